Context: an optimization exercise on an open-source flow, tuned for small area and a short achievable clock period. The choices shown serve that exercise and are no tape-out recipe. RTL that was checked went through simulation tests only; none was proved equivalent to the original. Runs are listed by start time; runs that overlapped did not see each other's results, and the first one shown may already differ from the original design. The series may have gaps, and a smaller design here may also do less where the tests do not look. Function not checked in runs 1, 5, 7, 8, 12, 17, 19 and 21 to 27: the RTL went through the layout flow alone. No driver is modelled on the clock port, so clocking that relies on it looks cheaper here than on a real chip. No activity file was given, so power comes from the tool's default toggle rates.

### design/flow/design.v
module dff16(reset_n,clk,d_in,q_out); 
input reset_n,clk; 
input [15:0]d_in; 
output reg [15:0]q_out;  
always @(posedge clk or negedge reset_n) 
begin 
if(!reset_n) 
	q_out<=16'h0; 
else  
	q_out<=d_in; 
end 
endmodule
module add32(a,b,out); 
input [31:0]a,b; 
output [34:0]out; 
assign out=a+b; 
endmodule
module mult16(outcome,a,b); 
input [15:0]a,b;  
output wire [31:0]outcome; 
wire [30:0] temp0; 
wire [29:0] temp1; 
wire [28:0] temp2; 
wire [27:0] temp3; 
wire [26:0] temp4;  
wire [25:0] temp5; 
wire [24:0] temp6; 
wire [23:0] temp7; 
wire [22:0] temp8; 
wire [21:0] temp9; 
wire [20:0] temp10; 
wire [19:0] temp11; 
wire [18:0] temp12; 
wire [17:0] temp13; 
wire [16:0] temp14; 
wire [15:0] temp15; 
function [15:0] mult16x1; 
input [15:0] operand; 
input sel; 
begin  
   mult16x1=(sel)?(operand):15'b0;  
end
endfunction 
assign temp15=mult16x1(a,b[0]); 
assign temp14=((mult16x1(a,b[1]))<<1); 
assign temp13=((mult16x1(a,b[2]))<<2); 
assign temp12=((mult16x1(a,b[3]))<<3); 
assign temp11=((mult16x1(a,b[4]))<<4); 
assign temp10=((mult16x1(a,b[5]))<<5); 
assign temp9=((mult16x1(a,b[6]))<<6); 
assign temp8=((mult16x1(a,b[7]))<<7); 
assign temp7=((mult16x1(a,b[8]))<<8); 
assign temp6=((mult16x1(a,b[9]))<<9); 
assign temp5=((mult16x1(a,b[10]))<<10); 
assign temp4=((mult16x1(a,b[11]))<<11); 
assign temp3=((mult16x1(a,b[12]))<<12); 
assign temp2=((mult16x1(a,b[13]))<<13); 
assign temp1=((mult16x1(a,b[14]))<<14); 
assign temp0=((mult16x1(a,b[15]))<<15); 
assign outcome=(temp0+temp1+temp2+temp3+temp4+temp5+temp6+temp7+temp8+temp9+temp10+temp11+temp12+temp13+temp14+temp15)/256; 
endmodule
module Fir(reset_n,clk,x_in,y_out);
input reset_n,clk;
input [15:0]x_in;
output [23:0]y_out;
wire [15:0]q1,q2,q3,q4;  
wire [31:0]mout0,mout1,mout2,mout3,mout4; 
wire [34:0]aout1,aout2,aout3,aout4; 
dff16 	D1(.reset_n(reset_n),.clk(clk),.d_in(x_in),.q_out(q1)), 
	D2(.reset_n(reset_n),.clk(clk),.d_in(q1),.q_out(q2)), 
	D3(.reset_n(reset_n),.clk(clk),.d_in(q2),.q_out(q3)),
	D4(.reset_n(reset_n),.clk(clk),.d_in(q3),.q_out(q4));	
mult16 	m0(.outcome(mout0),.a(x_in),.b(16'h0040)), 
	m1(.outcome(mout1),.a(q1),.b(16'h00e0)), 
	m2(.outcome(mout2),.a(q2),.b(16'h0100)), 
	m3(.outcome(mout3),.a(q3),.b(16'h00e0)),
	m4(.outcome(mout4),.a(q4),.b(16'h0040)); 
add32 	a1(.a(mout0),.b(mout1),.out(aout1)),  
      	a2(.a(aout1),.b(mout2),.out(aout2)), 
      	a3(.a(aout2),.b(mout3),.out(aout3)),
	a4(.a(aout3),.b(mout4),.out(aout4));
assign y_out=aout4[23:0];
endmodule
### design/flow/run.sh
#!/bin/bash
# synth_recipe.tcl (not shown) runs the flow's synth.tcl, then flattens the netlist and writes it again
# the make line also repeats each setting of config.mk as NAME=value (left out here)
make -C /OpenROAD-flow-scripts/flow DESIGN_CONFIG=/design/flow/config.mk WORK_HOME=/design/flow/orfs CLKGATE_MAP_FILE= SYNTH_SCRIPT=/design/flow/synth_recipe.tcl finish
### design/flow/config.mk
export PLATFORM = sky130hd
export DESIGN_NAME = Fir
export DESIGN_NICKNAME = Fir
export VERILOG_FILES = /design/flow/design.v
export SDC_FILE = /design/flow/constraint.sdc
export NUM_CORES = 4
export LEC_CHECK = 0
export CAP_MARGIN = 20
export CORE_MARGIN = 2
export CORE_UTILIZATION = 40
export SLEW_MARGIN = 20
### design/flow/constraint.sdc
create_clock -name core_clock -period 10.0 [get_ports {clk}]
set_input_delay 2.0000 -clock core_clock [delete_from_list [all_inputs] [get_ports {clk}]]
set_output_delay 2.0000 -clock core_clock [all_outputs]
set_load 0.01 [all_outputs]
==> out/results.ini, run 1 <==
[final_layout]
drive_gt1_frac = 0.04661
nets = 855
layoutNonFillerInstCount = 919
area_growth_pct = 15.15
fillers = 1468
antenna_cells = 0
utilization = 0.4725

[timing]
rsz0062_at_grt = no
fin_setup_tns_ns = 0
setup_viol = 0
max_freq_ghz = 0.1066
maxSlewHeadroom = 0.5938
tightest_slew_ns = 0.6014
period_needed_ns = 9.384
fin_crit_sh = 0.9384
hold_violations = 0
skew_ns = 0.005146
drv_slew = 0

[power_and_ir_drop]
totalPowerFinal_uw = 3052
cellPowerDensity_nw_per_um2 = 423.3
ir_drop_mv = 0.4223
p_leak_uw = 0.003390

[clock_network]
clockRootBuffer = clkbuf_16
htreeDepth = 3
cts_tree = built
clk_latency_ns = 0.32
post-cts-setup-buffers = 0
cts_max_path_buffers = 2
cts_resized = 0
holdBufCountCts = 0
cts_buffers = 9
clock_sinks = 62
path_clk_slew_ns = 0.06

[synth]
synth_xor_area_frac = 0.08393
synth_top_family_by_area = adder cells
synth_top_cell_area_share = 0.2478
syn_area_um2 = 6261
ys.flop_type = dfrtp_1
muxShareOfSynthArea = 0.005196
yosys.area_share.simple = 0.09932
avgSynthCellArea_um2 = 9.559
syn_inst = 655
yosys.area.top_type = dfrtp_1
synth_fa_ha_area_frac = 0.3229
synth_seq_cells = 62
synth-compound-area-share = 0.1839
synthArstFlopShare = 1.000
synthTopCellsByArea = dfrtp_1 (25%), ha_1 (18%), fa_1 (15%), xnor2_1 (6.2%), inv_1 (5.2%)
yosysUniqueCellTypes = 58
ys_seq_area_frac = 0.2478
yosysWarningCount = 5
synth_edf_count = 0

[placement]
routabilityCongestion = 0.8164
dpl.cell_count = 903
post-dp-hpwl_um = 10850
io_buffers = 37

[route]
detail-route-antenna-nets = 0
drt-initial-drc-count = 208
via_per_inst = 5.129
first_pass_iters = 4
wire_per_inst_um = 14.53
drc = 0
routed_wl_um = 13360
vias = 4714

[worst_setup_path]
reg2reg_depth = 0
required_ns = 8.00
path_class = flop to output pin
worst_setup_path_end_kind = output pin
startpoint_type = flop
cp.arrival_ns = 7.38
path_max_fanout = 5
reg2reg_slack_ns = 9.33

[global_routing]
grt-ovfl-total = 0
antenna_found_initial = 0
track_usage = 0.1717
grt_pass1_wl_um = 22870
grt_pass1_vias = 4845
grt_start_max_net_pins = 51

[die]
fp.dieArea_um2 = 16670
start_util = 0.4103
boundaryPins = 42
die_h_um = 129.1
num_rows = 45
core_um2 = 15260
die_width_um = 129.1

[min_path]
min_path_type = flop to flop
min_path_cells = 0

[outcome]
run_status = finished clean

[run]
cap_viol_max_count = 0

synth_stat cells, drive strengths merged (9+ instances only):
cell    number
dfrtp       62
nand2       29
ha          88
nor3         9
o21ai       42
xor2        16
a21o        16
a211oi       9
inv         86
fa          46
a21oi       56
nor2        45
xnor2       44
o21a        15
o21bai      10
power by group:
part	leakage (uW)	internal [uW]	total, uW	switching, uW
Sequential	0.000722	264	278	14.3
Clock	0.000163	226	340	114
Combinational	0.00250	1260	2430	1170
worst max-delay path, stage by stage, from the launching register on:
cell and delay, ns:
dfrtp_1 0.43, ha_1 0.29, fa_1 0.42, a21oi_1 0.17, nor2b_1 0.09, a41o_1 0.28, a21oi_1 0.24, o21bai_1 0.09
a21oi_1 0.18, xnor2_1 0.14, ha_1 0.28, and3_1 0.17, o31ai_1 0.10, a21oi_1 0.17, o41ai_1 0.53, o21bai_2 0.26
o211ai_1 0.10, and3_1 0.22, fa_1 0.51, inv_1 0.04, ha_1 0.29, ha_1 0.31, ha_1 0.26, or3_1 0.38
o22ai_1 0.28, nand3_1 0.11, o311ai_0 0.12, clkdlybuf4s50_1 0.60
path summary, 6_finish.rpt:
check                              from           end
min reg2reg                D2.q_out[15]  D3.q_out[15]
min in group asynchronous       reset_n   D1.q_out[3]
max in group asynchronous       reset_n  D1.q_out[10]
min                        D2.q_out[15]  D3.q_out[15]
max reg2reg                D1.q_out[15]  D2.q_out[15]
max                         D1.q_out[1]     y_out[18]
final cells by class:
type	instances	area, um^2	area share
multi-input combinational	506	4368	0.6059
inverter	86	322.8	0.04478
sequential	62	1551	0.2152
clock inverter	6	91.34	0.01267
tap	211	264.0	0.03662
clock buffer	10	239.0	0.03315
timing repair buffer	38	372.9	0.05172
registers in the layout (all words and copies together), names as in the netlist:
register  cells
D4.q_out     14
D3.q_out     16
D1.q_out     16
D2.q_out     16
placed cells by master, fill, tap and decap left out, types with 4 or more instances in the layout:
cell type,instances
a211oi_1,7
a21o_1,16
a21oi_1,55
and3_1,7
clkbuf_16,9
clkdlybuf4s50_1,36
conb_1,4
dfrtp_1,62
fa_1,46
ha_1,88
inv_1,86
nand2_1,29
nand2b_1,6
nand3_1,7
nor2_1,45
nor2b_1,7
nor3_1,8
o211ai_1,5
o21a_1,15
o21ai_0,36
o21ai_1,6
o21bai_1,9
xnor2_1,44
xor2_1,16
cells by family (layout without fill, tap and decap cells):
family          Yosys count  in the layout
compound gates          178            178
fa+ha+maj               134            134
simple gates            127            127
buf+inv                  90            140
flops                    62             62
xor+xnor                 60             60
mux                       3              3
other cells               1              4
through the flow:
stage,area (um^2),worst slack (ns),hold slack (ns)
after floorplan,6272,2.086,0.3537
after global placement,6879,1.120,0.3744
after detailed placement,6879,0.9792,0.3735
after CTS,7209,0.5749,0.3858
after global routing,7209,0.04158,0.4046
final,7209,0.6162,0.3798
layer usage:
layer / vias to the layer above / wire length [um] / track usage
met2: 94 / 6629 / 0.3062
met4: 0 / 227 / 0.03708
met1: 2242 / 6074 / 0.2162
li1: 2360 / - / -
met5: - / 0 / 0
met3: 18 / 424 / 0.03344
==> run 2: changes to the inputs <==
==> design/flow/design.v (replaced) <==
module dff16(reset_n,clk,d_in,q_out);
input reset_n,clk;
input [15:0]d_in;
output reg [15:0]q_out;
always @(posedge clk or negedge reset_n)
begin
if(!reset_n)
	q_out<=16'h0;
else
	q_out<=d_in;
end
endmodule
module add32(a,b,out);
input [31:0]a,b;
output [34:0]out;
assign out=a+b;
endmodule
module mult7_8(a,y);
input [15:0]a;
output [15:0]y;
wire [18:0]t;
assign t={a,3'b0}-{3'b0,a};
assign y=t[18:3];
endmodule
module Fir(reset_n,clk,x_in,y_out);
input reset_n,clk;
input [15:0]x_in;
output [23:0]y_out;
wire [15:0]f;    
wire [13:0]q;    
wire [16:0]s3;
wire [17:0]s2,s1;
wire [17:0]y;
reg [13:0]r4;
reg [16:0]r3;
reg [17:0]r2,r1;
mult7_8 m(.a(x_in),.y(f));
assign q=x_in[15:2];
assign s3=f+r4;
assign s2=x_in+r3;
assign s1=f+r2;
assign y=q+r1;
always @(posedge clk or negedge reset_n)
begin
if(!reset_n)
	begin
	r4<=14'h0;
	r3<=17'h0;
	r2<=18'h0;
	r1<=18'h0;
	end
else
	begin
	r4<=q;
	r3<=s3;
	r2<=s2;
	r1<=s1;
	end
end
assign y_out={6'b0,y};
endmodule
==> run 2 against run 1 <==
Compared with the run above:
- setup slack better by 2.1 ns
- worst hold slack better by 0.072 ns
- clock power down about 10%
- via count down 17%
- sequential power up 53%
- fmax up 28%
- wire length down 16%
- sequential cell count up 5
- sequential share of layout area up 7.0 points
- combinational power down 54%
- non-clock buffer count down 2
==> out/results.ini, run 2 <==
[global_routing]
grt_pass1_vias = 3919
track_usage = 0.1780
grt-ovfl-total = 0
grt_pass1_wl_um = 18510
antenna_found_initial = 0
grt_start_max_net_pins = 68

[die]
core_um2 = 12470
start_util = 0.4054
num_rows = 41
die_h_um = 116.4
die_width_um = 116.4
boundaryPins = 42
fp.dieArea_um2 = 13550

[final_layout]
final_cell_mix = ha_1 (73), dfrtp_1 (67), nor2_1 (47)
layoutNonFillerInstCount = 752
reg.largest.list = r1: 18 flops, r2: 18 flops, r3: 17 flops
antenna_cells = 0
area_growth_pct = 16.51
stdcell_area_um2 = 5888
nets = 670
mostFrequentLayoutCell = ha_1
drive_gt1_frac = 0.05000

[clock_network]
clock_sinks = 67
cts_tree = built
clk_latency_ns = 0.33
clockRootBuffer = clkbuf_16
holdBufCountCts = 0
cts_resized = 0
htreeDepth = 3
path_clk_slew_ns = 0.05
cts_buffers = 9
post-cts-setup-buffers = 0
cts_max_path_buffers = 2

[route]
drc = 0
first_pass_iters = 4
via_per_inst = 5.201
wire_per_inst_um = 14.91
routed_wl_um = 11210
drt-initial-drc-count = 178
detail-route-antenna-nets = 0
vias = 3911

[timing]
skew_ns = 0.005518
setup_viol = 0
max_freq_ghz = 0.1366
period_needed_ns = 7.321
worst_slack_ns = 2.679
maxSlewHeadroom = 0.4302
rsz0062_at_grt = no
drv_slew = 0
hold_violations = 0
fin_crit_sh = 0.7321
fin_setup_tns_ns = 0
tightest_slew_ns = 0.8547

[synth]
ys.flop_type = dfrtp_1
avgSynthCellArea_um2 = 9.553
syn_inst = 529
synth_edf_count = 0
synthArstFlopShare = 1.000
synthTopCellsByArea = dfrtp_1 (33%), ha_1 (18%), xnor2_1 (8.0%), a21oi_1 (4.0%), nor2_1 (3.5%)
synth_seq_cells = 67
yosysMostFrequentCell = ha_1
yosysWarningCount = 1
synth_top_cell_area_share = 0.3318
yosysUniqueCellTypes = 55
ys_seq_area_frac = 0.3318
syn_area_um2 = 5054
netlist_top_cells_count = ha_1 (73), dfrtp_1 (67), nor2_1 (47)
yosys.area.top_type = dfrtp_1

[worst_setup_path]
worst_setup_path_end_kind = output pin
path_class = input pin to output pin
required_ns = 8.00
crit-reg2reg-launch = r4[0]
cp.arrival_ns = 5.32
crit_path_start = x_in[2]
path_max_fanout = 6
startpoint_type = input pin

[placement]
placed_area_um2 = 5595
post-dp-hpwl_um = 8771
dpl.cell_count = 736
routabilityCongestion = 0.8265
place_ws_ns = 2.689
io_buffers = 35

[power_and_ir_drop]
cellPowerDensity_nw_per_um2 = 313.1
totalPowerFinal_uw = 1844
ir_drop_mv = 0.08925
p_leak_uw = 0.002643

[min_path]
hold_start = r2[17]
min_path_type = flop to flop

[run]
cap_viol_max_count = 0

[outcome]
run_status = finished clean

run 2: path summary, 6_finish.rpt:
path	to	cells after the start	slack [ns]
max	y_out[16]	12	2.68
min in group asynchronous	r2[3]	2	1.86
min reg2reg	r1[17]	1	0.45
max in group asynchronous	r1[2]	2	7.57
max reg2reg	r3[12]	9	7.36
min	r1[17]	1	0.45
run 2: where the power goes:
| part | internal (uW) | switching [uW] |
|---|---|---|
| Sequential | 384 | 42.4 |
| Clock | 195 | 112 |
| Combinational | 538 | 573 |
| Total | 1120 | 727 |
run 2: cell families (layout without fill, tap and decap cells):
logic type / after synthesis / in the layout / synth area share
xor gates and xnor gates: 64 / 64 / 0.1124
AOI/OAI and AO/OA: 148 / 148 / 0.1956
muxes: 1 / 1 / 0.001981
DFF: 67 / 67 / 0.3318
adders and majority gates: 77 / 77 / 0.1966
buffers and inverters: 44 / 90 / 0.03714
and+or+nand+nor: 127 / 127 / 0.1238
other: 1 / 6 / 0.0007420
run 2: stage by stage:
stage / util / hold slack (ns)
finish: 0.4723 / 0.4513
global route: 0.4723 / 0.4693
CTS: 0.4723 / 0.4520
detailed placement: 0.4489 / 0.4449
global placement: 0.4489 / 0.4449
floorplan: - / 0.4254
run 2: critical path, cell delays in order:
cell and delay, ns:
clkdlybuf4s50_1 0.62, ha_1 0.23, inv_1 0.06, fa_1 0.40, nor2b_1 0.17, o31a_1 0.21
o2111ai_1 0.20, a311oi_1 0.41, o21a_1 0.19, o211ai_1 0.10, xnor2_1 0.16, clkdlybuf4s50_1 0.56
run 2: per-layer routing:
metal	track usage	vias to the layer above	share of wire
met2	0.2957	54	0.47
met5	0	-	0
met3	0.02387	9	0.027
li1	-	1980	-
met1	0.2405	1868	0.49
met4	0.05952	0	0.012
run 2: final cells by class:
class                   count  area (um^2)
fillers                  1161         6578
multi-input cells         423         3208
flip-flops and latches     67         1677
repair buffers             36        352.8
clock buffers              15        287.8
well taps                 172        215.2
inverters                  38        142.6
clock inverters             1        5.005
==> run 3: changes to the inputs <==
--- a/design/flow/config.mk
+++ b/design/flow/config.mk
@@ -5,7 +5,9 @@
 export SDC_FILE = /design/flow/constraint.sdc
 export NUM_CORES = 4
 export LEC_CHECK = 0
+export ABC_CLOCK_PERIOD_IN_PS = 1500
 export CAP_MARGIN = 20
 export CORE_MARGIN = 2
 export CORE_UTILIZATION = 40
+export SETUP_SLACK_MARGIN = 4.5
 export SLEW_MARGIN = 20
==> run 3 against run 2 <==
Compared with the run above:
- non-clock buffer count is 15 higher
- still clean
- clock power is 1% lower
- largest power group unchanged
- via count is 4.0% higher
- sequential power is 4% higher
- synthesized area stayed put
- final cell count is 1.9% higher
- first-iteration DRC count is 58% higher
- die area stayed put
- utilization is 3.2 points higher
- global-route usage is 0.90 points higher
- sequential cell count stayed put
==> out/results.ini, run 3 <==
[outcome]
run_status = finished clean

[synth]
synth_seq_cells = 67
synthArstFlopShare = 1.000
synth_edf_count = 0
netlist_top_cells_count = ha_1 (73), dfrtp_1 (67), nor2_1 (47)
synthTopCellsByArea = dfrtp_1 (33%), ha_1 (18%), xnor2_1 (8.0%), a21oi_1 (4.0%), nor2_1 (3.5%)
yosysMostFrequentCell = ha_1
synth_top_cell_area_share = 0.3318
ys.flop_type = dfrtp_1
avgSynthCellArea_um2 = 9.553
yosysWarningCount = 1
yosysUniqueCellTypes = 55
syn_inst = 529
yosys.area.top_type = dfrtp_1
ys_seq_area_frac = 0.3318
syn_area_um2 = 5054

[route]
first_pass_iters = 6
wire_per_inst_um = 15.76
vias = 4066
detail-route-antenna-nets = 0
drt-initial-drc-count = 281
routed_wl_um = 12070
drc = 0
via_per_inst = 5.308

[clock_network]
htreeDepth = 3
clk_latency_ns = 0.33
path_clk_slew_ns = 0.05
clock_sinks = 67
clockRootBuffer = clkbuf_16
holdBufCountCts = 0
cts_max_path_buffers = 2
cts_buffers = 9
cts_tree = built

[timing]
tightest_slew_ns = 0.8364
fin_setup_tns_ns = 0
maxSlewHeadroom = 0.4424
period_needed_ns = 5.937
max_freq_ghz = 0.1684
drv_slew = 0
setup_viol = 0
rsz0062_at_grt = yes
hold_violations = 0
hold_ws_ns = 0.4506
fin_crit_sh = 0.5937
skew_ns = 0.003159

[global_routing]
grt_start_max_net_pins = 68
grt_pass1_wl_um = 19490
grt-ovfl-total = 0
grt_pass1_vias = 4084
antenna_found_initial = 0
track_usage = 0.1870

[die]
core_um2 = 12470
die_h_um = 116.4
num_rows = 41
fp.dieArea_um2 = 13550
die_width_um = 116.4
boundaryPins = 42
start_util = 0.4054

[worst_setup_path]
crit_chain = buf_12 > ha_4 > inv_2 > fa_2 > nor2b_2 > o31a_1 > o2111ai_2 > a311oi_2 > o21a_1 > nor2_2 > xnor2_1 > buf_2
path_class = input pin to output pin
startpoint_type = input pin
reg2reg_slack_ns = 7.42
slowest_stage = fa_2
max_stage_delay_ns = 0.34
cp.arrival_ns = 3.94
path_max_fanout = 2
worst_setup_path_end_kind = output pin
required_ns = 8.00

[placement]
post-dp-hpwl_um = 8784
io_buffers = 35
routabilityCongestion = 0.7954

[final_layout]
mostFrequentLayoutCell = dfrtp_1
fillers = 1122
nets = 685
antenna_cells = 0
drive_gt1_frac = 0.2003
utilization = 0.5047
area_growth_pct = 24.49
reg.largest.list = r1: 18 flops, r2: 18 flops, r3: 17 flops
final_cell_mix = dfrtp_1 (67), ha_1 (57), nor2_1 (43)

[run]
cap_viol_max_count = 0

[min_path]
min_path_type = flop to flop

[power_and_ir_drop]
p_leak_uw = 0.002790
ir_drop_mv = 0.09125
totalPowerFinal_uw = 1963
cellPowerDensity_nw_per_um2 = 312.0

[run 3: cell counts after synthesis]
Identical to the previous run, type by type.
[run 3: logic make-up (layout without fill, tap and decap cells)]
group / count (synthesis) / count (layout) / share of synthesized area
simple gates: 127 / 127 / 0.1238
mux: 1 / 1 / 0.001981
other cells: 1 / 6 / 0.0007420
buf+inv: 44 / 104 / 0.03714
compound gates: 148 / 148 / 0.1956
flops: 67 / 67 / 0.3318
xor+xnor: 64 / 64 / 0.1124
fa+ha+maj: 77 / 77 / 0.1966
[run 3: cell type report]
cell class	count	area, um^2	area share
clock buffers	12	236.5	0.03759
clock inverters	3	40.04	0.006364
inverters	38	142.6	0.02267
multi-input cells	423	3580	0.5690
flip-flops and latches	67	1677	0.2665
well taps	172	215.2	0.03421
repair buffers	51	400.4	0.06364
[run 3: timing repair]
item	in CTS	in global routing
pin swaps	32	25
gates resized for setup	165	31
buffers inserted	9	6
endpoints found under the setup margin	36	30
[run 3: critical path: cells and delay by family]
family / cells / cell delay, ns
XOR/XNOR: 1 / 0.17
AND/OR/NAND/NOR: 2 / 0.19
adder cells (fa/ha/maj): 2 / 0.47
AO/OA/AOI/OAI: 4 / 0.81
buffers and inverters: 3 / 0.28
[run 3: stage by stage]
step / area, um^2 / cells / setup slack, ns
after floorplan: 5100 / 534 / 4.227
after global placement: 5623 / 736 / 2.842
after detailed placement: 5623 / 736 / 2.784
after CTS: 6161 / 760 / 4.001
after global routing: 6291 / 766 / 3.936
final: 6291 / 766 / 4.063
[run 3: report_power, final]
part | internal, uW | switching (uW)
sequential | 384 | 57.7
clock | 191 | 111
combinational | 577 | 642
total | 1150 | 810
[run 3: worst paths after layout]
check | startpoint | cells after the start | to
max in group asynchronous | reset_n | 2 | r2[5]
min | r2[17] | 1 | r1[17]
max reg2reg | r2[0] | 9 | r1[16]
min reg2reg | r2[17] | 1 | r1[17]
min in group asynchronous | reset_n | 2 | r4[2]
max | x_in[2] | 12 | y_out[14]
[run 3: routing by layer]
metal	routed length, um	GRT usage
met1	5759	0.2523
met2	5712	0.3081
met3	353	0.01972
met4	244	0.07619
met5	0	0
==> run 4: changes to the inputs <==
--- a/design/flow/config.mk
+++ b/design/flow/config.mk
@@ -5,7 +5,6 @@
 export SDC_FILE = /design/flow/constraint.sdc
 export NUM_CORES = 4
 export LEC_CHECK = 0
-export ABC_CLOCK_PERIOD_IN_PS = 1500
 export CAP_MARGIN = 20
 export CORE_MARGIN = 2
 export CORE_UTILIZATION = 40
==> run 4 against run 3 <==
Compared with the run above:
- via count is the same
- clock power is essentially flat
- register-to-register slack is essentially flat
- clock skew did not move
- die area stayed put
- combinational power barely moved
- highest routed layer unchanged
==> out/results.ini, run 4 <==
[worst_setup_path]
cp.arrival_ns = 3.94
path_max_fanout = 2
required_ns = 8.00
path_class = input pin to output pin
reg2reg_depth = 9
path_depth = 12
reg2reg_slack_ns = 7.42
crit-reg2reg-launch = r2[0]
cpLargestDelayFamily = compound AO/OA/AOI/OAI gates
path_buf_inv = 3
slowest_stage = fa_2
worst_setup_path_end_kind = output pin
crit_chain = buf_12 > ha_4 > inv_2 > fa_2 > nor2b_2 > o31a_1 > o2111ai_2 > a311oi_2 > o21a_1 > nor2_2 > xnor2_1 > buf_2
crit_path_end = y_out[14]
crit_path_start = x_in[2]
max_stage_delay_ns = 0.34
startpoint_type = input pin
r2r_end = r1[16]

[placement]
io_buffers = 35
routabilityCongestion = 0.7954
post-dp-hpwl_um = 8784
place_ws_ns = 2.784

[power_and_ir_drop]
comb_power_share = 0.621
pwr-share-seq = 0.225
clockPowerShare = 0.154
totalPowerFinal_uw = 1963
p_switching_uw = 810.3
power.internal_uw = 1153
ir_drop_mv = 0.09125
cellPowerDensity_nw_per_um2 = 312.0
p_leak_uw = 0.002790
switching_share = 0.4128

[global_routing]
track_usage = 0.1870
grt_pass1_vias = 4084
antenna_found_initial = 0
grt_pass1_wl_um = 19490
grt-ovfl-total = 0
grt_start_max_net_pins = 68

[timing]
tightest_slew_ns = 0.8364
drv_slew = 0
skew_ns = 0.003159
maxSlewHeadroom = 0.4424
hold_ws_ns = 0.4506
max_freq_ghz = 0.1684
rsz0062_at_grt = yes
period_needed_ns = 5.937
fin_setup_tns_ns = 0
fin_crit_sh = 0.5937
hold_violations = 0
worst_slack_ns = 4.063
setup_viol = 0

[die]
boundaryPins = 42
fp.dieArea_um2 = 13550
die_h_um = 116.4
die_width_um = 116.4
num_rows = 41
core_um2 = 12470
start_util = 0.4054

[synth]
synth_top_family_by_area = adder cells
ys.flop_type = dfrtp_1
netlist_top_cells_count = ha_1 (73), dfrtp_1 (67), nor2_1 (47)
yosysMostFrequentCell = ha_1
synth-compound-area-share = 0.1956
synthArstFlopShare = 1.000
synth_top_cell_area_share = 0.3318
yosysUniqueCellTypes = 55
synthTopCellsByArea = dfrtp_1 (33%), ha_1 (18%), xnor2_1 (8.0%), a21oi_1 (4.0%), nor2_1 (3.5%)
syn_inst = 529
avgSynthCellArea_um2 = 9.553
yosys.area.top_type = dfrtp_1
synth_fa_ha_area_frac = 0.1966
yosys.area_share.simple = 0.1238
synth_edf_count = 0
yosysWarningCount = 1
muxShareOfSynthArea = 0.001981
synth_xor_area_frac = 0.1124
ys_seq_area_frac = 0.3318
syn_area_um2 = 5054
synth_seq_cells = 67

[final_layout]
antenna_cells = 0
drive_gt1_frac = 0.2003
final_cell_mix = dfrtp_1 (67), ha_1 (57), nor2_1 (43)
area_growth_pct = 24.49
reg.largest.list = r1: 18 flops, r2: 18 flops, r3: 17 flops
mostFrequentLayoutCell = dfrtp_1
nets = 685

[route]
wire_per_inst_um = 15.76
drt-initial-drc-count = 281
detail-route-antenna-nets = 0
routed_wl_um = 12070
drc = 0
via_per_inst = 5.308
first_pass_iters = 6
vias = 4066

[clock_network]
cts_max_path_buffers = 2
cts_tree = built
htreeDepth = 3
cts_buffers = 9
clock_sinks = 67
holdBufCountCts = 0
path_clk_slew_ns = 0.05
clk_latency_ns = 0.33
clockRootBuffer = clkbuf_16

[min_path]
min_path_cells = 1
min_path_type = flop to flop

[outcome]
run_status = finished clean

[run]
cap_viol_max_count = 0

-- run 4: how the worst min path moves through the flow --
| stage | start | to | slack (ns) |
|---|---|---|---|
| after floorplan | r2[17] | r1[17] | 0.43 |
| after global placement | r2[17] | r1[17] | 0.44 |
| after detailed placement | r2[17] | r1[17] | 0.45 |
| after CTS | r2[17] | r1[17] | 0.45 |
| after global routing | r2[17] | r1[17] | 0.48 |
| final | r2[17] | r1[17] | 0.45 |
-- run 4: power groups by stage --
stage               logic (uW)  clock network [uW]  registers, uW
floorplan                  802                   0            419
global placement          1090                   0            430
detailed placement        1120                   0            430
CTS                       1160                 309            436
global route              1350                 319            452
finish                    1220                 302            442
-- run 4: worst reg2reg max path, cell delays in order, from the launching register on --
cell and delay, ns:
dfrtp_1 0.36, ha_1 0.23, fa_1 0.42, a21o_1 0.19, a21oi_2 0.20, o21ai_1 0.13
a31oi_4 0.25, o21ai_2 0.13, nor4b_1 0.17, or3_1 0.38
-- run 4: through the flow --
stage                     instance area, um^2  instances    util
final                                    6291        766  0.5047
after global routing                     6291        766  0.5047
after CTS                                6161        760  0.4942
after detailed placement                 5623        736  0.4511
after global placement                   5623        736  0.4511
after floorplan                          5100        534       -
-- run 4: per-layer routing --
layer | vias to the layer above | share of wire | global-route usage
li1 | 2008 | - | -
met1 | 1960 | 0.48 | 0.2523
met2 | 79 | 0.47 | 0.3081
met3 | 19 | 0.029 | 0.01972
met4 | 0 | 0.020 | 0.07619
met5 | - | 0 | 0
-- run 4: layout make-up --
type | instances | area (um^2)
clock buffers | 12 | 236.5
repair buffers | 51 | 400.4
inverters | 38 | 142.6
flip-flops and latches | 67 | 1677
fillers | 1122 | 6175
clock inverters | 3 | 40.04
well taps | 172 | 215.2
multi-input cells | 423 | 3580
-- run 4: logic make-up (layout without fill, tap and decap cells) --
group	Yosys count	count (layout)
AO/OA/AOI/OAI	148	148
flip-flops	67	67
XOR/XNOR	64	64
multiplexers	1	1
AND/OR/NAND/NOR	127	127
other	1	6
adder cells (fa/ha/maj)	77	77
buffers and inverters	44	104
-- run 4: repair_timing --
action                                  in CTS  in global routing
pin swaps                                   32                 25
gates resized for setup                    165                 31
endpoints found under the setup margin      36                 30
buffers inserted                             9                  6
==> run 5: changes to the inputs <==
==> design/flow/design.v (replaced) <==
module dffr(reset_n,clk,d_in,q_out);
parameter W=16;
input reset_n,clk;
input [W-1:0]d_in;
output reg [W-1:0]q_out;
always @(posedge clk or negedge reset_n)
begin
if(!reset_n)
	q_out<={W{1'b0}};
else
	q_out<=d_in;
end
endmodule
module add_f(a,b,cin,s);
input [15:0]a,b;
input cin;
output [16:0]s;
wire [15:0]p=a^b;
wire [15:0]g0=a&b;
wire G0_1,G0_3,P0_3,G0_5,P0_5,G0_7,P0_7,G0_9,P0_9,G0_11,P0_11,G0_13,P0_13,G0_15,P0_15,G1_2,G1_3,G1_6,P1_6,G1_7,P1_7,G1_10,P1_10,G1_11,P1_11,G1_14,P1_14,G1_15,P1_15,G2_4,G2_5,G2_6,G2_7,G2_12,P2_12,G2_13,P2_13,G2_14,P2_14,G2_15,P2_15,G3_8,G3_9,G3_10,G3_11,G3_12,G3_13,G3_14,G3_15,G4_16;
assign G0_1=g0[0]|(p[0]&cin);
assign G0_3=g0[2]|(p[2]&g0[1]);
assign P0_3=p[2]&p[1];
assign G0_5=g0[4]|(p[4]&g0[3]);
assign P0_5=p[4]&p[3];
assign G0_7=g0[6]|(p[6]&g0[5]);
assign P0_7=p[6]&p[5];
assign G0_9=g0[8]|(p[8]&g0[7]);
assign P0_9=p[8]&p[7];
assign G0_11=g0[10]|(p[10]&g0[9]);
assign P0_11=p[10]&p[9];
assign G0_13=g0[12]|(p[12]&g0[11]);
assign P0_13=p[12]&p[11];
assign G0_15=g0[14]|(p[14]&g0[13]);
assign P0_15=p[14]&p[13];
assign G1_2=g0[1]|(p[1]&G0_1);
assign G1_3=G0_3|(P0_3&G0_1);
assign G1_6=g0[5]|(p[5]&G0_5);
assign P1_6=p[5]&P0_5;
assign G1_7=G0_7|(P0_7&G0_5);
assign P1_7=P0_7&P0_5;
assign G1_10=g0[9]|(p[9]&G0_9);
assign P1_10=p[9]&P0_9;
assign G1_11=G0_11|(P0_11&G0_9);
assign P1_11=P0_11&P0_9;
assign G1_14=g0[13]|(p[13]&G0_13);
assign P1_14=p[13]&P0_13;
assign G1_15=G0_15|(P0_15&G0_13);
assign P1_15=P0_15&P0_13;
assign G2_4=g0[3]|(p[3]&G1_3);
assign G2_5=G0_5|(P0_5&G1_3);
assign G2_6=G1_6|(P1_6&G1_3);
assign G2_7=G1_7|(P1_7&G1_3);
assign G2_12=g0[11]|(p[11]&G1_11);
assign P2_12=p[11]&P1_11;
assign G2_13=G0_13|(P0_13&G1_11);
assign P2_13=P0_13&P1_11;
assign G2_14=G1_14|(P1_14&G1_11);
assign P2_14=P1_14&P1_11;
assign G2_15=G1_15|(P1_15&G1_11);
assign P2_15=P1_15&P1_11;
assign G3_8=g0[7]|(p[7]&G2_7);
assign G3_9=G0_9|(P0_9&G2_7);
assign G3_10=G1_10|(P1_10&G2_7);
assign G3_11=G1_11|(P1_11&G2_7);
assign G3_12=G2_12|(P2_12&G2_7);
assign G3_13=G2_13|(P2_13&G2_7);
assign G3_14=G2_14|(P2_14&G2_7);
assign G3_15=G2_15|(P2_15&G2_7);
assign G4_16=g0[15]|(p[15]&G3_15);
assign s[0]=p[0]^cin;
assign s[1]=p[1]^G0_1;
assign s[2]=p[2]^G1_2;
assign s[3]=p[3]^G1_3;
assign s[4]=p[4]^G2_4;
assign s[5]=p[5]^G2_5;
assign s[6]=p[6]^G2_6;
assign s[7]=p[7]^G2_7;
assign s[8]=p[8]^G3_8;
assign s[9]=p[9]^G3_9;
assign s[10]=p[10]^G3_10;
assign s[11]=p[11]^G3_11;
assign s[12]=p[12]^G3_12;
assign s[13]=p[13]^G3_13;
assign s[14]=p[14]^G3_14;
assign s[15]=p[15]^G3_15;
assign s[16]=G4_16;
endmodule
module add_3(a,b,cin,s);
input [15:0]a,b;
input cin;
output [16:0]s;
wire [15:0]p=a^b;
wire [15:0]g0=a&b;
wire G0_1,G0_3,P0_3,G0_5,P0_5,G0_7,P0_7,G0_9,P0_9,G0_11,P0_11,G0_13,P0_13,G0_15,P0_15,G1_2,G1_3,G1_6,P1_6,G1_7,P1_7,G1_10,P1_10,G1_11,P1_11,G1_14,P1_14,G1_15,P1_15,G2_4,G2_5,G2_6,G2_7,G2_12,P2_12,G2_13,P2_13,G2_14,P2_14,G2_15,P2_15,G3_8,G3_9,G3_10,G3_11,G3_12,G3_13,G3_14,G3_15,G4_16;
assign G0_1=g0[0]|(p[0]&cin);
assign G0_3=g0[2]|(p[2]&g0[1]);
assign P0_3=p[2]&p[1];
assign G0_5=g0[4]|(p[4]&g0[3]);
assign P0_5=p[4]&p[3];
assign G0_7=g0[6]|(p[6]&g0[5]);
assign P0_7=p[6]&p[5];
assign G0_9=g0[8]|(p[8]&g0[7]);
assign P0_9=p[8]&p[7];
assign G0_11=g0[10]|(p[10]&g0[9]);
assign P0_11=p[10]&p[9];
assign G0_13=g0[12]|(p[12]&g0[11]);
assign P0_13=p[12]&p[11];
assign G0_15=g0[14]|(p[14]&g0[13]);
assign P0_15=p[14]&p[13];
assign G1_2=g0[1]|(p[1]&G0_1);
assign G1_3=G0_3|(P0_3&G0_1);
assign G1_6=g0[5]|(p[5]&G0_5);
assign P1_6=p[5]&P0_5;
assign G1_7=G0_7|(P0_7&G0_5);
assign P1_7=P0_7&P0_5;
assign G1_10=g0[9]|(p[9]&G0_9);
assign P1_10=p[9]&P0_9;
assign G1_11=G0_11|(P0_11&G0_9);
assign P1_11=P0_11&P0_9;
assign G1_14=g0[13]|(p[13]&G0_13);
assign P1_14=p[13]&P0_13;
assign G1_15=G0_15|(P0_15&G0_13);
assign P1_15=P0_15&P0_13;
assign G2_4=g0[3]|(p[3]&G1_3);
assign G2_5=G0_5|(P0_5&G1_3);
assign G2_6=G1_6|(P1_6&G1_3);
assign G2_7=G1_7|(P1_7&G1_3);
assign G2_12=g0[11]|(p[11]&G1_11);
assign P2_12=p[11]&P1_11;
assign G2_13=G0_13|(P0_13&G1_11);
assign P2_13=P0_13&P1_11;
assign G2_14=G1_14|(P1_14&G1_11);
assign P2_14=P1_14&P1_11;
assign G2_15=G1_15|(P1_15&G1_11);
assign P2_15=P1_15&P1_11;
assign G3_8=g0[7]|(p[7]&G2_7);
assign G3_9=G0_9|(P0_9&G2_7);
assign G3_10=G1_10|(P1_10&G2_7);
assign G3_11=G1_11|(P1_11&G2_7);
assign G3_12=G2_12|(P2_12&G2_7);
assign G3_13=G2_13|(P2_13&G2_7);
assign G3_14=G2_14|(P2_14&G2_7);
assign G3_15=G2_15|(P2_15&G2_7);
assign G4_16=g0[15]|(p[15]&G3_15);
assign s[0]=p[0]^cin;
assign s[1]=p[1]^G0_1;
assign s[2]=p[2]^G1_2;
assign s[3]=p[3]^G1_3;
assign s[4]=p[4]^G2_4;
assign s[5]=p[5]^G2_5;
assign s[6]=p[6]^G2_6;
assign s[7]=p[7]^G2_7;
assign s[8]=p[8]^G3_8;
assign s[9]=p[9]^G3_9;
assign s[10]=p[10]^G3_10;
assign s[11]=p[11]^G3_11;
assign s[12]=p[12]^G3_12;
assign s[13]=p[13]^G3_13;
assign s[14]=p[14]^G3_14;
assign s[15]=p[15]^G3_15;
assign s[16]=G4_16;
endmodule
module add_2(a,b,cin,s);
input [16:0]a,b;
input cin;
output [17:0]s;
wire [16:0]p=a^b;
wire [16:0]g0=a&b;
wire G0_1,G0_3,P0_3,G0_5,P0_5,G0_7,P0_7,G0_9,P0_9,G0_11,P0_11,G0_13,P0_13,G0_15,P0_15,G0_17,P0_17,G1_2,G1_3,G1_6,P1_6,G1_7,P1_7,G1_10,P1_10,G1_11,P1_11,G1_14,P1_14,G1_15,P1_15,G2_4,G2_5,G2_6,G2_7,G2_12,P2_12,G2_13,P2_13,G2_14,P2_14,G2_15,P2_15,G3_8,G3_9,G3_10,G3_11,G3_12,G3_13,G3_14,G3_15,G4_16,G4_17;
assign G0_1=g0[0]|(p[0]&cin);
assign G0_3=g0[2]|(p[2]&g0[1]);
assign P0_3=p[2]&p[1];
assign G0_5=g0[4]|(p[4]&g0[3]);
assign P0_5=p[4]&p[3];
assign G0_7=g0[6]|(p[6]&g0[5]);
assign P0_7=p[6]&p[5];
assign G0_9=g0[8]|(p[8]&g0[7]);
assign P0_9=p[8]&p[7];
assign G0_11=g0[10]|(p[10]&g0[9]);
assign P0_11=p[10]&p[9];
assign G0_13=g0[12]|(p[12]&g0[11]);
assign P0_13=p[12]&p[11];
assign G0_15=g0[14]|(p[14]&g0[13]);
assign P0_15=p[14]&p[13];
assign G0_17=g0[16]|(p[16]&g0[15]);
assign P0_17=p[16]&p[15];
assign G1_2=g0[1]|(p[1]&G0_1);
assign G1_3=G0_3|(P0_3&G0_1);
assign G1_6=g0[5]|(p[5]&G0_5);
assign P1_6=p[5]&P0_5;
assign G1_7=G0_7|(P0_7&G0_5);
assign P1_7=P0_7&P0_5;
assign G1_10=g0[9]|(p[9]&G0_9);
assign P1_10=p[9]&P0_9;
assign G1_11=G0_11|(P0_11&G0_9);
assign P1_11=P0_11&P0_9;
assign G1_14=g0[13]|(p[13]&G0_13);
assign P1_14=p[13]&P0_13;
assign G1_15=G0_15|(P0_15&G0_13);
assign P1_15=P0_15&P0_13;
assign G2_4=g0[3]|(p[3]&G1_3);
assign G2_5=G0_5|(P0_5&G1_3);
assign G2_6=G1_6|(P1_6&G1_3);
assign G2_7=G1_7|(P1_7&G1_3);
assign G2_12=g0[11]|(p[11]&G1_11);
assign P2_12=p[11]&P1_11;
assign G2_13=G0_13|(P0_13&G1_11);
assign P2_13=P0_13&P1_11;
assign G2_14=G1_14|(P1_14&G1_11);
assign P2_14=P1_14&P1_11;
assign G2_15=G1_15|(P1_15&G1_11);
assign P2_15=P1_15&P1_11;
assign G3_8=g0[7]|(p[7]&G2_7);
assign G3_9=G0_9|(P0_9&G2_7);
assign G3_10=G1_10|(P1_10&G2_7);
assign G3_11=G1_11|(P1_11&G2_7);
assign G3_12=G2_12|(P2_12&G2_7);
assign G3_13=G2_13|(P2_13&G2_7);
assign G3_14=G2_14|(P2_14&G2_7);
assign G3_15=G2_15|(P2_15&G2_7);
assign G4_16=g0[15]|(p[15]&G3_15);
assign G4_17=G0_17|(P0_17&G3_15);
assign s[0]=p[0]^cin;
assign s[1]=p[1]^G0_1;
assign s[2]=p[2]^G1_2;
assign s[3]=p[3]^G1_3;
assign s[4]=p[4]^G2_4;
assign s[5]=p[5]^G2_5;
assign s[6]=p[6]^G2_6;
assign s[7]=p[7]^G2_7;
assign s[8]=p[8]^G3_8;
assign s[9]=p[9]^G3_9;
assign s[10]=p[10]^G3_10;
assign s[11]=p[11]^G3_11;
assign s[12]=p[12]^G3_12;
assign s[13]=p[13]^G3_13;
assign s[14]=p[14]^G3_14;
assign s[15]=p[15]^G3_15;
assign s[16]=p[16]^G4_16;
assign s[17]=G4_17;
endmodule
module add_1(a,b,cin,s);
input [17:0]a,b;
input cin;
output [18:0]s;
wire [17:0]p=a^b;
wire [17:0]g0=a&b;
wire G0_1,G0_3,P0_3,G0_5,P0_5,G0_7,P0_7,G0_9,P0_9,G0_11,P0_11,G0_13,P0_13,G0_15,P0_15,G0_17,P0_17,G1_2,G1_3,G1_6,P1_6,G1_7,P1_7,G1_10,P1_10,G1_11,P1_11,G1_14,P1_14,G1_15,P1_15,G1_18,P1_18,G2_4,G2_5,G2_6,G2_7,G2_12,P2_12,G2_13,P2_13,G2_14,P2_14,G2_15,P2_15,G3_8,G3_9,G3_10,G3_11,G3_12,G3_13,G3_14,G3_15,G4_16,G4_17,G4_18;
assign G0_1=g0[0]|(p[0]&cin);
assign G0_3=g0[2]|(p[2]&g0[1]);
assign P0_3=p[2]&p[1];
assign G0_5=g0[4]|(p[4]&g0[3]);
assign P0_5=p[4]&p[3];
assign G0_7=g0[6]|(p[6]&g0[5]);
assign P0_7=p[6]&p[5];
assign G0_9=g0[8]|(p[8]&g0[7]);
assign P0_9=p[8]&p[7];
assign G0_11=g0[10]|(p[10]&g0[9]);
assign P0_11=p[10]&p[9];
assign G0_13=g0[12]|(p[12]&g0[11]);
assign P0_13=p[12]&p[11];
assign G0_15=g0[14]|(p[14]&g0[13]);
assign P0_15=p[14]&p[13];
assign G0_17=g0[16]|(p[16]&g0[15]);
assign P0_17=p[16]&p[15];
assign G1_2=g0[1]|(p[1]&G0_1);
assign G1_3=G0_3|(P0_3&G0_1);
assign G1_6=g0[5]|(p[5]&G0_5);
assign P1_6=p[5]&P0_5;
assign G1_7=G0_7|(P0_7&G0_5);
assign P1_7=P0_7&P0_5;
assign G1_10=g0[9]|(p[9]&G0_9);
assign P1_10=p[9]&P0_9;
assign G1_11=G0_11|(P0_11&G0_9);
assign P1_11=P0_11&P0_9;
assign G1_14=g0[13]|(p[13]&G0_13);
assign P1_14=p[13]&P0_13;
assign G1_15=G0_15|(P0_15&G0_13);
assign P1_15=P0_15&P0_13;
assign G1_18=g0[17]|(p[17]&G0_17);
assign P1_18=p[17]&P0_17;
assign G2_4=g0[3]|(p[3]&G1_3);
assign G2_5=G0_5|(P0_5&G1_3);
assign G2_6=G1_6|(P1_6&G1_3);
assign G2_7=G1_7|(P1_7&G1_3);
assign G2_12=g0[11]|(p[11]&G1_11);
assign P2_12=p[11]&P1_11;
assign G2_13=G0_13|(P0_13&G1_11);
assign P2_13=P0_13&P1_11;
assign G2_14=G1_14|(P1_14&G1_11);
assign P2_14=P1_14&P1_11;
assign G2_15=G1_15|(P1_15&G1_11);
assign P2_15=P1_15&P1_11;
assign G3_8=g0[7]|(p[7]&G2_7);
assign G3_9=G0_9|(P0_9&G2_7);
assign G3_10=G1_10|(P1_10&G2_7);
assign G3_11=G1_11|(P1_11&G2_7);
assign G3_12=G2_12|(P2_12&G2_7);
assign G3_13=G2_13|(P2_13&G2_7);
assign G3_14=G2_14|(P2_14&G2_7);
assign G3_15=G2_15|(P2_15&G2_7);
assign G4_16=g0[15]|(p[15]&G3_15);
assign G4_17=G0_17|(P0_17&G3_15);
assign G4_18=G1_18|(P1_18&G3_15);
assign s[0]=p[0]^cin;
assign s[1]=p[1]^G0_1;
assign s[2]=p[2]^G1_2;
assign s[3]=p[3]^G1_3;
assign s[4]=p[4]^G2_4;
assign s[5]=p[5]^G2_5;
assign s[6]=p[6]^G2_6;
assign s[7]=p[7]^G2_7;
assign s[8]=p[8]^G3_8;
assign s[9]=p[9]^G3_9;
assign s[10]=p[10]^G3_10;
assign s[11]=p[11]^G3_11;
assign s[12]=p[12]^G3_12;
assign s[13]=p[13]^G3_13;
assign s[14]=p[14]^G3_14;
assign s[15]=p[15]^G3_15;
assign s[16]=p[16]^G4_16;
assign s[17]=p[17]^G4_17;
assign s[18]=G4_18;
endmodule
module add_y(a,b,cin,s);
input [17:0]a,b;
input cin;
output [18:0]s;
wire [17:0]p=a^b;
wire [17:0]g0=a&b;
wire G0_1,G0_3,P0_3,G0_5,P0_5,G0_7,P0_7,G0_9,P0_9,G0_11,P0_11,G0_13,P0_13,G0_15,P0_15,G0_17,P0_17,G1_2,G1_3,G1_6,P1_6,G1_7,P1_7,G1_10,P1_10,G1_11,P1_11,G1_14,P1_14,G1_15,P1_15,G1_18,P1_18,G2_4,G2_5,G2_6,G2_7,G2_12,P2_12,G2_13,P2_13,G2_14,P2_14,G2_15,P2_15,G3_8,G3_9,G3_10,G3_11,G3_12,G3_13,G3_14,G3_15,G4_16,G4_17,G4_18;
assign G0_1=g0[0]|(p[0]&cin);
assign G0_3=g0[2]|(p[2]&g0[1]);
assign P0_3=p[2]&p[1];
assign G0_5=g0[4]|(p[4]&g0[3]);
assign P0_5=p[4]&p[3];
assign G0_7=g0[6]|(p[6]&g0[5]);
assign P0_7=p[6]&p[5];
assign G0_9=g0[8]|(p[8]&g0[7]);
assign P0_9=p[8]&p[7];
assign G0_11=g0[10]|(p[10]&g0[9]);
assign P0_11=p[10]&p[9];
assign G0_13=g0[12]|(p[12]&g0[11]);
assign P0_13=p[12]&p[11];
assign G0_15=g0[14]|(p[14]&g0[13]);
assign P0_15=p[14]&p[13];
assign G0_17=g0[16]|(p[16]&g0[15]);
assign P0_17=p[16]&p[15];
assign G1_2=g0[1]|(p[1]&G0_1);
assign G1_3=G0_3|(P0_3&G0_1);
assign G1_6=g0[5]|(p[5]&G0_5);
assign P1_6=p[5]&P0_5;
assign G1_7=G0_7|(P0_7&G0_5);
assign P1_7=P0_7&P0_5;
assign G1_10=g0[9]|(p[9]&G0_9);
assign P1_10=p[9]&P0_9;
assign G1_11=G0_11|(P0_11&G0_9);
assign P1_11=P0_11&P0_9;
assign G1_14=g0[13]|(p[13]&G0_13);
assign P1_14=p[13]&P0_13;
assign G1_15=G0_15|(P0_15&G0_13);
assign P1_15=P0_15&P0_13;
assign G1_18=g0[17]|(p[17]&G0_17);
assign P1_18=p[17]&P0_17;
assign G2_4=g0[3]|(p[3]&G1_3);
assign G2_5=G0_5|(P0_5&G1_3);
assign G2_6=G1_6|(P1_6&G1_3);
assign G2_7=G1_7|(P1_7&G1_3);
assign G2_12=g0[11]|(p[11]&G1_11);
assign P2_12=p[11]&P1_11;
assign G2_13=G0_13|(P0_13&G1_11);
assign P2_13=P0_13&P1_11;
assign G2_14=G1_14|(P1_14&G1_11);
assign P2_14=P1_14&P1_11;
assign G2_15=G1_15|(P1_15&G1_11);
assign P2_15=P1_15&P1_11;
assign G3_8=g0[7]|(p[7]&G2_7);
assign G3_9=G0_9|(P0_9&G2_7);
assign G3_10=G1_10|(P1_10&G2_7);
assign G3_11=G1_11|(P1_11&G2_7);
assign G3_12=G2_12|(P2_12&G2_7);
assign G3_13=G2_13|(P2_13&G2_7);
assign G3_14=G2_14|(P2_14&G2_7);
assign G3_15=G2_15|(P2_15&G2_7);
assign G4_16=g0[15]|(p[15]&G3_15);
assign G4_17=G0_17|(P0_17&G3_15);
assign G4_18=G1_18|(P1_18&G3_15);
assign s[0]=p[0]^cin;
assign s[1]=p[1]^G0_1;
assign s[2]=p[2]^G1_2;
assign s[3]=p[3]^G1_3;
assign s[4]=p[4]^G2_4;
assign s[5]=p[5]^G2_5;
assign s[6]=p[6]^G2_6;
assign s[7]=p[7]^G2_7;
assign s[8]=p[8]^G3_8;
assign s[9]=p[9]^G3_9;
assign s[10]=p[10]^G3_10;
assign s[11]=p[11]^G3_11;
assign s[12]=p[12]^G3_12;
assign s[13]=p[13]^G3_13;
assign s[14]=p[14]^G3_14;
assign s[15]=p[15]^G3_15;
assign s[16]=p[16]^G4_16;
assign s[17]=p[17]^G4_17;
assign s[18]=G4_18;
endmodule
module mult7_8(a,y);
input [15:0]a;
output [15:0]y;
wire [16:0]t;
add_f s(.a(a),.b({3'b111,~a[15:3]}),.cin(a[2:0]==3'b0),.s(t));
assign y=t[15:0];
endmodule
module Fir(reset_n,clk,x_in,y_out);
input reset_n,clk;
input [15:0]x_in;
output [23:0]y_out;
wire [15:0]f;    
wire [13:0]q;    
wire [16:0]s3,s2;
wire [18:0]s1,y;
wire [13:0]r4;
wire [16:0]r3;
wire [17:0]r2,r1;
wire s2_hi;
mult7_8 m(.a(x_in),.y(f));
assign q=x_in[15:2];
add_3 a3(.a(f),.b({2'b0,r4}),.cin(1'b0),.s(s3));
add_2 a2(.a({1'b0,x_in}),.b(r3),.cin(1'b0),.s({s2_hi,s2}));
add_1 a1(.a({2'b0,f}),.b(r2),.cin(1'b0),.s(s1));
add_y a0(.a({4'b0,q}),.b(r1),.cin(1'b0),.s(y));
dffr #(14) d4(.reset_n(reset_n),.clk(clk),.d_in(q),.q_out(r4));
dffr #(17) d3(.reset_n(reset_n),.clk(clk),.d_in(s3),.q_out(r3));
dffr #(18) d2(.reset_n(reset_n),.clk(clk),.d_in({s2_hi,s2}),.q_out(r2));
dffr #(18) d1(.reset_n(reset_n),.clk(clk),.d_in(s1[17:0]),.q_out(r1));
assign y_out={6'b0,y[17:0]};
endmodule
--- a/design/flow/config.mk
+++ b/design/flow/config.mk
@@ -8,5 +8,7 @@
 export CAP_MARGIN = 20
 export CORE_MARGIN = 2
 export CORE_UTILIZATION = 40
+export CTS_BUF_LIST = sky130_fd_sc_hd__clkbuf_4
+export CTS_CLUSTER_SIZE = 30
 export SETUP_SLACK_MARGIN = 4.5
 export SLEW_MARGIN = 20
==> run 5 against run 4 <==
Compared with the run above:
- wire length down 16%
- die area fell by 4.5%
- global-route usage decreased by 1.6 points
- synthesized cell count down 14%
- sequential power about the same
- critical path type unchanged
- critical endpoint is now y_out[16]
- largest cell class unchanged
- largest power group unchanged
==> out/results.ini, run 5 <==
[synth]
synth_top_cell_area_share = 0.3480
ys_seq_area_frac = 0.3480
synth_edf_count = 0
netlist_top_cells_count = ha_1 (74), dfrtp_1 (67), inv_1 (38), xnor2_1 (38), a21oi_1 (34)
yosysMostFrequentCell = ha_1
yosysWarningCount = 3
synthArstFlopShare = 1.000
synth_seq_cells = 67
synthTopCellsByArea = dfrtp_1 (35%), ha_1 (19%), fa_1 (7.5%), xnor2_1 (6.9%), a21oi_1 (3.5%)
ys.flop_type = dfrtp_1
yosys.area.top_type = dfrtp_1
yosysUniqueCellTypes = 51
syn_inst = 455
avgSynthCellArea_um2 = 10.59
syn_area_um2 = 4818

[clock_network]
cts_buffers = 9
htreeDepth = 3
cts_max_path_buffers = 2
clock_sinks = 67
clockRootBuffer = clkbuf_4
path_clk_slew_ns = 0.11
clk_latency_ns = 0.43
cts_tree = built

[die]
num_rows = 40
die_h_um = 113.8
core_um2 = 11860
start_util = 0.4062
fp.dieArea_um2 = 12940
die_width_um = 113.8
boundaryPins = 42

[timing]
maxSlewHeadroom = 0.4503
period_needed_ns = 6.035
drv_slew = 0
hold_ws_ns = 0.4716
skew_ns = 0.01844
setup_viol = 0
rsz0062_at_grt = yes
max_freq_ghz = 0.1657
fin_setup_tns_ns = 0
hold_violations = 0
fin_crit_sh = 0.6035
tightest_slew_ns = 0.8246

[route]
routed_wl_um = 10160
first_pass_iters = 4
detail-route-antenna-nets = 0
drt-initial-drc-count = 132
drc = 0
via_per_inst = 5.260
vias = 3524
wire_per_inst_um = 15.16

[global_routing]
track_usage = 0.1710
grt_start_max_net_pins = 68
grt_pass1_vias = 3679
grt_pass1_wl_um = 17270
grt-ovfl-total = 0
antenna_found_initial = 0

[worst_setup_path]
path_max_fanout = 3
worst_setup_path_end_kind = output pin
required_ns = 8.00
reg2reg_depth = 9
cp.arrival_ns = 4.03
path_class = input pin to output pin
startpoint_type = input pin

[final_layout]
final_cell_mix = dfrtp_1 (67), ha_1 (60), inv_1 (36)
mostFrequentLayoutCell = dfrtp_1
area_growth_pct = 22.15
seq_area_um2 = 1677
multi_input_area_um2 = 3306
nets = 628
fillers = 1076
reg.largest.list = d1.q_out: 18 flops, d2.q_out: 18 flops, d3.q_out: 17 flops
drive_gt1_frac = 0.2161
antenna_cells = 0

[power_and_ir_drop]
cellPowerDensity_nw_per_um2 = 299.1
p_leak_uw = 0.002719
ir_drop_mv = 0.08364

[run]
cap_viol_max_count = 0

[min_path]
min_path_cells = 1
min_path_type = flop to flop

[outcome]
run_status = finished clean

[placement]
io_buffers = 35
post-dp-hpwl_um = 7770
routabilityCongestion = 0.8226

## run 5: cell families (layout without fill, tap and decap cells)
family                     count (synthesis)  after routing  share of synthesized area
other                                      1              6                  0.0007783
xor gates and xnor gates                  55             55                    0.09997
DFF                                       67             67                     0.3480
and+or+nand+nor                           77             77                    0.07739
AOI/OAI and AO/OA                        119            119                     0.1680
buffers and inverters                     44            107                    0.03895
adders and majority gates                 92             92                     0.2669
## run 5: worst max-delay path, cell delays in order
cell and delay [ns]:
buf_12 0.11, ha_4 0.15, or3_4 0.37, a311o_1 0.36, buf_6 0.14, a221oi_4 0.22
buf_4 0.17, o31ai_4 0.06, ha_2 0.19, xor2_2 0.13, buf_2 0.13
## run 5: cell type report
type                    count  area share
inverters                  38     0.02466
clock buffers              10     0.01276
well taps                 147     0.03125
flip-flops and latches     67      0.2849
multi-input cells         349      0.5617
clock inverters             6     0.01361
repair buffers             53     0.07122
## run 5: metrics by stage
step             util  area [um^2]  setup slack, ns  total power, uW  std cells
2_1_floorplan       -         4887            4.358             1159        460
3_3_place_gp   0.4535         5379            2.977             1446        637
3_5_place_dp   0.4535         5379            2.940             1473        637
4_1_cts        0.4883         5792            3.951             1730        666
5_1_grt        0.4962         5886            3.874             1926        670
6_report       0.4962         5886            3.965             1760        670
## run 5: power breakdown
| group | total, uW | internal [uW] | switching [uW] |
|---|---|---|---|
| sequential | 441 | 384 | 56.9 |
| combinational | 1120 | 560 | 557 |
| clock | 203 | 102 | 101 |
## run 5: routing by layer
| metal | vias to the layer above | track usage | part of all wire |
|---|---|---|---|
| li1 | 1733 | - | - |
| met1 | 1714 | 0.2296 | 0.48 |
| met2 | 56 | 0.2719 | 0.46 |
| met3 | 21 | 0.02976 | 0.037 |
| met4 | 0 | 0.07724 | 0.024 |
| met5 | - | 0 | 0 |
## run 5: path summary, 6_finish.rpt
kind / from / endpoint / slack, ns
max: x_in[5] / y_out[16] / 3.97
min: d3.q_out[16] / d2.q_out[16] / 0.47
max reg2reg: d3.q_out[1] / d2.q_out[15] / 7.19
min reg2reg: d3.q_out[16] / d2.q_out[16] / 0.47
max in group asynchronous: reset_n / d1.q_out[16] / 7.72
min in group asynchronous: reset_n / d4.q_out[8] / 1.75
## run 5: what timing repair did
item	CTS	global route
hold buffers	0	0
setup buffers	13	4
endpoints found under the setup margin	33	23
resized for setup	145	32
pin swaps	22	17
==> run 6: changes to the inputs <==
==> design/flow/design.v (replaced) <==
module dff16(reset_n,clk,d_in,q_out);
input reset_n,clk;
input [15:0]d_in;
output reg [15:0]q_out;
always @(posedge clk or negedge reset_n)
begin
if(!reset_n)
	q_out<=16'h0;
else
	q_out<=d_in;
end
endmodule
module add32(a,b,out);
input [31:0]a,b;
output [34:0]out;
assign out=a+b;
endmodule
module mult7_8(a,y);
input [15:0]a;
output [15:0]y;
wire [18:0]t;
assign t={a,3'b0}-{3'b0,a};
assign y=t[18:3];
endmodule
module Fir(reset_n,clk,x_in,y_out);
input reset_n,clk;
input [15:0]x_in;
output [23:0]y_out;
wire [15:0]f;    
wire [13:0]q;    
wire [16:0]s3;
wire [17:0]s2,s1;
wire [17:0]y;
reg [13:0]r4;
reg [16:0]r3;
reg [17:0]r2,r1;
mult7_8 m(.a(x_in),.y(f));
assign q=x_in[15:2];
assign s3=f+r4;
assign s2=x_in+r3;
assign s1=f+r2;
assign y=q+r1;
always @(posedge clk or negedge reset_n)
begin
if(!reset_n)
	begin
	r4<=14'h0;
	r3<=17'h0;
	r2<=18'h0;
	r1<=18'h0;
	end
else
	begin
	r4<=q;
	r3<=s3;
	r2<=s2;
	r1<=s1;
	end
end
assign y_out={6'b0,y};
endmodule
==> run 6 against run 5 <==
Compared with the run above:
- final cell count rose by 14%
- total power rose by 4.1%
- utilization fell by 0.40 points
- global-route usage rose by 1.3 points
- first-iteration DRC count rose by 83%
- wire length rose by 18%
- sequential share of layout area fell by 1.2 points
- largest power group unchanged
==> out/results.ini, run 6 <==
[worst_setup_path]
path_max_fanout = 2
crit_path_end = y_out[14]
r2r_end = r1[16]
worst_setup_path_end_kind = output pin
required_ns = 8.00
crit_path_start = x_in[2]
startpoint_type = input pin
path_class = input pin to output pin
reg2reg_depth = 9
cp.arrival_ns = 3.94
crit-reg2reg-launch = r2[0]
reg2reg_slack_ns = 7.40

[power_and_ir_drop]
cellPowerDensity_nw_per_um2 = 298.6
power.internal_uw = 1042
p_leak_uw = 0.002718
clockPowerShare = 0.097
ir_drop_mv = 0.08268
comb_power_share = 0.663
switching_share = 0.4311
totalPowerFinal_uw = 1832
pwr-share-seq = 0.240
p_switching_uw = 789.9

[die]
core_um2 = 12470
die_h_um = 116.4
boundaryPins = 42
num_rows = 41
die_width_um = 116.4
start_util = 0.4054
fp.dieArea_um2 = 13550

[route]
vias = 4047
routed_wl_um = 11960
detail-route-antenna-nets = 0
wire_per_inst_um = 15.64
drc = 0
first_pass_iters = 4
drt-initial-drc-count = 242
via_per_inst = 5.290

[clock_network]
cts_tree = built
clk_latency_ns = 0.42
holdBufCountCts = 0
clock_sinks = 67
cts_max_path_buffers = 2
clockRootBuffer = clkbuf_4
path_clk_slew_ns = 0.10
htreeDepth = 3
cts_buffers = 9

[synth]
yosysWarningCount = 1
syn_area_um2 = 5054
yosys.area.top_type = dfrtp_1
synth_top_cell_area_share = 0.3318
ys_seq_area_frac = 0.3318
netlist_top_cells_count = ha_1 (73), dfrtp_1 (67), nor2_1 (47)
syn_inst = 529
ys.flop_type = dfrtp_1
yosysMostFrequentCell = ha_1
synth_edf_count = 0
synth_seq_cells = 67
avgSynthCellArea_um2 = 9.553
yosysUniqueCellTypes = 55
synthTopCellsByArea = dfrtp_1 (33%), ha_1 (18%), xnor2_1 (8.0%), a21oi_1 (4.0%), nor2_1 (3.5%)
synthArstFlopShare = 1.000

[timing]
max_freq_ghz = 0.1684
maxSlewHeadroom = 0.4463
skew_ns = 0.008237
hold_violations = 0
fin_setup_tns_ns = 0
period_needed_ns = 5.937
drv_slew = 0
rsz0062_at_grt = yes
worst_slack_ns = 4.063
setup_viol = 0
tightest_slew_ns = 0.8306
fin_crit_sh = 0.5937

[global_routing]
grt.busiest_layer = met2
track_usage = 0.1840
antenna_found_initial = 0
grt_util_met1 = 0.2500
grt_pass1_wl_um = 19180
gr-usage-met3 = 0.02491
grt-ovfl-total = 0
grt_pass1_vias = 4024
met2_usage = 0.3016
grt_start_max_net_pins = 68

[final_layout]
final_cell_mix = dfrtp_1 (67), ha_1 (56), xnor2_1 (43), nor2_1 (43)
seq_area_um2 = 1677
area_growth_pct = 21.42
antenna_cells = 0
fillers = 1142
reg.largest.list = r1: 18 flops, r2: 18 flops, r3: 17 flops
nets = 684
multi_input_area_um2 = 3578
mostFrequentLayoutCell = dfrtp_1
drive_gt1_frac = 0.2024
stdcell_area_um2 = 6136
utilization = 0.4922

[placement]
post-dp-hpwl_um = 8784
place_ws_ns = 2.784
placed_area_um2 = 5623
io_buffers = 35
routabilityCongestion = 0.7954

[outcome]
run_status = finished clean

[run]
cap_viol_max_count = 0

[min_path]
min_path_type = flop to flop

## run 6: area by class of cell
type                    instances  share of cell area
inverters                      38             0.02325
flip-flops and latches         67              0.2732
repair buffers                 50             0.06403
clock inverters                 3            0.006525
well taps                     172             0.03507
clock buffers                  12             0.01468
multi-input cells             423              0.5832
## run 6: worst max-delay path, cell delays in order
cell       delay [ns]
buf_12           0.08
ha_4             0.13
inv_2            0.03
fa_2             0.34
nor2b_2          0.14
o31a_1           0.19
o2111ai_2        0.16
a311oi_2         0.27
o21a_1           0.19
nor2_2           0.05
xnor2_1          0.17
buf_2            0.16
## run 6: timing repair
item	CTS	global route
resized for setup	158	35
setup endpoints to repair	32	28
cloned	0	0
buffers inserted	7	7
pin swaps	31	29
hold endpoints to repair	0	0
## run 6: logic make-up (layout without fill, tap and decap cells)
kind of cell | Yosys count | after routing | share of synthesized area
AOI/OAI and AO/OA | 148 | 148 | 0.1956
xor gates and xnor gates | 64 | 64 | 0.1124
adders and majority gates | 77 | 77 | 0.1966
buffers and inverters | 44 | 103 | 0.03714
DFF | 67 | 67 | 0.3318
muxes | 1 | 1 | 0.001981
other | 1 | 6 | 0.0007420
and+or+nand+nor | 127 | 127 | 0.1238
## run 6: worst min path at each step
stage | startpoint | to | cells after the start
floorplan | r2[17] | r1[17] | 1
global placement | r2[17] | r1[17] | 1
detailed placement | r2[17] | r1[17] | 1
CTS | r2[17] | r1[17] | 1
global route | r2[17] | r1[17] | 1
finish | r2[17] | r1[17] | 1
## run 6: power groups by stage
stage | Combinational [uW] | Sequential [uW] | Clock (uW)
2_1_floorplan | 802 | 419 | 0
3_3_place_gp | 1090 | 430 | 0
3_5_place_dp | 1120 | 430 | 0
4_1_cts | 1150 | 434 | 186
5_1_grt | 1340 | 450 | 195
6_report | 1210 | 440 | 178
## run 6: per-layer routing
| metal | up-vias | part of all wire |
|---|---|---|
| li1 | 2009 | - |
| met1 | 1947 | 0.48 |
| met2 | 80 | 0.48 |
| met3 | 11 | 0.028 |
| met4 | 0 | 0.0090 |
| met5 | - | 0 |
## run 6: through the flow
step	instances	hold WS [ns]
after global routing	765	0.4915
final	765	0.4577
after detailed placement	736	0.4470
after CTS	758	0.4622
after global placement	736	0.4443
after floorplan	534	0.4254
==> run 7: changes to the inputs <==
==> design/flow/design.v (replaced) <==
module fadd(a,b,c,s,co);
input a,b,c;
output s,co;
assign s=a^b^c;
assign co=(a&b)|(a&c)|(b&c);
endmodule
module hadd(a,b,s,co);
input a,b;
output s,co;
assign s=a^b;
assign co=a&b;
endmodule
module Fir(reset_n,clk,x_in,y_out);
input reset_n,clk;
input [15:0]x_in;
output [23:0]y_out;
reg [13:0]r4;
reg [17:0]r3;
reg [17:0]r2;
reg [17:0]r1;
reg c3_9;
reg c2_9;
reg c1_9;
wire zx;
wire [17:0]a3_s;
wire [18:0]a3_c;
wire [17:0]a3_r;
wire [18:0]a3_k;
wire [17:0]a2_s;
wire [18:0]a2_c;
wire [17:0]a2_r;
wire [18:0]a2_k;
wire [17:0]a1_s;
wire [18:0]a1_c;
wire [17:0]a1_r;
wire [18:0]a1_k;
wire [17:0]r1i9;
wire [17:0]yg;
wire [17:0]yp;
wire [17:0]yt;
wire yG0_1;
wire yP0_1;
wire yG0_3;
wire yP0_3;
wire yG0_5;
wire yP0_5;
wire yG0_7;
wire yP0_7;
wire yG0_9;
wire yP0_9;
wire yG0_11;
wire yP0_11;
wire yG0_13;
wire yP0_13;
wire yG0_15;
wire yP0_15;
wire yG0_17;
wire yP0_17;
wire yG1_2;
wire yP1_2;
wire yG1_3;
wire yP1_3;
wire yG1_6;
wire yP1_6;
wire yG1_7;
wire yP1_7;
wire yG1_10;
wire yP1_10;
wire yG1_11;
wire yP1_11;
wire yG1_14;
wire yP1_14;
wire yG1_15;
wire yP1_15;
wire yG2_4;
wire yP2_4;
wire yG2_5;
wire yP2_5;
wire yG2_6;
wire yP2_6;
wire yG2_7;
wire yP2_7;
wire yG2_12;
wire yP2_12;
wire yG2_13;
wire yP2_13;
wire yG2_14;
wire yP2_14;
wire yG2_15;
wire yP2_15;
wire yG3_8;
wire yP3_8;
wire yG3_9;
wire yP3_9;
wire yG3_10;
wire yP3_10;
wire yG3_11;
wire yP3_11;
wire yG3_12;
wire yP3_12;
wire yG3_13;
wire yP3_13;
wire yG3_14;
wire yP3_14;
wire yG3_15;
wire yP3_15;
wire yG4_16;
wire yP4_16;
wire yG4_17;
wire yP4_17;
wire [17:0]y;
assign zx=~(x_in[2]|x_in[1]|x_in[0]);    
fadd u1(.a(x_in[0]),.b(~x_in[3]),.c(r4[0]),.s(a3_s[0]),.co(a3_c[1]));
fadd u2(.a(x_in[1]),.b(~x_in[4]),.c(r4[1]),.s(a3_s[1]),.co(a3_c[2]));
fadd u3(.a(x_in[2]),.b(~x_in[5]),.c(r4[2]),.s(a3_s[2]),.co(a3_c[3]));
fadd u4(.a(x_in[3]),.b(~x_in[6]),.c(r4[3]),.s(a3_s[3]),.co(a3_c[4]));
fadd u5(.a(x_in[4]),.b(~x_in[7]),.c(r4[4]),.s(a3_s[4]),.co(a3_c[5]));
fadd u6(.a(x_in[5]),.b(~x_in[8]),.c(r4[5]),.s(a3_s[5]),.co(a3_c[6]));
fadd u7(.a(x_in[6]),.b(~x_in[9]),.c(r4[6]),.s(a3_s[6]),.co(a3_c[7]));
fadd u8(.a(x_in[7]),.b(~x_in[10]),.c(r4[7]),.s(a3_s[7]),.co(a3_c[8]));
fadd u9(.a(x_in[8]),.b(~x_in[11]),.c(r4[8]),.s(a3_s[8]),.co(a3_c[9]));
fadd u10(.a(x_in[9]),.b(~x_in[12]),.c(r4[9]),.s(a3_s[9]),.co(a3_c[10]));
fadd u11(.a(x_in[10]),.b(~x_in[13]),.c(r4[10]),.s(a3_s[10]),.co(a3_c[11]));
fadd u12(.a(x_in[11]),.b(~x_in[14]),.c(r4[11]),.s(a3_s[11]),.co(a3_c[12]));
fadd u13(.a(x_in[12]),.b(~x_in[15]),.c(r4[12]),.s(a3_s[12]),.co(a3_c[13]));
assign a3_s[13]=~(x_in[13]^r4[13]);
assign a3_c[14]=x_in[13]|r4[13];
assign a3_s[14]=~(x_in[14]^a3_c[14]);
assign a3_c[15]=x_in[14]|a3_c[14];
assign a3_s[15]=~(x_in[15]^a3_c[15]);
assign a3_c[16]=x_in[15]|a3_c[15];
hadd u14(.a(a3_s[0]),.b(zx),.s(a3_r[0]),.co(a3_k[1]));
fadd u15(.a(a3_s[1]),.b(a3_c[1]),.c(a3_k[1]),.s(a3_r[1]),.co(a3_k[2]));
fadd u16(.a(a3_s[2]),.b(a3_c[2]),.c(a3_k[2]),.s(a3_r[2]),.co(a3_k[3]));
fadd u17(.a(a3_s[3]),.b(a3_c[3]),.c(a3_k[3]),.s(a3_r[3]),.co(a3_k[4]));
fadd u18(.a(a3_s[4]),.b(a3_c[4]),.c(a3_k[4]),.s(a3_r[4]),.co(a3_k[5]));
fadd u19(.a(a3_s[5]),.b(a3_c[5]),.c(a3_k[5]),.s(a3_r[5]),.co(a3_k[6]));
fadd u20(.a(a3_s[6]),.b(a3_c[6]),.c(a3_k[6]),.s(a3_r[6]),.co(a3_k[7]));
fadd u21(.a(a3_s[7]),.b(a3_c[7]),.c(a3_k[7]),.s(a3_r[7]),.co(a3_k[8]));
fadd u22(.a(a3_s[8]),.b(a3_c[8]),.c(a3_k[8]),.s(a3_r[8]),.co(a3_k[9]));
hadd u23(.a(a3_s[9]),.b(a3_c[9]),.s(a3_r[9]),.co(a3_k[10]));
fadd u24(.a(a3_s[10]),.b(a3_c[10]),.c(a3_k[10]),.s(a3_r[10]),.co(a3_k[11]));
fadd u25(.a(a3_s[11]),.b(a3_c[11]),.c(a3_k[11]),.s(a3_r[11]),.co(a3_k[12]));
fadd u26(.a(a3_s[12]),.b(a3_c[12]),.c(a3_k[12]),.s(a3_r[12]),.co(a3_k[13]));
fadd u27(.a(a3_s[13]),.b(a3_c[13]),.c(a3_k[13]),.s(a3_r[13]),.co(a3_k[14]));
hadd u28(.a(a3_s[14]),.b(a3_k[14]),.s(a3_r[14]),.co(a3_k[15]));
hadd u29(.a(a3_s[15]),.b(a3_k[15]),.s(a3_r[15]),.co(a3_k[16]));
assign a3_r[16]=~(a3_c[16]^a3_k[16]);
assign a3_k[17]=a3_c[16]|a3_k[16];
hadd u30(.a(1'b1),.b(a3_k[17]),.s(a3_r[17]),.co(a3_k[18]));
hadd u31(.a(x_in[0]),.b(r3[0]),.s(a2_r[0]),.co(a2_k[1]));
fadd u32(.a(x_in[1]),.b(r3[1]),.c(a2_k[1]),.s(a2_r[1]),.co(a2_k[2]));
fadd u33(.a(x_in[2]),.b(r3[2]),.c(a2_k[2]),.s(a2_r[2]),.co(a2_k[3]));
fadd u34(.a(x_in[3]),.b(r3[3]),.c(a2_k[3]),.s(a2_r[3]),.co(a2_k[4]));
fadd u35(.a(x_in[4]),.b(r3[4]),.c(a2_k[4]),.s(a2_r[4]),.co(a2_k[5]));
fadd u36(.a(x_in[5]),.b(r3[5]),.c(a2_k[5]),.s(a2_r[5]),.co(a2_k[6]));
fadd u37(.a(x_in[6]),.b(r3[6]),.c(a2_k[6]),.s(a2_r[6]),.co(a2_k[7]));
fadd u38(.a(x_in[7]),.b(r3[7]),.c(a2_k[7]),.s(a2_r[7]),.co(a2_k[8]));
fadd u39(.a(x_in[8]),.b(r3[8]),.c(a2_k[8]),.s(a2_r[8]),.co(a2_k[9]));
fadd u40(.a(x_in[9]),.b(r3[9]),.c(c3_9),.s(a2_r[9]),.co(a2_k[10]));
fadd u41(.a(x_in[10]),.b(r3[10]),.c(a2_k[10]),.s(a2_r[10]),.co(a2_k[11]));
fadd u42(.a(x_in[11]),.b(r3[11]),.c(a2_k[11]),.s(a2_r[11]),.co(a2_k[12]));
fadd u43(.a(x_in[12]),.b(r3[12]),.c(a2_k[12]),.s(a2_r[12]),.co(a2_k[13]));
fadd u44(.a(x_in[13]),.b(r3[13]),.c(a2_k[13]),.s(a2_r[13]),.co(a2_k[14]));
fadd u45(.a(x_in[14]),.b(r3[14]),.c(a2_k[14]),.s(a2_r[14]),.co(a2_k[15]));
fadd u46(.a(x_in[15]),.b(r3[15]),.c(a2_k[15]),.s(a2_r[15]),.co(a2_k[16]));
hadd u47(.a(r3[16]),.b(a2_k[16]),.s(a2_r[16]),.co(a2_k[17]));
hadd u48(.a(r3[17]),.b(a2_k[17]),.s(a2_r[17]),.co(a2_k[18]));
fadd u49(.a(x_in[0]),.b(~x_in[3]),.c(r2[0]),.s(a1_s[0]),.co(a1_c[1]));
fadd u50(.a(x_in[1]),.b(~x_in[4]),.c(r2[1]),.s(a1_s[1]),.co(a1_c[2]));
fadd u51(.a(x_in[2]),.b(~x_in[5]),.c(r2[2]),.s(a1_s[2]),.co(a1_c[3]));
fadd u52(.a(x_in[3]),.b(~x_in[6]),.c(r2[3]),.s(a1_s[3]),.co(a1_c[4]));
fadd u53(.a(x_in[4]),.b(~x_in[7]),.c(r2[4]),.s(a1_s[4]),.co(a1_c[5]));
fadd u54(.a(x_in[5]),.b(~x_in[8]),.c(r2[5]),.s(a1_s[5]),.co(a1_c[6]));
fadd u55(.a(x_in[6]),.b(~x_in[9]),.c(r2[6]),.s(a1_s[6]),.co(a1_c[7]));
fadd u56(.a(x_in[7]),.b(~x_in[10]),.c(r2[7]),.s(a1_s[7]),.co(a1_c[8]));
fadd u57(.a(x_in[8]),.b(~x_in[11]),.c(r2[8]),.s(a1_s[8]),.co(a1_c[9]));
fadd u58(.a(x_in[9]),.b(~x_in[12]),.c(r2[9]),.s(a1_s[9]),.co(a1_c[10]));
fadd u59(.a(x_in[10]),.b(~x_in[13]),.c(r2[10]),.s(a1_s[10]),.co(a1_c[11]));
fadd u60(.a(x_in[11]),.b(~x_in[14]),.c(r2[11]),.s(a1_s[11]),.co(a1_c[12]));
fadd u61(.a(x_in[12]),.b(~x_in[15]),.c(r2[12]),.s(a1_s[12]),.co(a1_c[13]));
assign a1_s[13]=~(x_in[13]^r2[13]);
assign a1_c[14]=x_in[13]|r2[13];
assign a1_s[14]=~(x_in[14]^r2[14]);
assign a1_c[15]=x_in[14]|r2[14];
assign a1_s[15]=~(x_in[15]^r2[15]);
assign a1_c[16]=x_in[15]|r2[15];
assign a1_s[16]=~(r2[16]^a1_c[16]);
assign a1_c[17]=r2[16]|a1_c[16];
assign a1_s[17]=~(r2[17]^a1_c[17]);
assign a1_c[18]=r2[17]|a1_c[17];
hadd u62(.a(a1_s[0]),.b(zx),.s(a1_r[0]),.co(a1_k[1]));
fadd u63(.a(a1_s[1]),.b(a1_c[1]),.c(a1_k[1]),.s(a1_r[1]),.co(a1_k[2]));
fadd u64(.a(a1_s[2]),.b(a1_c[2]),.c(a1_k[2]),.s(a1_r[2]),.co(a1_k[3]));
fadd u65(.a(a1_s[3]),.b(a1_c[3]),.c(a1_k[3]),.s(a1_r[3]),.co(a1_k[4]));
fadd u66(.a(a1_s[4]),.b(a1_c[4]),.c(a1_k[4]),.s(a1_r[4]),.co(a1_k[5]));
fadd u67(.a(a1_s[5]),.b(a1_c[5]),.c(a1_k[5]),.s(a1_r[5]),.co(a1_k[6]));
fadd u68(.a(a1_s[6]),.b(a1_c[6]),.c(a1_k[6]),.s(a1_r[6]),.co(a1_k[7]));
fadd u69(.a(a1_s[7]),.b(a1_c[7]),.c(a1_k[7]),.s(a1_r[7]),.co(a1_k[8]));
fadd u70(.a(a1_s[8]),.b(a1_c[8]),.c(a1_k[8]),.s(a1_r[8]),.co(a1_k[9]));
fadd u71(.a(a1_s[9]),.b(a1_c[9]),.c(c2_9),.s(a1_r[9]),.co(a1_k[10]));
fadd u72(.a(a1_s[10]),.b(a1_c[10]),.c(a1_k[10]),.s(a1_r[10]),.co(a1_k[11]));
fadd u73(.a(a1_s[11]),.b(a1_c[11]),.c(a1_k[11]),.s(a1_r[11]),.co(a1_k[12]));
fadd u74(.a(a1_s[12]),.b(a1_c[12]),.c(a1_k[12]),.s(a1_r[12]),.co(a1_k[13]));
fadd u75(.a(a1_s[13]),.b(a1_c[13]),.c(a1_k[13]),.s(a1_r[13]),.co(a1_k[14]));
fadd u76(.a(a1_s[14]),.b(a1_c[14]),.c(a1_k[14]),.s(a1_r[14]),.co(a1_k[15]));
fadd u77(.a(a1_s[15]),.b(a1_c[15]),.c(a1_k[15]),.s(a1_r[15]),.co(a1_k[16]));
hadd u78(.a(a1_s[16]),.b(a1_k[16]),.s(a1_r[16]),.co(a1_k[17]));
hadd u79(.a(a1_s[17]),.b(a1_k[17]),.s(a1_r[17]),.co(a1_k[18]));
assign r1i9[8:0]=r1[8:0];
assign r1i9[9]=r1[9]^c1_9;
assign r1i9[10]=r1[10]^(c1_9&(&r1[9:9]));
assign r1i9[11]=r1[11]^(c1_9&(&r1[10:9]));
assign r1i9[12]=r1[12]^(c1_9&(&r1[11:9]));
assign r1i9[13]=r1[13]^(c1_9&(&r1[12:9]));
assign r1i9[14]=r1[14]^(c1_9&(&r1[13:9]));
assign r1i9[15]=r1[15]^(c1_9&(&r1[14:9]));
assign r1i9[16]=r1[16]^(c1_9&(&r1[15:9]));
assign r1i9[17]=r1[17]^(c1_9&(&r1[16:9]));
assign yg[0]=x_in[2]&r1i9[0];
assign yp[0]=x_in[2]|r1i9[0];
assign yt[0]=x_in[2]^r1i9[0];
assign yg[1]=x_in[3]&r1i9[1];
assign yp[1]=x_in[3]|r1i9[1];
assign yt[1]=x_in[3]^r1i9[1];
assign yg[2]=x_in[4]&r1i9[2];
assign yp[2]=x_in[4]|r1i9[2];
assign yt[2]=x_in[4]^r1i9[2];
assign yg[3]=x_in[5]&r1i9[3];
assign yp[3]=x_in[5]|r1i9[3];
assign yt[3]=x_in[5]^r1i9[3];
assign yg[4]=x_in[6]&r1i9[4];
assign yp[4]=x_in[6]|r1i9[4];
assign yt[4]=x_in[6]^r1i9[4];
assign yg[5]=x_in[7]&r1i9[5];
assign yp[5]=x_in[7]|r1i9[5];
assign yt[5]=x_in[7]^r1i9[5];
assign yg[6]=x_in[8]&r1i9[6];
assign yp[6]=x_in[8]|r1i9[6];
assign yt[6]=x_in[8]^r1i9[6];
assign yg[7]=x_in[9]&r1i9[7];
assign yp[7]=x_in[9]|r1i9[7];
assign yt[7]=x_in[9]^r1i9[7];
assign yg[8]=x_in[10]&r1i9[8];
assign yp[8]=x_in[10]|r1i9[8];
assign yt[8]=x_in[10]^r1i9[8];
assign yg[9]=x_in[11]&r1i9[9];
assign yp[9]=x_in[11]|r1i9[9];
assign yt[9]=x_in[11]^r1i9[9];
assign yg[10]=x_in[12]&r1i9[10];
assign yp[10]=x_in[12]|r1i9[10];
assign yt[10]=x_in[12]^r1i9[10];
assign yg[11]=x_in[13]&r1i9[11];
assign yp[11]=x_in[13]|r1i9[11];
assign yt[11]=x_in[13]^r1i9[11];
assign yg[12]=x_in[14]&r1i9[12];
assign yp[12]=x_in[14]|r1i9[12];
assign yt[12]=x_in[14]^r1i9[12];
assign yg[13]=x_in[15]&r1i9[13];
assign yp[13]=x_in[15]|r1i9[13];
assign yt[13]=x_in[15]^r1i9[13];
assign yg[14]=1'b0;
assign yp[14]=r1i9[14];
assign yt[14]=r1i9[14];
assign yg[15]=1'b0;
assign yp[15]=r1i9[15];
assign yt[15]=r1i9[15];
assign yg[16]=1'b0;
assign yp[16]=r1i9[16];
assign yt[16]=r1i9[16];
assign yg[17]=1'b0;
assign yp[17]=r1i9[17];
assign yt[17]=r1i9[17];
assign yG0_1=yg[1]|(yp[1]&yg[0]);
assign yP0_1=yp[1]&yp[0];
assign yG0_3=yg[3]|(yp[3]&yg[2]);
assign yP0_3=yp[3]&yp[2];
assign yG0_5=yg[5]|(yp[5]&yg[4]);
assign yP0_5=yp[5]&yp[4];
assign yG0_7=yg[7]|(yp[7]&yg[6]);
assign yP0_7=yp[7]&yp[6];
assign yG0_9=yg[9]|(yp[9]&yg[8]);
assign yP0_9=yp[9]&yp[8];
assign yG0_11=yg[11]|(yp[11]&yg[10]);
assign yP0_11=yp[11]&yp[10];
assign yG0_13=yg[13]|(yp[13]&yg[12]);
assign yP0_13=yp[13]&yp[12];
assign yG0_15=yg[15]|(yp[15]&yg[14]);
assign yP0_15=yp[15]&yp[14];
assign yG0_17=yg[17]|(yp[17]&yg[16]);
assign yP0_17=yp[17]&yp[16];
assign yG1_2=yg[2]|(yp[2]&yG0_1);
assign yP1_2=yp[2]&yP0_1;
assign yG1_3=yG0_3|(yP0_3&yG0_1);
assign yP1_3=yP0_3&yP0_1;
assign yG1_6=yg[6]|(yp[6]&yG0_5);
assign yP1_6=yp[6]&yP0_5;
assign yG1_7=yG0_7|(yP0_7&yG0_5);
assign yP1_7=yP0_7&yP0_5;
assign yG1_10=yg[10]|(yp[10]&yG0_9);
assign yP1_10=yp[10]&yP0_9;
assign yG1_11=yG0_11|(yP0_11&yG0_9);
assign yP1_11=yP0_11&yP0_9;
assign yG1_14=yg[14]|(yp[14]&yG0_13);
assign yP1_14=yp[14]&yP0_13;
assign yG1_15=yG0_15|(yP0_15&yG0_13);
assign yP1_15=yP0_15&yP0_13;
assign yG2_4=yg[4]|(yp[4]&yG1_3);
assign yP2_4=yp[4]&yP1_3;
assign yG2_5=yG0_5|(yP0_5&yG1_3);
assign yP2_5=yP0_5&yP1_3;
assign yG2_6=yG1_6|(yP1_6&yG1_3);
assign yP2_6=yP1_6&yP1_3;
assign yG2_7=yG1_7|(yP1_7&yG1_3);
assign yP2_7=yP1_7&yP1_3;
assign yG2_12=yg[12]|(yp[12]&yG1_11);
assign yP2_12=yp[12]&yP1_11;
assign yG2_13=yG0_13|(yP0_13&yG1_11);
assign yP2_13=yP0_13&yP1_11;
assign yG2_14=yG1_14|(yP1_14&yG1_11);
assign yP2_14=yP1_14&yP1_11;
assign yG2_15=yG1_15|(yP1_15&yG1_11);
assign yP2_15=yP1_15&yP1_11;
assign yG3_8=yg[8]|(yp[8]&yG2_7);
assign yP3_8=yp[8]&yP2_7;
assign yG3_9=yG0_9|(yP0_9&yG2_7);
assign yP3_9=yP0_9&yP2_7;
assign yG3_10=yG1_10|(yP1_10&yG2_7);
assign yP3_10=yP1_10&yP2_7;
assign yG3_11=yG1_11|(yP1_11&yG2_7);
assign yP3_11=yP1_11&yP2_7;
assign yG3_12=yG2_12|(yP2_12&yG2_7);
assign yP3_12=yP2_12&yP2_7;
assign yG3_13=yG2_13|(yP2_13&yG2_7);
assign yP3_13=yP2_13&yP2_7;
assign yG3_14=yG2_14|(yP2_14&yG2_7);
assign yP3_14=yP2_14&yP2_7;
assign yG3_15=yG2_15|(yP2_15&yG2_7);
assign yP3_15=yP2_15&yP2_7;
assign yG4_16=yg[16]|(yp[16]&yG3_15);
assign yP4_16=yp[16]&yP3_15;
assign yG4_17=yG0_17|(yP0_17&yG3_15);
assign yP4_17=yP0_17&yP3_15;
assign y[0]=yt[0];
assign y[1]=yt[1]^yg[0];
assign y[2]=yt[2]^yG0_1;
assign y[3]=yt[3]^yG1_2;
assign y[4]=yt[4]^yG1_3;
assign y[5]=yt[5]^yG2_4;
assign y[6]=yt[6]^yG2_5;
assign y[7]=yt[7]^yG2_6;
assign y[8]=yt[8]^yG2_7;
assign y[9]=yt[9]^yG3_8;
assign y[10]=yt[10]^yG3_9;
assign y[11]=yt[11]^yG3_10;
assign y[12]=yt[12]^yG3_11;
assign y[13]=yt[13]^yG3_12;
assign y[14]=yt[14]^yG3_13;
assign y[15]=yt[15]^yG3_14;
assign y[16]=yt[16]^yG3_15;
assign y[17]=yt[17]^yG4_16;
always @(posedge clk or negedge reset_n)
begin
if(!reset_n)
	begin
	r4<=14'h0;
	r3<=18'h0;
	r2<=18'h0;
	r1<=18'h0;
	c3_9<=1'h0;
	c2_9<=1'h0;
	c1_9<=1'h0;
	end
else
	begin
	r4<=x_in[15:2];
	r3<={a3_r[17],a3_r[16],a3_r[15],a3_r[14],a3_r[13],a3_r[12],a3_r[11],a3_r[10],a3_r[9],a3_r[8],a3_r[7],a3_r[6],a3_r[5],a3_r[4],a3_r[3],a3_r[2],a3_r[1],a3_r[0]};
	r2<={a2_r[17],a2_r[16],a2_r[15],a2_r[14],a2_r[13],a2_r[12],a2_r[11],a2_r[10],a2_r[9],a2_r[8],a2_r[7],a2_r[6],a2_r[5],a2_r[4],a2_r[3],a2_r[2],a2_r[1],a2_r[0]};
	r1<={a1_r[17],a1_r[16],a1_r[15],a1_r[14],a1_r[13],a1_r[12],a1_r[11],a1_r[10],a1_r[9],a1_r[8],a1_r[7],a1_r[6],a1_r[5],a1_r[4],a1_r[3],a1_r[2],a1_r[1],a1_r[0]};
	c3_9<=a3_k[9];
	c2_9<=a2_k[9];
	c1_9<=a1_k[9];
	end
end
assign y_out={6'b0,y};
endmodule
--- a/design/flow/config.mk
+++ b/design/flow/config.mk
@@ -12,3 +12,5 @@
 export CTS_CLUSTER_SIZE = 30
 export SETUP_SLACK_MARGIN = 4.5
 export SLEW_MARGIN = 20
+export SYNTH_HIERARCHICAL = 1
+export SYNTH_MINIMUM_KEEP_SIZE = 0
==> run 7 against run 6 <==
Compared with the run above:
- still clean on timing, DRC and antenna
- non-clock buffer count is 2 lower
- clock power up 19%
- die area shrank 11%
- sequential cell count grew 4
- total power down 13%
- final cell count decreased by 33%
- combinational power down 23%
- setup slack got worse by 0.22 ns
- fmax fell by 3.6%
- critical path type unchanged
- critical endpoint is now y_out[15]
- highest routed layer unchanged
==> out/results.ini, run 7 <==
[outcome]
run_status = finished clean

[placement]
place_ws_ns = 2.726
routabilityCongestion = 0.7774
io_buffers = 35
post-dp-hpwl_um = 6023

[power_and_ir_drop]
totalPowerFinal_uw = 1602
cellPowerDensity_nw_per_um2 = 299.0
ir_drop_mv = 0.1326
p_leak_uw = 0.002454

[route]
first_pass_iters = 4
wire_per_inst_um = 14.73
via_per_inst = 4.561
drt-initial-drc-count = 44
vias = 2349
drc = 0
detail-route-antenna-nets = 0
routed_wl_um = 7586

[worst_setup_path]
crit-reg2reg-launch = r4[0]
r2r_end = r3[8]
worst_setup_path_end_kind = output pin
reg2reg_depth = 10
required_ns = 8.00
path_class = input pin to output pin
reg2reg_slack_ns = 5.86
startpoint_type = input pin
path_max_fanout = 3
crit_path_start = x_in[2]
cp.arrival_ns = 4.16
crit_path_end = y_out[15]

[die]
die_h_um = 110.0
die_width_um = 110.0
start_util = 0.4124
core_um2 = 10890
num_rows = 38
fp.dieArea_um2 = 12090
boundaryPins = 42

[synth]
ys.flop_type = dfrtp_1
yosysUniqueCellTypes = 33
netlist_top_cells_count = fa_1 (72), dfrtp_1 (71), inv_1 (52)
synthTopCellsByArea = dfrtp_1 (40%), fa_1 (32%), ha_1 (13%), inv_1 (4.3%), xnor2_1 (2.5%)
ys_seq_area_frac = 0.3957
syn_area_um2 = 4491
synthArstFlopShare = 1.000
yosysMostFrequentCell = fa_1
synth_top_cell_area_share = 0.3957
syn_inst = 312
yosysWarningCount = 7
synth_seq_cells = 71
avgSynthCellArea_um2 = 14.39
synth_edf_count = 0
yosys.area.top_type = dfrtp_1

[timing]
tightest_slew_ns = 0.9154
maxSlewHeadroom = 0.3898
drv_slew = 0
skew_ns = 0.008190
rsz0062_at_grt = yes
max_freq_ghz = 0.1624
worst_slack_ns = 3.844
hold_violations = 0
period_needed_ns = 6.156
fin_setup_tns_ns = 0
fin_crit_sh = 0.6156
setup_viol = 0

[global_routing]
grt_pass1_vias = 2637
antenna_found_initial = 0
grt_pass1_wl_um = 13010
grt_start_max_net_pins = 72
track_usage = 0.1503
grt-ovfl-total = 0

[clock_network]
cts_buffers = 9
clk_latency_ns = 0.44
holdBufCountCts = 0
clock_sinks = 71
clockRootBuffer = clkbuf_4
path_clk_slew_ns = 0.12
cts_tree = built
cts_max_path_buffers = 2
htreeDepth = 3

[final_layout]
area_growth_pct = 19.28
reg.largest.list = r1: 18 flops, r2: 18 flops, r3: 18 flops
antenna_cells = 0
nets = 506
final_cell_mix = dfrtp_1 (71), fa_1 (47), inv_1 (41)
mostFrequentLayoutCell = dfrtp_1
drive_gt1_frac = 0.3200

[min_path]
min_path_type = flop to flop
hold_start = r3[17]

[run]
cap_viol_max_count = 0

run 7: how the worst min path moves through the flow:
stage,end,slack [ns],cells after the start
after detailed placement,r2[16],0.47,1
after global routing,r2[16],0.52,1
final,r2[17],0.49,1
after CTS,r2[17],0.50,1
after global placement,r2[16],0.47,1
after floorplan,r2[0],0.44,1
run 7: critical path: stages:
cell	delay (ns)
buf_12	0.10
ha_4	0.15
fa_2	0.36
and2b_2	0.23
o2111ai_2	0.18
nand3_2	0.11
a21o_1	0.21
buf_4	0.14
buf_6	0.10
maj3_2	0.29
xor2_1	0.13
buf_2	0.15
run 7: through the flow:
stage	cell area, um^2	util	hold WS (ns)	cells
finish	5356	0.4920	0.4870	515
global route	5356	0.4920	0.5190	515
CTS	5340	0.4905	0.4967	513
detailed placement	5087	0.4672	0.4688	487
global placement	5087	0.4672	0.4700	487
floorplan	4604	-	0.4430	317
run 7: area by class of cell:
type,instances,area [um^2]
clock buffers,9,67.56
clock inverters,7,96.34
fillers,959,5532
inverters,52,201.4
multi-input cells,188,2669
flip-flops and latches,71,1777
well taps,140,175.2
repair buffers,48,370.4
run 7: modules after synthesis, one instance, submodules excluded:
module / times used / cells / cell area [um^2] / flip-flops and latches
Fir: 1 / 233 / 2992 / 71
fadd: 68 / 1 / 20.02 / 0
hadd: 11 / 1 / 12.51 / 0
run 7: cells by family (layout without fill, tap and decap cells):
| kind of cell | Yosys count | in the layout | synth area share |
|---|---|---|---|
| buf+inv | 58 | 116 | 0.05350 |
| compound gates | 15 | 15 | 0.02424 |
| simple gates | 27 | 27 | 0.03427 |
| flops | 71 | 71 | 0.3957 |
| other cells | 2 | 7 | 0.001672 |
| xor+xnor | 20 | 20 | 0.03901 |
| fa+ha+maj | 119 | 119 | 0.4517 |
run 7: timing repair:
action	4_1_cts	5_1_grt
resized for setup	148	22
pin swaps	17	14
setup endpoints to repair	34	18
setup buffers	10	2
run 7: metal layers:
| metal | vias to the layer above | global-route usage | share of wire |
|---|---|---|---|
| met2 | 40 | 0.2498 | 0.52 |
| met5 | - | 0 | 0 |
| met3 | 11 | 0.03616 | 0.039 |
| met1 | 1232 | 0.1892 | 0.42 |
| met4 | 0 | 0.05967 | 0.016 |
| li1 | 1066 | - | - |
run 7: report_power, final:
part           switching, uW  total (uW)  internal, uW
sequential              60.4         461           400
clock                    109         211           102
combinational            454         930           476
==> run 8: changes to the inputs <==
==> design/flow/design.v (replaced) <==
module fadd(a,b,c,s,co);
input a,b,c;
output s,co;
assign s=a^b^c;
assign co=(a&b)|(a&c)|(b&c);
endmodule
module hadd(a,b,s,co);
input a,b;
output s,co;
assign s=a^b;
assign co=a&b;
endmodule
module ygp(a,b,gn,pn);
input a,b;
output gn,pn;
assign gn=~(a&b);
assign pn=~(a|b);
endmodule
module yxor(a,b,t);
input a,b;
output t;
assign t=a^b;
endmodule
module yadd(gn,pn,t,h,h1,h2,h3,y);
input [13:0]gn,pn,t;
input [3:0]h;
input h1,h2,h3;    
output [17:0]y;
wire G0_1,G0_3,P0_3,G0_5,P0_5,G0_7,P0_7,G0_9,P0_9,G0_11,P0_11,G0_13,P0_13,G1_2,G1_3,G1_6,P1_6,G1_7,P1_7,G1_10,P1_10,G1_11,P1_11,G2_4,G2_5,G2_6,G2_7,G2_12,P2_12,G2_13,P2_13,G3_8,G3_9,G3_10,G3_11,G3_12,G3_13;
assign G0_1=~gn[1]|(~pn[1]&~gn[0]);
assign G0_3=~gn[3]|(~pn[3]&~gn[2]);
assign P0_3=~pn[3]&~pn[2];
assign G0_5=~gn[5]|(~pn[5]&~gn[4]);
assign P0_5=~pn[5]&~pn[4];
assign G0_7=~gn[7]|(~pn[7]&~gn[6]);
assign P0_7=~pn[7]&~pn[6];
assign G0_9=~gn[9]|(~pn[9]&~gn[8]);
assign P0_9=~pn[9]&~pn[8];
assign G0_11=~gn[11]|(~pn[11]&~gn[10]);
assign P0_11=~pn[11]&~pn[10];
assign G0_13=~gn[13]|(~pn[13]&~gn[12]);
assign P0_13=~pn[13]&~pn[12];
assign G1_2=~gn[2]|(~pn[2]&G0_1);
assign G1_3=G0_3|(P0_3&G0_1);
assign G1_6=~gn[6]|(~pn[6]&G0_5);
assign P1_6=~pn[6]&P0_5;
assign G1_7=G0_7|(P0_7&G0_5);
assign P1_7=P0_7&P0_5;
assign G1_10=~gn[10]|(~pn[10]&G0_9);
assign P1_10=~pn[10]&P0_9;
assign G1_11=G0_11|(P0_11&G0_9);
assign P1_11=P0_11&P0_9;
assign G2_4=~gn[4]|(~pn[4]&G1_3);
assign G2_5=G0_5|(P0_5&G1_3);
assign G2_6=G1_6|(P1_6&G1_3);
assign G2_7=G1_7|(P1_7&G1_3);
assign G2_12=~gn[12]|(~pn[12]&G1_11);
assign P2_12=~pn[12]&P1_11;
assign G2_13=G0_13|(P0_13&G1_11);
assign P2_13=P0_13&P1_11;
assign G3_8=~gn[8]|(~pn[8]&G2_7);
assign G3_9=G0_9|(P0_9&G2_7);
assign G3_10=G1_10|(P1_10&G2_7);
assign G3_11=G1_11|(P1_11&G2_7);
assign G3_12=G2_12|(P2_12&G2_7);
assign G3_13=G2_13|(P2_13&G2_7);
assign y[0]=t[0];
assign y[1]=t[1]^~gn[0];
assign y[2]=t[2]^G0_1;
assign y[3]=t[3]^G1_2;
assign y[4]=t[4]^G1_3;
assign y[5]=t[5]^G2_4;
assign y[6]=t[6]^G2_5;
assign y[7]=t[7]^G2_6;
assign y[8]=t[8]^G2_7;
assign y[9]=t[9]^G3_8;
assign y[10]=t[10]^G3_9;
assign y[11]=t[11]^G3_10;
assign y[12]=t[12]^G3_11;
assign y[13]=t[13]^G3_12;
assign y[14]=h[0]^G3_13;
assign y[15]=h[1]^(G3_13&h1);
assign y[16]=h[2]^(G3_13&h2);
assign y[17]=h[3]^(G3_13&h3);
endmodule
module Fir(reset_n,clk,x_in,y_out);
input reset_n,clk;
input [15:0]x_in;
output [23:0]y_out;
reg [13:0]r4;
reg [17:0]r3;
reg [17:0]r2;
reg [17:0]r1;
reg c3_6;
reg c2_6;
reg c1_6;
reg c3_12;
reg c2_12;
reg c1_12;
wire zx;
wire [17:0]a3_s;
wire [18:0]a3_c;
wire [17:0]a3_r;
wire [18:0]a3_k;
wire [17:0]a2_s;
wire [18:0]a2_c;
wire [17:0]a2_r;
wire [18:0]a2_k;
wire [17:0]a1_s;
wire [18:0]a1_c;
wire [17:0]a1_r;
wire [18:0]a1_k;
wire [17:0]r1i6;
wire [17:0]r1i12;
wire [13:0]yg;
wire [13:0]yp;
wire [13:0]yt;
wire [17:0]y;
wire yh1;
wire yh2;
assign zx=~(x_in[2]|x_in[1]|x_in[0]);    
fadd u1(.a(x_in[0]),.b(~x_in[3]),.c(r4[0]),.s(a3_s[0]),.co(a3_c[1]));
fadd u2(.a(x_in[1]),.b(~x_in[4]),.c(r4[1]),.s(a3_s[1]),.co(a3_c[2]));
fadd u3(.a(x_in[2]),.b(~x_in[5]),.c(r4[2]),.s(a3_s[2]),.co(a3_c[3]));
fadd u4(.a(x_in[3]),.b(~x_in[6]),.c(r4[3]),.s(a3_s[3]),.co(a3_c[4]));
fadd u5(.a(x_in[4]),.b(~x_in[7]),.c(r4[4]),.s(a3_s[4]),.co(a3_c[5]));
fadd u6(.a(x_in[5]),.b(~x_in[8]),.c(r4[5]),.s(a3_s[5]),.co(a3_c[6]));
fadd u7(.a(x_in[6]),.b(~x_in[9]),.c(r4[6]),.s(a3_s[6]),.co(a3_c[7]));
fadd u8(.a(x_in[7]),.b(~x_in[10]),.c(r4[7]),.s(a3_s[7]),.co(a3_c[8]));
fadd u9(.a(x_in[8]),.b(~x_in[11]),.c(r4[8]),.s(a3_s[8]),.co(a3_c[9]));
fadd u10(.a(x_in[9]),.b(~x_in[12]),.c(r4[9]),.s(a3_s[9]),.co(a3_c[10]));
fadd u11(.a(x_in[10]),.b(~x_in[13]),.c(r4[10]),.s(a3_s[10]),.co(a3_c[11]));
fadd u12(.a(x_in[11]),.b(~x_in[14]),.c(r4[11]),.s(a3_s[11]),.co(a3_c[12]));
fadd u13(.a(x_in[12]),.b(~x_in[15]),.c(r4[12]),.s(a3_s[12]),.co(a3_c[13]));
assign a3_s[13]=~(x_in[13]^r4[13]);
assign a3_c[14]=x_in[13]|r4[13];
assign a3_s[14]=~(x_in[14]^a3_c[14]);
assign a3_c[15]=x_in[14]|a3_c[14];
assign a3_s[15]=~(x_in[15]^a3_c[15]);
assign a3_c[16]=x_in[15]|a3_c[15];
hadd u14(.a(a3_s[0]),.b(zx),.s(a3_r[0]),.co(a3_k[1]));
fadd u15(.a(a3_s[1]),.b(a3_c[1]),.c(a3_k[1]),.s(a3_r[1]),.co(a3_k[2]));
fadd u16(.a(a3_s[2]),.b(a3_c[2]),.c(a3_k[2]),.s(a3_r[2]),.co(a3_k[3]));
fadd u17(.a(a3_s[3]),.b(a3_c[3]),.c(a3_k[3]),.s(a3_r[3]),.co(a3_k[4]));
fadd u18(.a(a3_s[4]),.b(a3_c[4]),.c(a3_k[4]),.s(a3_r[4]),.co(a3_k[5]));
fadd u19(.a(a3_s[5]),.b(a3_c[5]),.c(a3_k[5]),.s(a3_r[5]),.co(a3_k[6]));
hadd u20(.a(a3_s[6]),.b(a3_c[6]),.s(a3_r[6]),.co(a3_k[7]));
fadd u21(.a(a3_s[7]),.b(a3_c[7]),.c(a3_k[7]),.s(a3_r[7]),.co(a3_k[8]));
fadd u22(.a(a3_s[8]),.b(a3_c[8]),.c(a3_k[8]),.s(a3_r[8]),.co(a3_k[9]));
fadd u23(.a(a3_s[9]),.b(a3_c[9]),.c(a3_k[9]),.s(a3_r[9]),.co(a3_k[10]));
fadd u24(.a(a3_s[10]),.b(a3_c[10]),.c(a3_k[10]),.s(a3_r[10]),.co(a3_k[11]));
fadd u25(.a(a3_s[11]),.b(a3_c[11]),.c(a3_k[11]),.s(a3_r[11]),.co(a3_k[12]));
hadd u26(.a(a3_s[12]),.b(a3_c[12]),.s(a3_r[12]),.co(a3_k[13]));
fadd u27(.a(a3_s[13]),.b(a3_c[13]),.c(a3_k[13]),.s(a3_r[13]),.co(a3_k[14]));
hadd u28(.a(a3_s[14]),.b(a3_k[14]),.s(a3_r[14]),.co(a3_k[15]));
hadd u29(.a(a3_s[15]),.b(a3_k[15]),.s(a3_r[15]),.co(a3_k[16]));
assign a3_r[16]=~(a3_c[16]^a3_k[16]);
assign a3_k[17]=a3_c[16]|a3_k[16];
hadd u30(.a(1'b1),.b(a3_k[17]),.s(a3_r[17]),.co(a3_k[18]));
hadd u31(.a(x_in[0]),.b(r3[0]),.s(a2_r[0]),.co(a2_k[1]));
fadd u32(.a(x_in[1]),.b(r3[1]),.c(a2_k[1]),.s(a2_r[1]),.co(a2_k[2]));
fadd u33(.a(x_in[2]),.b(r3[2]),.c(a2_k[2]),.s(a2_r[2]),.co(a2_k[3]));
fadd u34(.a(x_in[3]),.b(r3[3]),.c(a2_k[3]),.s(a2_r[3]),.co(a2_k[4]));
fadd u35(.a(x_in[4]),.b(r3[4]),.c(a2_k[4]),.s(a2_r[4]),.co(a2_k[5]));
fadd u36(.a(x_in[5]),.b(r3[5]),.c(a2_k[5]),.s(a2_r[5]),.co(a2_k[6]));
fadd u37(.a(x_in[6]),.b(r3[6]),.c(c3_6),.s(a2_r[6]),.co(a2_k[7]));
fadd u38(.a(x_in[7]),.b(r3[7]),.c(a2_k[7]),.s(a2_r[7]),.co(a2_k[8]));
fadd u39(.a(x_in[8]),.b(r3[8]),.c(a2_k[8]),.s(a2_r[8]),.co(a2_k[9]));
fadd u40(.a(x_in[9]),.b(r3[9]),.c(a2_k[9]),.s(a2_r[9]),.co(a2_k[10]));
fadd u41(.a(x_in[10]),.b(r3[10]),.c(a2_k[10]),.s(a2_r[10]),.co(a2_k[11]));
fadd u42(.a(x_in[11]),.b(r3[11]),.c(a2_k[11]),.s(a2_r[11]),.co(a2_k[12]));
fadd u43(.a(x_in[12]),.b(r3[12]),.c(c3_12),.s(a2_r[12]),.co(a2_k[13]));
fadd u44(.a(x_in[13]),.b(r3[13]),.c(a2_k[13]),.s(a2_r[13]),.co(a2_k[14]));
fadd u45(.a(x_in[14]),.b(r3[14]),.c(a2_k[14]),.s(a2_r[14]),.co(a2_k[15]));
fadd u46(.a(x_in[15]),.b(r3[15]),.c(a2_k[15]),.s(a2_r[15]),.co(a2_k[16]));
hadd u47(.a(r3[16]),.b(a2_k[16]),.s(a2_r[16]),.co(a2_k[17]));
hadd u48(.a(r3[17]),.b(a2_k[17]),.s(a2_r[17]),.co(a2_k[18]));
fadd u49(.a(x_in[0]),.b(~x_in[3]),.c(r2[0]),.s(a1_s[0]),.co(a1_c[1]));
fadd u50(.a(x_in[1]),.b(~x_in[4]),.c(r2[1]),.s(a1_s[1]),.co(a1_c[2]));
fadd u51(.a(x_in[2]),.b(~x_in[5]),.c(r2[2]),.s(a1_s[2]),.co(a1_c[3]));
fadd u52(.a(x_in[3]),.b(~x_in[6]),.c(r2[3]),.s(a1_s[3]),.co(a1_c[4]));
fadd u53(.a(x_in[4]),.b(~x_in[7]),.c(r2[4]),.s(a1_s[4]),.co(a1_c[5]));
fadd u54(.a(x_in[5]),.b(~x_in[8]),.c(r2[5]),.s(a1_s[5]),.co(a1_c[6]));
fadd u55(.a(x_in[6]),.b(~x_in[9]),.c(r2[6]),.s(a1_s[6]),.co(a1_c[7]));
fadd u56(.a(x_in[7]),.b(~x_in[10]),.c(r2[7]),.s(a1_s[7]),.co(a1_c[8]));
fadd u57(.a(x_in[8]),.b(~x_in[11]),.c(r2[8]),.s(a1_s[8]),.co(a1_c[9]));
fadd u58(.a(x_in[9]),.b(~x_in[12]),.c(r2[9]),.s(a1_s[9]),.co(a1_c[10]));
fadd u59(.a(x_in[10]),.b(~x_in[13]),.c(r2[10]),.s(a1_s[10]),.co(a1_c[11]));
fadd u60(.a(x_in[11]),.b(~x_in[14]),.c(r2[11]),.s(a1_s[11]),.co(a1_c[12]));
fadd u61(.a(x_in[12]),.b(~x_in[15]),.c(r2[12]),.s(a1_s[12]),.co(a1_c[13]));
assign a1_s[13]=~(x_in[13]^r2[13]);
assign a1_c[14]=x_in[13]|r2[13];
assign a1_s[14]=~(x_in[14]^r2[14]);
assign a1_c[15]=x_in[14]|r2[14];
assign a1_s[15]=~(x_in[15]^r2[15]);
assign a1_c[16]=x_in[15]|r2[15];
assign a1_s[16]=~(r2[16]^a1_c[16]);
assign a1_c[17]=r2[16]|a1_c[16];
assign a1_s[17]=~(r2[17]^a1_c[17]);
assign a1_c[18]=r2[17]|a1_c[17];
hadd u62(.a(a1_s[0]),.b(zx),.s(a1_r[0]),.co(a1_k[1]));
fadd u63(.a(a1_s[1]),.b(a1_c[1]),.c(a1_k[1]),.s(a1_r[1]),.co(a1_k[2]));
fadd u64(.a(a1_s[2]),.b(a1_c[2]),.c(a1_k[2]),.s(a1_r[2]),.co(a1_k[3]));
fadd u65(.a(a1_s[3]),.b(a1_c[3]),.c(a1_k[3]),.s(a1_r[3]),.co(a1_k[4]));
fadd u66(.a(a1_s[4]),.b(a1_c[4]),.c(a1_k[4]),.s(a1_r[4]),.co(a1_k[5]));
fadd u67(.a(a1_s[5]),.b(a1_c[5]),.c(a1_k[5]),.s(a1_r[5]),.co(a1_k[6]));
fadd u68(.a(a1_s[6]),.b(a1_c[6]),.c(c2_6),.s(a1_r[6]),.co(a1_k[7]));
fadd u69(.a(a1_s[7]),.b(a1_c[7]),.c(a1_k[7]),.s(a1_r[7]),.co(a1_k[8]));
fadd u70(.a(a1_s[8]),.b(a1_c[8]),.c(a1_k[8]),.s(a1_r[8]),.co(a1_k[9]));
fadd u71(.a(a1_s[9]),.b(a1_c[9]),.c(a1_k[9]),.s(a1_r[9]),.co(a1_k[10]));
fadd u72(.a(a1_s[10]),.b(a1_c[10]),.c(a1_k[10]),.s(a1_r[10]),.co(a1_k[11]));
fadd u73(.a(a1_s[11]),.b(a1_c[11]),.c(a1_k[11]),.s(a1_r[11]),.co(a1_k[12]));
fadd u74(.a(a1_s[12]),.b(a1_c[12]),.c(c2_12),.s(a1_r[12]),.co(a1_k[13]));
fadd u75(.a(a1_s[13]),.b(a1_c[13]),.c(a1_k[13]),.s(a1_r[13]),.co(a1_k[14]));
fadd u76(.a(a1_s[14]),.b(a1_c[14]),.c(a1_k[14]),.s(a1_r[14]),.co(a1_k[15]));
fadd u77(.a(a1_s[15]),.b(a1_c[15]),.c(a1_k[15]),.s(a1_r[15]),.co(a1_k[16]));
hadd u78(.a(a1_s[16]),.b(a1_k[16]),.s(a1_r[16]),.co(a1_k[17]));
hadd u79(.a(a1_s[17]),.b(a1_k[17]),.s(a1_r[17]),.co(a1_k[18]));
assign r1i6[5:0]=r1[5:0];
assign r1i6[6]=r1[6]^c1_6;
assign r1i6[7]=r1[7]^(c1_6&(&r1[6:6]));
assign r1i6[8]=r1[8]^(c1_6&(&r1[7:6]));
assign r1i6[9]=r1[9]^(c1_6&(&r1[8:6]));
assign r1i6[10]=r1[10]^(c1_6&(&r1[9:6]));
assign r1i6[11]=r1[11]^(c1_6&(&r1[10:6]));
assign r1i6[12]=r1[12]^(c1_6&(&r1[11:6]));
assign r1i6[13]=r1[13]^(c1_6&(&r1[12:6]));
assign r1i6[14]=r1[14]^(c1_6&(&r1[13:6]));
assign r1i6[15]=r1[15]^(c1_6&(&r1[14:6]));
assign r1i6[16]=r1[16]^(c1_6&(&r1[15:6]));
assign r1i6[17]=r1[17]^(c1_6&(&r1[16:6]));
assign r1i12[11:0]=r1i6[11:0];
assign r1i12[12]=r1i6[12]^c1_12;
assign r1i12[13]=r1i6[13]^(c1_12&(&r1i6[12:12]));
assign r1i12[14]=r1i6[14]^(c1_12&(&r1i6[13:12]));
assign r1i12[15]=r1i6[15]^(c1_12&(&r1i6[14:12]));
assign r1i12[16]=r1i6[16]^(c1_12&(&r1i6[15:12]));
assign r1i12[17]=r1i6[17]^(c1_12&(&r1i6[16:12]));
ygp u80(.a(x_in[2]),.b(r1i12[0]),.gn(yg[0]),.pn(yp[0]));
yxor u81(.a(x_in[2]),.b(r1i12[0]),.t(yt[0]));
ygp u82(.a(x_in[3]),.b(r1i12[1]),.gn(yg[1]),.pn(yp[1]));
yxor u83(.a(x_in[3]),.b(r1i12[1]),.t(yt[1]));
ygp u84(.a(x_in[4]),.b(r1i12[2]),.gn(yg[2]),.pn(yp[2]));
yxor u85(.a(x_in[4]),.b(r1i12[2]),.t(yt[2]));
ygp u86(.a(x_in[5]),.b(r1i12[3]),.gn(yg[3]),.pn(yp[3]));
yxor u87(.a(x_in[5]),.b(r1i12[3]),.t(yt[3]));
ygp u88(.a(x_in[6]),.b(r1i12[4]),.gn(yg[4]),.pn(yp[4]));
yxor u89(.a(x_in[6]),.b(r1i12[4]),.t(yt[4]));
ygp u90(.a(x_in[7]),.b(r1i12[5]),.gn(yg[5]),.pn(yp[5]));
yxor u91(.a(x_in[7]),.b(r1i12[5]),.t(yt[5]));
ygp u92(.a(x_in[8]),.b(r1i12[6]),.gn(yg[6]),.pn(yp[6]));
yxor u93(.a(x_in[8]),.b(r1i12[6]),.t(yt[6]));
ygp u94(.a(x_in[9]),.b(r1i12[7]),.gn(yg[7]),.pn(yp[7]));
yxor u95(.a(x_in[9]),.b(r1i12[7]),.t(yt[7]));
ygp u96(.a(x_in[10]),.b(r1i12[8]),.gn(yg[8]),.pn(yp[8]));
yxor u97(.a(x_in[10]),.b(r1i12[8]),.t(yt[8]));
ygp u98(.a(x_in[11]),.b(r1i12[9]),.gn(yg[9]),.pn(yp[9]));
yxor u99(.a(x_in[11]),.b(r1i12[9]),.t(yt[9]));
ygp u100(.a(x_in[12]),.b(r1i12[10]),.gn(yg[10]),.pn(yp[10]));
yxor u101(.a(x_in[12]),.b(r1i12[10]),.t(yt[10]));
ygp u102(.a(x_in[13]),.b(r1i12[11]),.gn(yg[11]),.pn(yp[11]));
yxor u103(.a(x_in[13]),.b(r1i12[11]),.t(yt[11]));
ygp u104(.a(x_in[14]),.b(r1i12[12]),.gn(yg[12]),.pn(yp[12]));
yxor u105(.a(x_in[14]),.b(r1i12[12]),.t(yt[12]));
ygp u106(.a(x_in[15]),.b(r1i12[13]),.gn(yg[13]),.pn(yp[13]));
yxor u107(.a(x_in[15]),.b(r1i12[13]),.t(yt[13]));
assign yh2=r1i12[14]&r1i12[15]&r1i12[16];
assign yh1=r1i12[14]&r1i12[15];
yadd ya(.gn(yg),.pn(yp),.t(yt),.h(r1i12[17:14]),.h1(r1i12[14]),.h2(yh1),.h3(yh2),.y(y));
always @(posedge clk or negedge reset_n)
begin
if(!reset_n)
	begin
	r4<=14'h0;
	r3<=18'h0;
	r2<=18'h0;
	r1<=18'h0;
	c3_6<=1'h0;
	c2_6<=1'h0;
	c1_6<=1'h0;
	c3_12<=1'h0;
	c2_12<=1'h0;
	c1_12<=1'h0;
	end
else
	begin
	r4<=x_in[15:2];
	r3<={a3_r[17],a3_r[16],a3_r[15],a3_r[14],a3_r[13],a3_r[12],a3_r[11],a3_r[10],a3_r[9],a3_r[8],a3_r[7],a3_r[6],a3_r[5],a3_r[4],a3_r[3],a3_r[2],a3_r[1],a3_r[0]};
	r2<={a2_r[17],a2_r[16],a2_r[15],a2_r[14],a2_r[13],a2_r[12],a2_r[11],a2_r[10],a2_r[9],a2_r[8],a2_r[7],a2_r[6],a2_r[5],a2_r[4],a2_r[3],a2_r[2],a2_r[1],a2_r[0]};
	r1<={a1_r[17],a1_r[16],a1_r[15],a1_r[14],a1_r[13],a1_r[12],a1_r[11],a1_r[10],a1_r[9],a1_r[8],a1_r[7],a1_r[6],a1_r[5],a1_r[4],a1_r[3],a1_r[2],a1_r[1],a1_r[0]};
	c3_6<=a3_k[6];
	c2_6<=a2_k[6];
	c1_6<=a1_k[6];
	c3_12<=a3_k[12];
	c2_12<=a2_k[12];
	c1_12<=a1_k[12];
	end
end
assign y_out={6'b0,y};
endmodule
--- a/design/flow/config.mk
+++ b/design/flow/config.mk
@@ -8,9 +8,9 @@
 export CAP_MARGIN = 20
 export CORE_MARGIN = 2
 export CORE_UTILIZATION = 40
-export CTS_BUF_LIST = sky130_fd_sc_hd__clkbuf_4
+export CTS_BUF_LIST = sky130_fd_sc_hd__clkbuf_4 sky130_fd_sc_hd__clkbuf_8
 export CTS_CLUSTER_SIZE = 30
-export SETUP_SLACK_MARGIN = 4.5
+export SETUP_SLACK_MARGIN = 4.3
 export SLEW_MARGIN = 20
 export SYNTH_HIERARCHICAL = 1
 export SYNTH_MINIMUM_KEEP_SIZE = 0
==> run 8 against run 7 <==
Compared with the run above:
- still clean on timing, DRC and antenna
- setup slack gained 0.57 ns
- combinational power increased by 17%
- clock skew rose by 0.0013 ns
- synthesized cell count is 27% higher
- final area up 6.0%
- critical path type unchanged
- clock power grew 12%
- global-route usage decreased by 0.49 points
- utilization shrank 1.5 points
- critical path depth is 4 lower
- die area rose by 7.9%
- total power is 14% higher
- first-iteration DRC count grew to 3.3 times the previous value
==> out/results.ini, run 8 <==
[placement]
routabilityCongestion = 0.8520
io_buffers = 35
post-dp-hpwl_um = 6427
dpl.cell_count = 573

[final_layout]
layoutNonFillerInstCount = 601
final_cell_mix = dfrtp_1 (74), fa_1 (67), inv_1 (40)
utilization = 0.4766
drive_gt1_frac = 0.1740
antenna_cells = 0
reg.largest.list = r1: 18 flops, r2: 18 flops, r3: 18 flops
area_growth_pct = 16.84
nets = 556
mostFrequentLayoutCell = dfrtp_1

[die]
core_um2 = 11910
fp.dieArea_um2 = 13040
num_rows = 40
boundaryPins = 42
start_util = 0.4079
die_width_um = 114.2
die_h_um = 114.2

[clock_network]
clock_sinks = 74
htreeDepth = 3
cts_tree = built
cts_max_path_buffers = 2
holdBufCountCts = 0
path_clk_slew_ns = 0.08
clk_latency_ns = 0.35
cts_buffers = 9
clockRootBuffer = clkbuf_8

[synth]
syn_area_um2 = 4858
syn_inst = 395
yosysWarningCount = 7
avgSynthCellArea_um2 = 12.30

[timing]
maxSlewHeadroom = 0.3732
rsz0062_at_grt = yes
hold_ws_ns = 0.4789
period_needed_ns = 5.591
max_freq_ghz = 0.1789
skew_ns = 0.009484
tightest_slew_ns = 0.9402
fin_crit_sh = 0.5591
drv_slew = 0
hold_violations = 0
fin_setup_tns_ns = 0
setup_viol = 0

[worst_setup_path]
crit_chain = clkbuf_4 > nand2_1 > o21a_1 > o21ai_4 > nor2_2 > o2111a_1 > a311oi_1 > clkdlybuf4s15_1
path_max_fanout = 8
cpLargestDelayFamily = compound AO/OA/AOI/OAI gates
path_class = input pin to output pin
required_ns = 8.00
max_stage_delay_ns = 0.28
worst_setup_path_end_kind = output pin
slowest_stage = clkdlybuf4s15_1
cp.arrival_ns = 3.59
path_buf_inv = 2
startpoint_type = input pin

[min_path]
min_path_type = flop to flop

[global_routing]
grt_start_max_net_pins = 75
antenna_found_initial = 0
track_usage = 0.1454
grt_pass1_vias = 3172
grt-ovfl-total = 0
grt_pass1_wl_um = 14730

[route]
wire_per_inst_um = 13.74
drt-initial-drc-count = 146
detail-route-antenna-nets = 0
drc = 0
routed_wl_um = 8255
first_pass_iters = 4
via_per_inst = 4.855
vias = 2918

[power_and_ir_drop]
p_leak_uw = 0.002510
cellPowerDensity_nw_per_um2 = 320.3
ir_drop_mv = 0.09218

[run]
cap_viol_max_count = 0

[outcome]
run_status = finished clean

[run 8: layer usage]
| metal | global-route usage | part of all wire |
|---|---|---|
| met5 | 0 | 0 |
| met2 | 0.2282 | 0.48 |
| met4 | 0.05366 | 0.017 |
| met1 | 0.2006 | 0.47 |
| met3 | 0.03176 | 0.033 |
[run 8: worst paths after layout]
path	from	end	slack, ns	depth (start not counted)
worst min register to register	r3[0]	r2[0]	0.48	1
worst max register to register	r2[6]	r1[11]	6.58	7
worst min-delay path	r3[0]	r2[0]	0.48	1
worst max-delay path	x_in[4]	y_out[7]	4.41	8
min in group asynchronous	reset_n	r1[17]	1.79	1
max in group asynchronous	reset_n	r4[1]	7.60	1
[run 8: layout make-up]
cell class / instances / area (um^2)
fillers: 1082 / 6235
clock inverters: 5 / 63.81
inverters: 40 / 150.1
repair buffers: 47 / 362.8
well taps: 147 / 183.9
clock buffers: 11 / 145.1
flip-flops and latches: 74 / 1852
multi-input cells: 277 / 2919
[run 8: per-stage QoR]
| stage | cell area, um^2 | power, uW | worst slack, ns |
|---|---|---|---|
| after floorplan | 4877 | 1208 | 4.719 |
| after global placement | 5348 | 1561 | 3.310 |
| after detailed placement | 5348 | 1600 | 3.211 |
| after CTS | 5629 | 1828 | 4.298 |
| after global routing | 5677 | 2005 | 4.277 |
| final | 5677 | 1818 | 4.409 |
[run 8: repair_timing]
action | in CTS | in global routing
resized for setup | 109 | 31
buffers inserted | 8 | 4
endpoints found under the hold margin | 0 | 0
pin swaps | 7 | 9
setup endpoints to repair | 17 | 12
[run 8: worst register-to-register path, stage by stage (launching register included)]
cell	delay [ns]
dfrtp_1	0.38
fa_1	0.46
fa_1	0.44
fa_1	0.38
fa_1	0.40
fa_1	0.39
fa_1	0.39
fa_1	0.45
[run 8: power by group]
part	switching [uW]	internal, uW	total [uW]
sequential	79.8	415	495
combinational	575	512	1090
clock	110	126	237
==> run 9: changes to the inputs <==
--- a/design/flow/design.v
+++ b/design/flow/design.v
@@ -91,12 +91,9 @@
 reg [17:0]r3;
 reg [17:0]r2;
 reg [17:0]r1;
-reg c3_6;
-reg c2_6;
-reg c1_6;
-reg c3_12;
-reg c2_12;
-reg c1_12;
+reg c3_9;
+reg c2_9;
+reg c1_9;
 wire zx;
 wire [17:0]a3_s;
 wire [18:0]a3_c;
@@ -110,8 +107,7 @@
 wire [18:0]a1_c;
 wire [17:0]a1_r;
 wire [18:0]a1_k;
-wire [17:0]r1i6;
-wire [17:0]r1i12;
+wire [17:0]r1i9;
 wire [13:0]yg;
 wire [13:0]yp;
 wire [13:0]yt;
@@ -144,13 +140,13 @@
 fadd u17(.a(a3_s[3]),.b(a3_c[3]),.c(a3_k[3]),.s(a3_r[3]),.co(a3_k[4]));
 fadd u18(.a(a3_s[4]),.b(a3_c[4]),.c(a3_k[4]),.s(a3_r[4]),.co(a3_k[5]));
 fadd u19(.a(a3_s[5]),.b(a3_c[5]),.c(a3_k[5]),.s(a3_r[5]),.co(a3_k[6]));
-hadd u20(.a(a3_s[6]),.b(a3_c[6]),.s(a3_r[6]),.co(a3_k[7]));
+fadd u20(.a(a3_s[6]),.b(a3_c[6]),.c(a3_k[6]),.s(a3_r[6]),.co(a3_k[7]));
 fadd u21(.a(a3_s[7]),.b(a3_c[7]),.c(a3_k[7]),.s(a3_r[7]),.co(a3_k[8]));
 fadd u22(.a(a3_s[8]),.b(a3_c[8]),.c(a3_k[8]),.s(a3_r[8]),.co(a3_k[9]));
-fadd u23(.a(a3_s[9]),.b(a3_c[9]),.c(a3_k[9]),.s(a3_r[9]),.co(a3_k[10]));
+hadd u23(.a(a3_s[9]),.b(a3_c[9]),.s(a3_r[9]),.co(a3_k[10]));
 fadd u24(.a(a3_s[10]),.b(a3_c[10]),.c(a3_k[10]),.s(a3_r[10]),.co(a3_k[11]));
 fadd u25(.a(a3_s[11]),.b(a3_c[11]),.c(a3_k[11]),.s(a3_r[11]),.co(a3_k[12]));
-hadd u26(.a(a3_s[12]),.b(a3_c[12]),.s(a3_r[12]),.co(a3_k[13]));
+fadd u26(.a(a3_s[12]),.b(a3_c[12]),.c(a3_k[12]),.s(a3_r[12]),.co(a3_k[13]));
 fadd u27(.a(a3_s[13]),.b(a3_c[13]),.c(a3_k[13]),.s(a3_r[13]),.co(a3_k[14]));
 hadd u28(.a(a3_s[14]),.b(a3_k[14]),.s(a3_r[14]),.co(a3_k[15]));
 hadd u29(.a(a3_s[15]),.b(a3_k[15]),.s(a3_r[15]),.co(a3_k[16]));
@@ -163,13 +159,13 @@
 fadd u34(.a(x_in[3]),.b(r3[3]),.c(a2_k[3]),.s(a2_r[3]),.co(a2_k[4]));
 fadd u35(.a(x_in[4]),.b(r3[4]),.c(a2_k[4]),.s(a2_r[4]),.co(a2_k[5]));
 fadd u36(.a(x_in[5]),.b(r3[5]),.c(a2_k[5]),.s(a2_r[5]),.co(a2_k[6]));
-fadd u37(.a(x_in[6]),.b(r3[6]),.c(c3_6),.s(a2_r[6]),.co(a2_k[7]));
+fadd u37(.a(x_in[6]),.b(r3[6]),.c(a2_k[6]),.s(a2_r[6]),.co(a2_k[7]));
 fadd u38(.a(x_in[7]),.b(r3[7]),.c(a2_k[7]),.s(a2_r[7]),.co(a2_k[8]));
 fadd u39(.a(x_in[8]),.b(r3[8]),.c(a2_k[8]),.s(a2_r[8]),.co(a2_k[9]));
-fadd u40(.a(x_in[9]),.b(r3[9]),.c(a2_k[9]),.s(a2_r[9]),.co(a2_k[10]));
+fadd u40(.a(x_in[9]),.b(r3[9]),.c(c3_9),.s(a2_r[9]),.co(a2_k[10]));
 fadd u41(.a(x_in[10]),.b(r3[10]),.c(a2_k[10]),.s(a2_r[10]),.co(a2_k[11]));
 fadd u42(.a(x_in[11]),.b(r3[11]),.c(a2_k[11]),.s(a2_r[11]),.co(a2_k[12]));
-fadd u43(.a(x_in[12]),.b(r3[12]),.c(c3_12),.s(a2_r[12]),.co(a2_k[13]));
+fadd u43(.a(x_in[12]),.b(r3[12]),.c(a2_k[12]),.s(a2_r[12]),.co(a2_k[13]));
 fadd u44(.a(x_in[13]),.b(r3[13]),.c(a2_k[13]),.s(a2_r[13]),.co(a2_k[14]));
 fadd u45(.a(x_in[14]),.b(r3[14]),.c(a2_k[14]),.s(a2_r[14]),.co(a2_k[15]));
 fadd u46(.a(x_in[15]),.b(r3[15]),.c(a2_k[15]),.s(a2_r[15]),.co(a2_k[16]));
@@ -204,69 +200,59 @@
 fadd u65(.a(a1_s[3]),.b(a1_c[3]),.c(a1_k[3]),.s(a1_r[3]),.co(a1_k[4]));
 fadd u66(.a(a1_s[4]),.b(a1_c[4]),.c(a1_k[4]),.s(a1_r[4]),.co(a1_k[5]));
 fadd u67(.a(a1_s[5]),.b(a1_c[5]),.c(a1_k[5]),.s(a1_r[5]),.co(a1_k[6]));
-fadd u68(.a(a1_s[6]),.b(a1_c[6]),.c(c2_6),.s(a1_r[6]),.co(a1_k[7]));
+fadd u68(.a(a1_s[6]),.b(a1_c[6]),.c(a1_k[6]),.s(a1_r[6]),.co(a1_k[7]));
 fadd u69(.a(a1_s[7]),.b(a1_c[7]),.c(a1_k[7]),.s(a1_r[7]),.co(a1_k[8]));
 fadd u70(.a(a1_s[8]),.b(a1_c[8]),.c(a1_k[8]),.s(a1_r[8]),.co(a1_k[9]));
-fadd u71(.a(a1_s[9]),.b(a1_c[9]),.c(a1_k[9]),.s(a1_r[9]),.co(a1_k[10]));
+fadd u71(.a(a1_s[9]),.b(a1_c[9]),.c(c2_9),.s(a1_r[9]),.co(a1_k[10]));
 fadd u72(.a(a1_s[10]),.b(a1_c[10]),.c(a1_k[10]),.s(a1_r[10]),.co(a1_k[11]));
 fadd u73(.a(a1_s[11]),.b(a1_c[11]),.c(a1_k[11]),.s(a1_r[11]),.co(a1_k[12]));
-fadd u74(.a(a1_s[12]),.b(a1_c[12]),.c(c2_12),.s(a1_r[12]),.co(a1_k[13]));
+fadd u74(.a(a1_s[12]),.b(a1_c[12]),.c(a1_k[12]),.s(a1_r[12]),.co(a1_k[13]));
 fadd u75(.a(a1_s[13]),.b(a1_c[13]),.c(a1_k[13]),.s(a1_r[13]),.co(a1_k[14]));
 fadd u76(.a(a1_s[14]),.b(a1_c[14]),.c(a1_k[14]),.s(a1_r[14]),.co(a1_k[15]));
 fadd u77(.a(a1_s[15]),.b(a1_c[15]),.c(a1_k[15]),.s(a1_r[15]),.co(a1_k[16]));
 hadd u78(.a(a1_s[16]),.b(a1_k[16]),.s(a1_r[16]),.co(a1_k[17]));
 hadd u79(.a(a1_s[17]),.b(a1_k[17]),.s(a1_r[17]),.co(a1_k[18]));
-assign r1i6[5:0]=r1[5:0];
-assign r1i6[6]=r1[6]^c1_6;
-assign r1i6[7]=r1[7]^(c1_6&(&r1[6:6]));
-assign r1i6[8]=r1[8]^(c1_6&(&r1[7:6]));
-assign r1i6[9]=r1[9]^(c1_6&(&r1[8:6]));
-assign r1i6[10]=r1[10]^(c1_6&(&r1[9:6]));
-assign r1i6[11]=r1[11]^(c1_6&(&r1[10:6]));
-assign r1i6[12]=r1[12]^(c1_6&(&r1[11:6]));
-assign r1i6[13]=r1[13]^(c1_6&(&r1[12:6]));
-assign r1i6[14]=r1[14]^(c1_6&(&r1[13:6]));
-assign r1i6[15]=r1[15]^(c1_6&(&r1[14:6]));
-assign r1i6[16]=r1[16]^(c1_6&(&r1[15:6]));
-assign r1i6[17]=r1[17]^(c1_6&(&r1[16:6]));
-assign r1i12[11:0]=r1i6[11:0];
-assign r1i12[12]=r1i6[12]^c1_12;
-assign r1i12[13]=r1i6[13]^(c1_12&(&r1i6[12:12]));
-assign r1i12[14]=r1i6[14]^(c1_12&(&r1i6[13:12]));
-assign r1i12[15]=r1i6[15]^(c1_12&(&r1i6[14:12]));
-assign r1i12[16]=r1i6[16]^(c1_12&(&r1i6[15:12]));
-assign r1i12[17]=r1i6[17]^(c1_12&(&r1i6[16:12]));
-ygp u80(.a(x_in[2]),.b(r1i12[0]),.gn(yg[0]),.pn(yp[0]));
-yxor u81(.a(x_in[2]),.b(r1i12[0]),.t(yt[0]));
-ygp u82(.a(x_in[3]),.b(r1i12[1]),.gn(yg[1]),.pn(yp[1]));
-yxor u83(.a(x_in[3]),.b(r1i12[1]),.t(yt[1]));
-ygp u84(.a(x_in[4]),.b(r1i12[2]),.gn(yg[2]),.pn(yp[2]));
-yxor u85(.a(x_in[4]),.b(r1i12[2]),.t(yt[2]));
-ygp u86(.a(x_in[5]),.b(r1i12[3]),.gn(yg[3]),.pn(yp[3]));
-yxor u87(.a(x_in[5]),.b(r1i12[3]),.t(yt[3]));
-ygp u88(.a(x_in[6]),.b(r1i12[4]),.gn(yg[4]),.pn(yp[4]));
-yxor u89(.a(x_in[6]),.b(r1i12[4]),.t(yt[4]));
-ygp u90(.a(x_in[7]),.b(r1i12[5]),.gn(yg[5]),.pn(yp[5]));
-yxor u91(.a(x_in[7]),.b(r1i12[5]),.t(yt[5]));
-ygp u92(.a(x_in[8]),.b(r1i12[6]),.gn(yg[6]),.pn(yp[6]));
-yxor u93(.a(x_in[8]),.b(r1i12[6]),.t(yt[6]));
-ygp u94(.a(x_in[9]),.b(r1i12[7]),.gn(yg[7]),.pn(yp[7]));
-yxor u95(.a(x_in[9]),.b(r1i12[7]),.t(yt[7]));
-ygp u96(.a(x_in[10]),.b(r1i12[8]),.gn(yg[8]),.pn(yp[8]));
-yxor u97(.a(x_in[10]),.b(r1i12[8]),.t(yt[8]));
-ygp u98(.a(x_in[11]),.b(r1i12[9]),.gn(yg[9]),.pn(yp[9]));
-yxor u99(.a(x_in[11]),.b(r1i12[9]),.t(yt[9]));
-ygp u100(.a(x_in[12]),.b(r1i12[10]),.gn(yg[10]),.pn(yp[10]));
-yxor u101(.a(x_in[12]),.b(r1i12[10]),.t(yt[10]));
-ygp u102(.a(x_in[13]),.b(r1i12[11]),.gn(yg[11]),.pn(yp[11]));
-yxor u103(.a(x_in[13]),.b(r1i12[11]),.t(yt[11]));
-ygp u104(.a(x_in[14]),.b(r1i12[12]),.gn(yg[12]),.pn(yp[12]));
-yxor u105(.a(x_in[14]),.b(r1i12[12]),.t(yt[12]));
-ygp u106(.a(x_in[15]),.b(r1i12[13]),.gn(yg[13]),.pn(yp[13]));
-yxor u107(.a(x_in[15]),.b(r1i12[13]),.t(yt[13]));
-assign yh2=r1i12[14]&r1i12[15]&r1i12[16];
-assign yh1=r1i12[14]&r1i12[15];
-yadd ya(.gn(yg),.pn(yp),.t(yt),.h(r1i12[17:14]),.h1(r1i12[14]),.h2(yh1),.h3(yh2),.y(y));
+assign r1i9[8:0]=r1[8:0];
+assign r1i9[9]=r1[9]^c1_9;
+assign r1i9[10]=r1[10]^(c1_9&(&r1[9:9]));
+assign r1i9[11]=r1[11]^(c1_9&(&r1[10:9]));
+assign r1i9[12]=r1[12]^(c1_9&(&r1[11:9]));
+assign r1i9[13]=r1[13]^(c1_9&(&r1[12:9]));
+assign r1i9[14]=r1[14]^(c1_9&(&r1[13:9]));
+assign r1i9[15]=r1[15]^(c1_9&(&r1[14:9]));
+assign r1i9[16]=r1[16]^(c1_9&(&r1[15:9]));
+assign r1i9[17]=r1[17]^(c1_9&(&r1[16:9]));
+ygp u80(.a(x_in[2]),.b(r1i9[0]),.gn(yg[0]),.pn(yp[0]));
+yxor u81(.a(x_in[2]),.b(r1i9[0]),.t(yt[0]));
+ygp u82(.a(x_in[3]),.b(r1i9[1]),.gn(yg[1]),.pn(yp[1]));
+yxor u83(.a(x_in[3]),.b(r1i9[1]),.t(yt[1]));
+ygp u84(.a(x_in[4]),.b(r1i9[2]),.gn(yg[2]),.pn(yp[2]));
+yxor u85(.a(x_in[4]),.b(r1i9[2]),.t(yt[2]));
+ygp u86(.a(x_in[5]),.b(r1i9[3]),.gn(yg[3]),.pn(yp[3]));
+yxor u87(.a(x_in[5]),.b(r1i9[3]),.t(yt[3]));
+ygp u88(.a(x_in[6]),.b(r1i9[4]),.gn(yg[4]),.pn(yp[4]));
+yxor u89(.a(x_in[6]),.b(r1i9[4]),.t(yt[4]));
+ygp u90(.a(x_in[7]),.b(r1i9[5]),.gn(yg[5]),.pn(yp[5]));
+yxor u91(.a(x_in[7]),.b(r1i9[5]),.t(yt[5]));
+ygp u92(.a(x_in[8]),.b(r1i9[6]),.gn(yg[6]),.pn(yp[6]));
+yxor u93(.a(x_in[8]),.b(r1i9[6]),.t(yt[6]));
+ygp u94(.a(x_in[9]),.b(r1i9[7]),.gn(yg[7]),.pn(yp[7]));
+yxor u95(.a(x_in[9]),.b(r1i9[7]),.t(yt[7]));
+ygp u96(.a(x_in[10]),.b(r1i9[8]),.gn(yg[8]),.pn(yp[8]));
+yxor u97(.a(x_in[10]),.b(r1i9[8]),.t(yt[8]));
+ygp u98(.a(x_in[11]),.b(r1i9[9]),.gn(yg[9]),.pn(yp[9]));
+yxor u99(.a(x_in[11]),.b(r1i9[9]),.t(yt[9]));
+ygp u100(.a(x_in[12]),.b(r1i9[10]),.gn(yg[10]),.pn(yp[10]));
+yxor u101(.a(x_in[12]),.b(r1i9[10]),.t(yt[10]));
+ygp u102(.a(x_in[13]),.b(r1i9[11]),.gn(yg[11]),.pn(yp[11]));
+yxor u103(.a(x_in[13]),.b(r1i9[11]),.t(yt[11]));
+ygp u104(.a(x_in[14]),.b(r1i9[12]),.gn(yg[12]),.pn(yp[12]));
+yxor u105(.a(x_in[14]),.b(r1i9[12]),.t(yt[12]));
+ygp u106(.a(x_in[15]),.b(r1i9[13]),.gn(yg[13]),.pn(yp[13]));
+yxor u107(.a(x_in[15]),.b(r1i9[13]),.t(yt[13]));
+assign yh2=r1i9[14]&r1i9[15]&r1i9[16];
+assign yh1=r1i9[14]&r1i9[15];
+yadd ya(.gn(yg),.pn(yp),.t(yt),.h(r1i9[17:14]),.h1(r1i9[14]),.h2(yh1),.h3(yh2),.y(y));
 always @(posedge clk or negedge reset_n)
 begin
 if(!reset_n)
@@ -275,12 +261,9 @@
 	r3<=18'h0;
 	r2<=18'h0;
 	r1<=18'h0;
-	c3_6<=1'h0;
-	c2_6<=1'h0;
-	c1_6<=1'h0;
-	c3_12<=1'h0;
-	c2_12<=1'h0;
-	c1_12<=1'h0;
+	c3_9<=1'h0;
+	c2_9<=1'h0;
+	c1_9<=1'h0;
 	end
 else
 	begin
@@ -288,12 +271,9 @@
 	r3<={a3_r[17],a3_r[16],a3_r[15],a3_r[14],a3_r[13],a3_r[12],a3_r[11],a3_r[10],a3_r[9],a3_r[8],a3_r[7],a3_r[6],a3_r[5],a3_r[4],a3_r[3],a3_r[2],a3_r[1],a3_r[0]};
 	r2<={a2_r[17],a2_r[16],a2_r[15],a2_r[14],a2_r[13],a2_r[12],a2_r[11],a2_r[10],a2_r[9],a2_r[8],a2_r[7],a2_r[6],a2_r[5],a2_r[4],a2_r[3],a2_r[2],a2_r[1],a2_r[0]};
 	r1<={a1_r[17],a1_r[16],a1_r[15],a1_r[14],a1_r[13],a1_r[12],a1_r[11],a1_r[10],a1_r[9],a1_r[8],a1_r[7],a1_r[6],a1_r[5],a1_r[4],a1_r[3],a1_r[2],a1_r[1],a1_r[0]};
-	c3_6<=a3_k[6];
-	c2_6<=a2_k[6];
-	c1_6<=a1_k[6];
-	c3_12<=a3_k[12];
-	c2_12<=a2_k[12];
-	c1_12<=a1_k[12];
+	c3_9<=a3_k[9];
+	c2_9<=a2_k[9];
+	c1_9<=a1_k[9];
 	end
 end
 assign y_out={6'b0,y};
==> run 9 against run 8 <==
Compared with the run above:
- count of clock-buffer cells in the layout is the same
- utilization is 1.1 points higher
- global-route usage increased by 0.36 points
- highest routed layer unchanged
==> out/results.ini, run 9 <==
[outcome]
run_status = finished clean

[run]
cap_viol_max_count = 0

[min_path]
hold_end = r2[0]
hold_start = r3[0]
min_path_cells = 1
min_path_type = flop to flop

[route]
via_per_inst = 4.754
detail-route-antenna-nets = 0
vias = 2710
routed_wl_um = 8026
wire_per_inst_um = 14.08
drc = 0
first_pass_iters = 4
drt-initial-drc-count = 92

[clock_network]
clk_latency_ns = 0.34
htreeDepth = 3
cts_buffers = 9
clockRootBuffer = clkbuf_8
path_clk_slew_ns = 0.08
holdBufCountCts = 0
cts_max_path_buffers = 2
cts_tree = built
clock_sinks = 71

[die]
start_util = 0.4080
die_width_um = 111.5
boundaryPins = 42
num_rows = 39
fp.dieArea_um2 = 12420
die_h_um = 111.5
core_um2 = 11320

[timing]
fin_setup_tns_ns = 0
period_needed_ns = 5.629
fin_crit_sh = 0.5629
tightest_slew_ns = 0.9100
rsz0062_at_grt = no
drv_slew = 0
hold_violations = 0
max_freq_ghz = 0.1777
maxSlewHeadroom = 0.3933
setup_viol = 0
skew_ns = 0.008707
hold_ws_ns = 0.4720

[power_and_ir_drop]
totalPowerFinal_uw = 1709
p_leak_uw = 0.002441
ir_drop_mv = 0.1526
cellPowerDensity_nw_per_um2 = 309.6

[synth]
yosysWarningCount = 7
syn_area_um2 = 4619
syn_inst = 363
avgSynthCellArea_um2 = 12.73

[global_routing]
grt_pass1_vias = 3083
grt_pass1_wl_um = 14660
grt-ovfl-total = 0
grt_start_max_net_pins = 72
track_usage = 0.1490
antenna_found_initial = 0

[placement]
io_buffers = 35
post-dp-hpwl_um = 6279
routabilityCongestion = 0.8046

[final_layout]
reg.largest.list = r1: 18 flops, r2: 18 flops, r3: 18 flops
final_cell_mix = dfrtp_1 (71), fa_1 (50), inv_1 (37)
area_growth_pct = 19.50
antenna_cells = 0
drive_gt1_frac = 0.2459
mostFrequentLayoutCell = dfrtp_1
nets = 528

[worst_setup_path]
startpoint_type = input pin
path_class = input pin to flop
crit-reg2reg-launch = r4[0]
reg2reg_slack_ns = 5.94
required_ns = 10.22
path_max_fanout = 4
r2r_end = r3[8]
cp.arrival_ns = 5.85
worst_setup_path_end_kind = flop
reg2reg_depth = 10

run 9: how the worst max path moves through the flow:
stage                       start   endpoint  slack, ns  depth (start not counted)
after floorplan           x_in[3]      r1[8]       4.31                         11
after global placement    x_in[5]  y_out[14]       3.30                          8
after detailed placement  x_in[5]  y_out[13]       3.22                          8
after CTS                 x_in[2]  y_out[13]       4.24                         10
after global routing      x_in[3]  y_out[11]       4.30                         10
final                     x_in[0]      r3[8]       4.37                         11
run 9: area by class of cell:
class	instances	area (um^2)
Timing Repair Buffer	51	402.9
Clock buffer	11	145.1
Multi-Input combinational cell	252	2796
Sequential cell	71	1777
Clock inverter	5	81.33
Inverter	37	138.9
Fill cell	974	5801
Tap cell	143	178.9
run 9: layer usage:
| layer | global-route usage | wire (um) |
|---|---|---|
| met2 | 0.2378 | 3876 |
| met4 | 0.04198 | 94 |
| met5 | 0 | 0 |
| met1 | 0.2078 | 3817 |
| met3 | 0.03375 | 237 |
run 9: worst max-delay path, stage by stage:
cell             delay, ns
clkdlybuf4s15_2       0.23
fa_1                  0.49
ha_1                  0.22
fa_1                  0.39
fa_2                  0.36
fa_2                  0.35
fa_2                  0.34
fa_2                  0.34
fa_2                  0.34
fa_2                  0.34
fa_1                  0.43
run 9: where the power goes:
part           internal (uW)  switching, uW
Sequential               401           68.9
Clock                    150            106
Combinational            478            505
run 9: timing repair:
action,in CTS,in global routing
pin swaps,7,7
gates cloned,0,0
buffers inserted,14,1
gates resized for setup,118,35
endpoints found under the setup margin,29,16
run 9: per-stage QoR:
step                cell area [um^2]  cells    util  worst slack [ns]
global placement                5154    539  0.4552             3.303
global route                    5520    570  0.4876             4.298
detailed placement              5154    539  0.4552             3.220
finish                          5520    570  0.4876             4.371
CTS                             5494    569  0.4853             4.238
floorplan                       4678    368       -             4.311
==> run 10: changes to the inputs <==
==> design/flow/flow/run.sh (new file) <==
#!/bin/bash
# Own layout flow: the standard flow (standard.sh), with two changes:
#  - clock tree synthesis without dummy load cells (-dont_use_dummy_load),
#  - port buffers start from buf_2 instead of the flow's default choice.
# Each tool's output goes to the ORFS logs under orfs/logs/; make's own output
# goes to flow_make.log here.
set -euo pipefail
bash standard.sh \
  "CTS_ARGS=-sink_clustering_enable -repair_clock_nets -dont_use_dummy_load -sink_clustering_size 30 -buf_list {sky130_fd_sc_hd__clkbuf_4 sky130_fd_sc_hd__clkbuf_8}" \
  "BUFFER_PORTS_ARGS=-buffer_cell sky130_fd_sc_hd__buf_2" \
  finish > flow_make.log 2>&1
==> design/flow/standard.sh (new file) <==
#!/bin/bash
# synth_recipe.tcl (not shown) runs the flow's synth.tcl, then flattens the netlist and writes it again
# the make line also repeats each setting of config.mk as NAME=value (left out here)
make -C /OpenROAD-flow-scripts/flow DESIGN_CONFIG=/design/flow/config.mk WORK_HOME=/design/flow/orfs CLKGATE_MAP_FILE= SYNTH_SCRIPT=/design/flow/synth_recipe.tcl "${@:-finish}"
removed: design/flow/run.sh
==> run 10 against run 9 <==
Compared with the run above:
- still clean on timing, DRC and antenna
- sequential share of layout area rose by 1.8 points
- register-to-register slack got worse by 0.03 ns
- first-iteration DRC count rose by 27%
- utilization fell by 2.6 points
- global-route usage fell by 0.89 points
- largest cell class unchanged
==> out/results.ini, run 10 <==
[global_routing]
track_usage = 0.1401
grt_pass1_vias = 2880
grt_start_max_net_pins = 72
grt-ovfl-total = 0
antenna_found_initial = 0
grt_pass1_wl_um = 13710

[final_layout]
nets = 522
final_cell_mix = dfrtp_1 (71), fa_1 (52), inv_1 (36)
fillers = 1021
antenna_cells = 0
multi_input_area_um2 = 2729
reg.largest.list = r1: 18 flops, r2: 18 flops, r3: 18 flops
mostFrequentLayoutCell = dfrtp_1
seq_area_um2 = 1777
area_growth_pct = 13.24
drive_gt1_frac = 0.2174

[die]
start_util = 0.4080
die_h_um = 111.5
boundaryPins = 42
fp.dieArea_um2 = 12420
core_um2 = 11320
die_width_um = 111.5
num_rows = 39

[placement]
post-dp-hpwl_um = 6071
routabilityCongestion = 0.7860
io_buffers = 35

[worst_setup_path]
startpoint_type = input pin
cp.arrival_ns = 5.80
reg2reg_slack_ns = 5.91
reg2reg_depth = 10
required_ns = 10.21
path_max_fanout = 8
critPathMostFrequentCell = fa_2
r2r_end = r1[8]
cpLargestDelayFamily = adder cells
path_buf_inv = 2
max_stage_delay_ns = 0.46
slowest_stage = fa_1
crit-reg2reg-launch = r2[0]
worst_setup_path_end_kind = flop
crit_chain = buf_6 > inv_1 > fa_1 > ha_1 > fa_1 > fa_2 > fa_2 > fa_2 > fa_2 > fa_2 > fa_2 > fa_1
path_class = input pin to flop

[timing]
drv_slew = 0
setup_viol = 0
period_needed_ns = 5.594
skew_ns = 0.02960
rsz0062_at_grt = yes
tightest_slew_ns = 0.8952
max_freq_ghz = 0.1788
fin_crit_sh = 0.5594
maxSlewHeadroom = 0.4032
hold_violations = 0
fin_setup_tns_ns = 0

[power_and_ir_drop]
ir_drop_mv = 0.1446
totalPowerFinal_uw = 1537
cellPowerDensity_nw_per_um2 = 293.8
p_leak_uw = 0.002339

[clock_network]
clock_sinks = 71
holdBufCountCts = 0
cts_buffers = 9
clk_latency_ns = 0.35
cts_tree = built
path_clk_slew_ns = 0.07
clockRootBuffer = clkbuf_8
htreeDepth = 3
cts_max_path_buffers = 2

[route]
first_pass_iters = 4
drt-initial-drc-count = 117
drc = 0
via_per_inst = 4.801
drt-met1-wl_um = 3810
wl_met2_um = 3562
dr_wl_met3_um = 280
vias = 2674
dr.max_layer_used = met4
routed_wl_um = 7781
detail-route-antenna-nets = 0
wire_per_inst_um = 13.97

[min_path]
min_path_type = flop to flop
hold_start = r3[16]
min_path_cells = 1
hold_end = r2[16]

[synth]
avgSynthCellArea_um2 = 12.73
syn_inst = 363
yosysWarningCount = 7
syn_area_um2 = 4619

[run]
cap_viol_max_count = 0

[outcome]
run_status = finished clean

[run 10: power by group]
| part | internal (uW) | switching (uW) |
|---|---|---|
| Clock | 80.1 | 90.1 |
| Sequential | 402 | 65.5 |
| Combinational | 416 | 484 |
| Total | 898 | 639 |
[run 10: through the flow]
stage                     hold WS, ns  setup slack [ns]    util  area (um^2)  std cells
after global routing           0.4955             4.257  0.4621         5231        557
after detailed placement       0.4651             3.876  0.4402         4984        539
after floorplan                0.4430             4.311       -         4678        368
after global placement         0.4472             3.932  0.4402         4984        539
final                          0.4875             4.406  0.4621         5231        557
after CTS                      0.4897             4.304  0.4548         5149        551
[run 10: how the worst max path moves through the flow]
stage / startpoint / endpoint / slack [ns] / depth (start not counted)
finish: x_in[3] / r1[8] / 4.41 / 12
CTS: x_in[2] / y_out[16] / 4.30 / 10
detailed placement: x_in[12] / r1[17] / 3.88 / 12
global placement: x_in[3] / r1[8] / 3.93 / 12
global route: x_in[2] / y_out[14] / 4.26 / 9
floorplan: x_in[3] / r1[8] / 4.31 / 11
[run 10: metal layers]
layer | track usage | up-vias
li1 | - | 1258
met1 | 0.1988 | 1356
met2 | 0.2122 | 50
met5 | 0 | -
met4 | 0.04691 | 0
met3 | 0.03702 | 10
[run 10: worst reg2reg max path, cell delays in order (launching register included)]
cell and delay, ns:
dfrtp_1 0.39, fa_1 0.44, ha_1 0.22, fa_1 0.41
fa_2 0.36, fa_2 0.34, fa_2 0.34, fa_2 0.34
fa_2 0.34, fa_2 0.34, fa_1 0.42
[run 10: area by class of cell]
cell class / count / area share
clock buffer: 9 / 0.02368
inverter: 37 / 0.02655
multi-input combinational: 252 / 0.5216
sequential: 71 / 0.3396
tap: 143 / 0.03420
timing repair buffer: 45 / 0.05429
[run 10: timing repair]
item	CTS	global route
endpoints found under the setup margin	9	12
buffers inserted	3	6
resized for setup	8	14
endpoints found under the hold margin	0	0
pin swaps	3	3
==> run 11: changes to the inputs <==
==> design/flow/flow/run.sh (replaced) <==
#!/bin/bash
# Own layout flow: the standard flow (standard.sh), with two changes:
#  - clock tree synthesis without dummy load cells (-dont_use_dummy_load),
#  - port buffers start from buf_1 instead of the flow's default choice.
# Each tool's output goes to the ORFS logs under orfs/logs/; make's own output
# goes to flow_make.log here.
set -euo pipefail
bash standard.sh \
  "CTS_ARGS=-sink_clustering_enable -repair_clock_nets -dont_use_dummy_load -sink_clustering_size 30 -buf_list {sky130_fd_sc_hd__clkbuf_4 sky130_fd_sc_hd__clkbuf_8}" \
  "BUFFER_PORTS_ARGS=-buffer_cell sky130_fd_sc_hd__buf_1" \
  finish > flow_make.log 2>&1
--- a/design/flow/config.mk
+++ b/design/flow/config.mk
@@ -10,7 +10,7 @@
 export CORE_UTILIZATION = 40
 export CTS_BUF_LIST = sky130_fd_sc_hd__clkbuf_4 sky130_fd_sc_hd__clkbuf_8
 export CTS_CLUSTER_SIZE = 30
-export SETUP_SLACK_MARGIN = 4.3
+export SETUP_SLACK_MARGIN = 4.6
 export SLEW_MARGIN = 20
 export SYNTH_HIERARCHICAL = 1
 export SYNTH_MINIMUM_KEEP_SIZE = 0
==> run 11 against run 10 <==
Compared with the run above:
- final cell count grew 2.7%
- die area did not move
- highest routed layer unchanged
- synthesized area is the same
- still clean on timing, DRC and antenna
- utilization grew 2.6 points
==> out/results.ini, run 11 <==
[outcome]
run_status = finished clean

[timing]
period_needed_ns = 5.556
fin_setup_tns_ns = 0
rsz0062_at_grt = yes
skew_ns = 0.02720
fin_crit_sh = 0.5556
max_freq_ghz = 0.1800
worst_slack_ns = 4.444
drv_slew = 0
hold_violations = 0
setup_viol = 0
tightest_slew_ns = 0.9070
maxSlewHeadroom = 0.3953

[power_and_ir_drop]
switching_share = 0.4196
p_leak_uw = 0.002423
comb_power_share = 0.606
totalPowerFinal_uw = 1632
ir_drop_mv = 0.1824
p_switching_uw = 685.0
power.internal_uw = 947.4
clockPowerShare = 0.105
pwr-share-seq = 0.289
cellPowerDensity_nw_per_um2 = 295.7

[clock_network]
path_clk_slew_ns = 0.08
clockRootBuffer = clkbuf_8
clk_latency_ns = 0.35
cts_tree = built
htreeDepth = 3
cts_buffers = 9
clock_sinks = 71
cts_max_path_buffers = 2

[global_routing]
grt_pass1_vias = 3074
antenna_found_initial = 0
grt_start_max_net_pins = 72
grt_pass1_wl_um = 14970
grt-ovfl-total = 0
track_usage = 0.1531

[min_path]
min_path_type = flop to flop

[die]
die_h_um = 111.5
num_rows = 39
boundaryPins = 42
die_width_um = 111.5
core_um2 = 11320
start_util = 0.4080
fp.dieArea_um2 = 12420

[worst_setup_path]
cpLargestDelayFamily = buffers and inverters
crit_chain = buf_12 > nand2_4 > o21a_4 > nor4_4 > buf_4 > o211ai_1 > buf_4 > nand4_1 > xor2_1 > buf_2
path_buf_inv = 4
reg2reg_slack_ns = 5.93
max_stage_delay_ns = 0.28
slowest_stage = nor4_4
critPathMostFrequentCell = buf_4
required_ns = 8.00
path_max_fanout = 4
path_class = input pin to output pin
startpoint_type = input pin
worst_setup_path_end_kind = output pin
cp.arrival_ns = 3.56

[route]
wire_per_inst_um = 14.46
drt-initial-drc-count = 129
detail-route-antenna-nets = 0
first_pass_iters = 4
via_per_inst = 4.818
routed_wl_um = 8273
drc = 0
vias = 2756

[placement]
post-dp-hpwl_um = 6207
routabilityCongestion = 0.7623
place_ws_ns = 3.728
io_buffers = 35

[final_layout]
mostFrequentLayoutCell = dfrtp_1
drive_gt1_frac = 0.2984
antenna_cells = 0
area_growth_pct = 19.50
reg.largest.list = r1: 18 flops, r2: 18 flops, r3: 18 flops
fillers = 1016
final_cell_mix = dfrtp_1 (71), fa_1 (43), inv_1 (35)
nets = 537

[synth]
avgSynthCellArea_um2 = 12.73
syn_inst = 363
syn_area_um2 = 4619
yosysWarningCount = 7

[run]
cap_viol_max_count = 0

==> run 11: routing by layer <==
metal	routed length, um	global-route usage
met1	3857	0.2163
met2	3936	0.2354
met3	284	0.03430
met4	194	0.05597
met5	0	0
==> run 11: worst register-to-register path, stage by stage (launching register included) <==
cell     delay, ns
dfrtp_1       0.40
fa_1          0.47
ha_2          0.20
fa_2          0.33
fa_2          0.34
fa_2          0.35
fa_2          0.35
fa_2          0.34
fa_2          0.34
fa_2          0.35
fa_2          0.52
==> run 11: area by class of cell <==
| class | instances | area (um^2) | share of cell area |
|---|---|---|---|
| multi-input combinational | 252 | 2872 | 0.5202 |
| sequential | 71 | 1777 | 0.3218 |
| timing repair buffer | 60 | 427.9 | 0.07752 |
| tap | 143 | 178.9 | 0.03241 |
| inverter | 37 | 141.4 | 0.02561 |
| clock buffer | 9 | 123.9 | 0.02244 |
==> run 11: final timing paths <==
| check | endpoint | startpoint | cells past startpoint |
|---|---|---|---|
| worst min-delay path | r2[0] | r3[0] | 1 |
| max in group asynchronous | r2[10] | reset_n | 2 |
| worst min register to register | r2[0] | r3[0] | 1 |
| min in group asynchronous | r2[17] | reset_n | 2 |
| worst max-delay path | y_out[11] | x_in[2] | 10 |
| worst max register to register | r3[8] | r4[0] | 10 |
==> run 11: repair_timing <==
| item | CTS | global route |
|---|---|---|
| setup endpoints to repair | 25 | 20 |
| hold buffers | 0 | 0 |
| resized for setup | 67 | 29 |
| gates cloned | 0 | 0 |
| buffers inserted | 11 | 13 |
| pin swaps | 14 | 17 |
==> run 11: stage by stage <==
stage	cell area [um^2]	hold WS (ns)	util	instances
after global routing	5520	0.4942	0.4876	572
after floorplan	4693	0.4430	-	368
after CTS	5330	0.4751	0.4708	559
final	5520	0.4733	0.4876	572
after detailed placement	4956	0.4566	0.4378	539
after global placement	4956	0.4482	0.4378	539
==> run 11: power by group through the flow <==
stage               Sequential, uW  Clock [uW]  Combinational, uW
finish                         472         171                989
global route                   487         189               1140
CTS                            472         179                932
detailed placement             475           0                847
global placement               471           0                818
floorplan                      461           0                637
==> run 12: changes to the inputs <==
==> design/flow/design.v: back to that of run 8 <==
==> run 12 against run 11 <==
Compared with the run above:
- still clean on timing, DRC and antenna
- utilization rose by 0.30 points
- combinational power rose by 18%
- clock skew barely moved
- setup slack improved by 0.13 ns
- global-route usage fell by 0.30 points
- count of clock-buffer cells in the layout did not move
- sequential cell count rose by 3
- non-clock buffer count rose by 6
- sequential share of layout area fell by 0.50 points
- via count rose by 10%
- total power rose by 13%
- final area rose by 5.9%
- largest cell class unchanged
- largest power group unchanged
==> out/results.ini, run 12 <==
[global_routing]
antenna_found_initial = 0
grt_pass1_vias = 3130
grt_start_max_net_pins = 75
grt_pass1_wl_um = 15030
track_usage = 0.1502
grt-ovfl-total = 0

[clock_network]
clk_latency_ns = 0.35
path_clk_slew_ns = 0.08
clockRootBuffer = clkbuf_8
cts_buffers = 9
cts_tree = built
holdBufCountCts = 0
cts_max_path_buffers = 2
htreeDepth = 3
clock_sinks = 74

[die]
fp.dieArea_um2 = 13040
start_util = 0.4079
die_width_um = 114.2
num_rows = 40
die_h_um = 114.2
boundaryPins = 42
core_um2 = 11910

[route]
first_pass_iters = 4
vias = 3040
drc = 0
drt-initial-drc-count = 153
detail-route-antenna-nets = 0
via_per_inst = 4.959
wire_per_inst_um = 14.51
routed_wl_um = 8893

[worst_setup_path]
path_class = input pin to output pin
reg2reg_slack_ns = 6.60
reg2reg_depth = 7
crit-reg2reg-launch = r2[6]
crit_path_start = x_in[5]
worst_setup_path_end_kind = output pin
crit_chain = buf_12 > nor2_4 > buf_6 > nor4_4 > buf_4 > o211ai_1 > buf_4 > buf_6 > nand4_1 > o2111ai_2 > buf_2
required_ns = 8.00
startpoint_type = input pin
path_max_fanout = 8
r2r_end = r1[11]
cp.arrival_ns = 3.43
max_stage_delay_ns = 0.23
crit_path_end = y_out[16]
slowest_stage = nor4_4

[timing]
hold_ws_ns = 0.4725
period_needed_ns = 5.426
setup_viol = 0
maxSlewHeadroom = 0.3811
fin_setup_tns_ns = 0
fin_crit_sh = 0.5426
skew_ns = 0.02726
rsz0062_at_grt = yes
hold_violations = 0
max_freq_ghz = 0.1843
drv_slew = 0
tightest_slew_ns = 0.9284

[min_path]
min_path_type = flop to flop
hold_start = r3[0]

[placement]
routabilityCongestion = 0.8509
io_buffers = 35
placed_area_um2 = 5135
post-dp-hpwl_um = 6588

[outcome]
run_status = finished clean

[power_and_ir_drop]
ir_drop_mv = 0.08822
p_leak_uw = 0.002598
cellPowerDensity_nw_per_um2 = 315.4

[final_layout]
reg.largest.list = r1: 18 flops, r2: 18 flops, r3: 18 flops
nets = 575
mostFrequentLayoutCell = dfrtp_1
area_growth_pct = 20.29
antenna_cells = 0
stdcell_area_um2 = 5844
seq_area_um2 = 1852
multi_input_area_um2 = 3000
final_cell_mix = dfrtp_1 (74), fa_1 (67), inv_1 (40)
fillers = 1071
drive_gt1_frac = 0.2275
utilization = 0.4907

[run]
cap_viol_max_count = 0

[synth]
syn_area_um2 = 4858
syn_inst = 395
yosysWarningCount = 7
avgSynthCellArea_um2 = 12.30

run 12: layer usage:
metal,up-vias,track usage,routed length [um]
li1,1418,-,-
met1,1549,0.2088,4048
met2,64,0.2357,4382
met3,9,0.03229,349
met4,0,0.05203,113
met5,-,0,0
run 12: area by class of cell:
cell class	count	share of cell area
repair buffers	66	0.09141
clock buffers	9	0.02119
flip-flops and latches	74	0.3168
well taps	147	0.03147
multi-input cells	277	0.5134
inverters	40	0.02569
run 12: stage by stage:
| step | cells | worst slack [ns] | total power (uW) |
|---|---|---|---|
| after floorplan | 400 | 4.719 | 1208 |
| after global routing | 613 | 4.483 | 2029 |
| after detailed placement | 573 | 4.011 | 1458 |
| final | 613 | 4.574 | 1843 |
| after CTS | 595 | 4.489 | 1726 |
| after global placement | 573 | 4.070 | 1416 |
run 12: worst min path at each step:
stage	end	slack (ns)	depth (start not counted)
floorplan	r2[0]	0.44	1
global route	r2[0]	0.51	1
global placement	r2[0]	0.45	1
finish	r2[0]	0.47	1
CTS	r2[0]	0.48	1
detailed placement	r2[0]	0.46	1
run 12: worst max-delay path: cells and delay by family:
family          cells  cell delay, ns
compound gates      2            0.20
buf+inv             6            0.84
simple gates        3            0.37
run 12: power breakdown:
| part | internal (uW) | switching (uW) | leakage, uW |
|---|---|---|---|
| combinational | 547 | 626 | 0.00167 |
| clock | 80.2 | 92.5 | 0.0000647 |
| sequential | 415 | 81.9 | 0.000864 |
| total | 1040 | 800 | 0.00260 |
run 12: what timing repair did:
| action | in CTS | in global routing |
|---|---|---|
| buffers inserted | 13 | 18 |
| gates resized for setup | 67 | 43 |
| setup endpoints to repair | 16 | 13 |
| pin swaps | 17 | 20 |
==> run 13: changes to the inputs <==
==> design/flow/design.v (replaced) <==
module fadd(a,b,c,s,co);
input a,b,c;
output s,co;
assign s=a^b^c;
assign co=(a&b)|(a&c)|(b&c);
endmodule
module hadd(a,b,s,co);
input a,b;
output s,co;
assign s=a^b;
assign co=a&b;
endmodule
module ygp(a,b,gn,pn);
input a,b;
output gn,pn;
assign gn=~(a&b);
assign pn=~(a|b);
endmodule
module yxor(a,b,t);
input a,b;
output t;
assign t=a^b;
endmodule
module yadd(gn,pn,t,h,h1,h2,h3,y);
input [13:0]gn,pn,t;
input [3:0]h;
input h1,h2,h3;    
output [17:0]y;
wire G0_1,G0_2,P0_2,G0_3,P0_3,G0_4,P0_4,G0_5,P0_5,G0_6,P0_6,G0_7,P0_7,G0_8,P0_8,G0_9,P0_9,G0_10,P0_10,G0_11,P0_11,G0_12,P0_12,G0_13,P0_13,G1_2,G1_3,G1_4,P1_4,G1_5,P1_5,G1_6,P1_6,G1_7,P1_7,G1_8,P1_8,G1_9,P1_9,G1_10,P1_10,G1_11,P1_11,G1_12,P1_12,G1_13,P1_13,G2_4,G2_5,G2_6,G2_7,G2_8,P2_8,G2_9,P2_9,G2_10,P2_10,G2_11,P2_11,G2_12,P2_12,G2_13,P2_13,G3_8,G3_9,G3_10,G3_11,G3_12,G3_13;
assign G0_1=~gn[1]|(~pn[1]&~gn[0]);
assign G0_2=~gn[2]|(~pn[2]&~gn[1]);
assign P0_2=~pn[2]&~pn[1];
assign G0_3=~gn[3]|(~pn[3]&~gn[2]);
assign P0_3=~pn[3]&~pn[2];
assign G0_4=~gn[4]|(~pn[4]&~gn[3]);
assign P0_4=~pn[4]&~pn[3];
assign G0_5=~gn[5]|(~pn[5]&~gn[4]);
assign P0_5=~pn[5]&~pn[4];
assign G0_6=~gn[6]|(~pn[6]&~gn[5]);
assign P0_6=~pn[6]&~pn[5];
assign G0_7=~gn[7]|(~pn[7]&~gn[6]);
assign P0_7=~pn[7]&~pn[6];
assign G0_8=~gn[8]|(~pn[8]&~gn[7]);
assign P0_8=~pn[8]&~pn[7];
assign G0_9=~gn[9]|(~pn[9]&~gn[8]);
assign P0_9=~pn[9]&~pn[8];
assign G0_10=~gn[10]|(~pn[10]&~gn[9]);
assign P0_10=~pn[10]&~pn[9];
assign G0_11=~gn[11]|(~pn[11]&~gn[10]);
assign P0_11=~pn[11]&~pn[10];
assign G0_12=~gn[12]|(~pn[12]&~gn[11]);
assign P0_12=~pn[12]&~pn[11];
assign G0_13=~gn[13]|(~pn[13]&~gn[12]);
assign P0_13=~pn[13]&~pn[12];
assign G1_2=G0_2|(P0_2&~gn[0]);
assign G1_3=G0_3|(P0_3&G0_1);
assign G1_4=G0_4|(P0_4&G0_2);
assign P1_4=P0_4&P0_2;
assign G1_5=G0_5|(P0_5&G0_3);
assign P1_5=P0_5&P0_3;
assign G1_6=G0_6|(P0_6&G0_4);
assign P1_6=P0_6&P0_4;
assign G1_7=G0_7|(P0_7&G0_5);
assign P1_7=P0_7&P0_5;
assign G1_8=G0_8|(P0_8&G0_6);
assign P1_8=P0_8&P0_6;
assign G1_9=G0_9|(P0_9&G0_7);
assign P1_9=P0_9&P0_7;
assign G1_10=G0_10|(P0_10&G0_8);
assign P1_10=P0_10&P0_8;
assign G1_11=G0_11|(P0_11&G0_9);
assign P1_11=P0_11&P0_9;
assign G1_12=G0_12|(P0_12&G0_10);
assign P1_12=P0_12&P0_10;
assign G1_13=G0_13|(P0_13&G0_11);
assign P1_13=P0_13&P0_11;
assign G2_4=G1_4|(P1_4&~gn[0]);
assign G2_5=G1_5|(P1_5&G0_1);
assign G2_6=G1_6|(P1_6&G1_2);
assign G2_7=G1_7|(P1_7&G1_3);
assign G2_8=G1_8|(P1_8&G1_4);
assign P2_8=P1_8&P1_4;
assign G2_9=G1_9|(P1_9&G1_5);
assign P2_9=P1_9&P1_5;
assign G2_10=G1_10|(P1_10&G1_6);
assign P2_10=P1_10&P1_6;
assign G2_11=G1_11|(P1_11&G1_7);
assign P2_11=P1_11&P1_7;
assign G2_12=G1_12|(P1_12&G1_8);
assign P2_12=P1_12&P1_8;
assign G2_13=G1_13|(P1_13&G1_9);
assign P2_13=P1_13&P1_9;
assign G3_8=G2_8|(P2_8&~gn[0]);
assign G3_9=G2_9|(P2_9&G0_1);
assign G3_10=G2_10|(P2_10&G1_2);
assign G3_11=G2_11|(P2_11&G1_3);
assign G3_12=G2_12|(P2_12&G2_4);
assign G3_13=G2_13|(P2_13&G2_5);
assign y[0]=t[0];
assign y[1]=t[1]^~gn[0];
assign y[2]=t[2]^G0_1;
assign y[3]=t[3]^G1_2;
assign y[4]=t[4]^G1_3;
assign y[5]=t[5]^G2_4;
assign y[6]=t[6]^G2_5;
assign y[7]=t[7]^G2_6;
assign y[8]=t[8]^G2_7;
assign y[9]=t[9]^G3_8;
assign y[10]=t[10]^G3_9;
assign y[11]=t[11]^G3_10;
assign y[12]=t[12]^G3_11;
assign y[13]=t[13]^G3_12;
assign y[14]=h[0]^G3_13;
assign y[15]=h[1]^(G3_13&h1);
assign y[16]=h[2]^(G3_13&h2);
assign y[17]=h[3]^(G3_13&h3);
endmodule
module Fir(reset_n,clk,x_in,y_out);
input reset_n,clk;
input [15:0]x_in;
output [23:0]y_out;
reg [13:0]r4;
reg [17:0]r3;
reg [17:0]r2;
reg [17:0]r1;
reg c3_9;
reg c2_9;
reg c1_9;
wire zx;
wire [17:0]a3_s;
wire [18:0]a3_c;
wire [17:0]a3_r;
wire [18:0]a3_k;
wire [17:0]a2_s;
wire [18:0]a2_c;
wire [17:0]a2_r;
wire [18:0]a2_k;
wire [17:0]a1_s;
wire [18:0]a1_c;
wire [17:0]a1_r;
wire [18:0]a1_k;
wire [17:0]r1i9;
wire [13:0]yg;
wire [13:0]yp;
wire [13:0]yt;
wire [17:0]y;
wire yh1;
wire yh2;
assign zx=~(x_in[2]|x_in[1]|x_in[0]);    
fadd u1(.a(x_in[0]),.b(~x_in[3]),.c(r4[0]),.s(a3_s[0]),.co(a3_c[1]));
fadd u2(.a(x_in[1]),.b(~x_in[4]),.c(r4[1]),.s(a3_s[1]),.co(a3_c[2]));
fadd u3(.a(x_in[2]),.b(~x_in[5]),.c(r4[2]),.s(a3_s[2]),.co(a3_c[3]));
fadd u4(.a(x_in[3]),.b(~x_in[6]),.c(r4[3]),.s(a3_s[3]),.co(a3_c[4]));
fadd u5(.a(x_in[4]),.b(~x_in[7]),.c(r4[4]),.s(a3_s[4]),.co(a3_c[5]));
fadd u6(.a(x_in[5]),.b(~x_in[8]),.c(r4[5]),.s(a3_s[5]),.co(a3_c[6]));
fadd u7(.a(x_in[6]),.b(~x_in[9]),.c(r4[6]),.s(a3_s[6]),.co(a3_c[7]));
fadd u8(.a(x_in[7]),.b(~x_in[10]),.c(r4[7]),.s(a3_s[7]),.co(a3_c[8]));
fadd u9(.a(x_in[8]),.b(~x_in[11]),.c(r4[8]),.s(a3_s[8]),.co(a3_c[9]));
fadd u10(.a(x_in[9]),.b(~x_in[12]),.c(r4[9]),.s(a3_s[9]),.co(a3_c[10]));
fadd u11(.a(x_in[10]),.b(~x_in[13]),.c(r4[10]),.s(a3_s[10]),.co(a3_c[11]));
fadd u12(.a(x_in[11]),.b(~x_in[14]),.c(r4[11]),.s(a3_s[11]),.co(a3_c[12]));
fadd u13(.a(x_in[12]),.b(~x_in[15]),.c(r4[12]),.s(a3_s[12]),.co(a3_c[13]));
assign a3_s[13]=~(x_in[13]^r4[13]);
assign a3_c[14]=x_in[13]|r4[13];
assign a3_s[14]=~(x_in[14]^a3_c[14]);
assign a3_c[15]=x_in[14]|a3_c[14];
assign a3_s[15]=~(x_in[15]^a3_c[15]);
assign a3_c[16]=x_in[15]|a3_c[15];
hadd u14(.a(a3_s[0]),.b(zx),.s(a3_r[0]),.co(a3_k[1]));
fadd u15(.a(a3_s[1]),.b(a3_c[1]),.c(a3_k[1]),.s(a3_r[1]),.co(a3_k[2]));
fadd u16(.a(a3_s[2]),.b(a3_c[2]),.c(a3_k[2]),.s(a3_r[2]),.co(a3_k[3]));
fadd u17(.a(a3_s[3]),.b(a3_c[3]),.c(a3_k[3]),.s(a3_r[3]),.co(a3_k[4]));
fadd u18(.a(a3_s[4]),.b(a3_c[4]),.c(a3_k[4]),.s(a3_r[4]),.co(a3_k[5]));
fadd u19(.a(a3_s[5]),.b(a3_c[5]),.c(a3_k[5]),.s(a3_r[5]),.co(a3_k[6]));
fadd u20(.a(a3_s[6]),.b(a3_c[6]),.c(a3_k[6]),.s(a3_r[6]),.co(a3_k[7]));
fadd u21(.a(a3_s[7]),.b(a3_c[7]),.c(a3_k[7]),.s(a3_r[7]),.co(a3_k[8]));
fadd u22(.a(a3_s[8]),.b(a3_c[8]),.c(a3_k[8]),.s(a3_r[8]),.co(a3_k[9]));
hadd u23(.a(a3_s[9]),.b(a3_c[9]),.s(a3_r[9]),.co(a3_k[10]));
fadd u24(.a(a3_s[10]),.b(a3_c[10]),.c(a3_k[10]),.s(a3_r[10]),.co(a3_k[11]));
fadd u25(.a(a3_s[11]),.b(a3_c[11]),.c(a3_k[11]),.s(a3_r[11]),.co(a3_k[12]));
fadd u26(.a(a3_s[12]),.b(a3_c[12]),.c(a3_k[12]),.s(a3_r[12]),.co(a3_k[13]));
fadd u27(.a(a3_s[13]),.b(a3_c[13]),.c(a3_k[13]),.s(a3_r[13]),.co(a3_k[14]));
hadd u28(.a(a3_s[14]),.b(a3_k[14]),.s(a3_r[14]),.co(a3_k[15]));
hadd u29(.a(a3_s[15]),.b(a3_k[15]),.s(a3_r[15]),.co(a3_k[16]));
assign a3_r[16]=~(a3_c[16]^a3_k[16]);
assign a3_k[17]=a3_c[16]|a3_k[16];
hadd u30(.a(1'b1),.b(a3_k[17]),.s(a3_r[17]),.co(a3_k[18]));
hadd u31(.a(x_in[0]),.b(r3[0]),.s(a2_r[0]),.co(a2_k[1]));
fadd u32(.a(x_in[1]),.b(r3[1]),.c(a2_k[1]),.s(a2_r[1]),.co(a2_k[2]));
fadd u33(.a(x_in[2]),.b(r3[2]),.c(a2_k[2]),.s(a2_r[2]),.co(a2_k[3]));
fadd u34(.a(x_in[3]),.b(r3[3]),.c(a2_k[3]),.s(a2_r[3]),.co(a2_k[4]));
fadd u35(.a(x_in[4]),.b(r3[4]),.c(a2_k[4]),.s(a2_r[4]),.co(a2_k[5]));
fadd u36(.a(x_in[5]),.b(r3[5]),.c(a2_k[5]),.s(a2_r[5]),.co(a2_k[6]));
fadd u37(.a(x_in[6]),.b(r3[6]),.c(a2_k[6]),.s(a2_r[6]),.co(a2_k[7]));
fadd u38(.a(x_in[7]),.b(r3[7]),.c(a2_k[7]),.s(a2_r[7]),.co(a2_k[8]));
fadd u39(.a(x_in[8]),.b(r3[8]),.c(a2_k[8]),.s(a2_r[8]),.co(a2_k[9]));
fadd u40(.a(x_in[9]),.b(r3[9]),.c(c3_9),.s(a2_r[9]),.co(a2_k[10]));
fadd u41(.a(x_in[10]),.b(r3[10]),.c(a2_k[10]),.s(a2_r[10]),.co(a2_k[11]));
fadd u42(.a(x_in[11]),.b(r3[11]),.c(a2_k[11]),.s(a2_r[11]),.co(a2_k[12]));
fadd u43(.a(x_in[12]),.b(r3[12]),.c(a2_k[12]),.s(a2_r[12]),.co(a2_k[13]));
fadd u44(.a(x_in[13]),.b(r3[13]),.c(a2_k[13]),.s(a2_r[13]),.co(a2_k[14]));
fadd u45(.a(x_in[14]),.b(r3[14]),.c(a2_k[14]),.s(a2_r[14]),.co(a2_k[15]));
fadd u46(.a(x_in[15]),.b(r3[15]),.c(a2_k[15]),.s(a2_r[15]),.co(a2_k[16]));
hadd u47(.a(r3[16]),.b(a2_k[16]),.s(a2_r[16]),.co(a2_k[17]));
hadd u48(.a(r3[17]),.b(a2_k[17]),.s(a2_r[17]),.co(a2_k[18]));
fadd u49(.a(x_in[0]),.b(~x_in[3]),.c(r2[0]),.s(a1_s[0]),.co(a1_c[1]));
fadd u50(.a(x_in[1]),.b(~x_in[4]),.c(r2[1]),.s(a1_s[1]),.co(a1_c[2]));
fadd u51(.a(x_in[2]),.b(~x_in[5]),.c(r2[2]),.s(a1_s[2]),.co(a1_c[3]));
fadd u52(.a(x_in[3]),.b(~x_in[6]),.c(r2[3]),.s(a1_s[3]),.co(a1_c[4]));
fadd u53(.a(x_in[4]),.b(~x_in[7]),.c(r2[4]),.s(a1_s[4]),.co(a1_c[5]));
fadd u54(.a(x_in[5]),.b(~x_in[8]),.c(r2[5]),.s(a1_s[5]),.co(a1_c[6]));
fadd u55(.a(x_in[6]),.b(~x_in[9]),.c(r2[6]),.s(a1_s[6]),.co(a1_c[7]));
fadd u56(.a(x_in[7]),.b(~x_in[10]),.c(r2[7]),.s(a1_s[7]),.co(a1_c[8]));
fadd u57(.a(x_in[8]),.b(~x_in[11]),.c(r2[8]),.s(a1_s[8]),.co(a1_c[9]));
fadd u58(.a(x_in[9]),.b(~x_in[12]),.c(r2[9]),.s(a1_s[9]),.co(a1_c[10]));
fadd u59(.a(x_in[10]),.b(~x_in[13]),.c(r2[10]),.s(a1_s[10]),.co(a1_c[11]));
fadd u60(.a(x_in[11]),.b(~x_in[14]),.c(r2[11]),.s(a1_s[11]),.co(a1_c[12]));
fadd u61(.a(x_in[12]),.b(~x_in[15]),.c(r2[12]),.s(a1_s[12]),.co(a1_c[13]));
assign a1_s[13]=~(x_in[13]^r2[13]);
assign a1_c[14]=x_in[13]|r2[13];
assign a1_s[14]=~(x_in[14]^r2[14]);
assign a1_c[15]=x_in[14]|r2[14];
assign a1_s[15]=~(x_in[15]^r2[15]);
assign a1_c[16]=x_in[15]|r2[15];
assign a1_s[16]=~(r2[16]^a1_c[16]);
assign a1_c[17]=r2[16]|a1_c[16];
assign a1_s[17]=~(r2[17]^a1_c[17]);
assign a1_c[18]=r2[17]|a1_c[17];
hadd u62(.a(a1_s[0]),.b(zx),.s(a1_r[0]),.co(a1_k[1]));
fadd u63(.a(a1_s[1]),.b(a1_c[1]),.c(a1_k[1]),.s(a1_r[1]),.co(a1_k[2]));
fadd u64(.a(a1_s[2]),.b(a1_c[2]),.c(a1_k[2]),.s(a1_r[2]),.co(a1_k[3]));
fadd u65(.a(a1_s[3]),.b(a1_c[3]),.c(a1_k[3]),.s(a1_r[3]),.co(a1_k[4]));
fadd u66(.a(a1_s[4]),.b(a1_c[4]),.c(a1_k[4]),.s(a1_r[4]),.co(a1_k[5]));
fadd u67(.a(a1_s[5]),.b(a1_c[5]),.c(a1_k[5]),.s(a1_r[5]),.co(a1_k[6]));
fadd u68(.a(a1_s[6]),.b(a1_c[6]),.c(a1_k[6]),.s(a1_r[6]),.co(a1_k[7]));
fadd u69(.a(a1_s[7]),.b(a1_c[7]),.c(a1_k[7]),.s(a1_r[7]),.co(a1_k[8]));
fadd u70(.a(a1_s[8]),.b(a1_c[8]),.c(a1_k[8]),.s(a1_r[8]),.co(a1_k[9]));
fadd u71(.a(a1_s[9]),.b(a1_c[9]),.c(c2_9),.s(a1_r[9]),.co(a1_k[10]));
fadd u72(.a(a1_s[10]),.b(a1_c[10]),.c(a1_k[10]),.s(a1_r[10]),.co(a1_k[11]));
fadd u73(.a(a1_s[11]),.b(a1_c[11]),.c(a1_k[11]),.s(a1_r[11]),.co(a1_k[12]));
fadd u74(.a(a1_s[12]),.b(a1_c[12]),.c(a1_k[12]),.s(a1_r[12]),.co(a1_k[13]));
fadd u75(.a(a1_s[13]),.b(a1_c[13]),.c(a1_k[13]),.s(a1_r[13]),.co(a1_k[14]));
fadd u76(.a(a1_s[14]),.b(a1_c[14]),.c(a1_k[14]),.s(a1_r[14]),.co(a1_k[15]));
fadd u77(.a(a1_s[15]),.b(a1_c[15]),.c(a1_k[15]),.s(a1_r[15]),.co(a1_k[16]));
hadd u78(.a(a1_s[16]),.b(a1_k[16]),.s(a1_r[16]),.co(a1_k[17]));
hadd u79(.a(a1_s[17]),.b(a1_k[17]),.s(a1_r[17]),.co(a1_k[18]));
assign r1i9[8:0]=r1[8:0];
assign r1i9[9]=r1[9]^c1_9;
assign r1i9[10]=r1[10]^(c1_9&(&r1[9:9]));
assign r1i9[11]=r1[11]^(c1_9&(&r1[10:9]));
assign r1i9[12]=r1[12]^(c1_9&(&r1[11:9]));
assign r1i9[13]=r1[13]^(c1_9&(&r1[12:9]));
assign r1i9[14]=r1[14]^(c1_9&(&r1[13:9]));
assign r1i9[15]=r1[15]^(c1_9&(&r1[14:9]));
assign r1i9[16]=r1[16]^(c1_9&(&r1[15:9]));
assign r1i9[17]=r1[17]^(c1_9&(&r1[16:9]));
ygp u80(.a(x_in[2]),.b(r1i9[0]),.gn(yg[0]),.pn(yp[0]));
yxor u81(.a(x_in[2]),.b(r1i9[0]),.t(yt[0]));
ygp u82(.a(x_in[3]),.b(r1i9[1]),.gn(yg[1]),.pn(yp[1]));
yxor u83(.a(x_in[3]),.b(r1i9[1]),.t(yt[1]));
ygp u84(.a(x_in[4]),.b(r1i9[2]),.gn(yg[2]),.pn(yp[2]));
yxor u85(.a(x_in[4]),.b(r1i9[2]),.t(yt[2]));
ygp u86(.a(x_in[5]),.b(r1i9[3]),.gn(yg[3]),.pn(yp[3]));
yxor u87(.a(x_in[5]),.b(r1i9[3]),.t(yt[3]));
ygp u88(.a(x_in[6]),.b(r1i9[4]),.gn(yg[4]),.pn(yp[4]));
yxor u89(.a(x_in[6]),.b(r1i9[4]),.t(yt[4]));
ygp u90(.a(x_in[7]),.b(r1i9[5]),.gn(yg[5]),.pn(yp[5]));
yxor u91(.a(x_in[7]),.b(r1i9[5]),.t(yt[5]));
ygp u92(.a(x_in[8]),.b(r1i9[6]),.gn(yg[6]),.pn(yp[6]));
yxor u93(.a(x_in[8]),.b(r1i9[6]),.t(yt[6]));
ygp u94(.a(x_in[9]),.b(r1i9[7]),.gn(yg[7]),.pn(yp[7]));
yxor u95(.a(x_in[9]),.b(r1i9[7]),.t(yt[7]));
ygp u96(.a(x_in[10]),.b(r1i9[8]),.gn(yg[8]),.pn(yp[8]));
yxor u97(.a(x_in[10]),.b(r1i9[8]),.t(yt[8]));
ygp u98(.a(x_in[11]),.b(r1i9[9]),.gn(yg[9]),.pn(yp[9]));
yxor u99(.a(x_in[11]),.b(r1i9[9]),.t(yt[9]));
ygp u100(.a(x_in[12]),.b(r1i9[10]),.gn(yg[10]),.pn(yp[10]));
yxor u101(.a(x_in[12]),.b(r1i9[10]),.t(yt[10]));
ygp u102(.a(x_in[13]),.b(r1i9[11]),.gn(yg[11]),.pn(yp[11]));
yxor u103(.a(x_in[13]),.b(r1i9[11]),.t(yt[11]));
ygp u104(.a(x_in[14]),.b(r1i9[12]),.gn(yg[12]),.pn(yp[12]));
yxor u105(.a(x_in[14]),.b(r1i9[12]),.t(yt[12]));
ygp u106(.a(x_in[15]),.b(r1i9[13]),.gn(yg[13]),.pn(yp[13]));
yxor u107(.a(x_in[15]),.b(r1i9[13]),.t(yt[13]));
assign yh2=r1i9[14]&r1i9[15]&r1i9[16];
assign yh1=r1i9[14]&r1i9[15];
yadd ya(.gn(yg),.pn(yp),.t(yt),.h(r1i9[17:14]),.h1(r1i9[14]),.h2(yh1),.h3(yh2),.y(y));
always @(posedge clk or negedge reset_n)
begin
if(!reset_n)
	begin
	r4<=14'h0;
	r3<=18'h0;
	r2<=18'h0;
	r1<=18'h0;
	c3_9<=1'h0;
	c2_9<=1'h0;
	c1_9<=1'h0;
	end
else
	begin
	r4<=x_in[15:2];
	r3<={a3_r[17],a3_r[16],a3_r[15],a3_r[14],a3_r[13],a3_r[12],a3_r[11],a3_r[10],a3_r[9],a3_r[8],a3_r[7],a3_r[6],a3_r[5],a3_r[4],a3_r[3],a3_r[2],a3_r[1],a3_r[0]};
	r2<={a2_r[17],a2_r[16],a2_r[15],a2_r[14],a2_r[13],a2_r[12],a2_r[11],a2_r[10],a2_r[9],a2_r[8],a2_r[7],a2_r[6],a2_r[5],a2_r[4],a2_r[3],a2_r[2],a2_r[1],a2_r[0]};
	r1<={a1_r[17],a1_r[16],a1_r[15],a1_r[14],a1_r[13],a1_r[12],a1_r[11],a1_r[10],a1_r[9],a1_r[8],a1_r[7],a1_r[6],a1_r[5],a1_r[4],a1_r[3],a1_r[2],a1_r[1],a1_r[0]};
	c3_9<=a3_k[9];
	c2_9<=a2_k[9];
	c1_9<=a1_k[9];
	end
end
assign y_out={6'b0,y};
endmodule
--- a/design/flow/config.mk
+++ b/design/flow/config.mk
@@ -10,7 +10,7 @@
 export CORE_UTILIZATION = 40
 export CTS_BUF_LIST = sky130_fd_sc_hd__clkbuf_4 sky130_fd_sc_hd__clkbuf_8
 export CTS_CLUSTER_SIZE = 30
-export SETUP_SLACK_MARGIN = 4.6
+export SETUP_SLACK_MARGIN = 4.0
 export SLEW_MARGIN = 20
 export SYNTH_HIERARCHICAL = 1
 export SYNTH_MINIMUM_KEEP_SIZE = 0
==> run 13 against run 12 <==
Compared with the run above:
- combinational power fell by 36%
- sequential share of layout area rose by 4.6 points
- utilization fell by 3.9 points
- critical path depth did not move
- still clean
- sequential power fell by 6.0%
- critical path type is now input pin to flop
- synthesized cell count fell by 15%
- largest cell class unchanged
- total power fell by 25%
==> out/results.ini, run 13 <==
[clock_network]
cts_buffers = 9
path_clk_slew_ns = 0.08
holdBufCountCts = 0
cts_max_path_buffers = 2
clock_sinks = 71
post-cts-setup-buffers = 0
cts_tree = built
htreeDepth = 3
clockRootBuffer = clkbuf_8
clk_latency_ns = 0.34

[die]
die_width_um = 109.6
die_h_um = 109.6
boundaryPins = 42
start_util = 0.4114
fp.dieArea_um2 = 12010
num_rows = 38
core_um2 = 10840

[timing]
fin_crit_sh = 0.5864
hold_violations = 0
period_needed_ns = 5.864
drv_slew = 0
max_freq_ghz = 0.1705
tightest_slew_ns = 0.9000
setup_viol = 0
maxSlewHeadroom = 0.4000
rsz0062_at_grt = yes
fin_setup_tns_ns = 0
skew_ns = 0.02346

[worst_setup_path]
path_max_fanout = 4
cpLargestDelayFamily = adder cells
max_stage_delay_ns = 0.45
crit-reg2reg-launch = r2[0]
path_buf_inv = 1
critPathMostFrequentCell = fa_1
worst_setup_path_end_kind = flop
startpoint_type = input pin
required_ns = 10.20
slowest_stage = fa_1
cp.arrival_ns = 6.07
crit_path_start = x_in[0]
crit_chain = buf_1 > fa_1 > ha_1 > fa_1 > fa_1 > fa_1 > fa_1 > fa_1 > fa_1 > fa_1 > fa_1
path_class = input pin to flop

[global_routing]
grt_start_max_net_pins = 72
grt_pass1_vias = 2566
track_usage = 0.1409
grt-ovfl-total = 0
grt_pass1_wl_um = 12540
antenna_found_initial = 0

[final_layout]
utilization = 0.4515
antenna_cells = 0
nets = 486
drive_gt1_frac = 0.08730
mostFrequentLayoutCell = dfrtp_1
area_growth_pct = 9.764
final_cell_mix = dfrtp_1 (71), fa_1 (68), inv_1 (32)
stdcell_area_um2 = 4895
reg.largest.list = r1: 18 flops, r2: 18 flops, r3: 18 flops

[route]
drt-initial-drc-count = 101
first_pass_iters = 4
detail-route-antenna-nets = 0
wire_per_inst_um = 13.97
vias = 2426
via_per_inst = 4.683
drc = 0
routed_wl_um = 7237

[run]
cap_viol_max_count = 0

[placement]
routabilityCongestion = 0.8249
post-dp-hpwl_um = 5820
io_buffers = 35
placed_area_um2 = 4741

[synth]
avgSynthCellArea_um2 = 13.31
yosysWarningCount = 7
syn_inst = 335
syn_area_um2 = 4459

[min_path]
min_path_type = flop to flop
hold_start = r3[0]

[outcome]
run_status = finished clean

[power_and_ir_drop]
cellPowerDensity_nw_per_um2 = 282.6
ir_drop_mv = 0.09956
p_leak_uw = 0.002187

## run 13: layer usage
layer / track usage / part of all wire / vias up
li1: - / - / 1144
met1: 0.1972 / 0.47 / 1236
met2: 0.2191 / 0.48 / 38
met3: 0.03082 / 0.036 / 8
met4: 0.04882 / 0.013 / 0
met5: 0 / 0 / -
## run 13: repair_timing
action / in CTS / in global routing
gates resized for setup: 10 / 6
pin swaps: 0 / 0
setup endpoints to repair: 11 / 8
## run 13: worst reg2reg max path, stage by stage, from the launching register on
cell,delay (ns)
dfrtp_1,0.39
fa_1,0.44
ha_1,0.22
fa_1,0.39
fa_1,0.39
fa_1,0.39
fa_1,0.39
fa_1,0.39
fa_1,0.39
fa_1,0.39
fa_1,0.43
## run 13: through the flow
step | hold WS [ns] | setup slack (ns) | total power, uW | instances
2_1_floorplan | 0.4430 | 4.073 | 1026 | 340
5_1_grt | 0.5101 | 4.000 | 1542 | 518
3_5_place_dp | 0.4602 | 3.345 | 1233 | 509
6_report | 0.4797 | 4.136 | 1383 | 518
4_1_cts | 0.4810 | 4.047 | 1408 | 518
3_3_place_gp | 0.4466 | 3.380 | 1205 | 509
## run 13: layout make-up
class / count / area [um^2]
fillers: 999 / 5946
well taps: 140 / 175.2
multi-input cells: 230 / 2534
clock buffers: 9 / 123.9
flip-flops and latches: 71 / 1777
inverters: 32 / 120.1
repair buffers: 36 / 165.2
## run 13: final timing paths
path                           to  slack [ns]  cells after the start
min                         r2[0]        0.48                      1
min reg2reg                 r2[0]        0.48                      1
min in group asynchronous   r3[0]        1.85                      2
max in group asynchronous  r2[11]        7.53                      2
max                         r1[8]        4.14                     11
max reg2reg                 r1[8]        5.66                     10
## run 13: report_power, final
group	switching [uW]	internal (uW)	leakage, uW	total [uW]
Sequential	65.2	402	0.000829	467
Clock	91.0	80.2	0.0000647	171
Combinational	424	321	0.00129	745
Total	580	803	0.00219	1380
==> run 14: changes to the inputs <==
--- a/design/flow/config.mk
+++ b/design/flow/config.mk
@@ -10,7 +10,7 @@
 export CORE_UTILIZATION = 40
 export CTS_BUF_LIST = sky130_fd_sc_hd__clkbuf_4 sky130_fd_sc_hd__clkbuf_8
 export CTS_CLUSTER_SIZE = 30
-export SETUP_SLACK_MARGIN = 4.0
+export SETUP_SLACK_MARGIN = 0.0
 export SLEW_MARGIN = 20
 export SYNTH_HIERARCHICAL = 1
 export SYNTH_MINIMUM_KEEP_SIZE = 0
==> run 14 against run 13 <==
Compared with the run above:
- still clean on timing, DRC and antenna
- worst hold slack is essentially flat
- wire length grew 0.47%
- register-to-register slack is essentially flat
- clock skew grew 0.0018 ns
- die area is the same
- first-iteration DRC count grew 2.0%
- count of clock-buffer cells in the layout is the same
- global-route usage is the same
- final area shrank 0.61%
- synthesized cell count is the same
- sequential power is essentially flat
- sequential share of layout area grew 0.22 points
- critical endpoint unchanged
- largest power group unchanged
==> out/results.ini, run 14 <==
[synth]
yosysWarningCount = 7
avgSynthCellArea_um2 = 13.31
syn_inst = 335
syn_area_um2 = 4459

[die]
die_width_um = 109.6
num_rows = 38
boundaryPins = 42
start_util = 0.4114
die_h_um = 109.6
core_um2 = 10840
fp.dieArea_um2 = 12010

[route]
drt-initial-drc-count = 103
detail-route-antenna-nets = 0
drc = 0
wire_per_inst_um = 14.04
vias = 2446
first_pass_iters = 4
routed_wl_um = 7271
via_per_inst = 4.722

[placement]
io_buffers = 35
place_ws_ns = 3.345
post-dp-hpwl_um = 5820
dpl.cell_count = 509
routabilityCongestion = 0.8249

[worst_setup_path]
max_stage_delay_ns = 0.49
required_ns = 10.20
crit_chain = buf_1 > inv_1 > fa_1 > ha_1 > fa_1 > fa_1 > fa_1 > fa_1 > fa_1 > fa_1 > fa_1 > fa_1
cp.arrival_ns = 6.48
startpoint_type = input pin
worst_setup_path_end_kind = flop
critPathMostFrequentCell = fa_1
reg2reg_slack_ns = 5.66
slowest_stage = fa_1
path_max_fanout = 8
path_class = input pin to flop

[global_routing]
grt_pass1_wl_um = 12540
track_usage = 0.1409
antenna_found_initial = 0
grt_start_max_net_pins = 72
grt-ovfl-total = 0
grt_pass1_vias = 2566

[clock_network]
clock_sinks = 71
cts_tree = built
cts_buffers = 9
holdBufCountCts = 0
post-cts-setup-buffers = 0
htreeDepth = 3
cts_resized = 0
cts_max_path_buffers = 2
clk_latency_ns = 0.34
path_clk_slew_ns = 0.08
clockRootBuffer = clkbuf_8

[timing]
max_freq_ghz = 0.1592
tightest_slew_ns = 0.8999
period_needed_ns = 6.280
worst_slack_ns = 3.720
fin_setup_tns_ns = 0
skew_ns = 0.02528
drv_slew = 0
hold_violations = 0
setup_viol = 0
rsz0062_at_grt = no
fin_crit_sh = 0.6280
maxSlewHeadroom = 0.4001

[outcome]
run_status = finished clean

[final_layout]
fillers = 999
area_growth_pct = 9.091
layoutNonFillerInstCount = 518
drive_gt1_frac = 0.05556
reg.largest.list = r1: 18 flops, r2: 18 flops, r3: 18 flops
final_cell_mix = dfrtp_1 (71), fa_1 (68), buf_1 (34)
antenna_cells = 0
mostFrequentLayoutCell = dfrtp_1
utilization = 0.4488
nets = 486

[min_path]
min_path_type = flop to flop

[power_and_ir_drop]
cellPowerDensity_nw_per_um2 = 283.8
totalPowerFinal_uw = 1381
p_leak_uw = 0.002152
ir_drop_mv = 0.09906

[run]
cap_viol_max_count = 0

-- run 14: path summary, 6_finish.rpt --
check,from,endpoint,cells past startpoint
setup / recovery,x_in[3],r1[8],12
hold / removal,r3[0],r2[0],1
setup reg to reg,r2[0],r1[8],10
hold reg to reg,r3[0],r2[0],1
max in group asynchronous,reset_n,r2[11],2
min in group asynchronous,reset_n,r3[0],2
-- run 14: area by class of cell --
type                    instances  area, um^2  area share
inverters                      32       120.1     0.02469
clock buffers                   9       123.9     0.02546
flip-flops and latches         71        1777      0.3652
well taps                     140       175.2     0.03601
repair buffers                 36       140.1     0.02881
multi-input cells             230        2529      0.5198
-- run 14: per-layer routing --
layer | global-route usage | share of wire | vias up | routed length, um
met5 | 0 | 0 | - | 0
met4 | 0.04882 | 0.013 | 0 | 97
met3 | 0.03082 | 0.033 | 10 | 242
met2 | 0.2191 | 0.48 | 39 | 3482
met1 | 0.1972 | 0.47 | 1250 | 3448
li1 | - | - | 1147 | -
-- run 14: worst max-delay path, delay by kind of cell --
| family | cells | cell delay, ns |
|---|---|---|
| buffers and inverters | 2 | 0.61 |
| adders and majority gates | 10 | 3.87 |
-- run 14: report_power, final --
group,internal [uW],switching (uW)
Clock,80.2,91.4
Sequential,402,65.4
Combinational,319,423
Total,801,580
-- run 14: through the flow --
stage	hold slack (ns)	cell area, um^2
6_report	0.4797	4865
3_5_place_dp	0.4602	4741
4_1_cts	0.4810	4865
2_1_floorplan	0.4430	4478
3_3_place_gp	0.4466	4741
5_1_grt	0.5101	4865
==> run 15: changes to the inputs <==
--- a/design/flow/config.mk
+++ b/design/flow/config.mk
@@ -10,7 +10,7 @@
 export CORE_UTILIZATION = 40
 export CTS_BUF_LIST = sky130_fd_sc_hd__clkbuf_4 sky130_fd_sc_hd__clkbuf_8
 export CTS_CLUSTER_SIZE = 30
-export SETUP_SLACK_MARGIN = 0.0
+export SETUP_SLACK_MARGIN = 3.7
 export SLEW_MARGIN = 20
 export SYNTH_HIERARCHICAL = 1
 export SYNTH_MINIMUM_KEEP_SIZE = 0
==> run 15 against run 14 <==
Compared with the run above:
- final cell count did not move
- synthesized cell count did not move
- still clean
- sequential power barely moved
- critical path depth fell by 4
- combinational power barely moved
- register-to-register slack barely moved
- setup slack improved by 0.22 ns
- highest routed layer unchanged
==> out/results.ini, run 15 <==
[timing]
skew_ns = 0.02526
drv_slew = 0
period_needed_ns = 6.063
setup_viol = 0
fin_setup_tns_ns = 0
fin_crit_sh = 0.6063
rsz0062_at_grt = no
tightest_slew_ns = 0.9025
hold_violations = 0
max_freq_ghz = 0.1649
maxSlewHeadroom = 0.3984

[worst_setup_path]
critPathMostFrequentCell = buf_1
path_max_fanout = 8
reg2reg_depth = 10
cp.arrival_ns = 4.06
max_stage_delay_ns = 0.55
startpoint_type = input pin
worst_setup_path_end_kind = output pin
slowest_stage = or4_4
path_class = input pin to output pin
crit_chain = buf_1 > nor2_1 > or4_4 > o21ai_2 > o211ai_2 > a21boi_1 > xor2_1 > buf_1
required_ns = 8.00

[die]
core_um2 = 10840
num_rows = 38
die_width_um = 109.6
start_util = 0.4114
boundaryPins = 42
fp.dieArea_um2 = 12010
die_h_um = 109.6

[clock_network]
htreeDepth = 3
cts_buffers = 9
cts_max_path_buffers = 2
cts_resized = 0
clk_latency_ns = 0.34
path_clk_slew_ns = 0.08
clock_sinks = 71
holdBufCountCts = 0
clockRootBuffer = clkbuf_8
cts_tree = built
post-cts-setup-buffers = 0

[final_layout]
final_cell_mix = dfrtp_1 (71), fa_1 (68), inv_1 (32)
fillers = 998
nets = 486
reg.largest.list = r1: 18 flops, r2: 18 flops, r3: 18 flops
antenna_cells = 0
mostFrequentLayoutCell = dfrtp_1
layoutNonFillerInstCount = 518
drive_gt1_frac = 0.06614
area_growth_pct = 9.203

[power_and_ir_drop]
p_leak_uw = 0.002163
switching_share = 0.4193
clockPowerShare = 0.124
comb_power_share = 0.538
pwr-share-seq = 0.338
p_switching_uw = 578.7
power.internal_uw = 801.3
cellPowerDensity_nw_per_um2 = 283.4
ir_drop_mv = 0.09907

[route]
detail-route-antenna-nets = 0
via_per_inst = 4.691
drc = 0
first_pass_iters = 4
vias = 2430
drt-initial-drc-count = 103
routed_wl_um = 7263
wire_per_inst_um = 14.02

[global_routing]
grt-ovfl-total = 0
antenna_found_initial = 0
track_usage = 0.1409
grt_pass1_wl_um = 12540
grt_pass1_vias = 2566
grt_start_max_net_pins = 72

[run]
cap_viol_max_count = 0

[placement]
routabilityCongestion = 0.8249
dpl.cell_count = 509
io_buffers = 35
post-dp-hpwl_um = 5820

[synth]
syn_area_um2 = 4459
syn_inst = 335
yosysWarningCount = 7
avgSynthCellArea_um2 = 13.31

[min_path]
min_path_type = flop to flop
min_path_cells = 1

[outcome]
run_status = finished clean

[run 15: final cells by class]
type | count | area, um^2 | share of cell area
well taps | 140 | 175.2 | 0.03597
repair buffers | 36 | 145.1 | 0.02980
multi-input cells | 230 | 2529 | 0.5193
flip-flops and latches | 71 | 1777 | 0.3649
clock buffers | 9 | 123.9 | 0.02544
inverters | 32 | 120.1 | 0.02467
[run 15: worst max-delay path: cells and delay by family]
family | cells | cell delay (ns)
compound gates | 3 | 0.54
xor+xnor | 1 | 0.16
buf+inv | 2 | 0.61
simple gates | 2 | 0.74
[run 15: final timing paths]
kind	from	to	slack (ns)
worst min register to register	r3[0]	r2[0]	0.48
worst max register to register	r2[0]	r1[8]	5.66
min in group asynchronous	reset_n	r3[0]	1.85
worst max-delay path	x_in[5]	y_out[16]	3.94
worst min-delay path	r3[0]	r2[0]	0.48
max in group asynchronous	reset_n	r2[11]	7.53
[run 15: power groups by stage]
stage / clock network [uW] / registers, uW / logic, uW
floorplan: 0 / 461 / 566
global placement: 0 / 469 / 736
finish: 171 / 467 / 742
CTS: 178 / 468 / 762
detailed placement: 0 / 474 / 759
global route: 191 / 481 / 866
[run 15: layer usage]
layer  vias up  track usage  wire length [um]  part of all wire
met2        37       0.2191              3485              0.48
met1      1237       0.1972              3437              0.47
li1       1147            -                 -                 -
met5         -            0                 0                 0
met4         0      0.04882                98             0.013
met3         9      0.03082               241             0.033
[run 15: through the flow]
stage | power (uW) | cell area (um^2) | setup WS, ns | utilization | hold WS, ns
floorplan | 1026 | 4478 | 4.073 | - | 0.4430
global placement | 1205 | 4741 | 3.380 | 0.4373 | 0.4466
detailed placement | 1233 | 4741 | 3.345 | 0.4373 | 0.4602
CTS | 1407 | 4865 | 3.701 | 0.4488 | 0.4810
global route | 1539 | 4870 | 3.734 | 0.4492 | 0.5101
finish | 1380 | 4870 | 3.937 | 0.4492 | 0.4797
==> run 16: changes to the inputs <==
--- a/design/flow/config.mk
+++ b/design/flow/config.mk
@@ -10,7 +10,7 @@
 export CORE_UTILIZATION = 40
 export CTS_BUF_LIST = sky130_fd_sc_hd__clkbuf_4 sky130_fd_sc_hd__clkbuf_8
 export CTS_CLUSTER_SIZE = 30
-export SETUP_SLACK_MARGIN = 3.7
+export SETUP_SLACK_MARGIN = 4.5
 export SLEW_MARGIN = 20
 export SYNTH_HIERARCHICAL = 1
 export SYNTH_MINIMUM_KEEP_SIZE = 0
==> run 16 against run 15 <==
Compared with the run above:
- final cell count is 1.9% higher
- largest power group unchanged
- still clean
- sequential power is 1% higher
- sequential share of layout area is 3.1 points lower
==> out/results.ini, run 16 <==
[power_and_ir_drop]
totalPowerFinal_uw = 1524
power.internal_uw = 880.3
pwr-share-seq = 0.311
switching_share = 0.4223
ir_drop_mv = 0.1628
clockPowerShare = 0.113
comb_power_share = 0.576
cellPowerDensity_nw_per_um2 = 286.6
p_leak_uw = 0.002294
p_switching_uw = 643.5

[die]
die_width_um = 109.6
num_rows = 38
core_um2 = 10840
die_h_um = 109.6
fp.dieArea_um2 = 12010
start_util = 0.4114
boundaryPins = 42

[route]
vias = 2568
routed_wl_um = 7834
detail-route-antenna-nets = 0
first_pass_iters = 4
drc = 0
via_per_inst = 4.864
wire_per_inst_um = 14.84
drt-initial-drc-count = 107

[worst_setup_path]
reg2reg_slack_ns = 5.98
slowest_stage = nor4_4
crit-reg2reg-launch = r2[0]
path_class = input pin to output pin
max_stage_delay_ns = 0.31
worst_setup_path_end_kind = output pin
path_buf_inv = 2
r2r_end = r1[8]
path_max_fanout = 8
cpLargestDelayFamily = compound AO/OA/AOI/OAI gates
cp.arrival_ns = 3.47
crit_chain = buf_8 > nor2_1 > o21a_4 > nor4_4 > o21ai_4 > a41oi_2 > xor2_1 > buf_2
startpoint_type = input pin
reg2reg_depth = 10
required_ns = 8.00

[final_layout]
mostFrequentLayoutCell = dfrtp_1
reg.largest.list = r1: 18 flops, r2: 18 flops, r3: 18 flops
final_cell_mix = dfrtp_1 (71), fa_1 (47), inv_1 (30)
antenna_cells = 0
utilization = 0.4905
drive_gt1_frac = 0.2706
area_growth_pct = 19.25
nets = 496

[timing]
rsz0062_at_grt = yes
tightest_slew_ns = 0.8894
max_freq_ghz = 0.1829
fin_crit_sh = 0.5466
hold_violations = 0
drv_slew = 0
setup_viol = 0
maxSlewHeadroom = 0.4070
fin_setup_tns_ns = 0
skew_ns = 0.02380
period_needed_ns = 5.466

[outcome]
run_status = finished clean

[synth]
avgSynthCellArea_um2 = 13.31
syn_area_um2 = 4459
yosysWarningCount = 7
syn_inst = 335

[placement]
post-dp-hpwl_um = 5721
io_buffers = 35
routabilityCongestion = 0.7645

[clock_network]
clk_latency_ns = 0.35
clockRootBuffer = clkbuf_8
cts_buffers = 9
htreeDepth = 3
path_clk_slew_ns = 0.08
clock_sinks = 71
cts_max_path_buffers = 2
cts_tree = built

[global_routing]
grt_pass1_wl_um = 13680
antenna_found_initial = 0
grt-ovfl-total = 0
grt_pass1_vias = 2806
grt_start_max_net_pins = 72
track_usage = 0.1537

[run]
cap_viol_max_count = 0

[min_path]
min_path_type = flop to flop
hold_start = r3[0]
min_path_cells = 1
hold_end = r2[0]

run 16: repair_timing:
action | 4_1_cts | 5_1_grt
cloned | 0 | 0
buffers inserted | 4 | 6
endpoints found under the setup margin | 24 | 17
endpoints found under the hold margin | 0 | 0
pin swaps | 7 | 17
resized for setup | 60 | 39
hold buffers | 0 | 0
run 16: metal layers:
layer  global-route usage  wire length [um]  vias to the layer above
met2               0.2390              3716                       61
met5                    0                 0                        -
li1                     -                 -                     1165
met3              0.03201               326                       11
met4              0.05154               119                        0
met1               0.2168              3672                     1331
run 16: how the worst max path moves through the flow:
stage / start / cells after the start / slack, ns / to
floorplan: x_in[3] / 11 / 4.42 / r1[8]
global placement: x_in[12] / 12 / 3.74 / r1[17]
detailed placement: x_in[3] / 12 / 3.74 / r1[8]
CTS: x_in[2] / 8 / 4.45 / y_out[11]
global route: x_in[2] / 8 / 4.44 / y_out[11]
finish: x_in[3] / 8 / 4.53 / y_out[11]
run 16: worst register-to-register path, delay by kind of cell, from the launching register on:
kind | cells | cell delay (ns)
adders and majority gates | 10 | 3.48
DFF | 1 | 0.38
run 16: stage by stage:
step / cells / worst slack, ns / cell area [um^2] / hold WS [ns]
after floorplan: 340 / 4.415 / 4533 / 0.4430
after global placement: 509 / 3.745 / 4796 / 0.4586
after detailed placement: 509 / 3.736 / 4796 / 0.4591
after CTS: 522 / 4.449 / 5150 / 0.4771
after global routing: 528 / 4.442 / 5318 / 0.5136
final: 528 / 4.534 / 5318 / 0.4745
run 16: power by group through the flow:
| stage | clock network (uW) | registers (uW) | logic (uW) |
|---|---|---|---|
| floorplan | 0 | 461 | 582 |
| global placement | 0 | 470 | 757 |
| detailed placement | 0 | 475 | 774 |
| CTS | 178 | 472 | 837 |
| global route | 191 | 490 | 1020 |
| finish | 172 | 474 | 878 |
run 16: cell type report:
class	instances	area, um^2
fill	943	5523
multi-input combinational	230	2785
sequential	71	1777
timing repair buffer	46	336.6
tap	140	175.2
clock buffer	9	123.9
inverter	32	120.1
==> run 17: changes to the inputs <==
==> design/flow/design.v (replaced) <==
module fadd(a,b,c,s,co);
input a,b,c;
output s,co;
assign s=a^b^c;
assign co=(a&b)|(a&c)|(b&c);
endmodule
module hadd(a,b,s,co);
input a,b;
output s,co;
assign s=a^b;
assign co=a&b;
endmodule
module ygp(a,b,gn,pn);
input a,b;
output gn,pn;
assign gn=~(a&b);
assign pn=~(a|b);
endmodule
module yxor(a,b,t);
input a,b;
output t;
assign t=a^b;
endmodule
module yadd(gn,pn,t,h,h1,h2,h3,y);
input [13:0]gn,pn,t;
input [3:0]h;
input h1,h2,h3;    
output [17:0]y;
wire G0_1,G0_2,P0_2,G0_3,P0_3,G0_4,P0_4,G0_5,P0_5,G0_6,P0_6,G0_7,P0_7,G0_8,P0_8,G0_9,P0_9,G0_10,P0_10,G0_11,P0_11,G0_12,P0_12,G0_13,P0_13,G1_2,G1_3,G1_4,P1_4,G1_5,P1_5,G1_6,P1_6,G1_7,P1_7,G1_8,P1_8,G1_9,P1_9,G1_10,P1_10,G1_11,P1_11,G1_12,P1_12,G1_13,P1_13,G2_4,G2_5,G2_6,G2_7,G2_8,P2_8,G2_9,P2_9,G2_10,P2_10,G2_11,P2_11,G2_12,P2_12,G2_13,P2_13,G3_8,G3_9,G3_10,G3_11,G3_12,G3_13;
assign G0_1=~gn[1]|(~pn[1]&~gn[0]);
assign G0_2=~gn[2]|(~pn[2]&~gn[1]);
assign P0_2=~pn[2]&~pn[1];
assign G0_3=~gn[3]|(~pn[3]&~gn[2]);
assign P0_3=~pn[3]&~pn[2];
assign G0_4=~gn[4]|(~pn[4]&~gn[3]);
assign P0_4=~pn[4]&~pn[3];
assign G0_5=~gn[5]|(~pn[5]&~gn[4]);
assign P0_5=~pn[5]&~pn[4];
assign G0_6=~gn[6]|(~pn[6]&~gn[5]);
assign P0_6=~pn[6]&~pn[5];
assign G0_7=~gn[7]|(~pn[7]&~gn[6]);
assign P0_7=~pn[7]&~pn[6];
assign G0_8=~gn[8]|(~pn[8]&~gn[7]);
assign P0_8=~pn[8]&~pn[7];
assign G0_9=~gn[9]|(~pn[9]&~gn[8]);
assign P0_9=~pn[9]&~pn[8];
assign G0_10=~gn[10]|(~pn[10]&~gn[9]);
assign P0_10=~pn[10]&~pn[9];
assign G0_11=~gn[11]|(~pn[11]&~gn[10]);
assign P0_11=~pn[11]&~pn[10];
assign G0_12=~gn[12]|(~pn[12]&~gn[11]);
assign P0_12=~pn[12]&~pn[11];
assign G0_13=~gn[13]|(~pn[13]&~gn[12]);
assign P0_13=~pn[13]&~pn[12];
assign G1_2=G0_2|(P0_2&~gn[0]);
assign G1_3=G0_3|(P0_3&G0_1);
assign G1_4=G0_4|(P0_4&G0_2);
assign P1_4=P0_4&P0_2;
assign G1_5=G0_5|(P0_5&G0_3);
assign P1_5=P0_5&P0_3;
assign G1_6=G0_6|(P0_6&G0_4);
assign P1_6=P0_6&P0_4;
assign G1_7=G0_7|(P0_7&G0_5);
assign P1_7=P0_7&P0_5;
assign G1_8=G0_8|(P0_8&G0_6);
assign P1_8=P0_8&P0_6;
assign G1_9=G0_9|(P0_9&G0_7);
assign P1_9=P0_9&P0_7;
assign G1_10=G0_10|(P0_10&G0_8);
assign P1_10=P0_10&P0_8;
assign G1_11=G0_11|(P0_11&G0_9);
assign P1_11=P0_11&P0_9;
assign G1_12=G0_12|(P0_12&G0_10);
assign P1_12=P0_12&P0_10;
assign G1_13=G0_13|(P0_13&G0_11);
assign P1_13=P0_13&P0_11;
assign G2_4=G1_4|(P1_4&~gn[0]);
assign G2_5=G1_5|(P1_5&G0_1);
assign G2_6=G1_6|(P1_6&G1_2);
assign G2_7=G1_7|(P1_7&G1_3);
assign G2_8=G1_8|(P1_8&G1_4);
assign P2_8=P1_8&P1_4;
assign G2_9=G1_9|(P1_9&G1_5);
assign P2_9=P1_9&P1_5;
assign G2_10=G1_10|(P1_10&G1_6);
assign P2_10=P1_10&P1_6;
assign G2_11=G1_11|(P1_11&G1_7);
assign P2_11=P1_11&P1_7;
assign G2_12=G1_12|(P1_12&G1_8);
assign P2_12=P1_12&P1_8;
assign G2_13=G1_13|(P1_13&G1_9);
assign P2_13=P1_13&P1_9;
assign G3_8=G2_8|(P2_8&~gn[0]);
assign G3_9=G2_9|(P2_9&G0_1);
assign G3_10=G2_10|(P2_10&G1_2);
assign G3_11=G2_11|(P2_11&G1_3);
assign G3_12=G2_12|(P2_12&G2_4);
assign G3_13=G2_13|(P2_13&G2_5);
assign y[0]=t[0];
assign y[1]=t[1]^~gn[0];
assign y[2]=t[2]^G0_1;
assign y[3]=t[3]^G1_2;
assign y[4]=t[4]^G1_3;
assign y[5]=t[5]^G2_4;
assign y[6]=t[6]^G2_5;
assign y[7]=t[7]^G2_6;
assign y[8]=t[8]^G2_7;
assign y[9]=t[9]^G3_8;
assign y[10]=t[10]^G3_9;
assign y[11]=t[11]^G3_10;
assign y[12]=t[12]^G3_11;
assign y[13]=t[13]^G3_12;
assign y[14]=h[0]^G3_13;
assign y[15]=h[1]^(G3_13&h1);
assign y[16]=h[2]^(G3_13&h2);
assign y[17]=h[3]^(G3_13&h3);
endmodule
module Fir(reset_n,clk,x_in,y_out);
input reset_n,clk;
input [15:0]x_in;
output [23:0]y_out;
reg [13:0]r4;
reg [17:0]r3;
reg [17:0]r2;
reg [17:0]r1;
reg c3a;
reg c3b;
reg c2a;
reg c2b;
reg c1a;
reg c1b;
reg c1c;
wire zx;
wire [17:0]af_s;
wire [18:0]af_c;
wire [17:0]af_r;
wire [18:0]af_k;
wire [17:0]a3_s;
wire [18:0]a3_c;
wire [17:0]a3_r;
wire [18:0]a3_k;
wire [17:0]a2_s;
wire [18:0]a2_c;
wire [17:0]a2_r;
wire [18:0]a2_k;
wire [17:0]a1_s;
wire [18:0]a1_c;
wire [17:0]a1_r;
wire [18:0]a1_k;
wire [17:0]r1v;
wire r1s;
wire r1c;
wire [17:0]r1k;
wire r1u;
wire [13:0]yg;
wire [13:0]yp;
wire [13:0]yt;
wire [17:0]y;
wire yh1;
wire yh2;
assign zx=~(x_in[2]|x_in[1]|x_in[0]);    
fadd u1(.a(x_in[0]),.b(~x_in[3]),.c(zx),.s(af_r[0]),.co(af_k[1]));
fadd u2(.a(x_in[1]),.b(~x_in[4]),.c(af_k[1]),.s(af_r[1]),.co(af_k[2]));
fadd u3(.a(x_in[2]),.b(~x_in[5]),.c(af_k[2]),.s(af_r[2]),.co(af_k[3]));
fadd u4(.a(x_in[3]),.b(~x_in[6]),.c(af_k[3]),.s(af_r[3]),.co(af_k[4]));
fadd u5(.a(x_in[4]),.b(~x_in[7]),.c(af_k[4]),.s(af_r[4]),.co(af_k[5]));
fadd u6(.a(x_in[5]),.b(~x_in[8]),.c(af_k[5]),.s(af_r[5]),.co(af_k[6]));
fadd u7(.a(x_in[6]),.b(~x_in[9]),.c(af_k[6]),.s(af_r[6]),.co(af_k[7]));
fadd u8(.a(x_in[7]),.b(~x_in[10]),.c(af_k[7]),.s(af_r[7]),.co(af_k[8]));
fadd u9(.a(x_in[8]),.b(~x_in[11]),.c(af_k[8]),.s(af_r[8]),.co(af_k[9]));
hadd u10(.a(x_in[9]),.b(~x_in[12]),.s(af_r[9]),.co(af_k[10]));
fadd u11(.a(x_in[10]),.b(~x_in[13]),.c(af_k[10]),.s(af_r[10]),.co(af_k[11]));
fadd u12(.a(x_in[11]),.b(~x_in[14]),.c(af_k[11]),.s(af_r[11]),.co(af_k[12]));
fadd u13(.a(x_in[12]),.b(~x_in[15]),.c(af_k[12]),.s(af_r[12]),.co(af_k[13]));
assign af_r[13]=~(x_in[13]^af_k[13]);
assign af_k[14]=x_in[13]|af_k[13];
assign af_r[14]=~(x_in[14]^af_k[14]);
assign af_k[15]=x_in[14]|af_k[14];
assign af_r[15]=~(x_in[15]^af_k[15]);
assign af_k[16]=x_in[15]|af_k[15];
hadd u14(.a(1'b1),.b(af_k[16]),.s(af_r[16]),.co(af_k[17]));
hadd u15(.a(1'b1),.b(af_k[17]),.s(af_r[17]),.co(af_k[18]));
hadd u16(.a(af_r[0]),.b(r4[0]),.s(a3_r[0]),.co(a3_k[1]));
fadd u17(.a(af_r[1]),.b(r4[1]),.c(a3_k[1]),.s(a3_r[1]),.co(a3_k[2]));
fadd u18(.a(af_r[2]),.b(r4[2]),.c(a3_k[2]),.s(a3_r[2]),.co(a3_k[3]));
fadd u19(.a(af_r[3]),.b(r4[3]),.c(a3_k[3]),.s(a3_r[3]),.co(a3_k[4]));
fadd u20(.a(af_r[4]),.b(r4[4]),.c(a3_k[4]),.s(a3_r[4]),.co(a3_k[5]));
fadd u21(.a(af_r[5]),.b(r4[5]),.c(a3_k[5]),.s(a3_r[5]),.co(a3_k[6]));
fadd u22(.a(af_r[6]),.b(r4[6]),.c(a3_k[6]),.s(a3_r[6]),.co(a3_k[7]));
fadd u23(.a(af_r[7]),.b(r4[7]),.c(a3_k[7]),.s(a3_r[7]),.co(a3_k[8]));
fadd u24(.a(af_r[8]),.b(r4[8]),.c(a3_k[8]),.s(a3_r[8]),.co(a3_k[9]));
hadd u25(.a(af_r[9]),.b(r4[9]),.s(a3_r[9]),.co(a3_k[10]));
fadd u26(.a(af_r[10]),.b(r4[10]),.c(a3_k[10]),.s(a3_r[10]),.co(a3_k[11]));
fadd u27(.a(af_r[11]),.b(r4[11]),.c(a3_k[11]),.s(a3_r[11]),.co(a3_k[12]));
fadd u28(.a(af_r[12]),.b(r4[12]),.c(a3_k[12]),.s(a3_r[12]),.co(a3_k[13]));
fadd u29(.a(af_r[13]),.b(r4[13]),.c(a3_k[13]),.s(a3_r[13]),.co(a3_k[14]));
hadd u30(.a(af_r[14]),.b(a3_k[14]),.s(a3_r[14]),.co(a3_k[15]));
hadd u31(.a(af_r[15]),.b(a3_k[15]),.s(a3_r[15]),.co(a3_k[16]));
hadd u32(.a(af_r[16]),.b(a3_k[16]),.s(a3_r[16]),.co(a3_k[17]));
hadd u33(.a(af_r[17]),.b(a3_k[17]),.s(a3_r[17]),.co(a3_k[18]));
hadd u34(.a(x_in[0]),.b(r3[0]),.s(a2_r[0]),.co(a2_k[1]));
fadd u35(.a(x_in[1]),.b(r3[1]),.c(a2_k[1]),.s(a2_r[1]),.co(a2_k[2]));
fadd u36(.a(x_in[2]),.b(r3[2]),.c(a2_k[2]),.s(a2_r[2]),.co(a2_k[3]));
fadd u37(.a(x_in[3]),.b(r3[3]),.c(a2_k[3]),.s(a2_r[3]),.co(a2_k[4]));
fadd u38(.a(x_in[4]),.b(r3[4]),.c(a2_k[4]),.s(a2_r[4]),.co(a2_k[5]));
fadd u39(.a(x_in[5]),.b(r3[5]),.c(a2_k[5]),.s(a2_r[5]),.co(a2_k[6]));
fadd u40(.a(x_in[6]),.b(r3[6]),.c(a2_k[6]),.s(a2_r[6]),.co(a2_k[7]));
fadd u41(.a(x_in[7]),.b(r3[7]),.c(a2_k[7]),.s(a2_r[7]),.co(a2_k[8]));
fadd u42(.a(x_in[8]),.b(r3[8]),.c(a2_k[8]),.s(a2_r[8]),.co(a2_k[9]));
fadd u43(.a(x_in[9]),.b(r3[9]),.c(c3a),.s(a2_r[9]),.co(a2_k[10]));
fadd u44(.a(x_in[10]),.b(r3[10]),.c(a2_k[10]),.s(a2_r[10]),.co(a2_k[11]));
fadd u45(.a(x_in[11]),.b(r3[11]),.c(a2_k[11]),.s(a2_r[11]),.co(a2_k[12]));
fadd u46(.a(x_in[12]),.b(r3[12]),.c(a2_k[12]),.s(a2_r[12]),.co(a2_k[13]));
fadd u47(.a(x_in[13]),.b(r3[13]),.c(a2_k[13]),.s(a2_r[13]),.co(a2_k[14]));
fadd u48(.a(x_in[14]),.b(r3[14]),.c(a2_k[14]),.s(a2_r[14]),.co(a2_k[15]));
fadd u49(.a(x_in[15]),.b(r3[15]),.c(a2_k[15]),.s(a2_r[15]),.co(a2_k[16]));
hadd u50(.a(r3[16]),.b(a2_k[16]),.s(a2_r[16]),.co(a2_k[17]));
hadd u51(.a(r3[17]),.b(a2_k[17]),.s(a2_r[17]),.co(a2_k[18]));
hadd u52(.a(af_r[0]),.b(r2[0]),.s(a1_r[0]),.co(a1_k[1]));
fadd u53(.a(af_r[1]),.b(r2[1]),.c(a1_k[1]),.s(a1_r[1]),.co(a1_k[2]));
fadd u54(.a(af_r[2]),.b(r2[2]),.c(a1_k[2]),.s(a1_r[2]),.co(a1_k[3]));
fadd u55(.a(af_r[3]),.b(r2[3]),.c(a1_k[3]),.s(a1_r[3]),.co(a1_k[4]));
fadd u56(.a(af_r[4]),.b(r2[4]),.c(a1_k[4]),.s(a1_r[4]),.co(a1_k[5]));
fadd u57(.a(af_r[5]),.b(r2[5]),.c(a1_k[5]),.s(a1_r[5]),.co(a1_k[6]));
fadd u58(.a(af_r[6]),.b(r2[6]),.c(a1_k[6]),.s(a1_r[6]),.co(a1_k[7]));
fadd u59(.a(af_r[7]),.b(r2[7]),.c(a1_k[7]),.s(a1_r[7]),.co(a1_k[8]));
fadd u60(.a(af_r[8]),.b(r2[8]),.c(a1_k[8]),.s(a1_r[8]),.co(a1_k[9]));
fadd u61(.a(af_r[9]),.b(r2[9]),.c(c2a),.s(a1_r[9]),.co(a1_k[10]));
fadd u62(.a(af_r[10]),.b(r2[10]),.c(a1_k[10]),.s(a1_r[10]),.co(a1_k[11]));
fadd u63(.a(af_r[11]),.b(r2[11]),.c(a1_k[11]),.s(a1_r[11]),.co(a1_k[12]));
fadd u64(.a(af_r[12]),.b(r2[12]),.c(a1_k[12]),.s(a1_r[12]),.co(a1_k[13]));
fadd u65(.a(af_r[13]),.b(r2[13]),.c(a1_k[13]),.s(a1_r[13]),.co(a1_k[14]));
fadd u66(.a(af_r[14]),.b(r2[14]),.c(a1_k[14]),.s(a1_r[14]),.co(a1_k[15]));
fadd u67(.a(af_r[15]),.b(r2[15]),.c(a1_k[15]),.s(a1_r[15]),.co(a1_k[16]));
fadd u68(.a(af_r[16]),.b(r2[16]),.c(a1_k[16]),.s(a1_r[16]),.co(a1_k[17]));
fadd u69(.a(af_r[17]),.b(r2[17]),.c(a1_k[17]),.s(a1_r[17]),.co(a1_k[18]));
fadd u70(.a(c1a),.b(c1b),.c(c1c),.s(r1s),.co(r1c));
assign r1k[9:0]={r1[9]^r1s,r1[8:0]};
assign r1k[10]=r1[10]^r1c^(r1[9]&r1s);
assign r1u=(r1[10]&r1c)|(r1[10]&r1[9]&r1s)|(r1c&r1[9]&r1s);    
assign r1k[11]=r1[11]^r1u;
assign r1k[12]=r1[12]^(r1u&(&r1[11:11]));
assign r1k[13]=r1[13]^(r1u&(&r1[12:11]));
assign r1k[14]=r1[14]^(r1u&(&r1[13:11]));
assign r1k[15]=r1[15]^(r1u&(&r1[14:11]));
assign r1k[16]=r1[16]^(r1u&(&r1[15:11]));
assign r1k[17]=r1[17]^(r1u&(&r1[16:11]));
ygp u71(.a(x_in[2]),.b(r1k[0]),.gn(yg[0]),.pn(yp[0]));
yxor u72(.a(x_in[2]),.b(r1k[0]),.t(yt[0]));
ygp u73(.a(x_in[3]),.b(r1k[1]),.gn(yg[1]),.pn(yp[1]));
yxor u74(.a(x_in[3]),.b(r1k[1]),.t(yt[1]));
ygp u75(.a(x_in[4]),.b(r1k[2]),.gn(yg[2]),.pn(yp[2]));
yxor u76(.a(x_in[4]),.b(r1k[2]),.t(yt[2]));
ygp u77(.a(x_in[5]),.b(r1k[3]),.gn(yg[3]),.pn(yp[3]));
yxor u78(.a(x_in[5]),.b(r1k[3]),.t(yt[3]));
ygp u79(.a(x_in[6]),.b(r1k[4]),.gn(yg[4]),.pn(yp[4]));
yxor u80(.a(x_in[6]),.b(r1k[4]),.t(yt[4]));
ygp u81(.a(x_in[7]),.b(r1k[5]),.gn(yg[5]),.pn(yp[5]));
yxor u82(.a(x_in[7]),.b(r1k[5]),.t(yt[5]));
ygp u83(.a(x_in[8]),.b(r1k[6]),.gn(yg[6]),.pn(yp[6]));
yxor u84(.a(x_in[8]),.b(r1k[6]),.t(yt[6]));
ygp u85(.a(x_in[9]),.b(r1k[7]),.gn(yg[7]),.pn(yp[7]));
yxor u86(.a(x_in[9]),.b(r1k[7]),.t(yt[7]));
ygp u87(.a(x_in[10]),.b(r1k[8]),.gn(yg[8]),.pn(yp[8]));
yxor u88(.a(x_in[10]),.b(r1k[8]),.t(yt[8]));
ygp u89(.a(x_in[11]),.b(r1k[9]),.gn(yg[9]),.pn(yp[9]));
yxor u90(.a(x_in[11]),.b(r1k[9]),.t(yt[9]));
ygp u91(.a(x_in[12]),.b(r1k[10]),.gn(yg[10]),.pn(yp[10]));
yxor u92(.a(x_in[12]),.b(r1k[10]),.t(yt[10]));
ygp u93(.a(x_in[13]),.b(r1k[11]),.gn(yg[11]),.pn(yp[11]));
yxor u94(.a(x_in[13]),.b(r1k[11]),.t(yt[11]));
ygp u95(.a(x_in[14]),.b(r1k[12]),.gn(yg[12]),.pn(yp[12]));
yxor u96(.a(x_in[14]),.b(r1k[12]),.t(yt[12]));
ygp u97(.a(x_in[15]),.b(r1k[13]),.gn(yg[13]),.pn(yp[13]));
yxor u98(.a(x_in[15]),.b(r1k[13]),.t(yt[13]));
assign yh2=r1k[14]&r1k[15]&r1k[16];
assign yh1=r1k[14]&r1k[15];
yadd ya(.gn(yg),.pn(yp),.t(yt),.h(r1k[17:14]),.h1(r1k[14]),.h2(yh1),.h3(yh2),.y(y));
always @(posedge clk or negedge reset_n)
begin
if(!reset_n)
	begin
	r4<=14'h0;
	r3<=18'h0;
	r2<=18'h0;
	r1<=18'h0;
	c3a<=1'h0;
	c3b<=1'h0;
	c2a<=1'h0;
	c2b<=1'h0;
	c1a<=1'h0;
	c1b<=1'h0;
	c1c<=1'h0;
	end
else
	begin
	r4<=x_in[15:2];
	r3<={a3_r[17],a3_r[16],a3_r[15],a3_r[14],a3_r[13],a3_r[12],a3_r[11],a3_r[10],a3_r[9],a3_r[8],a3_r[7],a3_r[6],a3_r[5],a3_r[4],a3_r[3],a3_r[2],a3_r[1],a3_r[0]};
	r2<={a2_r[17],a2_r[16],a2_r[15],a2_r[14],a2_r[13],a2_r[12],a2_r[11],a2_r[10],a2_r[9],a2_r[8],a2_r[7],a2_r[6],a2_r[5],a2_r[4],a2_r[3],a2_r[2],a2_r[1],a2_r[0]};
	r1<={a1_r[17],a1_r[16],a1_r[15],a1_r[14],a1_r[13],a1_r[12],a1_r[11],a1_r[10],a1_r[9],a1_r[8],a1_r[7],a1_r[6],a1_r[5],a1_r[4],a1_r[3],a1_r[2],a1_r[1],a1_r[0]};
	c3a<=a3_k[9];
	c3b<=af_k[9];
	c2a<=a2_k[9];
	c2b<=c3b;
	c1a<=a1_k[9];
	c1b<=c2b;
	c1c<=af_k[9];
	end
end
assign y_out={6'b0,y};
endmodule
--- a/design/flow/config.mk
+++ b/design/flow/config.mk
@@ -10,7 +10,7 @@
 export CORE_UTILIZATION = 40
 export CTS_BUF_LIST = sky130_fd_sc_hd__clkbuf_4 sky130_fd_sc_hd__clkbuf_8
 export CTS_CLUSTER_SIZE = 30
-export SETUP_SLACK_MARGIN = 4.5
+export SETUP_SLACK_MARGIN = 4.3
 export SLEW_MARGIN = 20
 export SYNTH_HIERARCHICAL = 1
 export SYNTH_MINIMUM_KEEP_SIZE = 0
==> run 17 against run 16 <==
Compared with the run above:
- still clean on timing, DRC and antenna
- via count shrank 5.1%
- total power increased by 4.9%
- global-route usage grew 0.14 points
- wire length rose by 0.51%
- sequential power rose by 4.6%
- final cell count down 5.9%
- die area fell by 4.0%
- largest cell class unchanged
- largest power group unchanged
==> out/results.ini, run 17 <==
[final_layout]
reg.largest.list = r1: 18 flops, r2: 18 flops, r3: 18 flops
nets = 457
mostFrequentLayoutCell = dfrtp_1
antenna_cells = 0
final_cell_mix = dfrtp_1 (74), fa_2 (36), xor2_1 (28)
drive_gt1_frac = 0.2604
area_growth_pct = 17.51

[synth]
avgSynthCellArea_um2 = 13.61
syn_inst = 314
syn_area_um2 = 4273
yosysWarningCount = 7

[die]
num_rows = 37
boundaryPins = 42
start_util = 0.4120
die_width_um = 107.4
fp.dieArea_um2 = 11530
die_h_um = 107.4
core_um2 = 10370

[clock_network]
cts_max_path_buffers = 2
clockRootBuffer = clkbuf_8
cts_buffers = 9
htreeDepth = 3
holdBufCountCts = 0
cts_tree = built
path_clk_slew_ns = 0.07
clk_latency_ns = 0.34
clock_sinks = 74

[global_routing]
grt_start_max_net_pins = 75
grt_pass1_wl_um = 13300
antenna_found_initial = 0
grt_pass1_vias = 2678
grt-ovfl-total = 0
track_usage = 0.1551

[timing]
period_needed_ns = 5.824
skew_ns = 0.02702
hold_violations = 0
maxSlewHeadroom = 0.3926
tightest_slew_ns = 0.9111
max_freq_ghz = 0.1717
rsz0062_at_grt = yes
drv_slew = 0
setup_viol = 0
fin_crit_sh = 0.5824
fin_setup_tns_ns = 0

[worst_setup_path]
startpoint_type = input pin
crit_chain = buf_8 > fa_2 > fa_2 > fa_2 > fa_2 > fa_2 > fa_2 > fa_2 > fa_2 > fa_2 > fa_2
cp.arrival_ns = 6.10
worst_setup_path_end_kind = flop
critPathMostFrequentCell = fa_2
path_buf_inv = 1
reg2reg_slack_ns = 6.11
slowest_stage = fa_2
path_max_fanout = 3
path_class = input pin to flop
max_stage_delay_ns = 0.57
required_ns = 10.28
cpLargestDelayFamily = adder cells

[route]
routed_wl_um = 7874
drc = 0
vias = 2438
detail-route-antenna-nets = 0
first_pass_iters = 4
drt-initial-drc-count = 68
wire_per_inst_um = 15.84
via_per_inst = 4.905

[min_path]
min_path_type = flop to flop

[power_and_ir_drop]
cellPowerDensity_nw_per_um2 = 318.4
p_leak_uw = 0.002113
ir_drop_mv = 0.1123
totalPowerFinal_uw = 1599

[outcome]
run_status = finished clean

[placement]
io_buffers = 35
post-dp-hpwl_um = 6074
routabilityCongestion = 0.7715

[run]
cap_viol_max_count = 0

-- run 17: repair_timing --
action	4_1_cts	5_1_grt
setup endpoints to repair	19	11
resized for setup	46	27
buffers inserted	2	2
cloned	0	0
endpoints found under the hold margin	0	0
pin swaps	4	9
-- run 17: power breakdown --
part	total, uW	switching (uW)	leakage, uW	internal, uW
Combinational	928	530	0.00119	399
Clock	175	94.6	0.0000647	80.3
Sequential	496	79.8	0.000862	416
-- run 17: worst paths after layout --
check	start	to	depth (start not counted)
min reg2reg	c2b	c1b	0
max	x_in[0]	r3[8]	11
max in group asynchronous	reset_n	r1[11]	1
min in group asynchronous	reset_n	r1[3]	1
max reg2reg	r3[0]	r2[8]	9
min	c2b	c1b	0
-- run 17: area by class of cell --
class,instances,area [um^2]
timing repair buffer,39,254.0
multi-input combinational,218,2542
fill,926,5349
inverter,21,78.83
tap,136,170.2
clock buffer,9,123.9
sequential,74,1852
-- run 17: stage by stage --
stage	utilization	instances	hold slack [ns]	setup WS (ns)	area (um^2)
final	0.4842	497	0.3508	4.176	5021
after global routing	0.4842	497	0.3660	4.115	5021
after CTS	0.4708	495	0.3601	4.142	4882
after detailed placement	0.4453	484	0.3510	3.423	4618
after global placement	0.4453	484	0.3358	3.495	4618
after floorplan	-	320	0.3312	3.980	4365
-- run 17: metal layers --
layer	track usage	wire, um	share of wire
met4	0.06410	147	0.019
met2	0.2599	4167	0.53
met3	0.03148	242	0.031
met1	0.1973	3316	0.42
met5	0	0	0
==> run 18: changes to the inputs <==
==> design/flow/design.v: back to that of run 13 <==
==> run 18 against run 17 <==
Compared with the run above:
- first-iteration DRC count increased by 100%
- final cell count increased by 4.2%
- critical path depth decreased by 3
- fmax increased by 4.0%
- critical endpoint is now y_out[17]
- largest cell class unchanged
==> out/results.ini, run 18 <==
[synth]
avgSynthCellArea_um2 = 13.31
syn_inst = 335
syn_area_um2 = 4459
yosysWarningCount = 7

[timing]
drv_slew = 0
setup_viol = 0
tightest_slew_ns = 0.9139
skew_ns = 0.01876
maxSlewHeadroom = 0.3907
rsz0062_at_grt = yes
hold_ws_ns = 0.4709
fin_crit_sh = 0.5601
period_needed_ns = 5.601
fin_setup_tns_ns = 0
max_freq_ghz = 0.1785
hold_violations = 0

[worst_setup_path]
startpoint_type = input pin
crit-reg2reg-launch = r4[0]
crit_path_start = x_in[5]
r2r_end = r3[8]
cp.arrival_ns = 3.60
worst_setup_path_end_kind = output pin
path_max_fanout = 8
reg2reg_depth = 10
required_ns = 8.00
reg2reg_slack_ns = 5.94
crit_path_end = y_out[17]
path_class = input pin to output pin

[route]
detail-route-antenna-nets = 0
drt-met1-wl_um = 3350
drc = 0
drt-initial-drc-count = 138
via_per_inst = 4.739
dr.max_layer_used = met4
routed_wl_um = 7173
wl_met2_um = 3447
vias = 2455
first_pass_iters = 4
dr_wl_met3_um = 244
wire_per_inst_um = 13.85

[clock_network]
clockRootBuffer = clkbuf_8
post-cts-setup-buffers = 0
htreeDepth = 3
cts_max_path_buffers = 2
cts_tree = built
cts_buffers = 9
holdBufCountCts = 0
path_clk_slew_ns = 0.07
clk_latency_ns = 0.34
clock_sinks = 71

[placement]
routabilityCongestion = 0.7885
io_buffers = 35
post-dp-hpwl_um = 5572

[run]
cap_viol_max_count = 0

[global_routing]
grt-ovfl-total = 0
grt_pass1_wl_um = 12050
grt_pass1_vias = 2532
antenna_found_initial = 0
grt_start_max_net_pins = 72
track_usage = 0.1373

[die]
num_rows = 38
core_um2 = 10840
boundaryPins = 42
die_width_um = 109.6
die_h_um = 109.6
start_util = 0.4114
fp.dieArea_um2 = 12010

[final_layout]
mostFrequentLayoutCell = dfrtp_1
drive_gt1_frac = 0.1772
final_cell_mix = dfrtp_1 (71), fa_1 (52), inv_1 (30)
reg.largest.list = r1: 18 flops, r2: 18 flops, r3: 18 flops
nets = 486
antenna_cells = 0
area_growth_pct = 13.02

[power_and_ir_drop]
cellPowerDensity_nw_per_um2 = 283.5
p_leak_uw = 0.002197
ir_drop_mv = 0.1359

[min_path]
min_path_type = flop to flop

[outcome]
run_status = finished clean

==> run 18: cell count changes in the layout (fill, tap and decap cells not counted), sizes merged, moves of 2 or more <==
cell and delta:
fa +11, nand3 +2, nand2 +3, dfrtp -3, clkbuf +3, o211ai -3
inv +11, buf -6
==> run 18: layout make-up <==
class	count	area (um^2)
clock buffer	9	123.9
inverter	32	120.1
multi-input combinational	230	2654
sequential	71	1777
tap	140	175.2
fill	966	5801
timing repair buffer	36	190.2
==> run 18: routing by layer <==
| layer | track usage | vias up |
|---|---|---|
| li1 | - | 1142 |
| met1 | 0.1904 | 1258 |
| met2 | 0.2086 | 44 |
| met3 | 0.03142 | 11 |
| met4 | 0.05967 | 0 |
| met5 | 0 | - |
==> run 18: timing repair <==
action	CTS	global route
setup endpoints to repair	20	12
gates resized for setup	21	25
pin swaps	0	0
==> run 18: worst max-delay path, cell delays in order <==
cell and delay (ns):
buf_4 0.18, nor2_2 0.09, or4_4 0.53, o21ai_4 0.17, o211ai_4 0.12, a21boi_1 0.20
xor2_1 0.15, clkbuf_2 0.14
==> run 18: where the power goes <==
part | switching, uW | leakage [uW] | internal, uW
registers | 64.5 | 0.000829 | 402
clock network | 88.8 | 0.0000647 | 80.1
logic | 447 | 0.00130 | 347
==> run 18: how the worst min path moves through the flow <==
| stage | cells past startpoint | slack (ns) | from | end |
|---|---|---|---|---|
| floorplan | 1 | 0.44 | r3[0] | r2[0] |
| global placement | 1 | 0.45 | r3[0] | r2[0] |
| detailed placement | 1 | 0.46 | r3[0] | r2[0] |
| CTS | 1 | 0.48 | r3[0] | r2[0] |
| global route | 1 | 0.49 | r3[0] | r2[0] |
| finish | 1 | 0.47 | r3[0] | r2[0] |
==> run 18: through the flow <==
stage	std cells	setup slack, ns	cell area, um^2	total power [uW]	utilization
after floorplan	340	4.311	4518	1040	-
after global placement	509	3.599	4781	1219	0.4410
after detailed placement	509	3.539	4781	1240	0.4410
after CTS	518	4.315	4945	1422	0.4561
after global routing	518	4.262	5040	1594	0.4649
final	518	4.399	5040	1429	0.4649
==> run 19: changes to the inputs <==
--- a/design/flow/design.v
+++ b/design/flow/design.v
@@ -123,9 +123,12 @@
 reg [17:0]r3;
 reg [17:0]r2;
 reg [17:0]r1;
-reg c3_9;
-reg c2_9;
-reg c1_9;
+reg c3_6;
+reg c2_6;
+reg c1_6;
+reg c3_12;
+reg c2_12;
+reg c1_12;
 wire zx;
 wire [17:0]a3_s;
 wire [18:0]a3_c;
@@ -139,7 +142,8 @@
 wire [18:0]a1_c;
 wire [17:0]a1_r;
 wire [18:0]a1_k;
-wire [17:0]r1i9;
+wire [17:0]r1i6;
+wire [17:0]r1i12;
 wire [13:0]yg;
 wire [13:0]yp;
 wire [13:0]yt;
@@ -172,13 +176,13 @@
 fadd u17(.a(a3_s[3]),.b(a3_c[3]),.c(a3_k[3]),.s(a3_r[3]),.co(a3_k[4]));
 fadd u18(.a(a3_s[4]),.b(a3_c[4]),.c(a3_k[4]),.s(a3_r[4]),.co(a3_k[5]));
 fadd u19(.a(a3_s[5]),.b(a3_c[5]),.c(a3_k[5]),.s(a3_r[5]),.co(a3_k[6]));
-fadd u20(.a(a3_s[6]),.b(a3_c[6]),.c(a3_k[6]),.s(a3_r[6]),.co(a3_k[7]));
+hadd u20(.a(a3_s[6]),.b(a3_c[6]),.s(a3_r[6]),.co(a3_k[7]));
 fadd u21(.a(a3_s[7]),.b(a3_c[7]),.c(a3_k[7]),.s(a3_r[7]),.co(a3_k[8]));
 fadd u22(.a(a3_s[8]),.b(a3_c[8]),.c(a3_k[8]),.s(a3_r[8]),.co(a3_k[9]));
-hadd u23(.a(a3_s[9]),.b(a3_c[9]),.s(a3_r[9]),.co(a3_k[10]));
+fadd u23(.a(a3_s[9]),.b(a3_c[9]),.c(a3_k[9]),.s(a3_r[9]),.co(a3_k[10]));
 fadd u24(.a(a3_s[10]),.b(a3_c[10]),.c(a3_k[10]),.s(a3_r[10]),.co(a3_k[11]));
 fadd u25(.a(a3_s[11]),.b(a3_c[11]),.c(a3_k[11]),.s(a3_r[11]),.co(a3_k[12]));
-fadd u26(.a(a3_s[12]),.b(a3_c[12]),.c(a3_k[12]),.s(a3_r[12]),.co(a3_k[13]));
+hadd u26(.a(a3_s[12]),.b(a3_c[12]),.s(a3_r[12]),.co(a3_k[13]));
 fadd u27(.a(a3_s[13]),.b(a3_c[13]),.c(a3_k[13]),.s(a3_r[13]),.co(a3_k[14]));
 hadd u28(.a(a3_s[14]),.b(a3_k[14]),.s(a3_r[14]),.co(a3_k[15]));
 hadd u29(.a(a3_s[15]),.b(a3_k[15]),.s(a3_r[15]),.co(a3_k[16]));
@@ -191,13 +195,13 @@
 fadd u34(.a(x_in[3]),.b(r3[3]),.c(a2_k[3]),.s(a2_r[3]),.co(a2_k[4]));
 fadd u35(.a(x_in[4]),.b(r3[4]),.c(a2_k[4]),.s(a2_r[4]),.co(a2_k[5]));
 fadd u36(.a(x_in[5]),.b(r3[5]),.c(a2_k[5]),.s(a2_r[5]),.co(a2_k[6]));
-fadd u37(.a(x_in[6]),.b(r3[6]),.c(a2_k[6]),.s(a2_r[6]),.co(a2_k[7]));
+fadd u37(.a(x_in[6]),.b(r3[6]),.c(c3_6),.s(a2_r[6]),.co(a2_k[7]));
 fadd u38(.a(x_in[7]),.b(r3[7]),.c(a2_k[7]),.s(a2_r[7]),.co(a2_k[8]));
 fadd u39(.a(x_in[8]),.b(r3[8]),.c(a2_k[8]),.s(a2_r[8]),.co(a2_k[9]));
-fadd u40(.a(x_in[9]),.b(r3[9]),.c(c3_9),.s(a2_r[9]),.co(a2_k[10]));
+fadd u40(.a(x_in[9]),.b(r3[9]),.c(a2_k[9]),.s(a2_r[9]),.co(a2_k[10]));
 fadd u41(.a(x_in[10]),.b(r3[10]),.c(a2_k[10]),.s(a2_r[10]),.co(a2_k[11]));
 fadd u42(.a(x_in[11]),.b(r3[11]),.c(a2_k[11]),.s(a2_r[11]),.co(a2_k[12]));
-fadd u43(.a(x_in[12]),.b(r3[12]),.c(a2_k[12]),.s(a2_r[12]),.co(a2_k[13]));
+fadd u43(.a(x_in[12]),.b(r3[12]),.c(c3_12),.s(a2_r[12]),.co(a2_k[13]));
 fadd u44(.a(x_in[13]),.b(r3[13]),.c(a2_k[13]),.s(a2_r[13]),.co(a2_k[14]));
 fadd u45(.a(x_in[14]),.b(r3[14]),.c(a2_k[14]),.s(a2_r[14]),.co(a2_k[15]));
 fadd u46(.a(x_in[15]),.b(r3[15]),.c(a2_k[15]),.s(a2_r[15]),.co(a2_k[16]));
@@ -232,59 +236,69 @@
 fadd u65(.a(a1_s[3]),.b(a1_c[3]),.c(a1_k[3]),.s(a1_r[3]),.co(a1_k[4]));
 fadd u66(.a(a1_s[4]),.b(a1_c[4]),.c(a1_k[4]),.s(a1_r[4]),.co(a1_k[5]));
 fadd u67(.a(a1_s[5]),.b(a1_c[5]),.c(a1_k[5]),.s(a1_r[5]),.co(a1_k[6]));
-fadd u68(.a(a1_s[6]),.b(a1_c[6]),.c(a1_k[6]),.s(a1_r[6]),.co(a1_k[7]));
+fadd u68(.a(a1_s[6]),.b(a1_c[6]),.c(c2_6),.s(a1_r[6]),.co(a1_k[7]));
 fadd u69(.a(a1_s[7]),.b(a1_c[7]),.c(a1_k[7]),.s(a1_r[7]),.co(a1_k[8]));
 fadd u70(.a(a1_s[8]),.b(a1_c[8]),.c(a1_k[8]),.s(a1_r[8]),.co(a1_k[9]));
-fadd u71(.a(a1_s[9]),.b(a1_c[9]),.c(c2_9),.s(a1_r[9]),.co(a1_k[10]));
+fadd u71(.a(a1_s[9]),.b(a1_c[9]),.c(a1_k[9]),.s(a1_r[9]),.co(a1_k[10]));
 fadd u72(.a(a1_s[10]),.b(a1_c[10]),.c(a1_k[10]),.s(a1_r[10]),.co(a1_k[11]));
 fadd u73(.a(a1_s[11]),.b(a1_c[11]),.c(a1_k[11]),.s(a1_r[11]),.co(a1_k[12]));
-fadd u74(.a(a1_s[12]),.b(a1_c[12]),.c(a1_k[12]),.s(a1_r[12]),.co(a1_k[13]));
+fadd u74(.a(a1_s[12]),.b(a1_c[12]),.c(c2_12),.s(a1_r[12]),.co(a1_k[13]));
 fadd u75(.a(a1_s[13]),.b(a1_c[13]),.c(a1_k[13]),.s(a1_r[13]),.co(a1_k[14]));
 fadd u76(.a(a1_s[14]),.b(a1_c[14]),.c(a1_k[14]),.s(a1_r[14]),.co(a1_k[15]));
 fadd u77(.a(a1_s[15]),.b(a1_c[15]),.c(a1_k[15]),.s(a1_r[15]),.co(a1_k[16]));
 hadd u78(.a(a1_s[16]),.b(a1_k[16]),.s(a1_r[16]),.co(a1_k[17]));
 hadd u79(.a(a1_s[17]),.b(a1_k[17]),.s(a1_r[17]),.co(a1_k[18]));
-assign r1i9[8:0]=r1[8:0];
-assign r1i9[9]=r1[9]^c1_9;
-assign r1i9[10]=r1[10]^(c1_9&(&r1[9:9]));
-assign r1i9[11]=r1[11]^(c1_9&(&r1[10:9]));
-assign r1i9[12]=r1[12]^(c1_9&(&r1[11:9]));
-assign r1i9[13]=r1[13]^(c1_9&(&r1[12:9]));
-assign r1i9[14]=r1[14]^(c1_9&(&r1[13:9]));
-assign r1i9[15]=r1[15]^(c1_9&(&r1[14:9]));
-assign r1i9[16]=r1[16]^(c1_9&(&r1[15:9]));
-assign r1i9[17]=r1[17]^(c1_9&(&r1[16:9]));
-ygp u80(.a(x_in[2]),.b(r1i9[0]),.gn(yg[0]),.pn(yp[0]));
-yxor u81(.a(x_in[2]),.b(r1i9[0]),.t(yt[0]));
-ygp u82(.a(x_in[3]),.b(r1i9[1]),.gn(yg[1]),.pn(yp[1]));
-yxor u83(.a(x_in[3]),.b(r1i9[1]),.t(yt[1]));
-ygp u84(.a(x_in[4]),.b(r1i9[2]),.gn(yg[2]),.pn(yp[2]));
-yxor u85(.a(x_in[4]),.b(r1i9[2]),.t(yt[2]));
-ygp u86(.a(x_in[5]),.b(r1i9[3]),.gn(yg[3]),.pn(yp[3]));
-yxor u87(.a(x_in[5]),.b(r1i9[3]),.t(yt[3]));
-ygp u88(.a(x_in[6]),.b(r1i9[4]),.gn(yg[4]),.pn(yp[4]));
-yxor u89(.a(x_in[6]),.b(r1i9[4]),.t(yt[4]));
-ygp u90(.a(x_in[7]),.b(r1i9[5]),.gn(yg[5]),.pn(yp[5]));
-yxor u91(.a(x_in[7]),.b(r1i9[5]),.t(yt[5]));
-ygp u92(.a(x_in[8]),.b(r1i9[6]),.gn(yg[6]),.pn(yp[6]));
-yxor u93(.a(x_in[8]),.b(r1i9[6]),.t(yt[6]));
-ygp u94(.a(x_in[9]),.b(r1i9[7]),.gn(yg[7]),.pn(yp[7]));
-yxor u95(.a(x_in[9]),.b(r1i9[7]),.t(yt[7]));
-ygp u96(.a(x_in[10]),.b(r1i9[8]),.gn(yg[8]),.pn(yp[8]));
-yxor u97(.a(x_in[10]),.b(r1i9[8]),.t(yt[8]));
-ygp u98(.a(x_in[11]),.b(r1i9[9]),.gn(yg[9]),.pn(yp[9]));
-yxor u99(.a(x_in[11]),.b(r1i9[9]),.t(yt[9]));
-ygp u100(.a(x_in[12]),.b(r1i9[10]),.gn(yg[10]),.pn(yp[10]));
-yxor u101(.a(x_in[12]),.b(r1i9[10]),.t(yt[10]));
-ygp u102(.a(x_in[13]),.b(r1i9[11]),.gn(yg[11]),.pn(yp[11]));
-yxor u103(.a(x_in[13]),.b(r1i9[11]),.t(yt[11]));
-ygp u104(.a(x_in[14]),.b(r1i9[12]),.gn(yg[12]),.pn(yp[12]));
-yxor u105(.a(x_in[14]),.b(r1i9[12]),.t(yt[12]));
-ygp u106(.a(x_in[15]),.b(r1i9[13]),.gn(yg[13]),.pn(yp[13]));
-yxor u107(.a(x_in[15]),.b(r1i9[13]),.t(yt[13]));
-assign yh2=r1i9[14]&r1i9[15]&r1i9[16];
-assign yh1=r1i9[14]&r1i9[15];
-yadd ya(.gn(yg),.pn(yp),.t(yt),.h(r1i9[17:14]),.h1(r1i9[14]),.h2(yh1),.h3(yh2),.y(y));
+assign r1i6[5:0]=r1[5:0];
+assign r1i6[6]=r1[6]^c1_6;
+assign r1i6[7]=r1[7]^(c1_6&(&r1[6:6]));
+assign r1i6[8]=r1[8]^(c1_6&(&r1[7:6]));
+assign r1i6[9]=r1[9]^(c1_6&(&r1[8:6]));
+assign r1i6[10]=r1[10]^(c1_6&(&r1[9:6]));
+assign r1i6[11]=r1[11]^(c1_6&(&r1[10:6]));
+assign r1i6[12]=r1[12]^(c1_6&(&r1[11:6]));
+assign r1i6[13]=r1[13]^(c1_6&(&r1[12:6]));
+assign r1i6[14]=r1[14]^(c1_6&(&r1[13:6]));
+assign r1i6[15]=r1[15]^(c1_6&(&r1[14:6]));
+assign r1i6[16]=r1[16]^(c1_6&(&r1[15:6]));
+assign r1i6[17]=r1[17]^(c1_6&(&r1[16:6]));
+assign r1i12[11:0]=r1i6[11:0];
+assign r1i12[12]=r1i6[12]^c1_12;
+assign r1i12[13]=r1i6[13]^(c1_12&(&r1i6[12:12]));
+assign r1i12[14]=r1i6[14]^(c1_12&(&r1i6[13:12]));
+assign r1i12[15]=r1i6[15]^(c1_12&(&r1i6[14:12]));
+assign r1i12[16]=r1i6[16]^(c1_12&(&r1i6[15:12]));
+assign r1i12[17]=r1i6[17]^(c1_12&(&r1i6[16:12]));
+ygp u80(.a(x_in[2]),.b(r1i12[0]),.gn(yg[0]),.pn(yp[0]));
+yxor u81(.a(x_in[2]),.b(r1i12[0]),.t(yt[0]));
+ygp u82(.a(x_in[3]),.b(r1i12[1]),.gn(yg[1]),.pn(yp[1]));
+yxor u83(.a(x_in[3]),.b(r1i12[1]),.t(yt[1]));
+ygp u84(.a(x_in[4]),.b(r1i12[2]),.gn(yg[2]),.pn(yp[2]));
+yxor u85(.a(x_in[4]),.b(r1i12[2]),.t(yt[2]));
+ygp u86(.a(x_in[5]),.b(r1i12[3]),.gn(yg[3]),.pn(yp[3]));
+yxor u87(.a(x_in[5]),.b(r1i12[3]),.t(yt[3]));
+ygp u88(.a(x_in[6]),.b(r1i12[4]),.gn(yg[4]),.pn(yp[4]));
+yxor u89(.a(x_in[6]),.b(r1i12[4]),.t(yt[4]));
+ygp u90(.a(x_in[7]),.b(r1i12[5]),.gn(yg[5]),.pn(yp[5]));
+yxor u91(.a(x_in[7]),.b(r1i12[5]),.t(yt[5]));
+ygp u92(.a(x_in[8]),.b(r1i12[6]),.gn(yg[6]),.pn(yp[6]));
+yxor u93(.a(x_in[8]),.b(r1i12[6]),.t(yt[6]));
+ygp u94(.a(x_in[9]),.b(r1i12[7]),.gn(yg[7]),.pn(yp[7]));
+yxor u95(.a(x_in[9]),.b(r1i12[7]),.t(yt[7]));
+ygp u96(.a(x_in[10]),.b(r1i12[8]),.gn(yg[8]),.pn(yp[8]));
+yxor u97(.a(x_in[10]),.b(r1i12[8]),.t(yt[8]));
+ygp u98(.a(x_in[11]),.b(r1i12[9]),.gn(yg[9]),.pn(yp[9]));
+yxor u99(.a(x_in[11]),.b(r1i12[9]),.t(yt[9]));
+ygp u100(.a(x_in[12]),.b(r1i12[10]),.gn(yg[10]),.pn(yp[10]));
+yxor u101(.a(x_in[12]),.b(r1i12[10]),.t(yt[10]));
+ygp u102(.a(x_in[13]),.b(r1i12[11]),.gn(yg[11]),.pn(yp[11]));
+yxor u103(.a(x_in[13]),.b(r1i12[11]),.t(yt[11]));
+ygp u104(.a(x_in[14]),.b(r1i12[12]),.gn(yg[12]),.pn(yp[12]));
+yxor u105(.a(x_in[14]),.b(r1i12[12]),.t(yt[12]));
+ygp u106(.a(x_in[15]),.b(r1i12[13]),.gn(yg[13]),.pn(yp[13]));
+yxor u107(.a(x_in[15]),.b(r1i12[13]),.t(yt[13]));
+assign yh2=r1i12[14]&r1i12[15]&r1i12[16];
+assign yh1=r1i12[14]&r1i12[15];
+yadd ya(.gn(yg),.pn(yp),.t(yt),.h(r1i12[17:14]),.h1(r1i12[14]),.h2(yh1),.h3(yh2),.y(y));
 always @(posedge clk or negedge reset_n)
 begin
 if(!reset_n)
@@ -293,9 +307,12 @@
 	r3<=18'h0;
 	r2<=18'h0;
 	r1<=18'h0;
-	c3_9<=1'h0;
-	c2_9<=1'h0;
-	c1_9<=1'h0;
+	c3_6<=1'h0;
+	c2_6<=1'h0;
+	c1_6<=1'h0;
+	c3_12<=1'h0;
+	c2_12<=1'h0;
+	c1_12<=1'h0;
 	end
 else
 	begin
@@ -303,9 +320,12 @@
 	r3<={a3_r[17],a3_r[16],a3_r[15],a3_r[14],a3_r[13],a3_r[12],a3_r[11],a3_r[10],a3_r[9],a3_r[8],a3_r[7],a3_r[6],a3_r[5],a3_r[4],a3_r[3],a3_r[2],a3_r[1],a3_r[0]};
 	r2<={a2_r[17],a2_r[16],a2_r[15],a2_r[14],a2_r[13],a2_r[12],a2_r[11],a2_r[10],a2_r[9],a2_r[8],a2_r[7],a2_r[6],a2_r[5],a2_r[4],a2_r[3],a2_r[2],a2_r[1],a2_r[0]};
 	r1<={a1_r[17],a1_r[16],a1_r[15],a1_r[14],a1_r[13],a1_r[12],a1_r[11],a1_r[10],a1_r[9],a1_r[8],a1_r[7],a1_r[6],a1_r[5],a1_r[4],a1_r[3],a1_r[2],a1_r[1],a1_r[0]};
-	c3_9<=a3_k[9];
-	c2_9<=a2_k[9];
-	c1_9<=a1_k[9];
+	c3_6<=a3_k[6];
+	c2_6<=a2_k[6];
+	c1_6<=a1_k[6];
+	c3_12<=a3_k[12];
+	c2_12<=a2_k[12];
+	c1_12<=a1_k[12];
 	end
 end
 assign y_out={6'b0,y};
--- a/design/flow/config.mk
+++ b/design/flow/config.mk
@@ -10,7 +10,7 @@
 export CORE_UTILIZATION = 40
 export CTS_BUF_LIST = sky130_fd_sc_hd__clkbuf_4 sky130_fd_sc_hd__clkbuf_8
 export CTS_CLUSTER_SIZE = 30
-export SETUP_SLACK_MARGIN = 4.3
+export SETUP_SLACK_MARGIN = 4.5
 export SLEW_MARGIN = 20
 export SYNTH_HIERARCHICAL = 1
 export SYNTH_MINIMUM_KEEP_SIZE = 0
==> run 19 against run 18 <==
Compared with the run above:
- total power increased by 17%
- synthesized cell count rose by 9.6%
- critical endpoint is now y_out[16]
- sequential share of layout area fell by 2.0 points
- largest cell class unchanged
- via count increased by 14%
- fmax grew 2.3%
- register-to-register slack improved by 0.69 ns
==> out/results.ini, run 19 <==
[outcome]
run_status = finished clean

[route]
drt-initial-drc-count = 164
via_per_inst = 4.959
first_pass_iters = 4
drc = 0
routed_wl_um = 8173
detail-route-antenna-nets = 0
vias = 2807
wire_per_inst_um = 14.44

[timing]
worst_slack_ns = 4.525
rsz0062_at_grt = yes
skew_ns = 0.02814
setup_viol = 0
hold_violations = 0
maxSlewHeadroom = 0.4018
max_freq_ghz = 0.1826
period_needed_ns = 5.475
fin_setup_tns_ns = 0
tightest_slew_ns = 0.8972
drv_slew = 0
fin_crit_sh = 0.5475

[min_path]
min_path_type = flop to flop
hold_start = r3[16]
min_path_cells = 1
hold_end = r2[16]

[synth]
syn_area_um2 = 4698
yosysWarningCount = 7
avgSynthCellArea_um2 = 12.80
syn_inst = 367

[clock_network]
htreeDepth = 3
clk_latency_ns = 0.35
cts_buffers = 9
clockRootBuffer = clkbuf_8
clock_sinks = 74
path_clk_slew_ns = 0.08
cts_max_path_buffers = 2
cts_tree = built

[global_routing]
grt-ovfl-total = 0
grt_pass1_vias = 2884
grt_pass1_wl_um = 14000
grt_start_max_net_pins = 75
antenna_found_initial = 0
track_usage = 0.1418

[power_and_ir_drop]
ir_drop_mv = 0.2206
cellPowerDensity_nw_per_um2 = 299.1
totalPowerFinal_uw = 1667
p_leak_uw = 0.002442

[worst_setup_path]
path_buf_inv = 2
slowest_stage = or4_4
required_ns = 8.00
reg2reg_slack_ns = 6.63
cp.arrival_ns = 3.48
path_class = input pin to output pin
startpoint_type = input pin
cpLargestDelayFamily = simple AND/OR/NAND/NOR gates
max_stage_delay_ns = 0.55
crit_chain = buf_12 > nor2_4 > or4_4 > o21ai_4 > o211ai_4 > a21boi_2 > xor2_1 > buf_2
path_max_fanout = 4
worst_setup_path_end_kind = output pin
r2r_end = r1[11]
crit-reg2reg-launch = r2[6]
reg2reg_depth = 7

[placement]
place_ws_ns = 3.886
dpl.cell_count = 542
io_buffers = 35
routabilityCongestion = 0.8304
post-dp-hpwl_um = 6165

[final_layout]
final_cell_mix = dfrtp_1 (74), fa_1 (67), inv_1 (35)
layoutNonFillerInstCount = 566
utilization = 0.4882
drive_gt1_frac = 0.2033
area_growth_pct = 18.64
mostFrequentLayoutCell = dfrtp_1
nets = 532
reg.largest.list = r1: 18 flops, r2: 18 flops, r3: 18 flops
antenna_cells = 0

[die]
die_width_um = 112.4
fp.dieArea_um2 = 12630
die_h_um = 112.4
start_util = 0.4115
core_um2 = 11420
num_rows = 39
boundaryPins = 42

[run]
cap_viol_max_count = 0

-- run 19: power by group --
part	switching, uW	internal [uW]
combinational	552	447
sequential	83.9	415
clock	88.9	80.0
total	725	942
-- run 19: metrics by stage --
step           area [um^2]  hold WS [ns]
3_3_place_gp          4974        0.4510
2_1_floorplan         4717        0.4430
3_5_place_dp          4974        0.4674
5_1_grt               5574        0.5175
4_1_cts               5406        0.4973
6_report              5574        0.4964
-- run 19: timing repair --
action,CTS,global route
cloned,0,0
pin swaps,12,14
endpoints found under the setup margin,14,10
buffers inserted,5,10
hold buffers,0,0
resized for setup,76,29
-- run 19: how the worst max path moves through the flow --
stage | slack [ns] | start | cells past startpoint | end
2_1_floorplan | 4.75 | x_in[4] | 6 | y_out[15]
3_3_place_gp | 3.96 | x_in[5] | 8 | y_out[17]
3_5_place_dp | 3.89 | x_in[4] | 8 | y_out[16]
4_1_cts | 4.48 | x_in[6] | 8 | y_out[16]
5_1_grt | 4.45 | x_in[6] | 8 | y_out[15]
6_report | 4.52 | x_in[6] | 8 | y_out[16]
-- run 19: per-layer routing --
| layer | track usage | vias up | part of all wire |
|---|---|---|---|
| met5 | 0 | - | 0 |
| met4 | 0.03740 | 0 | 0.013 |
| met3 | 0.03726 | 8 | 0.047 |
| met2 | 0.2165 | 63 | 0.49 |
| met1 | 0.2043 | 1449 | 0.45 |
| li1 | - | 1287 | - |
-- run 19: cell type report --
class                   instances  area [um^2]
well taps                     143        178.9
multi-input cells             255         2889
repair buffers                 50        399.1
clock buffers                   9        123.9
inverters                      35        131.4
fillers                       982         5844
flip-flops and latches         74         1852
==> run 20: changes to the inputs <==
==> design/flow/design.v: back to that of run 13 <==
==> design/flow/config.mk (replaced) <==
export PLATFORM = sky130hd
export DESIGN_NAME = Fir
export DESIGN_NICKNAME = Fir
export VERILOG_FILES = /design/flow/design.v
export SDC_FILE = /design/flow/constraint.sdc
export NUM_CORES = 4
export LEC_CHECK = 0
export CAP_MARGIN = 20
export CORE_MARGIN = 2
export CORE_UTILIZATION = 60
export SETUP_SLACK_MARGIN = 4.3
export SLEW_MARGIN = 20
export SYNTH_HIERARCHICAL = 1
export SYNTH_MINIMUM_KEEP_SIZE = 0
==> run 20 against run 19 <==
Compared with the run above:
- sequential power decreased by 4.6%
- register-to-register slack lost 0.76 ns
- count of clock-buffer cells in the layout is the same
- clock skew increased by 0.0043 ns
- critical path type unchanged
- final cell count fell by 16%
- utilization rose by 20 points
- critical path depth is the same
- fmax fell by 2.5%
- largest power group unchanged
- first-iteration DRC count down 27%
==> out/results.ini, run 20 <==
[timing]
hold_violations = 0
rsz0062_at_grt = no
tightest_slew_ns = 0.8831
setup_viol = 0
drv_slew = 0
fin_setup_tns_ns = 0
period_needed_ns = 5.617
skew_ns = 0.03245
hold_ws_ns = 0.4799
max_freq_ghz = 0.1780
maxSlewHeadroom = 0.4113
fin_crit_sh = 0.5617

[route]
dr_wl_met3_um = 280
vias = 2502
first_pass_iters = 4
via_per_inst = 5.245
routed_wl_um = 7731
detail-route-antenna-nets = 0
wire_per_inst_um = 16.21
dr.max_layer_used = met4
drc = 0
drt-initial-drc-count = 120
wl_met2_um = 4234
drt-met1-wl_um = 3120

[die]
core_um2 = 7214
die_h_um = 90.21
boundaryPins = 42
die_width_um = 90.21
start_util = 0.6181
num_rows = 31
fp.dieArea_um2 = 8138

[placement]
routabilityCongestion = 0.8515
post-dp-hpwl_um = 6031
placed_area_um2 = 4730
io_buffers = 35

[power_and_ir_drop]
cellPowerDensity_nw_per_um2 = 295.7
power.internal_uw = 840.1
p_leak_uw = 0.002196
switching_share = 0.4297
pwr-share-seq = 0.323
comb_power_share = 0.560
ir_drop_mv = 0.1247
clockPowerShare = 0.117
p_switching_uw = 633.1

[worst_setup_path]
path_max_fanout = 8
path_class = input pin to output pin
cp.arrival_ns = 3.62
startpoint_type = input pin
required_ns = 8.00
worst_setup_path_end_kind = output pin

[final_layout]
drive_gt1_frac = 0.1772
seq_area_um2 = 1777
area_growth_pct = 11.73
multi_input_area_um2 = 2648
final_cell_mix = dfrtp_1 (71), fa_1 (52), inv_1 (30)
fillers = 546
stdcell_area_um2 = 4982
mostFrequentLayoutCell = dfrtp_1
antenna_cells = 0
nets = 486
reg.largest.list = r1: 18 flops, r2: 18 flops, r3: 18 flops

[clock_network]
clock_sinks = 71
clockRootBuffer = clkbuf_8
cts_tree = built
htreeDepth = 3
path_clk_slew_ns = 0.07
cts_max_path_buffers = 2
cts_buffers = 9
clk_latency_ns = 0.36

[global_routing]
grt_pass1_wl_um = 13300
track_usage = 0.2190
antenna_found_initial = 0
grt_pass1_vias = 2777
grt-ovfl-total = 0
grt_start_max_net_pins = 72

[synth]
syn_area_um2 = 4459
avgSynthCellArea_um2 = 13.31
yosysWarningCount = 7
syn_inst = 335

[run]
cap_viol_max_count = 0

[outcome]
run_status = finished clean

[min_path]
min_path_type = flop to flop

[run 20: path summary, 6_finish.rpt]
check                             to  startpoint  depth (start not counted)  slack, ns
min in group asynchronous      r1[0]     reset_n                          2       1.86
min                           r2[17]      r3[17]                          1       0.48
max in group asynchronous      r4[5]     reset_n                          2       7.57
max reg2reg                   r1[17]       r2[9]                         10       5.87
max                        y_out[13]     x_in[9]                          8       4.38
min reg2reg                   r2[17]      r3[17]                          1       0.48
[run 20: stage by stage]
step	setup slack, ns	util	total power [uW]	cells
detailed placement	3.596	0.6556	1288	468
global placement	3.691	0.6556	1261	468
finish	4.383	0.6906	1473	477
floorplan	4.311	-	1040	340
global route	4.296	0.6906	1625	477
CTS	4.275	0.6790	1472	477
[run 20: worst max-delay path, stage by stage]
cell     delay, ns
buf_2         0.17
nor2_1        0.30
o21a_1        0.21
o31a_1        0.30
and3_1        0.20
a21oi_1       0.08
xor2_1        0.18
buf_1         0.17
[run 20: power groups by stage]
stage               combinational (uW)  clock (uW)  sequential (uW)
global placement                   785           0              476
global route                       944         192              489
detailed placement                 809           0              479
CTS                                819         178              475
floorplan                          579           0              461
finish                             826         172              476
[run 20: final cells by class]
type                            instances  area share
Timing Repair Buffer                   36     0.03817
Multi-Input combinational cell        230      0.5314
Inverter                               32     0.02411
Tap cell                               99     0.02486
Sequential cell                        71      0.3566
Clock buffer                            9     0.02486
[run 20: what timing repair did]
item                       4_1_cts  5_1_grt
hold buffers                     0        0
setup buffers                    0        0
pin swaps                        0        5
resized for setup               21       24
setup endpoints to repair       18       13
[run 20: layer usage]
layer  up-vias  global-route usage
met5         -                   0
met3         5             0.05113
met2        48              0.3759
met1      1308              0.2722
met4         0             0.08333
li1       1141                   -
==> run 21: too many edits to list; what changed since run 20 <==
design/flow/design.v: 312 -> 323 lines; modules unchanged: 5
  xnor2m: new, 5 lines
  or2m: new, 5 lines
  Fir: edited, 195 -> 196 lines, not shown
==> module xnor2m as of run 21 <==
module xnor2m(a,b,y);
input a,b;
output y;
assign y=~(a^b);
endmodule
==> module or2m as of run 21 <==
module or2m(a,b,y);
input a,b;
output y;
assign y=a|b;
endmodule
--- a/design/flow/config.mk
+++ b/design/flow/config.mk
@@ -7,7 +7,7 @@
 export LEC_CHECK = 0
 export CAP_MARGIN = 20
 export CORE_MARGIN = 2
-export CORE_UTILIZATION = 60
+export CORE_UTILIZATION = 40
 export SETUP_SLACK_MARGIN = 4.3
 export SLEW_MARGIN = 20
 export SYNTH_HIERARCHICAL = 1
==> run 21 against run 20 <==
Compared with the run above:
- final area rose by 0.48%
- die area rose by 46%
- wire length down 6.9%
- clock power about the same
- first-iteration DRC count fell by 29%
- critical path depth is the same
- critical endpoint is now y_out[16]
==> out/results.ini, run 21 <==
[die]
boundaryPins = 42
core_um2 = 10790
die_h_um = 108.9
start_util = 0.4080
fp.dieArea_um2 = 11860
die_width_um = 108.9
num_rows = 38

[global_routing]
grt_pass1_vias = 2669
grt_pass1_wl_um = 12620
antenna_found_initial = 0
grt_start_max_net_pins = 72
track_usage = 0.1437
grt-ovfl-total = 0

[worst_setup_path]
path_class = input pin to output pin
required_ns = 8.00
worst_setup_path_end_kind = output pin
startpoint_type = input pin
cp.arrival_ns = 3.63
path_max_fanout = 8

[clock_network]
cts_tree = built
path_clk_slew_ns = 0.08
clk_latency_ns = 0.35
clock_sinks = 71
cts_max_path_buffers = 2
htreeDepth = 3
holdBufCountCts = 0
clockRootBuffer = clkbuf_8
cts_buffers = 9

[final_layout]
final_cell_mix = dfrtp_1 (71), fa_1 (52), xor2_1 (28)
reg.largest.list = r1: 18 flops, r2: 18 flops, r3: 18 flops
mostFrequentLayoutCell = dfrtp_1
fillers = 961
layoutNonFillerInstCount = 510
drive_gt1_frac = 0.1892
nets = 469
area_growth_pct = 13.70
multi_input_area_um2 = 2664
antenna_cells = 0
stdcell_area_um2 = 5006
seq_area_um2 = 1777

[timing]
drv_slew = 0
max_freq_ghz = 0.1777
fin_setup_tns_ns = 0
setup_viol = 0
tightest_slew_ns = 0.8930
fin_crit_sh = 0.5627
skew_ns = 0.02247
hold_ws_ns = 0.4834
rsz0062_at_grt = yes
worst_slack_ns = 4.373
period_needed_ns = 5.627
hold_violations = 0
maxSlewHeadroom = 0.4047

[placement]
routabilityCongestion = 0.7726
placed_area_um2 = 4725
post-dp-hpwl_um = 5522
dpl.cell_count = 499
io_buffers = 35
place_ws_ns = 3.549

[synth]
avgSynthCellArea_um2 = 13.55
syn_area_um2 = 4403
yosysWarningCount = 7
syn_inst = 325

[power_and_ir_drop]
p_leak_uw = 0.002100
cellPowerDensity_nw_per_um2 = 289.3
ir_drop_mv = 0.1103

[min_path]
min_path_type = flop to flop

[route]
via_per_inst = 4.739
detail-route-antenna-nets = 0
vias = 2417
wire_per_inst_um = 14.12
first_pass_iters = 4
drt-initial-drc-count = 85
drc = 0
routed_wl_um = 7200

[run]
cap_viol_max_count = 0

[outcome]
run_status = finished clean

run 21: final cells by class:
class                           count  share of cell area
Sequential cell                    71              0.3549
Inverter                           16             0.01200
Clock buffer                        9             0.02474
Timing Repair Buffer               38             0.04124
Tap cell                          140             0.03499
Multi-Input combinational cell    236              0.5321
run 21: power by group:
| group | internal (uW) | switching [uW] | total (uW) |
|---|---|---|---|
| registers | 401 | 68.4 | 470 |
| clock network | 80.1 | 91.7 | 172 |
| logic | 356 | 451 | 807 |
| total | 837 | 611 | 1450 |
run 21: final timing paths:
| kind | startpoint | to | slack (ns) | cells past startpoint |
|---|---|---|---|---|
| worst max-delay path | x_in[5] | y_out[16] | 4.37 | 8 |
| worst min-delay path | r3[0] | r2[0] | 0.48 | 1 |
| worst max register to register | r2[0] | r1[8] | 5.94 | 10 |
| worst min register to register | r3[0] | r2[0] | 0.48 | 1 |
| max in group asynchronous | reset_n | r1[12] | 7.56 | 2 |
| min in group asynchronous | reset_n | r4[0] | 1.85 | 2 |
run 21: critical path, cell delays in order:
cell      delay, ns
buf_4          0.17
nor2_2         0.09
or4_4          0.53
o21ai_4        0.18
o211ai_4       0.13
a21boi_2       0.17
xor2_1         0.18
clkbuf_2       0.16
run 21: per-stage QoR:
step	utilization	power (uW)
floorplan	-	1041
global placement	0.4377	1219
detailed placement	0.4377	1243
CTS	0.4535	1431
global route	0.4638	1621
finish	0.4638	1448
run 21: per-layer routing:
metal / routed length [um] / track usage
met3: 274 / 0.03885
met5: 0 / 0
met1: 3364 / 0.1949
met4: 121 / 0.05861
met2: 3439 / 0.2201
run 21: repair_timing:
item | in CTS | in global routing
pin swaps | 0 | 2
resized for setup | 23 | 26
setup buffers | 0 | 2
endpoints found under the setup margin | 20 | 12
==> run 22: changes to the inputs <==
--- a/design/flow/config.mk
+++ b/design/flow/config.mk
@@ -8,7 +8,7 @@
 export CAP_MARGIN = 20
 export CORE_MARGIN = 2
 export CORE_UTILIZATION = 40
-export SETUP_SLACK_MARGIN = 4.3
+export SETUP_SLACK_MARGIN = 4.1
 export SLEW_MARGIN = 20
 export SYNTH_HIERARCHICAL = 1
 export SYNTH_MINIMUM_KEEP_SIZE = 0
==> run 22 against run 21 <==
Compared with the run above:
- clock skew about the same
- die area stayed put
- non-clock buffer count down 2
- global-route usage is 0.14 points lower
- critical path type unchanged
==> out/results.ini, run 22 <==
[synth]
syn_inst = 325
avgSynthCellArea_um2 = 13.55
syn_area_um2 = 4403
yosysWarningCount = 7

[route]
vias = 2423
drt-initial-drc-count = 91
detail-route-antenna-nets = 0
wire_per_inst_um = 14.04
drc = 0
routed_wl_um = 7134
first_pass_iters = 4
via_per_inst = 4.770

[min_path]
hold_start = r3[17]
min_path_type = flop to flop
min_path_cells = 1
hold_end = r2[17]

[clock_network]
clk_latency_ns = 0.35
cts_tree = built
cts_max_path_buffers = 2
path_clk_slew_ns = 0.08
cts_buffers = 9
htreeDepth = 3
clock_sinks = 71
holdBufCountCts = 0
clockRootBuffer = clkbuf_8

[final_layout]
mostFrequentLayoutCell = dfrtp_1
antenna_cells = 0
nets = 467
drive_gt1_frac = 0.1196
reg.largest.list = r1: 18 flops, r2: 18 flops, r3: 18 flops
utilization = 0.4512
layoutNonFillerInstCount = 508
final_cell_mix = dfrtp_1 (71), fa_1 (64), xor2_1 (28)
fillers = 974
area_growth_pct = 10.60

[timing]
tightest_slew_ns = 0.8908
setup_viol = 0
fin_crit_sh = 0.5776
drv_slew = 0
period_needed_ns = 5.776
max_freq_ghz = 0.1731
maxSlewHeadroom = 0.4061
hold_violations = 0
rsz0062_at_grt = yes
skew_ns = 0.02287
fin_setup_tns_ns = 0

[worst_setup_path]
required_ns = 8.00
path_max_fanout = 8
slowest_stage = or4_4
crit-reg2reg-launch = r2[0]
startpoint_type = input pin
path_class = input pin to output pin
reg2reg_depth = 10
max_stage_delay_ns = 0.53
r2r_end = r1[8]
crit_path_start = x_in[5]
crit_chain = buf_2 > nor2_1 > or4_4 > o21ai_2 > o211ai_2 > a21boi_1 > xor2_1 > buf_1
cp.arrival_ns = 3.78
reg2reg_slack_ns = 5.75
worst_setup_path_end_kind = output pin

[die]
fp.dieArea_um2 = 11860
num_rows = 38
start_util = 0.4080
die_width_um = 108.9
boundaryPins = 42
core_um2 = 10790
die_h_um = 108.9

[placement]
routabilityCongestion = 0.8379
post-dp-hpwl_um = 5637
io_buffers = 35
dpl.cell_count = 499

[global_routing]
grt-ovfl-total = 0
gr-usage-met3 = 0.03168
grt_util_met1 = 0.1970
grt_start_max_net_pins = 72
grt.busiest_layer = met2
met2_usage = 0.2214
antenna_found_initial = 0
grt_pass1_wl_um = 12480
grt_pass1_vias = 2591
track_usage = 0.1422

[power_and_ir_drop]
cellPowerDensity_nw_per_um2 = 284.9
ir_drop_mv = 0.1575
p_leak_uw = 0.002081

[outcome]
run_status = finished clean

[run]
cap_viol_max_count = 0

## run 22: metrics by stage
stage                     hold WS, ns  power [uW]  cell area, um^2  setup slack (ns)
after floorplan                0.4430        1029             4427             4.110
after CTS                      0.4902        1406             4832             4.102
after global placement         0.4472        1202             4690             3.420
after detailed placement       0.4652        1231             4690             3.336
final                          0.4911        1388             4870             4.224
after global routing           0.5070        1548             4870             4.080
## run 22: worst max-delay path: cells and delay by family
family	cells	cell delay (ns)
AO/OA/AOI/OAI	3	0.54
buffers and inverters	2	0.40
XOR/XNOR	1	0.16
AND/OR/NAND/NOR	2	0.68
## run 22: area by class of cell
cell class,instances,area (um^2),share of cell area
clock buffer,9,123.9,0.02544
inverter,16,60.06,0.01233
multi-input combinational,236,2560,0.5257
sequential,71,1777,0.3649
tap,140,175.2,0.03597
timing repair buffer,36,173.9,0.03571
## run 22: power by group
part | total (uW) | leakage [uW] | switching (uW) | internal (uW)
clock | 170 | 0.0000647 | 90.2 | 80.2
sequential | 469 | 0.000833 | 67.6 | 401
combinational | 748 | 0.00118 | 420 | 329
total | 1390 | 0.00208 | 578 | 810
## run 22: how the worst max path moves through the flow
| stage | to | slack [ns] | depth (start not counted) |
|---|---|---|---|
| 2_1_floorplan | r1[8] | 4.11 | 11 |
| 3_3_place_gp | r1[17] | 3.42 | 12 |
| 3_5_place_dp | r3[8] | 3.34 | 12 |
| 4_1_cts | r3[8] | 4.10 | 12 |
| 5_1_grt | y_out[16] | 4.08 | 8 |
| 6_report | y_out[17] | 4.22 | 8 |
## run 22: timing repair
item	4_1_cts	5_1_grt
endpoints found under the setup margin	18	14
buffers inserted	0	0
resized for setup	13	16
hold endpoints to repair	0	0
## run 22: metal layers
metal,vias to the layer above,routed length [um]
met5,-,0
met4,0,93
met3,10,265
met2,40,3518
met1,1245,3256
li1,1128,-
==> run 23: changes to the inputs <==
--- a/design/flow/config.mk
+++ b/design/flow/config.mk
@@ -8,7 +8,8 @@
 export CAP_MARGIN = 20
 export CORE_MARGIN = 2
 export CORE_UTILIZATION = 40
-export SETUP_SLACK_MARGIN = 4.1
+export GPL_TIMING_DRIVEN = 1
+export SETUP_SLACK_MARGIN = 4.2
 export SLEW_MARGIN = 20
 export SYNTH_HIERARCHICAL = 1
 export SYNTH_MINIMUM_KEEP_SIZE = 0
==> run 23 against run 22 <==
Compared with the run above:
- clock power hardly changed
- combinational power is 1% higher
- via count is 0.50% lower
- synthesized cell count stayed put
- sequential cell count stayed put
- register-to-register slack better by 0.08 ns
- worst hold slack worse by 0.013 ns
- highest routed layer unchanged
==> out/results.ini, run 23 <==
[clock_network]
post-cts-setup-buffers = 0
cts_tree = built
cts_max_path_buffers = 2
holdBufCountCts = 0
path_clk_slew_ns = 0.08
clk_latency_ns = 0.34
clockRootBuffer = clkbuf_8
cts_buffers = 9
clock_sinks = 71
htreeDepth = 3

[global_routing]
track_usage = 0.1400
grt_pass1_vias = 2601
antenna_found_initial = 0
grt_start_max_net_pins = 72
grt-ovfl-total = 0
grt_pass1_wl_um = 12420

[placement]
dpl.cell_count = 499
place_ws_ns = 3.494
io_buffers = 35
post-dp-hpwl_um = 5540
routabilityCongestion = 0.8037

[timing]
drv_slew = 0
fin_setup_tns_ns = 0
period_needed_ns = 5.723
fin_crit_sh = 0.5723
hold_violations = 0
skew_ns = 0.02424
maxSlewHeadroom = 0.4108
setup_viol = 0
hold_ws_ns = 0.4786
tightest_slew_ns = 0.8837
max_freq_ghz = 0.1747
rsz0062_at_grt = yes
worst_slack_ns = 4.277

[route]
drt-initial-drc-count = 124
routed_wl_um = 7100
dr.max_layer_used = met4
detail-route-antenna-nets = 0
wire_per_inst_um = 13.98
via_per_inst = 4.746
first_pass_iters = 5
dr_wl_met3_um = 228
drt-met1-wl_um = 3415
wl_met2_um = 3376
vias = 2411
drc = 0

[power_and_ir_drop]
p_leak_uw = 0.002079
cellPowerDensity_nw_per_um2 = 285.1
ir_drop_mv = 0.1486

[worst_setup_path]
required_ns = 8.00
max_stage_delay_ns = 0.53
startpoint_type = input pin
worst_setup_path_end_kind = output pin
slowest_stage = or4_4
path_class = input pin to output pin
cp.arrival_ns = 3.72
reg2reg_slack_ns = 5.83
path_max_fanout = 8
crit_chain = clkbuf_4 > nor2_1 > or4_4 > o21ai_2 > o211ai_2 > a21boi_1 > xor2_1 > buf_1

[final_layout]
reg.largest.list = r1: 18 flops, r2: 18 flops, r3: 18 flops
layoutNonFillerInstCount = 508
drive_gt1_frac = 0.1467
final_cell_mix = dfrtp_1 (71), fa_1 (57), xor2_1 (28)
mostFrequentLayoutCell = dfrtp_1
area_growth_pct = 11.20
antenna_cells = 0
fillers = 1005
nets = 467

[run]
cap_viol_max_count = 0

[synth]
yosysWarningCount = 7
avgSynthCellArea_um2 = 13.55
syn_area_um2 = 4403
syn_inst = 325

[outcome]
run_status = finished clean

[die]
die_h_um = 108.9
boundaryPins = 42
start_util = 0.4080
fp.dieArea_um2 = 11860
core_um2 = 10790
num_rows = 38
die_width_um = 108.9

[min_path]
min_path_type = flop to flop

-- run 23: final cells by class --
class | count | area (um^2) | area share
multi-input combinational | 236 | 2577 | 0.5264
timing repair buffer | 36 | 182.7 | 0.03731
inverter | 16 | 60.06 | 0.01227
clock buffer | 9 | 123.9 | 0.02530
sequential | 71 | 1777 | 0.3629
tap | 140 | 175.2 | 0.03578
-- run 23: worst paths after layout --
kind	cells past startpoint	end	start
max reg2reg	10	r3[8]	r4[0]
max	8	y_out[17]	x_in[5]
min reg2reg	1	r2[0]	r3[0]
min in group asynchronous	2	r1[17]	reset_n
min	1	r2[0]	r3[0]
max in group asynchronous	2	r4[4]	reset_n
-- run 23: repair_timing --
action                                  in CTS  in global routing
pin swaps                                    0                  1
endpoints found under the setup margin      19                 13
gates cloned                                 0                  0
gates resized for setup                     15                 19
-- run 23: metrics by stage --
stage / area [um^2] / util / total power (uW)
3_3_place_gp: 4707 / 0.4361 / 1210
5_1_grt: 4896 / 0.4536 / 1566
4_1_cts: 4853 / 0.4497 / 1408
6_report: 4896 / 0.4536 / 1396
3_5_place_dp: 4707 / 0.4361 / 1232
2_1_floorplan: 4444 / - / 1034
-- run 23: worst max-delay path, delay by kind of cell --
family	cells	cell delay (ns)
and+or+nand+nor	2	0.66
xor gates and xnor gates	1	0.15
AOI/OAI and AO/OA	3	0.54
buffers and inverters	2	0.36
-- run 23: where the power goes --
group	switching [uW]	internal [uW]	leakage (uW)
clock	89.5	80.2	0.0000647
combinational	426	332	0.00118
sequential	67.3	401	0.000833
total	583	813	0.00208
-- run 23: metal layers --
layer,global-route usage,vias up
met5,0,-
met4,0.04945,0
met2,0.2116,41
met1,0.1989,1244
met3,0.03347,8
li1,-,1118
==> run 24: changes to the inputs <==
--- a/design/flow/config.mk
+++ b/design/flow/config.mk
@@ -8,7 +8,7 @@
 export CAP_MARGIN = 20
 export CORE_MARGIN = 2
 export CORE_UTILIZATION = 40
-export GPL_TIMING_DRIVEN = 1
+export PLACE_DENSITY = 0.8
 export SETUP_SLACK_MARGIN = 4.2
 export SLEW_MARGIN = 20
 export SYNTH_HIERARCHICAL = 1
==> run 24 against run 23 <==
Compared with the run above:
- synthesized area unchanged
- setup slack improved by 0.0069 ns
- largest power group unchanged
- highest routed layer unchanged
- still clean
- first-iteration DRC count shrank 12%
- clock skew grew 0.0080 ns
- die area unchanged
- wire length grew 7.4%
- final cell count increased by 0.20%
==> out/results.ini, run 24 <==
[outcome]
run_status = finished clean

[timing]
rsz0062_at_grt = yes
maxSlewHeadroom = 0.4190
period_needed_ns = 5.716
hold_violations = 0
setup_viol = 0
skew_ns = 0.03222
tightest_slew_ns = 0.8715
drv_slew = 0
fin_crit_sh = 0.5716
max_freq_ghz = 0.1749
fin_setup_tns_ns = 0

[synth]
syn_area_um2 = 4403
avgSynthCellArea_um2 = 13.55
syn_inst = 325
yosysWarningCount = 7

[die]
start_util = 0.4080
boundaryPins = 42
num_rows = 38
core_um2 = 10790
die_width_um = 108.9
die_h_um = 108.9
fp.dieArea_um2 = 11860

[worst_setup_path]
crit_chain = clkbuf_4 > nor2_1 > or4_4 > o21ai_2 > o211ai_4 > a21boi_1 > xor2_1 > buf_1
crit_path_end = y_out[17]
worst_setup_path_end_kind = output pin
cpLargestDelayFamily = simple AND/OR/NAND/NOR gates
path_buf_inv = 2
crit_path_start = x_in[4]
path_depth = 8
crit-reg2reg-launch = r2[9]
path_class = input pin to output pin
max_stage_delay_ns = 0.54
cp.arrival_ns = 3.72
path_max_fanout = 8
startpoint_type = input pin
reg2reg_depth = 10
required_ns = 8.00
slowest_stage = or4_4
r2r_end = r1[17]
reg2reg_slack_ns = 5.79

[final_layout]
fillers = 931
nets = 468
multi_input_area_um2 = 2600
drive_gt1_frac = 0.1572
seq_area_um2 = 1777
stdcell_area_um2 = 4925
area_growth_pct = 11.85
reg.largest.list = r1: 18 flops, r2: 18 flops, r3: 18 flops
final_cell_mix = dfrtp_1 (71), fa_1 (56), xor2_1 (28)
antenna_cells = 0
layoutNonFillerInstCount = 509
mostFrequentLayoutCell = dfrtp_1

[clock_network]
holdBufCountCts = 0
cts_max_path_buffers = 2
clk_latency_ns = 0.36
clockRootBuffer = clkbuf_8
path_clk_slew_ns = 0.08
clock_sinks = 71
cts_buffers = 9
cts_tree = built
htreeDepth = 3

[placement]
routabilityCongestion = 0.8853
placed_area_um2 = 4707
io_buffers = 35
post-dp-hpwl_um = 6131
dpl.cell_count = 499

[route]
drt-initial-drc-count = 109
vias = 2522
detail-route-antenna-nets = 0
wire_per_inst_um = 14.98
drc = 0
first_pass_iters = 4
routed_wl_um = 7624
via_per_inst = 4.955

[global_routing]
grt_start_max_net_pins = 72
track_usage = 0.1496
antenna_found_initial = 0
grt-ovfl-total = 0
grt_pass1_wl_um = 13250
grt_pass1_vias = 2770

[power_and_ir_drop]
p_switching_uw = 614.8
comb_power_share = 0.554
ir_drop_mv = 0.08975
power.internal_uw = 828.3
p_leak_uw = 0.002080
switching_share = 0.4260
pwr-share-seq = 0.327
cellPowerDensity_nw_per_um2 = 293.0
clockPowerShare = 0.118

[run]
cap_viol_max_count = 0

[min_path]
min_path_type = flop to flop

==> run 24: stage by stage <==
step | util | worst slack (ns) | total power (uW) | hold slack, ns
after global placement | 0.4361 | 3.601 | 1213 | 0.4445
final | 0.4563 | 4.284 | 1443 | 0.4971
after global routing | 0.4563 | 4.172 | 1600 | 0.5140
after CTS | 0.4495 | 4.078 | 1445 | 0.5023
after detailed placement | 0.4361 | 3.421 | 1266 | 0.4721
after floorplan | - | 4.221 | 1034 | 0.4430
==> run 24: final cells by class <==
class | count | area share
Timing Repair Buffer | 37 | 0.03836
Tap cell | 140 | 0.03557
Clock buffer | 9 | 0.02515
Multi-Input combinational cell | 236 | 0.5279
Sequential cell | 71 | 0.3608
Inverter | 16 | 0.01220
==> run 24: timing repair <==
action,CTS,global route
gates cloned,0,0
hold endpoints to repair,0,0
setup buffers,0,1
gates resized for setup,14,24
endpoints found under the setup margin,19,15
pin swaps,0,2
==> run 24: worst reg2reg max path: cells and delay by family (launching register included) <==
family | cells | cell delay, ns
adder cells (fa/ha/maj) | 10 | 3.69
flip-flops | 1 | 0.39
==> run 24: layer usage <==
metal  part of all wire  wire length, um  track usage  up-vias
met4              0.016              121      0.05769        0
li1                   -                -            -     1131
met1               0.42             3195       0.1853     1333
met3              0.042              322      0.03825        9
met5                  0                0            0        -
met2               0.52             3984       0.2520       49
==> run 24: worst min-delay path by stage <==
stage           start     end  slack [ns]  cells after the start
6_report       r3[17]  r2[17]        0.50                      1
4_1_cts        r3[16]  r2[16]        0.50                      1
5_1_grt        r3[16]  r2[16]        0.51                      1
2_1_floorplan   r3[0]   r2[0]        0.44                      1
3_5_place_dp    r3[0]   r2[0]        0.47                      1
3_3_place_gp    r3[0]   r2[0]        0.44                      1
==> run 24: power groups by stage <==
stage | sequential [uW] | combinational [uW] | clock, uW
finish | 473 | 800 | 171
global route | 485 | 926 | 189
CTS | 473 | 795 | 177
detailed placement | 477 | 788 | 0
global placement | 470 | 743 | 0
floorplan | 463 | 571 | 0
==> run 25: changes to the inputs <==
==> design/flow/design.v (replaced) <==
module fadd(a,b,c,s,co);
input a,b,c;
output s,co;
assign s=a^b^c;
assign co=(a&b)|(a&c)|(b&c);
endmodule
module xnor2m(a,b,y);
input a,b;
output y;
assign y=~(a^b);
endmodule
module or2m(a,b,y);
input a,b;
output y;
assign y=a|b;
endmodule
module hadd(a,b,s,co);
input a,b;
output s,co;
assign s=a^b;
assign co=a&b;
endmodule
module ygp(a,b,gn,pn);
input a,b;
output gn,pn;
assign gn=~(a&b);
assign pn=~(a|b);
endmodule
module yxor(a,b,t);
input a,b;
output t;
assign t=a^b;
endmodule
module yadd(gn,pn,t,h,h1,h2,h3,y);
input [13:0]gn,pn,t;
input [3:0]h;
input h1,h2,h3;    
output [17:0]y;
wire G0_1,G0_2,P0_2,G0_3,P0_3,G0_4,P0_4,G0_5,P0_5,G0_6,P0_6,G0_7,P0_7,G0_8,P0_8,G0_9,P0_9,G0_10,P0_10,G0_11,P0_11,G0_12,P0_12,G0_13,P0_13,G1_2,G1_3,G1_4,P1_4,G1_5,P1_5,G1_6,P1_6,G1_7,P1_7,G1_8,P1_8,G1_9,P1_9,G1_10,P1_10,G1_11,P1_11,G1_12,P1_12,G1_13,P1_13,G2_4,G2_5,G2_6,G2_7,G2_8,P2_8,G2_9,P2_9,G2_10,P2_10,G2_11,P2_11,G2_12,P2_12,G2_13,P2_13,G3_8,G3_9,G3_10,G3_11,G3_12,G3_13;
assign G0_1=~gn[1]|(~pn[1]&~gn[0]);
assign G0_2=~gn[2]|(~pn[2]&~gn[1]);
assign P0_2=~pn[2]&~pn[1];
assign G0_3=~gn[3]|(~pn[3]&~gn[2]);
assign P0_3=~pn[3]&~pn[2];
assign G0_4=~gn[4]|(~pn[4]&~gn[3]);
assign P0_4=~pn[4]&~pn[3];
assign G0_5=~gn[5]|(~pn[5]&~gn[4]);
assign P0_5=~pn[5]&~pn[4];
assign G0_6=~gn[6]|(~pn[6]&~gn[5]);
assign P0_6=~pn[6]&~pn[5];
assign G0_7=~gn[7]|(~pn[7]&~gn[6]);
assign P0_7=~pn[7]&~pn[6];
assign G0_8=~gn[8]|(~pn[8]&~gn[7]);
assign P0_8=~pn[8]&~pn[7];
assign G0_9=~gn[9]|(~pn[9]&~gn[8]);
assign P0_9=~pn[9]&~pn[8];
assign G0_10=~gn[10]|(~pn[10]&~gn[9]);
assign P0_10=~pn[10]&~pn[9];
assign G0_11=~gn[11]|(~pn[11]&~gn[10]);
assign P0_11=~pn[11]&~pn[10];
assign G0_12=~gn[12]|(~pn[12]&~gn[11]);
assign P0_12=~pn[12]&~pn[11];
assign G0_13=~gn[13]|(~pn[13]&~gn[12]);
assign P0_13=~pn[13]&~pn[12];
assign G1_2=G0_2|(P0_2&~gn[0]);
assign G1_3=G0_3|(P0_3&G0_1);
assign G1_4=G0_4|(P0_4&G0_2);
assign P1_4=P0_4&P0_2;
assign G1_5=G0_5|(P0_5&G0_3);
assign P1_5=P0_5&P0_3;
assign G1_6=G0_6|(P0_6&G0_4);
assign P1_6=P0_6&P0_4;
assign G1_7=G0_7|(P0_7&G0_5);
assign P1_7=P0_7&P0_5;
assign G1_8=G0_8|(P0_8&G0_6);
assign P1_8=P0_8&P0_6;
assign G1_9=G0_9|(P0_9&G0_7);
assign P1_9=P0_9&P0_7;
assign G1_10=G0_10|(P0_10&G0_8);
assign P1_10=P0_10&P0_8;
assign G1_11=G0_11|(P0_11&G0_9);
assign P1_11=P0_11&P0_9;
assign G1_12=G0_12|(P0_12&G0_10);
assign P1_12=P0_12&P0_10;
assign G1_13=G0_13|(P0_13&G0_11);
assign P1_13=P0_13&P0_11;
assign G2_4=G1_4|(P1_4&~gn[0]);
assign G2_5=G1_5|(P1_5&G0_1);
assign G2_6=G1_6|(P1_6&G1_2);
assign G2_7=G1_7|(P1_7&G1_3);
assign G2_8=G1_8|(P1_8&G1_4);
assign P2_8=P1_8&P1_4;
assign G2_9=G1_9|(P1_9&G1_5);
assign P2_9=P1_9&P1_5;
assign G2_10=G1_10|(P1_10&G1_6);
assign P2_10=P1_10&P1_6;
assign G2_11=G1_11|(P1_11&G1_7);
assign P2_11=P1_11&P1_7;
assign G2_12=G1_12|(P1_12&G1_8);
assign P2_12=P1_12&P1_8;
assign G2_13=G1_13|(P1_13&G1_9);
assign P2_13=P1_13&P1_9;
assign G3_8=G2_8|(P2_8&~gn[0]);
assign G3_9=G2_9|(P2_9&G0_1);
assign G3_10=G2_10|(P2_10&G1_2);
assign G3_11=G2_11|(P2_11&G1_3);
assign G3_12=G2_12|(P2_12&G2_4);
assign G3_13=G2_13|(P2_13&G2_5);
assign y[0]=t[0];
assign y[1]=t[1]^~gn[0];
assign y[2]=t[2]^G0_1;
assign y[3]=t[3]^G1_2;
assign y[4]=t[4]^G1_3;
assign y[5]=t[5]^G2_4;
assign y[6]=t[6]^G2_5;
assign y[7]=t[7]^G2_6;
assign y[8]=t[8]^G2_7;
assign y[9]=t[9]^G3_8;
assign y[10]=t[10]^G3_9;
assign y[11]=t[11]^G3_10;
assign y[12]=t[12]^G3_11;
assign y[13]=t[13]^G3_12;
assign y[14]=h[0]^G3_13;
assign y[15]=h[1]^(G3_13&h1);
assign y[16]=h[2]^(G3_13&h2);
assign y[17]=h[3]^(G3_13&h3);
endmodule
module Fir(reset_n,clk,x_in,y_out);
input reset_n,clk;
input [15:0]x_in;
output [23:0]y_out;
reg [13:0]r4;
reg [17:0]r3;
reg [17:0]r2;
reg [17:0]r1;
reg c3a;
reg c3b;
reg c2a;
reg c2b;
reg c1a;
reg c1b;
reg c1c;
wire zx;
wire [17:0]af_s;
wire [18:0]af_c;
wire [17:0]af_r;
wire [18:0]af_k;
wire [17:0]a3_s;
wire [18:0]a3_c;
wire [17:0]a3_r;
wire [18:0]a3_k;
wire [17:0]a2_s;
wire [18:0]a2_c;
wire [17:0]a2_r;
wire [18:0]a2_k;
wire [17:0]a1_s;
wire [18:0]a1_c;
wire [17:0]a1_r;
wire [18:0]a1_k;
wire [17:0]r1v;
wire r1s;
wire r1c;
wire [17:0]r1k;
wire r1u;
wire [13:0]yg;
wire [13:0]yp;
wire [13:0]yt;
wire [17:0]y;
wire yh1;
wire yh2;
assign zx=~(x_in[2]|x_in[1]|x_in[0]);    
fadd u1(.a(x_in[0]),.b(~x_in[3]),.c(zx),.s(af_r[0]),.co(af_k[1]));
fadd u2(.a(x_in[1]),.b(~x_in[4]),.c(af_k[1]),.s(af_r[1]),.co(af_k[2]));
fadd u3(.a(x_in[2]),.b(~x_in[5]),.c(af_k[2]),.s(af_r[2]),.co(af_k[3]));
fadd u4(.a(x_in[3]),.b(~x_in[6]),.c(af_k[3]),.s(af_r[3]),.co(af_k[4]));
fadd u5(.a(x_in[4]),.b(~x_in[7]),.c(af_k[4]),.s(af_r[4]),.co(af_k[5]));
fadd u6(.a(x_in[5]),.b(~x_in[8]),.c(af_k[5]),.s(af_r[5]),.co(af_k[6]));
fadd u7(.a(x_in[6]),.b(~x_in[9]),.c(af_k[6]),.s(af_r[6]),.co(af_k[7]));
fadd u8(.a(x_in[7]),.b(~x_in[10]),.c(af_k[7]),.s(af_r[7]),.co(af_k[8]));
fadd u9(.a(x_in[8]),.b(~x_in[11]),.c(af_k[8]),.s(af_r[8]),.co(af_k[9]));
hadd u10(.a(x_in[9]),.b(~x_in[12]),.s(af_r[9]),.co(af_k[10]));
fadd u11(.a(x_in[10]),.b(~x_in[13]),.c(af_k[10]),.s(af_r[10]),.co(af_k[11]));
fadd u12(.a(x_in[11]),.b(~x_in[14]),.c(af_k[11]),.s(af_r[11]),.co(af_k[12]));
fadd u13(.a(x_in[12]),.b(~x_in[15]),.c(af_k[12]),.s(af_r[12]),.co(af_k[13]));
xnor2m u14(.a(x_in[13]),.b(af_k[13]),.y(af_r[13]));
or2m u15(.a(x_in[13]),.b(af_k[13]),.y(af_k[14]));
xnor2m u16(.a(x_in[14]),.b(af_k[14]),.y(af_r[14]));
or2m u17(.a(x_in[14]),.b(af_k[14]),.y(af_k[15]));
xnor2m u18(.a(x_in[15]),.b(af_k[15]),.y(af_r[15]));
or2m u19(.a(x_in[15]),.b(af_k[15]),.y(af_k[16]));
assign af_r[16]=~af_k[16];
assign af_k[17]=af_k[16];
assign af_r[17]=~af_k[17];
assign af_k[18]=af_k[17];
hadd u20(.a(af_r[0]),.b(r4[0]),.s(a3_r[0]),.co(a3_k[1]));
fadd u21(.a(af_r[1]),.b(r4[1]),.c(a3_k[1]),.s(a3_r[1]),.co(a3_k[2]));
fadd u22(.a(af_r[2]),.b(r4[2]),.c(a3_k[2]),.s(a3_r[2]),.co(a3_k[3]));
fadd u23(.a(af_r[3]),.b(r4[3]),.c(a3_k[3]),.s(a3_r[3]),.co(a3_k[4]));
fadd u24(.a(af_r[4]),.b(r4[4]),.c(a3_k[4]),.s(a3_r[4]),.co(a3_k[5]));
fadd u25(.a(af_r[5]),.b(r4[5]),.c(a3_k[5]),.s(a3_r[5]),.co(a3_k[6]));
fadd u26(.a(af_r[6]),.b(r4[6]),.c(a3_k[6]),.s(a3_r[6]),.co(a3_k[7]));
fadd u27(.a(af_r[7]),.b(r4[7]),.c(a3_k[7]),.s(a3_r[7]),.co(a3_k[8]));
fadd u28(.a(af_r[8]),.b(r4[8]),.c(a3_k[8]),.s(a3_r[8]),.co(a3_k[9]));
hadd u29(.a(af_r[9]),.b(r4[9]),.s(a3_r[9]),.co(a3_k[10]));
fadd u30(.a(af_r[10]),.b(r4[10]),.c(a3_k[10]),.s(a3_r[10]),.co(a3_k[11]));
fadd u31(.a(af_r[11]),.b(r4[11]),.c(a3_k[11]),.s(a3_r[11]),.co(a3_k[12]));
fadd u32(.a(af_r[12]),.b(r4[12]),.c(a3_k[12]),.s(a3_r[12]),.co(a3_k[13]));
fadd u33(.a(af_r[13]),.b(r4[13]),.c(a3_k[13]),.s(a3_r[13]),.co(a3_k[14]));
hadd u34(.a(af_r[14]),.b(a3_k[14]),.s(a3_r[14]),.co(a3_k[15]));
hadd u35(.a(af_r[15]),.b(a3_k[15]),.s(a3_r[15]),.co(a3_k[16]));
hadd u36(.a(af_r[16]),.b(a3_k[16]),.s(a3_r[16]),.co(a3_k[17]));
hadd u37(.a(af_r[17]),.b(a3_k[17]),.s(a3_r[17]),.co(a3_k[18]));
hadd u38(.a(x_in[0]),.b(r3[0]),.s(a2_r[0]),.co(a2_k[1]));
fadd u39(.a(x_in[1]),.b(r3[1]),.c(a2_k[1]),.s(a2_r[1]),.co(a2_k[2]));
fadd u40(.a(x_in[2]),.b(r3[2]),.c(a2_k[2]),.s(a2_r[2]),.co(a2_k[3]));
fadd u41(.a(x_in[3]),.b(r3[3]),.c(a2_k[3]),.s(a2_r[3]),.co(a2_k[4]));
fadd u42(.a(x_in[4]),.b(r3[4]),.c(a2_k[4]),.s(a2_r[4]),.co(a2_k[5]));
fadd u43(.a(x_in[5]),.b(r3[5]),.c(a2_k[5]),.s(a2_r[5]),.co(a2_k[6]));
fadd u44(.a(x_in[6]),.b(r3[6]),.c(a2_k[6]),.s(a2_r[6]),.co(a2_k[7]));
fadd u45(.a(x_in[7]),.b(r3[7]),.c(a2_k[7]),.s(a2_r[7]),.co(a2_k[8]));
fadd u46(.a(x_in[8]),.b(r3[8]),.c(a2_k[8]),.s(a2_r[8]),.co(a2_k[9]));
fadd u47(.a(x_in[9]),.b(r3[9]),.c(c3a),.s(a2_r[9]),.co(a2_k[10]));
fadd u48(.a(x_in[10]),.b(r3[10]),.c(a2_k[10]),.s(a2_r[10]),.co(a2_k[11]));
fadd u49(.a(x_in[11]),.b(r3[11]),.c(a2_k[11]),.s(a2_r[11]),.co(a2_k[12]));
fadd u50(.a(x_in[12]),.b(r3[12]),.c(a2_k[12]),.s(a2_r[12]),.co(a2_k[13]));
fadd u51(.a(x_in[13]),.b(r3[13]),.c(a2_k[13]),.s(a2_r[13]),.co(a2_k[14]));
fadd u52(.a(x_in[14]),.b(r3[14]),.c(a2_k[14]),.s(a2_r[14]),.co(a2_k[15]));
fadd u53(.a(x_in[15]),.b(r3[15]),.c(a2_k[15]),.s(a2_r[15]),.co(a2_k[16]));
hadd u54(.a(r3[16]),.b(a2_k[16]),.s(a2_r[16]),.co(a2_k[17]));
hadd u55(.a(r3[17]),.b(a2_k[17]),.s(a2_r[17]),.co(a2_k[18]));
hadd u56(.a(af_r[0]),.b(r2[0]),.s(a1_r[0]),.co(a1_k[1]));
fadd u57(.a(af_r[1]),.b(r2[1]),.c(a1_k[1]),.s(a1_r[1]),.co(a1_k[2]));
fadd u58(.a(af_r[2]),.b(r2[2]),.c(a1_k[2]),.s(a1_r[2]),.co(a1_k[3]));
fadd u59(.a(af_r[3]),.b(r2[3]),.c(a1_k[3]),.s(a1_r[3]),.co(a1_k[4]));
fadd u60(.a(af_r[4]),.b(r2[4]),.c(a1_k[4]),.s(a1_r[4]),.co(a1_k[5]));
fadd u61(.a(af_r[5]),.b(r2[5]),.c(a1_k[5]),.s(a1_r[5]),.co(a1_k[6]));
fadd u62(.a(af_r[6]),.b(r2[6]),.c(a1_k[6]),.s(a1_r[6]),.co(a1_k[7]));
fadd u63(.a(af_r[7]),.b(r2[7]),.c(a1_k[7]),.s(a1_r[7]),.co(a1_k[8]));
fadd u64(.a(af_r[8]),.b(r2[8]),.c(a1_k[8]),.s(a1_r[8]),.co(a1_k[9]));
fadd u65(.a(af_r[9]),.b(r2[9]),.c(c2a),.s(a1_r[9]),.co(a1_k[10]));
fadd u66(.a(af_r[10]),.b(r2[10]),.c(a1_k[10]),.s(a1_r[10]),.co(a1_k[11]));
fadd u67(.a(af_r[11]),.b(r2[11]),.c(a1_k[11]),.s(a1_r[11]),.co(a1_k[12]));
fadd u68(.a(af_r[12]),.b(r2[12]),.c(a1_k[12]),.s(a1_r[12]),.co(a1_k[13]));
fadd u69(.a(af_r[13]),.b(r2[13]),.c(a1_k[13]),.s(a1_r[13]),.co(a1_k[14]));
fadd u70(.a(af_r[14]),.b(r2[14]),.c(a1_k[14]),.s(a1_r[14]),.co(a1_k[15]));
fadd u71(.a(af_r[15]),.b(r2[15]),.c(a1_k[15]),.s(a1_r[15]),.co(a1_k[16]));
fadd u72(.a(af_r[16]),.b(r2[16]),.c(a1_k[16]),.s(a1_r[16]),.co(a1_k[17]));
fadd u73(.a(af_r[17]),.b(r2[17]),.c(a1_k[17]),.s(a1_r[17]),.co(a1_k[18]));
fadd u74(.a(c1a),.b(c1b),.c(c1c),.s(r1s),.co(r1c));
assign r1k[9:0]={r1[9]^r1s,r1[8:0]};
assign r1k[10]=r1[10]^r1c^(r1[9]&r1s);
assign r1u=(r1[10]&r1c)|(r1[10]&r1[9]&r1s)|(r1c&r1[9]&r1s);    
assign r1k[11]=r1[11]^r1u;
assign r1k[12]=r1[12]^(r1u&(&r1[11:11]));
assign r1k[13]=r1[13]^(r1u&(&r1[12:11]));
assign r1k[14]=r1[14]^(r1u&(&r1[13:11]));
assign r1k[15]=r1[15]^(r1u&(&r1[14:11]));
assign r1k[16]=r1[16]^(r1u&(&r1[15:11]));
assign r1k[17]=r1[17]^(r1u&(&r1[16:11]));
ygp u75(.a(x_in[2]),.b(r1k[0]),.gn(yg[0]),.pn(yp[0]));
yxor u76(.a(x_in[2]),.b(r1k[0]),.t(yt[0]));
ygp u77(.a(x_in[3]),.b(r1k[1]),.gn(yg[1]),.pn(yp[1]));
yxor u78(.a(x_in[3]),.b(r1k[1]),.t(yt[1]));
ygp u79(.a(x_in[4]),.b(r1k[2]),.gn(yg[2]),.pn(yp[2]));
yxor u80(.a(x_in[4]),.b(r1k[2]),.t(yt[2]));
ygp u81(.a(x_in[5]),.b(r1k[3]),.gn(yg[3]),.pn(yp[3]));
yxor u82(.a(x_in[5]),.b(r1k[3]),.t(yt[3]));
ygp u83(.a(x_in[6]),.b(r1k[4]),.gn(yg[4]),.pn(yp[4]));
yxor u84(.a(x_in[6]),.b(r1k[4]),.t(yt[4]));
ygp u85(.a(x_in[7]),.b(r1k[5]),.gn(yg[5]),.pn(yp[5]));
yxor u86(.a(x_in[7]),.b(r1k[5]),.t(yt[5]));
ygp u87(.a(x_in[8]),.b(r1k[6]),.gn(yg[6]),.pn(yp[6]));
yxor u88(.a(x_in[8]),.b(r1k[6]),.t(yt[6]));
ygp u89(.a(x_in[9]),.b(r1k[7]),.gn(yg[7]),.pn(yp[7]));
yxor u90(.a(x_in[9]),.b(r1k[7]),.t(yt[7]));
ygp u91(.a(x_in[10]),.b(r1k[8]),.gn(yg[8]),.pn(yp[8]));
yxor u92(.a(x_in[10]),.b(r1k[8]),.t(yt[8]));
ygp u93(.a(x_in[11]),.b(r1k[9]),.gn(yg[9]),.pn(yp[9]));
yxor u94(.a(x_in[11]),.b(r1k[9]),.t(yt[9]));
ygp u95(.a(x_in[12]),.b(r1k[10]),.gn(yg[10]),.pn(yp[10]));
yxor u96(.a(x_in[12]),.b(r1k[10]),.t(yt[10]));
ygp u97(.a(x_in[13]),.b(r1k[11]),.gn(yg[11]),.pn(yp[11]));
yxor u98(.a(x_in[13]),.b(r1k[11]),.t(yt[11]));
ygp u99(.a(x_in[14]),.b(r1k[12]),.gn(yg[12]),.pn(yp[12]));
yxor u100(.a(x_in[14]),.b(r1k[12]),.t(yt[12]));
ygp u101(.a(x_in[15]),.b(r1k[13]),.gn(yg[13]),.pn(yp[13]));
yxor u102(.a(x_in[15]),.b(r1k[13]),.t(yt[13]));
assign yh2=r1k[14]&r1k[15]&r1k[16];
assign yh1=r1k[14]&r1k[15];
yadd ya(.gn(yg),.pn(yp),.t(yt),.h(r1k[17:14]),.h1(r1k[14]),.h2(yh1),.h3(yh2),.y(y));
always @(posedge clk or negedge reset_n)
begin
if(!reset_n)
	begin
	r4<=14'h0;
	r3<=18'h0;
	r2<=18'h0;
	r1<=18'h0;
	c3a<=1'h0;
	c3b<=1'h0;
	c2a<=1'h0;
	c2b<=1'h0;
	c1a<=1'h0;
	c1b<=1'h0;
	c1c<=1'h0;
	end
else
	begin
	r4<=x_in[15:2];
	r3<={a3_r[17],a3_r[16],a3_r[15],a3_r[14],a3_r[13],a3_r[12],a3_r[11],a3_r[10],a3_r[9],a3_r[8],a3_r[7],a3_r[6],a3_r[5],a3_r[4],a3_r[3],a3_r[2],a3_r[1],a3_r[0]};
	r2<={a2_r[17],a2_r[16],a2_r[15],a2_r[14],a2_r[13],a2_r[12],a2_r[11],a2_r[10],a2_r[9],a2_r[8],a2_r[7],a2_r[6],a2_r[5],a2_r[4],a2_r[3],a2_r[2],a2_r[1],a2_r[0]};
	r1<={a1_r[17],a1_r[16],a1_r[15],a1_r[14],a1_r[13],a1_r[12],a1_r[11],a1_r[10],a1_r[9],a1_r[8],a1_r[7],a1_r[6],a1_r[5],a1_r[4],a1_r[3],a1_r[2],a1_r[1],a1_r[0]};
	c3a<=a3_k[9];
	c3b<=af_k[9];
	c2a<=a2_k[9];
	c2b<=c3b;
	c1a<=a1_k[9];
	c1b<=c2b;
	c1c<=af_k[9];
	end
end
assign y_out={6'b0,y};
endmodule
--- a/design/flow/config.mk
+++ b/design/flow/config.mk
@@ -8,8 +8,8 @@
 export CAP_MARGIN = 20
 export CORE_MARGIN = 2
 export CORE_UTILIZATION = 40
-export PLACE_DENSITY = 0.8
-export SETUP_SLACK_MARGIN = 4.2
+export GPL_TIMING_DRIVEN = 1
+export SETUP_SLACK_MARGIN = 4.3
 export SLEW_MARGIN = 20
 export SYNTH_HIERARCHICAL = 1
 export SYNTH_MINIMUM_KEEP_SIZE = 0
==> run 25 against run 24 <==
Compared with the run above:
- sequential cell count grew 3
- first-iteration DRC count increased by 1.8%
- via count decreased by 5.6%
- non-clock buffer count up 2
- setup slack worse by 0.11 ns
- clock skew down 0.019 ns
- final cell count is 3.3% lower
- critical endpoint is now r1[8]
- critical path depth is 3 higher
- sequential share of layout area increased by 1.3 points
==> out/results.ini, run 25 <==
[clock_network]
cts_max_path_buffers = 2
cts_buffers = 9
clk_latency_ns = 0.34
cts_tree = built
path_clk_slew_ns = 0.06
clockRootBuffer = clkbuf_8
holdBufCountCts = 0
clock_sinks = 74
htreeDepth = 3

[synth]
syn_inst = 310
yosysWarningCount = 7
avgSynthCellArea_um2 = 13.67
syn_area_um2 = 4237

[global_routing]
grt-ovfl-total = 0
grt_pass1_vias = 2614
antenna_found_initial = 0
grt_pass1_wl_um = 13000
track_usage = 0.1547
grt_start_max_net_pins = 75

[die]
start_util = 0.4104
boundaryPins = 42
num_rows = 37
core_um2 = 10320
die_h_um = 106.9
die_width_um = 106.9
fp.dieArea_um2 = 11430

[final_layout]
mostFrequentLayoutCell = dfrtp_1
seq_area_um2 = 1852
drive_gt1_frac = 0.2640
nets = 447
fillers = 919
area_growth_pct = 17.04
layoutNonFillerInstCount = 492
reg.largest.list = r1: 18 flops, r2: 18 flops, r3: 18 flops
stdcell_area_um2 = 4959
final_cell_mix = dfrtp_1 (74), fa_2 (33), xor2_1 (27)
antenna_cells = 0
multi_input_area_um2 = 2484

[placement]
io_buffers = 35
routabilityCongestion = 0.7798
place_ws_ns = 3.421
post-dp-hpwl_um = 6143
placed_area_um2 = 4578
dpl.cell_count = 479

[timing]
hold_violations = 0
drv_slew = 0
tightest_slew_ns = 0.9201
setup_viol = 0
skew_ns = 0.01303
maxSlewHeadroom = 0.3866
fin_crit_sh = 0.5826
fin_setup_tns_ns = 0
worst_slack_ns = 4.174
hold_ws_ns = 0.3580
period_needed_ns = 5.826
rsz0062_at_grt = yes
max_freq_ghz = 0.1716

[route]
dr_wl_met3_um = 260
drt-met1-wl_um = 3352
detail-route-antenna-nets = 0
drc = 0
via_per_inst = 4.837
wl_met2_um = 4164
vias = 2380
routed_wl_um = 7899
dr.max_layer_used = met4
first_pass_iters = 4
drt-initial-drc-count = 111
wire_per_inst_um = 16.05

[worst_setup_path]
reg2reg_depth = 9
worst_setup_path_end_kind = flop
startpoint_type = input pin
path_max_fanout = 3
crit-reg2reg-launch = c2a
path_class = input pin to flop
cp.arrival_ns = 6.03
required_ns = 10.21
reg2reg_slack_ns = 6.08
r2r_end = r1[17]

[min_path]
hold_start = c2b
min_path_type = flop to flop
hold_end = c1b
min_path_cells = 0

[power_and_ir_drop]
p_leak_uw = 0.002092
ir_drop_mv = 0.1106
cellPowerDensity_nw_per_um2 = 317.2

[outcome]
run_status = finished clean

[run]
cap_viol_max_count = 0

## run 25: cell count changes in the layout (fill, tap and decap cells not counted), sizes merged, moves of 2 or more
| cell | before | now |
|---|---|---|
| fa | 68 | 57 |
| xnor2 | 19 | 12 |
| or2 | 9 | 5 |
| dfrtp | 71 | 74 |
| ha | 11 | 14 |
| nand2 | 23 | 20 |
| o211ai | 2 | 5 |
| buf | 29 | 31 |
| nand3 | 2 | 0 |
## run 25: layout make-up
cell class                 instances  share of cell area
multi-input combinational        217              0.5009
sequential                        74              0.3735
timing repair buffer              39             0.05349
tap                              136             0.03432
clock buffer                       9             0.02498
inverter                          17             0.01287
## run 25: repair_timing
item / in CTS / in global routing
setup buffers: 2 / 2
gates resized for setup: 44 / 28
pin swaps: 4 / 9
setup endpoints to repair: 19 / 16
## run 25: per-stage QoR
stage                     total power [uW]  utilization
after global placement                1341       0.4435
after global routing                  1735       0.4803
final                                 1573       0.4803
after floorplan                       1091            -
after detailed placement              1359       0.4435
after CTS                             1564       0.4677
## run 25: worst max path at each step
stage	start	end	slack, ns	cells after the start
final	x_in[0]	r1[8]	4.17	11
after global routing	x_in[0]	r1[8]	4.07	11
after CTS	x_in[0]	r3[8]	4.17	11
after detailed placement	x_in[3]	r3[8]	3.42	12
after global placement	x_in[3]	r3[8]	3.50	12
after floorplan	x_in[0]	r3[8]	3.98	10
## run 25: where the power goes
| part | internal (uW) | switching, uW | total (uW) | leakage, uW |
|---|---|---|---|---|
| combinational | 396 | 511 | 907 | 0.00116 |
| sequential | 414 | 79.5 | 493 | 0.000868 |
| clock | 80.2 | 92.4 | 173 | 0.0000647 |
## run 25: metal layers
metal / track usage / up-vias
li1: - / 1093
met1: 0.1954 / 1232
met2: 0.2625 / 45
met3: 0.03769 / 10
met4: 0.05102 / 0
met5: 0 / -
## run 25: critical path: stages
cell and delay [ns]:
buf_8 0.10, fa_2 0.38, fa_2 0.35, fa_2 0.35, fa_2 0.35, fa_2 0.37
fa_2 0.36, fa_2 0.35, fa_2 0.40, fa_2 0.58, fa_2 0.43
==> run 26: changes to the inputs <==
--- a/design/flow/config.mk
+++ b/design/flow/config.mk
@@ -9,7 +9,7 @@
 export CORE_MARGIN = 2
 export CORE_UTILIZATION = 40
 export GPL_TIMING_DRIVEN = 1
-export SETUP_SLACK_MARGIN = 4.3
+export SETUP_SLACK_MARGIN = 4.1
 export SLEW_MARGIN = 20
 export SYNTH_HIERARCHICAL = 1
 export SYNTH_MINIMUM_KEEP_SIZE = 0
==> run 26 against run 25 <==
Compared with the run above:
- still clean
- wire length down 3.9%
- synthesized area unchanged
- synthesized cell count unchanged
- sequential power about the same
- final cell count down 0.81%
- fmax down 0.93%
- combinational power down 6.5%
- sequential share of layout area up 1.7 points
- via count down 1.9%
- critical path depth up 1
- clock skew up 0.019 ns
- total power down 3.8%
==> out/results.ini, run 26 <==
[die]
die_width_um = 106.9
num_rows = 37
core_um2 = 10320
fp.dieArea_um2 = 11430
start_util = 0.4104
boundaryPins = 42
die_h_um = 106.9

[clock_network]
cts_tree = built
cts_buffers = 9
htreeDepth = 3
cts_max_path_buffers = 2
clockRootBuffer = clkbuf_8
clock_sinks = 74
holdBufCountCts = 0
post-cts-setup-buffers = 0
clk_latency_ns = 0.36
path_clk_slew_ns = 0.07

[timing]
setup_viol = 0
skew_ns = 0.03239
period_needed_ns = 5.881
fin_crit_sh = 0.5881
hold_violations = 0
max_freq_ghz = 0.1700
tightest_slew_ns = 0.9247
hold_ws_ns = 0.3498
maxSlewHeadroom = 0.3835
rsz0062_at_grt = yes
drv_slew = 0
fin_setup_tns_ns = 0

[worst_setup_path]
path_max_fanout = 3
path_class = input pin to flop
required_ns = 10.21
startpoint_type = input pin
cp.arrival_ns = 6.09
worst_setup_path_end_kind = flop

[route]
first_pass_iters = 4
drt-initial-drc-count = 91
via_per_inst = 4.785
drc = 0
wire_per_inst_um = 15.56
routed_wl_um = 7592
detail-route-antenna-nets = 0
vias = 2335

[final_layout]
reg.largest.list = r1: 18 flops, r2: 18 flops, r3: 18 flops
area_growth_pct = 12.08
layoutNonFillerInstCount = 488
stdcell_area_um2 = 4748
antenna_cells = 0
drive_gt1_frac = 0.1875
final_cell_mix = dfrtp_1 (74), fa_2 (30), xor2_1 (28)
nets = 443
mostFrequentLayoutCell = dfrtp_1

[power_and_ir_drop]
p_leak_uw = 0.002032
ir_drop_mv = 0.1198
totalPowerFinal_uw = 1513
cellPowerDensity_nw_per_um2 = 318.5

[outcome]
run_status = finished clean

[synth]
syn_inst = 310
yosysWarningCount = 7
syn_area_um2 = 4237
avgSynthCellArea_um2 = 13.67

[global_routing]
grt_start_max_net_pins = 75
grt_pass1_vias = 2635
track_usage = 0.1561
grt-ovfl-total = 0
grt_pass1_wl_um = 13390
antenna_found_initial = 0

[placement]
placed_area_um2 = 4573
dpl.cell_count = 479
io_buffers = 35
routabilityCongestion = 0.8272
post-dp-hpwl_um = 5974

[min_path]
min_path_type = flop to flop

[run]
cap_viol_max_count = 0

-- run 26: final cells by class --
class	instances	area (um^2)
clock buffer	9	123.9
fill	948	5575
inverter	17	63.81
multi-input combinational	217	2376
sequential	74	1852
tap	136	170.2
timing repair buffer	35	162.7
-- run 26: metal layers --
layer	global-route usage	vias up	share of wire
met1	0.2030	1189	0.43
met3	0.04134	9	0.042
met5	0	-	0
met2	0.2616	55	0.52
met4	0.03989	0	0.0096
li1	-	1082	-
-- run 26: what timing repair did --
item                       CTS  global route
gates resized for setup     15            13
pin swaps                    3             0
setup endpoints to repair   16            11
-- run 26: path summary, 6_finish.rpt --
path,start,to,slack (ns),cells after the start
max,x_in[1],r3[8],4.12,12
min,c2b,c1b,0.35,0
max reg2reg,c2a,r1[17],6.00,9
min reg2reg,c2b,c1b,0.35,0
max in group asynchronous,reset_n,r1[12],7.61,1
min in group asynchronous,reset_n,r4[11],1.79,1
-- run 26: power breakdown --
group          leakage, uW  internal [uW]  switching [uW]
clock            0.0000647           80.1            94.0
combinational      0.00110            363             486
sequential        0.000868            414            76.4
-- run 26: critical path, cell delays in order --
cell      delay [ns]
clkbuf_4        0.16
nor3_4          0.05
fa_2            0.33
fa_2            0.34
fa_2            0.35
fa_2            0.36
fa_2            0.37
fa_2            0.34
fa_2            0.35
fa_2            0.50
fa_2            0.42
fa_1            0.50
-- run 26: through the flow --
step	utilization	setup slack, ns
finish	0.4599	4.119
global route	0.4599	4.019
CTS	0.4574	4.102
detailed placement	0.4430	3.426
global placement	0.4430	3.493
floorplan	-	3.980
==> run 27: changes to the inputs <==
--- a/design/flow/design.v
+++ b/design/flow/design.v
@@ -31,99 +31,111 @@
 output t;
 assign t=a^b;
 endmodule
+module m_inv(a,y);
+input a;
+output y;
+assign y=~a;
+endmodule
+module m_nand2(a,b,y);
+input a,b;
+output y;
+assign y=~(a&b);
+endmodule
+module m_nor2(a,b,y);
+input a,b;
+output y;
+assign y=~(a|b);
+endmodule
+module m_a21oi(a,b,c,y);
+input a,b,c;
+output y;
+assign y=~((a&b)|c);
+endmodule
+module m_o21ai(a,b,c,y);
+input a,b,c;
+output y;
+assign y=~((a|b)&c);
+endmodule
+module m_xor2(a,b,y);
+input a,b;
+output y;
+assign y=a^b;
+endmodule
+module m_xnor2(a,b,y);
+input a,b;
+output y;
+assign y=~(a^b);
+endmodule
 module yadd(gn,pn,t,h,h1,h2,h3,y);
 input [13:0]gn,pn,t;
 input [3:0]h;
 input h1,h2,h3;    
 output [17:0]y;
-wire G0_1,G0_2,P0_2,G0_3,P0_3,G0_4,P0_4,G0_5,P0_5,G0_6,P0_6,G0_7,P0_7,G0_8,P0_8,G0_9,P0_9,G0_10,P0_10,G0_11,P0_11,G0_12,P0_12,G0_13,P0_13,G1_2,G1_3,G1_4,P1_4,G1_5,P1_5,G1_6,P1_6,G1_7,P1_7,G1_8,P1_8,G1_9,P1_9,G1_10,P1_10,G1_11,P1_11,G1_12,P1_12,G1_13,P1_13,G2_4,G2_5,G2_6,G2_7,G2_8,P2_8,G2_9,P2_9,G2_10,P2_10,G2_11,P2_11,G2_12,P2_12,G2_13,P2_13,G3_8,G3_9,G3_10,G3_11,G3_12,G3_13;
-assign G0_1=~gn[1]|(~pn[1]&~gn[0]);
-assign G0_2=~gn[2]|(~pn[2]&~gn[1]);
-assign P0_2=~pn[2]&~pn[1];
-assign G0_3=~gn[3]|(~pn[3]&~gn[2]);
-assign P0_3=~pn[3]&~pn[2];
-assign G0_4=~gn[4]|(~pn[4]&~gn[3]);
-assign P0_4=~pn[4]&~pn[3];
-assign G0_5=~gn[5]|(~pn[5]&~gn[4]);
-assign P0_5=~pn[5]&~pn[4];
-assign G0_6=~gn[6]|(~pn[6]&~gn[5]);
-assign P0_6=~pn[6]&~pn[5];
-assign G0_7=~gn[7]|(~pn[7]&~gn[6]);
-assign P0_7=~pn[7]&~pn[6];
-assign G0_8=~gn[8]|(~pn[8]&~gn[7]);
-assign P0_8=~pn[8]&~pn[7];
-assign G0_9=~gn[9]|(~pn[9]&~gn[8]);
-assign P0_9=~pn[9]&~pn[8];
-assign G0_10=~gn[10]|(~pn[10]&~gn[9]);
-assign P0_10=~pn[10]&~pn[9];
-assign G0_11=~gn[11]|(~pn[11]&~gn[10]);
-assign P0_11=~pn[11]&~pn[10];
-assign G0_12=~gn[12]|(~pn[12]&~gn[11]);
-assign P0_12=~pn[12]&~pn[11];
-assign G0_13=~gn[13]|(~pn[13]&~gn[12]);
-assign P0_13=~pn[13]&~pn[12];
-assign G1_2=G0_2|(P0_2&~gn[0]);
-assign G1_3=G0_3|(P0_3&G0_1);
-assign G1_4=G0_4|(P0_4&G0_2);
-assign P1_4=P0_4&P0_2;
-assign G1_5=G0_5|(P0_5&G0_3);
-assign P1_5=P0_5&P0_3;
-assign G1_6=G0_6|(P0_6&G0_4);
-assign P1_6=P0_6&P0_4;
-assign G1_7=G0_7|(P0_7&G0_5);
-assign P1_7=P0_7&P0_5;
-assign G1_8=G0_8|(P0_8&G0_6);
-assign P1_8=P0_8&P0_6;
-assign G1_9=G0_9|(P0_9&G0_7);
-assign P1_9=P0_9&P0_7;
-assign G1_10=G0_10|(P0_10&G0_8);
-assign P1_10=P0_10&P0_8;
-assign G1_11=G0_11|(P0_11&G0_9);
-assign P1_11=P0_11&P0_9;
-assign G1_12=G0_12|(P0_12&G0_10);
-assign P1_12=P0_12&P0_10;
-assign G1_13=G0_13|(P0_13&G0_11);
-assign P1_13=P0_13&P0_11;
-assign G2_4=G1_4|(P1_4&~gn[0]);
-assign G2_5=G1_5|(P1_5&G0_1);
-assign G2_6=G1_6|(P1_6&G1_2);
-assign G2_7=G1_7|(P1_7&G1_3);
-assign G2_8=G1_8|(P1_8&G1_4);
-assign P2_8=P1_8&P1_4;
-assign G2_9=G1_9|(P1_9&G1_5);
-assign P2_9=P1_9&P1_5;
-assign G2_10=G1_10|(P1_10&G1_6);
-assign P2_10=P1_10&P1_6;
-assign G2_11=G1_11|(P1_11&G1_7);
-assign P2_11=P1_11&P1_7;
-assign G2_12=G1_12|(P1_12&G1_8);
-assign P2_12=P1_12&P1_8;
-assign G2_13=G1_13|(P1_13&G1_9);
-assign P2_13=P1_13&P1_9;
-assign G3_8=G2_8|(P2_8&~gn[0]);
-assign G3_9=G2_9|(P2_9&G0_1);
-assign G3_10=G2_10|(P2_10&G1_2);
-assign G3_11=G2_11|(P2_11&G1_3);
-assign G3_12=G2_12|(P2_12&G2_4);
-assign G3_13=G2_13|(P2_13&G2_5);
+wire G0_1,G0_3,P0_3,G0_5,P0_5,G0_7,P0_7,G0_9,P0_9,G0_11,P0_11,G0_13,P0_13,G1_3,G1_5,P1_5,G1_7,P1_7,G1_9,P1_9,G1_11,P1_11,G1_13,P1_13,I_0,G2_5,G2_7,G2_9,P2_9,G2_11,P2_11,G2_13,P2_13,G3_9,I_1,G3_11,G3_13,G4_2,G4_4,I_2,G4_6,I_3,G4_8,G4_10,G4_12,c14;
+m_o21ai y1(.a(pn[1]),.b(gn[0]),.c(gn[1]),.y(G0_1));
+m_o21ai y2(.a(pn[3]),.b(gn[2]),.c(gn[3]),.y(G0_3));
+m_nor2 y3(.a(pn[3]),.b(pn[2]),.y(P0_3));
+m_o21ai y4(.a(pn[5]),.b(gn[4]),.c(gn[5]),.y(G0_5));
+m_nor2 y5(.a(pn[5]),.b(pn[4]),.y(P0_5));
+m_o21ai y6(.a(pn[7]),.b(gn[6]),.c(gn[7]),.y(G0_7));
+m_nor2 y7(.a(pn[7]),.b(pn[6]),.y(P0_7));
+m_o21ai y8(.a(pn[9]),.b(gn[8]),.c(gn[9]),.y(G0_9));
+m_nor2 y9(.a(pn[9]),.b(pn[8]),.y(P0_9));
+m_o21ai y10(.a(pn[11]),.b(gn[10]),.c(gn[11]),.y(G0_11));
+m_nor2 y11(.a(pn[11]),.b(pn[10]),.y(P0_11));
+m_o21ai y12(.a(pn[13]),.b(gn[12]),.c(gn[13]),.y(G0_13));
+m_nor2 y13(.a(pn[13]),.b(pn[12]),.y(P0_13));
+m_a21oi y14(.a(P0_3),.b(G0_1),.c(G0_3),.y(G1_3));
+m_a21oi y15(.a(P0_5),.b(G0_3),.c(G0_5),.y(G1_5));
+m_nand2 y16(.a(P0_5),.b(P0_3),.y(P1_5));
+m_a21oi y17(.a(P0_7),.b(G0_5),.c(G0_7),.y(G1_7));
+m_nand2 y18(.a(P0_7),.b(P0_5),.y(P1_7));
+m_a21oi y19(.a(P0_9),.b(G0_7),.c(G0_9),.y(G1_9));
+m_nand2 y20(.a(P0_9),.b(P0_7),.y(P1_9));
+m_a21oi y21(.a(P0_11),.b(G0_9),.c(G0_11),.y(G1_11));
+m_nand2 y22(.a(P0_11),.b(P0_9),.y(P1_11));
+m_a21oi y23(.a(P0_13),.b(G0_11),.c(G0_13),.y(G1_13));
+m_nand2 y24(.a(P0_13),.b(P0_11),.y(P1_13));
+m_inv y25(.a(G0_1),.y(I_0));
+m_o21ai y26(.a(P1_5),.b(I_0),.c(G1_5),.y(G2_5));
+m_o21ai y27(.a(P1_7),.b(G1_3),.c(G1_7),.y(G2_7));
+m_o21ai y28(.a(P1_9),.b(G1_5),.c(G1_9),.y(G2_9));
+m_nor2 y29(.a(P1_9),.b(P1_5),.y(P2_9));
+m_o21ai y30(.a(P1_11),.b(G1_7),.c(G1_11),.y(G2_11));
+m_nor2 y31(.a(P1_11),.b(P1_7),.y(P2_11));
+m_o21ai y32(.a(P1_13),.b(G1_9),.c(G1_13),.y(G2_13));
+m_nor2 y33(.a(P1_13),.b(P1_9),.y(P2_13));
+m_a21oi y34(.a(P2_9),.b(G0_1),.c(G2_9),.y(G3_9));
+m_inv y35(.a(G1_3),.y(I_1));
+m_a21oi y36(.a(P2_11),.b(I_1),.c(G2_11),.y(G3_11));
+m_a21oi y37(.a(P2_13),.b(G2_5),.c(G2_13),.y(G3_13));
+m_o21ai y38(.a(pn[2]),.b(I_0),.c(gn[2]),.y(G4_2));
+m_o21ai y39(.a(pn[4]),.b(G1_3),.c(gn[4]),.y(G4_4));
+m_inv y40(.a(G2_5),.y(I_2));
+m_o21ai y41(.a(pn[6]),.b(I_2),.c(gn[6]),.y(G4_6));
+m_inv y42(.a(G2_7),.y(I_3));
+m_o21ai y43(.a(pn[8]),.b(I_3),.c(gn[8]),.y(G4_8));
+m_o21ai y44(.a(pn[10]),.b(G3_9),.c(gn[10]),.y(G4_10));
+m_o21ai y45(.a(pn[12]),.b(G3_11),.c(gn[12]),.y(G4_12));
 assign y[0]=t[0];
-assign y[1]=t[1]^~gn[0];
-assign y[2]=t[2]^G0_1;
-assign y[3]=t[3]^G1_2;
-assign y[4]=t[4]^G1_3;
-assign y[5]=t[5]^G2_4;
-assign y[6]=t[6]^G2_5;
-assign y[7]=t[7]^G2_6;
-assign y[8]=t[8]^G2_7;
-assign y[9]=t[9]^G3_8;
-assign y[10]=t[10]^G3_9;
-assign y[11]=t[11]^G3_10;
-assign y[12]=t[12]^G3_11;
-assign y[13]=t[13]^G3_12;
-assign y[14]=h[0]^G3_13;
-assign y[15]=h[1]^(G3_13&h1);
-assign y[16]=h[2]^(G3_13&h2);
-assign y[17]=h[3]^(G3_13&h3);
+m_xnor2 y46(.a(t[1]),.b(gn[0]),.y(y[1]));
+m_xor2 y47(.a(t[2]),.b(G0_1),.y(y[2]));
+m_xor2 y48(.a(t[3]),.b(G4_2),.y(y[3]));
+m_xnor2 y49(.a(t[4]),.b(G1_3),.y(y[4]));
+m_xor2 y50(.a(t[5]),.b(G4_4),.y(y[5]));
+m_xor2 y51(.a(t[6]),.b(G2_5),.y(y[6]));
+m_xor2 y52(.a(t[7]),.b(G4_6),.y(y[7]));
+m_xor2 y53(.a(t[8]),.b(G2_7),.y(y[8]));
+m_xor2 y54(.a(t[9]),.b(G4_8),.y(y[9]));
+m_xnor2 y55(.a(t[10]),.b(G3_9),.y(y[10]));
+m_xor2 y56(.a(t[11]),.b(G4_10),.y(y[11]));
+m_xnor2 y57(.a(t[12]),.b(G3_11),.y(y[12]));
+m_xor2 y58(.a(t[13]),.b(G4_12),.y(y[13]));
+assign c14=~G3_13;
+assign y[14]=h[0]^c14;
+assign y[15]=h[1]^(c14&h1);
+assign y[16]=h[2]^(c14&h2);
+assign y[17]=h[3]^(c14&h3);
 endmodule
 module Fir(reset_n,clk,x_in,y_out);
 input reset_n,clk;
==> run 27 against run 26 <==
Compared with the run above:
- clock skew down 0.0033 ns
- non-clock buffer count up 7
- count of clock-buffer cells in the layout unchanged
- worst hold slack about the same
- register-to-register slack worse by 0.06 ns
- global-route usage down 0.94 points
- via count down 4.8%
- critical path type unchanged
==> out/results.ini, run 27 <==
[timing]
skew_ns = 0.02909
tightest_slew_ns = 0.9180
max_freq_ghz = 0.1704
setup_viol = 0
worst_slack_ns = 4.131
hold_violations = 0
period_needed_ns = 5.869
maxSlewHeadroom = 0.3880
fin_crit_sh = 0.5869
drv_slew = 0
fin_setup_tns_ns = 0
rsz0062_at_grt = yes

[final_layout]
final_cell_mix = dfrtp_1 (74), fa_2 (30), fa_1 (27)
nets = 443
mostFrequentLayoutCell = dfrtp_1
reg.largest.list = r1: 18 flops, r2: 18 flops, r3: 18 flops
area_growth_pct = 14.80
antenna_cells = 0
drive_gt1_frac = 0.2188

[power_and_ir_drop]
switching_share = 0.4217
clockPowerShare = 0.121
cellPowerDensity_nw_per_um2 = 304.8
p_switching_uw = 612.7
power.internal_uw = 840.0
ir_drop_mv = 0.1144
pwr-share-seq = 0.338
comb_power_share = 0.541
p_leak_uw = 0.002040

[worst_setup_path]
reg2reg_slack_ns = 5.94
startpoint_type = input pin
path_max_fanout = 3
reg2reg_depth = 9
required_ns = 10.19
path_depth = 11
critPathMostFrequentCell = fa_2
worst_setup_path_end_kind = flop
path_class = input pin to flop
crit_chain = buf_8 > fa_2 > fa_2 > fa_2 > fa_2 > fa_2 > fa_2 > fa_2 > fa_2 > fa_2 > fa_1
max_stage_delay_ns = 0.51
slowest_stage = fa_2
cp.arrival_ns = 6.06
path_buf_inv = 1
cpLargestDelayFamily = adder cells

[die]
die_width_um = 105.9
die_h_um = 105.9
num_rows = 37
start_util = 0.4076
fp.dieArea_um2 = 11210
boundaryPins = 42
core_um2 = 10180

[route]
routed_wl_um = 7072
detail-route-antenna-nets = 0
wire_per_inst_um = 14.49
vias = 2222
drt-initial-drc-count = 92
first_pass_iters = 4
drc = 0
via_per_inst = 4.553

[global_routing]
grt_start_max_net_pins = 75
grt_pass1_vias = 2509
grt_pass1_wl_um = 12270
track_usage = 0.1467
antenna_found_initial = 0
grt-ovfl-total = 0

[clock_network]
htreeDepth = 3
cts_buffers = 9
clock_sinks = 74
clockRootBuffer = clkbuf_8
path_clk_slew_ns = 0.06
cts_max_path_buffers = 2
clk_latency_ns = 0.35
cts_tree = built

[placement]
place_ws_ns = 3.393
io_buffers = 35
post-dp-hpwl_um = 5576
routabilityCongestion = 0.8218

[synth]
syn_area_um2 = 4151
avgSynthCellArea_um2 = 13.70
yosysWarningCount = 7
syn_inst = 303

[run]
cap_viol_max_count = 0

[min_path]
min_path_cells = 0
min_path_type = flop to flop

[outcome]
run_status = finished clean

-- run 27: worst paths after layout --
check / start / endpoint
worst min register to register: c2b / c1b
max in group asynchronous: reset_n / r1[9]
min in group asynchronous: reset_n / r3[4]
worst max register to register: c2a / r1[17]
worst min-delay path: c2b / c1b
worst max-delay path: x_in[0] / r3[8]
-- run 27: power by group through the flow --
| stage | sequential (uW) | clock, uW | combinational [uW] |
|---|---|---|---|
| global placement | 492 | 0 | 780 |
| CTS | 493 | 182 | 803 |
| detailed placement | 498 | 0 | 794 |
| floorplan | 481 | 0 | 586 |
| global route | 507 | 197 | 908 |
| finish | 491 | 175 | 786 |
-- run 27: area by class of cell --
type	instances	area, um^2
Fill cell	923	5419
Inverter	19	71.32
Tap cell	136	170.2
Timing Repair Buffer	42	251.5
Clock buffer	9	123.9
Multi-Input combinational cell	208	2297
Sequential cell	74	1852
-- run 27: per-stage QoR --
step	cells	hold WS [ns]	area, um^2	power, uW	utilization
2_1_floorplan	308	0.3312	4235	1067	-
3_3_place_gp	472	0.3352	4488	1273	0.4407
3_5_place_dp	472	0.3379	4488	1293	0.4407
4_1_cts	481	0.3530	4631	1478	0.4547
5_1_grt	488	0.3655	4766	1611	0.4679
6_report	488	0.3497	4766	1453	0.4679
-- run 27: what timing repair did --
action                                 CTS  global route
setup buffers                            0             7
setup endpoints to repair                9             9
hold buffers                             0             0
resized for setup                       11            26
pin swaps                                3             6
endpoints found under the hold margin    0             0
cloned                                   0             0
-- run 27: routing by layer --
layer	GRT usage	wire [um]
met3	0.04329	295
met4	0.05827	68
met2	0.2253	3297
met5	0	0
met1	0.1968	3411
==> run 28: too many edits to list; what changed since run 27 <==
design/flow/design.v: 335 -> 335 lines; modules unchanged: 14
  Fir: edited, 196 -> 196 lines, not shown
--- a/design/flow/config.mk
+++ b/design/flow/config.mk
@@ -9,7 +9,7 @@
 export CORE_MARGIN = 2
 export CORE_UTILIZATION = 40
 export GPL_TIMING_DRIVEN = 1
-export SETUP_SLACK_MARGIN = 4.1
+export SETUP_SLACK_MARGIN = 4.3
 export SLEW_MARGIN = 20
 export SYNTH_HIERARCHICAL = 1
 export SYNTH_MINIMUM_KEEP_SIZE = 0
==> run 28 against run 27 <==
Compared with the run above:
- non-clock buffer count shrank 6
- synthesized cell count grew 5.0%
- clock power shrank 2%
- total power shrank 5.1%
- combinational power shrank 6.2%
- global-route usage shrank 0.70 points
- critical path depth shrank 2
- register-to-register slack lost 0.06 ns
- count of clock-buffer cells in the layout is the same
- sequential share of layout area shrank 2.0 points
- final cell count grew 1.8%
- sequential cell count shrank 3
==> out/results.ini, run 28 <==
[timing]
skew_ns = 0.03251
period_needed_ns = 5.585
rsz0062_at_grt = yes
max_freq_ghz = 0.1790
fin_setup_tns_ns = 0
fin_crit_sh = 0.5585
setup_viol = 0
drv_slew = 0
hold_ws_ns = 0.4753
tightest_slew_ns = 0.8919
hold_violations = 0
maxSlewHeadroom = 0.4054

[power_and_ir_drop]
ir_drop_mv = 0.1416
p_leak_uw = 0.002040
cellPowerDensity_nw_per_um2 = 286.1

[worst_setup_path]
cpLargestDelayFamily = compound AO/OA/AOI/OAI gates
reg2reg_depth = 10
path_max_fanout = 7
max_stage_delay_ns = 0.25
crit_path_start = x_in[2]
slowest_stage = o21ai_2
crit-reg2reg-launch = r2[0]
crit_path_end = y_out[15]
path_buf_inv = 3
worst_setup_path_end_kind = output pin
crit_chain = buf_2 > nand2_1 > o21ai_4 > inv_1 > o21ai_2 > a21oi_2 > nand2b_1 > xnor2_1 > buf_1
r2r_end = r1[8]
required_ns = 8.00
reg2reg_slack_ns = 5.88
path_depth = 9
startpoint_type = input pin
cp.arrival_ns = 3.59
path_class = input pin to output pin

[placement]
routabilityCongestion = 0.8072
io_buffers = 35
placed_area_um2 = 4634
post-dp-hpwl_um = 5512

[final_layout]
utilization = 0.4623
antenna_cells = 0
final_cell_mix = dfrtp_1 (71), fa_1 (51), xor2_1 (25)
drive_gt1_frac = 0.1745
stdcell_area_um2 = 4816
reg.largest.list = r1: 18 flops, r2: 18 flops, r3: 18 flops
nets = 460
mostFrequentLayoutCell = dfrtp_1
area_growth_pct = 11.53

[global_routing]
antenna_found_initial = 0
grt_pass1_vias = 2546
grt_start_max_net_pins = 72
track_usage = 0.1396
grt-ovfl-total = 0
grt_pass1_wl_um = 12160

[clock_network]
clock_sinks = 71
holdBufCountCts = 0
clk_latency_ns = 0.35
clockRootBuffer = clkbuf_8
cts_buffers = 9
htreeDepth = 3
cts_max_path_buffers = 2
path_clk_slew_ns = 0.08
cts_tree = built

[die]
core_um2 = 10420
die_h_um = 107.9
die_width_um = 107.9
fp.dieArea_um2 = 11640
num_rows = 37
start_util = 0.4145
boundaryPins = 42

[min_path]
min_path_type = flop to flop

[run]
cap_viol_max_count = 0

[route]
routed_wl_um = 6907
via_per_inst = 4.700
first_pass_iters = 4
wire_per_inst_um = 13.90
vias = 2336
drt-initial-drc-count = 109
drc = 0
detail-route-antenna-nets = 0

[synth]
syn_inst = 318
avgSynthCellArea_um2 = 13.58
syn_area_um2 = 4318
yosysWarningCount = 7

[outcome]
run_status = finished clean

## run 28: per-stage QoR
step	cells	total power, uW	setup slack [ns]
2_1_floorplan	323	1022	4.311
3_3_place_gp	488	1197	3.615
3_5_place_dp	488	1224	3.571
4_1_cts	497	1402	4.296
5_1_grt	497	1526	4.292
6_report	497	1378	4.415
## run 28: repair_timing
action	in CTS	in global routing
pin swaps	0	1
buffers inserted	0	0
setup endpoints to repair	20	9
gates resized for setup	17	11
endpoints found under the hold margin	0	0
## run 28: final cells by class
class	instances	area (um^2)
Fill cell	945	5600
Tap cell	136	170.2
Multi-Input combinational cell	227	2501
Timing Repair Buffer	36	176.4
Inverter	18	67.56
Clock buffer	9	123.9
Sequential cell	71	1777
## run 28: power breakdown
group | total [uW] | switching (uW) | leakage [uW] | internal, uW
Sequential | 470 | 68.6 | 0.000833 | 402
Combinational | 737 | 414 | 0.00114 | 324
Clock | 171 | 90.5 | 0.0000647 | 80.0
Total | 1380 | 573 | 0.00204 | 805
## run 28: metal layers
layer | up-vias | GRT usage | routed length, um
li1 | 1074 | - | -
met1 | 1205 | 0.2012 | 3298
met2 | 44 | 0.2035 | 3211
met3 | 13 | 0.03329 | 255
met4 | 0 | 0.05769 | 141
met5 | - | 0 | 0
## run 28: how the worst min path moves through the flow
stage | from | endpoint | depth (start not counted)
2_1_floorplan | r3[0] | r2[0] | 1
3_3_place_gp | r3[0] | r2[0] | 1
3_5_place_dp | r3[0] | r2[0] | 1
4_1_cts | r3[0] | r2[0] | 1
5_1_grt | r3[0] | r2[0] | 1
6_report | r3[0] | r2[0] | 1
==> run 29: changes to the inputs <==
--- a/design/flow/config.mk
+++ b/design/flow/config.mk
@@ -9,7 +9,7 @@
 export CORE_MARGIN = 2
 export CORE_UTILIZATION = 40
 export GPL_TIMING_DRIVEN = 1
-export SETUP_SLACK_MARGIN = 4.3
+export SETUP_SLACK_MARGIN = 4.5
 export SLEW_MARGIN = 20
 export SYNTH_HIERARCHICAL = 1
 export SYNTH_MINIMUM_KEEP_SIZE = 0
==> run 29 against run 28 <==
Compared with the run above:
- clock power hardly changed
- combinational power up 6.6%
- wire length grew 0.68%
- die area unchanged
- global-route usage fell by 0.37 points
- setup slack better by 0.15 ns
- still clean on timing, DRC and antenna
- final cell count up 1.0%
- synthesized area is the same
- register-to-register slack improved by 0.11 ns
- critical path depth rose by 2
- worst hold slack got worse by 0.019 ns
- sequential share of layout area decreased by 1.2 points
==> out/results.ini, run 29 <==
[final_layout]
nets = 465
antenna_cells = 0
reg.largest.list = r1: 18 flops, r2: 18 flops, r3: 18 flops
layoutNonFillerInstCount = 502
area_growth_pct = 15.27
mostFrequentLayoutCell = dfrtp_1
drive_gt1_frac = 0.2568
final_cell_mix = dfrtp_1 (71), fa_1 (48), xor2_1 (25)

[synth]
syn_area_um2 = 4318
avgSynthCellArea_um2 = 13.58
yosysWarningCount = 7
syn_inst = 318

[worst_setup_path]
required_ns = 10.20
worst_setup_path_end_kind = flop
cp.arrival_ns = 5.64
r2r_end = r1[8]
crit-reg2reg-launch = r2[0]
slowest_stage = fa_1
path_max_fanout = 4
reg2reg_slack_ns = 5.99
crit_chain = buf_6 > fa_1 > ha_2 > fa_2 > fa_2 > fa_2 > fa_2 > fa_2 > fa_2 > fa_2 > fa_1
crit_path_end = r1[8]
path_class = input pin to flop
reg2reg_depth = 10
crit_path_start = x_in[0]
critPathMostFrequentCell = fa_2
startpoint_type = input pin
max_stage_delay_ns = 0.49

[global_routing]
antenna_found_initial = 0
grt_pass1_wl_um = 11890
grt-ovfl-total = 0
grt_pass1_vias = 2446
track_usage = 0.1359
grt_start_max_net_pins = 72

[timing]
skew_ns = 0.03146
fin_crit_sh = 0.5439
rsz0062_at_grt = yes
tightest_slew_ns = 0.8874
setup_viol = 0
hold_violations = 0
maxSlewHeadroom = 0.4084
drv_slew = 0
period_needed_ns = 5.439
fin_setup_tns_ns = 0
max_freq_ghz = 0.1838

[route]
detail-route-antenna-nets = 0
wire_per_inst_um = 13.85
drt-initial-drc-count = 62
vias = 2379
first_pass_iters = 4
routed_wl_um = 6954
via_per_inst = 4.739
drc = 0

[placement]
routabilityCongestion = 0.8051
post-dp-hpwl_um = 5370
dpl.cell_count = 488
io_buffers = 35

[clock_network]
cts_tree = built
htreeDepth = 3
path_clk_slew_ns = 0.09
clock_sinks = 71
clockRootBuffer = clkbuf_8
cts_buffers = 9
cts_max_path_buffers = 2
clk_latency_ns = 0.35

[power_and_ir_drop]
p_leak_uw = 0.002094
switching_share = 0.4157
comb_power_share = 0.551
power.internal_uw = 834.1
clockPowerShare = 0.120
p_switching_uw = 593.5
pwr-share-seq = 0.329
cellPowerDensity_nw_per_um2 = 286.8
ir_drop_mv = 0.1500

[min_path]
min_path_type = flop to flop
min_path_cells = 1

[die]
boundaryPins = 42
fp.dieArea_um2 = 11640
start_util = 0.4145
die_h_um = 107.9
core_um2 = 10420
die_width_um = 107.9
num_rows = 37

[outcome]
run_status = finished clean

[run]
cap_viol_max_count = 0

## run 29: cell types whose count changed in the layout (fill, tap and decap cells not counted), moves of 4 or more
cell / before / now
buf_4: 1 / 11
o21ai_1: 15 / 9
o21ai_2: 2 / 7
buf_1: 19 / 15
nor2_2: 0 / 7
buf_2: 9 / 1
clkbuf_4: 2 / 6
nor2_1: 22 / 15
## run 29: critical path: cells and delay by family
family | cells | cell delay (ns)
adder cells (fa/ha/maj) | 10 | 3.53
buffers and inverters | 1 | 0.11
## run 29: per-stage QoR
| step | power [uW] | instance area (um^2) | hold WS (ns) | util | worst slack [ns] |
|---|---|---|---|---|---|
| 3_3_place_gp | 1203 | 4649 | 0.4596 | 0.4464 | 3.732 |
| 5_1_grt | 1586 | 4977 | 0.4758 | 0.4778 | 4.455 |
| 3_5_place_dp | 1222 | 4649 | 0.4639 | 0.4464 | 3.710 |
| 2_1_floorplan | 1025 | 4392 | 0.4430 | - | 4.415 |
| 6_report | 1428 | 4977 | 0.4566 | 0.4778 | 4.561 |
| 4_1_cts | 1419 | 4851 | 0.4579 | 0.4657 | 4.500 |
## run 29: area by class of cell
cell class	instances	area [um^2]
fillers	921	5439
inverters	18	70.07
repair buffers	41	262.8
clock buffers	9	123.9
flip-flops and latches	71	1777
multi-input cells	227	2574
well taps	136	170.2
## run 29: how the worst min path moves through the flow
| stage | from | to | slack, ns |
|---|---|---|---|
| finish | r3[16] | r2[16] | 0.46 |
| CTS | r3[16] | r2[16] | 0.46 |
| floorplan | r3[0] | r2[0] | 0.44 |
| global placement | r3[0] | r2[0] | 0.46 |
| detailed placement | r3[16] | r2[16] | 0.46 |
| global route | r3[16] | r2[16] | 0.48 |
## run 29: per-layer routing
metal	share of wire	GRT usage
met5	0	0
met4	0.011	0.03846
met3	0.050	0.04358
met2	0.48	0.2004
met1	0.46	0.1942
## run 29: repair_timing
action                                  CTS  global route
pin swaps                                 2             4
resized for setup                        30            37
hold endpoints to repair                  0             0
hold buffers                              0             0
endpoints found under the setup margin   24            12
setup buffers                             0             5
## run 29: power groups by stage
stage          logic, uW  registers (uW)  clock network, uW
2_1_floorplan        561             463                  0
3_3_place_gp         730             473                  0
3_5_place_dp         746             475                  0
4_1_cts              767             470                182
5_1_grt              910             484                192
6_report             786             470                172
==> run 30: changes to the inputs <==
--- a/design/flow/design.v
+++ b/design/flow/design.v
@@ -162,6 +162,14 @@
 wire [17:0]a1_r;
 wire [18:0]a1_k;
 wire [17:0]r1i9;
+wire r1i9_k10;
+wire r1i9_k11;
+wire r1i9_k12;
+wire r1i9_k13;
+wire r1i9_k14;
+wire r1i9_k15;
+wire r1i9_k16;
+wire r1i9_k17;
 wire [13:0]yg;
 wire [13:0]yp;
 wire [13:0]yt;
@@ -268,43 +276,43 @@
 hadd u95(.a(a1_s[16]),.b(a1_k[16]),.s(a1_r[16]),.co(a1_k[17]));
 hadd u96(.a(a1_s[17]),.b(a1_k[17]),.s(a1_r[17]),.co(a1_k[18]));
 assign r1i9[8:0]=r1[8:0];
-assign r1i9[9]=r1[9]^c1_9;
-assign r1i9[10]=r1[10]^(c1_9&(&r1[9:9]));
-assign r1i9[11]=r1[11]^(c1_9&(&r1[10:9]));
-assign r1i9[12]=r1[12]^(c1_9&(&r1[11:9]));
-assign r1i9[13]=r1[13]^(c1_9&(&r1[12:9]));
-assign r1i9[14]=r1[14]^(c1_9&(&r1[13:9]));
-assign r1i9[15]=r1[15]^(c1_9&(&r1[14:9]));
-assign r1i9[16]=r1[16]^(c1_9&(&r1[15:9]));
-assign r1i9[17]=r1[17]^(c1_9&(&r1[16:9]));
-ygp u97(.a(x_in[2]),.b(r1i9[0]),.gn(yg[0]),.pn(yp[0]));
-yxor u98(.a(x_in[2]),.b(r1i9[0]),.t(yt[0]));
-ygp u99(.a(x_in[3]),.b(r1i9[1]),.gn(yg[1]),.pn(yp[1]));
-yxor u100(.a(x_in[3]),.b(r1i9[1]),.t(yt[1]));
-ygp u101(.a(x_in[4]),.b(r1i9[2]),.gn(yg[2]),.pn(yp[2]));
-yxor u102(.a(x_in[4]),.b(r1i9[2]),.t(yt[2]));
-ygp u103(.a(x_in[5]),.b(r1i9[3]),.gn(yg[3]),.pn(yp[3]));
-yxor u104(.a(x_in[5]),.b(r1i9[3]),.t(yt[3]));
-ygp u105(.a(x_in[6]),.b(r1i9[4]),.gn(yg[4]),.pn(yp[4]));
-yxor u106(.a(x_in[6]),.b(r1i9[4]),.t(yt[4]));
-ygp u107(.a(x_in[7]),.b(r1i9[5]),.gn(yg[5]),.pn(yp[5]));
-yxor u108(.a(x_in[7]),.b(r1i9[5]),.t(yt[5]));
-ygp u109(.a(x_in[8]),.b(r1i9[6]),.gn(yg[6]),.pn(yp[6]));
-yxor u110(.a(x_in[8]),.b(r1i9[6]),.t(yt[6]));
-ygp u111(.a(x_in[9]),.b(r1i9[7]),.gn(yg[7]),.pn(yp[7]));
-yxor u112(.a(x_in[9]),.b(r1i9[7]),.t(yt[7]));
-ygp u113(.a(x_in[10]),.b(r1i9[8]),.gn(yg[8]),.pn(yp[8]));
-yxor u114(.a(x_in[10]),.b(r1i9[8]),.t(yt[8]));
-ygp u115(.a(x_in[11]),.b(r1i9[9]),.gn(yg[9]),.pn(yp[9]));
-yxor u116(.a(x_in[11]),.b(r1i9[9]),.t(yt[9]));
-ygp u117(.a(x_in[12]),.b(r1i9[10]),.gn(yg[10]),.pn(yp[10]));
-yxor u118(.a(x_in[12]),.b(r1i9[10]),.t(yt[10]));
-ygp u119(.a(x_in[13]),.b(r1i9[11]),.gn(yg[11]),.pn(yp[11]));
-yxor u120(.a(x_in[13]),.b(r1i9[11]),.t(yt[11]));
-ygp u121(.a(x_in[14]),.b(r1i9[12]),.gn(yg[12]),.pn(yp[12]));
-yxor u122(.a(x_in[14]),.b(r1i9[12]),.t(yt[12]));
-ygp u123(.a(x_in[15]),.b(r1i9[13]),.gn(yg[13]),.pn(yp[13]));
-yxor u124(.a(x_in[15]),.b(r1i9[13]),.t(yt[13]));
+hadd u97(.a(r1[9]),.b(c1_9),.s(r1i9[9]),.co(r1i9_k10));
+hadd u98(.a(r1[10]),.b(r1i9_k10),.s(r1i9[10]),.co(r1i9_k11));
+hadd u99(.a(r1[11]),.b(r1i9_k11),.s(r1i9[11]),.co(r1i9_k12));
+hadd u100(.a(r1[12]),.b(r1i9_k12),.s(r1i9[12]),.co(r1i9_k13));
+hadd u101(.a(r1[13]),.b(r1i9_k13),.s(r1i9[13]),.co(r1i9_k14));
+hadd u102(.a(r1[14]),.b(r1i9_k14),.s(r1i9[14]),.co(r1i9_k15));
+hadd u103(.a(r1[15]),.b(r1i9_k15),.s(r1i9[15]),.co(r1i9_k16));
+hadd u104(.a(r1[16]),.b(r1i9_k16),.s(r1i9[16]),.co(r1i9_k17));
+assign r1i9[17]=r1[17]^r1i9_k17;
+ygp u105(.a(x_in[2]),.b(r1i9[0]),.gn(yg[0]),.pn(yp[0]));
+yxor u106(.a(x_in[2]),.b(r1i9[0]),.t(yt[0]));
+ygp u107(.a(x_in[3]),.b(r1i9[1]),.gn(yg[1]),.pn(yp[1]));
+yxor u108(.a(x_in[3]),.b(r1i9[1]),.t(yt[1]));
+ygp u109(.a(x_in[4]),.b(r1i9[2]),.gn(yg[2]),.pn(yp[2]));
+yxor u110(.a(x_in[4]),.b(r1i9[2]),.t(yt[2]));
+ygp u111(.a(x_in[5]),.b(r1i9[3]),.gn(yg[3]),.pn(yp[3]));
+yxor u112(.a(x_in[5]),.b(r1i9[3]),.t(yt[3]));
+ygp u113(.a(x_in[6]),.b(r1i9[4]),.gn(yg[4]),.pn(yp[4]));
+yxor u114(.a(x_in[6]),.b(r1i9[4]),.t(yt[4]));
+ygp u115(.a(x_in[7]),.b(r1i9[5]),.gn(yg[5]),.pn(yp[5]));
+yxor u116(.a(x_in[7]),.b(r1i9[5]),.t(yt[5]));
+ygp u117(.a(x_in[8]),.b(r1i9[6]),.gn(yg[6]),.pn(yp[6]));
+yxor u118(.a(x_in[8]),.b(r1i9[6]),.t(yt[6]));
+ygp u119(.a(x_in[9]),.b(r1i9[7]),.gn(yg[7]),.pn(yp[7]));
+yxor u120(.a(x_in[9]),.b(r1i9[7]),.t(yt[7]));
+ygp u121(.a(x_in[10]),.b(r1i9[8]),.gn(yg[8]),.pn(yp[8]));
+yxor u122(.a(x_in[10]),.b(r1i9[8]),.t(yt[8]));
+ygp u123(.a(x_in[11]),.b(r1i9[9]),.gn(yg[9]),.pn(yp[9]));
+yxor u124(.a(x_in[11]),.b(r1i9[9]),.t(yt[9]));
+ygp u125(.a(x_in[12]),.b(r1i9[10]),.gn(yg[10]),.pn(yp[10]));
+yxor u126(.a(x_in[12]),.b(r1i9[10]),.t(yt[10]));
+ygp u127(.a(x_in[13]),.b(r1i9[11]),.gn(yg[11]),.pn(yp[11]));
+yxor u128(.a(x_in[13]),.b(r1i9[11]),.t(yt[11]));
+ygp u129(.a(x_in[14]),.b(r1i9[12]),.gn(yg[12]),.pn(yp[12]));
+yxor u130(.a(x_in[14]),.b(r1i9[12]),.t(yt[12]));
+ygp u131(.a(x_in[15]),.b(r1i9[13]),.gn(yg[13]),.pn(yp[13]));
+yxor u132(.a(x_in[15]),.b(r1i9[13]),.t(yt[13]));
 assign yh2=r1i9[14]&r1i9[15]&r1i9[16];
 assign yh1=r1i9[14]&r1i9[15];
 yadd ya(.gn(yg),.pn(yp),.t(yt),.h(r1i9[17:14]),.h1(r1i9[14]),.h2(yh1),.h3(yh2),.y(y));
--- a/design/flow/config.mk
+++ b/design/flow/config.mk
@@ -9,7 +9,7 @@
 export CORE_MARGIN = 2
 export CORE_UTILIZATION = 40
 export GPL_TIMING_DRIVEN = 1
-export SETUP_SLACK_MARGIN = 4.5
+export SETUP_SLACK_MARGIN = 4.3
 export SLEW_MARGIN = 20
 export SYNTH_HIERARCHICAL = 1
 export SYNTH_MINIMUM_KEEP_SIZE = 0
==> run 30 against run 29 <==
Compared with the run above:
- still clean on timing, DRC and antenna
- total power down 4.8%
- count of clock-buffer cells in the layout stayed put
- sequential share of layout area is 1.5 points higher
- combinational power fell by 6.7%
- clock skew increased by 0.0017 ns
- setup slack got worse by 0.16 ns
- critical path type unchanged
- largest cell class unchanged
==> out/results.ini, run 30 <==
[run]
cap_viol_max_count = 0

[timing]
maxSlewHeadroom = 0.4148
rsz0062_at_grt = yes
setup_viol = 0
hold_violations = 0
drv_slew = 0
max_freq_ghz = 0.1787
fin_setup_tns_ns = 0
fin_crit_sh = 0.5595
skew_ns = 0.03318
period_needed_ns = 5.595
tightest_slew_ns = 0.8778

[clock_network]
cts_max_path_buffers = 2
htreeDepth = 3
clk_latency_ns = 0.34
cts_tree = built
path_clk_slew_ns = 0.09
clockRootBuffer = clkbuf_8
post-cts-setup-buffers = 0
clock_sinks = 71
cts_buffers = 9

[power_and_ir_drop]
clockPowerShare = 0.125
cellPowerDensity_nw_per_um2 = 284.6
switching_share = 0.4069
power.internal_uw = 805.9
totalPowerFinal_uw = 1359
p_leak_uw = 0.002060
p_switching_uw = 552.9
ir_drop_mv = 0.1526
comb_power_share = 0.539
pwr-share-seq = 0.336

[die]
fp.dieArea_um2 = 11510
boundaryPins = 42
num_rows = 37
die_h_um = 107.3
core_um2 = 10320
start_util = 0.4134
die_width_um = 107.3

[worst_setup_path]
startpoint_type = input pin
worst_setup_path_end_kind = flop
path_max_fanout = 8
cp.arrival_ns = 5.80
required_ns = 10.20
path_class = input pin to flop

[final_layout]
antenna_cells = 0
area_growth_pct = 11.87
mostFrequentLayoutCell = dfrtp_1
drive_gt1_frac = 0.1662
reg.largest.list = r1: 18 flops, r2: 18 flops, r3: 18 flops
utilization = 0.4625
nets = 455
final_cell_mix = dfrtp_1 (71), fa_1 (51), xor2_1 (24)

[route]
drt-initial-drc-count = 170
routed_wl_um = 6693
first_pass_iters = 4
vias = 2218
via_per_inst = 4.573
detail-route-antenna-nets = 0
drc = 0
wire_per_inst_um = 13.80

[placement]
routabilityCongestion = 0.7714
post-dp-hpwl_um = 5338
io_buffers = 35

[synth]
yosysWarningCount = 7
syn_area_um2 = 4268
avgSynthCellArea_um2 = 13.95
syn_inst = 306

[global_routing]
grt_pass1_vias = 2414
antenna_found_initial = 0
track_usage = 0.1377
grt_start_max_net_pins = 72
grt-ovfl-total = 0
grt_pass1_wl_um = 11900

[min_path]
min_path_type = flop to flop

[outcome]
run_status = finished clean

==> run 30: path summary, 6_finish.rpt <==
path                       slack [ns]  cells after the start      to    start
max                              4.41                     12   r3[8]  x_in[3]
min                              0.48                      1   r2[0]    r3[0]
max reg2reg                      5.90                     10   r3[8]    r4[0]
min reg2reg                      0.48                      1   r2[0]    r3[0]
max in group asynchronous        7.54                      2   r4[2]  reset_n
min in group asynchronous        1.85                      2  r3[15]  reset_n
==> run 30: power groups by stage <==
stage,Sequential (uW),Combinational (uW),Clock (uW)
3_5_place_dp,463,733,0
6_report,456,733,170
5_1_grt,469,852,189
2_1_floorplan,452,550,0
3_3_place_gp,459,713,0
4_1_cts,457,742,177
==> run 30: final cells by class <==
type | count | area [um^2]
well taps | 136 | 170.2
repair buffers | 36 | 181.4
fillers | 923 | 5549
inverters | 18 | 67.56
multi-input cells | 215 | 2455
clock buffers | 9 | 123.9
flip-flops and latches | 71 | 1777
==> run 30: metal layers <==
metal  vias up  share of wire  global-route usage
met5         -              0                   0
met4         0          0.013             0.05473
met3         6          0.039             0.02906
met2        41           0.49              0.2089
met1      1144           0.46              0.1953
li1       1027              -                   -
==> run 30: repair_timing <==
| item | CTS | global route |
|---|---|---|
| endpoints found under the hold margin | 0 | 0 |
| hold buffers | 0 | 0 |
| endpoints found under the setup margin | 18 | 10 |
| pin swaps | 0 | 1 |
| gates cloned | 0 | 0 |
| resized for setup | 17 | 13 |
==> run 30: worst max-delay path, cell delays in order <==
cell and delay [ns]:
buf_6 0.13, inv_2 0.07, fa_1 0.45, ha_1 0.23, fa_1 0.40, fa_2 0.35
fa_2 0.35, fa_2 0.34, fa_2 0.35, fa_2 0.34, fa_2 0.34, fa_1 0.43
==> run 30: stage by stage <==
step           std cells  area [um^2]  hold slack [ns]  setup WS (ns)
4_1_cts              485         4736           0.4841          4.315
5_1_grt              485         4775           0.5021          4.294
3_3_place_gp         476         4584           0.4463          3.669
2_1_floorplan        311         4327           0.4430          4.311
6_report             485         4775           0.4801          4.405
3_5_place_dp         476         4584           0.4580          3.550
==> run 31: changes to the inputs <==
--- a/design/flow/config.mk
+++ b/design/flow/config.mk
@@ -9,7 +9,7 @@
 export CORE_MARGIN = 2
 export CORE_UTILIZATION = 40
 export GPL_TIMING_DRIVEN = 1
-export SETUP_SLACK_MARGIN = 4.3
+export SETUP_SLACK_MARGIN = 4.4
 export SLEW_MARGIN = 20
 export SYNTH_HIERARCHICAL = 1
 export SYNTH_MINIMUM_KEEP_SIZE = 0
==> run 31 against run 30 <==
Compared with the run above:
- still clean on timing, DRC and antenna
- critical path depth is 2 lower
- worst hold slack worse by 0.0034 ns
- synthesized cell count stayed put
- die area stayed put
- combinational power is 0.8% higher
- final area is 0.81% higher
- final cell count stayed put
- first-iteration DRC count is 36% lower
- clock power hardly changed
- total power is 0.44% higher
- clock skew is 0.014 ns lower
- synthesized area stayed put
- largest cell class unchanged
- highest routed layer unchanged
==> out/results.ini, run 31 <==
[timing]
period_needed_ns = 5.503
hold_violations = 0
max_freq_ghz = 0.1817
fin_setup_tns_ns = 0
tightest_slew_ns = 0.8766
fin_crit_sh = 0.5503
rsz0062_at_grt = yes
drv_slew = 0
hold_ws_ns = 0.4767
setup_viol = 0
skew_ns = 0.01963
maxSlewHeadroom = 0.4156

[die]
boundaryPins = 42
die_width_um = 107.3
die_h_um = 107.3
fp.dieArea_um2 = 11510
num_rows = 37
start_util = 0.4134
core_um2 = 10320

[synth]
syn_area_um2 = 4268
syn_inst = 306
yosysWarningCount = 7
avgSynthCellArea_um2 = 13.95

[worst_setup_path]
r2r_end = r1[8]
path_max_fanout = 4
reg2reg_depth = 10
reg2reg_slack_ns = 5.99
worst_setup_path_end_kind = flop
required_ns = 10.20
startpoint_type = input pin
crit-reg2reg-launch = r2[0]
cp.arrival_ns = 5.70
path_class = input pin to flop

[clock_network]
clockRootBuffer = clkbuf_8
path_clk_slew_ns = 0.07
cts_max_path_buffers = 2
clk_latency_ns = 0.34
cts_tree = built
clock_sinks = 71
post-cts-setup-buffers = 0
cts_buffers = 9
htreeDepth = 3
holdBufCountCts = 0

[min_path]
hold_start = r3[0]
min_path_cells = 1
hold_end = r2[0]
min_path_type = flop to flop

[final_layout]
reg.largest.list = r1: 18 flops, r2: 18 flops, r3: 18 flops
mostFrequentLayoutCell = dfrtp_1
area_growth_pct = 12.78
antenna_cells = 0
drive_gt1_frac = 0.1891
final_cell_mix = dfrtp_1 (71), fa_1 (48), xor2_1 (24)
nets = 455

[placement]
io_buffers = 35
post-dp-hpwl_um = 5170
routabilityCongestion = 0.7780

[route]
drt-initial-drc-count = 108
routed_wl_um = 6554
via_per_inst = 4.544
drc = 0
vias = 2204
wire_per_inst_um = 13.51
first_pass_iters = 4
detail-route-antenna-nets = 0

[global_routing]
antenna_found_initial = 0
track_usage = 0.1355
grt_pass1_vias = 2423
grt-ovfl-total = 0
grt_start_max_net_pins = 72
grt_pass1_wl_um = 11620

[power_and_ir_drop]
ir_drop_mv = 0.1816
p_leak_uw = 0.002061
cellPowerDensity_nw_per_um2 = 283.5

[run]
cap_viol_max_count = 0

[outcome]
run_status = finished clean

run 31: changes by cell type in the layout (fill, tap and decap cells not counted), moves of 3 or more:
cell / change
buf_2: -3
clkbuf_4: +3
fa_1: -3
fa_2: +3
nor2_1: -3
nor2_2: +3
run 31: power breakdown:
group / internal [uW] / leakage [uW] / total [uW] / switching (uW)
registers: 401 / 0.000833 / 456 / 55.2
clock network: 80.2 / 0.0000647 / 169 / 88.6
logic: 330 / 0.00116 / 739 / 410
run 31: critical path: stages:
cell,delay [ns]
buf_1,0.30
fa_1,0.50
fa_2,0.41
fa_2,0.35
fa_2,0.34
fa_2,0.35
fa_2,0.34
fa_2,0.34
fa_2,0.34
fa_1,0.42
run 31: per-layer routing:
metal / up-vias / wire length, um / share of wire / GRT usage
li1: 1026 / - / - / -
met1: 1138 / 3137 / 0.48 / 0.1971
met2: 32 / 3068 / 0.47 / 0.1958
met3: 8 / 239 / 0.036 / 0.03692
met4: 0 / 108 / 0.016 / 0.05009
met5: - / 0 / 0 / 0
run 31: layout make-up:
cell class | count | area, um^2
inverters | 18 | 67.56
multi-input cells | 215 | 2484
clock buffers | 9 | 123.9
flip-flops and latches | 71 | 1777
fillers | 932 | 5510
well taps | 136 | 170.2
repair buffers | 36 | 191.4
run 31: stage by stage:
step	cells	setup slack [ns]	area, um^2	utilization	total power (uW)
final	485	4.497	4813	0.4662	1365
after global routing	485	4.371	4813	0.4662	1517
after CTS	485	4.406	4760	0.4610	1380
after detailed placement	476	3.654	4597	0.4453	1197
after global placement	476	3.659	4597	0.4453	1176
after floorplan	311	4.395	4339	-	1005
run 31: how the worst max path moves through the flow:
| stage | startpoint | endpoint | slack, ns | cells past startpoint |
|---|---|---|---|---|
| after floorplan | x_in[3] | r1[8] | 4.39 | 11 |
| after global placement | x_in[12] | r1[17] | 3.66 | 12 |
| after detailed placement | x_in[12] | r1[17] | 3.65 | 12 |
| after CTS | x_in[15] | y_out[16] | 4.41 | 9 |
| after global routing | x_in[9] | y_out[16] | 4.37 | 9 |
| final | x_in[1] | r1[8] | 4.50 | 10 |
run 31: timing repair:
item,4_1_cts,5_1_grt
resized for setup,19,18
pin swaps,0,2
endpoints found under the setup margin,20,11
==> run 32: changes to the inputs <==
--- a/design/flow/config.mk
+++ b/design/flow/config.mk
@@ -9,7 +9,7 @@
 export CORE_MARGIN = 2
 export CORE_UTILIZATION = 40
 export GPL_TIMING_DRIVEN = 1
-export SETUP_SLACK_MARGIN = 4.4
+export SETUP_SLACK_MARGIN = 4.6
 export SLEW_MARGIN = 20
 export SYNTH_HIERARCHICAL = 1
 export SYNTH_MINIMUM_KEEP_SIZE = 0
==> run 32 against run 31 <==
Compared with the run above:
- worst hold slack got worse by 0.0064 ns
- still clean
- non-clock buffer count increased by 7
- synthesized area is the same
- via count rose by 2.2%
- combinational power increased by 9.7%
- clock skew decreased by 0.0072 ns
- count of clock-buffer cells in the layout unchanged
- synthesized cell count did not move
- utilization rose by 2.0 points
- wire length increased by 2.1%
- final area grew 4.4%
==> out/results.ini, run 32 <==
[die]
core_um2 = 10320
die_width_um = 107.3
num_rows = 37
fp.dieArea_um2 = 11510
die_h_um = 107.3
start_util = 0.4134
boundaryPins = 42

[placement]
routabilityCongestion = 0.7908
io_buffers = 35
placed_area_um2 = 4599
post-dp-hpwl_um = 5095

[worst_setup_path]
cp.arrival_ns = 5.62
path_max_fanout = 4
crit_chain = buf_12 > fa_1 > ha_2 > fa_2 > fa_2 > fa_2 > fa_2 > fa_2 > fa_2 > fa_2 > fa_1
path_buf_inv = 1
max_stage_delay_ns = 0.47
critPathMostFrequentCell = fa_2
cpLargestDelayFamily = adder cells
startpoint_type = input pin
worst_setup_path_end_kind = flop
slowest_stage = fa_1
path_class = input pin to flop
required_ns = 10.21

[timing]
max_freq_ghz = 0.1851
fin_crit_sh = 0.5402
fin_setup_tns_ns = 0
hold_violations = 0
period_needed_ns = 5.402
tightest_slew_ns = 0.8739
drv_slew = 0
skew_ns = 0.01238
setup_viol = 0
maxSlewHeadroom = 0.4174
rsz0062_at_grt = yes
hold_ws_ns = 0.4702

[route]
detail-route-antenna-nets = 0
dr_wl_met3_um = 277
vias = 2252
wire_per_inst_um = 13.60
drt-initial-drc-count = 120
drt-met1-wl_um = 3246
dr.max_layer_used = met4
via_per_inst = 4.577
drc = 0
first_pass_iters = 4
wl_met2_um = 3041
routed_wl_um = 6693

[final_layout]
area_growth_pct = 17.71
mostFrequentLayoutCell = dfrtp_1
drive_gt1_frac = 0.2978
reg.largest.list = r1: 18 flops, r2: 18 flops, r3: 18 flops
antenna_cells = 0
stdcell_area_um2 = 5024
nets = 462
final_cell_mix = dfrtp_1 (71), fa_1 (45), xor2_1 (24)
fillers = 888

[power_and_ir_drop]
clockPowerShare = 0.119
power.internal_uw = 857.7
p_leak_uw = 0.002146
p_switching_uw = 584.1
switching_share = 0.4051
ir_drop_mv = 0.1829
comb_power_share = 0.562
pwr-share-seq = 0.319
cellPowerDensity_nw_per_um2 = 287.0

[clock_network]
cts_tree = built
htreeDepth = 3
clockRootBuffer = clkbuf_8
clk_latency_ns = 0.35
holdBufCountCts = 0
path_clk_slew_ns = 0.07
cts_max_path_buffers = 2
clock_sinks = 71
cts_buffers = 9

[run]
cap_viol_max_count = 0

[global_routing]
grt-ovfl-total = 0
track_usage = 0.1339
antenna_found_initial = 0
grt_pass1_vias = 2300
grt_start_max_net_pins = 72
grt_pass1_wl_um = 11340

[synth]
syn_area_um2 = 4268
yosysWarningCount = 7
avgSynthCellArea_um2 = 13.95
syn_inst = 306

[outcome]
run_status = finished clean

[min_path]
min_path_type = flop to flop

[run 32: routing by layer]
| metal | track usage | up-vias |
|---|---|---|
| li1 | - | 1040 |
| met1 | 0.1994 | 1164 |
| met2 | 0.1840 | 38 |
| met3 | 0.03814 | 10 |
| met4 | 0.05566 | 0 |
| met5 | 0 | - |
[run 32: cell type report]
cell class	count	area, um^2	area share
Inverter	18	70.07	0.01395
Multi-Input combinational cell	215	2572	0.5121
Tap cell	136	170.2	0.03387
Clock buffer	9	123.9	0.02466
Timing Repair Buffer	43	310.3	0.06177
Sequential cell	71	1777	0.3537
[run 32: repair_timing]
action	CTS	global route
endpoints found under the hold margin	0	0
endpoints found under the setup margin	24	12
pin swaps	4	11
gates resized for setup	44	46
setup buffers	4	3
[run 32: through the flow]
stage	power, uW	util	std cells	setup WS [ns]
6_report	1442	0.4866	492	4.598
5_1_grt	1594	0.4866	492	4.532
4_1_cts	1405	0.4700	489	4.579
3_5_place_dp	1200	0.4455	476	3.707
3_3_place_gp	1176	0.4455	476	3.742
2_1_floorplan	1005	-	311	4.415
[run 32: final timing paths]
check                      endpoint  cells after the start     from  slack (ns)
setup / recovery              r1[8]                     11  x_in[0]        4.60
hold / removal                r2[0]                      1    r3[0]        0.47
setup reg to reg              r1[8]                     10    r2[0]        6.01
hold reg to reg               r2[0]                      1    r3[0]        0.47
max in group asynchronous     r3[6]                      2  reset_n        7.57
min in group asynchronous    r3[17]                      2  reset_n        1.84
[run 32: worst register-to-register path, cell delays in order (launching register included)]
cell and delay [ns]:
dfrtp_1 0.38, fa_1 0.44, ha_2 0.21, fa_2 0.34
fa_2 0.34, fa_2 0.35, fa_2 0.34, fa_2 0.34
fa_2 0.34, fa_2 0.34, fa_1 0.42
[run 32: power by group through the flow]
stage | combinational, uW | clock (uW) | sequential [uW]
global placement | 716 | 0 | 460
global route | 929 | 193 | 472
CTS | 767 | 181 | 457
finish | 811 | 171 | 460
detailed placement | 738 | 0 | 462
floorplan | 553 | 0 | 452
==> run 33: changes to the inputs <==
==> design/flow/flow/run.sh (replaced) <==
#!/bin/bash
# Own layout flow: the standard flow (standard.sh), with these changes:
#  - clock tree synthesis without dummy load cells (-dont_use_dummy_load),
#  - port buffers start from buf_1 instead of the flow's default choice,
set -euo pipefail
bash standard.sh \
  "CTS_ARGS=-sink_clustering_enable -repair_clock_nets -dont_use_dummy_load -sink_clustering_size 30 -buf_list {sky130_fd_sc_hd__clkbuf_4 sky130_fd_sc_hd__clkbuf_8}" \
  "BUFFER_PORTS_ARGS=-buffer_cell sky130_fd_sc_hd__buf_1" \
  "POST_CTS_TCL=$PWD/flow/post_cts.tcl" \
  finish > flow_make.log 2>&1
==> design/flow/flow/post_cts.tcl (new file) <==
set limit 0.105
proc worst_clk_slew {} {
  set ms 0
  foreach p [get_pins -of_objects [all_registers] -filter "direction==input"] {
    if {[get_property $p name] != "CLK"} continue
    set s [get_property $p slew_max]
    if {$s > $ms} { set ms $s }
  }
  return $ms
}
estimate_parasitics -placement
puts "post_cts: worst clock-pin slew before [worst_clk_slew]"
set block [ord::get_db_block]
foreach inst [$block getInsts] {
  set m [[$inst getMaster] getName]
  if {$m != "sky130_fd_sc_hd__clkbuf_8"} continue
  set name [$inst getName]
  if {![string match "clkbuf_*_f_clk" $name]} continue
  set kept sky130_fd_sc_hd__clkbuf_8
  foreach try {sky130_fd_sc_hd__clkbuf_4 sky130_fd_sc_hd__clkbuf_2} {
    replace_cell [get_cells $name] $try
    estimate_parasitics -placement
    set s [worst_clk_slew]
    if {$s > $limit} { break }
    set kept $try
  }
  replace_cell [get_cells $name] $kept
  estimate_parasitics -placement
  puts "post_cts: $name -> $kept"
}
detailed_placement
check_placement -verbose
estimate_parasitics -placement
puts "post_cts: worst clock-pin slew after [worst_clk_slew]"
--- a/design/flow/config.mk
+++ b/design/flow/config.mk
@@ -9,7 +9,7 @@
 export CORE_MARGIN = 2
 export CORE_UTILIZATION = 40
 export GPL_TIMING_DRIVEN = 1
-export SETUP_SLACK_MARGIN = 4.6
+export SETUP_SLACK_MARGIN = 4.4
 export SLEW_MARGIN = 20
 export SYNTH_HIERARCHICAL = 1
 export SYNTH_MINIMUM_KEEP_SIZE = 0
==> run 33 against run 32 <==
Compared with the run above:
- critical path depth unchanged
- setup slack worse by 0.095 ns
- via count shrank 2.2%
- wire length shrank 2.1%
- worst hold slack better by 0.0066 ns
- synthesized cell count unchanged
- largest power group unchanged
- largest cell class unchanged
- first-iteration DRC count down 22%
- fmax is 1.7% lower
==> out/results.ini, run 33 <==
[outcome]
run_status = finished clean

[timing]
period_needed_ns = 5.498
skew_ns = 0.02969
tightest_slew_ns = 0.8787
maxSlewHeadroom = 0.4142
fin_setup_tns_ns = 0
max_freq_ghz = 0.1819
hold_ws_ns = 0.4768
hold_violations = 0
rsz0062_at_grt = yes
fin_crit_sh = 0.5498
setup_viol = 0
drv_slew = 0

[global_routing]
track_usage = 0.1354
antenna_found_initial = 0
gr-usage-met3 = 0.03692
grt_pass1_wl_um = 11620
grt-ovfl-total = 0
grt_pass1_vias = 2411
grt.busiest_layer = met1
met2_usage = 0.1948
grt_util_met1 = 0.1975
grt_start_max_net_pins = 72

[synth]
syn_area_um2 = 4268
yosysWarningCount = 7
syn_inst = 306
avgSynthCellArea_um2 = 13.95

[placement]
io_buffers = 35
routabilityCongestion = 0.7780
post-dp-hpwl_um = 5170

[die]
boundaryPins = 42
die_width_um = 107.3
die_h_um = 107.3
fp.dieArea_um2 = 11510
num_rows = 37
start_util = 0.4134
core_um2 = 10320

[final_layout]
seq_area_um2 = 1777
nets = 455
mostFrequentLayoutCell = dfrtp_1
multi_input_area_um2 = 2474
final_cell_mix = dfrtp_1 (71), fa_1 (48), xor2_1 (24)
fillers = 941
drive_gt1_frac = 0.1862
antenna_cells = 0
area_growth_pct = 11.70
reg.largest.list = r1: 18 flops, r2: 18 flops, r3: 18 flops

[worst_setup_path]
startpoint_type = input pin
crit_chain = clkbuf_4 > inv_1 > fa_1 > fa_2 > fa_2 > fa_2 > fa_2 > fa_2 > fa_2 > fa_2 > fa_1
path_max_fanout = 8
cp.arrival_ns = 5.71
worst_setup_path_end_kind = flop
path_class = input pin to flop
required_ns = 10.22
crit-reg2reg-launch = r2[0]
max_stage_delay_ns = 0.51
slowest_stage = fa_1
critPathMostFrequentCell = fa_2
crit_path_start = x_in[4]

[clock_network]
clock_sinks = 71
clk_latency_ns = 0.34
cts_tree = built
path_clk_slew_ns = 0.08

[power_and_ir_drop]
ir_drop_mv = 0.1765
totalPowerFinal_uw = 1335
cellPowerDensity_nw_per_um2 = 280.0
p_leak_uw = 0.002045

[route]
vias = 2202
routed_wl_um = 6550
drt-initial-drc-count = 94
wire_per_inst_um = 13.51
via_per_inst = 4.540
detail-route-antenna-nets = 0
drc = 0
first_pass_iters = 4

[min_path]
min_path_type = flop to flop
hold_start = r3[0]

[run]
cap_viol_max_count = 0

## run 33: per-stage QoR
step / instance area, um^2 / instances / setup slack (ns) / utilization
finish: 4767 / 485 / 4.502 / 0.4618
global route: 4767 / 485 / 4.367 / 0.4618
detailed placement: 4597 / 476 / 3.654 / 0.4453
global placement: 4597 / 476 / 3.659 / 0.4453
floorplan: 4339 / 311 / 4.395 / -
## run 33: path summary, 6_finish.rpt
| path | to | slack (ns) | cells past startpoint |
|---|---|---|---|
| max reg2reg | r1[8] | 6.02 | 10 |
| min | r2[0] | 0.48 | 1 |
| max in group asynchronous | r2[2] | 7.56 | 2 |
| min in group asynchronous | r3[9] | 1.85 | 2 |
| max | r1[8] | 4.50 | 11 |
| min reg2reg | r2[0] | 0.48 | 1 |
## run 33: area by class of cell
| type | instances | share of cell area |
|---|---|---|
| multi-input cells | 215 | 0.5189 |
| flip-flops and latches | 71 | 0.3727 |
| repair buffers | 36 | 0.03911 |
| well taps | 136 | 0.03570 |
| clock buffers | 9 | 0.01942 |
| inverters | 18 | 0.01417 |
## run 33: metal layers
metal / share of wire / routed length, um
met1: 0.48 / 3118
met2: 0.46 / 3042
met3: 0.040 / 263
met4: 0.019 / 126
met5: 0 / 0
## run 33: power by group
group	internal (uW)	leakage [uW]	switching (uW)
Combinational	327	0.00116	407
Clock	59.3	0.0000518	85.9
Sequential	401	0.000833	55.0
## run 33: worst max-delay path, delay by kind of cell
family | cells | cell delay [ns]
fa+ha+maj | 9 | 3.40
buf+inv | 2 | 0.30
==> run 34: changes to the inputs <==
--- a/design/flow/config.mk
+++ b/design/flow/config.mk
@@ -9,7 +9,7 @@
 export CORE_MARGIN = 2
 export CORE_UTILIZATION = 40
 export GPL_TIMING_DRIVEN = 1
-export SETUP_SLACK_MARGIN = 4.4
+export SETUP_SLACK_MARGIN = 4.5
 export SLEW_MARGIN = 20
 export SYNTH_HIERARCHICAL = 1
 export SYNTH_MINIMUM_KEEP_SIZE = 0
==> run 34 against run 33 <==
Compared with the run above:
- worst hold slack worse by 0.0071 ns
- still clean on timing, DRC and antenna
- largest power group unchanged
- die area unchanged
- critical endpoint unchanged
- utilization up 0.72 points
- combinational power up 3.5%
- highest routed layer unchanged
==> out/results.ini, run 34 <==
[outcome]
run_status = finished clean

[synth]
syn_area_um2 = 4268
yosysWarningCount = 7
avgSynthCellArea_um2 = 13.95
syn_inst = 306

[die]
num_rows = 37
fp.dieArea_um2 = 11510
die_h_um = 107.3
boundaryPins = 42
start_util = 0.4134
die_width_um = 107.3
core_um2 = 10320

[placement]
routabilityCongestion = 0.7908
io_buffers = 35
post-dp-hpwl_um = 5095
placed_area_um2 = 4599

[final_layout]
fillers = 910
mostFrequentLayoutCell = dfrtp_1
reg.largest.list = r1: 18 flops, r2: 18 flops, r3: 18 flops
nets = 456
stdcell_area_um2 = 4841
drive_gt1_frac = 0.2229
final_cell_mix = dfrtp_1 (71), fa_1 (48), xor2_1 (24)
area_growth_pct = 13.43
antenna_cells = 0
multi_input_area_um2 = 2512
seq_area_um2 = 1777

[clock_network]
path_clk_slew_ns = 0.09
clock_sinks = 71
cts_tree = built
clk_latency_ns = 0.35

[worst_setup_path]
worst_setup_path_end_kind = flop
startpoint_type = input pin
critPathMostFrequentCell = fa_2
cpLargestDelayFamily = adder cells
slowest_stage = fa_1
path_buf_inv = 2
required_ns = 10.23
crit_chain = buf_12 > inv_2 > fa_1 > ha_2 > fa_2 > fa_2 > fa_2 > fa_2 > fa_2 > fa_2 > fa_2 > fa_1
max_stage_delay_ns = 0.43
cp.arrival_ns = 5.66
path_max_fanout = 8
path_class = input pin to flop

[power_and_ir_drop]
p_leak_uw = 0.002071
ir_drop_mv = 0.1739
cellPowerDensity_nw_per_um2 = 280.7

[timing]
hold_ws_ns = 0.4697
skew_ns = 0.02710
fin_crit_sh = 0.5429
hold_violations = 0
rsz0062_at_grt = yes
tightest_slew_ns = 0.8759
period_needed_ns = 5.429
fin_setup_tns_ns = 0
drv_slew = 0
max_freq_ghz = 0.1842
maxSlewHeadroom = 0.4160
setup_viol = 0

[route]
first_pass_iters = 4
drc = 0
wire_per_inst_um = 13.49
drt-initial-drc-count = 116
routed_wl_um = 6557
vias = 2220
via_per_inst = 4.568
detail-route-antenna-nets = 0

[global_routing]
antenna_found_initial = 0
grt-ovfl-total = 0
track_usage = 0.1337
grt_pass1_vias = 2286
grt_pass1_wl_um = 11300
grt_start_max_net_pins = 72

[run]
cap_viol_max_count = 0

[min_path]
min_path_type = flop to flop

-- run 34: cell types whose count changed in the layout (fill, tap and decap cells not counted), moves of 3 or more --
cell	change
nor2_1	-4
nor2_2	+3
buf_4	+5
o21ai_1	-3
clkbuf_4	+3
o21ai_2	+3
buf_2	-5
buf_1	-3
-- run 34: layer usage --
metal | up-vias | routed length, um | global-route usage
met5 | - | 0 | 0
met4 | 0 | 132 | 0.05566
met3 | 11 | 273 | 0.03814
met2 | 36 | 2964 | 0.1826
met1 | 1142 | 3186 | 0.1998
li1 | 1031 | - | -
-- run 34: final timing paths --
check / startpoint / endpoint / slack (ns) / cells after the start
min: r3[0] / r2[0] / 0.47 / 1
max reg2reg: r2[0] / r1[8] / 6.05 / 10
max in group asynchronous: reset_n / r3[0] / 7.56 / 2
min reg2reg: r3[0] / r2[0] / 0.47 / 1
max: x_in[3] / r1[8] / 4.57 / 12
min in group asynchronous: reset_n / r3[17] / 1.83 / 2
-- run 34: layout make-up --
class	count	area share
Multi-Input combinational cell	215	0.5190
Sequential cell	71	0.3670
Timing Repair Buffer	37	0.04704
Tap cell	136	0.03515
Clock buffer	9	0.01783
Inverter	18	0.01396
-- run 34: worst reg2reg max path, delay by kind of cell (launching register included) --
family                     cells  cell delay (ns)
adders and majority gates     10             3.47
DFF                            1             0.38
-- run 34: stage by stage --
step,total power [uW],std cells,util,setup WS (ns)
final,1359,486,0.4689,4.571
after global routing,1511,486,0.4689,4.474
after detailed placement,1200,476,0.4455,3.707
after global placement,1176,476,0.4455,3.742
after floorplan,1005,311,-,4.415
-- run 34: power breakdown --
part	switching [uW]	internal, uW	total (uW)	leakage (uW)
sequential	56.1	401	457	0.000833
combinational	419	341	760	0.00119
clock	86.9	55.0	142	0.0000492
==> run 35: changes to the inputs <==
--- a/design/flow/config.mk
+++ b/design/flow/config.mk
@@ -7,9 +7,9 @@
 export LEC_CHECK = 0
 export CAP_MARGIN = 20
 export CORE_MARGIN = 2
-export CORE_UTILIZATION = 40
+export CORE_UTILIZATION = 55
 export GPL_TIMING_DRIVEN = 1
-export SETUP_SLACK_MARGIN = 4.5
+export SETUP_SLACK_MARGIN = 4.4
 export SLEW_MARGIN = 20
 export SYNTH_HIERARCHICAL = 1
 export SYNTH_MINIMUM_KEEP_SIZE = 0
==> run 35 against run 34 <==
Compared with the run above:
- still clean on timing, DRC and antenna
- wire length down 0.58%
- sequential power about the same
- clock power barely moved
- highest routed layer unchanged
==> out/results.ini, run 35 <==
[timing]
hold_violations = 0
drv_slew = 0
setup_viol = 0
skew_ns = 0.01977
period_needed_ns = 5.513
max_freq_ghz = 0.1814
maxSlewHeadroom = 0.4116
tightest_slew_ns = 0.8826
fin_crit_sh = 0.5513
fin_setup_tns_ns = 0
rsz0062_at_grt = yes

[synth]
syn_inst = 306
yosysWarningCount = 7
avgSynthCellArea_um2 = 13.95
syn_area_um2 = 4268

[final_layout]
drive_gt1_frac = 0.1989
final_cell_mix = dfrtp_1 (71), fa_1 (47), xor2_1 (24)
nets = 458
utilization = 0.6230
mostFrequentLayoutCell = dfrtp_1
reg.largest.list = r1: 18 flops, r2: 18 flops, r3: 18 flops
fillers = 648
area_growth_pct = 11.05
antenna_cells = 0

[clock_network]
path_clk_slew_ns = 0.08
clock_sinks = 71
clk_latency_ns = 0.34
cts_tree = built

[global_routing]
grt-ovfl-total = 0
grt_start_max_net_pins = 72
antenna_found_initial = 0
grt_pass1_vias = 2452
grt_pass1_wl_um = 11720
track_usage = 0.1842

[route]
via_per_inst = 4.815
drt-initial-drc-count = 56
routed_wl_um = 6519
wire_per_inst_um = 14.36
drc = 0
vias = 2186
first_pass_iters = 4
detail-route-antenna-nets = 0

[placement]
post-dp-hpwl_um = 5112
routabilityCongestion = 0.7521
io_buffers = 35

[worst_setup_path]
required_ns = 10.20
cpLargestDelayFamily = adder cells
slowest_stage = fa_1
cp.arrival_ns = 5.71
critPathMostFrequentCell = fa_2
crit_chain = clkbuf_4 > inv_1 > fa_1 > fa_2 > fa_2 > fa_2 > fa_2 > fa_2 > fa_2 > fa_2 > fa_1
path_class = input pin to flop
startpoint_type = input pin
path_buf_inv = 2
path_max_fanout = 8
max_stage_delay_ns = 0.52
worst_setup_path_end_kind = flop

[power_and_ir_drop]
p_leak_uw = 0.002057
cellPowerDensity_nw_per_um2 = 287.7
totalPowerFinal_uw = 1364
ir_drop_mv = 0.1470

[run]
cap_viol_max_count = 0

[die]
start_util = 0.5610
num_rows = 32
core_um2 = 7607
die_width_um = 92.09
die_h_um = 92.09
fp.dieArea_um2 = 8481
boundaryPins = 42

[min_path]
min_path_type = flop to flop

[outcome]
run_status = finished clean

## run 35: cell count changes in the layout (fill, tap and decap cells not counted), moves of 2 or more
cell	before	now
o21ai_1	12	15
buf_1	16	18
nor2_2	5	2
clkbuf_4	13	10
buf_4	7	4
buf_2	1	7
o21ai_2	4	1
nor2_1	16	20
## run 35: path summary, 6_finish.rpt
| check | depth (start not counted) | slack, ns | startpoint | to |
|---|---|---|---|---|
| min in group asynchronous | 2 | 1.86 | reset_n | r1[2] |
| worst max-delay path | 11 | 4.49 | x_in[4] | r1[8] |
| worst min-delay path | 1 | 0.49 | r3[17] | r2[17] |
| worst max register to register | 10 | 5.99 | r2[0] | r1[8] |
| worst min register to register | 1 | 0.49 | r3[17] | r2[17] |
| max in group asynchronous | 2 | 7.54 | reset_n | r4[2] |
## run 35: metal layers
metal | global-route usage | vias to the layer above | wire, um
li1 | - | 1035 | -
met1 | 0.2631 | 1115 | 3006
met2 | 0.2849 | 29 | 3256
met3 | 0.05259 | 7 | 185
met4 | 0.04478 | 0 | 70
met5 | 0 | - | 0
## run 35: final cells by class
| cell class | count | area (um^2) | area share |
|---|---|---|---|
| Multi-Input combinational cell | 215 | 2476 | 0.5224 |
| Sequential cell | 71 | 1777 | 0.3749 |
| Tap cell | 102 | 127.6 | 0.02693 |
| Clock buffer | 9 | 86.33 | 0.01822 |
| Timing Repair Buffer | 39 | 205.2 | 0.04329 |
| Inverter | 18 | 67.56 | 0.01426 |
## run 35: power breakdown
| part | total [uW] | internal (uW) | switching (uW) |
|---|---|---|---|
| registers | 455 | 400 | 54.8 |
| logic | 768 | 341 | 426 |
| clock network | 141 | 55.2 | 85.6 |
## run 35: stage by stage
| stage | cells | hold slack (ns) | instance area [um^2] | setup slack (ns) |
|---|---|---|---|---|
| after floorplan | 311 | 0.4430 | 4339 | 4.395 |
| after global placement | 442 | 0.4521 | 4554 | 3.723 |
| after detailed placement | 442 | 0.4708 | 4554 | 3.701 |
| after global routing | 454 | 0.5040 | 4740 | 4.378 |
| final | 454 | 0.4867 | 4740 | 4.487 |
==> run 36: changes to the inputs <==
--- a/design/flow/config.mk
+++ b/design/flow/config.mk
@@ -7,8 +7,9 @@
 export LEC_CHECK = 0
 export CAP_MARGIN = 20
 export CORE_MARGIN = 2
-export CORE_UTILIZATION = 55
+export CORE_UTILIZATION = 40
 export GPL_TIMING_DRIVEN = 1
+export PLACE_DENSITY = 0.7
 export SETUP_SLACK_MARGIN = 4.4
 export SLEW_MARGIN = 20
 export SYNTH_HIERARCHICAL = 1
==> run 36 against run 35 <==
Compared with the run above:
- non-clock buffer count shrank 3
- count of clock-buffer cells in the layout is the same
- synthesized cell count did not move
- largest power group unchanged
- fmax increased by 0.58%
- worst hold slack worse by 0.012 ns
- still clean on timing, DRC and antenna
- critical endpoint is now r3[8]
==> out/results.ini, run 36 <==
[outcome]
run_status = finished clean

[worst_setup_path]
startpoint_type = input pin
path_max_fanout = 8
max_stage_delay_ns = 0.47
crit_chain = buf_6 > inv_2 > fa_1 > ha_2 > fa_2 > fa_2 > fa_2 > fa_2 > fa_2 > fa_2 > fa_2 > fa_1
slowest_stage = fa_1
critPathMostFrequentCell = fa_2
crit-reg2reg-launch = r4[0]
path_class = input pin to flop
crit_path_start = x_in[3]
path_buf_inv = 2
cpLargestDelayFamily = adder cells
required_ns = 10.22
cp.arrival_ns = 5.70
worst_setup_path_end_kind = flop

[timing]
drv_slew = 0
setup_viol = 0
fin_crit_sh = 0.5481
skew_ns = 0.02207
max_freq_ghz = 0.1824
tightest_slew_ns = 0.8731
rsz0062_at_grt = yes
maxSlewHeadroom = 0.4179
period_needed_ns = 5.481
fin_setup_tns_ns = 0
hold_violations = 0

[route]
wire_per_inst_um = 13.82
vias = 2232
detail-route-antenna-nets = 0
routed_wl_um = 6702
drt-initial-drc-count = 96
drc = 0
first_pass_iters = 4
via_per_inst = 4.602

[global_routing]
grt_pass1_vias = 2516
track_usage = 0.1380
grt_pass1_wl_um = 11850
grt-ovfl-total = 0
antenna_found_initial = 0
grt_start_max_net_pins = 72

[min_path]
hold_start = r3[0]
min_path_type = flop to flop

[die]
start_util = 0.4134
boundaryPins = 42
fp.dieArea_um2 = 11510
die_width_um = 107.3
die_h_um = 107.3
core_um2 = 10320
num_rows = 37

[synth]
syn_area_um2 = 4268
yosysWarningCount = 7
avgSynthCellArea_um2 = 13.95
syn_inst = 306

[placement]
io_buffers = 35
routabilityCongestion = 0.8452
post-dp-hpwl_um = 5239

[final_layout]
nets = 455
utilization = 0.4631
antenna_cells = 0
final_cell_mix = dfrtp_1 (71), fa_1 (48), xor2_1 (24)
area_growth_pct = 12.02
mostFrequentLayoutCell = dfrtp_1
reg.largest.list = r1: 18 flops, r2: 18 flops, r3: 18 flops
drive_gt1_frac = 0.1948

[clock_network]
clock_sinks = 71
cts_tree = built
clk_latency_ns = 0.34
path_clk_slew_ns = 0.08

[power_and_ir_drop]
cellPowerDensity_nw_per_um2 = 282.3
p_leak_uw = 0.002046
ir_drop_mv = 0.1644

[run]
cap_viol_max_count = 0

[run 36: cell types whose count changed in the layout (fill, tap and decap cells not counted), moves of 2 or more]
cell	change
clkbuf_4	+4
buf_2	-3
clkbuf_2	-3
nor2_1	-2
nor2_2	+2
[run 36: path summary, 6_finish.rpt]
kind | end | slack, ns | cells past startpoint
setup / recovery | r3[8] | 4.52 | 12
hold / removal | r2[0] | 0.47 | 1
setup reg to reg | r3[8] | 6.00 | 10
hold reg to reg | r2[0] | 0.47 | 1
max in group asynchronous | r2[0] | 7.57 | 2
min in group asynchronous | r4[12] | 1.85 | 2
[run 36: cell type report]
cell class | count | area, um^2
Inverter | 18 | 67.56
Tap cell | 136 | 170.2
Sequential cell | 71 | 1777
Fill cell | 906 | 5543
Multi-Input combinational cell | 215 | 2490
Clock buffer | 9 | 86.33
Timing Repair Buffer | 36 | 190.2
[run 36: report_power, final]
group	total [uW]	switching [uW]	internal, uW
sequential	456	55.8	400
combinational	752	421	332
clock	141	86.2	55.1
[run 36: per-stage QoR]
step	hold slack (ns)	cells	setup WS (ns)	instance area [um^2]	power (uW)
2_1_floorplan	0.4430	311	4.395	4339	1005
3_3_place_gp	0.4479	476	3.786	4597	1173
3_5_place_dp	0.4650	476	3.716	4597	1204
5_1_grt	0.4978	485	4.374	4781	1503
6_report	0.4746	485	4.519	4781	1350
[run 36: metal layers]
layer  up-vias  GRT usage  part of all wire
met1      1159     0.1840              0.44
met4         0    0.05937             0.019
met5         -          0                 0
met3        12    0.03935             0.036
met2        36     0.2125              0.50
li1       1025          -                 -

-- what the ideal ports hide --
No port has a modelled driver above. Below, the same layouts with a new extraction and two added sets of constraints. Step 1: set_driving_cell puts a clkbuf_16 on clk and a buf_2 on each other input, an assumption about the parent block. Step 2 also shifts input and output timing later by t, the mid clock arrival at the registers, as if the neighbouring blocks saw the same clock. Slacks: ideal / step 1 / step 2; pairs: ideal / step 1.
run	shift t [ns]	slack for setup (ns)	worst setup path at the end	worst data-port slew with drivers (ns)
run 1	0.353	0.616 / 0.584 / 0.937	register to output	0.04
run 2	0.368	2.679 / 2.657 / 2.657	input to output	0.03
run 3	0.366	4.063 / 4.001 / 4.001	input to output	0.06
run 4	0.366	4.063 / 4.001 / 4.001	input to output	0.06
run 5	0.448	3.965 / 3.917 / 3.917	input to output	0.06
run 6	0.442	4.063 / 4.000 / 4.000	input to output	0.06
run 7	0.467	3.844 / 3.792 / 3.792	input to output	0.07
run 8	0.376	4.409 / 4.384 / 4.384	input to output	0.04
run 9	0.369	4.371 / 4.381 / 4.014	input to register	0.06
run 10	0.365	4.406 / 4.390 / 4.036	input to register	0.04
run 11	0.371	4.444 / 4.381 / 4.075	input to register	0.06
run 12	0.369	4.574 / 4.514 / 4.514	input to output	0.06
run 13	0.361	4.136 / 4.133 / 3.772	input to register	0.04
run 14	0.361	3.720 / 3.729 / 3.368	input to register	0.03
run 15	0.360	3.937 / 3.914 / 3.618	input to register	0.03
run 16	0.367	4.534 / 4.481 / 4.164	input to register	0.06
run 17	0.365	4.176 / 4.153 / 3.788	input to register	0.07
run 18	0.365	4.399 / 4.376 / 4.040	input to register	0.04
run 19	0.364	4.525 / 4.462 / 4.462	input to output	0.08
run 20	0.381	4.383 / 4.359 / 4.028	input to register	0.04
run 21	0.378	4.373 / 4.343 / 4.061	input to register	0.04
run 22	0.367	4.224 / 4.200 / 3.875	input to register	0.04
run 23	0.356	4.277 / 4.245 / 3.958	input to register	0.05
run 24	0.370	4.284 / 4.259 / 3.946	input to register	0.04
run 25	0.366	4.174 / 4.164 / 3.798	input to register	0.06
run 26	0.373	4.119 / 4.123 / 3.750	input to register	0.04
run 27	0.372	4.131 / 4.122 / 3.749	input to register	0.06
run 28	0.367	4.415 / 4.392 / 4.048	input to register	0.04
run 29	0.362	4.561 / 4.541 / 4.179	input to register	0.06
run 30	0.355	4.405 / 4.395 / 4.040	input to register	0.05
run 31	0.360	4.497 / 4.497 / 4.137	input to register	0.05
run 32	0.370	4.598 / 4.569 / 4.199	input to register	0.07
run 33	0.362	4.502 / 4.491 / 4.129	input to register	0.05
run 34	0.367	4.571 / 4.539 / 4.172	input to register	0.06
run 35	0.357	4.487 / 4.490 / 4.133	input to register	0.04
run 36	0.364	4.519 / 4.494 / 4.146	input to register	0.05
After both steps setup and hold are still met in every run listed.
